Context: an optimization exercise on an open-source flow, tuned for small area, a short achievable clock period and few clock cycles per item. The choices shown serve that exercise and are no tape-out recipe. Where RTL was checked, it was by simulation tests only, not by an equivalence proof against the original. Runs are listed by start time; runs that overlapped did not see each other's results, and the first one shown may already differ from the original design. Not every run is shown, and edits may drop behaviour that the tests do not exercise. Function not checked in runs 3, 4, 6, 7, 13, 16, 22, 27, 28, 33 and 34: the RTL went through the layout flow alone. No activity file was given, so power comes from the tool's default toggle rates.

[run.sh]
#!/bin/bash
# synth_recipe.tcl (not shown) runs the flow's synth.tcl, then flattens the netlist and writes it again
# the make line also repeats each setting of config.mk as NAME=value (left out here)
make -C /OpenROAD-flow-scripts/flow DESIGN_CONFIG=/design/flow/config.mk WORK_HOME=/design/flow/orfs CLKGATE_MAP_FILE= SYNTH_SCRIPT=/design/flow/synth_recipe.tcl finish
[config.mk]
export PLATFORM = sky130hd
export DESIGN_NAME = AuctionSearch
export DESIGN_NICKNAME = AuctionSearch
export VERILOG_FILES = /design/flow/design.v
export SDC_FILE = /design/flow/constraint.sdc
export NUM_CORES = 4
export LEC_CHECK = 0
export CAP_MARGIN = 20
export CORE_MARGIN = 2
export CORE_UTILIZATION = 40
export PLACE_DENSITY = 0.6
export SLEW_MARGIN = 20
[constraint.sdc]
create_clock -name core_clock -period 4.0 [get_ports {clock}]
set_input_delay 0.8000 -clock core_clock [delete_from_list [all_inputs] [get_ports {clock}]]
set_output_delay 0.8000 -clock core_clock [all_outputs]
set_load 0.01 [all_outputs]
[design.v]
module ProcessingElement(
  input         clock,
  input         reset,
  input  [7:0]  io_price,
  output [10:0] io_agentIdx,
  output        io_rewardIn_ready,
  input         io_rewardIn_valid,
  input  [7:0]  io_rewardIn_bits_reward,
  input  [10:0] io_rewardIn_bits_idx,
  input         io_rewardIn_bits_last,
  input         io_PEResultOut_ready,
  output        io_PEResultOut_valid,
  output [7:0]  io_PEResultOut_bits_benefit,
  output [7:0]  io_PEResultOut_bits_oldPrice,
  output [10:0] io_PEResultOut_bits_id,
  output        io_PEResultOut_bits_last
);
  reg [7:0] s1_last;  
  reg [7:0] s1_reward;  
  reg [7:0] s1_idx;  
  reg  s1_valid;  
  reg [7:0] s2_price;  
  reg [7:0] s2_idx;  
  reg  s2_last;  
  reg  s2_valid;  
  reg [7:0] s2_reward;  
  reg [7:0] s3_benefit;  
  reg [7:0] s3_oldPrice;  
  reg  s3_valid;  
  reg [7:0] s3_last;  
  reg [7:0] s3_idx;  
  wire  stall = ~io_PEResultOut_ready;  
  wire  fire = io_rewardIn_ready & io_rewardIn_valid;  
  wire [10:0] _GEN_2 = fire ? io_rewardIn_bits_idx : {{3'd0}, s1_idx};  
  wire [8:0] _diff_T = {1'b0,$signed(s2_reward)};  
  wire [8:0] _diff_T_1 = {1'b0,$signed(s2_price)};  
  wire [8:0] diff = $signed(_diff_T) - $signed(_diff_T_1);  
  wire [10:0] _GEN_9 = ~stall ? _GEN_2 : {{3'd0}, s1_idx};  
  wire [7:0] _GEN_14 = ~stall ? s1_last : {{7'd0}, s2_last};  
  assign io_agentIdx = stall ? {3'd0, s1_idx} : io_rewardIn_bits_idx;
  assign io_rewardIn_ready = ~stall;  
  assign io_PEResultOut_valid = s3_valid;  
  assign io_PEResultOut_bits_benefit = s3_benefit;  
  assign io_PEResultOut_bits_oldPrice = s3_oldPrice;  
  assign io_PEResultOut_bits_id = {{3'd0}, s3_idx};  
  assign io_PEResultOut_bits_last = s3_last[0];  
  always @(posedge clock) begin
    if (reset) begin  
      s1_last <= 8'h0;  
    end else if (~stall) begin  
      if (fire) begin  
        s1_last <= {{7'd0}, io_rewardIn_bits_last};  
      end
    end
    if (reset) begin  
      s1_reward <= 8'h0;  
    end else if (~stall) begin  
      if (fire) begin  
        s1_reward <= io_rewardIn_bits_reward;  
      end
    end
    if (reset) begin  
      s1_idx <= 8'h0;  
    end else begin
      s1_idx <= _GEN_9[7:0];
    end
    if (reset) begin  
      s1_valid <= 1'h0;  
    end else if (~stall) begin  
      s1_valid <= fire;  
    end
    if (reset) begin  
      s2_price <= 8'h0;  
    end else if (~stall) begin  
      s2_price <= io_price;  
    end
    if (reset) begin  
      s2_idx <= 8'h0;  
    end else if (~stall) begin  
      s2_idx <= s1_idx;  
    end
    if (reset) begin  
      s2_last <= 1'h0;  
    end else begin
      s2_last <= _GEN_14[0];
    end
    if (reset) begin  
      s2_valid <= 1'h0;  
    end else if (~stall) begin  
      s2_valid <= s1_valid;  
    end
    if (reset) begin  
      s2_reward <= 8'h0;  
    end else if (~stall) begin  
      s2_reward <= s1_reward;  
    end
    if (reset) begin  
      s3_benefit <= 8'h0;  
    end else if (~stall) begin  
      if (diff[8]) begin  
        s3_benefit <= 8'h0;
      end else begin
        s3_benefit <= diff[7:0];
      end
    end
    if (reset) begin  
      s3_oldPrice <= 8'h0;  
    end else if (~stall) begin  
      s3_oldPrice <= s2_price;  
    end
    if (reset) begin  
      s3_valid <= 1'h0;  
    end else if (~stall) begin  
      s3_valid <= s2_valid;  
    end
    if (reset) begin  
      s3_last <= 8'h0;  
    end else if (~stall) begin  
      s3_last <= {{7'd0}, s2_last};  
    end
    if (reset) begin  
      s3_idx <= 8'h0;  
    end else if (~stall) begin  
      s3_idx <= s2_idx;  
    end
  end
endmodule
module SearchTask(
  input         clock,
  input         reset,
  output        io_benefitIn_0_ready,
  input         io_benefitIn_0_valid,
  input  [7:0]  io_benefitIn_0_bits_benefit,
  input  [7:0]  io_benefitIn_0_bits_oldPrice,
  input  [10:0] io_benefitIn_0_bits_id,
  input         io_benefitIn_0_bits_last,
  output        io_benefitIn_1_ready,
  input         io_benefitIn_1_valid,
  input  [7:0]  io_benefitIn_1_bits_benefit,
  input  [7:0]  io_benefitIn_1_bits_oldPrice,
  input  [10:0] io_benefitIn_1_bits_id,
  output        io_benefitIn_2_ready,
  input         io_benefitIn_2_valid,
  input  [7:0]  io_benefitIn_2_bits_benefit,
  input  [7:0]  io_benefitIn_2_bits_oldPrice,
  input  [10:0] io_benefitIn_2_bits_id,
  output        io_benefitIn_3_ready,
  input         io_benefitIn_3_valid,
  input  [7:0]  io_benefitIn_3_bits_benefit,
  input  [7:0]  io_benefitIn_3_bits_oldPrice,
  input  [10:0] io_benefitIn_3_bits_id,
  output        io_benefitIn_4_ready,
  input         io_benefitIn_4_valid,
  input  [7:0]  io_benefitIn_4_bits_benefit,
  input  [7:0]  io_benefitIn_4_bits_oldPrice,
  input  [10:0] io_benefitIn_4_bits_id,
  output        io_benefitIn_5_ready,
  input         io_benefitIn_5_valid,
  input  [7:0]  io_benefitIn_5_bits_benefit,
  input  [7:0]  io_benefitIn_5_bits_oldPrice,
  input  [10:0] io_benefitIn_5_bits_id,
  output        io_benefitIn_6_ready,
  input         io_benefitIn_6_valid,
  input  [7:0]  io_benefitIn_6_bits_benefit,
  input  [7:0]  io_benefitIn_6_bits_oldPrice,
  input  [10:0] io_benefitIn_6_bits_id,
  output        io_benefitIn_7_ready,
  input         io_benefitIn_7_valid,
  input  [7:0]  io_benefitIn_7_bits_benefit,
  input  [7:0]  io_benefitIn_7_bits_oldPrice,
  input  [10:0] io_benefitIn_7_bits_id,
  input         io_resultOut_ready,
  output        io_resultOut_valid,
  output [10:0] io_resultOut_bits_winner,
  output [7:0]  io_resultOut_bits_bid
);
  reg  s_valid_0;  
  reg  s_valid_1;  
  reg  s_valid_2;  
  reg  s_valid_3;  
  reg  s_last_0;  
  reg  s_last_1;  
  reg  s_last_2;  
  reg  s_last_3;  
  reg [7:0] compRegs_0_0_benefit;  
  reg [10:0] compRegs_0_0_id;  
  reg [7:0] compRegs_0_0_runningBid;  
  reg [7:0] compRegs_0_0_oldPrice;  
  reg [7:0] compRegs_0_1_benefit;  
  reg [10:0] compRegs_0_1_id;  
  reg [7:0] compRegs_0_1_runningBid;  
  reg [7:0] compRegs_0_1_oldPrice;  
  reg [7:0] compRegs_0_2_benefit;  
  reg [10:0] compRegs_0_2_id;  
  reg [7:0] compRegs_0_2_runningBid;  
  reg [7:0] compRegs_0_2_oldPrice;  
  reg [7:0] compRegs_0_3_benefit;  
  reg [10:0] compRegs_0_3_id;  
  reg [7:0] compRegs_0_3_runningBid;  
  reg [7:0] compRegs_0_3_oldPrice;  
  reg [7:0] compRegs_0_4_benefit;  
  reg [10:0] compRegs_0_4_id;  
  reg [7:0] compRegs_0_4_runningBid;  
  reg [7:0] compRegs_0_4_oldPrice;  
  reg [7:0] compRegs_0_5_benefit;  
  reg [10:0] compRegs_0_5_id;  
  reg [7:0] compRegs_0_5_runningBid;  
  reg [7:0] compRegs_0_5_oldPrice;  
  reg [7:0] compRegs_0_6_benefit;  
  reg [10:0] compRegs_0_6_id;  
  reg [7:0] compRegs_0_6_runningBid;  
  reg [7:0] compRegs_0_6_oldPrice;  
  reg [7:0] compRegs_0_7_benefit;  
  reg [10:0] compRegs_0_7_id;  
  reg [7:0] compRegs_0_7_runningBid;  
  reg [7:0] compRegs_0_7_oldPrice;  
  reg [7:0] compRegs_1_0_benefit;  
  reg [10:0] compRegs_1_0_id;  
  reg [7:0] compRegs_1_0_runningBid;  
  reg [7:0] compRegs_1_0_oldPrice;  
  reg [7:0] compRegs_1_1_benefit;  
  reg [10:0] compRegs_1_1_id;  
  reg [7:0] compRegs_1_1_runningBid;  
  reg [7:0] compRegs_1_1_oldPrice;  
  reg [7:0] compRegs_1_2_benefit;  
  reg [10:0] compRegs_1_2_id;  
  reg [7:0] compRegs_1_2_runningBid;  
  reg [7:0] compRegs_1_2_oldPrice;  
  reg [7:0] compRegs_1_3_benefit;  
  reg [10:0] compRegs_1_3_id;  
  reg [7:0] compRegs_1_3_runningBid;  
  reg [7:0] compRegs_1_3_oldPrice;  
  reg [7:0] compRegs_2_0_benefit;  
  reg [10:0] compRegs_2_0_id;  
  reg [7:0] compRegs_2_0_runningBid;  
  reg [7:0] compRegs_2_0_oldPrice;  
  reg [7:0] compRegs_2_1_benefit;  
  reg [10:0] compRegs_2_1_id;  
  reg [7:0] compRegs_2_1_runningBid;  
  reg [7:0] compRegs_2_1_oldPrice;  
  reg [7:0] compRegs_3_0_benefit;  
  reg [10:0] compRegs_3_0_id;  
  reg [7:0] compRegs_3_0_runningBid;  
  reg [7:0] compRegs_3_0_oldPrice;  
  reg [7:0] slast_runningWinner_benefit;  
  reg [10:0] slast_runningWinner_id;  
  reg [7:0] slast_runningWinner_runningBid;  
  reg [7:0] slast_runningWinner_oldPrice;  
  reg  slast_valid;  
  reg  slast_last;  
  wire  stall = ~io_resultOut_ready & slast_valid;  
  wire  _fire_T = io_benefitIn_0_ready & io_benefitIn_0_valid;  
  wire  _fire_T_1 = io_benefitIn_1_ready & io_benefitIn_1_valid;  
  wire  _fire_T_2 = io_benefitIn_2_ready & io_benefitIn_2_valid;  
  wire  _fire_T_3 = io_benefitIn_3_ready & io_benefitIn_3_valid;  
  wire  _fire_T_4 = io_benefitIn_4_ready & io_benefitIn_4_valid;  
  wire  _fire_T_5 = io_benefitIn_5_ready & io_benefitIn_5_valid;  
  wire  _fire_T_6 = io_benefitIn_6_ready & io_benefitIn_6_valid;  
  wire  _fire_T_7 = io_benefitIn_7_ready & io_benefitIn_7_valid;  
  wire  fire = _fire_T | _fire_T_1 | _fire_T_2 | _fire_T_3 | _fire_T_4 | _fire_T_5 | _fire_T_6 | _fire_T_7;  
  wire [7:0] hypoBid = compRegs_0_0_benefit - compRegs_0_1_benefit;  
  wire [7:0] hypoBid_1 = compRegs_0_1_benefit - compRegs_0_0_benefit;  
  wire [7:0] hypoBid_2 = compRegs_0_2_benefit - compRegs_0_3_benefit;  
  wire [7:0] hypoBid_3 = compRegs_0_3_benefit - compRegs_0_2_benefit;  
  wire [7:0] hypoBid_4 = compRegs_0_4_benefit - compRegs_0_5_benefit;  
  wire [7:0] hypoBid_5 = compRegs_0_5_benefit - compRegs_0_4_benefit;  
  wire [7:0] hypoBid_6 = compRegs_0_6_benefit - compRegs_0_7_benefit;  
  wire [7:0] hypoBid_7 = compRegs_0_7_benefit - compRegs_0_6_benefit;  
  wire [7:0] hypoBid_8 = compRegs_1_0_benefit - compRegs_1_1_benefit;  
  wire [7:0] hypoBid_9 = compRegs_1_1_benefit - compRegs_1_0_benefit;  
  wire [7:0] hypoBid_10 = compRegs_1_2_benefit - compRegs_1_3_benefit;  
  wire [7:0] hypoBid_11 = compRegs_1_3_benefit - compRegs_1_2_benefit;  
  wire [7:0] hypoBid_12 = compRegs_2_0_benefit - compRegs_2_1_benefit;  
  wire [7:0] hypoBid_13 = compRegs_2_1_benefit - compRegs_2_0_benefit;  
  wire [7:0] hypoBid_14 = compRegs_3_0_benefit - slast_runningWinner_benefit;  
  wire [7:0] _slast_runningWinner_runningBid_T_1 = hypoBid_14 < compRegs_3_0_runningBid ? hypoBid_14 :
    compRegs_3_0_runningBid;  
  wire [7:0] hypoBid_15 = slast_runningWinner_benefit - compRegs_3_0_benefit;  
  wire [7:0] _slast_runningWinner_runningBid_T_3 = hypoBid_15 < slast_runningWinner_runningBid ? hypoBid_15 :
    slast_runningWinner_runningBid;  
  wire [7:0] _io_resultOut_bits_bid_T_1 = slast_runningWinner_oldPrice + 8'h1;  
  wire [7:0] _io_resultOut_bits_bid_T_3 = slast_runningWinner_runningBid + slast_runningWinner_oldPrice;  
  wire [7:0] _GEN_152 = slast_runningWinner_benefit == 8'h0 ? 8'h0 : _io_resultOut_bits_bid_T_3;  
  assign io_benefitIn_0_ready = ~stall;  
  assign io_benefitIn_1_ready = ~stall;  
  assign io_benefitIn_2_ready = ~stall;  
  assign io_benefitIn_3_ready = ~stall;  
  assign io_benefitIn_4_ready = ~stall;  
  assign io_benefitIn_5_ready = ~stall;  
  assign io_benefitIn_6_ready = ~stall;  
  assign io_benefitIn_7_ready = ~stall;  
  assign io_resultOut_valid = slast_valid & slast_last;  
  assign io_resultOut_bits_winner = slast_runningWinner_id;  
  assign io_resultOut_bits_bid = slast_runningWinner_runningBid == 8'h0 & slast_runningWinner_benefit > 8'h0 ?
    _io_resultOut_bits_bid_T_1 : _GEN_152;  
  always @(posedge clock) begin
    if (reset) begin  
      s_valid_0 <= 1'h0;  
    end else if (~stall) begin  
      s_valid_0 <= fire;  
    end
    if (reset) begin  
      s_valid_1 <= 1'h0;  
    end else if (~stall) begin  
      s_valid_1 <= s_valid_0;  
    end
    if (reset) begin  
      s_valid_2 <= 1'h0;  
    end else if (~stall) begin  
      s_valid_2 <= s_valid_1;  
    end
    if (reset) begin  
      s_valid_3 <= 1'h0;  
    end else if (~stall) begin  
      s_valid_3 <= s_valid_2;  
    end
    if (reset) begin  
      s_last_0 <= 1'h0;  
    end else if (~stall) begin  
      if (fire) begin  
        s_last_0 <= io_benefitIn_0_bits_last;  
      end
    end
    if (reset) begin  
      s_last_1 <= 1'h0;  
    end else if (~stall) begin  
      s_last_1 <= s_last_0;  
    end
    if (reset) begin  
      s_last_2 <= 1'h0;  
    end else if (~stall) begin  
      s_last_2 <= s_last_1;  
    end
    if (reset) begin  
      s_last_3 <= 1'h0;  
    end else if (~stall) begin  
      s_last_3 <= s_last_2;  
    end
    if (reset) begin  
      compRegs_0_0_benefit <= 8'h0;  
    end else if (~stall) begin  
      if (fire) begin  
        if (_fire_T) begin  
          compRegs_0_0_benefit <= io_benefitIn_0_bits_benefit;  
        end else begin
          compRegs_0_0_benefit <= 8'h0;  
        end
      end
    end
    if (reset) begin  
      compRegs_0_0_id <= 11'h0;  
    end else if (~stall) begin  
      if (fire) begin  
        compRegs_0_0_id <= io_benefitIn_0_bits_id;  
      end
    end
    if (reset) begin  
      compRegs_0_0_runningBid <= 8'h0;  
    end else if (~stall) begin  
      if (fire) begin  
        compRegs_0_0_runningBid <= 8'hff;  
      end
    end
    if (reset) begin  
      compRegs_0_0_oldPrice <= 8'h0;  
    end else if (~stall) begin  
      if (fire) begin  
        compRegs_0_0_oldPrice <= io_benefitIn_0_bits_oldPrice;  
      end
    end
    if (reset) begin  
      compRegs_0_1_benefit <= 8'h0;  
    end else if (~stall) begin  
      if (fire) begin  
        if (_fire_T_1) begin  
          compRegs_0_1_benefit <= io_benefitIn_1_bits_benefit;  
        end else begin
          compRegs_0_1_benefit <= 8'h0;  
        end
      end
    end
    if (reset) begin  
      compRegs_0_1_id <= 11'h0;  
    end else if (~stall) begin  
      if (fire) begin  
        compRegs_0_1_id <= io_benefitIn_1_bits_id;  
      end
    end
    if (reset) begin  
      compRegs_0_1_runningBid <= 8'h0;  
    end else if (~stall) begin  
      if (fire) begin  
        compRegs_0_1_runningBid <= 8'hff;  
      end
    end
    if (reset) begin  
      compRegs_0_1_oldPrice <= 8'h0;  
    end else if (~stall) begin  
      if (fire) begin  
        compRegs_0_1_oldPrice <= io_benefitIn_1_bits_oldPrice;  
      end
    end
    if (reset) begin  
      compRegs_0_2_benefit <= 8'h0;  
    end else if (~stall) begin  
      if (fire) begin  
        if (_fire_T_2) begin  
          compRegs_0_2_benefit <= io_benefitIn_2_bits_benefit;  
        end else begin
          compRegs_0_2_benefit <= 8'h0;  
        end
      end
    end
    if (reset) begin  
      compRegs_0_2_id <= 11'h0;  
    end else if (~stall) begin  
      if (fire) begin  
        compRegs_0_2_id <= io_benefitIn_2_bits_id;  
      end
    end
    if (reset) begin  
      compRegs_0_2_runningBid <= 8'h0;  
    end else if (~stall) begin  
      if (fire) begin  
        compRegs_0_2_runningBid <= 8'hff;  
      end
    end
    if (reset) begin  
      compRegs_0_2_oldPrice <= 8'h0;  
    end else if (~stall) begin  
      if (fire) begin  
        compRegs_0_2_oldPrice <= io_benefitIn_2_bits_oldPrice;  
      end
    end
    if (reset) begin  
      compRegs_0_3_benefit <= 8'h0;  
    end else if (~stall) begin  
      if (fire) begin  
        if (_fire_T_3) begin  
          compRegs_0_3_benefit <= io_benefitIn_3_bits_benefit;  
        end else begin
          compRegs_0_3_benefit <= 8'h0;  
        end
      end
    end
    if (reset) begin  
      compRegs_0_3_id <= 11'h0;  
    end else if (~stall) begin  
      if (fire) begin  
        compRegs_0_3_id <= io_benefitIn_3_bits_id;  
      end
    end
    if (reset) begin  
      compRegs_0_3_runningBid <= 8'h0;  
    end else if (~stall) begin  
      if (fire) begin  
        compRegs_0_3_runningBid <= 8'hff;  
      end
    end
    if (reset) begin  
      compRegs_0_3_oldPrice <= 8'h0;  
    end else if (~stall) begin  
      if (fire) begin  
        compRegs_0_3_oldPrice <= io_benefitIn_3_bits_oldPrice;  
      end
    end
    if (reset) begin  
      compRegs_0_4_benefit <= 8'h0;  
    end else if (~stall) begin  
      if (fire) begin  
        if (_fire_T_4) begin  
          compRegs_0_4_benefit <= io_benefitIn_4_bits_benefit;  
        end else begin
          compRegs_0_4_benefit <= 8'h0;  
        end
      end
    end
    if (reset) begin  
      compRegs_0_4_id <= 11'h0;  
    end else if (~stall) begin  
      if (fire) begin  
        compRegs_0_4_id <= io_benefitIn_4_bits_id;  
      end
    end
    if (reset) begin  
      compRegs_0_4_runningBid <= 8'h0;  
    end else if (~stall) begin  
      if (fire) begin  
        compRegs_0_4_runningBid <= 8'hff;  
      end
    end
    if (reset) begin  
      compRegs_0_4_oldPrice <= 8'h0;  
    end else if (~stall) begin  
      if (fire) begin  
        compRegs_0_4_oldPrice <= io_benefitIn_4_bits_oldPrice;  
      end
    end
    if (reset) begin  
      compRegs_0_5_benefit <= 8'h0;  
    end else if (~stall) begin  
      if (fire) begin  
        if (_fire_T_5) begin  
          compRegs_0_5_benefit <= io_benefitIn_5_bits_benefit;  
        end else begin
          compRegs_0_5_benefit <= 8'h0;  
        end
      end
    end
    if (reset) begin  
      compRegs_0_5_id <= 11'h0;  
    end else if (~stall) begin  
      if (fire) begin  
        compRegs_0_5_id <= io_benefitIn_5_bits_id;  
      end
    end
    if (reset) begin  
      compRegs_0_5_runningBid <= 8'h0;  
    end else if (~stall) begin  
      if (fire) begin  
        compRegs_0_5_runningBid <= 8'hff;  
      end
    end
    if (reset) begin  
      compRegs_0_5_oldPrice <= 8'h0;  
    end else if (~stall) begin  
      if (fire) begin  
        compRegs_0_5_oldPrice <= io_benefitIn_5_bits_oldPrice;  
      end
    end
    if (reset) begin  
      compRegs_0_6_benefit <= 8'h0;  
    end else if (~stall) begin  
      if (fire) begin  
        if (_fire_T_6) begin  
          compRegs_0_6_benefit <= io_benefitIn_6_bits_benefit;  
        end else begin
          compRegs_0_6_benefit <= 8'h0;  
        end
      end
    end
    if (reset) begin  
      compRegs_0_6_id <= 11'h0;  
    end else if (~stall) begin  
      if (fire) begin  
        compRegs_0_6_id <= io_benefitIn_6_bits_id;  
      end
    end
    if (reset) begin  
      compRegs_0_6_runningBid <= 8'h0;  
    end else if (~stall) begin  
      if (fire) begin  
        compRegs_0_6_runningBid <= 8'hff;  
      end
    end
    if (reset) begin  
      compRegs_0_6_oldPrice <= 8'h0;  
    end else if (~stall) begin  
      if (fire) begin  
        compRegs_0_6_oldPrice <= io_benefitIn_6_bits_oldPrice;  
      end
    end
    if (reset) begin  
      compRegs_0_7_benefit <= 8'h0;  
    end else if (~stall) begin  
      if (fire) begin  
        if (_fire_T_7) begin  
          compRegs_0_7_benefit <= io_benefitIn_7_bits_benefit;  
        end else begin
          compRegs_0_7_benefit <= 8'h0;  
        end
      end
    end
    if (reset) begin  
      compRegs_0_7_id <= 11'h0;  
    end else if (~stall) begin  
      if (fire) begin  
        compRegs_0_7_id <= io_benefitIn_7_bits_id;  
      end
    end
    if (reset) begin  
      compRegs_0_7_runningBid <= 8'h0;  
    end else if (~stall) begin  
      if (fire) begin  
        compRegs_0_7_runningBid <= 8'hff;  
      end
    end
    if (reset) begin  
      compRegs_0_7_oldPrice <= 8'h0;  
    end else if (~stall) begin  
      if (fire) begin  
        compRegs_0_7_oldPrice <= io_benefitIn_7_bits_oldPrice;  
      end
    end
    if (reset) begin  
      compRegs_1_0_benefit <= 8'h0;  
    end else if (~stall) begin  
      if (compRegs_0_0_benefit >= compRegs_0_1_benefit) begin  
        compRegs_1_0_benefit <= compRegs_0_0_benefit;  
      end else begin
        compRegs_1_0_benefit <= compRegs_0_1_benefit;  
      end
    end
    if (reset) begin  
      compRegs_1_0_id <= 11'h0;  
    end else if (~stall) begin  
      if (compRegs_0_0_benefit >= compRegs_0_1_benefit) begin  
        compRegs_1_0_id <= compRegs_0_0_id;  
      end else begin
        compRegs_1_0_id <= compRegs_0_1_id;  
      end
    end
    if (reset) begin  
      compRegs_1_0_runningBid <= 8'h0;  
    end else if (~stall) begin  
      if (compRegs_0_0_benefit >= compRegs_0_1_benefit) begin  
        if (hypoBid < compRegs_0_0_runningBid) begin  
          compRegs_1_0_runningBid <= hypoBid;
        end else begin
          compRegs_1_0_runningBid <= compRegs_0_0_runningBid;
        end
      end else if (hypoBid_1 < compRegs_0_1_runningBid) begin  
        compRegs_1_0_runningBid <= hypoBid_1;
      end else begin
        compRegs_1_0_runningBid <= compRegs_0_1_runningBid;
      end
    end
    if (reset) begin  
      compRegs_1_0_oldPrice <= 8'h0;  
    end else if (~stall) begin  
      if (compRegs_0_0_benefit >= compRegs_0_1_benefit) begin  
        compRegs_1_0_oldPrice <= compRegs_0_0_oldPrice;  
      end else begin
        compRegs_1_0_oldPrice <= compRegs_0_1_oldPrice;  
      end
    end
    if (reset) begin  
      compRegs_1_1_benefit <= 8'h0;  
    end else if (~stall) begin  
      if (compRegs_0_2_benefit >= compRegs_0_3_benefit) begin  
        compRegs_1_1_benefit <= compRegs_0_2_benefit;  
      end else begin
        compRegs_1_1_benefit <= compRegs_0_3_benefit;  
      end
    end
    if (reset) begin  
      compRegs_1_1_id <= 11'h0;  
    end else if (~stall) begin  
      if (compRegs_0_2_benefit >= compRegs_0_3_benefit) begin  
        compRegs_1_1_id <= compRegs_0_2_id;  
      end else begin
        compRegs_1_1_id <= compRegs_0_3_id;  
      end
    end
    if (reset) begin  
      compRegs_1_1_runningBid <= 8'h0;  
    end else if (~stall) begin  
      if (compRegs_0_2_benefit >= compRegs_0_3_benefit) begin  
        if (hypoBid_2 < compRegs_0_2_runningBid) begin  
          compRegs_1_1_runningBid <= hypoBid_2;
        end else begin
          compRegs_1_1_runningBid <= compRegs_0_2_runningBid;
        end
      end else if (hypoBid_3 < compRegs_0_3_runningBid) begin  
        compRegs_1_1_runningBid <= hypoBid_3;
      end else begin
        compRegs_1_1_runningBid <= compRegs_0_3_runningBid;
      end
    end
    if (reset) begin  
      compRegs_1_1_oldPrice <= 8'h0;  
    end else if (~stall) begin  
      if (compRegs_0_2_benefit >= compRegs_0_3_benefit) begin  
        compRegs_1_1_oldPrice <= compRegs_0_2_oldPrice;  
      end else begin
        compRegs_1_1_oldPrice <= compRegs_0_3_oldPrice;  
      end
    end
    if (reset) begin  
      compRegs_1_2_benefit <= 8'h0;  
    end else if (~stall) begin  
      if (compRegs_0_4_benefit >= compRegs_0_5_benefit) begin  
        compRegs_1_2_benefit <= compRegs_0_4_benefit;  
      end else begin
        compRegs_1_2_benefit <= compRegs_0_5_benefit;  
      end
    end
    if (reset) begin  
      compRegs_1_2_id <= 11'h0;  
    end else if (~stall) begin  
      if (compRegs_0_4_benefit >= compRegs_0_5_benefit) begin  
        compRegs_1_2_id <= compRegs_0_4_id;  
      end else begin
        compRegs_1_2_id <= compRegs_0_5_id;  
      end
    end
    if (reset) begin  
      compRegs_1_2_runningBid <= 8'h0;  
    end else if (~stall) begin  
      if (compRegs_0_4_benefit >= compRegs_0_5_benefit) begin  
        if (hypoBid_4 < compRegs_0_4_runningBid) begin  
          compRegs_1_2_runningBid <= hypoBid_4;
        end else begin
          compRegs_1_2_runningBid <= compRegs_0_4_runningBid;
        end
      end else if (hypoBid_5 < compRegs_0_5_runningBid) begin  
        compRegs_1_2_runningBid <= hypoBid_5;
      end else begin
        compRegs_1_2_runningBid <= compRegs_0_5_runningBid;
      end
    end
    if (reset) begin  
      compRegs_1_2_oldPrice <= 8'h0;  
    end else if (~stall) begin  
      if (compRegs_0_4_benefit >= compRegs_0_5_benefit) begin  
        compRegs_1_2_oldPrice <= compRegs_0_4_oldPrice;  
      end else begin
        compRegs_1_2_oldPrice <= compRegs_0_5_oldPrice;  
      end
    end
    if (reset) begin  
      compRegs_1_3_benefit <= 8'h0;  
    end else if (~stall) begin  
      if (compRegs_0_6_benefit >= compRegs_0_7_benefit) begin  
        compRegs_1_3_benefit <= compRegs_0_6_benefit;  
      end else begin
        compRegs_1_3_benefit <= compRegs_0_7_benefit;  
      end
    end
    if (reset) begin  
      compRegs_1_3_id <= 11'h0;  
    end else if (~stall) begin  
      if (compRegs_0_6_benefit >= compRegs_0_7_benefit) begin  
        compRegs_1_3_id <= compRegs_0_6_id;  
      end else begin
        compRegs_1_3_id <= compRegs_0_7_id;  
      end
    end
    if (reset) begin  
      compRegs_1_3_runningBid <= 8'h0;  
    end else if (~stall) begin  
      if (compRegs_0_6_benefit >= compRegs_0_7_benefit) begin  
        if (hypoBid_6 < compRegs_0_6_runningBid) begin  
          compRegs_1_3_runningBid <= hypoBid_6;
        end else begin
          compRegs_1_3_runningBid <= compRegs_0_6_runningBid;
        end
      end else if (hypoBid_7 < compRegs_0_7_runningBid) begin  
        compRegs_1_3_runningBid <= hypoBid_7;
      end else begin
        compRegs_1_3_runningBid <= compRegs_0_7_runningBid;
      end
    end
    if (reset) begin  
      compRegs_1_3_oldPrice <= 8'h0;  
    end else if (~stall) begin  
      if (compRegs_0_6_benefit >= compRegs_0_7_benefit) begin  
        compRegs_1_3_oldPrice <= compRegs_0_6_oldPrice;  
      end else begin
        compRegs_1_3_oldPrice <= compRegs_0_7_oldPrice;  
      end
    end
    if (reset) begin  
      compRegs_2_0_benefit <= 8'h0;  
    end else if (~stall) begin  
      if (compRegs_1_0_benefit >= compRegs_1_1_benefit) begin  
        compRegs_2_0_benefit <= compRegs_1_0_benefit;  
      end else begin
        compRegs_2_0_benefit <= compRegs_1_1_benefit;  
      end
    end
    if (reset) begin  
      compRegs_2_0_id <= 11'h0;  
    end else if (~stall) begin  
      if (compRegs_1_0_benefit >= compRegs_1_1_benefit) begin  
        compRegs_2_0_id <= compRegs_1_0_id;  
      end else begin
        compRegs_2_0_id <= compRegs_1_1_id;  
      end
    end
    if (reset) begin  
      compRegs_2_0_runningBid <= 8'h0;  
    end else if (~stall) begin  
      if (compRegs_1_0_benefit >= compRegs_1_1_benefit) begin  
        if (hypoBid_8 < compRegs_1_0_runningBid) begin  
          compRegs_2_0_runningBid <= hypoBid_8;
        end else begin
          compRegs_2_0_runningBid <= compRegs_1_0_runningBid;
        end
      end else if (hypoBid_9 < compRegs_1_1_runningBid) begin  
        compRegs_2_0_runningBid <= hypoBid_9;
      end else begin
        compRegs_2_0_runningBid <= compRegs_1_1_runningBid;
      end
    end
    if (reset) begin  
      compRegs_2_0_oldPrice <= 8'h0;  
    end else if (~stall) begin  
      if (compRegs_1_0_benefit >= compRegs_1_1_benefit) begin  
        compRegs_2_0_oldPrice <= compRegs_1_0_oldPrice;  
      end else begin
        compRegs_2_0_oldPrice <= compRegs_1_1_oldPrice;  
      end
    end
    if (reset) begin  
      compRegs_2_1_benefit <= 8'h0;  
    end else if (~stall) begin  
      if (compRegs_1_2_benefit >= compRegs_1_3_benefit) begin  
        compRegs_2_1_benefit <= compRegs_1_2_benefit;  
      end else begin
        compRegs_2_1_benefit <= compRegs_1_3_benefit;  
      end
    end
    if (reset) begin  
      compRegs_2_1_id <= 11'h0;  
    end else if (~stall) begin  
      if (compRegs_1_2_benefit >= compRegs_1_3_benefit) begin  
        compRegs_2_1_id <= compRegs_1_2_id;  
      end else begin
        compRegs_2_1_id <= compRegs_1_3_id;  
      end
    end
    if (reset) begin  
      compRegs_2_1_runningBid <= 8'h0;  
    end else if (~stall) begin  
      if (compRegs_1_2_benefit >= compRegs_1_3_benefit) begin  
        if (hypoBid_10 < compRegs_1_2_runningBid) begin  
          compRegs_2_1_runningBid <= hypoBid_10;
        end else begin
          compRegs_2_1_runningBid <= compRegs_1_2_runningBid;
        end
      end else if (hypoBid_11 < compRegs_1_3_runningBid) begin  
        compRegs_2_1_runningBid <= hypoBid_11;
      end else begin
        compRegs_2_1_runningBid <= compRegs_1_3_runningBid;
      end
    end
    if (reset) begin  
      compRegs_2_1_oldPrice <= 8'h0;  
    end else if (~stall) begin  
      if (compRegs_1_2_benefit >= compRegs_1_3_benefit) begin  
        compRegs_2_1_oldPrice <= compRegs_1_2_oldPrice;  
      end else begin
        compRegs_2_1_oldPrice <= compRegs_1_3_oldPrice;  
      end
    end
    if (reset) begin  
      compRegs_3_0_benefit <= 8'h0;  
    end else if (~stall) begin  
      if (compRegs_2_0_benefit >= compRegs_2_1_benefit) begin  
        compRegs_3_0_benefit <= compRegs_2_0_benefit;  
      end else begin
        compRegs_3_0_benefit <= compRegs_2_1_benefit;  
      end
    end
    if (reset) begin  
      compRegs_3_0_id <= 11'h0;  
    end else if (~stall) begin  
      if (compRegs_2_0_benefit >= compRegs_2_1_benefit) begin  
        compRegs_3_0_id <= compRegs_2_0_id;  
      end else begin
        compRegs_3_0_id <= compRegs_2_1_id;  
      end
    end
    if (reset) begin  
      compRegs_3_0_runningBid <= 8'h0;  
    end else if (~stall) begin  
      if (compRegs_2_0_benefit >= compRegs_2_1_benefit) begin  
        if (hypoBid_12 < compRegs_2_0_runningBid) begin  
          compRegs_3_0_runningBid <= hypoBid_12;
        end else begin
          compRegs_3_0_runningBid <= compRegs_2_0_runningBid;
        end
      end else if (hypoBid_13 < compRegs_2_1_runningBid) begin  
        compRegs_3_0_runningBid <= hypoBid_13;
      end else begin
        compRegs_3_0_runningBid <= compRegs_2_1_runningBid;
      end
    end
    if (reset) begin  
      compRegs_3_0_oldPrice <= 8'h0;  
    end else if (~stall) begin  
      if (compRegs_2_0_benefit >= compRegs_2_1_benefit) begin  
        compRegs_3_0_oldPrice <= compRegs_2_0_oldPrice;  
      end else begin
        compRegs_3_0_oldPrice <= compRegs_2_1_oldPrice;  
      end
    end
    if (reset) begin  
      slast_runningWinner_benefit <= 8'h0;  
    end else if (~stall) begin  
      if (slast_last | ~slast_valid) begin  
        slast_runningWinner_benefit <= compRegs_3_0_benefit;  
      end else if (compRegs_3_0_benefit > slast_runningWinner_benefit) begin  
        slast_runningWinner_benefit <= compRegs_3_0_benefit;  
      end
    end
    if (reset) begin  
      slast_runningWinner_id <= 11'h0;  
    end else if (~stall) begin  
      if (slast_last | ~slast_valid) begin  
        slast_runningWinner_id <= compRegs_3_0_id;  
      end else if (compRegs_3_0_benefit > slast_runningWinner_benefit) begin  
        slast_runningWinner_id <= compRegs_3_0_id;  
      end
    end
    if (reset) begin  
      slast_runningWinner_runningBid <= 8'h0;  
    end else if (~stall) begin  
      if (slast_last | ~slast_valid) begin  
        slast_runningWinner_runningBid <= compRegs_3_0_runningBid;  
      end else if (compRegs_3_0_benefit > slast_runningWinner_benefit) begin  
        slast_runningWinner_runningBid <= _slast_runningWinner_runningBid_T_1;  
      end else begin
        slast_runningWinner_runningBid <= _slast_runningWinner_runningBid_T_3;  
      end
    end
    if (reset) begin  
      slast_runningWinner_oldPrice <= 8'h0;  
    end else if (~stall) begin  
      if (slast_last | ~slast_valid) begin  
        slast_runningWinner_oldPrice <= compRegs_3_0_oldPrice;  
      end else if (compRegs_3_0_benefit > slast_runningWinner_benefit) begin  
        slast_runningWinner_oldPrice <= compRegs_3_0_oldPrice;  
      end
    end
    if (reset) begin  
      slast_valid <= 1'h0;  
    end else if (~stall) begin  
      slast_valid <= s_valid_3;  
    end
    if (reset) begin  
      slast_last <= 1'h0;  
    end else if (~stall) begin  
      slast_last <= s_last_3;  
    end
  end
endmodule
module AuctionSearch(
  input         clock,
  input         reset,
  output        io_rewardIn_0_ready,
  input         io_rewardIn_0_valid,
  input  [7:0]  io_rewardIn_0_reward,
  input  [10:0] io_rewardIn_0_idx,
  input         io_rewardIn_0_last,
  output [10:0] io_agentIdx_0,
  input  [7:0]  io_price_0,
  output        io_rewardIn_1_ready,
  input         io_rewardIn_1_valid,
  input  [7:0]  io_rewardIn_1_reward,
  input  [10:0] io_rewardIn_1_idx,
  output [10:0] io_agentIdx_1,
  input  [7:0]  io_price_1,
  output        io_rewardIn_2_ready,
  input         io_rewardIn_2_valid,
  input  [7:0]  io_rewardIn_2_reward,
  input  [10:0] io_rewardIn_2_idx,
  output [10:0] io_agentIdx_2,
  input  [7:0]  io_price_2,
  output        io_rewardIn_3_ready,
  input         io_rewardIn_3_valid,
  input  [7:0]  io_rewardIn_3_reward,
  input  [10:0] io_rewardIn_3_idx,
  output [10:0] io_agentIdx_3,
  input  [7:0]  io_price_3,
  output        io_rewardIn_4_ready,
  input         io_rewardIn_4_valid,
  input  [7:0]  io_rewardIn_4_reward,
  input  [10:0] io_rewardIn_4_idx,
  output [10:0] io_agentIdx_4,
  input  [7:0]  io_price_4,
  output        io_rewardIn_5_ready,
  input         io_rewardIn_5_valid,
  input  [7:0]  io_rewardIn_5_reward,
  input  [10:0] io_rewardIn_5_idx,
  output [10:0] io_agentIdx_5,
  input  [7:0]  io_price_5,
  output        io_rewardIn_6_ready,
  input         io_rewardIn_6_valid,
  input  [7:0]  io_rewardIn_6_reward,
  input  [10:0] io_rewardIn_6_idx,
  output [10:0] io_agentIdx_6,
  input  [7:0]  io_price_6,
  output        io_rewardIn_7_ready,
  input         io_rewardIn_7_valid,
  input  [7:0]  io_rewardIn_7_reward,
  input  [10:0] io_rewardIn_7_idx,
  output [10:0] io_agentIdx_7,
  input  [7:0]  io_price_7,
  input         io_resultOut_ready,
  output        io_resultOut_valid,
  output [10:0] io_resultOut_winner,
  output [7:0]  io_resultOut_bid
);
  wire        pe0_valid;
  wire [7:0]  pe0_benefit;
  wire [7:0]  pe0_oldPrice;
  wire [10:0] pe0_id;
  wire        pe0_last;
  wire        pe0_ready;
  wire        pe1_valid;
  wire [7:0]  pe1_benefit;
  wire [7:0]  pe1_oldPrice;
  wire [10:0] pe1_id;
  wire        pe1_last;
  wire        pe1_ready;
  wire        pe2_valid;
  wire [7:0]  pe2_benefit;
  wire [7:0]  pe2_oldPrice;
  wire [10:0] pe2_id;
  wire        pe2_last;
  wire        pe2_ready;
  wire        pe3_valid;
  wire [7:0]  pe3_benefit;
  wire [7:0]  pe3_oldPrice;
  wire [10:0] pe3_id;
  wire        pe3_last;
  wire        pe3_ready;
  wire        pe4_valid;
  wire [7:0]  pe4_benefit;
  wire [7:0]  pe4_oldPrice;
  wire [10:0] pe4_id;
  wire        pe4_last;
  wire        pe4_ready;
  wire        pe5_valid;
  wire [7:0]  pe5_benefit;
  wire [7:0]  pe5_oldPrice;
  wire [10:0] pe5_id;
  wire        pe5_last;
  wire        pe5_ready;
  wire        pe6_valid;
  wire [7:0]  pe6_benefit;
  wire [7:0]  pe6_oldPrice;
  wire [10:0] pe6_id;
  wire        pe6_last;
  wire        pe6_ready;
  wire        pe7_valid;
  wire [7:0]  pe7_benefit;
  wire [7:0]  pe7_oldPrice;
  wire [10:0] pe7_id;
  wire        pe7_last;
  wire        pe7_ready;
  ProcessingElement pes_0 (
    .clock(clock),
    .reset(reset),
    .io_price(io_price_0),
    .io_agentIdx(io_agentIdx_0),
    .io_rewardIn_ready(io_rewardIn_0_ready),
    .io_rewardIn_valid(io_rewardIn_0_valid),
    .io_rewardIn_bits_reward(io_rewardIn_0_reward),
    .io_rewardIn_bits_idx(io_rewardIn_0_idx),
    .io_rewardIn_bits_last(io_rewardIn_0_last),
    .io_PEResultOut_ready(pe0_ready),
    .io_PEResultOut_valid(pe0_valid),
    .io_PEResultOut_bits_benefit(pe0_benefit),
    .io_PEResultOut_bits_oldPrice(pe0_oldPrice),
    .io_PEResultOut_bits_id(pe0_id),
    .io_PEResultOut_bits_last(pe0_last)
  );
  ProcessingElement pes_1 (
    .clock(clock),
    .reset(reset),
    .io_price(io_price_1),
    .io_agentIdx(io_agentIdx_1),
    .io_rewardIn_ready(io_rewardIn_1_ready),
    .io_rewardIn_valid(io_rewardIn_1_valid),
    .io_rewardIn_bits_reward(io_rewardIn_1_reward),
    .io_rewardIn_bits_idx(io_rewardIn_1_idx),
    .io_rewardIn_bits_last(1'b0),
    .io_PEResultOut_ready(pe1_ready),
    .io_PEResultOut_valid(pe1_valid),
    .io_PEResultOut_bits_benefit(pe1_benefit),
    .io_PEResultOut_bits_oldPrice(pe1_oldPrice),
    .io_PEResultOut_bits_id(pe1_id),
    .io_PEResultOut_bits_last(pe1_last)
  );
  ProcessingElement pes_2 (
    .clock(clock),
    .reset(reset),
    .io_price(io_price_2),
    .io_agentIdx(io_agentIdx_2),
    .io_rewardIn_ready(io_rewardIn_2_ready),
    .io_rewardIn_valid(io_rewardIn_2_valid),
    .io_rewardIn_bits_reward(io_rewardIn_2_reward),
    .io_rewardIn_bits_idx(io_rewardIn_2_idx),
    .io_rewardIn_bits_last(1'b0),
    .io_PEResultOut_ready(pe2_ready),
    .io_PEResultOut_valid(pe2_valid),
    .io_PEResultOut_bits_benefit(pe2_benefit),
    .io_PEResultOut_bits_oldPrice(pe2_oldPrice),
    .io_PEResultOut_bits_id(pe2_id),
    .io_PEResultOut_bits_last(pe2_last)
  );
  ProcessingElement pes_3 (
    .clock(clock),
    .reset(reset),
    .io_price(io_price_3),
    .io_agentIdx(io_agentIdx_3),
    .io_rewardIn_ready(io_rewardIn_3_ready),
    .io_rewardIn_valid(io_rewardIn_3_valid),
    .io_rewardIn_bits_reward(io_rewardIn_3_reward),
    .io_rewardIn_bits_idx(io_rewardIn_3_idx),
    .io_rewardIn_bits_last(1'b0),
    .io_PEResultOut_ready(pe3_ready),
    .io_PEResultOut_valid(pe3_valid),
    .io_PEResultOut_bits_benefit(pe3_benefit),
    .io_PEResultOut_bits_oldPrice(pe3_oldPrice),
    .io_PEResultOut_bits_id(pe3_id),
    .io_PEResultOut_bits_last(pe3_last)
  );
  ProcessingElement pes_4 (
    .clock(clock),
    .reset(reset),
    .io_price(io_price_4),
    .io_agentIdx(io_agentIdx_4),
    .io_rewardIn_ready(io_rewardIn_4_ready),
    .io_rewardIn_valid(io_rewardIn_4_valid),
    .io_rewardIn_bits_reward(io_rewardIn_4_reward),
    .io_rewardIn_bits_idx(io_rewardIn_4_idx),
    .io_rewardIn_bits_last(1'b0),
    .io_PEResultOut_ready(pe4_ready),
    .io_PEResultOut_valid(pe4_valid),
    .io_PEResultOut_bits_benefit(pe4_benefit),
    .io_PEResultOut_bits_oldPrice(pe4_oldPrice),
    .io_PEResultOut_bits_id(pe4_id),
    .io_PEResultOut_bits_last(pe4_last)
  );
  ProcessingElement pes_5 (
    .clock(clock),
    .reset(reset),
    .io_price(io_price_5),
    .io_agentIdx(io_agentIdx_5),
    .io_rewardIn_ready(io_rewardIn_5_ready),
    .io_rewardIn_valid(io_rewardIn_5_valid),
    .io_rewardIn_bits_reward(io_rewardIn_5_reward),
    .io_rewardIn_bits_idx(io_rewardIn_5_idx),
    .io_rewardIn_bits_last(1'b0),
    .io_PEResultOut_ready(pe5_ready),
    .io_PEResultOut_valid(pe5_valid),
    .io_PEResultOut_bits_benefit(pe5_benefit),
    .io_PEResultOut_bits_oldPrice(pe5_oldPrice),
    .io_PEResultOut_bits_id(pe5_id),
    .io_PEResultOut_bits_last(pe5_last)
  );
  ProcessingElement pes_6 (
    .clock(clock),
    .reset(reset),
    .io_price(io_price_6),
    .io_agentIdx(io_agentIdx_6),
    .io_rewardIn_ready(io_rewardIn_6_ready),
    .io_rewardIn_valid(io_rewardIn_6_valid),
    .io_rewardIn_bits_reward(io_rewardIn_6_reward),
    .io_rewardIn_bits_idx(io_rewardIn_6_idx),
    .io_rewardIn_bits_last(1'b0),
    .io_PEResultOut_ready(pe6_ready),
    .io_PEResultOut_valid(pe6_valid),
    .io_PEResultOut_bits_benefit(pe6_benefit),
    .io_PEResultOut_bits_oldPrice(pe6_oldPrice),
    .io_PEResultOut_bits_id(pe6_id),
    .io_PEResultOut_bits_last(pe6_last)
  );
  ProcessingElement pes_7 (
    .clock(clock),
    .reset(reset),
    .io_price(io_price_7),
    .io_agentIdx(io_agentIdx_7),
    .io_rewardIn_ready(io_rewardIn_7_ready),
    .io_rewardIn_valid(io_rewardIn_7_valid),
    .io_rewardIn_bits_reward(io_rewardIn_7_reward),
    .io_rewardIn_bits_idx(io_rewardIn_7_idx),
    .io_rewardIn_bits_last(1'b0),
    .io_PEResultOut_ready(pe7_ready),
    .io_PEResultOut_valid(pe7_valid),
    .io_PEResultOut_bits_benefit(pe7_benefit),
    .io_PEResultOut_bits_oldPrice(pe7_oldPrice),
    .io_PEResultOut_bits_id(pe7_id),
    .io_PEResultOut_bits_last(pe7_last)
  );
  SearchTask search (
    .clock(clock),
    .reset(reset),
    .io_benefitIn_0_ready(pe0_ready),
    .io_benefitIn_0_valid(pe0_valid),
    .io_benefitIn_0_bits_benefit(pe0_benefit),
    .io_benefitIn_0_bits_oldPrice(pe0_oldPrice),
    .io_benefitIn_0_bits_id(pe0_id),
    .io_benefitIn_0_bits_last(pe0_last),
    .io_benefitIn_1_ready(pe1_ready),
    .io_benefitIn_1_valid(pe1_valid),
    .io_benefitIn_1_bits_benefit(pe1_benefit),
    .io_benefitIn_1_bits_oldPrice(pe1_oldPrice),
    .io_benefitIn_1_bits_id(pe1_id),
    .io_benefitIn_2_ready(pe2_ready),
    .io_benefitIn_2_valid(pe2_valid),
    .io_benefitIn_2_bits_benefit(pe2_benefit),
    .io_benefitIn_2_bits_oldPrice(pe2_oldPrice),
    .io_benefitIn_2_bits_id(pe2_id),
    .io_benefitIn_3_ready(pe3_ready),
    .io_benefitIn_3_valid(pe3_valid),
    .io_benefitIn_3_bits_benefit(pe3_benefit),
    .io_benefitIn_3_bits_oldPrice(pe3_oldPrice),
    .io_benefitIn_3_bits_id(pe3_id),
    .io_benefitIn_4_ready(pe4_ready),
    .io_benefitIn_4_valid(pe4_valid),
    .io_benefitIn_4_bits_benefit(pe4_benefit),
    .io_benefitIn_4_bits_oldPrice(pe4_oldPrice),
    .io_benefitIn_4_bits_id(pe4_id),
    .io_benefitIn_5_ready(pe5_ready),
    .io_benefitIn_5_valid(pe5_valid),
    .io_benefitIn_5_bits_benefit(pe5_benefit),
    .io_benefitIn_5_bits_oldPrice(pe5_oldPrice),
    .io_benefitIn_5_bits_id(pe5_id),
    .io_benefitIn_6_ready(pe6_ready),
    .io_benefitIn_6_valid(pe6_valid),
    .io_benefitIn_6_bits_benefit(pe6_benefit),
    .io_benefitIn_6_bits_oldPrice(pe6_oldPrice),
    .io_benefitIn_6_bits_id(pe6_id),
    .io_benefitIn_7_ready(pe7_ready),
    .io_benefitIn_7_valid(pe7_valid),
    .io_benefitIn_7_bits_benefit(pe7_benefit),
    .io_benefitIn_7_bits_oldPrice(pe7_oldPrice),
    .io_benefitIn_7_bits_id(pe7_id),
    .io_resultOut_ready(io_resultOut_ready),
    .io_resultOut_valid(io_resultOut_valid),
    .io_resultOut_bits_winner(io_resultOut_winner),
    .io_resultOut_bits_bid(io_resultOut_bid)
  );
endmodule
==> results_tabular.tex, run 1 <==
\begin{tabular}{lr}
\hline
Metric & Value \\
\hline
\multicolumn{2}{l}{\textbf{Yosys}} \\
\quad Share of the synthesized area in the top cell type & 0.4136 \\
\quad Post-synthesis cell area & 48,310 sq um \\
\quad Xor and xnor fraction of the mapped netlist area & 0.02375 \\
\quad Post-synthesis cell type count & 79 \\
\quad Number of cells produced by synthesis & 6,125 \\
\quad Share of cell area taken by muxes after synthesis & 0.03424 \\
\quad Synthesized-area fraction occupied by and/or/nand/nor cells & 0.1908 \\
\quad Top cell type by total area after synthesis & dfxtp\_1 \\
\quad Post-synthesis async set-or-reset flop share & 0 \\
\quad Number of synthesized flops with an enable pin & 0 \\
\quad Most common library cells after synthesis & nand2\_1 (1,579), dfxtp\_1 (998), a21oi\_1 (865), nor2\_1 (415), clkbuf\_1 (340) \\
\quad Yosys reg bits & 998 \\
\quad Most frequent cell after synthesis & nand2\_1 \\
\quad Synthesized-area fraction occupied by adder cells & 0.08910 \\
\quad YS warnings & 2 \\
\quad Dominant register cell in the synthesized netlist & dfxtp\_1 \\
\quad Mean Syn Cell Area & 7.887 sq um \\
\quad Area fraction in compound gates after synthesis & 0.1915 \\
\quad Largest family of logic cells by synthesized area & compound AO/OA/AOI/OAI gates \\
\quad Main area contributors after synthesis & dfxtp\_1 (41\%), nand2\_1 (12\%), a21oi\_1 (9.0\%) \\
\quad Share of synthesized area occupied by flip-flops and latches & 0.4136 \\
\multicolumn{2}{l}{\textbf{Floorplan}} \\
\quad Die footprint & 123,600 sq um \\
\quad I/O pin total & 344 \\
\quad Standard-cell row count & 127 \\
\quad Die Width & 351.5 um \\
\quad Core Region & 119,800 sq um \\
\quad Die H & 351.5 um \\
\quad Initial core utilization & 0.4032 \\
\multicolumn{2}{l}{\textbf{Global routing}} \\
\quad Vias in the first global route & 39,160 \\
\quad Initial antenna violation count & 7 \\
\quad Wire length of the first global-routing pass & 218.2 mm \\
\quad Pin count of the biggest net entering global routing & 215 \\
\quad GRT Resource Usage Total & 0.2196 \\
\quad Remaining Overflow, GRT & 0 \\
\multicolumn{2}{l}{\textbf{Placement}} \\
\quad Count of input and output buffers & 340 \\
\quad Post-DP HPWL & 100.1 mm \\
\quad Placer Congestion & 0.9174 \\
\multicolumn{2}{l}{\textbf{Worst setup path}} \\
\quad Worst Path Arrival & 2.95 ns \\
\quad CP Class & reg -> out \\
\quad Setup crit end kind & output pin \\
\quad Worst endpoint required time & 3.20 ns \\
\quad CP max FO & 7 \\
\quad CP startpoint kind & flop \\
\multicolumn{2}{l}{\textbf{Timing}} \\
\quad Pin slew with the least headroom to its limit & 1.286 ns \\
\quad Peak Freq & 0.2664 GHz \\
\quad Worst Hold Margin & 0.4246 ns \\
\quad Unrepaired setup endpoints after global routing & false \\
\quad Slew headroom & 0.1425 \\
\quad Total Neg Setup Slack & 0 ns \\
\quad Worst clock skew & 0.04684 ns \\
\quad Setup-failing EPs final & 0 \\
\quad Final hold violation count & 0 \\
\quad Final period demand of the worst path & 3.754 ns \\
\quad Portion of the clock cycle consumed by the worst path in the final layout & 0.9386 \\
\quad Final max-slew violation count & 0 \\
\multicolumn{2}{l}{\textbf{Clock network}} \\
\quad Source-to-sink clock delay at the later pin of the worst-skew pair & 0.70 ns \\
\quad Clock root buffer & clkbuf\_16 \\
\quad Clock-pin slew on the worst setup and hold paths & 0.06 ns \\
\quad Max clock buf depth & 3 \\
\quad CTS HTree Levels & 3 \\
\quad CTS hold repair buffers & 0 \\
\quad Clock tree from TritonCTS & done \\
\quad Clock net sink count & 998 \\
\quad Number of clock buffers inserted by TritonCTS & 107 \\
\multicolumn{2}{l}{\textbf{Final layout}} \\
\quad Area overhead of the layout relative to synthesis & 18.32\% \\
\quad Area of all sequential standard cells & 19,990 sq um \\
\quad Share of cells above drive strength 1 & 0.05698 \\
\quad Filler Cell Count & 12,050 \\
\quad Nets & 6,852 \\
\quad Area used by multi-input combinational logic & 25,670 sq um \\
\multicolumn{2}{l}{\textbf{Routing}} \\
\quad Number of vias after detailed routing & 41,280 \\
\quad Remaining antenna violation count after routing & 0 \\
\quad Via density & 5.159 \\
\quad Average wire length per cell after detail routing & 17.29 um \\
\quad Drt initial violations & 2,566 \\
\quad Total wire length after detailed routing & 138.4 mm \\
\quad Remaining routing DRC violations & 0 \\
\quad 1st-pass router iterations & 8 \\
\multicolumn{2}{l}{\textbf{Run status}} \\
\quad Outcome & timing/DRC/antenna clean \\
\multicolumn{2}{l}{\textbf{Pwr}} \\
\quad Fraction of power spent switching nets & 0.2563 \\
\quad Internal power & 17.81 mW \\
\quad Total power density per cell area & 419.1 nW/um\^{}2 \\
\quad Sequential fraction of design power & 0.440 \\
\quad Part of the power in the clock network & 0.438 \\
\quad Switching power & 6.139 mW \\
\quad Combinational share of power & 0.121 \\
\quad Peak VDD IR & 0.3169 mV \\
\quad Static power due to leakage & 22.57 nW \\
\multicolumn{2}{l}{\textbf{Run}} \\
\quad Max-cap viol count & 0 \\
\multicolumn{2}{l}{\textbf{Worst hold path}} \\
\quad Tightest Hold Check Type & reg -> reg \\
\hline
\end{tabular}
path summary, 6_finish.rpt:
check	cells after the start	end	slack, ns	start
worst max-delay path	10	io_resultOut_bid[6]	0.25	search.slast_runningWinner_oldPrice[0]
worst min register to register	2	search.compRegs_0_7_oldPrice[6]	0.42	pes_7.s3_oldPrice[6]
worst min-delay path	2	search.compRegs_0_7_oldPrice[6]	0.42	pes_7.s3_oldPrice[6]
worst max register to register	15	search.compRegs_1_0_runningBid[5]	0.28	search.compRegs_0_1_benefit[0]
timing repair:
| item | CTS | global route |
|---|---|---|
| hold endpoints to repair | 0 | 0 |
| pin swaps | 0 | 1 |
| gates resized for setup | 4 | 9 |
| setup endpoints to repair | 2 | 20 |
| buffers inserted | 0 | 2 |
cell type report:
class	count	share of cell area
flip-flops and latches	998	0.3496
well taps	1612	0.03529
clock inverters	48	0.01116
diodes	2	0.00008756
clock buffers	154	0.05503
multi-input cells	4426	0.4490
repair buffers	466	0.08018
inverters	296	0.01957
layer usage:
layer  GRT usage  vias up  part of all wire
li1            -    21070                 -
met1      0.3018    19320              0.47
met2      0.3568      706              0.46
met3     0.03043      169             0.042
met4     0.06585       14             0.026
met5           0        -           0.00066
power groups by stage:
stage                     clock, mW  sequential (mW)  combinational, mW
after detailed placement          0             10.8               2.90
after global placement            0             10.8               2.88
final                          10.5             10.5               2.91
after global routing           11.1             10.6               3.23
after CTS                      10.7             10.5               2.92
after floorplan                   0             10.7               1.92
logic make-up (layout without fill, tap and decap cells):
kind of cell             after synthesis  count (layout)
AO/OA/AOI/OAI                       1517            1517
adder cells (fa/ha/maj)              329             329
AND/OR/NAND/NOR                     2281            2281
XOR/XNOR                             131             131
flip-flops                           998             998
buffers and inverters                703             964
other                                  1               5
multiplexers                         165             165
per-stage QoR:
stage | util | setup WS, ns | std cells | total power, mW | instance area [sq um]
6_report | 0.4771 | 0.2457 | 8002 | 23.95 | 57160
5_1_grt | 0.4770 | 0.02103 | 8000 | 24.95 | 57150
4_1_cts | 0.4767 | 0.01606 | 7998 | 24.19 | 57120
3_5_place_dp | 0.4451 | 0.2748 | 7796 | 13.66 | 53320
3_3_place_gp | 0.4451 | 0.3366 | 7796 | 13.63 | 53320
2_1_floorplan | - | 0.2018 | 6127 | 12.57 | 48320
layout by cell type, fill, tap and decap left out, types with 27 or more instances in the layout:
cell             count
o21ai_0             85
mux2i_1            163
and2_1              46
ha_1               304
nor3_1              27
a22oi_1             90
clkbuf_16          108
clkbuf_8            27
xor2_1              42
a221oi_1            33
nor2_1             413
a211oi_1           204
xnor2_1             89
nand2_1           1578
nor2b_1             53
buf_4              108
inv_1              294
clkdlybuf4s50_1    336
nand3_1             69
a21oi_1            863
dfxtp_1            995
a21o_1              55
critical path, cell delays in order (launching register included):
cell and delay [ns]:
dfxtp_2 0.36, ha_1 0.23, fa_1 0.40, a21o_1 0.18, a21oi_2 0.16, o21bai_1 0.08
a21oi_1 0.17, xnor2_1 0.13, nor2_1 0.05, a211oi_1 0.20, dlygate4sd2_1 0.30
Testbench counts, summed over its fixed seeds: cycles 66,811, rounds 5,813.
==> run 2: changes to the inputs <==
==> design.v (replaced) <==
module ProcessingElement(
  input         clock,
  input         io_rewardIn_valid,
  input  [7:0]  io_rewardIn_bits_reward,
  input  [10:0] io_rewardIn_bits_idx,
  output [10:0] io_agentIdx,
  input  [7:0]  io_price,
  output [7:0]  io_benefit,
  output [7:0]  io_oldPrice,
  output [7:0]  io_id
);
  reg [7:0] s1_reward;
  reg [7:0] s1_idx;
  reg       s1_valid;
  always @(posedge clock) begin
    s1_reward <= io_rewardIn_bits_reward;
    s1_idx    <= io_rewardIn_bits_idx[7:0];
    s1_valid  <= io_rewardIn_valid;
  end
  assign io_agentIdx = {3'd0, io_rewardIn_bits_idx[7:0]};
  wire [8:0] diff = {1'b0, s1_reward} - {1'b0, io_price};
  assign io_benefit  = (s1_valid & ~diff[8]) ? diff[7:0] : 8'd0;
  assign io_oldPrice = io_price;
  assign io_id       = s1_idx;
endmodule
module SearchTask(
  input         clock,
  input         reset,
  input         io_inValid,
  input         io_inLast,
  output        io_inReady,
  input  [63:0] io_benefit,
  input  [63:0] io_oldPrice,
  input  [63:0] io_id,
  input         io_resultOut_ready,
  output        io_resultOut_valid,
  output [10:0] io_resultOut_bits_winner,
  output [7:0]  io_resultOut_bits_bid
);
  reg       s_valid;    
  reg       s_last;     
  reg       act;        
  reg       done;       
  reg [7:0] accBest;
  reg [7:0] accSecond;
  reg [7:0] accId;
  reg [7:0] accPrice;
  wire busy = (done & ~io_resultOut_ready) | (s_valid & s_last);
  assign io_inReady = ~busy;
  wire [7:0] b [0:7];
  wire [7:0] p [0:7];
  wire [7:0] x [0:7];
  genvar k;
  generate
    for (k = 0; k < 8; k = k + 1) begin : lane
      assign b[k] = io_benefit[8*k +: 8];
      assign p[k] = io_oldPrice[8*k +: 8];
      assign x[k] = io_id[8*k +: 8];
    end
  endgenerate
  reg        g [0:7][0:7];
  reg  [7:0] ga;   
  reg  [7:0] gs;   
  integer i, j;
  always @* begin
    for (i = 0; i < 8; i = i + 1) begin
      for (j = 0; j < 8; j = j + 1)
        g[i][j] = (i < j) ? (b[i] >= b[j]) : 1'b0;
      ga[i] = accBest >= b[i];
      gs[i] = accSecond >= b[i];
    end
  end
  reg [8:0] beat_by [0:7];
  always @* begin
    for (i = 0; i < 8; i = i + 1) begin
      beat_by[i][8] = act & ga[i];
      beat_by[i][7] = act & gs[i];
      for (j = 0; j < 7; j = j + 1)
        beat_by[i][j] = (j < i) ? g[j][i] : ~g[i][j+1];
    end
  end
  function none9(input [8:0] v);
    none9 = ~|v;
  endfunction
  function one9(input [8:0] v);
    reg n01, o01, n23, o23, n45, o45, n67, o67, n03, o03, n47, o47, n07, o07;
    begin
      n01 = ~v[0] & ~v[1]; o01 = v[0] ^ v[1];
      n23 = ~v[2] & ~v[3]; o23 = v[2] ^ v[3];
      n45 = ~v[4] & ~v[5]; o45 = v[4] ^ v[5];
      n67 = ~v[6] & ~v[7]; o67 = v[6] ^ v[7];
      n03 = n01 & n23; o03 = (o01 & n23) | (n01 & o23);
      n47 = n45 & n67; o47 = (o45 & n67) | (n45 & o67);
      n07 = n03 & n47; o07 = (o03 & n47) | (n03 & o47);
      one9 = (o07 & ~v[8]) | (n07 & v[8]);
    end
  endfunction
  function one8(input [7:0] v);
    one8 = one9({1'b0, v});
  endfunction
  reg [7:0] wL, r1L;
  reg       wA, r1A, r1S;
  always @* begin
    for (i = 0; i < 8; i = i + 1) begin
      wL[i]  = none9(beat_by[i]);
      r1L[i] = one9(beat_by[i]);
    end
    wA  = act & (&ga);
    r1A = act & one8(~ga);
    r1S = act & (&gs);
  end
  reg [7:0] nBest, nSecond, nId, nPrice;
  always @* begin
    nBest   = {8{wA}}  & accBest;
    nSecond = ({8{r1A}} & accBest) | ({8{r1S}} & accSecond);
    nId     = {8{wA}}  & accId;
    nPrice  = {8{wA}}  & accPrice;
    for (i = 0; i < 8; i = i + 1) begin
      nBest   = nBest   | ({8{wL[i]}}  & b[i]);
      nSecond = nSecond | ({8{r1L[i]}} & b[i]);
      nId     = nId     | ({8{wL[i]}}  & x[i]);
      nPrice  = nPrice  | ({8{wL[i]}}  & p[i]);
    end
  end
  always @(posedge clock) begin
    if (reset) begin
      s_valid <= 1'b0;
      act     <= 1'b0;
      done    <= 1'b0;
    end else begin
      s_valid <= io_inValid & ~busy;
      if (s_valid) begin
        act  <= ~s_last;
        done <= s_last;
      end else if (io_resultOut_ready) begin
        done <= 1'b0;
      end
    end
    s_last <= io_inLast;
    if (s_valid) begin
      accBest   <= nBest;
      accSecond <= nSecond;
      accId     <= nId;
      accPrice  <= nPrice;
    end
  end
  wire [7:0] gap = accBest - accSecond;
  wire [7:0] inc = (accBest == accSecond) ? 8'd1 : gap;
  assign io_resultOut_valid       = done;
  assign io_resultOut_bits_winner = {3'd0, accId};
  assign io_resultOut_bits_bid    = (accBest == 8'd0) ? 8'd0 : accPrice + inc;
endmodule
module AuctionSearch(
  input         clock,
  input         reset,
  output        io_rewardIn_0_ready,
  input         io_rewardIn_0_valid,
  input  [7:0]  io_rewardIn_0_reward,
  input  [10:0] io_rewardIn_0_idx,
  input         io_rewardIn_0_last,
  output [10:0] io_agentIdx_0,
  input  [7:0]  io_price_0,
  output        io_rewardIn_1_ready,
  input         io_rewardIn_1_valid,
  input  [7:0]  io_rewardIn_1_reward,
  input  [10:0] io_rewardIn_1_idx,
  output [10:0] io_agentIdx_1,
  input  [7:0]  io_price_1,
  output        io_rewardIn_2_ready,
  input         io_rewardIn_2_valid,
  input  [7:0]  io_rewardIn_2_reward,
  input  [10:0] io_rewardIn_2_idx,
  output [10:0] io_agentIdx_2,
  input  [7:0]  io_price_2,
  output        io_rewardIn_3_ready,
  input         io_rewardIn_3_valid,
  input  [7:0]  io_rewardIn_3_reward,
  input  [10:0] io_rewardIn_3_idx,
  output [10:0] io_agentIdx_3,
  input  [7:0]  io_price_3,
  output        io_rewardIn_4_ready,
  input         io_rewardIn_4_valid,
  input  [7:0]  io_rewardIn_4_reward,
  input  [10:0] io_rewardIn_4_idx,
  output [10:0] io_agentIdx_4,
  input  [7:0]  io_price_4,
  output        io_rewardIn_5_ready,
  input         io_rewardIn_5_valid,
  input  [7:0]  io_rewardIn_5_reward,
  input  [10:0] io_rewardIn_5_idx,
  output [10:0] io_agentIdx_5,
  input  [7:0]  io_price_5,
  output        io_rewardIn_6_ready,
  input         io_rewardIn_6_valid,
  input  [7:0]  io_rewardIn_6_reward,
  input  [10:0] io_rewardIn_6_idx,
  output [10:0] io_agentIdx_6,
  input  [7:0]  io_price_6,
  output        io_rewardIn_7_ready,
  input         io_rewardIn_7_valid,
  input  [7:0]  io_rewardIn_7_reward,
  input  [10:0] io_rewardIn_7_idx,
  output [10:0] io_agentIdx_7,
  input  [7:0]  io_price_7,
  input         io_resultOut_ready,
  output        io_resultOut_valid,
  output [10:0] io_resultOut_winner,
  output [7:0]  io_resultOut_bid
);
  wire        ready;
  wire [63:0] benefit, oldPrice, id;
  assign io_rewardIn_0_ready = ready;
  assign io_rewardIn_1_ready = ready;
  assign io_rewardIn_2_ready = ready;
  assign io_rewardIn_3_ready = ready;
  assign io_rewardIn_4_ready = ready;
  assign io_rewardIn_5_ready = ready;
  assign io_rewardIn_6_ready = ready;
  assign io_rewardIn_7_ready = ready;
  ProcessingElement pes_0 (
    .clock(clock),
    .io_rewardIn_valid(io_rewardIn_0_valid),
    .io_rewardIn_bits_reward(io_rewardIn_0_reward),
    .io_rewardIn_bits_idx(io_rewardIn_0_idx),
    .io_agentIdx(io_agentIdx_0),
    .io_price(io_price_0),
    .io_benefit(benefit[7:0]),
    .io_oldPrice(oldPrice[7:0]),
    .io_id(id[7:0])
  );
  ProcessingElement pes_1 (
    .clock(clock),
    .io_rewardIn_valid(io_rewardIn_1_valid),
    .io_rewardIn_bits_reward(io_rewardIn_1_reward),
    .io_rewardIn_bits_idx(io_rewardIn_1_idx),
    .io_agentIdx(io_agentIdx_1),
    .io_price(io_price_1),
    .io_benefit(benefit[15:8]),
    .io_oldPrice(oldPrice[15:8]),
    .io_id(id[15:8])
  );
  ProcessingElement pes_2 (
    .clock(clock),
    .io_rewardIn_valid(io_rewardIn_2_valid),
    .io_rewardIn_bits_reward(io_rewardIn_2_reward),
    .io_rewardIn_bits_idx(io_rewardIn_2_idx),
    .io_agentIdx(io_agentIdx_2),
    .io_price(io_price_2),
    .io_benefit(benefit[23:16]),
    .io_oldPrice(oldPrice[23:16]),
    .io_id(id[23:16])
  );
  ProcessingElement pes_3 (
    .clock(clock),
    .io_rewardIn_valid(io_rewardIn_3_valid),
    .io_rewardIn_bits_reward(io_rewardIn_3_reward),
    .io_rewardIn_bits_idx(io_rewardIn_3_idx),
    .io_agentIdx(io_agentIdx_3),
    .io_price(io_price_3),
    .io_benefit(benefit[31:24]),
    .io_oldPrice(oldPrice[31:24]),
    .io_id(id[31:24])
  );
  ProcessingElement pes_4 (
    .clock(clock),
    .io_rewardIn_valid(io_rewardIn_4_valid),
    .io_rewardIn_bits_reward(io_rewardIn_4_reward),
    .io_rewardIn_bits_idx(io_rewardIn_4_idx),
    .io_agentIdx(io_agentIdx_4),
    .io_price(io_price_4),
    .io_benefit(benefit[39:32]),
    .io_oldPrice(oldPrice[39:32]),
    .io_id(id[39:32])
  );
  ProcessingElement pes_5 (
    .clock(clock),
    .io_rewardIn_valid(io_rewardIn_5_valid),
    .io_rewardIn_bits_reward(io_rewardIn_5_reward),
    .io_rewardIn_bits_idx(io_rewardIn_5_idx),
    .io_agentIdx(io_agentIdx_5),
    .io_price(io_price_5),
    .io_benefit(benefit[47:40]),
    .io_oldPrice(oldPrice[47:40]),
    .io_id(id[47:40])
  );
  ProcessingElement pes_6 (
    .clock(clock),
    .io_rewardIn_valid(io_rewardIn_6_valid),
    .io_rewardIn_bits_reward(io_rewardIn_6_reward),
    .io_rewardIn_bits_idx(io_rewardIn_6_idx),
    .io_agentIdx(io_agentIdx_6),
    .io_price(io_price_6),
    .io_benefit(benefit[55:48]),
    .io_oldPrice(oldPrice[55:48]),
    .io_id(id[55:48])
  );
  ProcessingElement pes_7 (
    .clock(clock),
    .io_rewardIn_valid(io_rewardIn_7_valid),
    .io_rewardIn_bits_reward(io_rewardIn_7_reward),
    .io_rewardIn_bits_idx(io_rewardIn_7_idx),
    .io_agentIdx(io_agentIdx_7),
    .io_price(io_price_7),
    .io_benefit(benefit[63:56]),
    .io_oldPrice(oldPrice[63:56]),
    .io_id(id[63:56])
  );
  SearchTask search (
    .clock(clock),
    .reset(reset),
    .io_inValid(io_rewardIn_0_valid),
    .io_inLast(io_rewardIn_0_last),
    .io_inReady(ready),
    .io_benefit(benefit),
    .io_oldPrice(oldPrice),
    .io_id(id),
    .io_resultOut_ready(io_resultOut_ready),
    .io_resultOut_valid(io_resultOut_valid),
    .io_resultOut_bits_winner(io_resultOut_winner),
    .io_resultOut_bits_bid(io_resultOut_bid)
  );
endmodule
==> run 2 against run 1 <==
Net effect:
- the layout now fails its checks (setup timing)
- combinational power is 120% higher
- clock skew down 0.028 ns
- clock-buffer cell count fell by 137
- utilization grew 20 points
- maximum frequency fell by 31%
- synthesized cell count shrank 65%
- critical path type is now in -> reg
- critical endpoint is now search.accSecond[5]
==> results_tabular.tex, run 2 <==
\begin{tabular}{lr}
\hline
Metric & Value \\
\hline
\multicolumn{2}{l}{\textbf{Run status}} \\
\quad Outcome & finished with violations \\
\quad Causes of the layout check failure & setup timing \\
\multicolumn{2}{l}{\textbf{Timing}} \\
\quad Worst setup slack after layout & -1.459 ns \\
\quad Worst Hold Margin & 0.5224 ns \\
\quad Peak Freq & 0.1832 GHz \\
\quad Worst clock skew & 0.01863 ns \\
\quad Portion of the clock cycle consumed by the worst path in the final layout & 1.365 \\
\quad Total Neg Setup Slack & -40.99 ns \\
\quad Pin slew with the least headroom to its limit & 0.6569 ns \\
\quad Final hold violation count & 0 \\
\quad Final max-slew violation count & 0 \\
\quad Final period demand of the worst path & 5.459 ns \\
\quad Unrepaired setup endpoints after global routing & true \\
\quad Slew headroom & 0.5604 \\
\quad Setup-failing EPs final & 36 \\
\multicolumn{2}{l}{\textbf{Run}} \\
\quad Max-cap viol count & 0 \\
\multicolumn{2}{l}{\textbf{Yosys}} \\
\quad Most common library cells after synthesis & ha\_1 (466), inv\_1 (206), dfxtp\_1 (140), nand2\_1 (131), nor2\_1 (126) \\
\quad Share of synthesized area occupied by flip-flops and latches & 0.2013 \\
\quad Dominant register cell in the synthesized netlist & dfxtp\_1 \\
\quad Mean Syn Cell Area & 8.729 sq um \\
\quad YS warnings & 4 \\
\quad Most frequent cell after synthesis & ha\_1 \\
\quad Top cell type by total area after synthesis & ha\_1 \\
\quad Number of synthesized flops with an enable pin & 32 \\
\quad Share of the synthesized area in the top cell type & 0.3118 \\
\quad Post-synthesis cell type count & 91 \\
\quad Yosys reg bits & 172 \\
\quad Main area contributors after synthesis & ha\_1 (31\%), dfxtp\_1 (15\%), edfxtp\_1 (5.1\%) \\
\quad Number of cells produced by synthesis & 2,142 \\
\quad Post-synthesis async set-or-reset flop share & 0 \\
\quad Post-synthesis cell area & 18,700 sq um \\
\multicolumn{2}{l}{\textbf{Floorplan}} \\
\quad Standard-cell row count & 79 \\
\quad Die footprint & 48,490 sq um \\
\quad Initial core utilization & 0.4033 \\
\quad Core Region & 46,360 sq um \\
\quad Die H & 220.2 um \\
\quad I/O pin total & 344 \\
\quad Die Width & 220.2 um \\
\multicolumn{2}{l}{\textbf{Global routing}} \\
\quad Initial antenna violation count & 0 \\
\quad Vias in the first global route & 21,330 \\
\quad Wire length of the first global-routing pass & 135.2 mm \\
\quad GRT Resource Usage Total & 0.3846 \\
\quad Pin count of the biggest net entering global routing & 36 \\
\quad Remaining Overflow, GRT & 0 \\
\multicolumn{2}{l}{\textbf{Routing}} \\
\quad Number of vias after detailed routing & 21,130 \\
\quad Remaining routing DRC violations & 0 \\
\quad Drt initial violations & 1,532 \\
\quad 1st-pass router iterations & 7 \\
\quad Remaining antenna violation count after routing & 0 \\
\quad Average wire length per cell after detail routing & 25.56 um \\
\quad Via density & 5.654 \\
\quad Total wire length after detailed routing & 95.55 mm \\
\multicolumn{2}{l}{\textbf{Final layout}} \\
\quad Area overhead of the layout relative to synthesis & 67.20\% \\
\quad Share of cells above drive strength 1 & 0.4053 \\
\quad Leading cell type in the layout, fill and taps excluded & buf\_4 \\
\quad Commonest non-fill, non-tap cells in the layout & buf\_4 (673), ha\_1 (379), clkdlybuf4s50\_1 (226), inv\_1 (145), dfxtp\_1 (139) \\
\quad Util after Layout & 0.6744 \\
\quad Diode count & 0 \\
\quad Nets & 3,822 \\
\multicolumn{2}{l}{\textbf{Clock network}} \\
\quad Source-to-sink clock delay at the later pin of the worst-skew pair & 0.47 ns \\
\quad CTS hold repair buffers & 0 \\
\quad CTS HTree Levels & 4 \\
\quad Number of clock buffers inserted by TritonCTS & 17 \\
\quad Clock-pin slew on the worst setup and hold paths & 0.09 ns \\
\quad Clock net sink count & 172 \\
\quad Clock root buffer & clkbuf\_16 \\
\quad Max clock buf depth & 2 \\
\quad Clock tree from TritonCTS & done \\
\multicolumn{2}{l}{\textbf{Placement}} \\
\quad Placer Congestion & 1.031 \\
\quad Post-DP HPWL & 75.88 mm \\
\quad Place WS & -2.664 ns \\
\quad Count of input and output buffers & 292 \\
\multicolumn{2}{l}{\textbf{Pwr}} \\
\quad Overall power consumption & 10.21 mW \\
\quad Static power due to leakage & 14.60 nW \\
\quad Peak VDD IR & 0.3475 mV \\
\quad Total power density per cell area & 326.4 nW/um\^{}2 \\
\multicolumn{2}{l}{\textbf{Worst setup path}} \\
\quad Setup crit end kind & flop \\
\quad CP Class & in -> reg \\
\quad Worst endpoint required time & 4.21 ns \\
\quad Worst Path Arrival & 5.66 ns \\
\quad Slack of the worst reg-to-reg path & -1.41 ns \\
\quad CP startpoint kind & input port \\
\quad CP max FO & 6 \\
\multicolumn{2}{l}{\textbf{Worst hold path}} \\
\quad Tightest Hold Check Type & reg -> reg \\
\hline
\end{tabular}
run 2: cell types whose count changed in the layout (fill, tap and decap cells not counted), moves of 69 or more:
cell	delta
nand2_1	-1469
dfxtp_1	-856
a21oi_1	-790
buf_4	+565
nor2_1	-312
a211oi_1	-192
mux2i_1	-161
inv_1	-149
clkdlybuf4s50_1	-110
clkbuf_16	-88
a22oi_1	-80
ha_1	+75
ha_4	+70
xnor2_1	-69
run 2: repair_timing:
item / in CTS / in global routing
setup buffers: 92 / 55
pin swaps: 159 / 142
gates resized for setup: 516 / 185
setup endpoints to repair: 39 / 37
cloned: 3 / 2
run 2: worst max-delay path, cell delays in order:
cell	delay, ns
buf_8	0.11
ha_4	0.16
fa_2	0.40
nand2b_4	0.16
a21oi_2	0.17
o211ai_1	0.16
a21oi_2	0.16
buf_4	0.15
buf_6	0.13
and3b_2	0.26
inv_8	0.07
ha_4	0.17
a2111oi_4	0.21
nor2b_2	0.19
o21ai_1	0.06
o211ai_1	0.16
inv_1	0.08
ha_1	0.29
a22o_1	0.20
a32o_1	0.22
nand2_1	0.08
a21oi_2	0.07
a31oi_4	0.27
buf_4	0.17
o221ai_2	0.09
a221oi_2	0.19
or4b_1	0.46
run 2: final timing paths:
| check | from | to | depth (start not counted) |
|---|---|---|---|
| worst max-delay path | io_price_5[0] | search.accSecond[5] | 27 |
| worst min-delay path | search.s_last | search.act | 1 |
| worst max register to register | pes_5.s1_reward[0] | search.accSecond[5] | 27 |
| worst min register to register | search.s_last | search.act | 1 |
run 2: report_power, final:
| part | switching (mW) | total, mW | internal, mW |
|---|---|---|---|
| sequential | 0.0631 | 1.94 | 1.88 |
| clock | 0.983 | 1.87 | 0.887 |
| combinational | 3.21 | 6.39 | 3.18 |
run 2: through the flow:
step           std cells  instance area, sq um
2_1_floorplan       2168                 19300
3_3_place_gp        3567                 26990
4_1_cts             3690                 30000
3_5_place_dp        3567                 27000
5_1_grt             3738                 31260
6_report            3738                 31260
run 2: area by class of cell:
type	count	area [sq um]
Sequential cell	172	3765
Multi-Input combinational cell	1658	16020
Fill cell	3788	15090
Tap cell	607	759.5
Inverter	218	889.6
Timing Repair Buffer	1051	9184
Clock buffer	17	425.4
Clock inverter	15	220.2
run 2: logic make-up after synthesis:
family                   count (synthesis)  synth area share
AO/OA/AOI/OAI                          575            0.2238
XOR/XNOR                                36           0.01686
adder cells (fa/ha/maj)                476            0.3225
buffers and inverters                  340           0.08833
flip-flops                             172            0.2013
multiplexers                             6          0.003480
other                                    1         0.0002006
AND/OR/NAND/NOR                        536            0.1435
run 2: layer usage:
layer	vias up	routed length [um]	global-route usage
met1	10090	37720	0.4617
met4	0	6580	0.2360
met3	294	7057	0.06103
li1	9786	-	-
met2	965	44190	0.6443
met5	-	0	0
Testbench counts for the RTL of run 2, summed over its fixed seeds: cycles 31,933, rounds 5,813.
==> run 3: changes to the inputs <==
==> design.v (replaced) <==
module ProcessingElement(
  input         clock,
  input         io_rewardIn_valid,
  input  [7:0]  io_rewardIn_bits_reward,
  input  [10:0] io_rewardIn_bits_idx,
  output [10:0] io_agentIdx,
  input  [7:0]  io_price,
  output [7:0]  io_diff,      
  output        io_neg,       
  output        io_zero,      
  output [7:0]  io_reward,
  output [7:0]  io_id
);
  reg [7:0] s1_reward;
  reg [7:0] s1_idx;
  reg       s1_valid;
  always @(posedge clock) begin
    s1_reward <= io_rewardIn_bits_reward;
    s1_idx    <= io_rewardIn_bits_idx[7:0];
    s1_valid  <= io_rewardIn_valid;
  end
  assign io_agentIdx = {3'd0, io_rewardIn_bits_idx[7:0]};
  wire [7:0] a = s1_reward;
  wire [7:0] nb = ~io_price;
  wire [7:0] g0 = {a[7:1] & nb[7:1], a[0] | nb[0]};
  wire [7:0] t0 = a | nb;
  wire [7:0] h  = a ^ nb;
  wire [7:0] g1, t1, g2, t2, g3, t3;
  genvar i;
  generate
    for (i = 0; i < 8; i = i + 1) begin : ks
      if (i >= 1) begin : l1
        assign g1[i] = g0[i] | (t0[i] & g0[i-1]);
        assign t1[i] = t0[i] & t0[i-1];
      end else begin : l1b
        assign g1[i] = g0[i];
        assign t1[i] = t0[i];
      end
      if (i >= 2) begin : l2
        assign g2[i] = g1[i] | (t1[i] & g1[i-2]);
        assign t2[i] = t1[i] & t1[i-2];
      end else begin : l2b
        assign g2[i] = g1[i];
        assign t2[i] = t1[i];
      end
      if (i >= 4) begin : l3
        assign g3[i] = g2[i] | (t2[i] & g2[i-4]);
      end else begin : l3b
        assign g3[i] = g2[i];
      end
    end
  endgenerate
  wire [7:0] c = {g3[6:0], 1'b1};
  assign io_diff = h ^ c;
  assign io_neg  = ~g3[7] | ~s1_valid;
  assign io_zero = io_neg | (s1_reward == io_price);
  assign io_reward = s1_reward;
  assign io_id     = s1_idx;
endmodule
module SearchTask(
  input         clock,
  input         reset,
  input         io_inValid,
  input         io_inLast,
  output        io_inReady,
  input  [63:0] io_diff,
  input  [7:0]  io_neg,
  input  [7:0]  io_zero,
  input  [63:0] io_reward,
  input  [63:0] io_id,
  input         io_resultOut_ready,
  output        io_resultOut_valid,
  output [10:0] io_resultOut_bits_winner,
  output [7:0]  io_resultOut_bits_bid
);
  function ge8(input [7:0] a, input [7:0] b);
    reg [7:0] g, t;
    reg [3:0] g1, t1;
    reg [1:0] g2, t2;
    integer k;
    begin
      g = a & ~b;
      t = a | ~b;
      for (k = 0; k < 4; k = k + 1) begin
        g1[k] = g[2*k+1] | (t[2*k+1] & g[2*k]);
        t1[k] = t[2*k+1] & t[2*k];
      end
      for (k = 0; k < 2; k = k + 1) begin
        g2[k] = g1[2*k+1] | (t1[2*k+1] & g1[2*k]);
        t2[k] = t1[2*k+1] & t1[2*k];
      end
      ge8 = g2[1] | (t2[1] & (g2[0] | t2[0]));
    end
  endfunction
  reg       s_valid;    
  reg       s_last;
  reg       t_valid;    
  reg       t_last;
  reg       act;        
  reg [7:0] tBest, tSecond, tId, tReward;
  reg [7:0] aBest, aSecond, aId, aReward;
  wire pending = t_valid & t_last;
  wire busy = (s_valid & s_last) | (pending & ~io_resultOut_ready);
  assign io_inReady = ~busy;
  wire [7:0] d [0:7];
  wire [7:0] r [0:7];
  wire [7:0] x [0:7];
  wire [7:0] b [0:7];
  genvar k;
  generate
    for (k = 0; k < 8; k = k + 1) begin : lane
      assign d[k] = io_diff[8*k +: 8];
      assign r[k] = io_reward[8*k +: 8];
      assign x[k] = io_id[8*k +: 8];
      assign b[k] = io_neg[k] ? 8'd0 : d[k];
    end
  endgenerate
  reg g [0:7][0:7];
  reg [6:0] beat_by [0:7];
  integer i, j;
  always @* begin
    for (i = 0; i < 8; i = i + 1)
      for (j = 0; j < 8; j = j + 1)
        g[i][j] = (i < j) ? (io_zero[j] | (~io_neg[i] & ge8(d[i], d[j]))) : 1'b0;
    for (i = 0; i < 8; i = i + 1)
      for (j = 0; j < 7; j = j + 1)
        beat_by[i][j] = (j < i) ? g[j][i] : ~g[i][j+1];
  end
  function one7(input [6:0] v);
    reg n01, o01, n23, o23, n45, o45, n03, o03;
    begin
      n01 = ~v[0] & ~v[1]; o01 = v[0] ^ v[1];
      n23 = ~v[2] & ~v[3]; o23 = v[2] ^ v[3];
      n45 = ~v[4] & ~v[5]; o45 = v[4] ^ v[5];
      n03 = n01 & n23; o03 = (o01 & n23) | (n01 & o23);
      one7 = (o03 & n45 & ~v[6]) | (n03 & o45 & ~v[6]) | (n03 & n45 & v[6]);
    end
  endfunction
  reg [7:0] w, s;
  reg [7:0] nBest, nSecond, nId, nReward;
  always @* begin
    for (i = 0; i < 8; i = i + 1) begin
      w[i] = ~|beat_by[i];
      s[i] = one7(beat_by[i]);
    end
    nBest = 8'd0; nSecond = 8'd0; nId = 8'd0; nReward = 8'd0;
    for (i = 0; i < 8; i = i + 1) begin
      nBest   = nBest   | ({8{w[i]}} & b[i]);
      nSecond = nSecond | ({8{s[i]}} & b[i]);
      nId     = nId     | ({8{w[i]}} & x[i]);
      nReward = nReward | ({8{w[i]}} & r[i]);
    end
  end
  wire accWins = act & ge8(aBest, tBest);
  wire [7:0] mBest   = accWins ? aBest   : tBest;
  wire [7:0] mId     = accWins ? aId     : tId;
  wire [7:0] mReward = accWins ? aReward : tReward;
  wire [7:0] mSecond = accWins ? (ge8(aSecond, tBest) ? aSecond : tBest) :
                       (act & ge8(aBest, tSecond)) ? aBest : tSecond;
  always @(posedge clock) begin
    if (reset) begin
      s_valid <= 1'b0;
      t_valid <= 1'b0;
      act     <= 1'b0;
    end else begin
      s_valid <= io_inValid & ~busy;
      t_valid <= s_valid | (pending & ~io_resultOut_ready);
      if (t_valid & ~t_last)
        act <= 1'b1;
      else if (pending & io_resultOut_ready)
        act <= 1'b0;
    end
    s_last <= io_inLast;
    if (s_valid) begin
      t_last  <= s_last;
      tBest   <= nBest;
      tSecond <= nSecond;
      tId     <= nId;
      tReward <= nReward;
    end
    if (t_valid & ~t_last) begin
      aBest   <= mBest;
      aSecond <= mSecond;
      aId     <= mId;
      aReward <= mReward;
    end
  end
  assign io_resultOut_valid       = pending;
  assign io_resultOut_bits_winner = {3'd0, mId};
  assign io_resultOut_bits_bid    = (mBest == 8'd0) ? 8'd0 :
                                    mReward - mSecond + {7'd0, mBest == mSecond};
endmodule
module AuctionSearch(
  input         clock,
  input         reset,
  output        io_rewardIn_0_ready,
  input         io_rewardIn_0_valid,
  input  [7:0]  io_rewardIn_0_reward,
  input  [10:0] io_rewardIn_0_idx,
  input         io_rewardIn_0_last,
  output [10:0] io_agentIdx_0,
  input  [7:0]  io_price_0,
  output        io_rewardIn_1_ready,
  input         io_rewardIn_1_valid,
  input  [7:0]  io_rewardIn_1_reward,
  input  [10:0] io_rewardIn_1_idx,
  output [10:0] io_agentIdx_1,
  input  [7:0]  io_price_1,
  output        io_rewardIn_2_ready,
  input         io_rewardIn_2_valid,
  input  [7:0]  io_rewardIn_2_reward,
  input  [10:0] io_rewardIn_2_idx,
  output [10:0] io_agentIdx_2,
  input  [7:0]  io_price_2,
  output        io_rewardIn_3_ready,
  input         io_rewardIn_3_valid,
  input  [7:0]  io_rewardIn_3_reward,
  input  [10:0] io_rewardIn_3_idx,
  output [10:0] io_agentIdx_3,
  input  [7:0]  io_price_3,
  output        io_rewardIn_4_ready,
  input         io_rewardIn_4_valid,
  input  [7:0]  io_rewardIn_4_reward,
  input  [10:0] io_rewardIn_4_idx,
  output [10:0] io_agentIdx_4,
  input  [7:0]  io_price_4,
  output        io_rewardIn_5_ready,
  input         io_rewardIn_5_valid,
  input  [7:0]  io_rewardIn_5_reward,
  input  [10:0] io_rewardIn_5_idx,
  output [10:0] io_agentIdx_5,
  input  [7:0]  io_price_5,
  output        io_rewardIn_6_ready,
  input         io_rewardIn_6_valid,
  input  [7:0]  io_rewardIn_6_reward,
  input  [10:0] io_rewardIn_6_idx,
  output [10:0] io_agentIdx_6,
  input  [7:0]  io_price_6,
  output        io_rewardIn_7_ready,
  input         io_rewardIn_7_valid,
  input  [7:0]  io_rewardIn_7_reward,
  input  [10:0] io_rewardIn_7_idx,
  output [10:0] io_agentIdx_7,
  input  [7:0]  io_price_7,
  input         io_resultOut_ready,
  output        io_resultOut_valid,
  output [10:0] io_resultOut_winner,
  output [7:0]  io_resultOut_bid
);
  wire        ready;
  wire [63:0] diff, reward, id;
  wire [7:0]  neg, zero;
  assign io_rewardIn_0_ready = ready;
  assign io_rewardIn_1_ready = ready;
  assign io_rewardIn_2_ready = ready;
  assign io_rewardIn_3_ready = ready;
  assign io_rewardIn_4_ready = ready;
  assign io_rewardIn_5_ready = ready;
  assign io_rewardIn_6_ready = ready;
  assign io_rewardIn_7_ready = ready;
  ProcessingElement pes_0 (
    .clock(clock),
    .io_rewardIn_valid(io_rewardIn_0_valid),
    .io_rewardIn_bits_reward(io_rewardIn_0_reward),
    .io_rewardIn_bits_idx(io_rewardIn_0_idx),
    .io_agentIdx(io_agentIdx_0),
    .io_price(io_price_0),
    .io_diff(diff[7:0]),
    .io_neg(neg[0]),
    .io_zero(zero[0]),
    .io_reward(reward[7:0]),
    .io_id(id[7:0])
  );
  ProcessingElement pes_1 (
    .clock(clock),
    .io_rewardIn_valid(io_rewardIn_1_valid),
    .io_rewardIn_bits_reward(io_rewardIn_1_reward),
    .io_rewardIn_bits_idx(io_rewardIn_1_idx),
    .io_agentIdx(io_agentIdx_1),
    .io_price(io_price_1),
    .io_diff(diff[15:8]),
    .io_neg(neg[1]),
    .io_zero(zero[1]),
    .io_reward(reward[15:8]),
    .io_id(id[15:8])
  );
  ProcessingElement pes_2 (
    .clock(clock),
    .io_rewardIn_valid(io_rewardIn_2_valid),
    .io_rewardIn_bits_reward(io_rewardIn_2_reward),
    .io_rewardIn_bits_idx(io_rewardIn_2_idx),
    .io_agentIdx(io_agentIdx_2),
    .io_price(io_price_2),
    .io_diff(diff[23:16]),
    .io_neg(neg[2]),
    .io_zero(zero[2]),
    .io_reward(reward[23:16]),
    .io_id(id[23:16])
  );
  ProcessingElement pes_3 (
    .clock(clock),
    .io_rewardIn_valid(io_rewardIn_3_valid),
    .io_rewardIn_bits_reward(io_rewardIn_3_reward),
    .io_rewardIn_bits_idx(io_rewardIn_3_idx),
    .io_agentIdx(io_agentIdx_3),
    .io_price(io_price_3),
    .io_diff(diff[31:24]),
    .io_neg(neg[3]),
    .io_zero(zero[3]),
    .io_reward(reward[31:24]),
    .io_id(id[31:24])
  );
  ProcessingElement pes_4 (
    .clock(clock),
    .io_rewardIn_valid(io_rewardIn_4_valid),
    .io_rewardIn_bits_reward(io_rewardIn_4_reward),
    .io_rewardIn_bits_idx(io_rewardIn_4_idx),
    .io_agentIdx(io_agentIdx_4),
    .io_price(io_price_4),
    .io_diff(diff[39:32]),
    .io_neg(neg[4]),
    .io_zero(zero[4]),
    .io_reward(reward[39:32]),
    .io_id(id[39:32])
  );
  ProcessingElement pes_5 (
    .clock(clock),
    .io_rewardIn_valid(io_rewardIn_5_valid),
    .io_rewardIn_bits_reward(io_rewardIn_5_reward),
    .io_rewardIn_bits_idx(io_rewardIn_5_idx),
    .io_agentIdx(io_agentIdx_5),
    .io_price(io_price_5),
    .io_diff(diff[47:40]),
    .io_neg(neg[5]),
    .io_zero(zero[5]),
    .io_reward(reward[47:40]),
    .io_id(id[47:40])
  );
  ProcessingElement pes_6 (
    .clock(clock),
    .io_rewardIn_valid(io_rewardIn_6_valid),
    .io_rewardIn_bits_reward(io_rewardIn_6_reward),
    .io_rewardIn_bits_idx(io_rewardIn_6_idx),
    .io_agentIdx(io_agentIdx_6),
    .io_price(io_price_6),
    .io_diff(diff[55:48]),
    .io_neg(neg[6]),
    .io_zero(zero[6]),
    .io_reward(reward[55:48]),
    .io_id(id[55:48])
  );
  ProcessingElement pes_7 (
    .clock(clock),
    .io_rewardIn_valid(io_rewardIn_7_valid),
    .io_rewardIn_bits_reward(io_rewardIn_7_reward),
    .io_rewardIn_bits_idx(io_rewardIn_7_idx),
    .io_agentIdx(io_agentIdx_7),
    .io_price(io_price_7),
    .io_diff(diff[63:56]),
    .io_neg(neg[7]),
    .io_zero(zero[7]),
    .io_reward(reward[63:56]),
    .io_id(id[63:56])
  );
  SearchTask search (
    .clock(clock),
    .reset(reset),
    .io_inValid(io_rewardIn_0_valid),
    .io_inLast(io_rewardIn_0_last),
    .io_inReady(ready),
    .io_diff(diff),
    .io_neg(neg),
    .io_zero(zero),
    .io_reward(reward),
    .io_id(id),
    .io_resultOut_ready(io_resultOut_ready),
    .io_resultOut_valid(io_resultOut_valid),
    .io_resultOut_bits_winner(io_resultOut_winner),
    .io_resultOut_bits_bid(io_resultOut_bid)
  );
endmodule
==> run 3 against run 2 <==
Net effect:
- the layout still fails its checks (setup timing)
- register-to-register slack barely moved
- clock power rose by 21%
- cell area fell by 6.6%
- sequential cell count rose by 33
- worst setup slack got worse by 0.89 ns
- clock-buffer cell count rose by 14
- cell count fell by 2.9%
- combinational power fell by 8.3%
- power rose by 3.0%
- worst hold slack got worse by 0.085 ns
- critical path type is now reg -> out
- critical endpoint is now io_resultOut_bid[7]
- largest power group unchanged
- highest routed layer is now met5
==> results_tabular.tex, run 3 <==
\begin{tabular}{lr}
\hline
Metric & Value \\
\hline
\multicolumn{2}{l}{\textbf{Worst setup path}} \\
\quad CP max FO & 7 \\
\quad Slowest stage cell, crit path & or4\_4 \\
\quad CP Class & reg -> out \\
\quad Setup crit end kind & output pin \\
\quad CP startpoint kind & flop \\
\quad Worst endpoint required time & 3.20 ns \\
\quad Worst setup path startpoint & search.aBest[0] \\
\quad Worst Path Arrival & 5.55 ns \\
\quad Startpoint of the worst-slack reg-to-reg timing path & pes\_0.s1\_reward[0] \\
\quad Cell breakdown of the critical path & nand2b\_4, maj3\_2, o221ai\_2, o311ai\_2, maj3\_2, maj3\_2, o21bai\_4, and3\_4, mux2i\_4, xnor2\_1, or4\_4, a2111oi\_4, ha\_2, a21o\_1, a21o\_1, a21o\_1, a21oi\_2, o21bai\_1, a21oi\_1, xor2\_1, xnor2\_1, xnor2\_1, nor2b\_4, buf\_2 \\
\quad Largest stage delay on the critical path & 0.52 ns \\
\multicolumn{2}{l}{\textbf{Timing}} \\
\quad Final hold violation count & 0 \\
\quad Pin slew with the least headroom to its limit & 0.9139 ns \\
\quad Slew headroom & 0.3907 \\
\quad Final period demand of the worst path & 6.346 ns \\
\quad Setup-failing EPs final & 48 \\
\quad Worst Hold Margin & 0.4375 ns \\
\quad Worst setup slack after layout & -2.346 ns \\
\quad Portion of the clock cycle consumed by the worst path in the final layout & 1.586 \\
\quad Total Neg Setup Slack & -48.20 ns \\
\quad Unrepaired setup endpoints after global routing & true \\
\quad Peak Freq & 0.1576 GHz \\
\quad Final max-slew violation count & 0 \\
\quad Worst clock skew & 0.01665 ns \\
\multicolumn{2}{l}{\textbf{Final layout}} \\
\quad Post-route cell area & 29,190 sq um \\
\quad Nets & 3,431 \\
\quad Util after Layout & 0.6747 \\
\quad Area overhead of the layout relative to synthesis & 65.91\% \\
\quad Share of cells above drive strength 1 & 0.3985 \\
\quad Diode count & 0 \\
\quad Leading cell type in the layout, fill and taps excluded & buf\_4 \\
\quad Commonest non-fill, non-tap cells in the layout & buf\_4 (748), clkdlybuf4s50\_1 (252), inv\_1 (201), ha\_1 (141), dfxtp\_1 (137) \\
\multicolumn{2}{l}{\textbf{Floorplan}} \\
\quad Initial core utilization & 0.4067 \\
\quad Standard-cell row count & 76 \\
\quad Die Width & 213.7 um \\
\quad Die footprint & 45,680 sq um \\
\quad I/O pin total & 344 \\
\quad Core Region & 43,270 sq um \\
\quad Die H & 213.7 um \\
\multicolumn{2}{l}{\textbf{Routing}} \\
\quad Total wire length after detailed routing & 87.04 mm \\
\quad Average wire length per cell after detail routing & 23.98 um \\
\quad Drt initial violations & 2,317 \\
\quad 1st-pass router iterations & 7 \\
\quad Remaining routing DRC violations & 0 \\
\quad Via density & 5.690 \\
\quad Remaining antenna violation count after routing & 0 \\
\quad Number of vias after detailed routing & 20,650 \\
\multicolumn{2}{l}{\textbf{Run status}} \\
\quad Outcome & finished with violations \\
\quad Causes of the layout check failure & setup timing \\
\multicolumn{2}{l}{\textbf{Global routing}} \\
\quad Remaining Overflow, GRT & 0 \\
\quad Vias in the first global route & 20,400 \\
\quad Initial antenna violation count & 2 \\
\quad Pin count of the biggest net entering global routing & 35 \\
\quad GRT Resource Usage Total & 0.3662 \\
\quad Wire length of the first global-routing pass & 124.3 mm \\
\multicolumn{2}{l}{\textbf{Yosys}} \\
\quad Dominant register cell in the synthesized netlist & dfxtp\_1 \\
\quad Post-synthesis cell type count & 93 \\
\quad Number of synthesized flops with an enable pin & 65 \\
\quad Mean Syn Cell Area & 8.553 sq um \\
\quad Share of synthesized area occupied by flip-flops and latches & 0.2702 \\
\quad Number of cells produced by synthesis & 2,057 \\
\quad Top cell type by total area after synthesis & dfxtp\_1 \\
\quad Main area contributors after synthesis & dfxtp\_1 (16\%), ha\_1 (12\%), edfxtp\_1 (11\%) \\
\quad Most common library cells after synthesis & inv\_1 (223), ha\_1 (168), dfxtp\_1 (140), nor2\_1 (134), nand2\_1 (107) \\
\quad Yosys reg bits & 205 \\
\quad Post-synthesis async set-or-reset flop share & 0 \\
\quad Share of the synthesized area in the top cell type & 0.1593 \\
\quad Post-synthesis cell area & 17,590 sq um \\
\quad Most frequent cell after synthesis & inv\_1 \\
\quad YS warnings & 4 \\
\multicolumn{2}{l}{\textbf{Pwr}} \\
\quad Static power due to leakage & 13.23 nW \\
\quad Overall power consumption & 10.51 mW \\
\quad Peak VDD IR & 0.4423 mV \\
\quad Total power density per cell area & 360.1 nW/um\^{}2 \\
\multicolumn{2}{l}{\textbf{Run}} \\
\quad Max-cap viol count & 0 \\
\multicolumn{2}{l}{\textbf{Placement}} \\
\quad Post-DP Area & 26,090 sq um \\
\quad Count of input and output buffers & 292 \\
\quad Post-DP HPWL & 70.83 mm \\
\quad Placer Congestion & 1.067 \\
\multicolumn{2}{l}{\textbf{Clock network}} \\
\quad CTS HTree Levels & 1 \\
\quad Source-to-sink clock delay at the later pin of the worst-skew pair & 0.56 ns \\
\quad Clock-pin slew on the worst setup and hold paths & 0.06 ns \\
\quad Max clock buf depth & 3 \\
\quad Clock net sink count & 205 \\
\quad Number of clock buffers inserted by TritonCTS & 24 \\
\quad CTS hold repair buffers & 0 \\
\quad Clock tree from TritonCTS & done \\
\quad Clock root buffer & clkbuf\_16 \\
\multicolumn{2}{l}{\textbf{Worst hold path}} \\
\quad Hold Startpoint & search.s\_last \\
\quad Tightest Hold Check Type & reg -> reg \\
\hline
\end{tabular}
==> run 3: worst max-delay path, delay by kind of cell (launching register included) <==
kind	cells	cell delay, ns
AND/OR/NAND/NOR	4	1.04
AO/OA/AOI/OAI	10	1.41
XOR/XNOR	4	0.66
buffers and inverters	1	0.13
flip-flops	1	0.38
adder cells (fa/ha/maj)	4	1.18
multiplexers	1	0.20
==> run 3: final timing paths <==
check | to | slack [ns] | depth (start not counted)
setup / recovery | io_resultOut_bid[7] | -2.35 | 24
setup reg to reg | search.tSecond[6] | -1.40 | 24
hold reg to reg | search.t_last | 0.44 | 0
hold / removal | search.t_last | 0.44 | 0
==> run 3: cell type report <==
cell class,instances,area (sq um)
clock buffers,31,668.1
fillers,3549,14070
multi-input cells,1479,12730
inverters,223,837.1
clock inverters,13,138.9
flip-flops and latches,205,4758
repair buffers,1093,9324
well taps,585,732.0
==> run 3: stage by stage <==
step	setup WS, ns	instances
floorplan	-1.610	2083
global route	-2.582	3629
CTS	-2.385	3597
detailed placement	-2.422	3515
global placement	-2.382	3515
finish	-2.346	3629
==> run 3: cells by family after synthesis <==
logic type | after synthesis | share of synthesized area
XOR/XNOR | 69 | 0.03563
flip-flops | 205 | 0.2702
multiplexers | 41 | 0.02510
AND/OR/NAND/NOR | 535 | 0.1585
AO/OA/AOI/OAI | 576 | 0.2411
other | 1 | 0.0002131
buffers and inverters | 399 | 0.1082
adder cells (fa/ha/maj) | 231 | 0.1610
==> run 3: what timing repair did <==
| action | in CTS | in global routing |
|---|---|---|
| endpoints found under the setup margin | 48 | 48 |
| resized for setup | 287 | 196 |
| buffers inserted | 39 | 37 |
| pin swaps | 116 | 131 |
| gates cloned | 2 | 0 |
==> run 3: metal layers <==
metal	global-route usage	wire, um
met5	0	13
met1	0.4807	35350
met3	0.06693	7681
met4	0.1576	4667
met2	0.5901	39320
==> run 3: power breakdown <==
part / internal (mW) / switching, mW
registers: 2.30 / 0.0799
clock network: 1.32 / 0.956
logic: 2.84 / 3.03
==> run 4: changes to the inputs <==
--- a/design.v
+++ b/design.v
@@ -57,21 +57,16 @@
   assign io_reward = s1_reward;
   assign io_id     = s1_idx;
 endmodule
-module SearchTask(
-  input         clock,
-  input         reset,
-  input         io_inValid,
-  input         io_inLast,
-  output        io_inReady,
+module BeatReduce(
   input  [63:0] io_diff,
   input  [7:0]  io_neg,
   input  [7:0]  io_zero,
   input  [63:0] io_reward,
   input  [63:0] io_id,
-  input         io_resultOut_ready,
-  output        io_resultOut_valid,
-  output [10:0] io_resultOut_bits_winner,
-  output [7:0]  io_resultOut_bits_bid
+  output reg [7:0] io_best,
+  output reg [7:0] io_second,
+  output reg [7:0] io_bestId,
+  output reg [7:0] io_bestReward
 );
   function ge8(input [7:0] a, input [7:0] b);
     reg [7:0] g, t;
@@ -92,16 +87,6 @@
       ge8 = g2[1] | (t2[1] & (g2[0] | t2[0]));
     end
   endfunction
-  reg       s_valid;    
-  reg       s_last;
-  reg       t_valid;    
-  reg       t_last;
-  reg       act;        
-  reg [7:0] tBest, tSecond, tId, tReward;
-  reg [7:0] aBest, aSecond, aId, aReward;
-  wire pending = t_valid & t_last;
-  wire busy = (s_valid & s_last) | (pending & ~io_resultOut_ready);
-  assign io_inReady = ~busy;
   wire [7:0] d [0:7];
   wire [7:0] r [0:7];
   wire [7:0] x [0:7];
@@ -137,20 +122,72 @@
     end
   endfunction
   reg [7:0] w, s;
-  reg [7:0] nBest, nSecond, nId, nReward;
   always @* begin
     for (i = 0; i < 8; i = i + 1) begin
       w[i] = ~|beat_by[i];
       s[i] = one7(beat_by[i]);
     end
-    nBest = 8'd0; nSecond = 8'd0; nId = 8'd0; nReward = 8'd0;
+    io_best = 8'd0; io_second = 8'd0; io_bestId = 8'd0; io_bestReward = 8'd0;
     for (i = 0; i < 8; i = i + 1) begin
-      nBest   = nBest   | ({8{w[i]}} & b[i]);
-      nSecond = nSecond | ({8{s[i]}} & b[i]);
-      nId     = nId     | ({8{w[i]}} & x[i]);
-      nReward = nReward | ({8{w[i]}} & r[i]);
+      io_best   = io_best   | ({8{w[i]}} & b[i]);
+      io_second = io_second | ({8{s[i]}} & b[i]);
+      io_bestId     = io_bestId     | ({8{w[i]}} & x[i]);
+      io_bestReward = io_bestReward | ({8{w[i]}} & r[i]);
     end
   end
+endmodule
+module SearchTask(
+  input         clock,
+  input         reset,
+  input         io_inValid,
+  input         io_inLast,
+  output        io_inReady,
+  input  [63:0] io_diff,
+  input  [7:0]  io_neg,
+  input  [7:0]  io_zero,
+  input  [63:0] io_reward,
+  input  [63:0] io_id,
+  input         io_resultOut_ready,
+  output        io_resultOut_valid,
+  output [10:0] io_resultOut_bits_winner,
+  output [7:0]  io_resultOut_bits_bid
+);
+  function ge8(input [7:0] a, input [7:0] b);
+    reg [7:0] g, t;
+    reg [3:0] g1, t1;
+    reg [1:0] g2, t2;
+    integer k;
+    begin
+      g = a & ~b;
+      t = a | ~b;
+      for (k = 0; k < 4; k = k + 1) begin
+        g1[k] = g[2*k+1] | (t[2*k+1] & g[2*k]);
+        t1[k] = t[2*k+1] & t[2*k];
+      end
+      for (k = 0; k < 2; k = k + 1) begin
+        g2[k] = g1[2*k+1] | (t1[2*k+1] & g1[2*k]);
+        t2[k] = t1[2*k+1] & t1[2*k];
+      end
+      ge8 = g2[1] | (t2[1] & (g2[0] | t2[0]));
+    end
+  endfunction
+  reg       s_valid;    
+  reg       s_last;
+  reg       t_valid;    
+  reg       t_last;
+  reg       act;        
+  reg [7:0] tBest, tSecond, tId, tReward;
+  reg [7:0] aBest, aSecond, aId, aReward;
+  wire pending = t_valid & t_last;
+  wire busy = (s_valid & s_last) | (pending & ~io_resultOut_ready);
+  assign io_inReady = ~busy;
+  wire [7:0] nBest, nSecond, nId, nReward;
+  BeatReduce reduce (
+    .io_diff(io_diff), .io_neg(io_neg), .io_zero(io_zero),
+    .io_reward(io_reward), .io_id(io_id),
+    .io_best(nBest), .io_second(nSecond), .io_bestId(nId), .io_bestReward(nReward)
+  );
+  integer i;
   wire accWins = act & ge8(aBest, tBest);
   wire [7:0] mBest   = accWins ? aBest   : tBest;
   wire [7:0] mId     = accWins ? aId     : tId;
--- a/config.mk
+++ b/config.mk
@@ -10,3 +10,4 @@
 export CORE_UTILIZATION = 40
 export PLACE_DENSITY = 0.6
 export SLEW_MARGIN = 20
+export SYNTH_HIERARCHICAL = 1
==> run 4 against run 3 <==
Net effect:
- still fails the layout checks on setup timing
- highest routed layer is now met4
- cell count down 0.14%
- utilization up 0.063 points
- synthesized cell count up 3.8%
- via count down 2.8%
- synthesized area up 1.8%
- sequential share of layout area down 0.34 points
- largest power group unchanged
==> results_tabular.tex, run 4 <==
\begin{tabular}{lr}
\hline
Metric & Value \\
\hline
\multicolumn{2}{l}{\textbf{Floorplan}} \\
\quad Die footprint & 46,470 sq um \\
\quad Die Width & 215.6 um \\
\quad Die H & 215.6 um \\
\quad Standard-cell row count & 77 \\
\quad I/O pin total & 344 \\
\quad Core Region & 44,220 sq um \\
\quad Initial core utilization & 0.4049 \\
\multicolumn{2}{l}{\textbf{Global routing}} \\
\quad GRT Resource Usage Total & 0.3464 \\
\quad Met2 Usage GRT & 0.5718 \\
\quad Initial antenna violation count & 1 \\
\quad Wire length of the first global-routing pass & 122.0 mm \\
\quad Vias in the first global route & 20,310 \\
\quad Remaining Overflow, GRT & 0 \\
\quad Layer carrying the most global-route usage & met2 \\
\quad Pin count of the biggest net entering global routing & 35 \\
\quad Met1 usage & 0.4230 \\
\quad Met3 Use GR & 0.05314 \\
\multicolumn{2}{l}{\textbf{Clock network}} \\
\quad Clock root buffer & clkbuf\_16 \\
\quad CTS HTree Levels & 1 \\
\quad CTS hold repair buffers & 0 \\
\quad Source-to-sink clock delay at the later pin of the worst-skew pair & 0.57 ns \\
\quad Clock tree from TritonCTS & done \\
\quad Number of clock buffers inserted by TritonCTS & 25 \\
\quad Clock-pin slew on the worst setup and hold paths & 0.06 ns \\
\quad Clock net sink count & 205 \\
\quad Max clock buf depth & 3 \\
\multicolumn{2}{l}{\textbf{Worst setup path}} \\
\quad WP buf/inv & 5 \\
\quad CP max FO & 5 \\
\quad Startpoint of the worst-slack reg-to-reg timing path & pes\_1.s1\_reward[0] \\
\quad Worst endpoint required time & 3.20 ns \\
\quad Worst Path Arrival & 4.87 ns \\
\quad Slowest stage cell, crit path & edfxtp\_1 \\
\quad Cell breakdown of the critical path & buf\_6, nand2b\_4, nand4\_1, buf\_4, nand4\_1, o21ai\_0, a211oi\_1, buf\_4, xnor2\_1, o21ai\_0, nand4\_1, ha\_4, inv\_2, ha\_4, a21o\_1, a21oi\_2, nor2b\_2, o21a\_1, o41ai\_2, xnor2\_1, xor3\_1, nor2\_2, buf\_2 \\
\quad Most frequent CP cell & nand4\_1 \\
\quad Worst setup path startpoint & search.tBest[5] \\
\quad CP startpoint kind & flop \\
\quad Setup crit end kind & output pin \\
\quad CP Class & reg -> out \\
\quad Critical path's top delay family & compound AO/OA/AOI/OAI gates \\
\quad Largest stage delay on the critical path & 0.49 ns \\
\multicolumn{2}{l}{\textbf{Routing}} \\
\quad Remaining routing DRC violations & 0 \\
\quad Number of vias after detailed routing & 20,070 \\
\quad Average wire length per cell after detail routing & 23.05 um \\
\quad Via density & 5.539 \\
\quad Drt initial violations & 1,622 \\
\quad 1st-pass router iterations & 7 \\
\quad Total wire length after detailed routing & 83.53 mm \\
\quad Remaining antenna violation count after routing & 0 \\
\multicolumn{2}{l}{\textbf{Final layout}} \\
\quad Post-route cell area & 29,860 sq um \\
\quad Filler Cell Count & 3,634 \\
\quad Share of cells above drive strength 1 & 0.4306 \\
\quad Commonest non-fill, non-tap cells in the layout & buf\_4 (639), clkdlybuf4s50\_1 (254), inv\_1 (204), nor2\_1 (154), dfxtp\_1 (133) \\
\quad Util after Layout & 0.6753 \\
\quad Area used by multi-input combinational logic & 13,520 sq um \\
\quad Nets & 3,407 \\
\quad Area overhead of the layout relative to synthesis & 66.79\% \\
\quad Leading cell type in the layout, fill and taps excluded & buf\_4 \\
\quad Area of all sequential standard cells & 4766 sq um \\
\multicolumn{2}{l}{\textbf{Pwr}} \\
\quad Peak VDD IR & 0.3768 mV \\
\quad Static power due to leakage & 13.22 nW \\
\quad Total power density per cell area & 354.3 nW/um\^{}2 \\
\multicolumn{2}{l}{\textbf{Timing}} \\
\quad Worst clock skew & 0.01156 ns \\
\quad Worst setup slack after layout & -1.667 ns \\
\quad Unrepaired setup endpoints after global routing & true \\
\quad Final hold violation count & 0 \\
\quad Final max-slew violation count & 0 \\
\quad Pin slew with the least headroom to its limit & 0.8932 ns \\
\quad Portion of the clock cycle consumed by the worst path in the final layout & 1.417 \\
\quad Setup-failing EPs final & 48 \\
\quad Peak Freq & 0.1765 GHz \\
\quad Slew headroom & 0.4033 \\
\quad Final period demand of the worst path & 5.667 ns \\
\multicolumn{2}{l}{\textbf{Worst hold path}} \\
\quad Hold Startpoint & search.s\_last \\
\quad Tightest Hold Check Type & reg -> reg \\
\multicolumn{2}{l}{\textbf{Run status}} \\
\quad Causes of the layout check failure & setup timing \\
\quad Outcome & finished with violations \\
\multicolumn{2}{l}{\textbf{Yosys}} \\
\quad Mean Syn Cell Area & 8.386 sq um \\
\quad Post-synthesis cell area & 17,900 sq um \\
\quad Number of cells produced by synthesis & 2,135 \\
\quad YS warnings & 11 \\
\multicolumn{2}{l}{\textbf{Placement}} \\
\quad Placer Congestion & 1.051 \\
\quad Count of input and output buffers & 292 \\
\quad Post-DP Area & 25,910 sq um \\
\quad Place WS & -2.944 ns \\
\quad Post-DP HPWL & 66.27 mm \\
\multicolumn{2}{l}{\textbf{Run}} \\
\quad Max-cap viol count & 0 \\
\hline
\end{tabular}
[run 4: cell types whose count changed in the layout (fill, tap and decap cells not counted), moves of 21 or more]
cell / delta
maj3_2: +33
a22o_1: -21
a21oi_1: -35
buf_4: -109
buf_6: +22
nor2_1: +30
[run 4: worst reg2reg max path, cell delays in order, from the launching register on]
cell	delay, ns
dfxtp_2	0.32
inv_2	0.06
ha_4	0.13
inv_2	0.04
fa_2	0.53
inv_2	0.04
maj3_2	0.29
maj3_2	0.29
maj3_2	0.30
maj3_2	0.29
maj3_2	0.30
maj3_2	0.33
a211oi_2	0.26
ha_1	0.27
a22o_1	0.21
a32o_2	0.24
o21a_4	0.23
a32o_2	0.26
a2111oi_4	0.36
and4_1	0.29
o221ai_2	0.11
[run 4: timing repair]
item | 4_1_cts | 5_1_grt
resized for setup | 459 | 167
endpoints found under the setup margin | 48 | 48
cloned | 2 | 1
setup buffers | 82 | 37
pin swaps | 214 | 153
[run 4: report_power, final]
| group | internal [mW] | switching [mW] | total (mW) | leakage [nW] |
|---|---|---|---|---|
| clock | 1.30 | 0.967 | 2.26 | 0.406 |
| sequential | 2.27 | 0.0666 | 2.33 | 1.82 |
| combinational | 2.92 | 3.06 | 5.98 | 11.0 |
[run 4: worst paths after layout]
check	to	slack, ns	depth (start not counted)
max	io_resultOut_bid[7]	-1.67	23
max reg2reg	search.tSecond[6]	-1.42	20
min	search.t_last	0.46	0
min reg2reg	search.t_last	0.46	0
[run 4: per-stage QoR]
step	instances	hold slack (ns)	power, mW	setup TNS (ns)
floorplan	2153	0.4086	4.753	-39.88
global placement	3471	0.4312	7.178	-86.76
detailed placement	3471	0.4469	7.215	-87.85
CTS	3593	0.4613	10.15	-46.56
global route	3623	0.4689	10.97	-55.18
finish	3624	0.4649	10.58	-48.25
[run 4: per-layer routing]
layer,vias up,part of all wire
li1,9294,-
met3,288,0.067
met4,0,0.081
met5,-,0
met2,881,0.45
met1,9611,0.40
[run 4: final cells by class]
type | instances | area share
clock buffers | 33 | 0.02438
flip-flops and latches | 205 | 0.1596
inverters | 261 | 0.03398
multi-input cells | 1500 | 0.4528
well taps | 592 | 0.02480
clock inverters | 11 | 0.003017
repair buffers | 1021 | 0.3014
diodes | 1 | 0.00008379
==> run 5: changes to the inputs <==
--- a/design.v
+++ b/design.v
@@ -20,120 +20,125 @@
     s1_valid  <= io_rewardIn_valid;
   end
   assign io_agentIdx = {3'd0, io_rewardIn_bits_idx[7:0]};
-  wire [7:0] a = s1_reward;
-  wire [7:0] nb = ~io_price;
-  wire [7:0] g0 = {a[7:1] & nb[7:1], a[0] | nb[0]};
-  wire [7:0] t0 = a | nb;
-  wire [7:0] h  = a ^ nb;
-  wire [7:0] g1, t1, g2, t2, g3, t3;
-  genvar i;
-  generate
-    for (i = 0; i < 8; i = i + 1) begin : ks
-      if (i >= 1) begin : l1
-        assign g1[i] = g0[i] | (t0[i] & g0[i-1]);
-        assign t1[i] = t0[i] & t0[i-1];
-      end else begin : l1b
-        assign g1[i] = g0[i];
-        assign t1[i] = t0[i];
-      end
-      if (i >= 2) begin : l2
-        assign g2[i] = g1[i] | (t1[i] & g1[i-2]);
-        assign t2[i] = t1[i] & t1[i-2];
-      end else begin : l2b
-        assign g2[i] = g1[i];
-        assign t2[i] = t1[i];
-      end
-      if (i >= 4) begin : l3
-        assign g3[i] = g2[i] | (t2[i] & g2[i-4]);
-      end else begin : l3b
-        assign g3[i] = g2[i];
-      end
-    end
-  endgenerate
-  wire [7:0] c = {g3[6:0], 1'b1};
-  assign io_diff = h ^ c;
-  assign io_neg  = ~g3[7] | ~s1_valid;
-  assign io_zero = io_neg | (s1_reward == io_price);
-  assign io_reward = s1_reward;
-  assign io_id     = s1_idx;
+  wire [7:0] diff;
+  wire borrow;
+  Sub8 sub (.a(s1_reward), .b(io_price), .d(diff), .borrow(borrow));
+  reg [7:0] s2_diff;
+  reg       s2_neg;
+  reg       s2_zero;
+  reg [7:0] s2_reward;
+  reg [7:0] s2_idx;
+  always @(posedge clock) begin
+    s2_diff   <= diff;
+    s2_neg    <= borrow | ~s1_valid;
+    s2_zero   <= borrow | ~s1_valid | (s1_reward == io_price);
+    s2_reward <= s1_reward;
+    s2_idx    <= s1_idx;
+  end
+  assign io_diff   = s2_diff;
+  assign io_neg    = s2_neg;
+  assign io_zero   = s2_zero;
+  assign io_reward = s2_reward;
+  assign io_id     = s2_idx;
 endmodule
-module BeatReduce(
-  input  [63:0] io_diff,
-  input  [7:0]  io_neg,
-  input  [7:0]  io_zero,
-  input  [63:0] io_reward,
-  input  [63:0] io_id,
-  output reg [7:0] io_best,
-  output reg [7:0] io_second,
-  output reg [7:0] io_bestId,
-  output reg [7:0] io_bestReward
-);
-  function ge8(input [7:0] a, input [7:0] b);
-    reg [7:0] g, t;
-    reg [3:0] g1, t1;
-    reg [1:0] g2, t2;
-    integer k;
+module Sub8(
+  input  [7:0] a,
+  input  [7:0] b,
+  output [7:0] d,
+  output       borrow
+);
+  wire [8:0] x = {1'b0, a} - {1'b0, b};
+  assign d = x[7:0];
+  assign borrow = x[8];
+endmodule
+module Ge8(
+  input  [7:0] a,
+  input  [7:0] b,
+  output       y
+);
+  assign y = a >= b;
+endmodule
+module LaneCmp(
+  input  [7:0] di,
+  input        negi,
+  input  [7:0] dj,
+  input        zeroj,
+  output       y
+);
+  wire ge;
+  Ge8 c (.a(di), .b(dj), .y(ge));
+  assign y = zeroj | (~negi & ge);
+endmodule
+module AccCmp(
+  input  [7:0] a,
+  input  [7:0] dj,
+  input        zeroj,
+  output       y
+);
+  wire ge;
+  Ge8 c (.a(a), .b(dj), .y(ge));
+  assign y = zeroj | ge;
+endmodule
+module Rank(
+  input        act,       
+  input  [27:0] g,        
+  input  [7:0] ga,        
+  input  [7:0] gs,        
+  output reg [7:0] wL,
+  output reg [7:0] sL,
+  output reg   wA,
+  output reg   sA,
+  output reg   sS
+);
+  function one9(input [8:0] v);
+    reg n01, o01, n23, o23, n45, o45, n67, o67, n03, o03, n47, o47, n07, o07;
     begin
-      g = a & ~b;
-      t = a | ~b;
-      for (k = 0; k < 4; k = k + 1) begin
-        g1[k] = g[2*k+1] | (t[2*k+1] & g[2*k]);
-        t1[k] = t[2*k+1] & t[2*k];
-      end
-      for (k = 0; k < 2; k = k + 1) begin
-        g2[k] = g1[2*k+1] | (t1[2*k+1] & g1[2*k]);
-        t2[k] = t1[2*k+1] & t1[2*k];
-      end
-      ge8 = g2[1] | (t2[1] & (g2[0] | t2[0]));
+      n01 = ~(v[0] | v[1]); o01 = v[0] ^ v[1];
+      n23 = ~(v[2] | v[3]); o23 = v[2] ^ v[3];
+      n45 = ~(v[4] | v[5]); o45 = v[4] ^ v[5];
+      n67 = ~(v[6] | v[7]); o67 = v[6] ^ v[7];
+      n03 = n01 & n23; o03 = (o01 & n23) | (n01 & o23);
+      n47 = n45 & n67; o47 = (o45 & n67) | (n45 & o67);
+      n07 = n03 & n47; o07 = (o03 & n47) | (n03 & o47);
+      one9 = (o07 & ~v[8]) | (n07 & v[8]);
     end
   endfunction
-  wire [7:0] d [0:7];
-  wire [7:0] r [0:7];
-  wire [7:0] x [0:7];
-  wire [7:0] b [0:7];
-  genvar k;
-  generate
-    for (k = 0; k < 8; k = k + 1) begin : lane
-      assign d[k] = io_diff[8*k +: 8];
-      assign r[k] = io_reward[8*k +: 8];
-      assign x[k] = io_id[8*k +: 8];
-      assign b[k] = io_neg[k] ? 8'd0 : d[k];
-    end
-  endgenerate
-  reg g [0:7][0:7];
-  reg [6:0] beat_by [0:7];
-  integer i, j;
+  reg gm [0:7][0:7];
+  reg [8:0] by [0:7];
+  integer i, j, n;
   always @* begin
+    n = 0;
     for (i = 0; i < 8; i = i + 1)
       for (j = 0; j < 8; j = j + 1)
-        g[i][j] = (i < j) ? (io_zero[j] | (~io_neg[i] & ge8(d[i], d[j]))) : 1'b0;
+        gm[i][j] = 1'b0;
     for (i = 0; i < 8; i = i + 1)
+      for (j = i + 1; j < 8; j = j + 1) begin
+        gm[i][j] = g[n];
+        n = n + 1;
+      end
+    for (i = 0; i < 8; i = i + 1) begin
+      by[i][8] = act & ga[i];
+      by[i][7] = act & gs[i];
       for (j = 0; j < 7; j = j + 1)
-        beat_by[i][j] = (j < i) ? g[j][i] : ~g[i][j+1];
+        by[i][j] = (j < i) ? gm[j][i] : ~gm[i][j+1];
+      wL[i] = ~|by[i];
+      sL[i] = one9(by[i]);
+    end
+    wA = act & (&ga);
+    sA = act & one9({1'b0, ~ga});
+    sS = act & (&gs);
   end
-  function one7(input [6:0] v);
-    reg n01, o01, n23, o23, n45, o45, n03, o03;
-    begin
-      n01 = ~v[0] & ~v[1]; o01 = v[0] ^ v[1];
-      n23 = ~v[2] & ~v[3]; o23 = v[2] ^ v[3];
-      n45 = ~v[4] & ~v[5]; o45 = v[4] ^ v[5];
-      n03 = n01 & n23; o03 = (o01 & n23) | (n01 & o23);
-      one7 = (o03 & n45 & ~v[6]) | (n03 & o45 & ~v[6]) | (n03 & n45 & v[6]);
-    end
-  endfunction
-  reg [7:0] w, s;
+endmodule
+module Sel10(
+  input  [79:0] v,
+  input  [9:0]  s,
+  output reg [7:0] y
+);
+  integer i;
   always @* begin
-    for (i = 0; i < 8; i = i + 1) begin
-      w[i] = ~|beat_by[i];
-      s[i] = one7(beat_by[i]);
-    end
-    io_best = 8'd0; io_second = 8'd0; io_bestId = 8'd0; io_bestReward = 8'd0;
-    for (i = 0; i < 8; i = i + 1) begin
-      io_best   = io_best   | ({8{w[i]}} & b[i]);
-      io_second = io_second | ({8{s[i]}} & b[i]);
-      io_bestId     = io_bestId     | ({8{w[i]}} & x[i]);
-      io_bestReward = io_bestReward | ({8{w[i]}} & r[i]);
-    end
+    y = 8'd0;
+    for (i = 0; i < 10; i = i + 1)
+      y = y | ({8{s[i]}} & v[8*i +: 8]);
   end
 endmodule
 module SearchTask(
@@ -152,80 +157,74 @@
   output [10:0] io_resultOut_bits_winner,
   output [7:0]  io_resultOut_bits_bid
 );
-  function ge8(input [7:0] a, input [7:0] b);
-    reg [7:0] g, t;
-    reg [3:0] g1, t1;
-    reg [1:0] g2, t2;
-    integer k;
-    begin
-      g = a & ~b;
-      t = a | ~b;
-      for (k = 0; k < 4; k = k + 1) begin
-        g1[k] = g[2*k+1] | (t[2*k+1] & g[2*k]);
-        t1[k] = t[2*k+1] & t[2*k];
-      end
-      for (k = 0; k < 2; k = k + 1) begin
-        g2[k] = g1[2*k+1] | (t1[2*k+1] & g1[2*k]);
-        t2[k] = t1[2*k+1] & t1[2*k];
-      end
-      ge8 = g2[1] | (t2[1] & (g2[0] | t2[0]));
-    end
-  endfunction
   reg       s_valid;    
-  reg       s_last;
-  reg       t_valid;    
-  reg       t_last;
+  reg       s_last;     
+  reg       s2_valid;   
+  reg       s2_last;
   reg       act;        
-  reg [7:0] tBest, tSecond, tId, tReward;
-  reg [7:0] aBest, aSecond, aId, aReward;
-  wire pending = t_valid & t_last;
-  wire busy = (s_valid & s_last) | (pending & ~io_resultOut_ready);
+  reg       done;       
+  reg [7:0] accBest;
+  reg [7:0] accSecond;
+  reg [7:0] accId;
+  reg [7:0] accReward;
+  wire busy = (done & ~io_resultOut_ready) | (s_valid & s_last) | (s2_valid & s2_last);
   assign io_inReady = ~busy;
+  wire [27:0] g;
+  wire [7:0]  ga, gs;
+  genvar i, j;
+  generate
+    for (i = 0; i < 8; i = i + 1) begin : row
+      for (j = i + 1; j < 8; j = j + 1) begin : col
+        LaneCmp c (.di(io_diff[8*i +: 8]), .negi(io_neg[i]), .dj(io_diff[8*j +: 8]),
+                   .zeroj(io_zero[j]), .y(g[i*7 - (i*(i-1))/2 + (j-i-1)]));
+      end
+      AccCmp ca (.a(accBest),   .dj(io_diff[8*i +: 8]), .zeroj(io_zero[i]), .y(ga[i]));
+      AccCmp cs (.a(accSecond), .dj(io_diff[8*i +: 8]), .zeroj(io_zero[i]), .y(gs[i]));
+    end
+  endgenerate
+  wire [7:0] wL, sL;
+  wire       wA, sA, sS;
+  Rank rank (.act(act), .g(g), .ga(ga), .gs(gs), .wL(wL), .sL(sL), .wA(wA), .sA(sA), .sS(sS));
+  wire [63:0] ben;
+  generate
+    for (i = 0; i < 8; i = i + 1) begin : bn
+      assign ben[8*i +: 8] = io_neg[i] ? 8'd0 : io_diff[8*i +: 8];
+    end
+  endgenerate
   wire [7:0] nBest, nSecond, nId, nReward;
-  BeatReduce reduce (
-    .io_diff(io_diff), .io_neg(io_neg), .io_zero(io_zero),
-    .io_reward(io_reward), .io_id(io_id),
-    .io_best(nBest), .io_second(nSecond), .io_bestId(nId), .io_bestReward(nReward)
-  );
-  integer i;
-  wire accWins = act & ge8(aBest, tBest);
-  wire [7:0] mBest   = accWins ? aBest   : tBest;
-  wire [7:0] mId     = accWins ? aId     : tId;
-  wire [7:0] mReward = accWins ? aReward : tReward;
-  wire [7:0] mSecond = accWins ? (ge8(aSecond, tBest) ? aSecond : tBest) :
-                       (act & ge8(aBest, tSecond)) ? aBest : tSecond;
+  Sel10 mb (.v({ben, 8'd0, accBest}),       .s({wL, 1'b0, wA}),  .y(nBest));
+  Sel10 ms (.v({ben, accSecond, accBest}),  .s({sL, sS, sA}),    .y(nSecond));
+  Sel10 mi (.v({io_id, 8'd0, accId}),       .s({wL, 1'b0, wA}),  .y(nId));
+  Sel10 mr (.v({io_reward, 8'd0, accReward}), .s({wL, 1'b0, wA}), .y(nReward));
   always @(posedge clock) begin
     if (reset) begin
-      s_valid <= 1'b0;
-      t_valid <= 1'b0;
-      act     <= 1'b0;
+      s_valid  <= 1'b0;
+      s2_valid <= 1'b0;
+      act      <= 1'b0;
+      done    <= 1'b0;
     end else begin
-      s_valid <= io_inValid & ~busy;
-      t_valid <= s_valid | (pending & ~io_resultOut_ready);
-      if (t_valid & ~t_last)
-        act <= 1'b1;
-      else if (pending & io_resultOut_ready)
-        act <= 1'b0;
-    end
-    s_last <= io_inLast;
-    if (s_valid) begin
-      t_last  <= s_last;
-      tBest   <= nBest;
-      tSecond <= nSecond;
-      tId     <= nId;
-      tReward <= nReward;
-    end
-    if (t_valid & ~t_last) begin
-      aBest   <= mBest;
-      aSecond <= mSecond;
-      aId     <= mId;
-      aReward <= mReward;
+      s_valid  <= io_inValid & ~busy;
+      s2_valid <= s_valid;
+      if (s2_valid) begin
+        act  <= ~s2_last;
+        done <= s2_last;
+      end else if (io_resultOut_ready) begin
+        done <= 1'b0;
+      end
+    end
+    s_last  <= io_inLast;
+    s2_last <= s_last;
+    if (s2_valid) begin
+      accBest   <= nBest;
+      accSecond <= nSecond;
+      accId     <= nId;
+      accReward <= nReward;
     end
   end
-  assign io_resultOut_valid       = pending;
-  assign io_resultOut_bits_winner = {3'd0, mId};
-  assign io_resultOut_bits_bid    = (mBest == 8'd0) ? 8'd0 :
-                                    mReward - mSecond + {7'd0, mBest == mSecond};
+  assign io_resultOut_valid       = done;
+  assign io_resultOut_bits_winner = {3'd0, accId};
+  assign io_resultOut_bits_bid    = (accBest == 8'd0) ? 8'd0 :
+                                    accReward - accSecond + {7'd0, accBest == accSecond};
 endmodule
 module AuctionSearch(
   input         clock,
==> run 5 against run 4 <==
Net effect:
- still fails the layout checks on setup timing
- sequential power increased by 100%
- maximum frequency increased by 41%
- via count increased by 3.0%
- first-iteration DRC count decreased by 11%
- global-route usage decreased by 8.8 points
- worst hold slack got worse by 0.14 ns
- worst setup slack improved by 1.6 ns
- cell area increased by 4.5%
- clock power increased by 68%
- synthesized cell count increased by 24%
- die area increased by 41%
- largest cell class unchanged
==> results_tabular.tex, run 5 <==
\begin{tabular}{lr}
\hline
Metric & Value \\
\hline
\multicolumn{2}{l}{\textbf{Yosys}} \\
\quad Top cell type by total area after synthesis & dfxtp\_1 \\
\quad Share of the synthesized area in the top cell type & 0.2764 \\
\quad Dominant register cell in the synthesized netlist & dfxtp\_1 \\
\quad YS warnings & 12 \\
\quad Number of synthesized flops with an enable pin & 32 \\
\quad Post-synthesis async set-or-reset flop share & 0 \\
\quad Number of cells produced by synthesis & 2,656 \\
\quad Share of synthesized area occupied by flip-flops and latches & 0.3144 \\
\quad Post-synthesis cell type count & 53 \\
\quad Most common library cells after synthesis & inv\_1 (505), ha\_1 (466), dfxtp\_1 (350), a21o\_1 (178), a22oi\_1 (106) \\
\quad Mean Syn Cell Area & 9.543 sq um \\
\quad Main area contributors after synthesis & dfxtp\_1 (28\%), ha\_1 (23\%), inv\_1 (7.5\%) \\
\quad Post-synthesis cell area & 25,350 sq um \\
\quad Yosys reg bits & 382 \\
\quad Most frequent cell after synthesis & inv\_1 \\
\multicolumn{2}{l}{\textbf{Floorplan}} \\
\quad Die Width & 255.7 um \\
\quad Core Region & 62,850 sq um \\
\quad Die footprint & 65,390 sq um \\
\quad Initial core utilization & 0.4033 \\
\quad Standard-cell row count & 92 \\
\quad Die H & 255.7 um \\
\quad I/O pin total & 344 \\
\multicolumn{2}{l}{\textbf{Pwr}} \\
\quad Switching power & 4.811 mW \\
\quad Overall power consumption & 13.74 mW \\
\quad Static power due to leakage & 15.97 nW \\
\quad Fraction of power spent switching nets & 0.3503 \\
\quad Part of the power in the clock network & 0.276 \\
\quad Total power density per cell area & 440.1 nW/um\^{}2 \\
\quad Combinational share of power & 0.384 \\
\quad Peak VDD IR & 0.3257 mV \\
\quad Internal power & 8.924 mW \\
\quad Sequential fraction of design power & 0.340 \\
\multicolumn{2}{l}{\textbf{Worst setup path}} \\
\quad CP Class & reg -> out \\
\quad CP max FO & 2 \\
\quad Worst Path Arrival & 3.22 ns \\
\quad CP startpoint kind & flop \\
\quad Worst R2R Path Depth & 14 \\
\quad Setup crit end kind & output pin \\
\quad Worst endpoint required time & 3.20 ns \\
\multicolumn{2}{l}{\textbf{Routing}} \\
\quad 1st-pass router iterations & 6 \\
\quad Via density & 5.305 \\
\quad Remaining antenna violation count after routing & 0 \\
\quad Average wire length per cell after detail routing & 22.16 um \\
\quad Number of vias after detailed routing & 20,680 \\
\quad Total wire length after detailed routing & 86.37 mm \\
\quad Remaining routing DRC violations & 0 \\
\quad Drt initial violations & 1,443 \\
\multicolumn{2}{l}{\textbf{Timing}} \\
\quad Final max-slew violation count & 0 \\
\quad Total Neg Setup Slack & -0.02422 ns \\
\quad Peak Freq & 0.2485 GHz \\
\quad Worst clock skew & 0.01288 ns \\
\quad Worst setup slack after layout & -0.02422 ns \\
\quad Final period demand of the worst path & 4.024 ns \\
\quad Unrepaired setup endpoints after global routing & true \\
\quad Final hold violation count & 0 \\
\quad Slew headroom & 0.3696 \\
\quad Setup-failing EPs final & 1 \\
\quad Pin slew with the least headroom to its limit & 0.9446 ns \\
\quad Portion of the clock cycle consumed by the worst path in the final layout & 1.006 \\
\multicolumn{2}{l}{\textbf{Global routing}} \\
\quad GRT Resource Usage Total & 0.2589 \\
\quad Wire length of the first global-routing pass & 128.7 mm \\
\quad Pin count of the biggest net entering global routing & 36 \\
\quad Vias in the first global route & 21,330 \\
\quad Initial antenna violation count & 8 \\
\quad Remaining Overflow, GRT & 0 \\
\multicolumn{2}{l}{\textbf{Placement}} \\
\quad Count of input and output buffers & 292 \\
\quad Total instance count after detailed placement & 3,823 \\
\quad Place WS & -0.02808 ns \\
\quad Placer Congestion & 0.9486 \\
\quad Post-DP HPWL & 66.96 mm \\
\multicolumn{2}{l}{\textbf{Clock network}} \\
\quad Source-to-sink clock delay at the later pin of the worst-skew pair & 0.55 ns \\
\quad CTS HTree Levels & 2 \\
\quad Clock-pin slew on the worst setup and hold paths & 0.06 ns \\
\quad Clock tree from TritonCTS & done \\
\quad Clock root buffer & clkbuf\_16 \\
\quad CTS hold repair buffers & 0 \\
\quad Number of clock buffers inserted by TritonCTS & 38 \\
\quad Max clock buf depth & 3 \\
\quad Clock net sink count & 382 \\
\multicolumn{2}{l}{\textbf{Run}} \\
\quad Max-cap viol count & 0 \\
\multicolumn{2}{l}{\textbf{Final layout}} \\
\quad Area of all sequential standard cells & 7989 sq um \\
\quad Area used by multi-input combinational logic & 14,680 sq um \\
\quad Finished Layout Cells & 3,898 \\
\quad Leading cell type in the layout, fill and taps excluded & inv\_1 \\
\quad Filler Cell Count & 5,814 \\
\quad Nets & 3,721 \\
\quad Area overhead of the layout relative to synthesis & 23.14\% \\
\quad Commonest non-fill, non-tap cells in the layout & inv\_1 (504), ha\_1 (464), dfxtp\_1 (337), clkdlybuf4s50\_1 (285), a21o\_1 (178) \\
\quad Share of cells above drive strength 1 & 0.1221 \\
\multicolumn{2}{l}{\textbf{Run status}} \\
\quad Causes of the layout check failure & setup timing \\
\quad Outcome & finished with violations \\
\multicolumn{2}{l}{\textbf{Worst hold path}} \\
\quad Worst hold path stage count & 0 \\
\quad Tightest Hold Check Type & reg -> reg \\
\hline
\end{tabular}
-- run 5: cell types whose count changed in the layout (fill, tap and decap cells not counted), moves of 97 or more --
cell	previous run	this run
buf_4	639	100
ha_1	124	464
inv_1	204	504
dfxtp_1	133	337
a21o_1	12	178
nor2_1	154	46
a22oi_1	9	106
-- run 5: routing by layer --
layer	wire [um]	GRT usage
met5	66	0
met4	4825	0.1290
met3	6023	0.04060
met2	39320	0.4321
met1	36130	0.3243
-- run 5: final timing paths --
path	startpoint	end	slack [ns]
setup / recovery	search.accSecond[3]	io_resultOut_bid[4]	-0.02
hold / removal	pes_3.s1_idx[4]	pes_3.s2_idx[4]	0.33
setup reg to reg	pes_5.s2_diff[7]	search.accSecond[7]	0.15
hold reg to reg	pes_3.s1_idx[4]	pes_3.s2_idx[4]	0.33
-- run 5: power groups by stage --
stage	Clock (mW)	Combinational, mW	Sequential, mW
2_1_floorplan	0	3.13	4.61
3_3_place_gp	0	4.87	4.73
3_5_place_dp	0	5.18	4.74
4_1_cts	3.87	5.21	4.66
5_1_grt	4.02	5.83	4.69
6_report	3.80	5.27	4.67
-- run 5: area by class of cell --
cell class                 count  share of cell area
antenna                        5           0.0004009
clock buffer                  49             0.03375
clock inverter                20            0.009902
inverter                     513             0.06170
multi-input combinational   1664              0.4704
sequential                   382              0.2560
tap                          846             0.03391
timing repair buffer         419              0.1340
-- run 5: modules after synthesis (local to each module, per instance) --
module	area [sq um]	times used
AccCmp	6.256	16
AuctionSearch	52.55	1
Ge8	197.7	44
LaneCmp	11.26	28
ProcessingElement	1050	8
Rank	1095	1
SearchTask	2132	1
Sel10	485.5	4
Sub8	326.6	8
-- run 5: logic make-up after synthesis --
logic type / synth area share
adders and majority gates: 0.2372
AOI/OAI and AO/OA: 0.1972
xor gates and xnor gates: 0.04250
DFF: 0.3144
buffers and inverters: 0.1168
and+or+nand+nor: 0.09064
other: 0.001333
-- run 5: timing repair --
item,in CTS,in global routing
setup endpoints to repair,8,21
buffers inserted,1,0
pin swaps,8,8
resized for setup,25,24
-- run 5: through the flow --
stage	hold slack, ns	utilization	area, sq um
final	0.3253	0.4966	31210
after CTS	0.3258	0.4955	31140
after detailed placement	0.3121	0.4735	29760
after global routing	0.3292	0.4964	31200
after floorplan	0.3096	-	25510
after global placement	0.3108	0.4735	29760
-- run 5: critical path: stages, from the launching register on --
cell and delay (ns):
edfxtp_1 0.40, xor2_1 0.19, nor4_2 0.33, nand2_1 0.17
ha_4 0.30, inv_2 0.04, ha_4 0.15, fa_2 0.34
buf_4 0.15, a21o_2 0.21, a211oi_2 0.20, nor3_2 0.06
buf_2 0.15
Testbench counts for the RTL of run 5, summed over its fixed seeds: cycles 37,746, rounds 5,813.
==> run 6: changes to the inputs <==
==> design.v (replaced) <==
module ProcessingElement(
  input         clock,
  input         io_valid,     
  input  [7:0]  io_rewardIn_bits_reward,
  input  [10:0] io_rewardIn_bits_idx,
  output [10:0] io_agentIdx,
  input  [7:0]  io_price,
  output [7:0]  io_ben,       
  output [7:0]  io_diff,      
  output [7:0]  io_ndiff,     
  output        io_pos,       
  output        io_zero,      
  output [7:0]  io_reward,
  output [7:0]  io_id
);
  reg [7:0] s1_reward;
  reg [7:0] s1_idx;
  reg       s1_valid;
  always @(posedge clock) begin
    s1_reward <= io_rewardIn_bits_reward;
    s1_idx    <= io_rewardIn_bits_idx[7:0];
    s1_valid  <= io_valid;
  end
  assign io_agentIdx = {3'd0, io_rewardIn_bits_idx[7:0]};
  wire neg, eq;
  Sub8G sub (.r(s1_reward), .p(io_price), .d(io_diff), .nd(io_ndiff), .neg(neg), .eq(eq));
  assign io_pos  = s1_valid & ~neg;
  assign io_zero = ~io_pos | eq;
  assign io_ben  = io_diff & {8{io_pos}};
  assign io_reward = s1_reward;
  assign io_id     = s1_idx;
endmodule
module Sub8G(
  input  [7:0] r,
  input  [7:0] p,
  output [7:0] d,
  output [7:0] nd,
  output       neg,
  output       eq
);
  wire [7:0] nr, g0, t0, h;
  wire [7:0] ng1, nt1, g2, t2, ng3;
  genvar k;
  generate
    for (k = 0; k < 8; k = k + 1) begin : b
      GInv  inr (.a(r[k]), .y(nr[k]));
      GNor2  ug (.a(nr[k]), .b(p[k]), .y(g0[k]));
      GNand2 ut (.a(nr[k]), .b(p[k]), .y(t0[k]));
      GXnor2 uh (.a(r[k]), .b(p[k]), .y(h[k]));
    end
    GInv l1z (.a(t0[0]), .y(ng1[0]));
    assign nt1[0] = 1'b1;   
    for (k = 1; k < 8; k = k + 1) begin : l1
      if (k == 1) begin : c
        GAoi21 ug (.a1(t0[1]), .a2(t0[0]), .b1(g0[1]), .y(ng1[1]));
      end else begin : n
        GAoi21 ug (.a1(t0[k]), .a2(g0[k-1]), .b1(g0[k]), .y(ng1[k]));
      end
      GNand2 ut (.a(t0[k]), .b(t0[k-1]), .y(nt1[k]));
    end
    for (k = 0; k < 8; k = k + 1) begin : l2
      if (k < 2) begin : c
        GInv ug (.a(ng1[k]), .y(g2[k]));
        assign t2[k] = 1'b0;   
      end else begin : n
        GOai21 ug (.a1(nt1[k]), .a2(ng1[k-2]), .b1(ng1[k]), .y(g2[k]));
        if (k >= 4) begin : t
          GNor2 ut (.a(nt1[k]), .b(nt1[k-2]), .y(t2[k]));
        end else begin : nt
          assign t2[k] = 1'b0;   
        end
      end
    end
    for (k = 0; k < 8; k = k + 1) begin : l3
      if (k < 4) begin : c
        GInv ug (.a(g2[k]), .y(ng3[k]));
      end else begin : n
        GAoi21 ug (.a1(t2[k]), .a2(g2[k-4]), .b1(g2[k]), .y(ng3[k]));
      end
    end
  endgenerate
  GInv  d0 (.a(h[0]), .y(d[0]));
  generate
    for (k = 1; k < 8; k = k + 1) begin : s
      GXnor2 ux (.a(h[k]), .b(ng3[k-1]), .y(d[k]));
    end
    for (k = 0; k < 8; k = k + 1) begin : n
      GInv un (.a(d[k]), .y(nd[k]));
    end
  endgenerate
  assign neg = ng3[7];
  wire e0, e1, ne;
  GNand3 q0 (.a(h[0]), .b(h[1]), .c(h[2]), .y(e0));
  GNand3 q1 (.a(h[3]), .b(h[4]), .c(h[5]), .y(e1));
  wire e2;
  GNand2 q2 (.a(h[6]), .b(h[7]), .y(e2));
  GNor3  q3 (.a(e0), .b(e1), .c(e2), .y(eq));
endmodule
module Ge8G(
  input  [7:0] a,
  input  [7:0] nb,
  output       y
);
  wire [7:0] ng, nt;
  wire [3:0] g1, t1;
  wire nglo, nghi, nthi;
  genvar k;
  generate
    for (k = 0; k < 8; k = k + 1) begin : b
      if (k > 0) begin : g
        GNand2 ug (.a(a[k]), .b(nb[k]), .y(ng[k]));    
      end else begin : g0
        assign ng[k] = 1'b1;  
      end
      GNor2  ut (.a(a[k]), .b(nb[k]), .y(nt[k]));       
    end
    for (k = 0; k < 4; k = k + 1) begin : l1
      if (k == 0) begin : c
        GOai21 ug (.a1(nt[1]), .a2(nt[0]), .b1(ng[1]), .y(g1[0]));
        assign t1[0] = 1'b0;  
      end else begin : n
        GOai21 ug (.a1(nt[2*k+1]), .a2(ng[2*k]), .b1(ng[2*k+1]), .y(g1[k]));
        GNor2  ut (.a(nt[2*k+1]), .b(nt[2*k]), .y(t1[k]));
      end
    end
  endgenerate
  GAoi21 l2a (.a1(t1[1]), .a2(g1[0]), .b1(g1[1]), .y(nglo));
  GAoi21 l2b (.a1(t1[3]), .a2(g1[2]), .b1(g1[3]), .y(nghi));
  GNand2 l2c (.a(t1[3]), .b(t1[2]), .y(nthi));
  GOai21 l3  (.a1(nthi), .a2(nglo), .b1(nghi), .y(y));
endmodule
module GInv(input a, output y); assign y = ~a; endmodule
module GNand2(input a, input b, output y); assign y = ~(a & b); endmodule
module GNor2(input a, input b, output y); assign y = ~(a | b); endmodule
module GNand3(input a, input b, input c, output y); assign y = ~(a & b & c); endmodule
module GNor3(input a, input b, input c, output y); assign y = ~(a | b | c); endmodule
module GXor2(input a, input b, output y); assign y = a ^ b; endmodule
module GXnor2(input a, input b, output y); assign y = ~(a ^ b); endmodule
module GAoi21(input a1, input a2, input b1, output y); assign y = ~((a1 & a2) | b1); endmodule
module GOai21(input a1, input a2, input b1, output y); assign y = ~((a1 | a2) & b1); endmodule
module LaneCmp(
  input  [7:0] di,
  input        posi,
  input  [7:0] ndj,
  input        zeroj,
  output       ny
);
  wire ge;
  Ge8G c (.a(di), .nb(ndj), .y(ge));
  GAoi21 o (.a1(posi), .a2(ge), .b1(zeroj), .y(ny));
endmodule
module AccCmp(
  input  [7:0] a,
  input  [7:0] ndj,
  input        zeroj,
  input        part,
  output       ny
);
  wire ge;
  Ge8G c (.a(a), .nb(ndj), .y(ge));
  GOai21 o (.a1(zeroj), .a2(ge), .b1(part), .y(ny));
endmodule
module All9(input [8:0] nb, output y);
  assign y = &nb;
endmodule
module One9(input [8:0] nb, output y);
  wire [8:0] v = ~nb;
  wire n01 = ~(v[0] | v[1]), o01 = v[0] ^ v[1];
  wire n23 = ~(v[2] | v[3]), o23 = v[2] ^ v[3];
  wire n45 = ~(v[4] | v[5]), o45 = v[4] ^ v[5];
  wire n67 = ~(v[6] | v[7]), o67 = v[6] ^ v[7];
  wire n03 = n01 & n23, o03 = (o01 & n23) | (n01 & o23);
  wire n47 = n45 & n67, o47 = (o45 & n67) | (n45 & o67);
  wire n07 = n03 & n47, o07 = (o03 & n47) | (n03 & o47);
  assign y = (o07 & ~v[8]) | (n07 & v[8]);
endmodule
module Sel10(
  input  [79:0] v,
  input  [9:0]  s,
  output reg [7:0] y
);
  integer i;
  always @* begin
    y = 8'd0;
    for (i = 0; i < 10; i = i + 1)
      y = y | ({8{s[i]}} & v[8*i +: 8]);
  end
endmodule
module BidCalc(
  input  [7:0] best,
  input  [7:0] second,
  input  [7:0] reward,
  output [7:0] bid
);
  wire [7:0] y0 = reward - second;
  wire [7:0] y1 = (reward + 8'd1) - second;
  wire [7:0] y = (best == second) ? y1 : y0;
  assign bid = (best == 8'd0) ? 8'd0 : y;
endmodule
module SearchTask(
  input         clock,
  input         reset,
  input         io_inValid,
  input         io_inLast,
  output        io_inReady,
  output        io_fire,
  input  [63:0] io_ben,
  input  [63:0] io_diff,
  input  [63:0] io_ndiff,
  input  [7:0]  io_pos,
  input  [7:0]  io_zero,
  input  [63:0] io_reward,
  input  [63:0] io_id,
  input         io_resultOut_ready,
  output        io_resultOut_valid,
  output [10:0] io_resultOut_bits_winner,
  output [7:0]  io_resultOut_bits_bid
);
  reg       s_valid;    
  reg       s_last;     
  reg       act;        
  reg       done;       
  reg [7:0] accBest;
  reg [7:0] accSecond;
  reg [7:0] accId;
  reg [7:0] accReward;
  wire busy = (done & ~io_resultOut_ready) | (s_valid & s_last);
  assign io_inReady = ~busy;
  assign io_fire = io_inValid & ~busy;
  wire part = act | ~s_valid;
  wire [8:0] nb [0:7];
  wire [7:0] nga, ngs;
  genvar i, j;
  generate
    for (i = 0; i < 8; i = i + 1) begin : row
      for (j = i + 1; j < 8; j = j + 1) begin : col
        wire ny, y;
        LaneCmp c (.di(io_diff[8*i +: 8]), .posi(io_pos[i]), .ndj(io_ndiff[8*j +: 8]),
                   .zeroj(io_zero[j]), .ny(ny));
        GInv inv (.a(ny), .y(y));
        assign nb[j][i] = ny;       
        assign nb[i][j-1] = y;      
      end
      AccCmp ca (.a(accBest),   .ndj(io_ndiff[8*i +: 8]), .zeroj(io_zero[i]), .part(part), .ny(nga[i]));
      AccCmp cs (.a(accSecond), .ndj(io_ndiff[8*i +: 8]), .zeroj(io_zero[i]), .part(part), .ny(ngs[i]));
      assign nb[i][7] = ngs[i];
      assign nb[i][8] = nga[i];
    end
  endgenerate
  wire [7:0] wL, sL;
  wire       wA, sA, sS;
  generate
    for (i = 0; i < 8; i = i + 1) begin : rk
      All9 w (.nb(nb[i]), .y(wL[i]));
      One9 s (.nb(nb[i]), .y(sL[i]));
    end
  endgenerate
  All9 wa (.nb({1'b1, ~nga}), .y(wA));
  One9 sa (.nb({1'b1, ~nga}), .y(sA));
  All9 ss (.nb({1'b1, ~ngs}), .y(sS));
  wire [7:0] nBest, nSecond, nId, nReward;
  Sel10 mb (.v({io_ben, 8'd0, accBest}),        .s({wL, 1'b0, wA}), .y(nBest));
  Sel10 ms (.v({io_ben, accSecond, accBest}),   .s({sL, sS, sA}),   .y(nSecond));
  Sel10 mi (.v({io_id, 8'd0, accId}),           .s({wL, 1'b0, wA}), .y(nId));
  Sel10 mr (.v({io_reward, 8'd0, accReward}),   .s({wL, 1'b0, wA}), .y(nReward));
  always @(posedge clock) begin
    if (reset) begin
      s_valid <= 1'b0;
      act     <= 1'b0;
      done    <= 1'b0;
    end else begin
      s_valid <= io_fire;
      if (s_valid) begin
        act  <= ~s_last;
        done <= s_last;
      end else if (io_resultOut_ready) begin
        done <= 1'b0;
      end
    end
    s_last    <= io_inLast;
    accBest   <= nBest;
    accSecond <= nSecond;
    accId     <= nId;
    accReward <= nReward;
  end
  assign io_resultOut_valid       = done;
  assign io_resultOut_bits_winner = {3'd0, accId};
  BidCalc bc (.best(accBest), .second(accSecond), .reward(accReward), .bid(io_resultOut_bits_bid));
endmodule
module AuctionSearch(
  input         clock,
  input         reset,
  output        io_rewardIn_0_ready,
  input         io_rewardIn_0_valid,
  input  [7:0]  io_rewardIn_0_reward,
  input  [10:0] io_rewardIn_0_idx,
  input         io_rewardIn_0_last,
  output [10:0] io_agentIdx_0,
  input  [7:0]  io_price_0,
  output        io_rewardIn_1_ready,
  input         io_rewardIn_1_valid,
  input  [7:0]  io_rewardIn_1_reward,
  input  [10:0] io_rewardIn_1_idx,
  output [10:0] io_agentIdx_1,
  input  [7:0]  io_price_1,
  output        io_rewardIn_2_ready,
  input         io_rewardIn_2_valid,
  input  [7:0]  io_rewardIn_2_reward,
  input  [10:0] io_rewardIn_2_idx,
  output [10:0] io_agentIdx_2,
  input  [7:0]  io_price_2,
  output        io_rewardIn_3_ready,
  input         io_rewardIn_3_valid,
  input  [7:0]  io_rewardIn_3_reward,
  input  [10:0] io_rewardIn_3_idx,
  output [10:0] io_agentIdx_3,
  input  [7:0]  io_price_3,
  output        io_rewardIn_4_ready,
  input         io_rewardIn_4_valid,
  input  [7:0]  io_rewardIn_4_reward,
  input  [10:0] io_rewardIn_4_idx,
  output [10:0] io_agentIdx_4,
  input  [7:0]  io_price_4,
  output        io_rewardIn_5_ready,
  input         io_rewardIn_5_valid,
  input  [7:0]  io_rewardIn_5_reward,
  input  [10:0] io_rewardIn_5_idx,
  output [10:0] io_agentIdx_5,
  input  [7:0]  io_price_5,
  output        io_rewardIn_6_ready,
  input         io_rewardIn_6_valid,
  input  [7:0]  io_rewardIn_6_reward,
  input  [10:0] io_rewardIn_6_idx,
  output [10:0] io_agentIdx_6,
  input  [7:0]  io_price_6,
  output        io_rewardIn_7_ready,
  input         io_rewardIn_7_valid,
  input  [7:0]  io_rewardIn_7_reward,
  input  [10:0] io_rewardIn_7_idx,
  output [10:0] io_agentIdx_7,
  input  [7:0]  io_price_7,
  input         io_resultOut_ready,
  output        io_resultOut_valid,
  output [10:0] io_resultOut_winner,
  output [7:0]  io_resultOut_bid
);
  wire        ready;
  wire        fire;
  wire [63:0] ben, diff, ndiff, reward, id;
  wire [7:0]  pos, zero;
  assign io_rewardIn_0_ready = ready;
  assign io_rewardIn_1_ready = ready;
  assign io_rewardIn_2_ready = ready;
  assign io_rewardIn_3_ready = ready;
  assign io_rewardIn_4_ready = ready;
  assign io_rewardIn_5_ready = ready;
  assign io_rewardIn_6_ready = ready;
  assign io_rewardIn_7_ready = ready;
  ProcessingElement pes_0 (
    .clock(clock),
    .io_valid(io_rewardIn_0_valid & fire),
    .io_rewardIn_bits_reward(io_rewardIn_0_reward),
    .io_rewardIn_bits_idx(io_rewardIn_0_idx),
    .io_agentIdx(io_agentIdx_0),
    .io_price(io_price_0),
    .io_ben(ben[7:0]),
    .io_diff(diff[7:0]),
    .io_ndiff(ndiff[7:0]),
    .io_pos(pos[0]),
    .io_zero(zero[0]),
    .io_reward(reward[7:0]),
    .io_id(id[7:0])
  );
  ProcessingElement pes_1 (
    .clock(clock),
    .io_valid(io_rewardIn_1_valid & fire),
    .io_rewardIn_bits_reward(io_rewardIn_1_reward),
    .io_rewardIn_bits_idx(io_rewardIn_1_idx),
    .io_agentIdx(io_agentIdx_1),
    .io_price(io_price_1),
    .io_ben(ben[15:8]),
    .io_diff(diff[15:8]),
    .io_ndiff(ndiff[15:8]),
    .io_pos(pos[1]),
    .io_zero(zero[1]),
    .io_reward(reward[15:8]),
    .io_id(id[15:8])
  );
  ProcessingElement pes_2 (
    .clock(clock),
    .io_valid(io_rewardIn_2_valid & fire),
    .io_rewardIn_bits_reward(io_rewardIn_2_reward),
    .io_rewardIn_bits_idx(io_rewardIn_2_idx),
    .io_agentIdx(io_agentIdx_2),
    .io_price(io_price_2),
    .io_ben(ben[23:16]),
    .io_diff(diff[23:16]),
    .io_ndiff(ndiff[23:16]),
    .io_pos(pos[2]),
    .io_zero(zero[2]),
    .io_reward(reward[23:16]),
    .io_id(id[23:16])
  );
  ProcessingElement pes_3 (
    .clock(clock),
    .io_valid(io_rewardIn_3_valid & fire),
    .io_rewardIn_bits_reward(io_rewardIn_3_reward),
    .io_rewardIn_bits_idx(io_rewardIn_3_idx),
    .io_agentIdx(io_agentIdx_3),
    .io_price(io_price_3),
    .io_ben(ben[31:24]),
    .io_diff(diff[31:24]),
    .io_ndiff(ndiff[31:24]),
    .io_pos(pos[3]),
    .io_zero(zero[3]),
    .io_reward(reward[31:24]),
    .io_id(id[31:24])
  );
  ProcessingElement pes_4 (
    .clock(clock),
    .io_valid(io_rewardIn_4_valid & fire),
    .io_rewardIn_bits_reward(io_rewardIn_4_reward),
    .io_rewardIn_bits_idx(io_rewardIn_4_idx),
    .io_agentIdx(io_agentIdx_4),
    .io_price(io_price_4),
    .io_ben(ben[39:32]),
    .io_diff(diff[39:32]),
    .io_ndiff(ndiff[39:32]),
    .io_pos(pos[4]),
    .io_zero(zero[4]),
    .io_reward(reward[39:32]),
    .io_id(id[39:32])
  );
  ProcessingElement pes_5 (
    .clock(clock),
    .io_valid(io_rewardIn_5_valid & fire),
    .io_rewardIn_bits_reward(io_rewardIn_5_reward),
    .io_rewardIn_bits_idx(io_rewardIn_5_idx),
    .io_agentIdx(io_agentIdx_5),
    .io_price(io_price_5),
    .io_ben(ben[47:40]),
    .io_diff(diff[47:40]),
    .io_ndiff(ndiff[47:40]),
    .io_pos(pos[5]),
    .io_zero(zero[5]),
    .io_reward(reward[47:40]),
    .io_id(id[47:40])
  );
  ProcessingElement pes_6 (
    .clock(clock),
    .io_valid(io_rewardIn_6_valid & fire),
    .io_rewardIn_bits_reward(io_rewardIn_6_reward),
    .io_rewardIn_bits_idx(io_rewardIn_6_idx),
    .io_agentIdx(io_agentIdx_6),
    .io_price(io_price_6),
    .io_ben(ben[55:48]),
    .io_diff(diff[55:48]),
    .io_ndiff(ndiff[55:48]),
    .io_pos(pos[6]),
    .io_zero(zero[6]),
    .io_reward(reward[55:48]),
    .io_id(id[55:48])
  );
  ProcessingElement pes_7 (
    .clock(clock),
    .io_valid(io_rewardIn_7_valid & fire),
    .io_rewardIn_bits_reward(io_rewardIn_7_reward),
    .io_rewardIn_bits_idx(io_rewardIn_7_idx),
    .io_agentIdx(io_agentIdx_7),
    .io_price(io_price_7),
    .io_ben(ben[63:56]),
    .io_diff(diff[63:56]),
    .io_ndiff(ndiff[63:56]),
    .io_pos(pos[7]),
    .io_zero(zero[7]),
    .io_reward(reward[63:56]),
    .io_id(id[63:56])
  );
  SearchTask search (
    .clock(clock),
    .reset(reset),
    .io_inValid(io_rewardIn_0_valid),
    .io_inLast(io_rewardIn_0_last),
    .io_inReady(ready),
    .io_fire(fire),
    .io_ben(ben),
    .io_diff(diff),
    .io_ndiff(ndiff),
    .io_pos(pos),
    .io_zero(zero),
    .io_reward(reward),
    .io_id(id),
    .io_resultOut_ready(io_resultOut_ready),
    .io_resultOut_valid(io_resultOut_valid),
    .io_resultOut_bits_winner(io_resultOut_winner),
    .io_resultOut_bits_bid(io_resultOut_bid)
  );
endmodule
==> run 6 against run 5 <==
Net effect:
- still fails the layout checks on setup timing
- register-to-register slack worse by 0.22 ns
- via count grew 9.4%
- cell count increased by 6.3%
- largest power group unchanged
- largest cell class unchanged
- first-iteration DRC count increased by 61%
- highest routed layer unchanged
==> results_tabular.tex, run 6 <==
\begin{tabular}{lr}
\hline
Metric & Value \\
\hline
\multicolumn{2}{l}{\textbf{Clock network}} \\
\quad Max clock buf depth & 2 \\
\quad Clock tree from TritonCTS & done \\
\quad Number of clock buffers inserted by TritonCTS & 17 \\
\quad Source-to-sink clock delay at the later pin of the worst-skew pair & 0.48 ns \\
\quad CTS HTree Levels & 4 \\
\quad CTS hold repair buffers & 0 \\
\quad Clock net sink count & 172 \\
\quad Clock-pin slew on the worst setup and hold paths & 0.08 ns \\
\quad Clock root buffer & clkbuf\_16 \\
\multicolumn{2}{l}{\textbf{Final layout}} \\
\quad Filler Cell Count & 4,092 \\
\quad Finished Layout Cells & 4,144 \\
\quad Share of cells above drive strength 1 & 0.3606 \\
\quad Area overhead of the layout relative to synthesis & 53.78\% \\
\quad Leading cell type in the layout, fill and taps excluded & nor2\_1 \\
\quad Diode count & 0 \\
\quad Commonest non-fill, non-tap cells in the layout & nor2\_1 (476), buf\_4 (452), nand2\_1 (444), clkdlybuf4s50\_1 (232), inv\_1 (227) \\
\quad Nets & 3,815 \\
\multicolumn{2}{l}{\textbf{Timing}} \\
\quad Pin slew with the least headroom to its limit & 0.8814 ns \\
\quad Setup-failing EPs final & 13 \\
\quad Worst setup slack after layout & -0.09654 ns \\
\quad Slew headroom & 0.4105 \\
\quad Peak Freq & 0.2441 GHz \\
\quad Final max-slew violation count & 0 \\
\quad Final period demand of the worst path & 4.097 ns \\
\quad Unrepaired setup endpoints after global routing & true \\
\quad Portion of the clock cycle consumed by the worst path in the final layout & 1.024 \\
\quad Worst clock skew & 0.01328 ns \\
\quad Final hold violation count & 0 \\
\multicolumn{2}{l}{\textbf{Routing}} \\
\quad Via density & 5.458 \\
\quad Total wire length after detailed routing & 85.94 mm \\
\quad Average wire length per cell after detail routing & 20.74 um \\
\quad Remaining routing DRC violations & 0 \\
\quad 1st-pass router iterations & 6 \\
\quad Number of vias after detailed routing & 22,620 \\
\quad Drt initial violations & 2,321 \\
\quad Remaining antenna violation count after routing & 0 \\
\multicolumn{2}{l}{\textbf{Worst setup path}} \\
\quad CP Class & in -> reg \\
\quad Worst Path Arrival & 4.42 ns \\
\quad Startpoint of the worst-slack reg-to-reg timing path & pes\_5.s1\_reward[1] \\
\quad Worst setup path startpoint & io\_price\_5[0] \\
\quad Setup crit end kind & flop \\
\quad Worst endpoint required time & 4.32 ns \\
\quad CP startpoint kind & input port \\
\quad CP max FO & 9 \\
\multicolumn{2}{l}{\textbf{Pwr}} \\
\quad Overall power consumption & 10.05 mW \\
\quad Static power due to leakage & 12.56 nW \\
\quad Peak VDD IR & 0.3361 mV \\
\quad Total power density per cell area & 356.7 nW/um\^{}2 \\
\multicolumn{2}{l}{\textbf{Floorplan}} \\
\quad Die footprint & 47,520 sq um \\
\quad I/O pin total & 344 \\
\quad Standard-cell row count & 78 \\
\quad Initial core utilization & 0.4045 \\
\quad Die H & 218 um \\
\quad Die Width & 218 um \\
\quad Core Region & 45,280 sq um \\
\multicolumn{2}{l}{\textbf{Placement}} \\
\quad Count of input and output buffers & 292 \\
\quad Placer Congestion & 1.011 \\
\quad Total instance count after detailed placement & 4,052 \\
\quad Post-DP HPWL & 68.03 mm \\
\multicolumn{2}{l}{\textbf{Run}} \\
\quad Max-cap viol count & 0 \\
\multicolumn{2}{l}{\textbf{Global routing}} \\
\quad Wire length of the first global-routing pass & 125.2 mm \\
\quad Initial antenna violation count & 1 \\
\quad Pin count of the biggest net entering global routing & 23 \\
\quad Layer carrying the most global-route usage & met2 \\
\quad Met1 usage & 0.4578 \\
\quad GRT Resource Usage Total & 0.3474 \\
\quad Met3 Use GR & 0.04561 \\
\quad Met2 Usage GRT & 0.5554 \\
\quad Vias in the first global route & 21,370 \\
\quad Remaining Overflow, GRT & 0 \\
\multicolumn{2}{l}{\textbf{Yosys}} \\
\quad YS warnings & 9 \\
\quad Post-synthesis cell area & 18,320 sq um \\
\quad Mean Syn Cell Area & 6.592 sq um \\
\quad Number of cells produced by synthesis & 2,779 \\
\multicolumn{2}{l}{\textbf{Worst hold path}} \\
\quad Hold Startpoint & pes\_0.s1\_idx[5] \\
\quad Tightest Hold Check Type & reg -> reg \\
\multicolumn{2}{l}{\textbf{Run status}} \\
\quad Outcome & finished with violations \\
\quad Causes of the layout check failure & setup timing \\
\hline
\end{tabular}
==> run 6: layout make-up <==
class                      instances  area [sq um]  area share
clock buffer                      17         425.4     0.01510
clock inverter                    15         222.7    0.007906
inverter                         265          1008     0.03580
multi-input combinational       2251         14860      0.5276
sequential                       172          3455      0.1226
tap                              600         750.7     0.02665
timing repair buffer             824          7445      0.2643
==> run 6: routing by layer <==
| metal | wire length, um | part of all wire |
|---|---|---|
| met4 | 4998 | 0.058 |
| met1 | 35960 | 0.42 |
| met5 | 7 | 0.000081 |
| met3 | 6664 | 0.078 |
| met2 | 38310 | 0.45 |
==> run 6: worst paths after layout <==
kind | end | slack, ns | cells past startpoint
setup / recovery | search.accReward[1] | -0.1 | 26
hold reg to reg | search.accId[5] | 0.45 | 2
hold / removal | search.accId[5] | 0.45 | 2
setup reg to reg | search.accReward[1] | -0.07 | 26
==> run 6: critical path, stage by stage <==
cell and delay [ns]:
clkdlybuf4s15_2 0.21, nand2_2 0.06, inv_2 0.08, o21ai_4 0.07
buf_6 0.12, a21oi_4 0.14, xnor2_1 0.13, buf_4 0.18
clkinvlp_4 0.17, buf_12 0.19, nor2_4 0.14, o21ai_2 0.09
a21oi_2 0.11, o21ai_2 0.08, a21oi_2 0.19, inv_1 0.09
buf_4 0.13, buf_4 0.12, buf_4 0.12, buf_4 0.12
nand4_1 0.11, nor3_4 0.07, buf_12 0.15, a22o_1 0.28
a221oi_4 0.26, nand4_1 0.17
==> run 6: timing repair <==
action                     4_1_cts  5_1_grt
pin swaps                       86      140
resized for setup              235      355
setup buffers                   31       31
setup endpoints to repair       35       37
gates cloned                     1        2
==> run 6: report_power, final <==
part | leakage [nW] | internal (mW) | switching (mW)
clock network | 0.311 | 0.877 | 0.915
logic | 10.8 | 2.64 | 3.69
registers | 1.45 | 1.82 | 0.102
total | 12.6 | 5.34 | 4.71
==> run 6: per-stage QoR <==
| step | utilization | setup TNS [ns] | instance area (sq um) | hold WS (ns) | setup slack (ns) |
|---|---|---|---|---|---|
| 6_report | 0.6221 | -0.4628 | 28170 | 0.4533 | -0.09654 |
| 5_1_grt | 0.6221 | -2.281 | 28170 | 0.4769 | -0.1594 |
| 4_1_cts | 0.5944 | -0.1107 | 26910 | 0.4605 | -0.1107 |
| 3_5_place_dp | 0.5601 | -28.47 | 25360 | 0.4432 | -1.005 |
| 3_3_place_gp | 0.5601 | -27.28 | 25360 | 0.4333 | -0.9528 |
| 2_1_floorplan | - | 0 | 18650 | 0.4241 | 0.007264 |
==> run 7: too many edits to list; what changed since run 6 <==
design.v: 498 -> 483 lines; modules unchanged: 11
  ProcessingElement: edited, 32 -> 25 lines
  Benefit8: new, 66 lines
  Ge8G: edited, 33 -> 33 lines
  GAnd2: new, 1 line
  GNor4: new, 1 line
  GAoi22: new, 1 line
  GOai22: new, 1 line
  Win9: new, 9 lines
  One9: edited, 11 -> 20 lines
  One8p: new, 16 lines
  None8p: new, 8 lines
  SearchTask: edited, 90 -> 89 lines, not shown
  AuctionSearch: edited, 209 -> 181 lines, shown in part
  removed: Sub8G, LaneCmp, AccCmp, All9
==> module ProcessingElement as of run 7 <==
module ProcessingElement(
  input         clock,
  input         io_valid,     
  input  [7:0]  io_rewardIn_bits_reward,
  input  [10:0] io_rewardIn_bits_idx,
  output [10:0] io_agentIdx,
  input  [7:0]  io_price,
  output [7:0]  io_ben,
  output [7:0]  io_nben,
  output [7:0]  io_reward,
  output [7:0]  io_id
);
  reg [7:0] s1_reward;
  reg [7:0] s1_idx;
  reg       s1_valid;
  always @(posedge clock) begin
    s1_reward <= io_rewardIn_bits_reward;
    s1_idx    <= io_rewardIn_bits_idx[7:0];
    s1_valid  <= io_valid;
  end
  assign io_agentIdx = {3'd0, io_rewardIn_bits_idx[7:0]};
  Benefit8 sub (.r(s1_reward), .v(s1_valid), .p(io_price), .b(io_ben), .nb(io_nben));
  assign io_reward = s1_reward;
  assign io_id     = s1_idx;
endmodule
==> module Benefit8 as of run 7 <==
module Benefit8(
  input  [7:0] r,
  input        v,
  input  [7:0] p,
  output [7:0] b,
  output [7:0] nb
);
  wire [7:0] nr, g0, t0, h;
  wire [7:0] ng1, nt1, g2, t2, ng3;
  genvar k;
  generate
    for (k = 0; k < 8; k = k + 1) begin : bt
      GInv  inr (.a(r[k]), .y(nr[k]));
      GNor2  ug (.a(nr[k]), .b(p[k]), .y(g0[k]));
      GNand2 ut (.a(nr[k]), .b(p[k]), .y(t0[k]));
      GXnor2 uh (.a(r[k]), .b(p[k]), .y(h[k]));
    end
    GInv l1z (.a(t0[0]), .y(ng1[0]));
    assign nt1[0] = 1'b1;   
    for (k = 1; k < 8; k = k + 1) begin : l1
      if (k == 1) begin : c
        GAoi21 ug (.a1(t0[1]), .a2(t0[0]), .b1(g0[1]), .y(ng1[1]));
      end else begin : n
        GAoi21 ug (.a1(t0[k]), .a2(g0[k-1]), .b1(g0[k]), .y(ng1[k]));
      end
      GNand2 ut (.a(t0[k]), .b(t0[k-1]), .y(nt1[k]));
    end
    for (k = 0; k < 8; k = k + 1) begin : l2
      if (k < 2) begin : c
        GInv ug (.a(ng1[k]), .y(g2[k]));
        assign t2[k] = 1'b0;   
      end else begin : n
        GOai21 ug (.a1(nt1[k]), .a2(ng1[k-2]), .b1(ng1[k]), .y(g2[k]));
        if (k >= 4) begin : t
          GNor2 ut (.a(nt1[k]), .b(nt1[k-2]), .y(t2[k]));
        end else begin : nt
          assign t2[k] = 1'b0;   
        end
      end
    end
    for (k = 0; k < 8; k = k + 1) begin : l3
      if (k < 4) begin : c
        GInv ug (.a(g2[k]), .y(ng3[k]));
      end else begin : n
        GAoi21 ug (.a1(t2[k]), .a2(g2[k-4]), .b1(g2[k]), .y(ng3[k]));
      end
    end
  endgenerate
  wire nv, pos, npos;
  GInv  iv (.a(v), .y(nv));
  GNor2 up (.a(ng3[7]), .b(nv), .y(pos));
  GInv  un (.a(pos), .y(npos));
  wire [7:0] d, nd;
  GInv  d0 (.a(h[0]), .y(d[0]));
  assign nd[0] = h[0];
  generate
    for (k = 1; k < 8; k = k + 1) begin : s
      GXnor2 ux (.a(h[k]), .b(ng3[k-1]), .y(d[k]));
      GXor2  uy (.a(h[k]), .b(ng3[k-1]), .y(nd[k]));
    end
    for (k = 0; k < 8; k = k + 1) begin : m
      GNor2  ub (.a(nd[k]), .b(npos), .y(b[k]));
      GNand2 un (.a(d[k]), .b(pos), .y(nb[k]));
    end
  endgenerate
endmodule
==> module Ge8G as of run 7 <==
module Ge8G(
  input  [7:0] a,
  input  [7:0] nb,
  output       y
);
  wire [7:0] ng, nt;
  wire [3:0] g1, t1;
  wire nglo, nghi, nthi;
  genvar k;
  generate
    for (k = 0; k < 8; k = k + 1) begin : bt
      if (k > 0) begin : g
        GNand2 ug (.a(a[k]), .b(nb[k]), .y(ng[k]));    
      end else begin : g0
        assign ng[k] = 1'b1;   
      end
      GNor2  ut (.a(a[k]), .b(nb[k]), .y(nt[k]));       
    end
    for (k = 0; k < 4; k = k + 1) begin : l1
      if (k == 0) begin : c
        GOai21 ug (.a1(nt[1]), .a2(nt[0]), .b1(ng[1]), .y(g1[0]));
        assign t1[0] = 1'b0;   
      end else begin : n
        GOai21 ug (.a1(nt[2*k+1]), .a2(ng[2*k]), .b1(ng[2*k+1]), .y(g1[k]));
        GNor2  ut (.a(nt[2*k+1]), .b(nt[2*k]), .y(t1[k]));
      end
    end
  endgenerate
  GAoi21 l2a (.a1(t1[1]), .a2(g1[0]), .b1(g1[1]), .y(nglo));
  GAoi21 l2b (.a1(t1[3]), .a2(g1[2]), .b1(g1[3]), .y(nghi));
  GNand2 l2c (.a(t1[3]), .b(t1[2]), .y(nthi));
  GOai21 l3  (.a1(nthi), .a2(nglo), .b1(nghi), .y(y));
endmodule
==> module GAnd2 as of run 7 <==
module GAnd2(input a, input b, output y); assign y = a & b; endmodule
==> module GNor4 as of run 7 <==
module GNor4(input a, input b, input c, input d, output y); assign y = ~(a | b | c | d); endmodule
==> module GAoi22 as of run 7 <==
module GAoi22(input a1, input a2, input b1, input b2, output y); assign y = ~((a1 & a2) | (b1 & b2)); endmodule
==> module GOai22 as of run 7 <==
module GOai22(input a1, input a2, input b1, input b2, output y); assign y = ~((a1 | a2) & (b1 | b2)); endmodule
==> module Win9 as of run 7 <==
module Win9(input [8:0] nb, output y0, output y1, output y2);
  wire a, b, c;
  GNand3 ua (.a(nb[0]), .b(nb[1]), .c(nb[2]), .y(a));
  GNand3 ub (.a(nb[3]), .b(nb[4]), .c(nb[5]), .y(b));
  GNand3 uc (.a(nb[6]), .b(nb[7]), .c(nb[8]), .y(c));
  GNor3  o0 (.a(a), .b(b), .c(c), .y(y0));
  GNor3  o1 (.a(a), .b(b), .c(c), .y(y1));
  GNor3  o2 (.a(a), .b(b), .c(c), .y(y2));
endmodule
==> module One9 as of run 7 <==
module One9(input [8:0] nb, output y);
  wire [3:0] nn2, o2, no2;
  wire [1:0] one4, none4;
  wire none8n, one8n, nb8n;
  genvar k;
  generate
    for (k = 0; k < 4; k = k + 1) begin : l1
      GNand2 un (.a(nb[2*k]), .b(nb[2*k+1]), .y(nn2[k]));    
      GXnor2 uo (.a(nb[2*k]), .b(nb[2*k+1]), .y(no2[k]));    
    end
    for (k = 0; k < 2; k = k + 1) begin : l2
      GOai22 uo (.a1(no2[2*k]), .a2(nn2[2*k+1]), .b1(nn2[2*k]), .b2(no2[2*k+1]), .y(one4[k]));
      GNor2  un (.a(nn2[2*k]), .b(nn2[2*k+1]), .y(none4[k]));
    end
  endgenerate
  GAoi22 l3o (.a1(one4[0]), .a2(none4[1]), .b1(none4[0]), .b2(one4[1]), .y(one8n));
  GNand2 l3n (.a(none4[0]), .b(none4[1]), .y(none8n));
  GInv   i8  (.a(nb[8]), .y(nb8n));
  GOai22 l4  (.a1(one8n), .a2(nb8n), .b1(none8n), .b2(nb[8]), .y(y));
endmodule
==> module One8p as of run 7 <==
module One8p(input [7:0] v, output y);
  wire [3:0] n2, o2;
  wire [1:0] one4n, none4n;
  genvar k;
  generate
    for (k = 0; k < 4; k = k + 1) begin : l1
      GNor2 un (.a(v[2*k]), .b(v[2*k+1]), .y(n2[k]));
      GXor2 uo (.a(v[2*k]), .b(v[2*k+1]), .y(o2[k]));
    end
    for (k = 0; k < 2; k = k + 1) begin : l2
      GAoi22 uo (.a1(o2[2*k]), .a2(n2[2*k+1]), .b1(n2[2*k]), .b2(o2[2*k+1]), .y(one4n[k]));
      GNand2 un (.a(n2[2*k]), .b(n2[2*k+1]), .y(none4n[k]));
    end
  endgenerate
  GOai22 l3 (.a1(one4n[0]), .a2(none4n[1]), .b1(none4n[0]), .b2(one4n[1]), .y(y));
endmodule
==> module None8p as of run 7 <==
module None8p(input [7:0] v, output y0, output y1, output y2);
  wire a, b;
  GNor4 ua (.a(v[0]), .b(v[1]), .c(v[2]), .d(v[3]), .y(a));
  GNor4 ub (.a(v[4]), .b(v[5]), .c(v[6]), .d(v[7]), .y(b));
  GAnd2 o0 (.a(a), .b(b), .y(y0));
  GAnd2 o1 (.a(a), .b(b), .y(y1));
  GAnd2 o2 (.a(a), .b(b), .y(y2));
endmodule
==> module AuctionSearch, changes in run 7, first 71 of 118 lines <==
@@ -57,8 +57,7 @@
 );
   wire        ready;
   wire        fire;
-  wire [63:0] ben, diff, ndiff, reward, id;
-  wire [7:0]  pos, zero;
+  wire [63:0] ben, nben, reward, id;
   assign io_rewardIn_0_ready = ready;
   assign io_rewardIn_1_ready = ready;
   assign io_rewardIn_2_ready = ready;
@@ -75,10 +74,7 @@
     .io_agentIdx(io_agentIdx_0),
     .io_price(io_price_0),
     .io_ben(ben[7:0]),
-    .io_diff(diff[7:0]),
-    .io_ndiff(ndiff[7:0]),
-    .io_pos(pos[0]),
-    .io_zero(zero[0]),
+    .io_nben(nben[7:0]),
     .io_reward(reward[7:0]),
     .io_id(id[7:0])
   );
@@ -90,10 +86,7 @@
     .io_agentIdx(io_agentIdx_1),
     .io_price(io_price_1),
     .io_ben(ben[15:8]),
-    .io_diff(diff[15:8]),
-    .io_ndiff(ndiff[15:8]),
-    .io_pos(pos[1]),
-    .io_zero(zero[1]),
+    .io_nben(nben[15:8]),
     .io_reward(reward[15:8]),
     .io_id(id[15:8])
   );
@@ -105,10 +98,7 @@
     .io_agentIdx(io_agentIdx_2),
     .io_price(io_price_2),
     .io_ben(ben[23:16]),
-    .io_diff(diff[23:16]),
-    .io_ndiff(ndiff[23:16]),
-    .io_pos(pos[2]),
-    .io_zero(zero[2]),
+    .io_nben(nben[23:16]),
     .io_reward(reward[23:16]),
     .io_id(id[23:16])
   );
@@ -120,10 +110,7 @@
     .io_agentIdx(io_agentIdx_3),
     .io_price(io_price_3),
     .io_ben(ben[31:24]),
-    .io_diff(diff[31:24]),
-    .io_ndiff(ndiff[31:24]),
-    .io_pos(pos[3]),
-    .io_zero(zero[3]),
+    .io_nben(nben[31:24]),
     .io_reward(reward[31:24]),
     .io_id(id[31:24])
   );
@@ -135,10 +122,7 @@
     .io_agentIdx(io_agentIdx_4),
     .io_price(io_price_4),
     .io_ben(ben[39:32]),
-    .io_diff(diff[39:32]),
-    .io_ndiff(ndiff[39:32]),
-    .io_pos(pos[4]),
-    .io_zero(zero[4]),
+    .io_nben(nben[39:32]),
     .io_reward(reward[39:32]),
     .io_id(id[39:32])
   );
@@ -150,10 +134,7 @@
==> run 7 against run 6 <==
Net effect:
- via count grew 3.2%
- global-route usage shrank 0.51 points
- critical endpoint is now io_resultOut_bid[7]
- worst hold slack gained 0.0059 ns
- clock power shrank 8%
- still fails the layout checks on setup timing
- highest routed layer unchanged
- sequential power grew 2%
==> results_tabular.tex, run 7 <==
\begin{tabular}{lr}
\hline
Metric & Value \\
\hline
\multicolumn{2}{l}{\textbf{Run status}} \\
\quad Outcome & finished with violations \\
\quad Causes of the layout check failure & setup timing \\
\multicolumn{2}{l}{\textbf{Timing}} \\
\quad Setup-failing EPs final & 1 \\
\quad Pin slew with the least headroom to its limit & 1.222 ns \\
\quad Final period demand of the worst path & 4.033 ns \\
\quad Worst clock skew & 0.01285 ns \\
\quad Worst setup slack after layout & -0.03312 ns \\
\quad Peak Freq & 0.2479 GHz \\
\quad Final hold violation count & 0 \\
\quad Portion of the clock cycle consumed by the worst path in the final layout & 1.008 \\
\quad Total Neg Setup Slack & -0.03312 ns \\
\quad Slew headroom & 0.1851 \\
\quad Worst Hold Margin & 0.4592 ns \\
\quad Final max-slew violation count & 0 \\
\quad Unrepaired setup endpoints after global routing & true \\
\multicolumn{2}{l}{\textbf{Worst setup path}} \\
\quad Worst endpoint required time & 3.20 ns \\
\quad Critical path's top delay family & adder cells \\
\quad CP Class & reg -> out \\
\quad WP buf/inv & 3 \\
\quad Cell breakdown of the critical path & ha\_4, inv\_4, ha\_4, inv\_2, fa\_2, nor4bb\_4, a311oi\_4, o31ai\_4, xor2\_1, a211oi\_2, nor3\_2, buf\_4 \\
\quad Worst Path Arrival & 3.23 ns \\
\quad CP startpoint kind & flop \\
\quad CP max FO & 3 \\
\quad Setup crit end kind & output pin \\
\quad Largest stage delay on the critical path & 0.42 ns \\
\quad Slowest stage cell, crit path & fa\_2 \\
\quad Most frequent CP cell & ha\_4 \\
\multicolumn{2}{l}{\textbf{Placement}} \\
\quad Post-DP Area & 26,510 sq um \\
\quad Placer Congestion & 1.027 \\
\quad Count of input and output buffers & 292 \\
\quad Post-DP HPWL & 67.56 mm \\
\multicolumn{2}{l}{\textbf{Final layout}} \\
\quad Post-route cell area & 29,550 sq um \\
\quad Commonest non-fill, non-tap cells in the layout & buf\_4 (647), nor2\_1 (540), nand2\_1 (504), clkdlybuf4s50\_1 (227), o21ai\_1 (219) \\
\quad Area overhead of the layout relative to synthesis & 64.10\% \\
\quad Nets & 4,023 \\
\quad Leading cell type in the layout, fill and taps excluded & buf\_4 \\
\quad Filler Cell Count & 3,880 \\
\quad Share of cells above drive strength 1 & 0.3664 \\
\multicolumn{2}{l}{\textbf{Yosys}} \\
\quad YS warnings & 9 \\
\quad Post-synthesis cell area & 18,010 sq um \\
\quad Mean Syn Cell Area & 6.396 sq um \\
\quad Number of cells produced by synthesis & 2,816 \\
\multicolumn{2}{l}{\textbf{Floorplan}} \\
\quad Die H & 216.2 um \\
\quad Core Region & 44,320 sq um \\
\quad Standard-cell row count & 77 \\
\quad Die footprint & 46,740 sq um \\
\quad Initial core utilization & 0.4064 \\
\quad I/O pin total & 344 \\
\quad Die Width & 216.2 um \\
\multicolumn{2}{l}{\textbf{Clock network}} \\
\quad Clock-pin slew on the worst setup and hold paths & 0.08 ns \\
\quad Source-to-sink clock delay at the later pin of the worst-skew pair & 0.46 ns \\
\quad Max clock buf depth & 2 \\
\quad Clock net sink count & 172 \\
\quad Number of clock buffers inserted by TritonCTS & 17 \\
\quad Clock root buffer & clkbuf\_16 \\
\quad Clock tree from TritonCTS & done \\
\quad CTS HTree Levels & 4 \\
\multicolumn{2}{l}{\textbf{Routing}} \\
\quad 1st-pass router iterations & 6 \\
\quad Total wire length after detailed routing & 85.21 mm \\
\quad Remaining routing DRC violations & 0 \\
\quad Average wire length per cell after detail routing & 19.45 um \\
\quad Number of vias after detailed routing & 23,330 \\
\quad Via density & 5.325 \\
\quad Remaining antenna violation count after routing & 0 \\
\quad Drt initial violations & 2,196 \\
\multicolumn{2}{l}{\textbf{Global routing}} \\
\quad Initial antenna violation count & 1 \\
\quad Remaining Overflow, GRT & 0 \\
\quad GRT Resource Usage Total & 0.3422 \\
\quad Pin count of the biggest net entering global routing & 20 \\
\quad Vias in the first global route & 22,230 \\
\quad Wire length of the first global-routing pass & 123.2 mm \\
\multicolumn{2}{l}{\textbf{Worst hold path}} \\
\quad Tightest Hold Check Type & reg -> reg \\
\multicolumn{2}{l}{\textbf{Pwr}} \\
\quad Peak VDD IR & 0.2665 mV \\
\quad Overall power consumption & 9.736 mW \\
\quad Static power due to leakage & 13.62 nW \\
\quad Total power density per cell area & 329.4 nW/um\^{}2 \\
\multicolumn{2}{l}{\textbf{Run}} \\
\quad Max-cap viol count & 0 \\
\hline
\end{tabular}
## run 7: cell types whose count changed in the layout (fill, tap and decap cells not counted), moves of 47 or more
cell	delta
and3b_2	-64
buf_4	+195
xnor2_1	+73
nor2_1	+64
dlymetal6s2s_1	+47
xor2_1	+52
nand2_1	+60
## run 7: report_power, final
| group | switching, mW | internal (mW) |
|---|---|---|
| clock network | 0.813 | 0.829 |
| registers | 0.125 | 1.84 |
| logic | 3.30 | 2.83 |
## run 7: final timing paths
path | slack (ns) | from | end | cells after the start
setup / recovery | -0.03 | search.accSecond[1] | io_resultOut_bid[7] | 12
hold reg to reg | 0.46 | pes_0.s1_idx[0] | search.accId[0] | 2
setup reg to reg | 0.14 | pes_2.s1_reward[1] | search.accSecond[0] | 24
hold / removal | 0.46 | pes_0.s1_idx[0] | search.accId[0] | 2
## run 7: worst register-to-register path, cell delays in order, from the launching register on
cell	delay [ns]
dfxtp_1	0.39
inv_1	0.09
nor2_2	0.14
a21oi_2	0.07
o21ai_2	0.19
a21oi_2	0.09
nor2_2	0.20
clkinv_4	0.12
buf_12	0.15
buf_12	0.12
nor2_4	0.22
buf_4	0.18
nand2_1	0.05
o21ai_1	0.17
a21oi_2	0.06
o21ai_2	0.10
buf_4	0.17
xnor2_2	0.10
o22ai_1	0.11
a22oi_2	0.14
o22ai_1	0.10
buf_4	0.18
a22o_1	0.25
a221oi_4	0.19
nand4_1	0.14
## run 7: layer usage
metal / GRT usage / vias up / part of all wire
met5: 0 / - / 0.00020
met4: 0.1651 / 2 / 0.051
met3: 0.04688 / 214 / 0.071
met2: 0.5767 / 1043 / 0.47
met1: 0.4297 / 10960 / 0.41
li1: - / 11110 / -
## run 7: cell type report
| class | instances | area (sq um) | area share |
|---|---|---|---|
| multi-input combinational | 2351 | 14470 | 0.4895 |
| antenna | 1 | 2.502 | 0.00008467 |
| sequential | 172 | 3458 | 0.1170 |
| timing repair buffer | 1033 | 9530 | 0.3225 |
| inverter | 200 | 779.5 | 0.02638 |
| clock buffer | 17 | 425.4 | 0.01439 |
| clock inverter | 15 | 148.9 | 0.005038 |
| tap | 592 | 740.7 | 0.02506 |
## run 7: what timing repair did
action                                  CTS  global route
endpoints found under the setup margin   37            36
gates cloned                              0             5
pin swaps                                26           153
setup buffers                            27            54
gates resized for setup                 123           358
hold endpoints to repair                  0             0
hold buffers                              0             0
## run 7: stage by stage
| step | util | setup slack (ns) | std cells |
|---|---|---|---|
| 5_1_grt | 0.6668 | -0.09857 | 4380 |
| 4_1_cts | 0.6261 | -0.08667 | 4321 |
| 3_5_place_dp | 0.5981 | -0.8988 | 4262 |
| 3_3_place_gp | 0.5981 | -0.8852 | 4262 |
| 2_1_floorplan | - | 0.06452 | 2861 |
| 6_report | 0.6669 | -0.03312 | 4381 |
==> run 8: changes to the inputs <==
--- a/design.v
+++ b/design.v
@@ -129,6 +129,8 @@
 module GNand3(input a, input b, input c, output y); assign y = ~(a & b & c); endmodule
 module GNor3(input a, input b, input c, output y); assign y = ~(a | b | c); endmodule
 module GNor4(input a, input b, input c, input d, output y); assign y = ~(a | b | c | d); endmodule
+module GNand4(input a, input b, input c, input d, output y); assign y = ~(a & b & c & d); endmodule
+module GMux2(input a, input b, input s, output y); assign y = s ? b : a; endmodule
 module GXor2(input a, input b, output y); assign y = a ^ b; endmodule
 module GXnor2(input a, input b, output y); assign y = ~(a ^ b); endmodule
 module GAoi21(input a1, input a2, input b1, output y); assign y = ~((a1 & a2) | b1); endmodule
@@ -206,10 +208,30 @@
   input  [7:0] reward,
   output [7:0] bid
 );
-  wire [7:0] y0 = reward - second;
-  wire [7:0] y1 = (reward + 8'd1) - second;
-  wire [7:0] y = (best == second) ? y1 : y0;
-  assign bid = (best == 8'd0) ? 8'd0 : y;
+  wire [7:0] x;
+  wire e0, e1, e;
+  genvar k;
+  generate
+    for (k = 0; k < 8; k = k + 1) begin : q
+      GXnor2 u (.a(best[k]), .b(second[k]), .y(x[k]));
+    end
+  endgenerate
+  GNand4 q0 (.a(x[0]), .b(x[1]), .c(x[2]), .d(x[3]), .y(e0));
+  GNand4 q1 (.a(x[4]), .b(x[5]), .c(x[6]), .d(x[7]), .y(e1));
+  GNor2  q2 (.a(e0), .b(e1), .y(e));
+  wire z0, z1, nz;
+  GNor4  n0 (.a(best[0]), .b(best[1]), .c(best[2]), .d(best[3]), .y(z0));
+  GNor4  n1 (.a(best[4]), .b(best[5]), .c(best[6]), .d(best[7]), .y(z1));
+  GNand2 n2 (.a(z0), .b(z1), .y(nz));
+  wire [7:0] dec = second - 8'd1;
+  wire [7:0] sub;
+  generate
+    for (k = 0; k < 8; k = k + 1) begin : m
+      GMux2 u (.a(second[k]), .b(dec[k]), .s(e), .y(sub[k]));
+    end
+  endgenerate
+  wire [7:0] nbid;
+  Benefit8 d (.r(reward), .v(nz), .p(sub), .b(bid), .nb(nbid));
 endmodule
 module SearchTask(
   input         clock,
--- a/config.mk
+++ b/config.mk
@@ -8,6 +8,7 @@
 export CAP_MARGIN = 20
 export CORE_MARGIN = 2
 export CORE_UTILIZATION = 40
+export GPL_TIMING_DRIVEN = 0
 export PLACE_DENSITY = 0.6
 export SLEW_MARGIN = 20
 export SYNTH_HIERARCHICAL = 1
==> run 8 against run 7 <==
Net effect:
- still fails the layout checks on setup timing
- via count shrank 2.1%
- clock power grew 8%
- routed wire length grew 2.1%
- die area shrank 0.33%
- register-to-register slack lost 0.09 ns
- clock skew grew 0.0095 ns
- clock-buffer cell count is the same
- critical path type is now in -> reg
- largest cell class unchanged
==> results_tabular.tex, run 8 <==
\begin{tabular}{lr}
\hline
Metric & Value \\
\hline
\multicolumn{2}{l}{\textbf{Global routing}} \\
\quad Wire length of the first global-routing pass & 121.0 mm \\
\quad Initial antenna violation count & 3 \\
\quad Pin count of the biggest net entering global routing & 19 \\
\quad GRT Resource Usage Total & 0.3426 \\
\quad Remaining Overflow, GRT & 0 \\
\quad Vias in the first global route & 20,660 \\
\multicolumn{2}{l}{\textbf{Routing}} \\
\quad Number of vias after detailed routing & 22,850 \\
\quad Drt initial violations & 2,710 \\
\quad Remaining routing DRC violations & 0 \\
\quad 1st-pass router iterations & 9 \\
\quad Total wire length after detailed routing & 87.02 mm \\
\quad Remaining antenna violation count after routing & 0 \\
\quad Average wire length per cell after detail routing & 21.61 um \\
\quad Via density & 5.674 \\
\multicolumn{2}{l}{\textbf{Run status}} \\
\quad Causes of the layout check failure & setup timing \\
\quad Outcome & finished with violations \\
\multicolumn{2}{l}{\textbf{Timing}} \\
\quad Final max-slew violation count & 0 \\
\quad Worst Hold Margin & 0.4501 ns \\
\quad Pin slew with the least headroom to its limit & 1.228 ns \\
\quad Slew headroom & 0.1814 \\
\quad Unrepaired setup endpoints after global routing & true \\
\quad Portion of the clock cycle consumed by the worst path in the final layout & 1.010 \\
\quad Setup-failing EPs final & 1 \\
\quad Final period demand of the worst path & 4.039 ns \\
\quad Final hold violation count & 0 \\
\quad Peak Freq & 0.2476 GHz \\
\quad Worst setup slack after layout & -0.03857 ns \\
\quad Worst clock skew & 0.02232 ns \\
\multicolumn{2}{l}{\textbf{Final layout}} \\
\quad Nets & 3,650 \\
\quad Util after Layout & 0.6085 \\
\quad Commonest non-fill, non-tap cells in the layout & nor2\_1 (546), nand2\_1 (502), buf\_4 (269), o21ai\_1 (221), clkdlybuf4s50\_1 (220) \\
\quad Filler Cell Count & 4,002 \\
\quad Leading cell type in the layout, fill and taps excluded & nor2\_1 \\
\quad Finished Layout Cells & 4,027 \\
\quad Post-route cell area & 26,910 sq um \\
\quad Area overhead of the layout relative to synthesis & 49.92\% \\
\quad Share of cells above drive strength 1 & 0.3093 \\
\multicolumn{2}{l}{\textbf{Clock network}} \\
\quad Source-to-sink clock delay at the later pin of the worst-skew pair & 0.47 ns \\
\quad Clock net sink count & 172 \\
\quad Clock-pin slew on the worst setup and hold paths & 0.07 ns \\
\quad Clock root buffer & clkbuf\_16 \\
\quad Clock tree from TritonCTS & done \\
\quad CTS HTree Levels & 4 \\
\quad Number of clock buffers inserted by TritonCTS & 17 \\
\quad Max clock buf depth & 2 \\
\quad CTS hold repair buffers & 0 \\
\multicolumn{2}{l}{\textbf{Worst hold path}} \\
\quad Worst Hold Path EP & search.accId[4] \\
\quad Tightest Hold Check Type & reg -> reg \\
\quad Hold Startpoint & pes\_0.s1\_idx[4] \\
\quad Worst hold path stage count & 2 \\
\multicolumn{2}{l}{\textbf{Placement}} \\
\quad Place WS & -1.675 ns \\
\quad Placer Congestion & 0.9423 \\
\quad Post-DP HPWL & 59.59 mm \\
\quad Total instance count after detailed placement & 3,759 \\
\quad Post-DP Area & 21,970 sq um \\
\quad Count of input and output buffers & 292 \\
\multicolumn{2}{l}{\textbf{Floorplan}} \\
\quad Die footprint & 46,580 sq um \\
\quad Core Region & 44,220 sq um \\
\quad Initial core utilization & 0.4059 \\
\quad Standard-cell row count & 77 \\
\quad I/O pin total & 344 \\
\quad Die Width & 215.8 um \\
\quad Die H & 215.8 um \\
\multicolumn{2}{l}{\textbf{Pwr}} \\
\quad Peak VDD IR & 0.3278 mV \\
\quad Static power due to leakage & 11.63 nW \\
\quad Total power density per cell area & 354.6 nW/um\^{}2 \\
\multicolumn{2}{l}{\textbf{Worst setup path}} \\
\quad CP max FO & 10 \\
\quad Cell breakdown of the critical path & dlygate4sd2\_1, nand2\_2, a21oi\_2, o21ai\_1, a21oi\_2, nor2\_4, buf\_4, buf\_4, nand2\_2, nor2\_1, o21ai\_1, a21oi\_2, o21ai\_1, nand2\_1, nand3\_1, nor3\_2, buf\_6, a22oi\_1, nand4\_1 \\
\quad Slack of the worst reg-to-reg path & 0.05 ns \\
\quad Startpoint of the worst-slack reg-to-reg timing path & pes\_3.s1\_reward[5] \\
\quad CP Class & in -> reg \\
\quad Slowest stage cell, crit path & a22oi\_1 \\
\quad Largest stage delay on the critical path & 0.43 ns \\
\quad Worst endpoint required time & 4.31 ns \\
\quad CP startpoint kind & input port \\
\quad Worst setup path startpoint & io\_price\_3[5] \\
\quad Worst R2R Path Depth & 23 \\
\quad Setup crit end kind & flop \\
\quad Crit Reg-Reg Endpoint & search.accSecond[7] \\
\quad Worst Path Arrival & 4.35 ns \\
\multicolumn{2}{l}{\textbf{Run}} \\
\quad Max-cap viol count & 0 \\
\multicolumn{2}{l}{\textbf{Yosys}} \\
\quad Number of cells produced by synthesis & 2,830 \\
\quad Post-synthesis cell area & 17,950 sq um \\
\quad YS warnings & 9 \\
\quad Mean Syn Cell Area & 6.343 sq um \\
\hline
\end{tabular}
-- run 8: layout make-up --
type / instances / area (sq um) / area share
diodes: 1 / 2.502 / 0.00009299
plain buffers: 135 / 1008 / 0.03748
clock buffers: 17 / 425.4 / 0.01581
clock inverters: 15 / 200.2 / 0.007439
inverters: 201 / 787.0 / 0.02925
multi-input cells: 2372 / 15030 / 0.5587
flip-flops and latches: 172 / 3507 / 0.1303
well taps: 592 / 740.7 / 0.02753
repair buffers: 521 / 5197 / 0.1931
repair inverters: 1 / 6.256 / 0.0002325
-- run 8: how the worst max path moves through the flow --
stage,end,slack (ns),depth (start not counted)
after global routing,search.accSecond[7],-0.05,21
final,search.accReward[6],-0.04,19
after detailed placement,search.accSecond[5],-1.67,20
after global placement,search.accReward[4],-1.67,18
after floorplan,search.accSecond[6],0.06,20
after CTS,search.accSecond[7],0.002,22
-- run 8: metal layers --
metal	vias to the layer above	share of wire	GRT usage	wire, um
met4	6	0.069	0.2078	5981
met2	1479	0.43	0.5330	37240
li1	10420	-	-	-
met1	10580	0.40	0.4407	34680
met5	-	0.00043	0	37
met3	372	0.10	0.06103	9074
-- run 8: worst max-delay path: cells and delay by family --
| family | cells | cell delay, ns |
|---|---|---|
| compound gates | 7 | 1.42 |
| buf+inv | 4 | 0.75 |
| simple gates | 8 | 1.37 |
-- run 8: per-stage QoR --
step                setup TNS [ns]  power (mW)
finish                    -0.03857       9.543
global placement            -54.41       6.363
CTS                              0       8.932
floorplan                        0       5.018
global route               -0.1756       9.915
detailed placement          -54.75       6.463
-- run 8: where the power goes --
| part | internal, mW | switching [mW] | leakage [nW] |
|---|---|---|---|
| combinational | 2.32 | 3.47 | 9.87 |
| sequential | 1.85 | 0.137 | 1.46 |
| clock | 0.956 | 0.817 | 0.302 |
-- run 8: timing repair --
action                     in CTS  in global routing
resized for setup             384                242
setup buffers                 173                 55
gates cloned                    3                  7
setup endpoints to repair      40                 37
pin swaps                     118                110
Testbench counts for the RTL of run 8, summed over its fixed seeds: cycles 31,933, rounds 5,813.
==> run 9: changes to the inputs <==
--- a/config.mk
+++ b/config.mk
@@ -8,7 +8,6 @@
 export CAP_MARGIN = 20
 export CORE_MARGIN = 2
 export CORE_UTILIZATION = 40
-export GPL_TIMING_DRIVEN = 0
 export PLACE_DENSITY = 0.6
 export SLEW_MARGIN = 20
 export SYNTH_HIERARCHICAL = 1
==> run 9 against run 8 <==
Net effect:
- global-route usage rose by 1.1 points
- combinational power rose by 7.8%
- synthesized cell count did not move
- largest cell class unchanged
- sequential share of layout area fell by 1.3 points
- maximum frequency rose by 3.6%
- now clean on timing, DRC and antenna
- register-to-register slack improved by 0.05 ns
- sequential cell count did not move
- clock skew fell by 0.0041 ns
- sequential power fell by 2%
- die area did not move
- via count rose by 1.4%
- cell area rose by 8.9%
==> results_tabular.tex, run 9 <==
\begin{tabular}{lr}
\hline
Metric & Value \\
\hline
\multicolumn{2}{l}{\textbf{Worst setup path}} \\
\quad Setup crit end kind & flop \\
\quad Worst endpoint required time & 4.41 ns \\
\quad CP startpoint kind & input port \\
\quad CP Class & in -> reg \\
\quad CP max FO & 8 \\
\quad Worst Path Arrival & 4.31 ns \\
\multicolumn{2}{l}{\textbf{Final layout}} \\
\quad Leading cell type in the layout, fill and taps excluded & buf\_4 \\
\quad Commonest non-fill, non-tap cells in the layout & buf\_4 (558), nor2\_1 (534), nand2\_1 (510), clkdlybuf4s50\_1 (221), o21ai\_1 (216) \\
\quad Finished Layout Cells & 4,325 \\
\quad Filler Cell Count & 3,865 \\
\quad Area overhead of the layout relative to synthesis & 63.24\% \\
\quad Nets & 3,949 \\
\quad Post-route cell area & 29,300 sq um \\
\quad Util after Layout & 0.6626 \\
\quad Share of cells above drive strength 1 & 0.3705 \\
\quad Diode count & 0 \\
\multicolumn{2}{l}{\textbf{Routing}} \\
\quad Total wire length after detailed routing & 86.79 mm \\
\quad Via density & 5.356 \\
\quad Average wire length per cell after detail routing & 20.07 um \\
\quad Remaining antenna violation count after routing & 0 \\
\quad 1st-pass router iterations & 7 \\
\quad Number of vias after detailed routing & 23,160 \\
\quad Drt initial violations & 1,965 \\
\quad Remaining routing DRC violations & 0 \\
\multicolumn{2}{l}{\textbf{Pwr}} \\
\quad Combinational share of power & 0.635 \\
\quad Switching power & 4.328 mW \\
\quad Overall power consumption & 9.831 mW \\
\quad Part of the power in the clock network & 0.167 \\
\quad Fraction of power spent switching nets & 0.4402 \\
\quad Static power due to leakage & 13.30 nW \\
\quad Peak VDD IR & 0.3280 mV \\
\quad Internal power & 5.503 mW \\
\quad Sequential fraction of design power & 0.197 \\
\quad Total power density per cell area & 335.5 nW/um\^{}2 \\
\multicolumn{2}{l}{\textbf{Yosys}} \\
\quad YS warnings & 9 \\
\quad Mean Syn Cell Area & 6.343 sq um \\
\quad Number of cells produced by synthesis & 2,830 \\
\quad Post-synthesis cell area & 17,950 sq um \\
\multicolumn{2}{l}{\textbf{Timing}} \\
\quad Total Neg Setup Slack & 0 ns \\
\quad Unrepaired setup endpoints after global routing & true \\
\quad Worst Hold Margin & 0.4594 ns \\
\quad Final hold violation count & 0 \\
\quad Portion of the clock cycle consumed by the worst path in the final layout & 0.9750 \\
\quad Pin slew with the least headroom to its limit & 0.9926 ns \\
\quad Peak Freq & 0.2564 GHz \\
\quad Slew headroom & 0.3383 \\
\quad Worst setup slack after layout & 0.09989 ns \\
\quad Final period demand of the worst path & 3.900 ns \\
\quad Setup-failing EPs final & 0 \\
\quad Final max-slew violation count & 0 \\
\quad Worst clock skew & 0.01823 ns \\
\multicolumn{2}{l}{\textbf{Global routing}} \\
\quad Met3 Use GR & 0.04820 \\
\quad Vias in the first global route & 22,010 \\
\quad Layer carrying the most global-route usage & met2 \\
\quad Wire length of the first global-routing pass & 126.1 mm \\
\quad Initial antenna violation count & 3 \\
\quad Met2 Usage GRT & 0.5860 \\
\quad GRT Resource Usage Total & 0.3539 \\
\quad Met1 usage & 0.4554 \\
\quad Pin count of the biggest net entering global routing & 23 \\
\quad Remaining Overflow, GRT & 0 \\
\multicolumn{2}{l}{\textbf{Clock network}} \\
\quad Clock-pin slew on the worst setup and hold paths & 0.07 ns \\
\quad Clock tree from TritonCTS & done \\
\quad Clock net sink count & 172 \\
\quad Clock root buffer & clkbuf\_16 \\
\quad Number of clock buffers inserted by TritonCTS & 17 \\
\quad CTS HTree Levels & 4 \\
\quad Max clock buf depth & 2 \\
\quad Source-to-sink clock delay at the later pin of the worst-skew pair & 0.47 ns \\
\quad CTS hold repair buffers & 0 \\
\multicolumn{2}{l}{\textbf{Placement}} \\
\quad Post-DP HPWL & 68.50 mm \\
\quad Place WS & -0.8968 ns \\
\quad Total instance count after detailed placement & 4,210 \\
\quad Post-DP Area & 26,090 sq um \\
\quad Placer Congestion & 1.039 \\
\quad Count of input and output buffers & 292 \\
\multicolumn{2}{l}{\textbf{Run status}} \\
\quad Outcome & timing/DRC/antenna clean \\
\multicolumn{2}{l}{\textbf{Floorplan}} \\
\quad Standard-cell row count & 77 \\
\quad Die H & 215.8 um \\
\quad Die Width & 215.8 um \\
\quad Initial core utilization & 0.4059 \\
\quad Die footprint & 46,580 sq um \\
\quad I/O pin total & 344 \\
\quad Core Region & 44,220 sq um \\
\multicolumn{2}{l}{\textbf{Run}} \\
\quad Max-cap viol count & 0 \\
\multicolumn{2}{l}{\textbf{Worst hold path}} \\
\quad Tightest Hold Check Type & reg -> reg \\
\hline
\end{tabular}
run 9: changes by cell type in the layout (fill, tap and decap cells not counted), sizes merged:
cell and delta:
clkdlybuf4s50 +1, buf +323, nor2 -2, bufinv -1, clkdlybuf4s15 +4, clkbuf -10
diode -1, dlymetal6s2s +12, clkinv +2, nand2 -5, inv -2, dlygate4sd2 -23
run 9: metal layers:
metal | routed length (um) | vias to the layer above | share of wire
met1 | 35870 | 10880 | 0.41
met2 | 39770 | 1087 | 0.46
li1 | - | 10990 | -
met5 | 44 | - | 0.00051
met4 | 4104 | 6 | 0.047
met3 | 7006 | 200 | 0.081
run 9: timing repair:
item                       in CTS  in global routing
cloned                          1                  5
setup endpoints to repair      40                 40
gates resized for setup       198                388
pin swaps                      71                174
buffers inserted               29                 50
run 9: path summary, 6_finish.rpt:
check                              to  cells past startpoint  slack (ns)               start
hold reg to reg       search.accId[5]                      2        0.46     pes_0.s1_idx[5]
hold / removal        search.accId[5]                      2        0.46     pes_0.s1_idx[5]
setup reg to reg  search.accSecond[2]                     24         0.1  pes_6.s1_reward[5]
setup / recovery  search.accReward[0]                     24         0.1       io_price_4[1]
run 9: power by group through the flow:
stage	Combinational, mW	Sequential (mW)	Clock, mW
floorplan	2.98	2.04	0
global placement	5.42	1.97	0
detailed placement	5.53	1.97	0
CTS	5.70	1.94	1.67
global route	6.63	1.95	1.74
finish	6.24	1.94	1.65
run 9: worst max-delay path: stages:
cell and delay [ns]:
dlymetal6s2s_1 0.16, nor2_2 0.16, a21oi_2 0.06, o21ai_2 0.15, a21oi_2 0.06, nor2_1 0.08, buf_4 0.15, clkinvlp_4 0.18
nor2_1 0.13, buf_4 0.16, buf_4 0.12, nor2_1 0.05, nor2_1 0.17, nand2_1 0.08, o21ai_1 0.13, buf_4 0.19
buf_4 0.13, nand3_1 0.16, buf_4 0.22, nor3_4 0.36, buf_4 0.20, buf_4 0.12, a22oi_1 0.14, nand4_1 0.12
run 9: layout make-up:
type                    count  area [sq um]  area share
clock inverters            14         152.6    0.005209
flip-flops and latches    172          3448      0.1177
well taps                 592         740.7     0.02528
repair buffers            962          9045      0.3087
inverters                 201         785.8     0.02682
repair inverters            1         8.758   0.0002989
clock buffers              18         429.2     0.01465
multi-input cells        2365         14690      0.5014
==> run 10: changes to the inputs <==
--- a/config.mk
+++ b/config.mk
@@ -7,7 +7,7 @@
 export LEC_CHECK = 0
 export CAP_MARGIN = 20
 export CORE_MARGIN = 2
-export CORE_UTILIZATION = 40
-export PLACE_DENSITY = 0.6
+export CORE_UTILIZATION = 60
+export PLACE_DENSITY = 0.75
 export SLEW_MARGIN = 20
 export SYNTH_HIERARCHICAL = 1
==> run 10 against run 9 <==
Net effect:
- the flow now stops in global routing
- synthesized cell count stayed put
- synthesized area did not move
==> results_tabular.tex, run 10 <==
\begin{tabular}{lr}
\hline
Metric & Value \\
\hline
\multicolumn{2}{l}{\textbf{Run status}} \\
\quad Outcome & stopped before the end \\
\quad Halt point of the flow & global routing \\
\quad First error in the log & [ERROR GRT-0116] Global routing finished with congestion. Check the congestion regions in the DRC Viewer. \\
\multicolumn{2}{l}{\textbf{Placement}} \\
\quad Post-DP HPWL & 66.49 mm \\
\quad Count of input and output buffers & 292 \\
\quad Placer Congestion & 1.084 \\
\quad Total instance count after detailed placement & 3,955 \\
\multicolumn{2}{l}{\textbf{Clock network}} \\
\quad Clock root buffer & clkbuf\_16 \\
\quad Max clock buf depth & 2 \\
\quad Number of clock buffers inserted by TritonCTS & 17 \\
\quad CTS HTree Levels & 4 \\
\quad Clock net sink count & 172 \\
\quad CTS hold repair buffers & 0 \\
\multicolumn{2}{l}{\textbf{Global routing}} \\
\quad Remaining Overflow, GRT & 74 \\
\quad Pin count of the biggest net entering global routing & 23 \\
\quad GRT Resource Usage Total & 0.7765 \\
\quad Wire length of the first global-routing pass & 184.0 mm \\
\quad Vias in the first global route & 29,990 \\
\multicolumn{2}{l}{\textbf{Floorplan}} \\
\quad I/O pin total & 344 \\
\quad Standard-cell row count & 63 \\
\quad Initial core utilization & 0.6072 \\
\quad Die Width & 177.0 um \\
\quad Die H & 177.0 um \\
\multicolumn{2}{l}{\textbf{Yosys}} \\
\quad Mean Syn Cell Area & 6.343 sq um \\
\quad Number of cells produced by synthesis & 2,830 \\
\quad Post-synthesis cell area & 17,950 sq um \\
\quad YS warnings & 9 \\
\hline
\end{tabular}
run 10: worst max-delay path by stage:
stage,end,cells past startpoint
floorplan,search.accSecond[6],20
global placement,search.accSecond[5],22
detailed placement,search.accId[6],19
CTS,search.accId[6],20
run 10: per-layer routing:
| metal | track usage | GRT overflow |
|---|---|---|
| met1 | 0.7511 | 0 |
| met2 | 0.9441 | 29 |
| met3 | 0.6568 | 1 |
| met4 | 0.7696 | 44 |
| met5 | 0.3542 | 0 |
run 10: repair_timing:
action | 4_1_cts
endpoints found under the setup margin | 40
setup buffers | 25
cloned | 1
resized for setup | 193
pin swaps | 47
run 10: stage by stage:
stage	instance area [sq um]	setup TNS, ns	hold WS [ns]	total power, mW	setup WS [ns]
3_3_place_gp	25180	-20.41	0.4298	7.050	-0.6999
4_1_cts	26660	0	0.4793	9.380	0.0006697
3_5_place_dp	25180	-25.51	0.4607	7.339	-0.8734
2_1_floorplan	18300	0	0.4241	5.018	0.06450
run 10: power groups by stage:
stage,clock (mW),combinational (mW),sequential [mW]
2_1_floorplan,0,2.98,2.04
3_3_place_gp,0,5.07,1.98
3_5_place_dp,0,5.35,1.99
4_1_cts,1.78,5.65,1.95
==> run 11: changes to the inputs <==
==> flow/run.sh (new file) <==
#!/bin/bash
# The standard layout (standard.sh), with plain buf_2 buffers on the ports
# instead of the flow's default choice (a delay cell). Every port still gets
# its own buffer. The full output of the flow goes to standard.log; ORFS's own
# per-step logs are under orfs/logs/.
set -euo pipefail
export BUFFER_PORTS_ARGS="-buffer_cell sky130_fd_sc_hd__buf_2"
bash standard.sh > standard.log 2>&1
==> standard.sh (new file) <==
#!/bin/bash
# synth_recipe.tcl (not shown) runs the flow's synth.tcl, then flattens the netlist and writes it again
# the make line also repeats each setting of config.mk as NAME=value (left out here)
make -C /OpenROAD-flow-scripts/flow DESIGN_CONFIG=/design/flow/config.mk WORK_HOME=/design/flow/orfs CLKGATE_MAP_FILE= SYNTH_SCRIPT=/design/flow/synth_recipe.tcl "${@:-finish}"
--- a/config.mk
+++ b/config.mk
@@ -7,7 +7,7 @@
 export LEC_CHECK = 0
 export CAP_MARGIN = 20
 export CORE_MARGIN = 2
-export CORE_UTILIZATION = 60
-export PLACE_DENSITY = 0.75
+export CORE_UTILIZATION = 40
+export PLACE_DENSITY = 0.6
 export SLEW_MARGIN = 20
 export SYNTH_HIERARCHICAL = 1
removed: run.sh
==> run 11 against run 10 <==
Net effect:
- synthesized cell count is the same
- the run now finishes clean
- synthesized area did not move
==> results_tabular.tex, run 11 <==
\begin{tabular}{lr}
\hline
Metric & Value \\
\hline
\multicolumn{2}{l}{\textbf{Worst setup path}} \\
\quad CP max FO & 9 \\
\quad Worst endpoint required time & 4.38 ns \\
\quad Cell breakdown of the critical path & buf\_2, nor2\_2, a21oi\_2, o21ai\_2, a21oi\_2, nor2\_2, clkinvlp\_4, buf\_12, nor2\_2, buf\_12, nor2\_1, o21ai\_1, a21oi\_2, o21ai\_2, buf\_4, nand3\_1, nor3\_4, a22oi\_1, buf\_4, nand4\_1 \\
\quad Largest stage delay on the critical path & 0.63 ns \\
\quad CP startpoint kind & input port \\
\quad CP Class & in -> reg \\
\quad Setup crit end kind & flop \\
\quad Worst Path Arrival & 4.27 ns \\
\quad Slowest stage cell, crit path & nor3\_4 \\
\multicolumn{2}{l}{\textbf{Clock network}} \\
\quad Max clock buf depth & 2 \\
\quad Clock-pin slew on the worst setup and hold paths & 0.07 ns \\
\quad Clock net sink count & 172 \\
\quad Clock root buffer & clkbuf\_16 \\
\quad Clock tree from TritonCTS & done \\
\quad Source-to-sink clock delay at the later pin of the worst-skew pair & 0.45 ns \\
\quad Number of clock buffers inserted by TritonCTS & 17 \\
\quad CTS HTree Levels & 4 \\
\multicolumn{2}{l}{\textbf{Yosys}} \\
\quad Mean Syn Cell Area & 6.343 sq um \\
\quad Number of cells produced by synthesis & 2,830 \\
\quad Post-synthesis cell area & 17,950 sq um \\
\quad YS warnings & 9 \\
\multicolumn{2}{l}{\textbf{Final layout}} \\
\quad Finished Layout Cells & 4,197 \\
\quad Filler Cell Count & 4,353 \\
\quad Diode count & 0 \\
\quad Area used by multi-input combinational logic & 13,400 sq um \\
\quad Share of cells above drive strength 1 & 0.3417 \\
\quad Leading cell type in the layout, fill and taps excluded & nor2\_1 \\
\quad Area of all sequential standard cells & 3455 sq um \\
\quad Commonest non-fill, non-tap cells in the layout & nor2\_1 (641), nand2\_1 (599), buf\_4 (483), buf\_2 (292), o21ai\_1 (256) \\
\quad Post-route cell area & 25,260 sq um \\
\quad Area overhead of the layout relative to synthesis & 40.72\% \\
\quad Nets & 3,821 \\
\quad Util after Layout & 0.5712 \\
\multicolumn{2}{l}{\textbf{Run}} \\
\quad Max-cap viol count & 0 \\
\multicolumn{2}{l}{\textbf{Placement}} \\
\quad Place WS & -0.5951 ns \\
\quad Total instance count after detailed placement & 4,154 \\
\quad Post-DP HPWL & 64.91 mm \\
\quad Count of input and output buffers & 292 \\
\quad Post-DP Area & 24,210 sq um \\
\quad Placer Congestion & 0.9385 \\
\multicolumn{2}{l}{\textbf{Timing}} \\
\quad Slew headroom & 0.3467 \\
\quad Peak Freq & 0.2575 GHz \\
\quad Final period demand of the worst path & 3.884 ns \\
\quad Final max-slew violation count & 0 \\
\quad Pin slew with the least headroom to its limit & 0.9757 ns \\
\quad Worst clock skew & 0.009174 ns \\
\quad Worst setup slack after layout & 0.1164 ns \\
\quad Final hold violation count & 0 \\
\quad Portion of the clock cycle consumed by the worst path in the final layout & 0.9709 \\
\quad Worst Hold Margin & 0.4456 ns \\
\quad Setup-failing EPs final & 0 \\
\multicolumn{2}{l}{\textbf{Global routing}} \\
\quad Remaining Overflow, GRT & 0 \\
\quad Vias in the first global route & 20,880 \\
\quad GRT Resource Usage Total & 0.3304 \\
\quad Pin count of the biggest net entering global routing & 23 \\
\quad Initial antenna violation count & 0 \\
\quad Wire length of the first global-routing pass & 118.4 mm \\
\multicolumn{2}{l}{\textbf{Routing}} \\
\quad 1st-pass router iterations & 6 \\
\quad Total wire length after detailed routing & 79.60 mm \\
\quad Number of vias after detailed routing & 22,180 \\
\quad Drt initial violations & 2,035 \\
\quad Average wire length per cell after detail routing & 18.97 um \\
\quad Via density & 5.284 \\
\quad Remaining routing DRC violations & 0 \\
\quad Remaining antenna violation count after routing & 0 \\
\multicolumn{2}{l}{\textbf{Run status}} \\
\quad Outcome & timing/DRC/antenna clean \\
\multicolumn{2}{l}{\textbf{Pwr}} \\
\quad Peak VDD IR & 0.2528 mV \\
\quad Total power density per cell area & 358.2 nW/um\^{}2 \\
\quad Static power due to leakage & 11.97 nW \\
\multicolumn{2}{l}{\textbf{Floorplan}} \\
\quad Die H & 215.8 um \\
\quad Die Width & 215.8 um \\
\quad Initial core utilization & 0.4059 \\
\quad Standard-cell row count & 77 \\
\quad Core Region & 44,220 sq um \\
\quad Die footprint & 46,580 sq um \\
\quad I/O pin total & 344 \\
\multicolumn{2}{l}{\textbf{Worst hold path}} \\
\quad Tightest Hold Check Type & in -> reg \\
\hline
\end{tabular}
==> run 11: layout make-up <==
cell class | count | share of cell area
Clock inverter | 14 | 0.006935
Tap cell | 592 | 0.02933
Clock buffer | 18 | 0.01699
Sequential cell | 172 | 0.1368
Inverter | 201 | 0.03022
Timing Repair Buffer | 836 | 0.2494
Multi-Input combinational cell | 2364 | 0.5303
==> run 11: layer usage <==
| metal | vias to the layer above | routed length, um | track usage |
|---|---|---|---|
| met5 | - | 0 | 0 |
| met4 | 0 | 2973 | 0.1340 |
| met3 | 131 | 6141 | 0.03566 |
| met2 | 985 | 35970 | 0.5422 |
| met1 | 10330 | 34520 | 0.4416 |
| li1 | 10730 | - | - |
==> run 11: through the flow <==
| step | setup TNS [ns] | total power, mW |
|---|---|---|
| 4_1_cts | 0 | 8.863 |
| 3_5_place_dp | -14.34 | 7.100 |
| 3_3_place_gp | -14.16 | 6.993 |
| 2_1_floorplan | 0 | 5.018 |
| 5_1_grt | -0.1342 | 9.545 |
| 6_report | 0 | 9.048 |
==> run 11: final timing paths <==
| check | from | endpoint | slack, ns | cells past startpoint |
|---|---|---|---|---|
| setup / recovery | io_price_3[1] | search.accReward[6] | 0.12 | 20 |
| hold / removal | io_rewardIn_3_reward[4] | pes_3.s1_reward[4] | 0.45 | 1 |
| setup reg to reg | pes_3.s1_reward[5] | search.accReward[6] | 0.17 | 20 |
| hold reg to reg | pes_0.s1_idx[1] | search.accId[1] | 0.45 | 2 |
==> run 11: worst max-delay path, delay by kind of cell <==
kind / cells / cell delay (ns)
AO/OA/AOI/OAI: 7 / 0.95
buffers and inverters: 6 / 0.97
AND/OR/NAND/NOR: 7 / 1.54
==> run 11: what timing repair did <==
| item | 4_1_cts | 5_1_grt |
|---|---|---|
| pin swaps | 0 | 9 |
| hold buffers | 0 | 0 |
| buffers inserted | 0 | 11 |
| gates resized for setup | 4 | 75 |
| endpoints found under the setup margin | 24 | 40 |
==> run 11: report_power, final <==
part	total (mW)	switching (mW)	internal [mW]	leakage, nW
Clock	1.75	0.797	0.949	0.295
Combinational	5.37	3.10	2.26	10.2
Sequential	1.94	0.0994	1.84	1.45
==> run 12: changes to the inputs <==
==> flow/run.sh (replaced) <==
#!/bin/bash
# The standard layout (standard.sh), with two changes:
# - plain buf_2 buffers on the ports instead of the flow's default choice (a
#   delay cell); every port still gets its own buffer;
# - after synthesis, every combinational cell is set to the smallest drive of
#   its kind (flow/downsize.tcl); the flow's resizing sizes up what timing needs.
# Each tool's full output goes to a log of its own here; ORFS's per-step logs
# are under orfs/logs/.
set -euo pipefail
export BUFFER_PORTS_ARGS="-buffer_cell sky130_fd_sc_hd__buf_2"
bash standard.sh synth > standard_synth.log 2>&1
export SYNTH_ODB=orfs/results/${FLOW_PLATFORM}/AuctionSearch/base/1_synth.odb
openroad -no_init -exit flow/downsize.tcl > downsize.log 2>&1
touch orfs/results/${FLOW_PLATFORM}/AuctionSearch/base/1_synth.sdc
bash standard.sh > standard.log 2>&1
==> flow/downsize.tcl (new file) <==
# Set every combinational cell of the synthesized netlist to the smallest
# drive of its kind (same function and footprint); placement's and timing
# repair's resizing then sizes up what the timing needs. Registers, tie cells
# and delay cells are left as synthesis made them.
read_db $::env(SYNTH_ODB)
set db [ord::get_db]
set block [ord::get_db_block]
set swapped 0
set saved 0.0
foreach inst [$block getInsts] {
  set m [$inst getMaster]
  set name [$m getName]
  if {![regexp {^(sky130_fd_sc_hd__([a-z0-9]+))_([0-9]+)$} $name -> base kind n]} { continue }
  if {[regexp {^(df|edf|sdf|dl|conb|tap|fill|decap|clkdly|dlygate|dlymetal|probe|lpflow|ebuf|einv)} $kind]} { continue }
  set best $m
  foreach s {0 1 2} {
    set c [$db findMaster ${base}_$s]
    if {$c ne "NULL" && [$c getWidth] < [$best getWidth]} { set best $c }
  }
  if {$best ne $m} {
    set saved [expr {$saved + ([$m getWidth] - [$best getWidth]) * [$m getHeight] / 1e6}]
    $inst swapMaster $best
    incr swapped
  }
}
puts "downsize: swapped $swapped cells, [format %.1f $saved] um2 less"
write_db $::env(SYNTH_ODB)
==> run 12 against run 11 <==
Net effect:
- via count grew 0.94%
- combinational power shrank 5.2%
- clock power shrank 4%
- sequential power is essentially flat
- clock skew grew 0.0077 ns
- die area shrank 9.2%
- critical path depth shrank 7
- routed wire length shrank 4.0%
- worst hold slack lost 0.015 ns
- global-route usage grew 1.8 points
==> results_tabular.tex, run 12 <==
\begin{tabular}{lr}
\hline
Metric & Value \\
\hline
\multicolumn{2}{l}{\textbf{Run status}} \\
\quad Outcome & timing/DRC/antenna clean \\
\multicolumn{2}{l}{\textbf{Global routing}} \\
\quad GRT Resource Usage Total & 0.3483 \\
\quad Layer carrying the most global-route usage & met2 \\
\quad Met3 Use GR & 0.05195 \\
\quad Met1 usage & 0.4516 \\
\quad Remaining Overflow, GRT & 0 \\
\quad Pin count of the biggest net entering global routing & 23 \\
\quad Initial antenna violation count & 2 \\
\quad Wire length of the first global-routing pass & 111.9 mm \\
\quad Met2 Usage GRT & 0.5565 \\
\quad Vias in the first global route & 20,460 \\
\multicolumn{2}{l}{\textbf{Timing}} \\
\quad Setup-failing EPs final & 0 \\
\quad Unrepaired setup endpoints after global routing & true \\
\quad Portion of the clock cycle consumed by the worst path in the final layout & 0.9733 \\
\quad Total Neg Setup Slack & 0 ns \\
\quad Slew headroom & 0.2635 \\
\quad Peak Freq & 0.2569 GHz \\
\quad Worst setup slack after layout & 0.1069 ns \\
\quad Final hold violation count & 0 \\
\quad Worst clock skew & 0.01684 ns \\
\quad Final max-slew violation count & 0 \\
\quad Pin slew with the least headroom to its limit & 1.105 ns \\
\quad Final period demand of the worst path & 3.893 ns \\
\multicolumn{2}{l}{\textbf{Clock network}} \\
\quad Number of clock buffers inserted by TritonCTS & 17 \\
\quad Clock-pin slew on the worst setup and hold paths & 0.08 ns \\
\quad Max clock buf depth & 2 \\
\quad CTS HTree Levels & 4 \\
\quad Clock tree from TritonCTS & done \\
\quad Clock net sink count & 172 \\
\quad Clock root buffer & clkbuf\_16 \\
\quad Source-to-sink clock delay at the later pin of the worst-skew pair & 0.46 ns \\
\quad CTS hold repair buffers & 0 \\
\multicolumn{2}{l}{\textbf{Pwr}} \\
\quad Fraction of power spent switching nets & 0.4428 \\
\quad Peak VDD IR & 0.2781 mV \\
\quad Total power density per cell area & 352.2 nW/um\^{}2 \\
\quad Internal power & 4.847 mW \\
\quad Combinational share of power & 0.585 \\
\quad Static power due to leakage & 12.01 nW \\
\quad Sequential fraction of design power & 0.222 \\
\quad Part of the power in the clock network & 0.193 \\
\quad Switching power & 3.852 mW \\
\multicolumn{2}{l}{\textbf{Routing}} \\
\quad Number of vias after detailed routing & 22,380 \\
\quad Total wire length after detailed routing & 76.45 mm \\
\quad Remaining routing DRC violations & 0 \\
\quad Remaining antenna violation count after routing & 0 \\
\quad Average wire length per cell after detail routing & 18.25 um \\
\quad 1st-pass router iterations & 12 \\
\quad Drt initial violations & 2,570 \\
\quad Via density & 5.345 \\
\multicolumn{2}{l}{\textbf{Worst setup path}} \\
\quad Setup crit end kind & output pin \\
\quad WP buf/inv & 3 \\
\quad Slack of the worst reg-to-reg path & 0.15 ns \\
\quad Startpoint of the worst-slack reg-to-reg timing path & pes\_3.s1\_reward[2] \\
\quad CP startpoint kind & flop \\
\quad Critical path's top delay family & simple AND/OR/NAND/NOR gates \\
\quad Cell breakdown of the critical path & xnor2\_1, nand4\_1, nor2\_2, buf\_4, mux2\_1, nand2\_1, nand2\_1, o21ai\_1, a21oi\_1, nor2\_1, inv\_1, nor2\_1, buf\_2 \\
\quad CP max FO & 8 \\
\quad Worst endpoint required time & 3.20 ns \\
\quad Worst Path Arrival & 3.09 ns \\
\quad Largest stage delay on the critical path & 0.43 ns \\
\quad Crit Reg-Reg Endpoint & search.accSecond[3] \\
\quad CP Class & reg -> out \\
\quad Slowest stage cell, crit path & mux2\_1 \\
\quad Worst R2R Path Depth & 25 \\
\multicolumn{2}{l}{\textbf{Final layout}} \\
\quad Finished Layout Cells & 4,188 \\
\quad Area overhead of the layout relative to synthesis & 51.76\% \\
\quad Commonest non-fill, non-tap cells in the layout & nor2\_1 (638), nand2\_1 (586), buf\_4 (527), buf\_2 (294), o21ai\_1 (257) \\
\quad Leading cell type in the layout, fill and taps excluded & nor2\_1 \\
\quad Share of cells above drive strength 1 & 0.2962 \\
\quad Diode count & 0 \\
\quad Nets & 3,879 \\
\multicolumn{2}{l}{\textbf{Placement}} \\
\quad Place WS & -0.8218 ns \\
\quad Total instance count after detailed placement & 4,112 \\
\quad Placer Congestion & 1.049 \\
\quad Post-DP HPWL & 61.24 mm \\
\quad Count of input and output buffers & 292 \\
\multicolumn{2}{l}{\textbf{Worst hold path}} \\
\quad Worst hold path stage count & 1 \\
\quad Worst Hold Path EP & pes\_0.s1\_reward[0] \\
\quad Hold Startpoint & io\_rewardIn\_0\_reward[0] \\
\quad Tightest Hold Check Type & in -> reg \\
\multicolumn{2}{l}{\textbf{Floorplan}} \\
\quad Standard-cell row count & 73 \\
\quad Die Width & 205.7 um \\
\quad Core Region & 39,910 sq um \\
\quad Initial core utilization & 0.4077 \\
\quad Die H & 205.7 um \\
\quad Die footprint & 42,310 sq um \\
\quad I/O pin total & 344 \\
\multicolumn{2}{l}{\textbf{Yosys}} \\
\quad Mean Syn Cell Area & 5.751 sq um \\
\quad YS warnings & 9 \\
\quad Post-synthesis cell area & 16,270 sq um \\
\quad Number of cells produced by synthesis & 2,830 \\
\multicolumn{2}{l}{\textbf{Run}} \\
\quad Max-cap viol count & 0 \\
\hline
\end{tabular}
run 12: layout make-up:
class	instances	area [sq um]
flip-flops and latches	172	3452
well taps	525	656.9
inverters	201	765.7
fillers	3809	15220
clock buffers	17	425.4
repair buffers	894	6784
multi-input cells	2364	12440
clock inverters	15	175.2
run 12: power groups by stage:
stage,logic (mW),registers [mW],clock network [mW]
6_report,5.09,1.93,1.68
5_1_grt,5.45,1.94,1.75
4_1_cts,4.73,1.93,1.68
3_5_place_dp,4.70,1.97,0
3_3_place_gp,4.60,1.96,0
2_1_floorplan,2.57,2.03,0
run 12: worst max path at each step:
stage | slack (ns) | to | cells past startpoint | start
final | 0.11 | io_resultOut_bid[3] | 13 | search.accSecond[7]
after detailed placement | -0.82 | search.accBest[5] | 23 | io_price_0[1]
after global placement | -0.74 | search.accBest[3] | 23 | io_price_0[3]
after CTS | 0.002 | search.accSecond[6] | 24 | io_price_1[1]
after global routing | -0.11 | search.accBest[2] | 19 | pes_4.s1_reward[5]
after floorplan | -0.0005 | search.accSecond[6] | 20 | io_price_0[1]
run 12: repair_timing:
item / CTS / global route
pin swaps: 3 / 63
buffers inserted: 0 / 44
endpoints found under the setup margin: 29 / 40
gates resized for setup: 10 / 148
gates cloned: 0 / 1
run 12: metrics by stage:
step	hold slack, ns	area [sq um]	power (mW)	utilization
2_1_floorplan	0.4241	16610	4.594	-
3_3_place_gp	0.4338	23070	6.566	0.5780
3_5_place_dp	0.4370	23080	6.668	0.5783
4_1_cts	0.4207	23730	8.334	0.5944
5_1_grt	0.4192	24700	9.139	0.6188
6_report	0.4301	24700	8.698	0.6188
run 12: metal layers:
layer	share of wire	vias to the layer above	routed length, um
met2	0.44	1152	33700
met1	0.42	10160	31800
met5	0.00013	-	10
li1	-	10850	-
met3	0.087	219	6627
met4	0.056	2	4314
==> run 13: changes to the inputs <==
--- a/design.v
+++ b/design.v
@@ -166,29 +166,33 @@
   GInv   i8  (.a(nb[8]), .y(nb8n));
   GOai22 l4  (.a1(one8n), .a2(nb8n), .b1(none8n), .b2(nb[8]), .y(y));
 endmodule
-module One8p(input [7:0] v, output y);
-  wire [3:0] n2, o2;
-  wire [1:0] one4n, none4n;
+module One8e(input [7:0] nb, input en, output y);
+  wire [3:0] nn2, no2;
+  wire [1:0] one4, none4;
+  wire one8n, nen;
   genvar k;
   generate
     for (k = 0; k < 4; k = k + 1) begin : l1
-      GNor2 un (.a(v[2*k]), .b(v[2*k+1]), .y(n2[k]));
-      GXor2 uo (.a(v[2*k]), .b(v[2*k+1]), .y(o2[k]));
+      GNand2 un (.a(nb[2*k]), .b(nb[2*k+1]), .y(nn2[k]));    
+      GXnor2 uo (.a(nb[2*k]), .b(nb[2*k+1]), .y(no2[k]));    
     end
     for (k = 0; k < 2; k = k + 1) begin : l2
-      GAoi22 uo (.a1(o2[2*k]), .a2(n2[2*k+1]), .b1(n2[2*k]), .b2(o2[2*k+1]), .y(one4n[k]));
-      GNand2 un (.a(n2[2*k]), .b(n2[2*k+1]), .y(none4n[k]));
+      GOai22 uo (.a1(no2[2*k]), .a2(nn2[2*k+1]), .b1(nn2[2*k]), .b2(no2[2*k+1]), .y(one4[k]));
+      GNor2  un (.a(nn2[2*k]), .b(nn2[2*k+1]), .y(none4[k]));
     end
   endgenerate
-  GOai22 l3 (.a1(one4n[0]), .a2(none4n[1]), .b1(none4n[0]), .b2(one4n[1]), .y(y));
+  GAoi22 l3 (.a1(one4[0]), .a2(none4[1]), .b1(none4[0]), .b2(one4[1]), .y(one8n));
+  GInv   ie (.a(en), .y(nen));
+  GNor2  l4 (.a(one8n), .b(nen), .y(y));
 endmodule
-module None8p(input [7:0] v, output y0, output y1, output y2);
-  wire a, b;
-  GNor4 ua (.a(v[0]), .b(v[1]), .c(v[2]), .d(v[3]), .y(a));
-  GNor4 ub (.a(v[4]), .b(v[5]), .c(v[6]), .d(v[7]), .y(b));
-  GAnd2 o0 (.a(a), .b(b), .y(y0));
-  GAnd2 o1 (.a(a), .b(b), .y(y1));
-  GAnd2 o2 (.a(a), .b(b), .y(y2));
+module All8e(input [7:0] v, input en, output y0, output y1, output y2);
+  wire a, b, c;
+  GNand3 ua (.a(v[0]), .b(v[1]), .c(v[2]), .y(a));
+  GNand3 ub (.a(v[3]), .b(v[4]), .c(v[5]), .y(b));
+  GNand3 uc (.a(v[6]), .b(v[7]), .c(en), .y(c));
+  GNor3  o0 (.a(a), .b(b), .c(c), .y(y0));
+  GNor3  o1 (.a(a), .b(b), .c(c), .y(y1));
+  GNor3  o2 (.a(a), .b(b), .c(c), .y(y2));
 endmodule
 module Sel10(
   input  [79:0] v,
@@ -262,7 +266,7 @@
   assign io_fire = io_inValid & ~busy;
   wire part = act | ~s_valid;
   wire [8:0] nb [0:7];
-  wire [7:0] bA, bS;    
+  wire [7:0] yA, yS;    
   genvar i, j;
   generate
     for (i = 0; i < 8; i = i + 1) begin : row
@@ -273,13 +277,10 @@
         assign nb[j][i]   = ny;
         assign nb[i][j-1] = y;
       end
-      wire ya, ys;
-      Ge8G ca (.a(accBest),   .nb(io_nben[8*i +: 8]), .y(ya));
-      Ge8G cs (.a(accSecond), .nb(io_nben[8*i +: 8]), .y(ys));
-      GNand2 na (.a(ya), .b(part), .y(nb[i][8]));
-      GNand2 ns (.a(ys), .b(part), .y(nb[i][7]));
-      assign bA[i] = nb[i][8];
-      assign bS[i] = nb[i][7];
+      Ge8G ca (.a(accBest),   .nb(io_nben[8*i +: 8]), .y(yA[i]));
+      Ge8G cs (.a(accSecond), .nb(io_nben[8*i +: 8]), .y(yS[i]));
+      GNand2 na (.a(yA[i]), .b(part), .y(nb[i][8]));
+      GNand2 ns (.a(yS[i]), .b(part), .y(nb[i][7]));
     end
   endgenerate
   wire [7:0] wB, wI, wR, sL;
@@ -290,9 +291,9 @@
       One9 s (.nb(nb[i]), .y(sL[i]));
     end
   endgenerate
-  None8p wa (.v(bA), .y0(wAB), .y1(wAI), .y2(wAR));
-  One8p  sa (.v(bA), .y(sA));
-  None8p ss (.v(bS), .y0(sS), .y1(sS1), .y2(sS2));
+  All8e wa (.v(yA), .en(part), .y0(wAB), .y1(wAI), .y2(wAR));
+  One8e sa (.nb(yA), .en(part), .y(sA));
+  All8e ss (.v(yS), .en(part), .y0(sS), .y1(sS1), .y2(sS2));
   wire [7:0] nBest, nSecond, nId, nReward;
   Sel10 mb (.v({io_ben, 8'd0, accBest}),        .s({wB, 1'b0, wAB}), .y(nBest));
   Sel10 ms (.v({io_ben, accSecond, accBest}),   .s({sL, sS, sA}),    .y(nSecond));
--- a/config.mk
+++ b/config.mk
@@ -8,6 +8,7 @@
 export CAP_MARGIN = 20
 export CORE_MARGIN = 2
 export CORE_UTILIZATION = 40
+export GPL_TIMING_DRIVEN = 0
 export PLACE_DENSITY = 0.6
 export SLEW_MARGIN = 20
 export SYNTH_HIERARCHICAL = 1
==> run 13 against run 12 <==
Net effect:
- now fails the layout checks on setup timing
- critical endpoint is now search.accReward[7]
- sequential power grew about 20%
- sequential cell count is the same
- cell area shrank 11%
- register-to-register slack lost 0.15 ns
- first-iteration DRC count grew 9.8%
- synthesized cell count grew 0.14%
- largest cell class unchanged
- highest routed layer unchanged
==> results_tabular.tex, run 13 <==
\begin{tabular}{lr}
\hline
Metric & Value \\
\hline
\multicolumn{2}{l}{\textbf{Worst hold path}} \\
\quad Tightest Hold Check Type & in -> reg \\
\quad Worst hold path stage count & 1 \\
\quad Worst Hold Path EP & pes\_3.s1\_reward[7] \\
\quad Hold Startpoint & io\_rewardIn\_3\_reward[7] \\
\multicolumn{2}{l}{\textbf{Timing}} \\
\quad Worst setup slack after layout & -0.03941 ns \\
\quad Portion of the clock cycle consumed by the worst path in the final layout & 1.010 \\
\quad Unrepaired setup endpoints after global routing & true \\
\quad Peak Freq & 0.2476 GHz \\
\quad Final max-slew violation count & 0 \\
\quad Final period demand of the worst path & 4.039 ns \\
\quad Pin slew with the least headroom to its limit & 1.008 ns \\
\quad Worst clock skew & 0.01107 ns \\
\quad Worst Hold Margin & 0.4334 ns \\
\quad Final hold violation count & 0 \\
\quad Setup-failing EPs final & 1 \\
\quad Slew headroom & 0.3278 \\
\multicolumn{2}{l}{\textbf{Final layout}} \\
\quad Area overhead of the layout relative to synthesis & 34.94\% \\
\quad Leading cell type in the layout, fill and taps excluded & nor2\_1 \\
\quad Commonest non-fill, non-tap cells in the layout & nor2\_1 (623), nand2\_1 (567), buf\_2 (299), o21ai\_1 (229), inv\_1 (192) \\
\quad Share of cells above drive strength 1 & 0.2154 \\
\quad Nets & 3,563 \\
\multicolumn{2}{l}{\textbf{Global routing}} \\
\quad Remaining Overflow, GRT & 0 \\
\quad Wire length of the first global-routing pass & 108.1 mm \\
\quad Initial antenna violation count & 1 \\
\quad Pin count of the biggest net entering global routing & 24 \\
\quad Vias in the first global route & 18,790 \\
\quad GRT Resource Usage Total & 0.3391 \\
\multicolumn{2}{l}{\textbf{Floorplan}} \\
\quad Initial core utilization & 0.4079 \\
\quad Die footprint & 42,330 sq um \\
\quad Die Width & 205.7 um \\
\quad I/O pin total & 344 \\
\quad Standard-cell row count & 73 \\
\quad Core Region & 39,910 sq um \\
\quad Die H & 205.7 um \\
\multicolumn{2}{l}{\textbf{Routing}} \\
\quad Remaining routing DRC violations & 0 \\
\quad Total wire length after detailed routing & 78.42 mm \\
\quad 1st-pass router iterations & 7 \\
\quad Number of vias after detailed routing & 21,660 \\
\quad Via density & 5.593 \\
\quad Remaining antenna violation count after routing & 0 \\
\quad Drt initial violations & 2,822 \\
\quad Average wire length per cell after detail routing & 20.25 um \\
\multicolumn{2}{l}{\textbf{Clock network}} \\
\quad Source-to-sink clock delay at the later pin of the worst-skew pair & 0.46 ns \\
\quad Clock tree from TritonCTS & done \\
\quad Clock net sink count & 172 \\
\quad Number of clock buffers inserted by TritonCTS & 17 \\
\quad Clock-pin slew on the worst setup and hold paths & 0.08 ns \\
\quad Clock root buffer & clkbuf\_16 \\
\quad Max clock buf depth & 2 \\
\quad CTS hold repair buffers & 0 \\
\quad CTS HTree Levels & 4 \\
\multicolumn{2}{l}{\textbf{Worst setup path}} \\
\quad Setup crit end kind & flop \\
\quad CP startpoint kind & input port \\
\quad Startpoint of the worst-slack reg-to-reg timing path & pes\_2.s1\_reward[1] \\
\quad Worst Path Arrival & 4.43 ns \\
\quad Worst endpoint required time & 4.39 ns \\
\quad Worst setup path startpoint & io\_price\_2[2] \\
\quad Slack of the worst reg-to-reg path & 0 ns \\
\quad CP max FO & 8 \\
\quad Worst R2R Path Depth & 19 \\
\quad Crit Reg-Reg Endpoint & search.accReward[7] \\
\quad CP Class & in -> reg \\
\multicolumn{2}{l}{\textbf{Pwr}} \\
\quad Peak VDD IR & 0.2615 mV \\
\quad Static power due to leakage & 10.12 nW \\
\quad Combinational share of power & 0.528 \\
\quad Total power density per cell area & 389.4 nW/um\^{}2 \\
\quad Sequential fraction of design power & 0.270 \\
\quad Switching power & 4.066 mW \\
\quad Internal power & 4.489 mW \\
\quad Overall power consumption & 8.555 mW \\
\quad Fraction of power spent switching nets & 0.4753 \\
\quad Part of the power in the clock network & 0.202 \\
\multicolumn{2}{l}{\textbf{Yosys}} \\
\quad Number of cells produced by synthesis & 2,834 \\
\quad Post-synthesis cell area & 16,280 sq um \\
\quad Mean Syn Cell Area & 5.744 sq um \\
\quad YS warnings & 9 \\
\multicolumn{2}{l}{\textbf{Run status}} \\
\quad Causes of the layout check failure & setup timing \\
\quad Outcome & finished with violations \\
\multicolumn{2}{l}{\textbf{Placement}} \\
\quad Count of input and output buffers & 292 \\
\quad Placer Congestion & 0.9585 \\
\quad Post-DP HPWL & 55.67 mm \\
\multicolumn{2}{l}{\textbf{Run}} \\
\quad Max-cap viol count & 0 \\
\hline
\end{tabular}
-- run 13: power groups by stage --
stage | registers [mW] | logic (mW) | clock network, mW
floorplan | 2.18 | 2.54 | 0
global route | 2.31 | 4.81 | 1.81
finish | 2.31 | 4.52 | 1.72
CTS | 2.36 | 3.85 | 1.75
detailed placement | 2.39 | 3.51 | 0
global placement | 2.38 | 3.42 | 0
-- run 13: how the worst max path moves through the flow --
stage | endpoint | slack [ns] | depth (start not counted)
after floorplan | search.accSecond[6] | 0.004 | 20
after global placement | search.accReward[5] | -1.51 | 17
after detailed placement | search.accReward[3] | -1.52 | 17
after CTS | io_resultOut_bid[3] | 0.0004 | 12
after global routing | search.accSecond[4] | -0.08 | 21
final | search.accReward[7] | -0.04 | 18
-- run 13: what timing repair did --
action                     CTS  global route
cloned                       2             2
setup endpoints to repair   40            40
gates resized for setup    174           155
pin swaps                   35            44
setup buffers               90            52
-- run 13: worst max-delay path: stages --
cell and delay, ns:
buf_2 0.12, nand2_1 0.09, a21oi_1 0.20, o21ai_1 0.12, a21oi_1 0.29, xor2_1 0.27, nor2_4 0.07, buf_12 0.14
nor2_1 0.17, nor2_1 0.10, a21oi_1 0.28, o21ai_4 0.17, inv_1 0.15, nand3_1 0.16, nor3_1 0.51, buf_2 0.36
a22oi_1 0.24, nand4_1 0.17
-- run 13: metal layers --
layer,global-route usage,up-vias,wire length [um]
met5,0,-,13
met4,0.1737,2,4708
met3,0.06826,282,8456
met2,0.5333,1401,33580
met1,0.4380,9759,31660
li1,-,10220,-
-- run 13: cell type report --
type | count | area (sq um)
buffer | 135 | 526.8
clock inverter | 15 | 193.9
inverter | 202 | 780.7
clock buffer | 17 | 425.4
sequential | 172 | 3523
antenna | 1 | 2.502
tap | 525 | 656.9
fill | 4013 | 17950
multi-input combinational | 2371 | 12940
timing repair buffer | 435 | 2917
-- run 13: per-stage QoR --
| step | instance area [sq um] | utilization | instances | setup TNS (ns) | setup WS (ns) |
|---|---|---|---|---|---|
| floorplan | 16620 | - | 2879 | 0 | 0.004209 |
| global placement | 18740 | 0.4694 | 3696 | -42.90 | -1.514 |
| global route | 21960 | 0.5503 | 3872 | -0.4085 | -0.07763 |
| detailed placement | 18750 | 0.4697 | 3697 | -43.51 | -1.517 |
| finish | 21970 | 0.5504 | 3873 | -0.03941 | -0.03941 |
| CTS | 20930 | 0.5244 | 3819 | 0 | 0.0003892 |
==> run 14: changes to the inputs <==
--- a/design.v
+++ b/design.v
@@ -71,20 +71,17 @@
       end
     end
   endgenerate
-  wire nv, pos, npos;
+  wire nv, pos;
   GInv  iv (.a(v), .y(nv));
   GNor2 up (.a(ng3[7]), .b(nv), .y(pos));
-  GInv  un (.a(pos), .y(npos));
-  wire [7:0] d, nd;
+  wire [7:0] d;
   GInv  d0 (.a(h[0]), .y(d[0]));
-  assign nd[0] = h[0];
   generate
     for (k = 1; k < 8; k = k + 1) begin : s
       GXnor2 ux (.a(h[k]), .b(ng3[k-1]), .y(d[k]));
-      GXor2  uy (.a(h[k]), .b(ng3[k-1]), .y(nd[k]));
     end
     for (k = 0; k < 8; k = k + 1) begin : m
-      GNor2  ub (.a(nd[k]), .b(npos), .y(b[k]));
+      GAnd2  ub (.a(d[k]), .b(pos), .y(b[k]));
       GNand2 un (.a(d[k]), .b(pos), .y(nb[k]));
     end
   endgenerate
--- a/config.mk
+++ b/config.mk
@@ -10,5 +10,6 @@
 export CORE_UTILIZATION = 40
 export GPL_TIMING_DRIVEN = 0
 export PLACE_DENSITY = 0.6
+export SETUP_SLACK_MARGIN = 0.1
 export SLEW_MARGIN = 20
 export SYNTH_HIERARCHICAL = 1
==> run 14 against run 13 <==
Net effect:
- worst setup slack gained 0.15 ns
- critical path type is now reg -> out
- highest routed layer is now met4
- sequential power decreased by 8%
- clock skew rose by 0.0012 ns
- sequential cell count unchanged
- largest power group unchanged
- now clean on timing, DRC and antenna
- power increased by 1.7%
- non-clock buffer count shrank 11
- synthesized cell count shrank 2.3%
- cell count shrank 1.9%
- clock power increased by 6%
- sequential share of layout area rose by 0.31 points
==> results_tabular.tex, run 14 <==
\begin{tabular}{lr}
\hline
Metric & Value \\
\hline
\multicolumn{2}{l}{\textbf{Routing}} \\
\quad Total wire length after detailed routing & 76.04 mm \\
\quad Via density & 5.571 \\
\quad Remaining routing DRC violations & 0 \\
\quad Remaining antenna violation count after routing & 0 \\
\quad Drt initial violations & 2,613 \\
\quad Average wire length per cell after detail routing & 20.01 um \\
\quad 1st-pass router iterations & 17 \\
\quad Number of vias after detailed routing & 21,170 \\
\multicolumn{2}{l}{\textbf{Timing}} \\
\quad Slew headroom & 0.3555 \\
\quad Worst clock skew & 0.01224 ns \\
\quad Unrepaired setup endpoints after global routing & true \\
\quad Setup-failing EPs final & 0 \\
\quad Total Neg Setup Slack & 0 ns \\
\quad Final period demand of the worst path & 3.890 ns \\
\quad Portion of the clock cycle consumed by the worst path in the final layout & 0.9726 \\
\quad Final max-slew violation count & 0 \\
\quad Worst setup slack after layout & 0.1096 ns \\
\quad Final hold violation count & 0 \\
\quad Peak Freq & 0.2570 GHz \\
\quad Pin slew with the least headroom to its limit & 0.9667 ns \\
\multicolumn{2}{l}{\textbf{Global routing}} \\
\quad Wire length of the first global-routing pass & 107.1 mm \\
\quad GRT Resource Usage Total & 0.3416 \\
\quad Pin count of the biggest net entering global routing & 20 \\
\quad Vias in the first global route & 18,620 \\
\quad Initial antenna violation count & 0 \\
\quad Remaining Overflow, GRT & 0 \\
\multicolumn{2}{l}{\textbf{Clock network}} \\
\quad Number of clock buffers inserted by TritonCTS & 17 \\
\quad Source-to-sink clock delay at the later pin of the worst-skew pair & 0.46 ns \\
\quad CTS hold repair buffers & 0 \\
\quad Clock net sink count & 172 \\
\quad Clock root buffer & clkbuf\_16 \\
\quad Clock tree from TritonCTS & done \\
\quad Max clock buf depth & 2 \\
\quad Clock-pin slew on the worst setup and hold paths & 0.08 ns \\
\quad CTS HTree Levels & 4 \\
\multicolumn{2}{l}{\textbf{Yosys}} \\
\quad Post-synthesis cell area & 15,940 sq um \\
\quad YS warnings & 9 \\
\quad Mean Syn Cell Area & 5.754 sq um \\
\quad Number of cells produced by synthesis & 2,770 \\
\multicolumn{2}{l}{\textbf{Worst setup path}} \\
\quad Slowest stage cell, crit path & or4\_4 \\
\quad Worst Path Arrival & 3.09 ns \\
\quad Startpoint of the worst-slack reg-to-reg timing path & pes\_0.s1\_reward[4] \\
\quad CP Class & reg -> out \\
\quad Slack of the worst reg-to-reg path & 0.17 ns \\
\quad CP max FO & 12 \\
\quad Setup crit end kind & output pin \\
\quad Largest stage delay on the critical path & 0.57 ns \\
\quad Worst endpoint required time & 3.20 ns \\
\quad Crit Reg-Reg Endpoint & search.accReward[7] \\
\quad Worst R2R Path Depth & 18 \\
\quad CP startpoint kind & flop \\
\quad Cell breakdown of the critical path & or4\_4, nor2\_1, xor2\_1, mux2\_4, nand2\_1, a21oi\_2, o21ai\_1, a21oi\_1, nor2\_2, buf\_4, and2\_1, buf\_2 \\
\multicolumn{2}{l}{\textbf{Placement}} \\
\quad Place WS & -1.361 ns \\
\quad Placer Congestion & 0.9606 \\
\quad Count of input and output buffers & 292 \\
\quad Post-DP HPWL & 54.18 mm \\
\multicolumn{2}{l}{\textbf{Pwr}} \\
\quad Static power due to leakage & 10.04 nW \\
\quad Peak VDD IR & 0.2845 mV \\
\quad Total power density per cell area & 400.9 nW/um\^{}2 \\
\multicolumn{2}{l}{\textbf{Floorplan}} \\
\quad Standard-cell row count & 73 \\
\quad Die H & 203.6 um \\
\quad Die footprint & 41,460 sq um \\
\quad Initial core utilization & 0.4030 \\
\quad Die Width & 203.6 um \\
\quad I/O pin total & 344 \\
\quad Core Region & 39,550 sq um \\
\multicolumn{2}{l}{\textbf{Worst hold path}} \\
\quad Tightest Hold Check Type & in -> reg \\
\quad Worst Hold Path EP & pes\_3.s1\_reward[0] \\
\quad Worst hold path stage count & 1 \\
\quad Hold Startpoint & io\_rewardIn\_3\_reward[0] \\
\multicolumn{2}{l}{\textbf{Final layout}} \\
\quad Commonest non-fill, non-tap cells in the layout & nor2\_1 (593), nand2\_1 (557), buf\_2 (298), o21ai\_1 (227), inv\_1 (189) \\
\quad Diode count & 0 \\
\quad Area overhead of the layout relative to synthesis & 36.10\% \\
\quad Area used by multi-input combinational logic & 12,890 sq um \\
\quad Area of all sequential standard cells & 3546 sq um \\
\quad Nets & 3,490 \\
\quad Share of cells above drive strength 1 & 0.2450 \\
\quad Filler Cell Count & 3,988 \\
\quad Leading cell type in the layout, fill and taps excluded & nor2\_1 \\
\multicolumn{2}{l}{\textbf{Run}} \\
\quad Max-cap viol count & 0 \\
\multicolumn{2}{l}{\textbf{Run status}} \\
\quad Outcome & timing/DRC/antenna clean \\
\hline
\end{tabular}
-- run 14: metal layers --
metal  vias up  GRT usage  part of all wire
met2      1268     0.5375              0.43
met4         0     0.1840             0.059
met1      9622     0.4486              0.41
li1      10040          -                 -
met5         -          0                 0
met3       235    0.05209             0.099
-- run 14: worst max-delay path, delay by kind of cell, from the launching register on --
family | cells | cell delay [ns]
AOI/OAI and AO/OA | 3 | 0.47
xor gates and xnor gates | 1 | 0.20
DFF | 1 | 0.42
muxes | 1 | 0.22
buffers and inverters | 2 | 0.29
and+or+nand+nor | 5 | 1.04
-- run 14: worst max path at each step --
| stage | start | endpoint | slack [ns] | cells past startpoint |
|---|---|---|---|---|
| after floorplan | io_price_6[1] | search.accSecond[4] | 0.10 | 19 |
| after global placement | io_price_1[1] | search.accSecond[6] | -1.26 | 20 |
| after detailed placement | io_price_0[1] | search.accSecond[6] | -1.36 | 20 |
| after CTS | search.accSecond[1] | io_resultOut_bid[0] | 0.11 | 11 |
| after global routing | search.accSecond[1] | io_resultOut_bid[0] | 0.007 | 12 |
| final | search.accSecond[1] | io_resultOut_bid[0] | 0.11 | 12 |
-- run 14: area by class of cell --
class,instances,share of cell area
clock buffers,17,0.01961
inverters,194,0.03357
multi-input cells,2317,0.5942
plain buffers,138,0.02567
repair buffers,421,0.1234
flip-flops and latches,172,0.1635
well taps,525,0.03028
clock inverters,15,0.009863
-- run 14: where the power goes --
part	total (mW)	switching [mW]	leakage [nW]	internal, mW
logic	4.74	2.91	8.27	1.83
registers	2.13	0.215	1.46	1.92
clock network	1.82	0.848	0.314	0.972
-- run 14: metrics by stage --
stage	instance area [sq um]	total power [mW]	instances	hold slack [ns]	util
floorplan	16120	4.618	2815	0.4241	-
global placement	18240	5.672	3632	0.4310	0.4611
detailed placement	18250	5.766	3633	0.4409	0.4615
CTS	20060	8.030	3723	0.4142	0.5073
global route	21690	9.083	3799	0.4240	0.5485
finish	21690	8.697	3799	0.4339	0.5485
-- run 14: timing repair --
| action | CTS | global route |
|---|---|---|
| setup buffers | 54 | 74 |
| pin swaps | 23 | 60 |
| cloned | 4 | 2 |
| setup endpoints to repair | 40 | 40 |
| resized for setup | 222 | 264 |
Testbench counts for the RTL of run 14, summed over its fixed seeds: cycles 31,933, rounds 5,813.
==> run 15: changes to the inputs <==
--- a/config.mk
+++ b/config.mk
@@ -10,6 +10,6 @@
 export CORE_UTILIZATION = 40
 export GPL_TIMING_DRIVEN = 0
 export PLACE_DENSITY = 0.6
-export SETUP_SLACK_MARGIN = 0.1
+export SETUP_SLACK_MARGIN = 0.2
 export SLEW_MARGIN = 20
 export SYNTH_HIERARCHICAL = 1
==> run 15 against run 14 <==
Net effect:
- power rose by 4.2%
- highest routed layer unchanged
- clock skew grew 0.0025 ns
- maximum frequency up 2.2%
- critical endpoint is now search.accSecond[4]
- worst hold slack better by 0.0016 ns
- largest power group unchanged
- via count up 2.9%
- synthesized cell count is the same
==> results_tabular.tex, run 15 <==
\begin{tabular}{lr}
\hline
Metric & Value \\
\hline
\multicolumn{2}{l}{\textbf{Routing}} \\
\quad Drt initial violations & 2,631 \\
\quad 1st-pass router iterations & 12 \\
\quad Remaining routing DRC violations & 0 \\
\quad Remaining antenna violation count after routing & 0 \\
\quad Number of vias after detailed routing & 21,780 \\
\quad Via density & 5.665 \\
\quad Average wire length per cell after detail routing & 20.62 um \\
\quad Total wire length after detailed routing & 79.29 mm \\
\multicolumn{2}{l}{\textbf{Worst setup path}} \\
\quad CP Class & reg -> reg \\
\quad Slowest stage cell, crit path & dfxtp\_1 \\
\quad Slack of the worst reg-to-reg path & 0.19 ns \\
\quad Worst R2R Path Depth & 20 \\
\quad Worst Path Arrival & 4.13 ns \\
\quad Worst endpoint required time & 4.32 ns \\
\quad Largest stage delay on the critical path & 0.44 ns \\
\quad CP max FO & 8 \\
\quad Crit Reg-Reg Endpoint & search.accSecond[4] \\
\quad Most frequent CP cell & inv\_1 \\
\quad Startpoint of the worst-slack reg-to-reg timing path & pes\_0.s1\_reward[0] \\
\quad Cell breakdown of the critical path & inv\_1, nand2\_1, inv\_1, o21ai\_1, a21oi\_2, xnor2\_2, and2\_4, buf\_4, nor2\_1, nor2\_1, nand2\_1, o21ai\_4, inv\_1, xnor2\_1, o22ai\_1, a22oi\_1, o22ai\_1, buf\_2, a22oi\_1, nand4\_1 \\
\quad CP startpoint kind & flop \\
\quad Critical path's top delay family & compound AO/OA/AOI/OAI gates \\
\quad Setup crit end kind & flop \\
\quad WP buf/inv & 5 \\
\multicolumn{2}{l}{\textbf{Final layout}} \\
\quad Leading cell type in the layout, fill and taps excluded & nor2\_1 \\
\quad Nets & 3,535 \\
\quad Share of cells above drive strength 1 & 0.3091 \\
\quad Area overhead of the layout relative to synthesis & 44.16\% \\
\quad Finished Layout Cells & 3,845 \\
\quad Commonest non-fill, non-tap cells in the layout & nor2\_1 (545), nand2\_1 (533), buf\_2 (294), o21ai\_1 (212), inv\_1 (181) \\
\multicolumn{2}{l}{\textbf{Clock network}} \\
\quad Number of clock buffers inserted by TritonCTS & 17 \\
\quad Source-to-sink clock delay at the later pin of the worst-skew pair & 0.46 ns \\
\quad Clock tree from TritonCTS & done \\
\quad Clock root buffer & clkbuf\_16 \\
\quad Max clock buf depth & 2 \\
\quad CTS HTree Levels & 4 \\
\quad Clock net sink count & 172 \\
\quad CTS hold repair buffers & 0 \\
\quad Clock-pin slew on the worst setup and hold paths & 0.08 ns \\
\multicolumn{2}{l}{\textbf{Pwr}} \\
\quad Overall power consumption & 9.066 mW \\
\quad Peak VDD IR & 0.3072 mV \\
\quad Total power density per cell area & 394.6 nW/um\^{}2 \\
\quad Static power due to leakage & 10.50 nW \\
\multicolumn{2}{l}{\textbf{Yosys}} \\
\quad Post-synthesis cell area & 15,940 sq um \\
\quad Mean Syn Cell Area & 5.754 sq um \\
\quad Number of cells produced by synthesis & 2,770 \\
\quad YS warnings & 9 \\
\multicolumn{2}{l}{\textbf{Run status}} \\
\quad Outcome & timing/DRC/antenna clean \\
\multicolumn{2}{l}{\textbf{Global routing}} \\
\quad Initial antenna violation count & 1 \\
\quad Pin count of the biggest net entering global routing & 20 \\
\quad Remaining Overflow, GRT & 0 \\
\quad Vias in the first global route & 18,750 \\
\quad Wire length of the first global-routing pass & 107.5 mm \\
\quad GRT Resource Usage Total & 0.3414 \\
\multicolumn{2}{l}{\textbf{Floorplan}} \\
\quad Die H & 203.6 um \\
\quad Core Region & 39,550 sq um \\
\quad Initial core utilization & 0.4030 \\
\quad Standard-cell row count & 73 \\
\quad Die footprint & 41,460 sq um \\
\quad I/O pin total & 344 \\
\quad Die Width & 203.6 um \\
\multicolumn{2}{l}{\textbf{Timing}} \\
\quad Setup-failing EPs final & 0 \\
\quad Portion of the clock cycle consumed by the worst path in the final layout & 0.9515 \\
\quad Final period demand of the worst path & 3.806 ns \\
\quad Total Neg Setup Slack & 0 ns \\
\quad Slew headroom & 0.2910 \\
\quad Peak Freq & 0.2628 GHz \\
\quad Pin slew with the least headroom to its limit & 1.063 ns \\
\quad Worst clock skew & 0.01474 ns \\
\quad Unrepaired setup endpoints after global routing & true \\
\quad Worst Hold Margin & 0.4355 ns \\
\quad Final max-slew violation count & 0 \\
\quad Final hold violation count & 0 \\
\multicolumn{2}{l}{\textbf{Run}} \\
\quad Max-cap viol count & 0 \\
\multicolumn{2}{l}{\textbf{Worst hold path}} \\
\quad Worst Hold Path EP & pes\_0.s1\_reward[6] \\
\quad Worst hold path stage count & 1 \\
\quad Hold Startpoint & io\_rewardIn\_0\_reward[6] \\
\quad Tightest Hold Check Type & in -> reg \\
\multicolumn{2}{l}{\textbf{Placement}} \\
\quad Count of input and output buffers & 292 \\
\quad Total instance count after detailed placement & 3,633 \\
\quad Placer Congestion & 0.9507 \\
\quad Post-DP HPWL & 53.79 mm \\
\hline
\end{tabular}
[run 15: final cells by class]
cell class,count,area (sq um)
clock inverters,15,196.4
fillers,3793,16570
inverters,194,728.2
flip-flops and latches,172,3575
multi-input cells,2324,13890
plain buffers,138,564.3
clock buffers,17,425.4
diodes,1,2.502
well taps,525,656.9
repair buffers,459,2942
[run 15: where the power goes]
part           leakage (nW)  total (mW)  switching, mW  internal (mW)
clock network         0.299        1.74          0.835          0.904
logic                  8.74        5.20           3.16           2.04
registers              1.46        2.13          0.209           1.92
[run 15: timing repair]
item	CTS	global route
pin swaps	32	144
gates resized for setup	268	486
buffers inserted	52	114
endpoints found under the setup margin	40	40
cloned	6	7
[run 15: metrics by stage]
step	cell area, sq um	worst slack (ns)	util
floorplan	16140	0.2111	-
global placement	18260	-1.253	0.4616
detailed placement	18270	-1.390	0.4620
CTS	20210	0.1970	0.5110
global route	22970	0.09692	0.5809
finish	22980	0.1941	0.5810
[run 15: worst max-delay path by stage]
| stage | from | endpoint | slack (ns) | cells past startpoint |
|---|---|---|---|---|
| after floorplan | io_price_0[1] | search.accSecond[6] | 0.21 | 19 |
| after global placement | io_price_5[1] | search.accReward[2] | -1.25 | 17 |
| after detailed placement | io_price_5[1] | search.accReward[5] | -1.39 | 17 |
| after CTS | io_price_4[1] | search.accSecond[6] | 0.20 | 20 |
| after global routing | pes_4.s1_reward[4] | search.accSecond[0] | 0.1 | 20 |
| final | pes_0.s1_reward[0] | search.accSecond[4] | 0.19 | 20 |
[run 15: layer usage]
| layer | GRT usage | wire length [um] |
|---|---|---|
| met1 | 0.4353 | 31360 |
| met2 | 0.5305 | 33940 |
| met3 | 0.07127 | 8382 |
| met4 | 0.2018 | 5604 |
| met5 | 0 | 0 |
==> run 16: changes to the inputs <==
--- a/design.v
+++ b/design.v
@@ -128,6 +128,7 @@
 module GNor4(input a, input b, input c, input d, output y); assign y = ~(a | b | c | d); endmodule
 module GNand4(input a, input b, input c, input d, output y); assign y = ~(a & b & c & d); endmodule
 module GMux2(input a, input b, input s, output y); assign y = s ? b : a; endmodule
+module GOr3(input a, input b, input c, output y); assign y = a | b | c; endmodule
 module GXor2(input a, input b, output y); assign y = a ^ b; endmodule
 module GXnor2(input a, input b, output y); assign y = ~(a ^ b); endmodule
 module GAoi21(input a1, input a2, input b1, output y); assign y = ~((a1 & a2) | b1); endmodule
@@ -194,14 +195,22 @@
 module Sel10(
   input  [79:0] v,
   input  [9:0]  s,
-  output reg [7:0] y
+  output [7:0]  y
 );
-  integer i;
-  always @* begin
-    y = 8'd0;
-    for (i = 0; i < 10; i = i + 1)
-      y = y | ({8{s[i]}} & v[8*i +: 8]);
-  end
+  genvar b, i;
+  generate
+    for (b = 0; b < 8; b = b + 1) begin : bsl
+      wire [9:0] t;
+      wire p0, p1, p2;
+      for (i = 0; i < 10; i = i + 1) begin : term
+        GNand2 u (.a(s[i]), .b(v[8*i+b]), .y(t[i]));
+      end
+      GNand4 o0 (.a(t[0]), .b(t[1]), .c(t[2]), .d(t[3]), .y(p0));
+      GNand3 o1 (.a(t[4]), .b(t[5]), .c(t[6]), .y(p1));
+      GNand3 o2 (.a(t[7]), .b(t[8]), .c(t[9]), .y(p2));
+      GOr3   o3 (.a(p0), .b(p1), .c(p2), .y(y[b]));
+    end
+  endgenerate
 endmodule
 module BidCalc(
   input  [7:0] best,
--- a/config.mk
+++ b/config.mk
@@ -10,6 +10,6 @@
 export CORE_UTILIZATION = 40
 export GPL_TIMING_DRIVEN = 0
 export PLACE_DENSITY = 0.6
-export SETUP_SLACK_MARGIN = 0.2
+export SETUP_SLACK_MARGIN = 0.1
 export SLEW_MARGIN = 20
 export SYNTH_HIERARCHICAL = 1
==> run 16 against run 15 <==
Net effect:
- still clean on timing, DRC and antenna
- via count rose by 3.0%
- maximum frequency is 2.3% lower
- cell area shrank 1.9%
- synthesized cell count grew 7.8%
- register-to-register slack got worse by 0.09 ns
- sequential cell count stayed put
- non-clock buffer count decreased by 59
- first-iteration DRC count shrank 0.53%
- clock-buffer cell count increased by 3
- clock power increased by 4%
- cell count increased by 5.7%
- critical path depth is 1 lower
- critical path type unchanged
==> results_tabular.tex, run 16 <==
\begin{tabular}{lr}
\hline
Metric & Value \\
\hline
\multicolumn{2}{l}{\textbf{Worst setup path}} \\
\quad CP max FO & 12 \\
\quad Slowest stage cell, crit path & xnor2\_2 \\
\quad Worst endpoint required time & 4.34 ns \\
\quad CP startpoint kind & flop \\
\quad Crit Reg-Reg Endpoint & search.accSecond[5] \\
\quad Worst R2R Path Depth & 19 \\
\quad Largest stage delay on the critical path & 0.45 ns \\
\quad Setup crit end kind & flop \\
\quad Startpoint of the worst-slack reg-to-reg timing path & pes\_2.s1\_reward[1] \\
\quad Cell breakdown of the critical path & inv\_1, nor2\_2, a21oi\_2, inv\_1, inv\_1, xnor2\_2, and2\_4, nand2\_1, o21ai\_1, a21oi\_1, o21ai\_4, inv\_1, xnor2\_1, o22ai\_1, a22oi\_2, o22ai\_4, nand2\_1, nand3\_1, or3\_1 \\
\quad Most frequent CP cell & inv\_1 \\
\quad Slack of the worst reg-to-reg path & 0.11 ns \\
\quad CP Class & reg -> reg \\
\quad Worst Path Arrival & 4.24 ns \\
\multicolumn{2}{l}{\textbf{Floorplan}} \\
\quad Initial core utilization & 0.4066 \\
\quad Die H & 205.4 um \\
\quad I/O pin total & 344 \\
\quad Die Width & 205.4 um \\
\quad Core Region & 39,910 sq um \\
\quad Standard-cell row count & 73 \\
\quad Die footprint & 42,200 sq um \\
\multicolumn{2}{l}{\textbf{Placement}} \\
\quad Total instance count after detailed placement & 3,876 \\
\quad Placer Congestion & 0.9739 \\
\quad Post-DP HPWL & 58.22 mm \\
\quad Count of input and output buffers & 292 \\
\multicolumn{2}{l}{\textbf{Final layout}} \\
\quad Share of cells above drive strength 1 & 0.2314 \\
\quad Leading cell type in the layout, fill and taps excluded & nand2\_1 \\
\quad Finished Layout Cells & 4,063 \\
\quad Commonest non-fill, non-tap cells in the layout & nand2\_1 (876), nor2\_1 (590), buf\_2 (292), o21ai\_1 (227), inv\_1 (188) \\
\quad Area overhead of the layout relative to synthesis & 38.94\% \\
\quad Nets & 3,751 \\
\multicolumn{2}{l}{\textbf{Global routing}} \\
\quad GRT Resource Usage Total & 0.3522 \\
\quad Vias in the first global route & 19,440 \\
\quad Remaining Overflow, GRT & 0 \\
\quad Wire length of the first global-routing pass & 110.6 mm \\
\quad Initial antenna violation count & 13 \\
\quad Pin count of the biggest net entering global routing & 23 \\
\multicolumn{2}{l}{\textbf{Worst hold path}} \\
\quad Worst hold path stage count & 1 \\
\quad Tightest Hold Check Type & in -> reg \\
\quad Worst Hold Path EP & pes\_0.s1\_reward[7] \\
\quad Hold Startpoint & io\_rewardIn\_0\_reward[7] \\
\multicolumn{2}{l}{\textbf{Clock network}} \\
\quad CTS hold repair buffers & 0 \\
\quad Max clock buf depth & 2 \\
\quad Source-to-sink clock delay at the later pin of the worst-skew pair & 0.46 ns \\
\quad Clock root buffer & clkbuf\_16 \\
\quad Clock tree from TritonCTS & done \\
\quad Number of clock buffers inserted by TritonCTS & 17 \\
\quad CTS HTree Levels & 4 \\
\quad Clock net sink count & 172 \\
\quad Clock-pin slew on the worst setup and hold paths & 0.08 ns \\
\multicolumn{2}{l}{\textbf{Timing}} \\
\quad Unrepaired setup endpoints after global routing & true \\
\quad Final hold violation count & 0 \\
\quad Final period demand of the worst path & 3.895 ns \\
\quad Total Neg Setup Slack & 0 ns \\
\quad Setup-failing EPs final & 0 \\
\quad Portion of the clock cycle consumed by the worst path in the final layout & 0.9737 \\
\quad Worst clock skew & 0.01071 ns \\
\quad Final max-slew violation count & 0 \\
\quad Peak Freq & 0.2568 GHz \\
\quad Pin slew with the least headroom to its limit & 0.9755 ns \\
\quad Slew headroom & 0.3496 \\
\multicolumn{2}{l}{\textbf{Yosys}} \\
\quad Post-synthesis cell area & 16,230 sq um \\
\quad Mean Syn Cell Area & 5.436 sq um \\
\quad YS warnings & 8 \\
\quad Number of cells produced by synthesis & 2,986 \\
\multicolumn{2}{l}{\textbf{Routing}} \\
\quad Via density & 5.519 \\
\quad Total wire length after detailed routing & 83.13 mm \\
\quad Remaining routing DRC violations & 0 \\
\quad Remaining antenna violation count after routing & 0 \\
\quad 1st-pass router iterations & 9 \\
\quad Average wire length per cell after detail routing & 20.46 um \\
\quad Number of vias after detailed routing & 22,430 \\
\quad Drt initial violations & 2,617 \\
\multicolumn{2}{l}{\textbf{Pwr}} \\
\quad Sequential fraction of design power & 0.244 \\
\quad Static power due to leakage & 10.68 nW \\
\quad Total power density per cell area & 400.5 nW/um\^{}2 \\
\quad Fraction of power spent switching nets & 0.4618 \\
\quad Peak VDD IR & 0.2483 mV \\
\quad Part of the power in the clock network & 0.200 \\
\quad Internal power & 4.861 mW \\
\quad Switching power & 4.171 mW \\
\quad Combinational share of power & 0.555 \\
\multicolumn{2}{l}{\textbf{Run}} \\
\quad Max-cap viol count & 0 \\
\multicolumn{2}{l}{\textbf{Run status}} \\
\quad Outcome & timing/DRC/antenna clean \\
\hline
\end{tabular}
run 16: cell count changes in the layout (fill, tap and decap cells not counted), sizes merged, moves of 25 or more:
cell and delta:
or3 +32, nand3 +64, nand2 +317, a22oi -96
clkbuf -25, buf -31, a22o -32, a221oi -32
run 16: what timing repair did:
item,4_1_cts,5_1_grt
pin swaps,16,72
setup endpoints to repair,40,40
setup buffers,20,121
resized for setup,231,248
cloned,2,9
run 16: critical path, delay by kind of cell, from the launching register on:
kind	cells	cell delay (ns)
DFF	1	0.41
and+or+nand+nor	6	1.21
xor gates and xnor gates	2	0.64
AOI/OAI and AO/OA	7	1.14
buffers and inverters	4	0.37
run 16: cell type report:
type / instances / area, sq um
antenna: 3 / 7.507
buffer: 98 / 367.9
clock buffer: 20 / 456.7
clock inverter: 12 / 177.7
fill: 4060 / 17360
inverter: 194 / 728.2
multi-input combinational: 2599 / 13850
sequential: 172 / 3525
tap: 525 / 656.9
timing repair buffer: 440 / 2778
run 16: power by group through the flow:
stage | clock, mW | sequential (mW) | combinational [mW]
global route | 1.90 | 2.21 | 5.29
CTS | 1.83 | 2.37 | 3.75
finish | 1.81 | 2.21 | 5.01
floorplan | 0 | 2.18 | 2.43
detailed placement | 0 | 2.40 | 3.47
global placement | 0 | 2.38 | 3.38
run 16: stage by stage:
| step | hold WS, ns | utilization | worst slack, ns | cell area, sq um | power [mW] |
|---|---|---|---|---|---|
| 2_1_floorplan | 0.4652 | - | 0.1056 | 16480 | 4.610 |
| 3_3_place_gp | 0.4819 | 0.4660 | -1.606 | 18600 | 5.765 |
| 3_5_place_dp | 0.4890 | 0.4691 | -1.457 | 18720 | 5.869 |
| 4_1_cts | 0.4192 | 0.5096 | 0.09863 | 20340 | 7.950 |
| 5_1_grt | 0.4253 | 0.5648 | 0.02939 | 22550 | 9.408 |
| 6_report | 0.4392 | 0.5650 | 0.1052 | 22550 | 9.032 |
run 16: worst max-delay path by stage:
| stage | start | endpoint | slack (ns) | depth (start not counted) |
|---|---|---|---|---|
| final | pes_2.s1_reward[1] | search.accSecond[5] | 0.11 | 19 |
| after global placement | io_price_2[1] | search.accId[1] | -1.61 | 16 |
| after detailed placement | io_price_2[1] | search.accReward[0] | -1.46 | 16 |
| after global routing | pes_1.s1_reward[3] | search.accSecond[7] | 0.03 | 19 |
| after floorplan | io_price_1[1] | search.accSecond[7] | 0.11 | 18 |
| after CTS | pes_4.s1_reward[1] | search.accSecond[5] | 0.1 | 19 |
run 16: layer usage:
metal,vias to the layer above,part of all wire,GRT usage
met2,1457,0.44,0.5770
met3,317,0.11,0.05512
met1,10090,0.38,0.4356
met4,8,0.070,0.2109
li1,10550,-,-
met5,-,0.00055,0
==> run 17: changes to the inputs <==
--- a/design.v
+++ b/design.v
@@ -128,7 +128,6 @@
 module GNor4(input a, input b, input c, input d, output y); assign y = ~(a | b | c | d); endmodule
 module GNand4(input a, input b, input c, input d, output y); assign y = ~(a & b & c & d); endmodule
 module GMux2(input a, input b, input s, output y); assign y = s ? b : a; endmodule
-module GOr3(input a, input b, input c, output y); assign y = a | b | c; endmodule
 module GXor2(input a, input b, output y); assign y = a ^ b; endmodule
 module GXnor2(input a, input b, output y); assign y = ~(a ^ b); endmodule
 module GAoi21(input a1, input a2, input b1, output y); assign y = ~((a1 & a2) | b1); endmodule
@@ -195,22 +194,14 @@
 module Sel10(
   input  [79:0] v,
   input  [9:0]  s,
-  output [7:0]  y
+  output reg [7:0] y
 );
-  genvar b, i;
-  generate
-    for (b = 0; b < 8; b = b + 1) begin : bsl
-      wire [9:0] t;
-      wire p0, p1, p2;
-      for (i = 0; i < 10; i = i + 1) begin : term
-        GNand2 u (.a(s[i]), .b(v[8*i+b]), .y(t[i]));
-      end
-      GNand4 o0 (.a(t[0]), .b(t[1]), .c(t[2]), .d(t[3]), .y(p0));
-      GNand3 o1 (.a(t[4]), .b(t[5]), .c(t[6]), .y(p1));
-      GNand3 o2 (.a(t[7]), .b(t[8]), .c(t[9]), .y(p2));
-      GOr3   o3 (.a(p0), .b(p1), .c(p2), .y(y[b]));
-    end
-  endgenerate
+  integer i;
+  always @* begin
+    y = 8'd0;
+    for (i = 0; i < 10; i = i + 1)
+      y = y | ({8{s[i]}} & v[8*i +: 8]);
+  end
 endmodule
 module BidCalc(
   input  [7:0] best,
--- a/config.mk
+++ b/config.mk
@@ -8,7 +8,6 @@
 export CAP_MARGIN = 20
 export CORE_MARGIN = 2
 export CORE_UTILIZATION = 40
-export GPL_TIMING_DRIVEN = 0
 export PLACE_DENSITY = 0.6
 export SETUP_SLACK_MARGIN = 0.1
 export SLEW_MARGIN = 20
==> run 17 against run 16 <==
Net effect:
- sequential power fell by 8%
- critical endpoint is now search.accSecond[2]
- largest power group unchanged
- die area down 1.8%
- cell count is 0.64% lower
- sequential cell count is the same
==> results_tabular.tex, run 17 <==
\begin{tabular}{lr}
\hline
Metric & Value \\
\hline
\multicolumn{2}{l}{\textbf{Timing}} \\
\quad Final hold violation count & 0 \\
\quad Peak Freq & 0.2586 GHz \\
\quad Portion of the clock cycle consumed by the worst path in the final layout & 0.9667 \\
\quad Final max-slew violation count & 0 \\
\quad Slew headroom & 0.2628 \\
\quad Final period demand of the worst path & 3.867 ns \\
\quad Pin slew with the least headroom to its limit & 1.106 ns \\
\quad Total Neg Setup Slack & 0 ns \\
\quad Worst setup slack after layout & 0.1333 ns \\
\quad Unrepaired setup endpoints after global routing & true \\
\quad Worst Hold Margin & 0.4379 ns \\
\quad Worst clock skew & 0.02077 ns \\
\quad Setup-failing EPs final & 0 \\
\multicolumn{2}{l}{\textbf{Final layout}} \\
\quad Area used by multi-input combinational logic & 12,500 sq um \\
\quad Diode count & 0 \\
\quad Area of all sequential standard cells & 3472 sq um \\
\quad Filler Cell Count & 3,852 \\
\quad Commonest non-fill, non-tap cells in the layout & nand2\_1 (582), nor2\_1 (570), buf\_4 (449), buf\_2 (294), o21ai\_1 (231) \\
\quad Leading cell type in the layout, fill and taps excluded & nand2\_1 \\
\quad Area overhead of the layout relative to synthesis & 49.59\% \\
\quad Finished Layout Cells & 4,037 \\
\quad Nets & 3,728 \\
\quad Share of cells above drive strength 1 & 0.3149 \\
\multicolumn{2}{l}{\textbf{Floorplan}} \\
\quad Die H & 203.6 um \\
\quad Die footprint & 41,460 sq um \\
\quad I/O pin total & 344 \\
\quad Die Width & 203.6 um \\
\quad Core Region & 39,550 sq um \\
\quad Initial core utilization & 0.4030 \\
\quad Standard-cell row count & 73 \\
\multicolumn{2}{l}{\textbf{Clock network}} \\
\quad Clock-pin slew on the worst setup and hold paths & 0.08 ns \\
\quad Clock tree from TritonCTS & done \\
\quad CTS HTree Levels & 4 \\
\quad Clock net sink count & 172 \\
\quad Max clock buf depth & 2 \\
\quad CTS hold repair buffers & 0 \\
\quad Number of clock buffers inserted by TritonCTS & 17 \\
\quad Clock root buffer & clkbuf\_16 \\
\quad Source-to-sink clock delay at the later pin of the worst-skew pair & 0.46 ns \\
\multicolumn{2}{l}{\textbf{Run}} \\
\quad Max-cap viol count & 0 \\
\multicolumn{2}{l}{\textbf{Worst setup path}} \\
\quad CP max FO & 8 \\
\quad CP Class & in -> reg \\
\quad CP startpoint kind & input port \\
\quad Worst Path Arrival & 4.16 ns \\
\quad Setup crit end kind & flop \\
\quad Worst endpoint required time & 4.30 ns \\
\multicolumn{2}{l}{\textbf{Placement}} \\
\quad Place WS & -0.6129 ns \\
\quad Post-DP HPWL & 60.05 mm \\
\quad Total instance count after detailed placement & 3,988 \\
\quad Placer Congestion & 1.007 \\
\quad Count of input and output buffers & 292 \\
\multicolumn{2}{l}{\textbf{Yosys}} \\
\quad Post-synthesis cell area & 15,940 sq um \\
\quad Mean Syn Cell Area & 5.754 sq um \\
\quad Number of cells produced by synthesis & 2,770 \\
\quad YS warnings & 9 \\
\multicolumn{2}{l}{\textbf{Global routing}} \\
\quad Initial antenna violation count & 0 \\
\quad Remaining Overflow, GRT & 0 \\
\quad Pin count of the biggest net entering global routing & 23 \\
\quad Wire length of the first global-routing pass & 108.8 mm \\
\quad GRT Resource Usage Total & 0.3410 \\
\quad Vias in the first global route & 19,530 \\
\multicolumn{2}{l}{\textbf{Pwr}} \\
\quad Peak VDD IR & 0.3155 mV \\
\quad Total power density per cell area & 365.7 nW/um\^{}2 \\
\quad Static power due to leakage & 11.43 nW \\
\multicolumn{2}{l}{\textbf{Worst hold path}} \\
\quad Tightest Hold Check Type & in -> reg \\
\multicolumn{2}{l}{\textbf{Routing}} \\
\quad 1st-pass router iterations & 6 \\
\quad Remaining antenna violation count after routing & 0 \\
\quad Average wire length per cell after detail routing & 18.50 um \\
\quad Via density & 5.349 \\
\quad Drt initial violations & 2,303 \\
\quad Number of vias after detailed routing & 21,590 \\
\quad Remaining routing DRC violations & 0 \\
\quad Total wire length after detailed routing & 74.68 mm \\
\multicolumn{2}{l}{\textbf{Run status}} \\
\quad Outcome & timing/DRC/antenna clean \\
\hline
\end{tabular}
## run 17: what timing repair did
item                                    4_1_cts  5_1_grt
hold endpoints to repair                      0        0
setup buffers                                 0       15
endpoints found under the setup margin       27       40
gates cloned                                  0        2
pin swaps                                     1       64
resized for setup                            29      297
## run 17: worst paths after layout
| path | cells after the start | startpoint | end | slack [ns] |
|---|---|---|---|---|
| setup / recovery | 24 | io_price_3[2] | search.accSecond[2] | 0.13 |
| hold / removal | 1 | io_rewardIn_3_reward[0] | pes_3.s1_reward[0] | 0.44 |
| setup reg to reg | 24 | pes_3.s1_reward[2] | search.accSecond[2] | 0.17 |
| hold reg to reg | 2 | pes_0.s1_idx[3] | search.accId[3] | 0.46 |
## run 17: critical path, stage by stage
cell      delay, ns
buf_2          0.14
nor2_2         0.17
a21oi_2        0.09
buf_4          0.13
o21ai_1        0.12
a21oi_1        0.06
xnor2_1        0.26
nand2_1        0.12
buf_6          0.16
buf_4          0.15
nor2_1         0.13
nor2_1         0.08
a21oi_1        0.16
o21ai_2        0.09
buf_4          0.17
inv_4          0.06
xnor2_1        0.11
o22ai_1        0.10
a22oi_1        0.17
o22ai_1        0.10
buf_4          0.17
a22o_1         0.27
a221oi_4       0.18
nand4_1        0.15
## run 17: power by group
part	internal [mW]	total, mW	switching [mW]
Combinational	2.16	5.03	2.87
Sequential	1.90	2.04	0.145
Clock	0.847	1.65	0.803
## run 17: per-layer routing
metal	wire length [um]	GRT usage	part of all wire
met5	0	0	0
met4	3694	0.1770	0.049
met3	6782	0.05513	0.091
met2	32570	0.5296	0.44
met1	31640	0.4538	0.42
## run 17: final cells by class
class / instances / area share
Clock buffer: 18 / 0.01842
Clock inverter: 14 / 0.006245
Inverter: 194 / 0.03075
Multi-Input combinational cell: 2311 / 0.5244
Sequential cell: 172 / 0.1456
Tap cell: 525 / 0.02755
Timing Repair Buffer: 803 / 0.2470
## run 17: through the flow
step                      area, sq um  utilization  power [mW]
final                           23840       0.6029       8.720
after global routing            23840       0.6029       9.192
after CTS                       22650       0.5727       8.224
after detailed placement        21960       0.5554       6.539
after global placement          21940       0.5549       6.426
after floorplan                 16120            -       4.618
Testbench counts for the RTL of run 17, summed over its fixed seeds: cycles 31,933, rounds 5,813.
==> run 18: changes to the inputs <==
--- a/config.mk
+++ b/config.mk
@@ -5,10 +5,11 @@
 export SDC_FILE = /design/flow/constraint.sdc
 export NUM_CORES = 4
 export LEC_CHECK = 0
-export CAP_MARGIN = 20
+export CAP_MARGIN = 5
 export CORE_MARGIN = 2
 export CORE_UTILIZATION = 40
+export GPL_TIMING_DRIVEN = 0
 export PLACE_DENSITY = 0.6
 export SETUP_SLACK_MARGIN = 0.1
-export SLEW_MARGIN = 20
+export SLEW_MARGIN = 5
 export SYNTH_HIERARCHICAL = 1
==> run 18 against run 17 <==
Net effect:
- still clean on timing, DRC and antenna
- first-iteration DRC count grew 13%
- critical endpoint is now io_resultOut_bid[0]
- cell count shrank 5.9%
- worst setup slack worse by 0.024 ns
- sequential power grew 4%
- routed wire length is 1.8% higher
- sequential share of layout area is 1.8 points higher
- clock-buffer cell count down 1
- largest power group unchanged
- register-to-register slack about the same
- clock power is about 10% higher
- synthesized cell count stayed put
==> results_tabular.tex, run 18 <==
\begin{tabular}{lr}
\hline
Metric & Value \\
\hline
\multicolumn{2}{l}{\textbf{Run status}} \\
\quad Outcome & timing/DRC/antenna clean \\
\multicolumn{2}{l}{\textbf{Floorplan}} \\
\quad Initial core utilization & 0.4030 \\
\quad Die Width & 203.6 um \\
\quad Die footprint & 41,460 sq um \\
\quad I/O pin total & 344 \\
\quad Die H & 203.6 um \\
\quad Core Region & 39,550 sq um \\
\quad Standard-cell row count & 73 \\
\multicolumn{2}{l}{\textbf{Yosys}} \\
\quad YS warnings & 9 \\
\quad Post-synthesis cell area & 15,940 sq um \\
\quad Number of cells produced by synthesis & 2,770 \\
\quad Mean Syn Cell Area & 5.754 sq um \\
\multicolumn{2}{l}{\textbf{Final layout}} \\
\quad Share of cells above drive strength 1 & 0.2450 \\
\quad Area used by multi-input combinational logic & 12,890 sq um \\
\quad Area overhead of the layout relative to synthesis & 36.10\% \\
\quad Finished Layout Cells & 3,799 \\
\quad Util after Layout & 0.5485 \\
\quad Leading cell type in the layout, fill and taps excluded & nor2\_1 \\
\quad Post-route cell area & 21,690 sq um \\
\quad Commonest non-fill, non-tap cells in the layout & nor2\_1 (593), nand2\_1 (557), buf\_2 (298), o21ai\_1 (227), inv\_1 (189) \\
\quad Nets & 3,490 \\
\quad Area of all sequential standard cells & 3546 sq um \\
\quad Filler Cell Count & 3,988 \\
\quad Diode count & 0 \\
\multicolumn{2}{l}{\textbf{Timing}} \\
\quad Final period demand of the worst path & 3.890 ns \\
\quad Worst clock skew & 0.01224 ns \\
\quad Setup-failing EPs final & 0 \\
\quad Unrepaired setup endpoints after global routing & true \\
\quad Portion of the clock cycle consumed by the worst path in the final layout & 0.9726 \\
\quad Final hold violation count & 0 \\
\quad Peak Freq & 0.2570 GHz \\
\quad Final max-slew violation count & 0 \\
\quad Worst Hold Margin & 0.4339 ns \\
\quad Pin slew with the least headroom to its limit & 0.9667 ns \\
\quad Slew headroom & 0.3555 \\
\multicolumn{2}{l}{\textbf{Routing}} \\
\quad Average wire length per cell after detail routing & 20.01 um \\
\quad 1st-pass router iterations & 17 \\
\quad Number of vias after detailed routing & 21,170 \\
\quad Via density & 5.571 \\
\quad Remaining routing DRC violations & 0 \\
\quad Remaining antenna violation count after routing & 0 \\
\quad Drt initial violations & 2,613 \\
\quad Total wire length after detailed routing & 76.04 mm \\
\multicolumn{2}{l}{\textbf{Clock network}} \\
\quad Clock net sink count & 172 \\
\quad Clock-pin slew on the worst setup and hold paths & 0.08 ns \\
\quad Max clock buf depth & 2 \\
\quad Clock tree from TritonCTS & done \\
\quad CTS HTree Levels & 4 \\
\quad Source-to-sink clock delay at the later pin of the worst-skew pair & 0.46 ns \\
\quad Number of clock buffers inserted by TritonCTS & 17 \\
\quad Clock root buffer & clkbuf\_16 \\
\multicolumn{2}{l}{\textbf{Global routing}} \\
\quad Vias in the first global route & 18,620 \\
\quad GRT Resource Usage Total & 0.3416 \\
\quad Remaining Overflow, GRT & 0 \\
\quad Initial antenna violation count & 0 \\
\quad Pin count of the biggest net entering global routing & 20 \\
\quad Wire length of the first global-routing pass & 107.1 mm \\
\multicolumn{2}{l}{\textbf{Pwr}} \\
\quad Total power density per cell area & 400.9 nW/um\^{}2 \\
\quad Static power due to leakage & 10.04 nW \\
\quad Peak VDD IR & 0.2845 mV \\
\quad Overall power consumption & 8.697 mW \\
\multicolumn{2}{l}{\textbf{Worst setup path}} \\
\quad CP max FO & 12 \\
\quad Setup crit end kind & output pin \\
\quad CP startpoint kind & flop \\
\quad Critical path's top delay family & simple AND/OR/NAND/NOR gates \\
\quad Largest stage delay on the critical path & 0.57 ns \\
\quad Startpoint of the worst-slack reg-to-reg timing path & pes\_0.s1\_reward[4] \\
\quad Cell breakdown of the critical path & or4\_4, nor2\_1, xor2\_1, mux2\_4, nand2\_1, a21oi\_2, o21ai\_1, a21oi\_1, nor2\_2, buf\_4, and2\_1, buf\_2 \\
\quad Path length in cells of the critical path & 12 \\
\quad Worst Path Arrival & 3.09 ns \\
\quad WP buf/inv & 2 \\
\quad Worst endpoint required time & 3.20 ns \\
\quad Worst setup path startpoint & search.accSecond[1] \\
\quad Slowest stage cell, crit path & or4\_4 \\
\quad Worst R2R Path Depth & 18 \\
\quad CP Class & reg -> out \\
\multicolumn{2}{l}{\textbf{Worst hold path}} \\
\quad Hold Startpoint & io\_rewardIn\_3\_reward[0] \\
\quad Tightest Hold Check Type & in -> reg \\
\quad Worst hold path stage count & 1 \\
\multicolumn{2}{l}{\textbf{Placement}} \\
\quad Total instance count after detailed placement & 3,633 \\
\quad Post-DP HPWL & 54.18 mm \\
\quad Placer Congestion & 0.9606 \\
\quad Count of input and output buffers & 292 \\
\quad Post-DP Area & 18,250 sq um \\
\multicolumn{2}{l}{\textbf{Run}} \\
\quad Max-cap viol count & 0 \\
\hline
\end{tabular}
run 18: layout make-up:
cell class,count,area share
Multi-Input combinational cell,2317,0.5942
Sequential cell,172,0.1635
Timing Repair Buffer,421,0.1234
Inverter,194,0.03357
Tap cell,525,0.03028
Buffer,138,0.02567
Clock buffer,17,0.01961
Clock inverter,15,0.009863
run 18: power breakdown:
group | internal (mW) | switching (mW) | leakage, nW
logic | 1.83 | 2.91 | 8.27
clock network | 0.972 | 0.848 | 0.314
registers | 1.92 | 0.215 | 1.46
total | 4.72 | 3.98 | 10.0
run 18: worst paths after layout:
kind	endpoint	slack [ns]
max	io_resultOut_bid[0]	0.11
min	pes_3.s1_reward[0]	0.43
max reg2reg	search.accReward[7]	0.17
min reg2reg	search.accId[0]	0.45
run 18: what timing repair did:
| item | 4_1_cts | 5_1_grt |
|---|---|---|
| resized for setup | 222 | 264 |
| endpoints found under the setup margin | 40 | 40 |
| gates cloned | 4 | 2 |
| pin swaps | 23 | 60 |
| buffers inserted | 54 | 74 |
| endpoints found under the hold margin | 0 | 0 |
| hold buffers | 0 | 0 |
run 18: metrics by stage:
step           TNS (ns)  setup slack, ns
4_1_cts               0           0.1097
5_1_grt               0         0.007456
3_5_place_dp     -38.37           -1.361
6_report              0           0.1096
3_3_place_gp     -34.48           -1.258
2_1_floorplan         0           0.1030
run 18: layer usage:
layer | up-vias | wire [um] | part of all wire | global-route usage
met4 | 0 | 4489 | 0.059 | 0.1840
met2 | 1268 | 33020 | 0.43 | 0.5375
li1 | 10040 | - | - | -
met1 | 9622 | 31020 | 0.41 | 0.4486
met5 | - | 0 | 0 | 0
met3 | 235 | 7499 | 0.099 | 0.05209
==> run 19: changes to the inputs <==
--- a/config.mk
+++ b/config.mk
@@ -5,11 +5,11 @@
 export SDC_FILE = /design/flow/constraint.sdc
 export NUM_CORES = 4
 export LEC_CHECK = 0
-export CAP_MARGIN = 5
+export CAP_MARGIN = 20
 export CORE_MARGIN = 2
 export CORE_UTILIZATION = 40
 export GPL_TIMING_DRIVEN = 0
-export PLACE_DENSITY = 0.6
+export PLACE_DENSITY = 0.5
 export SETUP_SLACK_MARGIN = 0.1
-export SLEW_MARGIN = 5
+export SLEW_MARGIN = 20
 export SYNTH_HIERARCHICAL = 1
==> run 19 against run 18 <==
Net effect:
- still clean
- routed wire length up 4.9%
- sequential cell count stayed put
- cell area increased by 1.7%
- synthesized cell count did not move
- combinational power up 2%
- worst hold slack worse by 0.0084 ns
- maximum frequency rose by 1.5%
==> results_tabular.tex, run 19 <==
\begin{tabular}{lr}
\hline
Metric & Value \\
\hline
\multicolumn{2}{l}{\textbf{Run status}} \\
\quad Outcome & timing/DRC/antenna clean \\
\multicolumn{2}{l}{\textbf{Timing}} \\
\quad Unrepaired setup endpoints after global routing & false \\
\quad Worst setup slack after layout & 0.1673 ns \\
\quad Portion of the clock cycle consumed by the worst path in the final layout & 0.9582 \\
\quad Peak Freq & 0.2609 GHz \\
\quad Final period demand of the worst path & 3.833 ns \\
\quad Pin slew with the least headroom to its limit & 0.9658 ns \\
\quad Worst clock skew & 0.02573 ns \\
\quad Setup-failing EPs final & 0 \\
\quad Slew headroom & 0.3562 \\
\quad Worst Hold Margin & 0.4255 ns \\
\quad Final max-slew violation count & 0 \\
\quad Final hold violation count & 0 \\
\multicolumn{2}{l}{\textbf{Worst setup path}} \\
\quad Slowest stage cell, crit path & o21ai\_2 \\
\quad Worst Path Arrival & 4.16 ns \\
\quad CP Class & in -> reg \\
\quad CP max FO & 8 \\
\quad CP startpoint kind & input port \\
\quad Setup crit end kind & flop \\
\quad Most frequent CP cell & nand2\_1 \\
\quad Largest stage delay on the critical path & 0.28 ns \\
\quad Worst endpoint required time & 4.33 ns \\
\quad Cell breakdown of the critical path & buf\_2, nand2\_1, a21oi\_2, o21ai\_2, a21oi\_4, nor2\_4, buf\_4, nand2\_1, nor2\_1, nor2\_1, nand2\_1, o21ai\_2, nand2\_1, xnor2\_1, o22ai\_1, a22oi\_1, o22ai\_1, buf\_2, a22o\_1, a221oi\_1, nand4\_1 \\
\multicolumn{2}{l}{\textbf{Yosys}} \\
\quad Post-synthesis cell area & 15,940 sq um \\
\quad YS warnings & 9 \\
\quad Mean Syn Cell Area & 5.754 sq um \\
\quad Number of cells produced by synthesis & 2,770 \\
\multicolumn{2}{l}{\textbf{Clock network}} \\
\quad Clock-pin slew on the worst setup and hold paths & 0.08 ns \\
\quad CTS HTree Levels & 4 \\
\quad Max clock buf depth & 2 \\
\quad Clock root buffer & clkbuf\_16 \\
\quad Clock tree from TritonCTS & done \\
\quad CTS hold repair buffers & 0 \\
\quad Number of clock buffers inserted by TritonCTS & 17 \\
\quad Clock net sink count & 172 \\
\quad Source-to-sink clock delay at the later pin of the worst-skew pair & 0.47 ns \\
\multicolumn{2}{l}{\textbf{Final layout}} \\
\quad Share of cells above drive strength 1 & 0.2680 \\
\quad Nets & 3,529 \\
\quad Leading cell type in the layout, fill and taps excluded & nor2\_1 \\
\quad Commonest non-fill, non-tap cells in the layout & nor2\_1 (573), nand2\_1 (561), buf\_2 (300), o21ai\_1 (222), inv\_1 (191) \\
\quad Area overhead of the layout relative to synthesis & 38.35\% \\
\quad Post-route cell area & 22,050 sq um \\
\multicolumn{2}{l}{\textbf{Placement}} \\
\quad Place WS & -1.605 ns \\
\quad Placer Congestion & 0.9662 \\
\quad Post-DP Area & 18,240 sq um \\
\quad Post-DP HPWL & 56.45 mm \\
\quad Count of input and output buffers & 292 \\
\multicolumn{2}{l}{\textbf{Routing}} \\
\quad Via density & 5.545 \\
\quad Number of vias after detailed routing & 21,290 \\
\quad Total wire length after detailed routing & 79.77 mm \\
\quad 1st-pass router iterations & 8 \\
\quad Average wire length per cell after detail routing & 20.78 um \\
\quad Drt initial violations & 2,733 \\
\quad Remaining antenna violation count after routing & 0 \\
\quad Remaining routing DRC violations & 0 \\
\multicolumn{2}{l}{\textbf{Pwr}} \\
\quad Switching power & 4.006 mW \\
\quad Total power density per cell area & 396.7 nW/um\^{}2 \\
\quad Sequential fraction of design power & 0.250 \\
\quad Part of the power in the clock network & 0.196 \\
\quad Internal power & 4.742 mW \\
\quad Overall power consumption & 8.748 mW \\
\quad Peak VDD IR & 0.3028 mV \\
\quad Static power due to leakage & 10.18 nW \\
\quad Fraction of power spent switching nets & 0.4579 \\
\quad Combinational share of power & 0.554 \\
\multicolumn{2}{l}{\textbf{Global routing}} \\
\quad GRT Resource Usage Total & 0.3570 \\
\quad Vias in the first global route & 18,390 \\
\quad Met2 Usage GRT & 0.5647 \\
\quad Wire length of the first global-routing pass & 110.8 mm \\
\quad Pin count of the biggest net entering global routing & 20 \\
\quad Remaining Overflow, GRT & 0 \\
\quad Met3 Use GR & 0.04858 \\
\quad Met1 usage & 0.4689 \\
\quad Layer carrying the most global-route usage & met2 \\
\quad Initial antenna violation count & 2 \\
\multicolumn{2}{l}{\textbf{Floorplan}} \\
\quad Standard-cell row count & 73 \\
\quad Die Width & 203.6 um \\
\quad Initial core utilization & 0.4030 \\
\quad I/O pin total & 344 \\
\quad Die footprint & 41,460 sq um \\
\quad Core Region & 39,550 sq um \\
\quad Die H & 203.6 um \\
\multicolumn{2}{l}{\textbf{Worst hold path}} \\
\quad Tightest Hold Check Type & in -> reg \\
\multicolumn{2}{l}{\textbf{Run}} \\
\quad Max-cap viol count & 0 \\
\hline
\end{tabular}
-- run 19: path summary, 6_finish.rpt --
path | startpoint | to | slack [ns] | cells past startpoint
setup / recovery | io_price_2[0] | search.accSecond[7] | 0.17 | 21
hold reg to reg | pes_0.s1_idx[5] | search.accId[5] | 0.46 | 2
setup reg to reg | pes_2.s1_reward[1] | search.accSecond[7] | 0.20 | 21
hold / removal | io_rewardIn_1_reward[4] | pes_1.s1_reward[4] | 0.43 | 1
-- run 19: what timing repair did --
item                                   CTS  global route
pin swaps                               28            75
setup endpoints to repair               40            40
cloned                                   4             9
gates resized for setup                240           284
endpoints found under the hold margin    0             0
buffers inserted                        66            96
-- run 19: critical path: cells and delay by family --
| family | cells | cell delay, ns |
|---|---|---|
| simple gates | 8 | 1.01 |
| compound gates | 9 | 1.63 |
| xor+xnor | 1 | 0.22 |
| buf+inv | 3 | 0.49 |
-- run 19: layer usage --
metal	share of wire	up-vias
met2	0.44	1205
met1	0.41	9722
met5	0	-
met4	0.057	0
met3	0.095	232
li1	-	10130
-- run 19: stage by stage --
| stage | cells | utilization | setup TNS (ns) |
|---|---|---|---|
| finish | 3839 | 0.5576 | 0 |
| global route | 3839 | 0.5576 | 0 |
| CTS | 3734 | 0.5130 | 0 |
| detailed placement | 3632 | 0.4612 | -46.28 |
| global placement | 3632 | 0.4611 | -42.76 |
| floorplan | 2815 | - | 0 |
-- run 19: area by class of cell --
type | instances | area (sq um)
timing repair buffer | 454 | 2893
multi-input combinational | 2324 | 13090
clock buffer | 17 | 425.4
buffer | 137 | 546.8
sequential | 172 | 3540
fill | 4022 | 17500
inverter | 194 | 728.2
tap | 525 | 656.9
clock inverter | 15 | 175.2
antenna | 1 | 2.502
-- run 19: power by group through the flow --
stage / Sequential (mW) / Clock [mW] / Combinational, mW
finish: 2.19 / 1.71 / 4.85
global route: 2.20 / 1.80 / 5.16
CTS: 2.27 / 1.73 / 3.99
detailed placement: 2.38 / 0 / 3.43
global placement: 2.37 / 0 / 3.37
floorplan: 2.18 / 0 / 2.44
==> run 20: changes to the inputs <==
--- a/design.v
+++ b/design.v
@@ -119,6 +119,39 @@
   GNand2 l2c (.a(t1[3]), .b(t1[2]), .y(nthi));
   GOai21 l3  (.a1(nthi), .a2(nglo), .b1(nghi), .y(y));
 endmodule
+module Gt8G(
+  input  [7:0] a,
+  input  [7:0] nb,
+  output       y
+);
+  wire [7:0] ng, nt;
+  wire [3:0] g1, t1;
+  wire nglo, nghi, nthi;
+  genvar k;
+  generate
+    for (k = 0; k < 8; k = k + 1) begin : bt
+      GNand2 ug (.a(a[k]), .b(nb[k]), .y(ng[k]));       
+      if (k > 0) begin : t
+        GNor2  ut (.a(a[k]), .b(nb[k]), .y(nt[k]));     
+      end else begin : t0
+        assign nt[k] = 1'b1;   
+      end
+    end
+    for (k = 0; k < 4; k = k + 1) begin : l1
+      if (k == 0) begin : c
+        GOai21 ug (.a1(nt[1]), .a2(ng[0]), .b1(ng[1]), .y(g1[0]));
+        assign t1[0] = 1'b0;   
+      end else begin : n
+        GOai21 ug (.a1(nt[2*k+1]), .a2(ng[2*k]), .b1(ng[2*k+1]), .y(g1[k]));
+        GNor2  ut (.a(nt[2*k+1]), .b(nt[2*k]), .y(t1[k]));
+      end
+    end
+  endgenerate
+  GAoi21 l2a (.a1(t1[1]), .a2(g1[0]), .b1(g1[1]), .y(nglo));
+  GAoi21 l2b (.a1(t1[3]), .a2(g1[2]), .b1(g1[3]), .y(nghi));
+  GNand2 l2c (.a(t1[3]), .b(t1[2]), .y(nthi));
+  GOai21 l3  (.a1(nthi), .a2(nglo), .b1(nghi), .y(y));
+endmodule
 module GInv(input a, output y); assign y = ~a; endmodule
 module GAnd2(input a, input b, output y); assign y = a & b; endmodule
 module GNand2(input a, input b, output y); assign y = ~(a & b); endmodule
@@ -268,11 +301,18 @@
   generate
     for (i = 0; i < 8; i = i + 1) begin : row
       for (j = i + 1; j < 8; j = j + 1) begin : col
-        wire y, ny;    
-        Ge8G c (.a(io_ben[8*i +: 8]), .nb(io_nben[8*j +: 8]), .y(y));
-        GInv inv (.a(y), .y(ny));
-        assign nb[j][i]   = ny;
-        assign nb[i][j-1] = y;
+        wire y, ny;
+        if ((i + j) % 2 == 0) begin : fwd
+          Ge8G c (.a(io_ben[8*i +: 8]), .nb(io_nben[8*j +: 8]), .y(y));
+          GInv inv (.a(y), .y(ny));
+          assign nb[j][i]   = ny;
+          assign nb[i][j-1] = y;
+        end else begin : rev
+          Gt8G c (.a(io_ben[8*j +: 8]), .nb(io_nben[8*i +: 8]), .y(y));
+          GInv inv (.a(y), .y(ny));
+          assign nb[i][j-1] = ny;
+          assign nb[j][i]   = y;
+        end
       end
       Ge8G ca (.a(accBest),   .nb(io_nben[8*i +: 8]), .y(yA[i]));
       Ge8G cs (.a(accSecond), .nb(io_nben[8*i +: 8]), .y(yS[i]));
--- a/config.mk
+++ b/config.mk
@@ -9,7 +9,7 @@
 export CORE_MARGIN = 2
 export CORE_UTILIZATION = 40
 export GPL_TIMING_DRIVEN = 0
-export PLACE_DENSITY = 0.5
+export PLACE_DENSITY = 0.6
 export SETUP_SLACK_MARGIN = 0.1
 export SLEW_MARGIN = 20
 export SYNTH_HIERARCHICAL = 1
==> run 20 against run 19 <==
Net effect:
- still clean
- worst setup slack improved by 0.012 ns
- clock-buffer cell count rose by 4
- highest routed layer is now met5
- die area did not move
- sequential power fell by 4%
- clock power barely moved
- largest cell class unchanged
- sequential cell count did not move
- cell area fell by 2.2%
==> results_tabular.tex, run 20 <==
\begin{tabular}{lr}
\hline
Metric & Value \\
\hline
\multicolumn{2}{l}{\textbf{Run status}} \\
\quad Outcome & timing/DRC/antenna clean \\
\multicolumn{2}{l}{\textbf{Clock network}} \\
\quad Source-to-sink clock delay at the later pin of the worst-skew pair & 0.49 ns \\
\quad CTS HTree Levels & 4 \\
\quad Clock-pin slew on the worst setup and hold paths & 0.08 ns \\
\quad Clock net sink count & 172 \\
\quad Clock tree from TritonCTS & done \\
\quad CTS hold repair buffers & 0 \\
\quad Number of clock buffers inserted by TritonCTS & 17 \\
\quad Clock root buffer & clkbuf\_16 \\
\quad Max clock buf depth & 2 \\
\multicolumn{2}{l}{\textbf{Worst setup path}} \\
\quad Most frequent CP cell & nand2\_1 \\
\quad Cell breakdown of the critical path & xnor2\_1, nand4\_1, nor2\_4, mux2\_2, nand2\_1, nand2\_1, o21ai\_2, a21oi\_1, nor2\_2, buf\_4, and2\_1, buf\_2 \\
\quad WP buf/inv & 2 \\
\quad Critical path's top delay family & simple AND/OR/NAND/NOR gates \\
\quad CP startpoint kind & flop \\
\quad Worst Path Arrival & 3.02 ns \\
\quad Slowest stage cell, crit path & mux2\_2 \\
\quad CP max FO & 8 \\
\quad Setup crit end kind & output pin \\
\quad CP Class & reg -> out \\
\quad Worst endpoint required time & 3.20 ns \\
\quad Largest stage delay on the critical path & 0.41 ns \\
\multicolumn{2}{l}{\textbf{Final layout}} \\
\quad Finished Layout Cells & 3,778 \\
\quad Post-route cell area & 21,570 sq um \\
\quad Leading cell type in the layout, fill and taps excluded & nor2\_1 \\
\quad Share of cells above drive strength 1 & 0.2499 \\
\quad Nets & 3,469 \\
\quad Util after Layout & 0.5453 \\
\quad Area overhead of the layout relative to synthesis & 35.30\% \\
\quad Diode count & 0 \\
\quad Commonest non-fill, non-tap cells in the layout & nor2\_1 (575), nand2\_1 (560), buf\_2 (300), o21ai\_1 (223), inv\_1 (192) \\
\multicolumn{2}{l}{\textbf{Global routing}} \\
\quad Wire length of the first global-routing pass & 107.6 mm \\
\quad Initial antenna violation count & 3 \\
\quad GRT Resource Usage Total & 0.3475 \\
\quad Vias in the first global route & 18,550 \\
\quad Pin count of the biggest net entering global routing & 20 \\
\quad Remaining Overflow, GRT & 0 \\
\multicolumn{2}{l}{\textbf{Floorplan}} \\
\quad I/O pin total & 344 \\
\quad Die footprint & 41,460 sq um \\
\quad Standard-cell row count & 73 \\
\quad Die Width & 203.6 um \\
\quad Core Region & 39,550 sq um \\
\quad Die H & 203.6 um \\
\quad Initial core utilization & 0.4030 \\
\multicolumn{2}{l}{\textbf{Timing}} \\
\quad Setup-failing EPs final & 0 \\
\quad Slew headroom & 0.3949 \\
\quad Final period demand of the worst path & 3.820 ns \\
\quad Final max-slew violation count & 0 \\
\quad Pin slew with the least headroom to its limit & 0.9077 ns \\
\quad Peak Freq & 0.2618 GHz \\
\quad Total Neg Setup Slack & 0 ns \\
\quad Final hold violation count & 0 \\
\quad Portion of the clock cycle consumed by the worst path in the final layout & 0.9551 \\
\quad Unrepaired setup endpoints after global routing & true \\
\quad Worst clock skew & 0.02735 ns \\
\multicolumn{2}{l}{\textbf{Pwr}} \\
\quad Static power due to leakage & 9.898 nW \\
\quad Peak VDD IR & 0.4206 mV \\
\quad Total power density per cell area & 402.1 nW/um\^{}2 \\
\multicolumn{2}{l}{\textbf{Yosys}} \\
\quad Mean Syn Cell Area & 5.754 sq um \\
\quad YS warnings & 9 \\
\quad Number of cells produced by synthesis & 2,770 \\
\quad Post-synthesis cell area & 15,940 sq um \\
\multicolumn{2}{l}{\textbf{Routing}} \\
\quad Total wire length after detailed routing & 76.70 mm \\
\quad Number of vias after detailed routing & 21,080 \\
\quad 1st-pass router iterations & 6 \\
\quad Remaining routing DRC violations & 0 \\
\quad Drt initial violations & 2,340 \\
\quad Remaining antenna violation count after routing & 0 \\
\quad Via density & 5.580 \\
\quad Average wire length per cell after detail routing & 20.30 um \\
\multicolumn{2}{l}{\textbf{Worst hold path}} \\
\quad Tightest Hold Check Type & in -> reg \\
\multicolumn{2}{l}{\textbf{Run}} \\
\quad Max-cap viol count & 0 \\
\multicolumn{2}{l}{\textbf{Placement}} \\
\quad Placer Congestion & 0.9885 \\
\quad Count of input and output buffers & 292 \\
\quad Post-DP Area & 18,240 sq um \\
\quad Post-DP HPWL & 55.86 mm \\
\quad Total instance count after detailed placement & 3,633 \\
\hline
\end{tabular}
## run 20: cell count changes in the layout (fill, tap and decap cells not counted), moves of 6 or more
cell and delta:
nor2_2 -21, and2_1 -18, inv_8 -6, buf_4 -41
nand2_2 +14, and2_4 +21, dfxtp_1 +23, clkbuf_1 +6
dfxtp_2 -23, buf_12 -6
## run 20: cell type report
cell class | count | area, sq um
plain buffers | 138 | 543.0
clock buffers | 21 | 460.4
fillers | 4003 | 17980
flip-flops and latches | 172 | 3511
inverters | 194 | 728.2
clock inverters | 11 | 133.9
repair buffers | 401 | 2406
well taps | 525 | 656.9
multi-input cells | 2316 | 13130
## run 20: per-layer routing
layer  vias up  part of all wire  global-route usage
met5         -           0.00016                   0
met3       254              0.10             0.07303
met4         2             0.066              0.2143
met2      1188              0.43              0.5383
li1       9991                 -                   -
met1      9647              0.40              0.4410
## run 20: worst paths after layout
kind / startpoint / endpoint / slack (ns) / depth (start not counted)
max reg2reg: pes_7.s1_reward[3] / search.accSecond[6] / 0.19 / 22
min reg2reg: pes_0.s1_idx[5] / search.accId[5] / 0.44 / 2
min: io_rewardIn_7_reward[2] / pes_7.s1_reward[2] / 0.43 / 1
max: search.accSecond[5] / io_resultOut_bid[6] / 0.18 / 12
## run 20: repair_timing
| action | 4_1_cts | 5_1_grt |
|---|---|---|
| pin swaps | 19 | 61 |
| setup buffers | 42 | 66 |
| cloned | 2 | 3 |
| resized for setup | 274 | 255 |
| endpoints found under the setup margin | 40 | 40 |
## run 20: per-stage QoR
stage               hold slack (ns)  worst slack [ns]  power [mW]
floorplan                    0.4241            0.1073       4.598
global placement             0.4332            -1.653       5.699
detailed placement           0.4356            -1.685       5.801
CTS                          0.3945           0.08457       8.014
global route                 0.4047           0.01990       9.062
finish                       0.4264            0.1796       8.671
## run 20: worst reg2reg max path, delay by kind of cell (launching register included)
family                 cells  cell delay, ns
XOR/XNOR                   1            0.17
AO/OA/AOI/OAI              9            1.78
flip-flops                 1            0.36
buffers and inverters      5            0.74
AND/OR/NAND/NOR            7            0.66
## run 20: where the power goes
part	switching [mW]	leakage, nW	total (mW)	internal [mW]
sequential	0.189	1.45	2.11	1.92
combinational	3.01	8.17	4.87	1.86
clock	0.741	0.277	1.70	0.958
Testbench counts for the RTL of run 20, summed over its fixed seeds: cycles 31,933, rounds 5,813.
==> run 21: changes to the inputs <==
--- a/config.mk
+++ b/config.mk
@@ -8,6 +8,7 @@
 export CAP_MARGIN = 20
 export CORE_MARGIN = 2
 export CORE_UTILIZATION = 40
+export CTS_BUF_LIST = sky130_fd_sc_hd__clkbuf_4 sky130_fd_sc_hd__clkbuf_8
 export GPL_TIMING_DRIVEN = 0
 export PLACE_DENSITY = 0.6
 export SETUP_SLACK_MARGIN = 0.1
==> run 21 against run 20 <==
Net effect:
- first-iteration DRC count grew 7.7%
- largest cell class unchanged
- utilization is 0.73 points lower
- synthesized area stayed put
- still clean
- register-to-register slack hardly changed
- non-clock buffer count decreased by 7
- synthesized cell count unchanged
- clock-buffer cell count is the same
==> results_tabular.tex, run 21 <==
\begin{tabular}{lr}
\hline
Metric & Value \\
\hline
\multicolumn{2}{l}{\textbf{Run status}} \\
\quad Outcome & timing/DRC/antenna clean \\
\multicolumn{2}{l}{\textbf{Timing}} \\
\quad Worst clock skew & 0.04219 ns \\
\quad Setup-failing EPs final & 0 \\
\quad Portion of the clock cycle consumed by the worst path in the final layout & 0.9555 \\
\quad Total Neg Setup Slack & 0 ns \\
\quad Pin slew with the least headroom to its limit & 0.9067 ns \\
\quad Peak Freq & 0.2616 GHz \\
\quad Final period demand of the worst path & 3.822 ns \\
\quad Final hold violation count & 0 \\
\quad Unrepaired setup endpoints after global routing & true \\
\quad Slew headroom & 0.3955 \\
\quad Final max-slew violation count & 0 \\
\multicolumn{2}{l}{\textbf{Clock network}} \\
\quad Clock tree from TritonCTS & done \\
\quad Number of clock buffers inserted by TritonCTS & 17 \\
\quad Clock root buffer & clkbuf\_8 \\
\quad Clock-pin slew on the worst setup and hold paths & 0.12 ns \\
\quad CTS HTree Levels & 4 \\
\quad Source-to-sink clock delay at the later pin of the worst-skew pair & 0.57 ns \\
\quad Clock net sink count & 172 \\
\quad Max clock buf depth & 2 \\
\multicolumn{2}{l}{\textbf{Global routing}} \\
\quad Wire length of the first global-routing pass & 107.6 mm \\
\quad Pin count of the biggest net entering global routing & 20 \\
\quad Remaining Overflow, GRT & 0 \\
\quad GRT Resource Usage Total & 0.3478 \\
\quad Vias in the first global route & 18,570 \\
\quad Initial antenna violation count & 2 \\
\multicolumn{2}{l}{\textbf{Pwr}} \\
\quad Static power due to leakage & 9.810 nW \\
\quad Sequential fraction of design power & 0.253 \\
\quad Internal power & 4.413 mW \\
\quad Switching power & 3.894 mW \\
\quad Total power density per cell area & 390.5 nW/um\^{}2 \\
\quad Peak VDD IR & 0.3390 mV \\
\quad Combinational share of power & 0.590 \\
\quad Fraction of power spent switching nets & 0.4688 \\
\quad Part of the power in the clock network & 0.157 \\
\multicolumn{2}{l}{\textbf{Placement}} \\
\quad Total instance count after detailed placement & 3,633 \\
\quad Placer Congestion & 0.9885 \\
\quad Count of input and output buffers & 292 \\
\quad Post-DP HPWL & 55.86 mm \\
\multicolumn{2}{l}{\textbf{Worst setup path}} \\
\quad CP max FO & 16 \\
\quad Worst Path Arrival & 4.27 ns \\
\quad CP startpoint kind & flop \\
\quad Cell breakdown of the critical path & inv\_1, nor2\_1, a21oi\_1, o21ai\_1, a21oi\_2, nor2\_4, buf\_12, and2\_2, nor2\_1, nor2\_1, a21oi\_1, o21ai\_4, inv\_1, xnor2\_1, o22ai\_1, a22oi\_1, o22ai\_1, buf\_2, a22o\_1, a221oi\_2, nand4\_1 \\
\quad Setup crit end kind & flop \\
\quad Largest stage delay on the critical path & 0.37 ns \\
\quad Slowest stage cell, crit path & dfxtp\_1 \\
\quad Worst endpoint required time & 4.45 ns \\
\quad Most frequent CP cell & nor2\_1 \\
\quad CP Class & reg -> reg \\
\multicolumn{2}{l}{\textbf{Floorplan}} \\
\quad Standard-cell row count & 73 \\
\quad Die Width & 203.6 um \\
\quad Core Region & 39,550 sq um \\
\quad Initial core utilization & 0.4030 \\
\quad I/O pin total & 344 \\
\quad Die footprint & 41,460 sq um \\
\quad Die H & 203.6 um \\
\multicolumn{2}{l}{\textbf{Routing}} \\
\quad Drt initial violations & 2,521 \\
\quad 1st-pass router iterations & 7 \\
\quad Via density & 5.570 \\
\quad Remaining routing DRC violations & 0 \\
\quad Total wire length after detailed routing & 76.65 mm \\
\quad Average wire length per cell after detail routing & 20.34 um \\
\quad Number of vias after detailed routing & 20,990 \\
\quad Remaining antenna violation count after routing & 0 \\
\multicolumn{2}{l}{\textbf{Final layout}} \\
\quad Commonest non-fill, non-tap cells in the layout & nor2\_1 (571), nand2\_1 (561), buf\_2 (299), o21ai\_1 (222), inv\_1 (193) \\
\quad Nets & 3,460 \\
\quad Leading cell type in the layout, fill and taps excluded & nor2\_1 \\
\quad Diode count & 0 \\
\quad Area overhead of the layout relative to synthesis & 33.48\% \\
\quad Share of cells above drive strength 1 & 0.2500 \\
\quad Finished Layout Cells & 3,769 \\
\multicolumn{2}{l}{\textbf{Run}} \\
\quad Max-cap viol count & 0 \\
\multicolumn{2}{l}{\textbf{Yosys}} \\
\quad Number of cells produced by synthesis & 2,770 \\
\quad Mean Syn Cell Area & 5.754 sq um \\
\quad Post-synthesis cell area & 15,940 sq um \\
\quad YS warnings & 9 \\
\multicolumn{2}{l}{\textbf{Worst hold path}} \\
\quad Tightest Hold Check Type & in -> reg \\
\hline
\end{tabular}
[run 21: final cells by class]
| type | instances | area, sq um |
|---|---|---|
| Fill cell | 4016 | 18270 |
| Multi-Input combinational cell | 2314 | 13030 |
| Sequential cell | 172 | 3520 |
| Timing Repair Buffer | 394 | 2381 |
| Inverter | 194 | 728.2 |
| Tap cell | 525 | 656.9 |
| Buffer | 138 | 546.8 |
| Clock buffer | 21 | 276.5 |
| Clock inverter | 11 | 133.9 |
[run 21: repair_timing]
action                     CTS  global route
setup endpoints to repair   40            40
resized for setup          264           273
pin swaps                   19            56
gates cloned                 1             2
setup buffers               59            42
hold buffers                 0             0
[run 21: power groups by stage]
stage	sequential, mW	combinational [mW]	clock (mW)
final	2.10	4.90	1.31
after global placement	2.34	3.36	0
after CTS	2.08	4.24	1.34
after floorplan	2.18	2.42	0
after detailed placement	2.35	3.45	0
after global routing	2.11	5.18	1.40
[run 21: stage by stage]
| step | area, sq um | total power, mW | worst slack (ns) | hold slack, ns | util |
|---|---|---|---|---|---|
| finish | 21280 | 8.307 | 0.1781 | 0.3444 | 0.5379 |
| global route | 21280 | 8.696 | 0.05110 | 0.3159 | 0.5379 |
| CTS | 19930 | 7.661 | 0.07657 | 0.3061 | 0.5039 |
| detailed placement | 18240 | 5.801 | -1.685 | 0.4356 | 0.4612 |
| global placement | 18230 | 5.699 | -1.653 | 0.4332 | 0.4609 |
| floorplan | 16110 | 4.598 | 0.1073 | 0.4241 | - |
[run 21: critical path: cells and delay by family, from the launching register on]
family / cells / cell delay, ns
compound gates: 10 / 1.63
simple gates: 6 / 0.96
buf+inv: 4 / 0.58
flops: 1 / 0.37
xor+xnor: 1 / 0.17
[run 21: metal layers]
layer  vias to the layer above  GRT usage  part of all wire
li1                       9966          -                 -
met1                      9634     0.4454              0.40
met2                      1167     0.5362              0.43
met3                       225    0.06839              0.10
met4                         2     0.2164             0.063
met5                         -          0           0.00017
[run 21: worst paths after layout]
check / startpoint / to / slack (ns) / depth (start not counted)
max: pes_6.s1_reward[4] / search.accSecond[5] / 0.18 / 21
min: io_rewardIn_7_reward[2] / pes_7.s1_reward[2] / 0.34 / 1
max reg2reg: pes_6.s1_reward[4] / search.accSecond[5] / 0.18 / 21
min reg2reg: pes_0.s1_idx[5] / search.accId[5] / 0.43 / 2
==> run 22: changes to the inputs <==
--- a/design.v
+++ b/design.v
@@ -224,17 +224,33 @@
   GNor3  o1 (.a(a), .b(b), .c(c), .y(y1));
   GNor3  o2 (.a(a), .b(b), .c(c), .y(y2));
 endmodule
-module Sel10(
+module Sel10n(
   input  [79:0] v,
   input  [9:0]  s,
-  output reg [7:0] y
+  output [7:0]  ny
 );
-  integer i;
-  always @* begin
-    y = 8'd0;
-    for (i = 0; i < 10; i = i + 1)
-      y = y | ({8{s[i]}} & v[8*i +: 8]);
-  end
+  genvar b, i;
+  generate
+    for (b = 0; b < 8; b = b + 1) begin : bsl
+      wire [9:0] t;
+      wire p0, p1, p2;
+      for (i = 0; i < 10; i = i + 1) begin : term
+        GNand2 u (.a(s[i]), .b(v[8*i+b]), .y(t[i]));
+      end
+      GNand4 o0 (.a(t[0]), .b(t[1]), .c(t[2]), .d(t[3]), .y(p0));
+      GNand3 o1 (.a(t[4]), .b(t[5]), .c(t[6]), .y(p1));
+      GNand3 o2 (.a(t[7]), .b(t[8]), .c(t[9]), .y(p2));
+      GNor3  o3 (.a(p0), .b(p1), .c(p2), .y(ny[b]));
+    end
+  endgenerate
+endmodule
+module Inv8(input [7:0] a, output [7:0] y);
+  genvar k;
+  generate
+    for (k = 0; k < 8; k = k + 1) begin : b
+      GInv u (.a(a[k]), .y(y[k]));
+    end
+  endgenerate
 endmodule
 module BidCalc(
   input  [7:0] best,
@@ -287,10 +303,15 @@
   reg       s_last;     
   reg       act;        
   reg       done;       
-  reg [7:0] accBest;
-  reg [7:0] accSecond;
-  reg [7:0] accId;
-  reg [7:0] accReward;
+  reg [7:0] accBestN;
+  reg [7:0] accSecondN;
+  reg [7:0] accIdN;
+  reg [7:0] accRewardN;
+  wire [7:0] accBest, accSecond, accId, accReward;
+  Inv8 ib (.a(accBestN),   .y(accBest));
+  Inv8 is (.a(accSecondN), .y(accSecond));
+  Inv8 ii (.a(accIdN),     .y(accId));
+  Inv8 ir (.a(accRewardN), .y(accReward));
   wire busy = (done & ~io_resultOut_ready) | (s_valid & s_last);
   assign io_inReady = ~busy;
   assign io_fire = io_inValid & ~busy;
@@ -331,11 +352,11 @@
   All8e wa (.v(yA), .en(part), .y0(wAB), .y1(wAI), .y2(wAR));
   One8e sa (.nb(yA), .en(part), .y(sA));
   All8e ss (.v(yS), .en(part), .y0(sS), .y1(sS1), .y2(sS2));
-  wire [7:0] nBest, nSecond, nId, nReward;
-  Sel10 mb (.v({io_ben, 8'd0, accBest}),        .s({wB, 1'b0, wAB}), .y(nBest));
-  Sel10 ms (.v({io_ben, accSecond, accBest}),   .s({sL, sS, sA}),    .y(nSecond));
-  Sel10 mi (.v({io_id, 8'd0, accId}),           .s({wI, 1'b0, wAI}), .y(nId));
-  Sel10 mr (.v({io_reward, 8'd0, accReward}),   .s({wR, 1'b0, wAR}), .y(nReward));
+  wire [7:0] nBestN, nSecondN, nIdN, nRewardN;
+  Sel10n mb (.v({io_ben, 8'd0, accBest}),        .s({wB, 1'b0, wAB}), .ny(nBestN));
+  Sel10n ms (.v({io_ben, accSecond, accBest}),   .s({sL, sS, sA}),    .ny(nSecondN));
+  Sel10n mi (.v({io_id, 8'd0, accId}),           .s({wI, 1'b0, wAI}), .ny(nIdN));
+  Sel10n mr (.v({io_reward, 8'd0, accReward}),   .s({wR, 1'b0, wAR}), .ny(nRewardN));
   always @(posedge clock) begin
     if (reset) begin
       s_valid <= 1'b0;
@@ -351,10 +372,10 @@
       end
     end
     s_last    <= io_inLast;
-    accBest   <= nBest;
-    accSecond <= nSecond;
-    accId     <= nId;
-    accReward <= nReward;
+    accBestN   <= nBestN;
+    accSecondN <= nSecondN;
+    accIdN     <= nIdN;
+    accRewardN <= nRewardN;
   end
   assign io_resultOut_valid       = done;
   assign io_resultOut_bits_winner = {3'd0, accId};
--- a/config.mk
+++ b/config.mk
@@ -8,7 +8,6 @@
 export CAP_MARGIN = 20
 export CORE_MARGIN = 2
 export CORE_UTILIZATION = 40
-export CTS_BUF_LIST = sky130_fd_sc_hd__clkbuf_4 sky130_fd_sc_hd__clkbuf_8
 export GPL_TIMING_DRIVEN = 0
 export PLACE_DENSITY = 0.6
 export SETUP_SLACK_MARGIN = 0.1
==> run 22 against run 21 <==
Net effect:
- sequential cell count is the same
- routed wire length grew 1.9%
- highest routed layer is now met4
- power grew 4.1%
- synthesized cell count rose by 9.0%
- critical path depth down 7
- utilization is 0.41 points higher
- largest cell class unchanged
- largest power group unchanged
- clock power rose by 29%
- sequential share of layout area shrank 0.56 points
- maximum frequency down 0.79%
==> results_tabular.tex, run 22 <==
\begin{tabular}{lr}
\hline
Metric & Value \\
\hline
\multicolumn{2}{l}{\textbf{Worst setup path}} \\
\quad CP Class & reg -> out \\
\quad Startpoint of the worst-slack reg-to-reg timing path & pes\_5.s1\_reward[3] \\
\quad Setup crit end kind & output pin \\
\quad CP startpoint kind & flop \\
\quad Worst setup path startpoint & search.accSecondN[6] \\
\quad Worst R2R Path Depth & 19 \\
\quad Worst Path Arrival & 3.05 ns \\
\quad Slack of the worst reg-to-reg path & 0.23 ns \\
\quad CP max FO & 8 \\
\quad Crit Reg-Reg Endpoint & search.accRewardN[5] \\
\quad Worst endpoint required time & 3.20 ns \\
\multicolumn{2}{l}{\textbf{Pwr}} \\
\quad Peak VDD IR & 0.2949 mV \\
\quad Internal power & 4.467 mW \\
\quad Switching power & 4.179 mW \\
\quad Total power density per cell area & 398.7 nW/um\^{}2 \\
\quad Part of the power in the clock network & 0.196 \\
\quad Sequential fraction of design power & 0.234 \\
\quad Combinational share of power & 0.571 \\
\quad Overall power consumption & 8.646 mW \\
\quad Fraction of power spent switching nets & 0.4834 \\
\quad Static power due to leakage & 10.16 nW \\
\multicolumn{2}{l}{\textbf{Global routing}} \\
\quad Met2 Usage GRT & 0.5292 \\
\quad Met1 usage & 0.4633 \\
\quad Met3 Use GR & 0.07490 \\
\quad Pin count of the biggest net entering global routing & 20 \\
\quad Remaining Overflow, GRT & 0 \\
\quad Vias in the first global route & 19,330 \\
\quad Initial antenna violation count & 0 \\
\quad Wire length of the first global-routing pass & 110.9 mm \\
\quad GRT Resource Usage Total & 0.3511 \\
\quad Layer carrying the most global-route usage & met2 \\
\multicolumn{2}{l}{\textbf{Final layout}} \\
\quad Util after Layout & 0.5420 \\
\quad Finished Layout Cells & 4,016 \\
\quad Area overhead of the layout relative to synthesis & 32.94\% \\
\quad Filler Cell Count & 4,143 \\
\quad Commonest non-fill, non-tap cells in the layout & nand2\_1 (873), nor2\_1 (583), buf\_2 (292), o21ai\_1 (231), inv\_1 (209) \\
\quad Nets & 3,707 \\
\quad Diode count & 0 \\
\quad Post-route cell area & 21,680 sq um \\
\quad Leading cell type in the layout, fill and taps excluded & nand2\_1 \\
\quad Share of cells above drive strength 1 & 0.2088 \\
\multicolumn{2}{l}{\textbf{Clock network}} \\
\quad CTS HTree Levels & 4 \\
\quad Clock net sink count & 172 \\
\quad Clock-pin slew on the worst setup and hold paths & 0.09 ns \\
\quad Clock root buffer & clkbuf\_16 \\
\quad Number of clock buffers inserted by TritonCTS & 17 \\
\quad Source-to-sink clock delay at the later pin of the worst-skew pair & 0.46 ns \\
\quad Max clock buf depth & 2 \\
\quad Clock tree from TritonCTS & done \\
\multicolumn{2}{l}{\textbf{Timing}} \\
\quad Final max-slew violation count & 0 \\
\quad Portion of the clock cycle consumed by the worst path in the final layout & 0.9630 \\
\quad Slew headroom & 0.4480 \\
\quad Setup-failing EPs final & 0 \\
\quad Worst setup slack after layout & 0.1478 ns \\
\quad Pin slew with the least headroom to its limit & 0.8235 ns \\
\quad Peak Freq & 0.2596 GHz \\
\quad Total Neg Setup Slack & 0 ns \\
\quad Final period demand of the worst path & 3.852 ns \\
\quad Final hold violation count & 0 \\
\quad Worst Hold Margin & 0.4442 ns \\
\quad Unrepaired setup endpoints after global routing & true \\
\quad Worst clock skew & 0.01828 ns \\
\multicolumn{2}{l}{\textbf{Routing}} \\
\quad Average wire length per cell after detail routing & 19.44 um \\
\quad Number of vias after detailed routing & 21,780 \\
\quad Remaining antenna violation count after routing & 0 \\
\quad Remaining routing DRC violations & 0 \\
\quad Via density & 5.424 \\
\quad 1st-pass router iterations & 9 \\
\quad Drt initial violations & 2,986 \\
\quad Total wire length after detailed routing & 78.09 mm \\
\multicolumn{2}{l}{\textbf{Floorplan}} \\
\quad Standard-cell row count & 73 \\
\quad Initial core utilization & 0.4077 \\
\quad I/O pin total & 344 \\
\quad Die H & 205.9 um \\
\quad Die footprint & 42,410 sq um \\
\quad Die Width & 205.9 um \\
\quad Core Region & 40,010 sq um \\
\multicolumn{2}{l}{\textbf{Worst hold path}} \\
\quad Worst Hold Path EP & pes\_1.s1\_reward[7] \\
\quad Tightest Hold Check Type & in -> reg \\
\quad Worst hold path stage count & 1 \\
\quad Hold Startpoint & io\_rewardIn\_1\_reward[7] \\
\multicolumn{2}{l}{\textbf{Placement}} \\
\quad Post-DP HPWL & 56.33 mm \\
\quad Place WS & -1.668 ns \\
\quad Count of input and output buffers & 292 \\
\quad Total instance count after detailed placement & 3,906 \\
\quad Placer Congestion & 0.9734 \\
\quad Post-DP Area & 18,860 sq um \\
\multicolumn{2}{l}{\textbf{Run status}} \\
\quad Outcome & timing/DRC/antenna clean \\
\multicolumn{2}{l}{\textbf{Run}} \\
\quad Max-cap viol count & 0 \\
\multicolumn{2}{l}{\textbf{Yosys}} \\
\quad Number of cells produced by synthesis & 3,018 \\
\quad YS warnings & 8 \\
\quad Mean Syn Cell Area & 5.404 sq um \\
\quad Post-synthesis cell area & 16,310 sq um \\
\hline
\end{tabular}
## run 22: critical path, cell delays in order (launching register included)
cell        delay (ns)
dfxtp_2           0.38
clkinvlp_4        0.22
xnor2_2           0.20
nand4_1           0.20
nor2_4            0.18
buf_12            0.14
buf_6             0.11
mux2_4            0.33
nor2_2            0.15
a21oi_1           0.08
o21ai_1           0.10
a21oi_2           0.06
nor2_4            0.15
and2_4            0.16
buf_2             0.12
## run 22: power groups by stage
| stage | Sequential [mW] | Combinational, mW | Clock, mW |
|---|---|---|---|
| final | 2.02 | 4.94 | 1.69 |
| after global routing | 2.04 | 5.23 | 1.80 |
| after CTS | 2.02 | 4.28 | 1.72 |
| after detailed placement | 2.00 | 3.87 | 0 |
| after global placement | 2.00 | 3.72 | 0 |
| after floorplan | 1.98 | 2.63 | 0 |
## run 22: repair_timing
action,4_1_cts,5_1_grt
gates cloned,14,4
pin swaps,15,45
setup endpoints to repair,40,40
buffers inserted,34,26
hold buffers,0,0
gates resized for setup,155,247
## run 22: cell type report
type	instances	area [sq um]	area share
clock inverters	14	168.9	0.007790
multi-input cells	2592	13410	0.6185
repair inverters	14	70.07	0.003231
inverters	226	908.4	0.04189
plain buffers	98	367.9	0.01696
clock buffers	18	439.2	0.02025
repair buffers	357	2195	0.1012
well taps	525	656.9	0.03029
flip-flops and latches	172	3466	0.1598
## run 22: metal layers
layer  wire length [um]  up-vias
li1                   -    10430
met1              31000     9808
met2              32440     1300
met3               9554      246
met4               5093        0
met5                  0        -
## run 22: how the worst max path moves through the flow
stage	to	slack [ns]	cells after the start
2_1_floorplan	search.accSecondN[0]	0.32	18
3_3_place_gp	search.accRewardN[5]	-2.03	17
3_5_place_dp	search.accSecondN[0]	-1.67	19
4_1_cts	search.accRewardN[5]	0.09	19
5_1_grt	search.accSecondN[5]	0.03	20
6_report	io_resultOut_bid[0]	0.15	14
==> run 23: changes to the inputs <==
==> design.v: back to that of run 20 <==
--- a/config.mk
+++ b/config.mk
@@ -13,3 +13,4 @@
 export SETUP_SLACK_MARGIN = 0.1
 export SLEW_MARGIN = 20
 export SYNTH_HIERARCHICAL = 1
+export TNS_END_PERCENT = 50
==> run 23 against run 22 <==
Net effect:
- worst hold slack worse by 0.017 ns
- maximum frequency decreased by 0.98%
- first-iteration DRC count decreased by 19%
- cell area is 1.1% lower
- largest cell class unchanged
- power is 0.56% lower
- largest power group unchanged
- via count shrank 3.2%
- global-route usage shrank 0.36 points
- register-to-register slack got worse by 0.05 ns
- sequential cell count unchanged
- worst setup slack lost 0.038 ns
- die area down 2.2%
==> results_tabular.tex, run 23 <==
\begin{tabular}{lr}
\hline
Metric & Value \\
\hline
\multicolumn{2}{l}{\textbf{Routing}} \\
\quad Via density & 5.596 \\
\quad Remaining antenna violation count after routing & 0 \\
\quad Remaining routing DRC violations & 0 \\
\quad Average wire length per cell after detail routing & 20.32 um \\
\quad 1st-pass router iterations & 6 \\
\quad Drt initial violations & 2,419 \\
\quad Number of vias after detailed routing & 21,090 \\
\quad Total wire length after detailed routing & 76.56 mm \\
\multicolumn{2}{l}{\textbf{Run status}} \\
\quad Outcome & timing/DRC/antenna clean \\
\multicolumn{2}{l}{\textbf{Timing}} \\
\quad Portion of the clock cycle consumed by the worst path in the final layout & 0.9726 \\
\quad Peak Freq & 0.2570 GHz \\
\quad Setup-failing EPs final & 0 \\
\quad Final period demand of the worst path & 3.890 ns \\
\quad Pin slew with the least headroom to its limit & 0.8779 ns \\
\quad Worst setup slack after layout & 0.1096 ns \\
\quad Final hold violation count & 0 \\
\quad Worst Hold Margin & 0.4269 ns \\
\quad Worst clock skew & 0.02986 ns \\
\quad Final max-slew violation count & 0 \\
\quad Unrepaired setup endpoints after global routing & true \\
\quad Slew headroom & 0.4147 \\
\multicolumn{2}{l}{\textbf{Pwr}} \\
\quad Peak VDD IR & 0.4204 mV \\
\quad Overall power consumption & 8.597 mW \\
\quad Static power due to leakage & 9.841 nW \\
\quad Total power density per cell area & 400.7 nW/um\^{}2 \\
\multicolumn{2}{l}{\textbf{Placement}} \\
\quad Post-DP Area & 18,240 sq um \\
\quad Count of input and output buffers & 292 \\
\quad Place WS & -1.685 ns \\
\quad Post-DP HPWL & 55.86 mm \\
\quad Placer Congestion & 0.9885 \\
\multicolumn{2}{l}{\textbf{Global routing}} \\
\quad Wire length of the first global-routing pass & 107.6 mm \\
\quad Vias in the first global route & 18,550 \\
\quad Initial antenna violation count & 3 \\
\quad Remaining Overflow, GRT & 0 \\
\quad Pin count of the biggest net entering global routing & 20 \\
\quad GRT Resource Usage Total & 0.3475 \\
\multicolumn{2}{l}{\textbf{Yosys}} \\
\quad YS warnings & 9 \\
\quad Mean Syn Cell Area & 5.754 sq um \\
\quad Number of cells produced by synthesis & 2,770 \\
\quad Post-synthesis cell area & 15,940 sq um \\
\multicolumn{2}{l}{\textbf{Clock network}} \\
\quad Source-to-sink clock delay at the later pin of the worst-skew pair & 0.49 ns \\
\quad Max clock buf depth & 2 \\
\quad Clock root buffer & clkbuf\_16 \\
\quad CTS hold repair buffers & 0 \\
\quad Clock-pin slew on the worst setup and hold paths & 0.07 ns \\
\quad Clock net sink count & 172 \\
\quad Clock tree from TritonCTS & done \\
\quad Number of clock buffers inserted by TritonCTS & 17 \\
\quad CTS HTree Levels & 4 \\
\multicolumn{2}{l}{\textbf{Final layout}} \\
\quad Share of cells above drive strength 1 & 0.2448 \\
\quad Util after Layout & 0.5425 \\
\quad Post-route cell area & 21,450 sq um \\
\quad Diode count & 0 \\
\quad Leading cell type in the layout, fill and taps excluded & nor2\_1 \\
\quad Nets & 3,459 \\
\quad Area overhead of the layout relative to synthesis & 34.60\% \\
\quad Filler Cell Count & 4,014 \\
\quad Commonest non-fill, non-tap cells in the layout & nor2\_1 (577), nand2\_1 (561), buf\_2 (300), o21ai\_1 (224), inv\_1 (192) \\
\multicolumn{2}{l}{\textbf{Worst setup path}} \\
\quad Worst endpoint required time & 3.20 ns \\
\quad CP startpoint kind & flop \\
\quad Cell breakdown of the critical path & xnor2\_1, nand4\_1, nor2\_4, mux2\_1, nor2\_1, a21oi\_1, o21ai\_1, a21oi\_1, nor2\_2, buf\_4, and2\_1, buf\_2 \\
\quad Slowest stage cell, crit path & dfxtp\_4 \\
\quad CP Class & reg -> out \\
\quad Setup crit end kind & output pin \\
\quad Largest stage delay on the critical path & 0.48 ns \\
\quad Worst Path Arrival & 3.09 ns \\
\quad Most frequent CP cell & a21oi\_1 \\
\quad CP max FO & 12 \\
\multicolumn{2}{l}{\textbf{Floorplan}} \\
\quad Die H & 203.6 um \\
\quad Standard-cell row count & 73 \\
\quad Die footprint & 41,460 sq um \\
\quad Core Region & 39,550 sq um \\
\quad Initial core utilization & 0.4030 \\
\quad Die Width & 203.6 um \\
\quad I/O pin total & 344 \\
\multicolumn{2}{l}{\textbf{Run}} \\
\quad Max-cap viol count & 0 \\
\multicolumn{2}{l}{\textbf{Worst hold path}} \\
\quad Tightest Hold Check Type & in -> reg \\
\hline
\end{tabular}
-- run 23: path summary, 6_finish.rpt --
check	from	end	slack, ns	cells past startpoint
hold / removal	io_rewardIn_7_reward[2]	pes_7.s1_reward[2]	0.43	1
setup reg to reg	pes_7.s1_reward[3]	search.accSecond[6]	0.18	22
setup / recovery	search.accBest[0]	io_resultOut_bid[2]	0.11	12
hold reg to reg	pes_0.s1_idx[5]	search.accId[5]	0.44	2
-- run 23: layout make-up --
class / instances / area [sq um] / share of cell area
multi-input combinational: 2316 / 13090 / 0.6101
inverter: 194 / 728.2 / 0.03394
sequential: 172 / 3511 / 0.1636
clock inverter: 11 / 133.9 / 0.006240
buffer: 138 / 543.0 / 0.02531
tap: 525 / 656.9 / 0.03062
clock buffer: 21 / 460.4 / 0.02146
timing repair buffer: 391 / 2331 / 0.1086
-- run 23: power by group --
part | switching (mW) | leakage (nW) | internal (mW) | total (mW)
Sequential | 0.224 | 1.45 | 1.92 | 2.14
Combinational | 2.94 | 8.11 | 1.82 | 4.76
Clock | 0.740 | 0.277 | 0.958 | 1.70
-- run 23: worst max-delay path: cells and delay by family (launching register included) --
family,cells,cell delay (ns)
simple gates,5,0.85
flops,1,0.48
compound gates,3,0.43
mux,1,0.40
buf+inv,2,0.30
xor+xnor,1,0.15
-- run 23: stage by stage --
step / instances / TNS (ns)
after floorplan: 2815 / 0
after global placement: 3632 / -43.86
after detailed placement: 3633 / -45.89
after CTS: 3709 / 0
after global routing: 3768 / -0.001542
final: 3768 / 0
-- run 23: layer usage --
| layer | vias to the layer above | GRT usage | wire length, um |
|---|---|---|---|
| li1 | 9970 | - | - |
| met1 | 9635 | 0.4410 | 30930 |
| met2 | 1206 | 0.5383 | 32790 |
| met3 | 273 | 0.07303 | 7614 |
| met4 | 2 | 0.2143 | 5205 |
| met5 | - | 0 | 12 |
-- run 23: timing repair --
| item | CTS | global route |
|---|---|---|
| pin swaps | 19 | 59 |
| endpoints found under the setup margin | 40 | 40 |
| cloned | 2 | 3 |
| gates resized for setup | 274 | 241 |
| buffers inserted | 42 | 56 |
Testbench counts for the RTL of run 23, summed over its fixed seeds: cycles 31,933, rounds 5,813.
==> run 24: changes to the inputs <==
--- a/config.mk
+++ b/config.mk
@@ -13,4 +13,4 @@
 export SETUP_SLACK_MARGIN = 0.1
 export SLEW_MARGIN = 20
 export SYNTH_HIERARCHICAL = 1
-export TNS_END_PERCENT = 50
+export TNS_END_PERCENT = 10
==> run 24 against run 23 <==
Net effect:
- routed wire length fell by 0.45%
- synthesized cell count did not move
- die area did not move
- clock-buffer cell count did not move
- sequential cell count did not move
- clock power barely moved
- worst hold slack got worse by 0.0062 ns
- non-clock buffer count fell by 1
==> results_tabular.tex, run 24 <==
\begin{tabular}{lr}
\hline
Metric & Value \\
\hline
\multicolumn{2}{l}{\textbf{Run status}} \\
\quad Outcome & timing/DRC/antenna clean \\
\multicolumn{2}{l}{\textbf{Routing}} \\
\quad Total wire length after detailed routing & 76.21 mm \\
\quad 1st-pass router iterations & 6 \\
\quad Remaining routing DRC violations & 0 \\
\quad Remaining antenna violation count after routing & 0 \\
\quad Via density & 5.587 \\
\quad Average wire length per cell after detail routing & 20.23 um \\
\quad Drt initial violations & 2,486 \\
\quad Number of vias after detailed routing & 21,050 \\
\multicolumn{2}{l}{\textbf{Yosys}} \\
\quad YS warnings & 9 \\
\quad Number of cells produced by synthesis & 2,770 \\
\quad Post-synthesis cell area & 15,940 sq um \\
\quad Mean Syn Cell Area & 5.754 sq um \\
\multicolumn{2}{l}{\textbf{Floorplan}} \\
\quad Core Region & 39,550 sq um \\
\quad I/O pin total & 344 \\
\quad Standard-cell row count & 73 \\
\quad Initial core utilization & 0.4030 \\
\quad Die H & 203.6 um \\
\quad Die Width & 203.6 um \\
\quad Die footprint & 41,460 sq um \\
\multicolumn{2}{l}{\textbf{Timing}} \\
\quad Portion of the clock cycle consumed by the worst path in the final layout & 0.9694 \\
\quad Total Neg Setup Slack & 0 ns \\
\quad Slew headroom & 0.3912 \\
\quad Final period demand of the worst path & 3.878 ns \\
\quad Final max-slew violation count & 0 \\
\quad Peak Freq & 0.2579 GHz \\
\quad Unrepaired setup endpoints after global routing & true \\
\quad Worst clock skew & 0.02634 ns \\
\quad Pin slew with the least headroom to its limit & 0.9132 ns \\
\quad Final hold violation count & 0 \\
\quad Worst Hold Margin & 0.4207 ns \\
\quad Setup-failing EPs final & 0 \\
\multicolumn{2}{l}{\textbf{Global routing}} \\
\quad Pin count of the biggest net entering global routing & 23 \\
\quad Vias in the first global route & 18,450 \\
\quad Wire length of the first global-routing pass & 106.4 mm \\
\quad Remaining Overflow, GRT & 0 \\
\quad GRT Resource Usage Total & 0.3428 \\
\quad Initial antenna violation count & 2 \\
\multicolumn{2}{l}{\textbf{Pwr}} \\
\quad Static power due to leakage & 9.820 nW \\
\quad Total power density per cell area & 401.0 nW/um\^{}2 \\
\quad Overall power consumption & 8.577 mW \\
\quad Peak VDD IR & 0.4200 mV \\
\multicolumn{2}{l}{\textbf{Final layout}} \\
\quad Finished Layout Cells & 3,767 \\
\quad Post-route cell area & 21,390 sq um \\
\quad Diode count & 0 \\
\quad Share of cells above drive strength 1 & 0.2428 \\
\quad Nets & 3,458 \\
\quad Leading cell type in the layout, fill and taps excluded & nor2\_1 \\
\quad Area overhead of the layout relative to synthesis & 34.19\% \\
\quad Commonest non-fill, non-tap cells in the layout & nor2\_1 (576), nand2\_1 (560), buf\_2 (301), o21ai\_1 (222), inv\_1 (193) \\
\multicolumn{2}{l}{\textbf{Worst setup path}} \\
\quad CP startpoint kind & flop \\
\quad Worst endpoint required time & 3.20 ns \\
\quad CP Class & reg -> out \\
\quad CP max FO & 8 \\
\quad Worst Path Arrival & 3.08 ns \\
\quad Setup crit end kind & output pin \\
\multicolumn{2}{l}{\textbf{Clock network}} \\
\quad CTS HTree Levels & 4 \\
\quad Source-to-sink clock delay at the later pin of the worst-skew pair & 0.49 ns \\
\quad Clock net sink count & 172 \\
\quad CTS hold repair buffers & 0 \\
\quad Clock root buffer & clkbuf\_16 \\
\quad Clock tree from TritonCTS & done \\
\quad Clock-pin slew on the worst setup and hold paths & 0.08 ns \\
\quad Number of clock buffers inserted by TritonCTS & 17 \\
\quad Max clock buf depth & 2 \\
\multicolumn{2}{l}{\textbf{Run}} \\
\quad Max-cap viol count & 0 \\
\multicolumn{2}{l}{\textbf{Worst hold path}} \\
\quad Tightest Hold Check Type & in -> reg \\
\multicolumn{2}{l}{\textbf{Placement}} \\
\quad Post-DP HPWL & 55.86 mm \\
\quad Placer Congestion & 0.9885 \\
\quad Post-DP Area & 18,240 sq um \\
\quad Count of input and output buffers & 292 \\
\quad Total instance count after detailed placement & 3,633 \\
\hline
\end{tabular}
run 24: changes by cell type in the layout (fill, tap and decap cells not counted), sizes merged:
cell | previous run | this run
clkbuf | 44 | 45
buf | 506 | 504
run 24: metrics by stage:
step | worst slack [ns] | util
6_report | 0.1223 | 0.5408
5_1_grt | 0.007781 | 0.5408
4_1_cts | 0.05083 | 0.5026
3_5_place_dp | -1.685 | 0.4612
3_3_place_gp | -1.653 | 0.4609
2_1_floorplan | 0.1073 | -
run 24: routing by layer:
layer	vias to the layer above	track usage	wire length, um
li1	9960	-	-
met1	9573	0.4382	30480
met2	1251	0.5397	33070
met3	263	0.06360	7872
met4	0	0.1976	4793
met5	-	0	0
run 24: what timing repair did:
| item | in CTS | in global routing |
|---|---|---|
| pin swaps | 15 | 57 |
| setup buffers | 32 | 65 |
| setup endpoints to repair | 40 | 40 |
| cloned | 2 | 3 |
| resized for setup | 250 | 259 |
run 24: layout make-up:
| class | count | area (sq um) |
|---|---|---|
| flip-flops and latches | 172 | 3511 |
| inverters | 194 | 728.2 |
| well taps | 525 | 656.9 |
| clock buffers | 21 | 460.4 |
| repair buffers | 390 | 2322 |
| multi-input cells | 2316 | 13030 |
| fillers | 4013 | 18160 |
| clock inverters | 11 | 133.9 |
| plain buffers | 138 | 544.3 |
run 24: path summary, 6_finish.rpt:
kind,endpoint,from,slack (ns),depth (start not counted)
max,io_resultOut_bid[6],search.accBest[4],0.12,12
min,pes_7.s1_reward[2],io_rewardIn_7_reward[2],0.42,1
max reg2reg,search.accReward[0],pes_2.s1_reward[0],0.18,17
min reg2reg,search.accId[5],pes_0.s1_idx[5],0.44,2
run 24: power breakdown:
part	switching (mW)	internal (mW)
Clock	0.741	0.958
Combinational	2.90	1.81
Sequential	0.251	1.92
run 24: critical path, stage by stage (launching register included):
cell     delay, ns
dfxtp_4       0.46
xnor2_1       0.14
nand4_1       0.18
nor2_4        0.29
mux2_2        0.41
nand2_1       0.13
nand2_1       0.10
o21ai_2       0.19
a21oi_1       0.10
nor2_2        0.10
buf_4         0.15
and2_1        0.17
buf_2         0.15
==> run 25: changes to the inputs <==
--- a/design.v
+++ b/design.v
@@ -18,7 +18,7 @@
     s1_idx    <= io_rewardIn_bits_idx[7:0];
     s1_valid  <= io_valid;
   end
-  assign io_agentIdx = {3'd0, io_rewardIn_bits_idx[7:0]};
+  assign io_agentIdx = io_rewardIn_bits_idx;
   Benefit8 sub (.r(s1_reward), .v(s1_valid), .p(io_price), .b(io_ben), .nb(io_nben));
   assign io_reward = s1_reward;
   assign io_id     = s1_idx;
@@ -71,9 +71,10 @@
       end
     end
   endgenerate
-  wire nv, pos;
+  wire nv, pos, pos2;
   GInv  iv (.a(v), .y(nv));
   GNor2 up (.a(ng3[7]), .b(nv), .y(pos));
+  GNor2 uq (.a(ng3[7]), .b(nv), .y(pos2));
   wire [7:0] d;
   GInv  d0 (.a(h[0]), .y(d[0]));
   generate
@@ -82,7 +83,7 @@
     end
     for (k = 0; k < 8; k = k + 1) begin : m
       GAnd2  ub (.a(d[k]), .b(pos), .y(b[k]));
-      GNand2 un (.a(d[k]), .b(pos), .y(nb[k]));
+      GNand2 un (.a(d[k]), .b(pos2), .y(nb[k]));
     end
   endgenerate
 endmodule
--- a/config.mk
+++ b/config.mk
@@ -13,4 +13,4 @@
 export SETUP_SLACK_MARGIN = 0.1
 export SLEW_MARGIN = 20
 export SYNTH_HIERARCHICAL = 1
-export TNS_END_PERCENT = 10
+export TNS_END_PERCENT = 50
==> run 25 against run 24 <==
Net effect:
- combinational power about the same
- clock power about the same
- cell area up 0.13%
- critical endpoint is now io_resultOut_bid[4]
- largest power group unchanged
==> results_tabular.tex, run 25 <==
\begin{tabular}{lr}
\hline
Metric & Value \\
\hline
\multicolumn{2}{l}{\textbf{Floorplan}} \\
\quad Core Region & 39,550 sq um \\
\quad Die Width & 203.6 um \\
\quad Die footprint & 41,460 sq um \\
\quad Standard-cell row count & 73 \\
\quad Die H & 203.6 um \\
\quad Initial core utilization & 0.4030 \\
\quad I/O pin total & 344 \\
\multicolumn{2}{l}{\textbf{Timing}} \\
\quad Setup-failing EPs final & 0 \\
\quad Unrepaired setup endpoints after global routing & true \\
\quad Worst clock skew & 0.01203 ns \\
\quad Final period demand of the worst path & 3.875 ns \\
\quad Final hold violation count & 0 \\
\quad Portion of the clock cycle consumed by the worst path in the final layout & 0.9687 \\
\quad Pin slew with the least headroom to its limit & 0.7452 ns \\
\quad Slew headroom & 0.5032 \\
\quad Final max-slew violation count & 0 \\
\quad Peak Freq & 0.2581 GHz \\
\multicolumn{2}{l}{\textbf{Worst hold path}} \\
\quad Tightest Hold Check Type & in -> reg \\
\multicolumn{2}{l}{\textbf{Clock network}} \\
\quad Clock-pin slew on the worst setup and hold paths & 0.08 ns \\
\quad Clock root buffer & clkbuf\_16 \\
\quad Max clock buf depth & 2 \\
\quad CTS HTree Levels & 4 \\
\quad Source-to-sink clock delay at the later pin of the worst-skew pair & 0.47 ns \\
\quad CTS hold repair buffers & 0 \\
\quad Number of clock buffers inserted by TritonCTS & 17 \\
\quad Clock tree from TritonCTS & done \\
\quad Clock net sink count & 172 \\
\multicolumn{2}{l}{\textbf{Routing}} \\
\quad 1st-pass router iterations & 7 \\
\quad Number of vias after detailed routing & 21,260 \\
\quad Remaining antenna violation count after routing & 0 \\
\quad Drt initial violations & 2,732 \\
\quad Via density & 5.630 \\
\quad Remaining routing DRC violations & 0 \\
\quad Average wire length per cell after detail routing & 20.17 um \\
\quad Total wire length after detailed routing & 76.18 mm \\
\multicolumn{2}{l}{\textbf{Pwr}} \\
\quad Total power density per cell area & 401.7 nW/um\^{}2 \\
\quad Overall power consumption & 8.604 mW \\
\quad Static power due to leakage & 9.984 nW \\
\quad Peak VDD IR & 0.3262 mV \\
\multicolumn{2}{l}{\textbf{Yosys}} \\
\quad Mean Syn Cell Area & 5.754 sq um \\
\quad Number of cells produced by synthesis & 2,770 \\
\quad Post-synthesis cell area & 15,940 sq um \\
\quad YS warnings & 9 \\
\multicolumn{2}{l}{\textbf{Worst setup path}} \\
\quad Cell breakdown of the critical path & xnor2\_1, nand4\_1, nor2\_4, mux2\_2, nor2\_1, a21oi\_1, o21ai\_1, a21oi\_1, nor2\_2, and2\_1, buf\_2 \\
\quad WP buf/inv & 1 \\
\quad Most frequent CP cell & a21oi\_1 \\
\quad Worst endpoint required time & 3.20 ns \\
\quad Largest stage delay on the critical path & 0.41 ns \\
\quad Critical path's top delay family & simple AND/OR/NAND/NOR gates \\
\quad Slowest stage cell, crit path & mux2\_2 \\
\quad CP startpoint kind & flop \\
\quad Worst Path Arrival & 3.07 ns \\
\quad Setup crit end kind & output pin \\
\quad CP max FO & 8 \\
\quad CP Class & reg -> out \\
\quad Slack of the worst reg-to-reg path & 0.24 ns \\
\multicolumn{2}{l}{\textbf{Final layout}} \\
\quad Util after Layout & 0.5416 \\
\quad Leading cell type in the layout, fill and taps excluded & nor2\_1 \\
\quad Post-route cell area & 21,420 sq um \\
\quad Share of cells above drive strength 1 & 0.2445 \\
\quad Diode count & 0 \\
\quad Filler Cell Count & 3,957 \\
\quad Nets & 3,467 \\
\quad Area overhead of the layout relative to synthesis & 34.37\% \\
\quad Commonest non-fill, non-tap cells in the layout & nor2\_1 (588), nand2\_1 (559), buf\_2 (325), o21ai\_1 (227), inv\_1 (194) \\
\multicolumn{2}{l}{\textbf{Global routing}} \\
\quad Remaining Overflow, GRT & 0 \\
\quad Pin count of the biggest net entering global routing & 23 \\
\quad GRT Resource Usage Total & 0.3399 \\
\quad Initial antenna violation count & 0 \\
\quad Vias in the first global route & 18,840 \\
\quad Wire length of the first global-routing pass & 106.6 mm \\
\multicolumn{2}{l}{\textbf{Run status}} \\
\quad Outcome & timing/DRC/antenna clean \\
\multicolumn{2}{l}{\textbf{Placement}} \\
\quad Post-DP Area & 18,300 sq um \\
\quad Count of input and output buffers & 316 \\
\quad Post-DP HPWL & 55.75 mm \\
\quad Placer Congestion & 0.9973 \\
\multicolumn{2}{l}{\textbf{Run}} \\
\quad Max-cap viol count & 0 \\
\hline
\end{tabular}
-- run 25: final cells by class --
cell class              count  area [sq um]  area share
clock inverters            15         178.9    0.008354
plain buffers             138         544.3     0.02541
inverters                 194         728.2     0.03400
repair buffers            414          2414      0.1127
clock buffers              17         425.4     0.01986
well taps                 525         656.9     0.03067
multi-input cells        2301         12960      0.6052
flip-flops and latches    172          3508      0.1638
-- run 25: per-stage QoR --
stage / hold slack (ns) / std cells / TNS [ns] / worst slack, ns
final: 0.4270 / 3776 / 0 / 0.1253
after global routing: 0.4113 / 3776 / 0 / 0.04652
after CTS: 0.4044 / 3699 / 0 / 0.07259
after detailed placement: 0.4465 / 3641 / -30.73 / -1.208
after global placement: 0.4333 / 3640 / -27.98 / -1.153
after floorplan: 0.4241 / 2799 / 0 / 0.3306
-- run 25: worst paths after layout --
check	cells past startpoint	start	endpoint
setup / recovery	11	search.accSecond[5]	io_resultOut_bid[4]
hold / removal	1	io_rewardIn_7_reward[0]	pes_7.s1_reward[0]
setup reg to reg	20	pes_0.s1_reward[2]	search.accSecond[0]
hold reg to reg	2	pes_0.s1_idx[1]	search.accId[1]
-- run 25: worst register-to-register path, stage by stage (launching register included) --
cell and delay, ns:
dfxtp_1 0.38, inv_1 0.07, nor2_1 0.18, a21oi_2 0.09, o21ai_1 0.18, a21oi_2 0.06, xnor2_2 0.31, and2_4 0.28
nor2_1 0.05, nor2_1 0.21, nand2_1 0.12, o21ai_4 0.25, inv_1 0.13, xnor2_1 0.15, o22ai_1 0.09, a22oi_1 0.20
o22ai_1 0.11, buf_2 0.21, a22o_1 0.23, a221oi_1 0.22, nand4_1 0.12
-- run 25: timing repair --
action,4_1_cts,5_1_grt
buffers inserted,26,71
setup endpoints to repair,40,40
resized for setup,254,243
pin swaps,11,59
cloned,0,6
-- run 25: report_power, final --
group          internal, mW  switching [mW]
clock network         0.895           0.826
logic                  1.82            2.91
registers              1.92           0.240
total                  4.63            3.97
-- run 25: metal layers --
| metal | wire [um] | vias up | global-route usage |
|---|---|---|---|
| li1 | - | 10020 | - |
| met1 | 30300 | 9677 | 0.4388 |
| met2 | 32700 | 1321 | 0.5300 |
| met3 | 8833 | 244 | 0.07015 |
| met4 | 4346 | 0 | 0.1838 |
| met5 | 0 | - | 0 |
Testbench counts for the RTL of run 25, summed over its fixed seeds: cycles 31,933, rounds 5,813.
==> run 26: changes to the inputs <==
--- a/design.v
+++ b/design.v
@@ -18,7 +18,7 @@
     s1_idx    <= io_rewardIn_bits_idx[7:0];
     s1_valid  <= io_valid;
   end
-  assign io_agentIdx = io_rewardIn_bits_idx;
+  assign io_agentIdx = {3'd0, io_rewardIn_bits_idx[7:0]};
   Benefit8 sub (.r(s1_reward), .v(s1_valid), .p(io_price), .b(io_ben), .nb(io_nben));
   assign io_reward = s1_reward;
   assign io_id     = s1_idx;
@@ -71,10 +71,9 @@
       end
     end
   endgenerate
-  wire nv, pos, pos2;
+  wire nv, pos;
   GInv  iv (.a(v), .y(nv));
   GNor2 up (.a(ng3[7]), .b(nv), .y(pos));
-  GNor2 uq (.a(ng3[7]), .b(nv), .y(pos2));
   wire [7:0] d;
   GInv  d0 (.a(h[0]), .y(d[0]));
   generate
@@ -83,7 +82,7 @@
     end
     for (k = 0; k < 8; k = k + 1) begin : m
       GAnd2  ub (.a(d[k]), .b(pos), .y(b[k]));
-      GNand2 un (.a(d[k]), .b(pos2), .y(nb[k]));
+      GNand2 un (.a(d[k]), .b(pos), .y(nb[k]));
     end
   endgenerate
 endmodule
--- a/config.mk
+++ b/config.mk
@@ -10,7 +10,7 @@
 export CORE_UTILIZATION = 40
 export GPL_TIMING_DRIVEN = 0
 export PLACE_DENSITY = 0.6
-export SETUP_SLACK_MARGIN = 0.1
+export SETUP_SLACK_MARGIN = 0.15
 export SLEW_MARGIN = 20
 export SYNTH_HIERARCHICAL = 1
-export TNS_END_PERCENT = 50
+export TNS_END_PERCENT = 10
==> run 26 against run 25 <==
Net effect:
- still clean on timing, DRC and antenna
- critical path depth is 9 higher
- register-to-register slack worse by 0.06 ns
- synthesized cell count unchanged
- die area did not move
- sequential power about the same
- power increased by 2.3%
- cell area increased by 1.4%
- largest cell class unchanged
- largest power group unchanged
==> results_tabular.tex, run 26 <==
\begin{tabular}{lr}
\hline
Metric & Value \\
\hline
\multicolumn{2}{l}{\textbf{Floorplan}} \\
\quad Die footprint & 41,460 sq um \\
\quad Die H & 203.6 um \\
\quad I/O pin total & 344 \\
\quad Die Width & 203.6 um \\
\quad Core Region & 39,550 sq um \\
\quad Initial core utilization & 0.4030 \\
\quad Standard-cell row count & 73 \\
\multicolumn{2}{l}{\textbf{Final layout}} \\
\quad Commonest non-fill, non-tap cells in the layout & nor2\_1 (572), nand2\_1 (553), buf\_2 (300), o21ai\_1 (219), inv\_1 (193) \\
\quad Util after Layout & 0.5491 \\
\quad Share of cells above drive strength 1 & 0.2557 \\
\quad Nets & 3,466 \\
\quad Area overhead of the layout relative to synthesis & 36.25\% \\
\quad Diode count & 0 \\
\quad Leading cell type in the layout, fill and taps excluded & nor2\_1 \\
\multicolumn{2}{l}{\textbf{Yosys}} \\
\quad Mean Syn Cell Area & 5.754 sq um \\
\quad Post-synthesis cell area & 15,940 sq um \\
\quad YS warnings & 9 \\
\quad Number of cells produced by synthesis & 2,770 \\
\multicolumn{2}{l}{\textbf{Pwr}} \\
\quad Static power due to leakage & 9.950 nW \\
\quad Part of the power in the clock network & 0.208 \\
\quad Overall power consumption & 8.800 mW \\
\quad Switching power & 3.975 mW \\
\quad Fraction of power spent switching nets & 0.4517 \\
\quad Combinational share of power & 0.547 \\
\quad Peak VDD IR & 0.2872 mV \\
\quad Internal power & 4.825 mW \\
\quad Total power density per cell area & 405.2 nW/um\^{}2 \\
\quad Sequential fraction of design power & 0.245 \\
\multicolumn{2}{l}{\textbf{Routing}} \\
\quad 1st-pass router iterations & 6 \\
\quad Number of vias after detailed routing & 21,360 \\
\quad Via density & 5.659 \\
\quad Total wire length after detailed routing & 76.45 mm \\
\quad Drt initial violations & 2,793 \\
\quad Remaining antenna violation count after routing & 0 \\
\quad Average wire length per cell after detail routing & 20.25 um \\
\quad Remaining routing DRC violations & 0 \\
\multicolumn{2}{l}{\textbf{Clock network}} \\
\quad Clock net sink count & 172 \\
\quad Max clock buf depth & 2 \\
\quad Clock tree from TritonCTS & done \\
\quad CTS hold repair buffers & 0 \\
\quad Clock root buffer & clkbuf\_16 \\
\quad CTS HTree Levels & 4 \\
\quad Clock-pin slew on the worst setup and hold paths & 0.08 ns \\
\quad Source-to-sink clock delay at the later pin of the worst-skew pair & 0.47 ns \\
\quad Number of clock buffers inserted by TritonCTS & 17 \\
\multicolumn{2}{l}{\textbf{Worst setup path}} \\
\quad CP Class & in -> reg \\
\quad CP startpoint kind & input port \\
\quad Largest stage delay on the critical path & 0.32 ns \\
\quad Worst Path Arrival & 4.18 ns \\
\quad Worst endpoint required time & 4.35 ns \\
\quad Setup crit end kind & flop \\
\quad WP buf/inv & 3 \\
\quad Slowest stage cell, crit path & xnor2\_2 \\
\quad Critical path's top delay family & compound AO/OA/AOI/OAI gates \\
\quad Cell breakdown of the critical path & buf\_2, nand2\_1, nand2\_1, o21ai\_1, a21oi\_2, xnor2\_2, and2\_4, nor2\_1, nor2\_1, nand2\_1, o21ai\_4, inv\_1, xnor2\_1, o22ai\_1, a22oi\_1, o22ai\_1, buf\_2, a22o\_1, a221oi\_1, nand4\_1 \\
\quad Startpoint of the worst-slack reg-to-reg timing path & pes\_5.s1\_reward[0] \\
\quad Most frequent CP cell & nand2\_1 \\
\quad CP max FO & 8 \\
\quad Worst setup path startpoint & io\_price\_4[2] \\
\multicolumn{2}{l}{\textbf{Global routing}} \\
\quad Layer carrying the most global-route usage & met2 \\
\quad Met2 Usage GRT & 0.5138 \\
\quad Met3 Use GR & 0.06935 \\
\quad Pin count of the biggest net entering global routing & 21 \\
\quad Remaining Overflow, GRT & 0 \\
\quad GRT Resource Usage Total & 0.3367 \\
\quad Vias in the first global route & 18,560 \\
\quad Met1 usage & 0.4380 \\
\quad Wire length of the first global-routing pass & 105.8 mm \\
\quad Initial antenna violation count & 2 \\
\multicolumn{2}{l}{\textbf{Run status}} \\
\quad Outcome & timing/DRC/antenna clean \\
\multicolumn{2}{l}{\textbf{Worst hold path}} \\
\quad Tightest Hold Check Type & in -> reg \\
\quad Hold Startpoint & io\_rewardIn\_5\_reward[6] \\
\multicolumn{2}{l}{\textbf{Placement}} \\
\quad Placer Congestion & 1.002 \\
\quad Post-DP HPWL & 54.23 mm \\
\quad Count of input and output buffers & 292 \\
\multicolumn{2}{l}{\textbf{Run}} \\
\quad Max-cap viol count & 0 \\
\multicolumn{2}{l}{\textbf{Timing}} \\
\quad Final period demand of the worst path & 3.829 ns \\
\quad Portion of the clock cycle consumed by the worst path in the final layout & 0.9572 \\
\quad Final hold violation count & 0 \\
\quad Unrepaired setup endpoints after global routing & true \\
\quad Setup-failing EPs final & 0 \\
\quad Worst clock skew & 0.02011 ns \\
\quad Peak Freq & 0.2612 GHz \\
\quad Slew headroom & 0.4253 \\
\quad Pin slew with the least headroom to its limit & 0.8621 ns \\
\quad Final max-slew violation count & 0 \\
\hline
\end{tabular}
==> run 26: routing by layer <==
metal,up-vias,wire (um),share of wire
li1,9990,-,-
met4,0,4744,0.062
met1,9789,30020,0.39
met3,240,9392,0.12
met5,-,0,0
met2,1345,32290,0.42
==> run 26: worst reg2reg max path, stage by stage, from the launching register on <==
cell	delay (ns)
dfxtp_1	0.39
inv_1	0.06
nand2_1	0.08
inv_1	0.06
inv_1	0.08
inv_1	0.05
xnor2_1	0.56
nand2_2	0.30
nor2_1	0.16
o21ai_1	0.08
a21oi_1	0.30
o21ai_1	0.26
nand2_1	0.18
nand3_1	0.16
nor3_2	0.32
clkbuf_1	0.43
a221oi_1	0.18
nand4_1	0.12
==> run 26: final timing paths <==
kind / to / slack, ns / cells after the start
worst max-delay path: search.accSecond[7] / 0.17 / 20
worst min-delay path: pes_5.s1_reward[6] / 0.43 / 1
worst max register to register: search.accReward[6] / 0.18 / 17
worst min register to register: search.accId[2] / 0.45 / 2
==> run 26: through the flow <==
step,worst slack (ns),std cells,hold slack [ns],area [sq um],setup TNS (ns)
2_1_floorplan,0.1417,2815,0.4241,16120,0
3_5_place_dp,-1.448,3633,0.4396,18250,-41.36
6_report,0.1713,3775,0.4334,21720,0
3_3_place_gp,-1.376,3632,0.4301,18240,-39.61
5_1_grt,0.05373,3775,0.4213,21720,0
4_1_cts,0.1400,3703,0.4128,19990,0
==> run 26: power groups by stage <==
| stage | logic (mW) | clock network, mW | registers, mW |
|---|---|---|---|
| 2_1_floorplan | 2.42 | 0 | 2.18 |
| 3_3_place_gp | 3.34 | 0 | 2.33 |
| 3_5_place_dp | 3.43 | 0 | 2.34 |
| 4_1_cts | 4.04 | 1.86 | 2.16 |
| 5_1_grt | 5.09 | 1.92 | 2.17 |
| 6_report | 4.81 | 1.83 | 2.16 |
==> run 26: repair_timing <==
| item | 4_1_cts | 5_1_grt |
|---|---|---|
| pin swaps | 17 | 70 |
| endpoints found under the setup margin | 40 | 40 |
| gates resized for setup | 242 | 309 |
| gates cloned | 1 | 11 |
| buffers inserted | 37 | 61 |
==> run 26: layout make-up <==
cell class,count,area (sq um)
fillers,3981,17830
multi-input cells,2321,13230
flip-flops and latches,172,3522
repair buffers,393,2406
inverters,194,728.2
well taps,525,656.9
plain buffers,138,541.8
clock buffers,18,429.2
clock inverters,14,207.7
Testbench counts for the RTL of run 26, summed over its fixed seeds: cycles 31,933, rounds 5,813.
==> run 27: changes to the inputs <==
--- a/design.v
+++ b/design.v
@@ -18,7 +18,7 @@
     s1_idx    <= io_rewardIn_bits_idx[7:0];
     s1_valid  <= io_valid;
   end
-  assign io_agentIdx = {3'd0, io_rewardIn_bits_idx[7:0]};
+  assign io_agentIdx = io_rewardIn_bits_idx;
   Benefit8 sub (.r(s1_reward), .v(s1_valid), .p(io_price), .b(io_ben), .nb(io_nben));
   assign io_reward = s1_reward;
   assign io_id     = s1_idx;
@@ -71,9 +71,10 @@
       end
     end
   endgenerate
-  wire nv, pos;
+  wire nv, pos, pos2;
   GInv  iv (.a(v), .y(nv));
   GNor2 up (.a(ng3[7]), .b(nv), .y(pos));
+  GNor2 uq (.a(ng3[7]), .b(nv), .y(pos2));
   wire [7:0] d;
   GInv  d0 (.a(h[0]), .y(d[0]));
   generate
@@ -82,7 +83,7 @@
     end
     for (k = 0; k < 8; k = k + 1) begin : m
       GAnd2  ub (.a(d[k]), .b(pos), .y(b[k]));
-      GNand2 un (.a(d[k]), .b(pos), .y(nb[k]));
+      GNand2 un (.a(d[k]), .b(pos2), .y(nb[k]));
     end
   endgenerate
 endmodule
@@ -176,6 +177,62 @@
   GNor3  o1 (.a(a), .b(b), .c(c), .y(y1));
   GNor3  o2 (.a(a), .b(b), .c(c), .y(y2));
 endmodule
+module Win8(input [7:0] nb, output y0, output y1, output y2);
+  wire a, b, c;
+  GNand3 ua (.a(nb[0]), .b(nb[1]), .c(nb[2]), .y(a));
+  GNand3 ub (.a(nb[3]), .b(nb[4]), .c(nb[5]), .y(b));
+  GNand2 uc (.a(nb[6]), .b(nb[7]), .y(c));
+  GNor3  o0 (.a(a), .b(b), .c(c), .y(y0));
+  GNor3  o1 (.a(a), .b(b), .c(c), .y(y1));
+  GNor3  o2 (.a(a), .b(b), .c(c), .y(y2));
+endmodule
+module One8(input [7:0] nb, output y);
+  wire [3:0] n2, o2;
+  wire [1:0] one4n, none4n;
+  genvar k;
+  generate
+    for (k = 0; k < 4; k = k + 1) begin : l1
+      GAnd2 un (.a(nb[2*k]), .b(nb[2*k+1]), .y(n2[k]));    
+      GXor2 uo (.a(nb[2*k]), .b(nb[2*k+1]), .y(o2[k]));    
+    end
+    for (k = 0; k < 2; k = k + 1) begin : l2
+      GAoi22 uo (.a1(o2[2*k]), .a2(n2[2*k+1]), .b1(n2[2*k]), .b2(o2[2*k+1]), .y(one4n[k]));
+      GNand2 un (.a(n2[2*k]), .b(n2[2*k+1]), .y(none4n[k]));
+    end
+  endgenerate
+  GOai22 l3 (.a1(one4n[0]), .a2(none4n[1]), .b1(none4n[0]), .b2(one4n[1]), .y(y));
+endmodule
+module Sel9(
+  input  [71:0] v,
+  input  [8:0]  s,
+  output reg [7:0] y
+);
+  integer i;
+  always @* begin
+    y = 8'd0;
+    for (i = 0; i < 9; i = i + 1)
+      y = y | ({8{s[i]}} & v[8*i +: 8]);
+  end
+endmodule
+module Max8(input [7:0] a, input [7:0] b, output [7:0] y, output ge);
+  wire [7:0] nb;
+  Inv8 ib (.a(b), .y(nb));
+  Ge8G c (.a(a), .nb(nb), .y(ge));
+  genvar k;
+  generate
+    for (k = 0; k < 8; k = k + 1) begin : m
+      GMux2 u (.a(b[k]), .b(a[k]), .s(ge), .y(y[k]));
+    end
+  endgenerate
+endmodule
+module Inv8(input [7:0] a, output [7:0] y);
+  genvar k;
+  generate
+    for (k = 0; k < 8; k = k + 1) begin : b
+      GInv u (.a(a[k]), .y(y[k]));
+    end
+  endgenerate
+endmodule
 module One9(input [8:0] nb, output y);
   wire [3:0] nn2, o2, no2;
   wire [1:0] one4, none4;
@@ -288,15 +345,19 @@
   reg       act;        
   reg       done;       
   reg [7:0] accBest;
-  reg [7:0] accSecond;
+  reg [7:0] accSecond1;   
+  reg [7:0] accSecond2;
   reg [7:0] accId;
   reg [7:0] accReward;
   wire busy = (done & ~io_resultOut_ready) | (s_valid & s_last);
   assign io_inReady = ~busy;
   assign io_fire = io_inValid & ~busy;
   wire part = act | ~s_valid;
-  wire [8:0] nb [0:7];
-  wire [7:0] yA, yS;    
+  wire [7:0] accSecond;
+  wire       second1;
+  Max8 ms2 (.a(accSecond1), .b(accSecond2), .y(accSecond), .ge(second1));
+  wire [7:0] nb [0:7];
+  wire [7:0] yA;    
   genvar i, j;
   generate
     for (i = 0; i < 8; i = i + 1) begin : row
@@ -314,28 +375,25 @@
           assign nb[j][i]   = y;
         end
       end
-      Ge8G ca (.a(accBest),   .nb(io_nben[8*i +: 8]), .y(yA[i]));
-      Ge8G cs (.a(accSecond), .nb(io_nben[8*i +: 8]), .y(yS[i]));
-      GNand2 na (.a(yA[i]), .b(part), .y(nb[i][8]));
-      GNand2 ns (.a(yS[i]), .b(part), .y(nb[i][7]));
+      Ge8G ca (.a(accBest), .nb(io_nben[8*i +: 8]), .y(yA[i]));
+      GNand2 na (.a(yA[i]), .b(part), .y(nb[i][7]));
     end
   endgenerate
   wire [7:0] wB, wI, wR, sL;
-  wire       wAB, wAI, wAR, sA, sS, sS1, sS2;
+  wire       wAB, wAI, wAR, sA;
   generate
     for (i = 0; i < 8; i = i + 1) begin : rk
-      Win9 w (.nb(nb[i]), .y0(wB[i]), .y1(wI[i]), .y2(wR[i]));
-      One9 s (.nb(nb[i]), .y(sL[i]));
+      Win8 w (.nb(nb[i]), .y0(wB[i]), .y1(wI[i]), .y2(wR[i]));
+      One8 s (.nb(nb[i]), .y(sL[i]));
     end
   endgenerate
   All8e wa (.v(yA), .en(part), .y0(wAB), .y1(wAI), .y2(wAR));
   One8e sa (.nb(yA), .en(part), .y(sA));
-  All8e ss (.v(yS), .en(part), .y0(sS), .y1(sS1), .y2(sS2));
-  wire [7:0] nBest, nSecond, nId, nReward;
-  Sel10 mb (.v({io_ben, 8'd0, accBest}),        .s({wB, 1'b0, wAB}), .y(nBest));
-  Sel10 ms (.v({io_ben, accSecond, accBest}),   .s({sL, sS, sA}),    .y(nSecond));
-  Sel10 mi (.v({io_id, 8'd0, accId}),           .s({wI, 1'b0, wAI}), .y(nId));
-  Sel10 mr (.v({io_reward, 8'd0, accReward}),   .s({wR, 1'b0, wAR}), .y(nReward));
+  wire [7:0] nBest, nNext, nId, nReward;
+  Sel9 mb (.v({io_ben, accBest}),      .s({wB, wAB}), .y(nBest));
+  Sel9 ms (.v({io_ben, accBest}),      .s({sL, sA}),  .y(nNext));
+  Sel9 mi (.v({io_id, accId}),         .s({wI, wAI}), .y(nId));
+  Sel9 mr (.v({io_reward, accReward}), .s({wR, wAR}), .y(nReward));
   always @(posedge clock) begin
     if (reset) begin
       s_valid <= 1'b0;
@@ -350,15 +408,23 @@
         done <= 1'b0;
       end
     end
-    s_last    <= io_inLast;
-    accBest   <= nBest;
-    accSecond <= nSecond;
-    accId     <= nId;
-    accReward <= nReward;
+    s_last     <= io_inLast;
+    accBest    <= nBest;
+    accSecond1 <= accSecond & {8{wAB}};
+    accSecond2 <= nNext;
+    accId      <= nId;
+    accReward  <= nReward;
   end
   assign io_resultOut_valid       = done;
   assign io_resultOut_bits_winner = {3'd0, accId};
-  BidCalc bc (.best(accBest), .second(accSecond), .reward(accReward), .bid(io_resultOut_bits_bid));
+  wire [7:0] bid1, bid2;
+  BidCalc bc1 (.best(accBest), .second(accSecond1), .reward(accReward), .bid(bid1));
+  BidCalc bc2 (.best(accBest), .second(accSecond2), .reward(accReward), .bid(bid2));
+  generate
+    for (i = 0; i < 8; i = i + 1) begin : bm
+      GMux2 u (.a(bid2[i]), .b(bid1[i]), .s(second1), .y(io_resultOut_bits_bid[i]));
+    end
+  endgenerate
 endmodule
 module AuctionSearch(
   input         clock,
--- a/config.mk
+++ b/config.mk
@@ -10,7 +10,7 @@
 export CORE_UTILIZATION = 40
 export GPL_TIMING_DRIVEN = 0
 export PLACE_DENSITY = 0.6
-export SETUP_SLACK_MARGIN = 0.15
+export SETUP_SLACK_MARGIN = 0.1
 export SLEW_MARGIN = 20
 export SYNTH_HIERARCHICAL = 1
 export TNS_END_PERCENT = 10
==> run 27 against run 26 <==
Net effect:
- the layout now fails its checks (setup timing)
- combinational power is 4.4% lower
- worst hold slack worse by 0.020 ns
- power is 5.1% lower
- first-iteration DRC count is 2.8% lower
- worst setup slack worse by 0.23 ns
- utilization is 0.50 points lower
- routed wire length is 3.8% lower
==> results_tabular.tex, run 27 <==
\begin{tabular}{lr}
\hline
Metric & Value \\
\hline
\multicolumn{2}{l}{\textbf{Floorplan}} \\
\quad Standard-cell row count & 73 \\
\quad Die Width & 204.3 um \\
\quad Die H & 204.3 um \\
\quad Core Region & 39,640 sq um \\
\quad Die footprint & 41,760 sq um \\
\quad I/O pin total & 344 \\
\quad Initial core utilization & 0.4050 \\
\multicolumn{2}{l}{\textbf{Pwr}} \\
\quad Fraction of power spent switching nets & 0.4498 \\
\quad Combinational share of power & 0.551 \\
\quad Sequential fraction of design power & 0.243 \\
\quad Static power due to leakage & 9.856 nW \\
\quad Total power density per cell area & 387.3 nW/um\^{}2 \\
\quad Part of the power in the clock network & 0.206 \\
\quad Overall power consumption & 8.354 mW \\
\quad Peak VDD IR & 0.3206 mV \\
\quad Internal power & 4.597 mW \\
\quad Switching power & 3.758 mW \\
\multicolumn{2}{l}{\textbf{Routing}} \\
\quad Drt initial violations & 2,714 \\
\quad 1st-pass router iterations & 8 \\
\quad Number of vias after detailed routing & 20,510 \\
\quad Total wire length after detailed routing & 73.56 mm \\
\quad Remaining routing DRC violations & 0 \\
\quad Remaining antenna violation count after routing & 0 \\
\quad Via density & 5.616 \\
\quad Average wire length per cell after detail routing & 20.14 um \\
\multicolumn{2}{l}{\textbf{Worst setup path}} \\
\quad Worst setup path startpoint & io\_price\_7[3] \\
\quad CP startpoint kind & input port \\
\quad Worst Path Arrival & 4.35 ns \\
\quad CP Class & in -> reg \\
\quad Worst endpoint required time & 4.30 ns \\
\quad Slack of the worst reg-to-reg path & -0.04 ns \\
\quad Worst R2R Path Depth & 18 \\
\quad Capturing element of the worst setup path & search.accSecond2[4] \\
\quad CP max FO & 10 \\
\quad Startpoint of the worst-slack reg-to-reg timing path & pes\_1.s1\_reward[5] \\
\quad Crit Reg-Reg Endpoint & search.accSecond2[4] \\
\quad Setup crit end kind & flop \\
\multicolumn{2}{l}{\textbf{Final layout}} \\
\quad Commonest non-fill, non-tap cells in the layout & nand2\_1 (505), nor2\_1 (489), buf\_2 (319), inv\_1 (214), o21ai\_1 (190) \\
\quad Area used by multi-input combinational logic & 12,890 sq um \\
\quad Nets & 3,345 \\
\quad Diode count & 0 \\
\quad Share of cells above drive strength 1 & 0.2727 \\
\quad Post-route cell area & 21,570 sq um \\
\quad Area overhead of the layout relative to synthesis & 34.35\% \\
\quad Leading cell type in the layout, fill and taps excluded & nand2\_1 \\
\quad Filler Cell Count & 3,957 \\
\quad Area of all sequential standard cells & 3725 sq um \\
\multicolumn{2}{l}{\textbf{Global routing}} \\
\quad Initial antenna violation count & 3 \\
\quad Vias in the first global route & 18,100 \\
\quad Pin count of the biggest net entering global routing & 20 \\
\quad Remaining Overflow, GRT & 0 \\
\quad Wire length of the first global-routing pass & 101.6 mm \\
\quad GRT Resource Usage Total & 0.3223 \\
\multicolumn{2}{l}{\textbf{Yosys}} \\
\quad Post-synthesis cell area & 16,060 sq um \\
\quad Mean Syn Cell Area & 5.993 sq um \\
\quad Number of cells produced by synthesis & 2,679 \\
\quad YS warnings & 9 \\
\multicolumn{2}{l}{\textbf{Timing}} \\
\quad Worst setup slack after layout & -0.05451 ns \\
\quad Unrepaired setup endpoints after global routing & true \\
\quad Final max-slew violation count & 0 \\
\quad Final hold violation count & 0 \\
\quad Pin slew with the least headroom to its limit & 1.048 ns \\
\quad Peak Freq & 0.2466 GHz \\
\quad Portion of the clock cycle consumed by the worst path in the final layout & 1.014 \\
\quad Final period demand of the worst path & 4.055 ns \\
\quad Setup-failing EPs final & 1 \\
\quad Worst Hold Margin & 0.4133 ns \\
\quad Slew headroom & 0.3013 \\
\quad Worst clock skew & 0.02864 ns \\
\multicolumn{2}{l}{\textbf{Clock network}} \\
\quad CTS HTree Levels & 4 \\
\quad Clock tree from TritonCTS & done \\
\quad Clock-pin slew on the worst setup and hold paths & 0.08 ns \\
\quad Max clock buf depth & 2 \\
\quad Source-to-sink clock delay at the later pin of the worst-skew pair & 0.49 ns \\
\quad Clock net sink count & 180 \\
\quad Number of clock buffers inserted by TritonCTS & 17 \\
\quad CTS hold repair buffers & 0 \\
\quad Clock root buffer & clkbuf\_16 \\
\multicolumn{2}{l}{\textbf{Placement}} \\
\quad Post-DP HPWL & 52.76 mm \\
\quad Post-DP Area & 18,340 sq um \\
\quad Placer Congestion & 0.9780 \\
\quad Place WS & -0.9877 ns \\
\quad Count of input and output buffers & 316 \\
\multicolumn{2}{l}{\textbf{Worst hold path}} \\
\quad Tightest Hold Check Type & in -> reg \\
\multicolumn{2}{l}{\textbf{Run status}} \\
\quad Outcome & finished with violations \\
\quad Causes of the layout check failure & setup timing \\
\multicolumn{2}{l}{\textbf{Run}} \\
\quad Max-cap viol count & 0 \\
\hline
\end{tabular}
[run 27: worst max-delay path, cell delays in order]
cell,delay (ns)
buf_2,0.11
nand2_1,0.08
a21oi_1,0.26
o21ai_2,0.11
a21oi_2,0.27
nor2_2,0.09
buf_4,0.15
and2_4,0.19
nor2_1,0.16
nor2_1,0.06
a21oi_1,0.36
o21ai_4,0.11
inv_1,0.12
xor2_1,0.08
a22oi_1,0.15
o22ai_1,0.15
buf_4,0.20
a222oi_1,0.67
nand3_1,0.24
[run 27: metrics by stage]
step	TNS (ns)	cells	utilization
global route	-0.08706	3653	0.5442
CTS	0	3586	0.5000
global placement	-31.87	3522	0.4617
finish	-0.05451	3653	0.5442
detailed placement	-28.35	3524	0.4626
floorplan	0	2681	-
[run 27: final cells by class]
| cell class | count | share of cell area |
|---|---|---|
| timing repair buffer | 406 | 0.1096 |
| buffer | 134 | 0.02488 |
| clock inverter | 14 | 0.007251 |
| tap | 525 | 0.03045 |
| sequential | 180 | 0.1727 |
| clock buffer | 18 | 0.02036 |
| multi-input combinational | 2162 | 0.5975 |
| inverter | 214 | 0.03724 |
[run 27: metal layers]
metal	routed length, um	up-vias	GRT usage
met3	8033	250	0.07270
met5	23	-	0
met1	28420	9396	0.4003
met4	4400	4	0.1812
li1	-	9644	-
met2	32680	1220	0.5142
[run 27: power groups by stage]
stage | registers [mW] | logic (mW) | clock network, mW
after floorplan | 2.03 | 2.47 | 0
after global placement | 2.08 | 3.34 | 0
after detailed placement | 2.08 | 3.46 | 0
final | 2.03 | 4.60 | 1.72
after CTS | 2.02 | 3.74 | 1.74
after global routing | 2.04 | 4.91 | 1.81
[run 27: how the worst min path moves through the flow]
stage               cells after the start  slack (ns)                 end                    start
floorplan                               2        0.42     search.accId[0]          pes_3.s1_idx[0]
global placement                        2        0.43     search.accId[4]          pes_3.s1_idx[4]
detailed placement                      2        0.43     search.accId[2]          pes_3.s1_idx[2]
CTS                                     1        0.40  pes_0.s1_reward[3]  io_rewardIn_0_reward[3]
global route                            1        0.40  pes_0.s1_reward[5]  io_rewardIn_0_reward[5]
finish                                  1        0.41  pes_5.s1_reward[4]  io_rewardIn_5_reward[4]
[run 27: timing repair]
| item | CTS | global route |
|---|---|---|
| buffers inserted | 30 | 57 |
| gates cloned | 0 | 10 |
| pin swaps | 16 | 92 |
| resized for setup | 265 | 330 |
| setup endpoints to repair | 40 | 40 |
==> run 28: changes to the inputs <==
--- a/design.v
+++ b/design.v
@@ -162,6 +162,7 @@
 module GNor4(input a, input b, input c, input d, output y); assign y = ~(a | b | c | d); endmodule
 module GNand4(input a, input b, input c, input d, output y); assign y = ~(a & b & c & d); endmodule
 module GMux2(input a, input b, input s, output y); assign y = s ? b : a; endmodule
+module GOr3(input a, input b, input c, output y); assign y = a | b | c; endmodule
 module GXor2(input a, input b, output y); assign y = a ^ b; endmodule
 module GXnor2(input a, input b, output y); assign y = ~(a ^ b); endmodule
 module GAoi21(input a1, input a2, input b1, output y); assign y = ~((a1 & a2) | b1); endmodule
@@ -205,14 +206,22 @@
 module Sel9(
   input  [71:0] v,
   input  [8:0]  s,
-  output reg [7:0] y
+  output [7:0]  y
 );
-  integer i;
-  always @* begin
-    y = 8'd0;
-    for (i = 0; i < 9; i = i + 1)
-      y = y | ({8{s[i]}} & v[8*i +: 8]);
-  end
+  genvar b, i;
+  generate
+    for (b = 0; b < 8; b = b + 1) begin : bsl
+      wire [8:0] t;
+      wire p0, p1, p2;
+      for (i = 0; i < 9; i = i + 1) begin : term
+        GNand2 u (.a(s[i]), .b(v[8*i+b]), .y(t[i]));
+      end
+      GNand3 o0 (.a(t[0]), .b(t[1]), .c(t[2]), .y(p0));
+      GNand3 o1 (.a(t[3]), .b(t[4]), .c(t[5]), .y(p1));
+      GNand3 o2 (.a(t[6]), .b(t[7]), .c(t[8]), .y(p2));
+      GOr3   o3 (.a(p0), .b(p1), .c(p2), .y(y[b]));
+    end
+  endgenerate
 endmodule
 module Max8(input [7:0] a, input [7:0] b, output [7:0] y, output ge);
   wire [7:0] nb;
==> run 28 against run 27 <==
Net effect:
- now clean on timing, DRC and antenna
- utilization decreased by 2.0 points
- combinational power decreased by 5.4%
- first-iteration DRC count decreased by 5.8%
- via count increased by 1.6%
- non-clock buffer count decreased by 61
- critical path depth decreased by 6
==> results_tabular.tex, run 28 <==
\begin{tabular}{lr}
\hline
Metric & Value \\
\hline
\multicolumn{2}{l}{\textbf{Clock network}} \\
\quad Clock root buffer & clkbuf\_16 \\
\quad Clock net sink count & 180 \\
\quad CTS HTree Levels & 4 \\
\quad Max clock buf depth & 2 \\
\quad Clock tree from TritonCTS & done \\
\quad Source-to-sink clock delay at the later pin of the worst-skew pair & 0.49 ns \\
\quad Clock-pin slew on the worst setup and hold paths & 0.09 ns \\
\quad Number of clock buffers inserted by TritonCTS & 17 \\
\quad CTS hold repair buffers & 0 \\
\multicolumn{2}{l}{\textbf{Routing}} \\
\quad 1st-pass router iterations & 9 \\
\quad Drt initial violations & 2,556 \\
\quad Via density & 5.410 \\
\quad Remaining routing DRC violations & 0 \\
\quad Total wire length after detailed routing & 72.33 mm \\
\quad Average wire length per cell after detail routing & 18.78 um \\
\quad Remaining antenna violation count after routing & 0 \\
\quad Number of vias after detailed routing & 20,840 \\
\multicolumn{2}{l}{\textbf{Timing}} \\
\quad Final period demand of the worst path & 3.906 ns \\
\quad Unrepaired setup endpoints after global routing & true \\
\quad Final hold violation count & 0 \\
\quad Pin slew with the least headroom to its limit & 0.8486 ns \\
\quad Peak Freq & 0.2560 GHz \\
\quad Final max-slew violation count & 0 \\
\quad Worst Hold Margin & 0.3985 ns \\
\quad Worst clock skew & 0.02152 ns \\
\quad Setup-failing EPs final & 0 \\
\quad Portion of the clock cycle consumed by the worst path in the final layout & 0.9765 \\
\quad Slew headroom & 0.4299 \\
\multicolumn{2}{l}{\textbf{Floorplan}} \\
\quad Die H & 206.5 um \\
\quad I/O pin total & 344 \\
\quad Core Region & 40,650 sq um \\
\quad Standard-cell row count & 74 \\
\quad Die footprint & 42,640 sq um \\
\quad Initial core utilization & 0.4035 \\
\quad Die Width & 206.5 um \\
\multicolumn{2}{l}{\textbf{Final layout}} \\
\quad Filler Cell Count & 4,144 \\
\quad Leading cell type in the layout, fill and taps excluded & nand2\_1 \\
\quad Finished Layout Cells & 3,851 \\
\quad Commonest non-fill, non-tap cells in the layout & nand2\_1 (791), nor2\_1 (504), buf\_2 (316), inv\_1 (214), o21ai\_1 (205) \\
\quad Nets & 3,535 \\
\quad Share of cells above drive strength 1 & 0.2170 \\
\quad Area overhead of the layout relative to synthesis & 29.79\% \\
\multicolumn{2}{l}{\textbf{Placement}} \\
\quad Post-DP HPWL & 52.43 mm \\
\quad Total instance count after detailed placement & 3,755 \\
\quad Placer Congestion & 1.000 \\
\quad Count of input and output buffers & 316 \\
\multicolumn{2}{l}{\textbf{Global routing}} \\
\quad Wire length of the first global-routing pass & 101.1 mm \\
\quad GRT Resource Usage Total & 0.3183 \\
\quad Initial antenna violation count & 6 \\
\quad Remaining Overflow, GRT & 0 \\
\quad Vias in the first global route & 18,230 \\
\quad Pin count of the biggest net entering global routing & 21 \\
\multicolumn{2}{l}{\textbf{Worst setup path}} \\
\quad CP startpoint kind & flop \\
\quad CP max FO & 7 \\
\quad CP Class & reg -> out \\
\quad Worst endpoint required time & 3.20 ns \\
\quad Setup crit end kind & output pin \\
\quad Worst Path Arrival & 3.11 ns \\
\multicolumn{2}{l}{\textbf{Pwr}} \\
\quad Total power density per cell area & 382.2 nW/um\^{}2 \\
\quad Overall power consumption & 8.136 mW \\
\quad Peak VDD IR & 0.3235 mV \\
\quad Static power due to leakage & 9.958 nW \\
\multicolumn{2}{l}{\textbf{Yosys}} \\
\quad Mean Syn Cell Area & 5.657 sq um \\
\quad Post-synthesis cell area & 16,400 sq um \\
\quad Number of cells produced by synthesis & 2,899 \\
\quad YS warnings & 8 \\
\multicolumn{2}{l}{\textbf{Run}} \\
\quad Max-cap viol count & 0 \\
\multicolumn{2}{l}{\textbf{Worst hold path}} \\
\quad Tightest Hold Check Type & in -> reg \\
\multicolumn{2}{l}{\textbf{Run status}} \\
\quad Outcome & timing/DRC/antenna clean \\
\hline
\end{tabular}
run 28: repair_timing:
item	CTS	global route
pin swaps	4	52
gates cloned	0	4
setup endpoints to repair	40	48
setup buffers	21	38
gates resized for setup	125	309
run 28: cell type report:
type,instances,area (sq um),share of cell area
repair buffers,381,2198,0.1033
clock buffers,18,439.2,0.02063
plain buffers,98,367.9,0.01728
flip-flops and latches,180,3684,0.1730
multi-input cells,2413,12950,0.6084
well taps,532,665.6,0.03127
inverters,214,803.3,0.03774
clock inverters,14,176.4,0.008288
diodes,1,2.502,0.0001176
run 28: stage by stage:
step           utilization  cell area (sq um)  setup TNS (ns)  worst slack [ns]
5_1_grt             0.5236              21280         -0.2356           -0.1007
6_report            0.5237              21290               0           0.09383
4_1_cts             0.4878              19830               0          0.005678
2_1_floorplan            -              16410               0            0.4554
3_5_place_dp        0.4613              18750          -31.29            -1.023
3_3_place_gp        0.4590              18660          -42.93            -1.108
run 28: power by group:
part           switching [mW]  total (mW)  internal [mW]
Combinational            2.64        4.35           1.71
Clock                   0.914        1.78          0.864
Sequential              0.108        2.01           1.90
Total                    3.66        8.14           4.47
run 28: worst max-delay path, stage by stage (launching register included):
cell and delay [ns]:
dfxtp_2 0.43, xnor2_1 0.14, nand4_1 0.15, nor2_4 0.20
buf_4 0.15, mux2_4 0.33, nor2_2 0.16, a21oi_1 0.11
o21ai_1 0.15, a21oi_1 0.07, xnor2_1 0.12, and2_1 0.15
mux2_1 0.30, buf_2 0.15
run 28: path summary, 6_finish.rpt:
kind	startpoint	to	slack, ns	depth (start not counted)
worst min-delay path	io_rewardIn_1_reward[7]	pes_1.s1_reward[7]	0.40	1
worst min register to register	search.act	search.act	0.50	2
worst max register to register	pes_2.s1_reward[1]	search.accSecond2[3]	0.18	19
worst max-delay path	search.accSecond1[6]	io_resultOut_bid[5]	0.09	13
run 28: layer usage:
metal  GRT usage  part of all wire  vias to the layer above
met5           0           0.00018                        -
met4      0.2028             0.066                        2
met3     0.07458              0.10                      264
met2      0.4914              0.44                     1132
met1      0.3969              0.39                     9416
li1            -                 -                    10020
==> run 29: changes to the inputs <==
==> design.v: back to that of run 25 <==
==> run 29 against run 28 <==
Net effect:
- worst setup slack improved by 0.052 ns
- non-clock buffer count increased by 58
- utilization increased by 1.4 points
- clock power decreased by 3%
- die area decreased by 2.8%
- highest routed layer is now met4
- clock-buffer cell count decreased by 1
- critical endpoint is now search.accReward[0]
- synthesized area decreased by 2.8%
- worst hold slack improved by 0.030 ns
- maximum frequency increased by 1.3%
- routed wire length increased by 5.0%
- cell count decreased by 2.3%
==> results_tabular.tex, run 29 <==
\begin{tabular}{lr}
\hline
Metric & Value \\
\hline
\multicolumn{2}{l}{\textbf{Final layout}} \\
\quad Nets & 3,452 \\
\quad Util after Layout & 0.5376 \\
\quad Finished Layout Cells & 3,761 \\
\quad Leading cell type in the layout, fill and taps excluded & nor2\_1 \\
\quad Area overhead of the layout relative to synthesis & 33.40\% \\
\quad Diode count & 0 \\
\quad Filler Cell Count & 3,991 \\
\quad Area used by multi-input combinational logic & 12,880 sq um \\
\quad Area of all sequential standard cells & 3518 sq um \\
\quad Commonest non-fill, non-tap cells in the layout & nor2\_1 (585), nand2\_1 (561), buf\_2 (325), o21ai\_1 (227), inv\_1 (194) \\
\quad Share of cells above drive strength 1 & 0.2417 \\
\multicolumn{2}{l}{\textbf{Worst setup path}} \\
\quad Largest stage delay on the critical path & 0.40 ns \\
\quad Most frequent CP cell & nor2\_1 \\
\quad Cell breakdown of the critical path & buf\_2, nor2\_1, a21oi\_1, o21ai\_1, inv\_1, xnor2\_2, nand2\_4, nor2\_1, nor2\_1, a21oi\_1, o21ai\_2, nand2\_1, nand3\_1, nor3\_2, clkbuf\_2, a22o\_1, a221oi\_1, nand4\_1 \\
\quad WP buf/inv & 3 \\
\quad CP max FO & 12 \\
\quad Worst endpoint required time & 4.41 ns \\
\quad Slowest stage cell, crit path & nor3\_2 \\
\quad CP Class & in -> reg \\
\quad Setup crit end kind & flop \\
\quad CP startpoint kind & input port \\
\quad Worst Path Arrival & 4.26 ns \\
\quad Critical path's top delay family & simple AND/OR/NAND/NOR gates \\
\multicolumn{2}{l}{\textbf{Run}} \\
\quad Max-cap viol count & 0 \\
\multicolumn{2}{l}{\textbf{Routing}} \\
\quad Total wire length after detailed routing & 75.96 mm \\
\quad Met2 wire length & 32.42 mm \\
\quad Via density & 5.615 \\
\quad 1st-pass router iterations & 8 \\
\quad WL met3 & 8.918 mm \\
\quad Top routing layer in use & met4 \\
\quad Routed metal-1 wirelength & 30.17 mm \\
\quad Remaining routing DRC violations & 0 \\
\quad Drt initial violations & 2,540 \\
\quad Average wire length per cell after detail routing & 20.20 um \\
\quad Number of vias after detailed routing & 21,120 \\
\quad Remaining antenna violation count after routing & 0 \\
\multicolumn{2}{l}{\textbf{Pwr}} \\
\quad Total power density per cell area & 401.3 nW/um\^{}2 \\
\quad Peak VDD IR & 0.3268 mV \\
\quad Static power due to leakage & 9.859 nW \\
\multicolumn{2}{l}{\textbf{Global routing}} \\
\quad Pin count of the biggest net entering global routing & 23 \\
\quad Initial antenna violation count & 1 \\
\quad Wire length of the first global-routing pass & 106.4 mm \\
\quad GRT Resource Usage Total & 0.3394 \\
\quad Vias in the first global route & 18,800 \\
\quad Remaining Overflow, GRT & 0 \\
\multicolumn{2}{l}{\textbf{Yosys}} \\
\quad YS warnings & 9 \\
\quad Post-synthesis cell area & 15,940 sq um \\
\quad Mean Syn Cell Area & 5.754 sq um \\
\quad Number of cells produced by synthesis & 2,770 \\
\multicolumn{2}{l}{\textbf{Clock network}} \\
\quad Number of clock buffers inserted by TritonCTS & 17 \\
\quad Clock tree from TritonCTS & done \\
\quad CTS HTree Levels & 4 \\
\quad Max clock buf depth & 2 \\
\quad Clock-pin slew on the worst setup and hold paths & 0.08 ns \\
\quad CTS hold repair buffers & 0 \\
\quad Clock root buffer & clkbuf\_16 \\
\quad Source-to-sink clock delay at the later pin of the worst-skew pair & 0.47 ns \\
\quad Clock net sink count & 172 \\
\multicolumn{2}{l}{\textbf{Timing}} \\
\quad Setup-failing EPs final & 0 \\
\quad Worst clock skew & 0.01226 ns \\
\quad Pin slew with the least headroom to its limit & 0.7629 ns \\
\quad Final period demand of the worst path & 3.854 ns \\
\quad Final hold violation count & 0 \\
\quad Portion of the clock cycle consumed by the worst path in the final layout & 0.9636 \\
\quad Unrepaired setup endpoints after global routing & true \\
\quad Slew headroom & 0.4914 \\
\quad Final max-slew violation count & 0 \\
\quad Peak Freq & 0.2594 GHz \\
\multicolumn{2}{l}{\textbf{Placement}} \\
\quad Placer Congestion & 0.9973 \\
\quad Total instance count after detailed placement & 3,641 \\
\quad Count of input and output buffers & 316 \\
\quad Post-DP HPWL & 55.75 mm \\
\multicolumn{2}{l}{\textbf{Floorplan}} \\
\quad Standard-cell row count & 73 \\
\quad I/O pin total & 344 \\
\quad Core Region & 39,550 sq um \\
\quad Die H & 203.6 um \\
\quad Initial core utilization & 0.4030 \\
\quad Die Width & 203.6 um \\
\quad Die footprint & 41,460 sq um \\
\multicolumn{2}{l}{\textbf{Worst hold path}} \\
\quad Tightest Hold Check Type & in -> reg \\
\multicolumn{2}{l}{\textbf{Run status}} \\
\quad Outcome & timing/DRC/antenna clean \\
\hline
\end{tabular}
run 29: power breakdown:
group          leakage, nW  total (mW)  switching, mW  internal (mW)
Clock                0.291        1.72          0.823          0.894
Combinational         8.11        4.66           2.87           1.79
Sequential            1.45        2.16          0.241           1.92
Total                 9.86        8.53           3.93           4.60
run 29: timing repair:
action,4_1_cts,5_1_grt
pin swaps,10,62
endpoints found under the setup margin,40,40
hold endpoints to repair,0,0
gates cloned,0,6
setup buffers,25,57
resized for setup,233,258
run 29: through the flow:
stage	area, sq um	setup WS, ns	TNS (ns)	power [mW]	hold WS [ns]
after floorplan	16050	0.3306	0	4.600	0.4241
after global placement	18290	-1.153	-27.98	5.666	0.4333
after detailed placement	18300	-1.208	-30.73	5.779	0.4465
after CTS	19760	0.05443	0	7.844	0.4044
after global routing	21260	0.02561	0	8.928	0.4113
final	21260	0.1455	0	8.534	0.4284
run 29: final timing paths:
check | start | endpoint | slack [ns] | cells after the start
worst max register to register | pes_2.s1_reward[1] | search.accReward[0] | 0.19 | 18
worst max-delay path | io_price_2[1] | search.accReward[0] | 0.15 | 18
worst min register to register | pes_0.s1_idx[1] | search.accId[1] | 0.46 | 2
worst min-delay path | io_rewardIn_1_reward[7] | pes_1.s1_reward[7] | 0.43 | 1
run 29: metal layers:
metal | vias up | global-route usage
li1 | 9994 | -
met1 | 9631 | 0.4369
met2 | 1239 | 0.5294
met3 | 253 | 0.07207
met4 | 0 | 0.1835
met5 | - | 0
run 29: final cells by class:
cell class / count / area share
Clock inverter: 15 / 0.008415
Sequential cell: 172 / 0.1655
Inverter: 194 / 0.03425
Tap cell: 525 / 0.03089
Multi-Input combinational cell: 2301 / 0.6056
Buffer: 138 / 0.02554
Timing Repair Buffer: 399 / 0.1099
Clock buffer: 17 / 0.02001
Testbench counts for the RTL of run 29, summed over its fixed seeds: cycles 31,933, rounds 5,813.
==> run 30: changes to the inputs <==
--- a/design.v
+++ b/design.v
@@ -87,6 +87,59 @@
     end
   endgenerate
 endmodule
+module Diff8(
+  input  [7:0] r,
+  input  [7:0] p,
+  output [7:0] d
+);
+  wire [7:0] nr, g0, t0, h;
+  wire [7:0] ng1, nt1, g2, t2, ng3;
+  genvar k;
+  generate
+    for (k = 0; k < 8; k = k + 1) begin : bt
+      GInv  inr (.a(r[k]), .y(nr[k]));
+      GNor2  ug (.a(nr[k]), .b(p[k]), .y(g0[k]));
+      GNand2 ut (.a(nr[k]), .b(p[k]), .y(t0[k]));
+      GXnor2 uh (.a(r[k]), .b(p[k]), .y(h[k]));
+    end
+    GInv l1z (.a(t0[0]), .y(ng1[0]));
+    assign nt1[0] = 1'b1;   
+    for (k = 1; k < 8; k = k + 1) begin : l1
+      if (k == 1) begin : c
+        GAoi21 ug (.a1(t0[1]), .a2(t0[0]), .b1(g0[1]), .y(ng1[1]));
+      end else begin : n
+        GAoi21 ug (.a1(t0[k]), .a2(g0[k-1]), .b1(g0[k]), .y(ng1[k]));
+      end
+      GNand2 ut (.a(t0[k]), .b(t0[k-1]), .y(nt1[k]));
+    end
+    for (k = 0; k < 8; k = k + 1) begin : l2
+      if (k < 2) begin : c
+        GInv ug (.a(ng1[k]), .y(g2[k]));
+        assign t2[k] = 1'b0;   
+      end else begin : n
+        GOai21 ug (.a1(nt1[k]), .a2(ng1[k-2]), .b1(ng1[k]), .y(g2[k]));
+        if (k >= 4) begin : t
+          GNor2 ut (.a(nt1[k]), .b(nt1[k-2]), .y(t2[k]));
+        end else begin : nt
+          assign t2[k] = 1'b0;   
+        end
+      end
+    end
+    for (k = 0; k < 8; k = k + 1) begin : l3
+      if (k < 4) begin : c
+        GInv ug (.a(g2[k]), .y(ng3[k]));
+      end else begin : n
+        GAoi21 ug (.a1(t2[k]), .a2(g2[k-4]), .b1(g2[k]), .y(ng3[k]));
+      end
+    end
+  endgenerate
+  GInv  d0 (.a(h[0]), .y(d[0]));
+  generate
+    for (k = 1; k < 8; k = k + 1) begin : s
+      GXnor2 ux (.a(h[k]), .b(ng3[k-1]), .y(d[k]));
+    end
+  endgenerate
+endmodule
 module Ge8G(
   input  [7:0] a,
   input  [7:0] nb,
@@ -162,6 +215,8 @@
 module GNor4(input a, input b, input c, input d, output y); assign y = ~(a | b | c | d); endmodule
 module GNand4(input a, input b, input c, input d, output y); assign y = ~(a & b & c & d); endmodule
 module GMux2(input a, input b, input s, output y); assign y = s ? b : a; endmodule
+module GOr3(input a, input b, input c, output y); assign y = a | b | c; endmodule
+module GAo22(input a1, input a2, input b1, input b2, output y); assign y = (a1 & a2) | (b1 & b2); endmodule
 module GXor2(input a, input b, output y); assign y = a ^ b; endmodule
 module GXnor2(input a, input b, output y); assign y = ~(a ^ b); endmodule
 module GAoi21(input a1, input a2, input b1, output y); assign y = ~((a1 & a2) | b1); endmodule
@@ -177,6 +232,70 @@
   GNor3  o1 (.a(a), .b(b), .c(c), .y(y1));
   GNor3  o2 (.a(a), .b(b), .c(c), .y(y2));
 endmodule
+module Win8(input [7:0] nb, output y0, output y1, output y2);
+  wire a, b, c;
+  GNand3 ua (.a(nb[0]), .b(nb[1]), .c(nb[2]), .y(a));
+  GNand3 ub (.a(nb[3]), .b(nb[4]), .c(nb[5]), .y(b));
+  GNand2 uc (.a(nb[6]), .b(nb[7]), .y(c));
+  GNor3  o0 (.a(a), .b(b), .c(c), .y(y0));
+  GNor3  o1 (.a(a), .b(b), .c(c), .y(y1));
+  GNor3  o2 (.a(a), .b(b), .c(c), .y(y2));
+endmodule
+module One8(input [7:0] nb, output y);
+  wire [3:0] n2, o2;
+  wire [1:0] one4n, none4n;
+  genvar k;
+  generate
+    for (k = 0; k < 4; k = k + 1) begin : l1
+      GAnd2 un (.a(nb[2*k]), .b(nb[2*k+1]), .y(n2[k]));    
+      GXor2 uo (.a(nb[2*k]), .b(nb[2*k+1]), .y(o2[k]));    
+    end
+    for (k = 0; k < 2; k = k + 1) begin : l2
+      GAoi22 uo (.a1(o2[2*k]), .a2(n2[2*k+1]), .b1(n2[2*k]), .b2(o2[2*k+1]), .y(one4n[k]));
+      GNand2 un (.a(n2[2*k]), .b(n2[2*k+1]), .y(none4n[k]));
+    end
+  endgenerate
+  GOai22 l3 (.a1(one4n[0]), .a2(none4n[1]), .b1(none4n[0]), .b2(one4n[1]), .y(y));
+endmodule
+module Sel9(
+  input  [71:0] v,
+  input  [8:0]  s,
+  output [7:0]  y
+);
+  genvar b, i;
+  generate
+    for (b = 0; b < 8; b = b + 1) begin : bsl
+      wire [8:0] t;
+      wire p0, p1, p2;
+      for (i = 0; i < 9; i = i + 1) begin : term
+        GNand2 u (.a(s[i]), .b(v[8*i+b]), .y(t[i]));
+      end
+      GNand3 o0 (.a(t[0]), .b(t[1]), .c(t[2]), .y(p0));
+      GNand3 o1 (.a(t[3]), .b(t[4]), .c(t[5]), .y(p1));
+      GNand3 o2 (.a(t[6]), .b(t[7]), .c(t[8]), .y(p2));
+      GOr3   o3 (.a(p0), .b(p1), .c(p2), .y(y[b]));
+    end
+  endgenerate
+endmodule
+module Max8(input [7:0] a, input [7:0] b, output [7:0] y, output ge);
+  wire [7:0] nb;
+  Inv8 ib (.a(b), .y(nb));
+  Ge8G c (.a(a), .nb(nb), .y(ge));
+  genvar k;
+  generate
+    for (k = 0; k < 8; k = k + 1) begin : m
+      GMux2 u (.a(b[k]), .b(a[k]), .s(ge), .y(y[k]));
+    end
+  endgenerate
+endmodule
+module Inv8(input [7:0] a, output [7:0] y);
+  genvar k;
+  generate
+    for (k = 0; k < 8; k = k + 1) begin : b
+      GInv u (.a(a[k]), .y(y[k]));
+    end
+  endgenerate
+endmodule
 module One9(input [8:0] nb, output y);
   wire [3:0] nn2, o2, no2;
   wire [1:0] one4, none4;
@@ -237,14 +356,14 @@
       y = y | ({8{s[i]}} & v[8*i +: 8]);
   end
 endmodule
-module BidCalc(
+module BidPart(
   input  [7:0] best,
   input  [7:0] second,
   input  [7:0] reward,
-  output [7:0] bid
+  output [7:0] d
 );
   wire [7:0] x;
-  wire e0, e1, e;
+  wire e0, e1, e, ne;
   genvar k;
   generate
     for (k = 0; k < 8; k = k + 1) begin : q
@@ -254,19 +373,40 @@
   GNand4 q0 (.a(x[0]), .b(x[1]), .c(x[2]), .d(x[3]), .y(e0));
   GNand4 q1 (.a(x[4]), .b(x[5]), .c(x[6]), .d(x[7]), .y(e1));
   GNor2  q2 (.a(e0), .b(e1), .y(e));
-  wire z0, z1, nz;
+  GInv   q3 (.a(e), .y(ne));
+  wire [7:0] dec = second - 8'd1;
+  wire [7:0] sub;
+  generate
+    for (k = 0; k < 8; k = k + 1) begin : m
+      GAo22 u (.a1(e), .a2(dec[k]), .b1(ne), .b2(second[k]), .y(sub[k]));
+    end
+  endgenerate
+  Diff8 df (.r(reward), .p(sub), .d(d));
+endmodule
+module BidCalc2(
+  input  [7:0] best,
+  input  [7:0] second1,
+  input  [7:0] second2,
+  input        first,     
+  input  [7:0] reward,
+  output [7:0] bid
+);
+  wire z0, z1, nz, nfirst, sel1, sel2;
   GNor4  n0 (.a(best[0]), .b(best[1]), .c(best[2]), .d(best[3]), .y(z0));
   GNor4  n1 (.a(best[4]), .b(best[5]), .c(best[6]), .d(best[7]), .y(z1));
   GNand2 n2 (.a(z0), .b(z1), .y(nz));
-  wire [7:0] dec = second - 8'd1;
-  wire [7:0] sub;
+  GInv   n3 (.a(first), .y(nfirst));
+  GAnd2  n4 (.a(nz), .b(first), .y(sel1));
+  GAnd2  n5 (.a(nz), .b(nfirst), .y(sel2));
+  wire [7:0] d1, d2;
+  BidPart p1 (.best(best), .second(second1), .reward(reward), .d(d1));
+  BidPart p2 (.best(best), .second(second2), .reward(reward), .d(d2));
+  genvar k;
   generate
     for (k = 0; k < 8; k = k + 1) begin : m
-      GMux2 u (.a(second[k]), .b(dec[k]), .s(e), .y(sub[k]));
+      GAo22 u (.a1(sel1), .a2(d1[k]), .b1(sel2), .b2(d2[k]), .y(bid[k]));
     end
   endgenerate
-  wire [7:0] nbid;
-  Benefit8 d (.r(reward), .v(nz), .p(sub), .b(bid), .nb(nbid));
 endmodule
 module SearchTask(
   input         clock,
@@ -289,15 +429,19 @@
   reg       act;        
   reg       done;       
   reg [7:0] accBest;
-  reg [7:0] accSecond;
+  reg [7:0] accSecond1;   
+  reg [7:0] accSecond2;
   reg [7:0] accId;
   reg [7:0] accReward;
   wire busy = (done & ~io_resultOut_ready) | (s_valid & s_last);
   assign io_inReady = ~busy;
   assign io_fire = io_inValid & ~busy;
   wire part = act | ~s_valid;
-  wire [8:0] nb [0:7];
-  wire [7:0] yA, yS;    
+  wire [7:0] accSecond;
+  wire       second1;
+  Max8 ms2 (.a(accSecond1), .b(accSecond2), .y(accSecond), .ge(second1));
+  wire [7:0] nb [0:7];
+  wire [7:0] yA;    
   genvar i, j;
   generate
     for (i = 0; i < 8; i = i + 1) begin : row
@@ -315,28 +459,25 @@
           assign nb[j][i]   = y;
         end
       end
-      Ge8G ca (.a(accBest),   .nb(io_nben[8*i +: 8]), .y(yA[i]));
-      Ge8G cs (.a(accSecond), .nb(io_nben[8*i +: 8]), .y(yS[i]));
-      GNand2 na (.a(yA[i]), .b(part), .y(nb[i][8]));
-      GNand2 ns (.a(yS[i]), .b(part), .y(nb[i][7]));
+      Ge8G ca (.a(accBest), .nb(io_nben[8*i +: 8]), .y(yA[i]));
+      GNand2 na (.a(yA[i]), .b(part), .y(nb[i][7]));
     end
   endgenerate
   wire [7:0] wB, wI, wR, sL;
-  wire       wAB, wAI, wAR, sA, sS, sS1, sS2;
+  wire       wAB, wAI, wAR, sA;
   generate
     for (i = 0; i < 8; i = i + 1) begin : rk
-      Win9 w (.nb(nb[i]), .y0(wB[i]), .y1(wI[i]), .y2(wR[i]));
-      One9 s (.nb(nb[i]), .y(sL[i]));
+      Win8 w (.nb(nb[i]), .y0(wB[i]), .y1(wI[i]), .y2(wR[i]));
+      One8 s (.nb(nb[i]), .y(sL[i]));
     end
   endgenerate
   All8e wa (.v(yA), .en(part), .y0(wAB), .y1(wAI), .y2(wAR));
   One8e sa (.nb(yA), .en(part), .y(sA));
-  All8e ss (.v(yS), .en(part), .y0(sS), .y1(sS1), .y2(sS2));
-  wire [7:0] nBest, nSecond, nId, nReward;
-  Sel10 mb (.v({io_ben, 8'd0, accBest}),        .s({wB, 1'b0, wAB}), .y(nBest));
-  Sel10 ms (.v({io_ben, accSecond, accBest}),   .s({sL, sS, sA}),    .y(nSecond));
-  Sel10 mi (.v({io_id, 8'd0, accId}),           .s({wI, 1'b0, wAI}), .y(nId));
-  Sel10 mr (.v({io_reward, 8'd0, accReward}),   .s({wR, 1'b0, wAR}), .y(nReward));
+  wire [7:0] nBest, nNext, nId, nReward;
+  Sel9 mb (.v({io_ben, accBest}),      .s({wB, wAB}), .y(nBest));
+  Sel9 ms (.v({io_ben, accBest}),      .s({sL, sA}),  .y(nNext));
+  Sel9 mi (.v({io_id, accId}),         .s({wI, wAI}), .y(nId));
+  Sel9 mr (.v({io_reward, accReward}), .s({wR, wAR}), .y(nReward));
   always @(posedge clock) begin
     if (reset) begin
       s_valid <= 1'b0;
@@ -351,15 +492,17 @@
         done <= 1'b0;
       end
     end
-    s_last    <= io_inLast;
-    accBest   <= nBest;
-    accSecond <= nSecond;
-    accId     <= nId;
-    accReward <= nReward;
+    s_last     <= io_inLast;
+    accBest    <= nBest;
+    accSecond1 <= accSecond & {8{wAB}};
+    accSecond2 <= nNext;
+    accId      <= nId;
+    accReward  <= nReward;
   end
   assign io_resultOut_valid       = done;
   assign io_resultOut_bits_winner = {3'd0, accId};
-  BidCalc bc (.best(accBest), .second(accSecond), .reward(accReward), .bid(io_resultOut_bits_bid));
+  BidCalc2 bc (.best(accBest), .second1(accSecond1), .second2(accSecond2), .first(second1),
+               .reward(accReward), .bid(io_resultOut_bits_bid));
 endmodule
 module AuctionSearch(
   input         clock,
==> flow/run.sh (replaced) <==
#!/bin/bash
# The standard layout (standard.sh), with two changes:
# - plain buf_1 buffers on the ports instead of the flow's default choice (a
#   delay cell); every port still gets its own buffer;
# - after synthesis, every combinational cell is set to the smallest drive of
#   its kind (flow/downsize.tcl); the flow's resizing sizes up what timing needs.
# Each tool's full output goes to a log of its own here; ORFS's per-step logs
# are under orfs/logs/.
set -euo pipefail
export BUFFER_PORTS_ARGS="-buffer_cell sky130_fd_sc_hd__buf_1"
bash standard.sh synth > standard_synth.log 2>&1
export SYNTH_ODB=orfs/results/${FLOW_PLATFORM}/AuctionSearch/base/1_synth.odb
openroad -no_init -exit flow/downsize.tcl > downsize.log 2>&1
touch orfs/results/${FLOW_PLATFORM}/AuctionSearch/base/1_synth.sdc
bash standard.sh > standard.log 2>&1
==> run 30 against run 29 <==
Net effect:
- still clean on timing, DRC and antenna
- routed wire length decreased by 9.6%
- cell count increased by 0.77%
- cell area decreased by 2.5%
- global-route usage decreased by 3.2 points
- worst hold slack got worse by 0.052 ns
- synthesized cell count increased by 3.4%
- die area increased by 1.4%
- critical path type unchanged
- highest routed layer unchanged
==> results_tabular.tex, run 30 <==
\begin{tabular}{lr}
\hline
Metric & Value \\
\hline
\multicolumn{2}{l}{\textbf{Timing}} \\
\quad Final period demand of the worst path & 3.851 ns \\
\quad Final hold violation count & 0 \\
\quad Slew headroom & 0.3981 \\
\quad Portion of the clock cycle consumed by the worst path in the final layout & 0.9628 \\
\quad Worst setup slack after layout & 0.1487 ns \\
\quad Worst clock skew & 0.01209 ns \\
\quad Peak Freq & 0.2596 GHz \\
\quad Final max-slew violation count & 0 \\
\quad Worst Hold Margin & 0.3764 ns \\
\quad Setup-failing EPs final & 0 \\
\quad Unrepaired setup endpoints after global routing & true \\
\quad Pin slew with the least headroom to its limit & 0.8969 ns \\
\multicolumn{2}{l}{\textbf{Worst hold path}} \\
\quad Tightest Hold Check Type & in -> reg \\
\quad Hold Startpoint & io\_rewardIn\_4\_reward[4] \\
\multicolumn{2}{l}{\textbf{Clock network}} \\
\quad Source-to-sink clock delay at the later pin of the worst-skew pair & 0.51 ns \\
\quad Clock net sink count & 180 \\
\quad CTS HTree Levels & 4 \\
\quad Clock tree from TritonCTS & done \\
\quad Max clock buf depth & 2 \\
\quad CTS hold repair buffers & 0 \\
\quad Number of clock buffers inserted by TritonCTS & 17 \\
\quad Clock root buffer & clkbuf\_16 \\
\quad Clock-pin slew on the worst setup and hold paths & 0.08 ns \\
\multicolumn{2}{l}{\textbf{Floorplan}} \\
\quad Standard-cell row count & 73 \\
\quad Die Width & 205.0 um \\
\quad Core Region & 39,820 sq um \\
\quad Die footprint & 42,040 sq um \\
\quad I/O pin total & 344 \\
\quad Die H & 205.0 um \\
\quad Initial core utilization & 0.4059 \\
\multicolumn{2}{l}{\textbf{Worst setup path}} \\
\quad CP max FO & 8 \\
\quad CP Class & in -> reg \\
\quad Setup crit end kind & flop \\
\quad Startpoint of the worst-slack reg-to-reg timing path & pes\_3.s1\_reward[3] \\
\quad Worst Path Arrival & 4.22 ns \\
\quad Worst setup path startpoint & io\_price\_3[3] \\
\quad CP startpoint kind & input port \\
\quad Worst endpoint required time & 4.37 ns \\
\multicolumn{2}{l}{\textbf{Yosys}} \\
\quad Number of cells produced by synthesis & 2,865 \\
\quad YS warnings & 8 \\
\quad Post-synthesis cell area & 16,170 sq um \\
\quad Mean Syn Cell Area & 5.642 sq um \\
\multicolumn{2}{l}{\textbf{Routing}} \\
\quad Drt initial violations & 2,235 \\
\quad Average wire length per cell after detail routing & 18.12 um \\
\quad Total wire length after detailed routing & 68.68 mm \\
\quad Number of vias after detailed routing & 20,300 \\
\quad Via density & 5.355 \\
\quad Remaining routing DRC violations & 0 \\
\quad 1st-pass router iterations & 6 \\
\quad Remaining antenna violation count after routing & 0 \\
\multicolumn{2}{l}{\textbf{Final layout}} \\
\quad Nets & 3,482 \\
\quad Leading cell type in the layout, fill and taps excluded & nand2\_1 \\
\quad Share of cells above drive strength 1 & 0.1207 \\
\quad Area overhead of the layout relative to synthesis & 28.27\% \\
\quad Commonest non-fill, non-tap cells in the layout & nand2\_1 (782), nor2\_1 (507), buf\_1 (414), inv\_1 (213), o21ai\_1 (206) \\
\quad Diode count & 0 \\
\multicolumn{2}{l}{\textbf{Placement}} \\
\quad Count of input and output buffers & 316 \\
\quad Placer Congestion & 0.9574 \\
\quad Place WS & -0.9943 ns \\
\quad Post-DP HPWL & 51.64 mm \\
\multicolumn{2}{l}{\textbf{Pwr}} \\
\quad Total power density per cell area & 387.4 nW/um\^{}2 \\
\quad Static power due to leakage & 9.036 nW \\
\quad Peak VDD IR & 0.3774 mV \\
\multicolumn{2}{l}{\textbf{Global routing}} \\
\quad GRT Resource Usage Total & 0.3072 \\
\quad Initial antenna violation count & 1 \\
\quad Wire length of the first global-routing pass & 96.80 mm \\
\quad Vias in the first global route & 17,490 \\
\quad Remaining Overflow, GRT & 0 \\
\quad Pin count of the biggest net entering global routing & 21 \\
\multicolumn{2}{l}{\textbf{Run status}} \\
\quad Outcome & timing/DRC/antenna clean \\
\multicolumn{2}{l}{\textbf{Run}} \\
\quad Max-cap viol count & 0 \\
\hline
\end{tabular}
==> run 30: worst paths after layout <==
check	end	slack (ns)	depth (start not counted)
hold / removal	pes_4.s1_reward[4]	0.38	1
setup / recovery	search.accSecond2[3]	0.15	19
setup reg to reg	search.accSecond2[3]	0.21	19
hold reg to reg	search.act	0.50	2
==> run 30: power breakdown <==
part | internal [mW] | total (mW) | leakage (nW) | switching (mW)
clock network | 0.905 | 1.80 | 0.301 | 0.894
registers | 1.90 | 2.03 | 1.51 | 0.125
logic | 1.56 | 4.21 | 7.22 | 2.65
total | 4.36 | 8.03 | 9.04 | 3.67
==> run 30: per-layer routing <==
| layer | vias to the layer above | global-route usage | share of wire |
|---|---|---|---|
| met3 | 229 | 0.06697 | 0.092 |
| met2 | 1019 | 0.4918 | 0.45 |
| li1 | 9888 | - | - |
| met5 | - | 0 | 0 |
| met4 | 0 | 0.1904 | 0.064 |
| met1 | 9161 | 0.3746 | 0.39 |
==> run 30: critical path: stages <==
cell and delay [ns]:
buf_1 0.17, nand2_1 0.13, a21oi_2 0.19, o21ai_2 0.10
a21oi_4 0.28, nor2_4 0.10, buf_12 0.15, nand2_1 0.15
nand2_1 0.09, o21ai_1 0.22, a21oi_2 0.12, o21ai_4 0.25
inv_1 0.13, xor2_1 0.18, a22oi_2 0.25, o22ai_4 0.16
nand2_1 0.10, nand3_1 0.15, or3_1 0.47
==> run 30: layout make-up <==
cell class	count	area (sq um)
multi-input cells	2379	12990
repair buffers	363	1643
flip-flops and latches	180	3649
fillers	4201	19090
plain buffers	98	367.9
clock buffers	17	425.4
well taps	525	656.9
clock inverters	15	203.9
inverters	213	799.5
==> run 30: per-stage QoR <==
step                  util  instance area, sq um  total power, mW  instances  setup TNS, ns
CTS                 0.4800                 19120            7.374       3750              0
floorplan                -                 16170            4.488       2867              0
global placement    0.4524                 18020            5.339       3708         -40.44
global route        0.5207                 20740            8.478       3790              0
detailed placement  0.4541                 18080            5.434       3711         -30.46
finish              0.5207                 20740            8.033       3790              0
==> run 30: what timing repair did <==
| action | 4_1_cts | 5_1_grt |
|---|---|---|
| gates cloned | 0 | 3 |
| setup endpoints to repair | 40 | 42 |
| buffers inserted | 7 | 37 |
| pin swaps | 0 | 51 |
| gates resized for setup | 117 | 320 |
Testbench counts for the RTL of run 30, summed over its fixed seeds: cycles 31,933, rounds 5,813.
==> run 31: changes to the inputs <==
--- a/design.v
+++ b/design.v
@@ -257,10 +257,10 @@
   endgenerate
   GOai22 l3 (.a1(one4n[0]), .a2(none4n[1]), .b1(none4n[0]), .b2(one4n[1]), .y(y));
 endmodule
-module Sel9(
+module Sel9n(
   input  [71:0] v,
   input  [8:0]  s,
-  output [7:0]  y
+  output [7:0]  ny
 );
   genvar b, i;
   generate
@@ -273,7 +273,7 @@
       GNand3 o0 (.a(t[0]), .b(t[1]), .c(t[2]), .y(p0));
       GNand3 o1 (.a(t[3]), .b(t[4]), .c(t[5]), .y(p1));
       GNand3 o2 (.a(t[6]), .b(t[7]), .c(t[8]), .y(p2));
-      GOr3   o3 (.a(p0), .b(p1), .c(p2), .y(y[b]));
+      GNor3  o3 (.a(p0), .b(p1), .c(p2), .y(ny[b]));
     end
   endgenerate
 endmodule
@@ -428,11 +428,16 @@
   reg       s_last;     
   reg       act;        
   reg       done;       
-  reg [7:0] accBest;
+  reg [7:0] accBestN;
   reg [7:0] accSecond1;   
-  reg [7:0] accSecond2;
-  reg [7:0] accId;
-  reg [7:0] accReward;
+  reg [7:0] accSecond2N;
+  reg [7:0] accIdN;
+  reg [7:0] accRewardN;
+  wire [7:0] accBest, accSecond2, accId, accReward;
+  Inv8 ib (.a(accBestN),    .y(accBest));
+  Inv8 is (.a(accSecond2N), .y(accSecond2));
+  Inv8 ii (.a(accIdN),      .y(accId));
+  Inv8 ir (.a(accRewardN),  .y(accReward));
   wire busy = (done & ~io_resultOut_ready) | (s_valid & s_last);
   assign io_inReady = ~busy;
   assign io_fire = io_inValid & ~busy;
@@ -473,11 +478,11 @@
   endgenerate
   All8e wa (.v(yA), .en(part), .y0(wAB), .y1(wAI), .y2(wAR));
   One8e sa (.nb(yA), .en(part), .y(sA));
-  wire [7:0] nBest, nNext, nId, nReward;
-  Sel9 mb (.v({io_ben, accBest}),      .s({wB, wAB}), .y(nBest));
-  Sel9 ms (.v({io_ben, accBest}),      .s({sL, sA}),  .y(nNext));
-  Sel9 mi (.v({io_id, accId}),         .s({wI, wAI}), .y(nId));
-  Sel9 mr (.v({io_reward, accReward}), .s({wR, wAR}), .y(nReward));
+  wire [7:0] nBestN, nNextN, nIdN, nRewardN;
+  Sel9n mb (.v({io_ben, accBest}),      .s({wB, wAB}), .ny(nBestN));
+  Sel9n ms (.v({io_ben, accBest}),      .s({sL, sA}),  .ny(nNextN));
+  Sel9n mi (.v({io_id, accId}),         .s({wI, wAI}), .ny(nIdN));
+  Sel9n mr (.v({io_reward, accReward}), .s({wR, wAR}), .ny(nRewardN));
   always @(posedge clock) begin
     if (reset) begin
       s_valid <= 1'b0;
@@ -493,11 +498,11 @@
       end
     end
     s_last     <= io_inLast;
-    accBest    <= nBest;
-    accSecond1 <= accSecond & {8{wAB}};
-    accSecond2 <= nNext;
-    accId      <= nId;
-    accReward  <= nReward;
+    accBestN    <= nBestN;
+    accSecond1  <= accSecond & {8{wAB}};
+    accSecond2N <= nNextN;
+    accIdN      <= nIdN;
+    accRewardN  <= nRewardN;
   end
   assign io_resultOut_valid       = done;
   assign io_resultOut_bits_winner = {3'd0, accId};
==> run 31 against run 30 <==
Net effect:
- highest routed layer unchanged
- power decreased by 2.9%
- critical endpoint is now io_resultOut_bid[7]
- sequential cell count unchanged
- non-clock buffer count shrank 18
- synthesized cell count grew 1.1%
- sequential power is 3% lower
- largest cell class unchanged
- cell count grew 0.47%
- critical path type is now reg -> out
- utilization is 2.1 points lower
- synthesized area is 0.50% higher
- via count increased by 1.4%
- clock skew is 0.0065 ns higher
- clock-buffer cell count stayed put
- maximum frequency shrank 0.13%
==> results_tabular.tex, run 31 <==
\begin{tabular}{lr}
\hline
Metric & Value \\
\hline
\multicolumn{2}{l}{\textbf{Run status}} \\
\quad Outcome & timing/DRC/antenna clean \\
\multicolumn{2}{l}{\textbf{Pwr}} \\
\quad Total power density per cell area & 390.6 nW/um\^{}2 \\
\quad Peak VDD IR & 0.2973 mV \\
\quad Static power due to leakage & 8.701 nW \\
\multicolumn{2}{l}{\textbf{Final layout}} \\
\quad Nets & 3,500 \\
\quad Leading cell type in the layout, fill and taps excluded & nand2\_1 \\
\quad Area overhead of the layout relative to synthesis & 22.89\% \\
\quad Filler Cell Count & 4,216 \\
\quad Finished Layout Cells & 3,808 \\
\quad Diode count & 0 \\
\quad Share of cells above drive strength 1 & 0.08925 \\
\quad Util after Layout & 0.5002 \\
\quad Commonest non-fill, non-tap cells in the layout & nand2\_1 (808), nor2\_1 (506), buf\_1 (412), inv\_1 (236), o21ai\_1 (209) \\
\quad Post-route cell area & 19,960 sq um \\
\multicolumn{2}{l}{\textbf{Worst setup path}} \\
\quad Worst endpoint required time & 3.20 ns \\
\quad Slowest stage cell, crit path & dfxtp\_4 \\
\quad Worst Path Arrival & 3.06 ns \\
\quad Setup crit end kind & output pin \\
\quad CP Class & reg -> out \\
\quad Largest stage delay on the critical path & 0.38 ns \\
\quad Slack of the worst reg-to-reg path & 0.17 ns \\
\quad Cell breakdown of the critical path & clkinvlp\_4, buf\_4, xnor2\_1, nand4\_1, nor2\_4, inv\_2, a22o\_1, nor2\_1, a21oi\_1, o21ai\_1, a21oi\_2, xnor2\_1, a22o\_1, buf\_1 \\
\quad CP startpoint kind & flop \\
\quad CP max FO & 8 \\
\multicolumn{2}{l}{\textbf{Timing}} \\
\quad Unrepaired setup endpoints after global routing & true \\
\quad Pin slew with the least headroom to its limit & 0.8304 ns \\
\quad Peak Freq & 0.2593 GHz \\
\quad Final max-slew violation count & 0 \\
\quad Worst clock skew & 0.01859 ns \\
\quad Setup-failing EPs final & 0 \\
\quad Final hold violation count & 0 \\
\quad Worst Hold Margin & 0.3799 ns \\
\quad Final period demand of the worst path & 3.856 ns \\
\quad Slew headroom & 0.4434 \\
\quad Portion of the clock cycle consumed by the worst path in the final layout & 0.9641 \\
\multicolumn{2}{l}{\textbf{Run}} \\
\quad Max-cap viol count & 0 \\
\multicolumn{2}{l}{\textbf{Worst hold path}} \\
\quad Tightest Hold Check Type & in -> reg \\
\multicolumn{2}{l}{\textbf{Floorplan}} \\
\quad Die footprint & 42,240 sq um \\
\quad I/O pin total & 344 \\
\quad Initial core utilization & 0.4070 \\
\quad Standard-cell row count & 73 \\
\quad Die H & 205.5 um \\
\quad Core Region & 39,910 sq um \\
\quad Die Width & 205.5 um \\
\multicolumn{2}{l}{\textbf{Global routing}} \\
\quad Pin count of the biggest net entering global routing & 22 \\
\quad Vias in the first global route & 18,460 \\
\quad Initial antenna violation count & 0 \\
\quad Remaining Overflow, GRT & 0 \\
\quad GRT Resource Usage Total & 0.3206 \\
\quad Wire length of the first global-routing pass & 101.9 mm \\
\multicolumn{2}{l}{\textbf{Routing}} \\
\quad Remaining antenna violation count after routing & 0 \\
\quad Remaining routing DRC violations & 0 \\
\quad Total wire length after detailed routing & 69.87 mm \\
\quad Drt initial violations & 2,439 \\
\quad 1st-pass router iterations & 8 \\
\quad Number of vias after detailed routing & 20,570 \\
\quad Average wire length per cell after detail routing & 18.35 um \\
\quad Via density & 5.403 \\
\multicolumn{2}{l}{\textbf{Clock network}} \\
\quad Clock tree from TritonCTS & done \\
\quad Max clock buf depth & 2 \\
\quad Clock root buffer & clkbuf\_16 \\
\quad Source-to-sink clock delay at the later pin of the worst-skew pair & 0.51 ns \\
\quad Clock net sink count & 180 \\
\quad CTS HTree Levels & 4 \\
\quad Clock-pin slew on the worst setup and hold paths & 0.09 ns \\
\quad Number of clock buffers inserted by TritonCTS & 17 \\
\multicolumn{2}{l}{\textbf{Yosys}} \\
\quad Number of cells produced by synthesis & 2,897 \\
\quad YS warnings & 8 \\
\quad Post-synthesis cell area & 16,250 sq um \\
\quad Mean Syn Cell Area & 5.608 sq um \\
\multicolumn{2}{l}{\textbf{Placement}} \\
\quad Post-DP Area & 18,220 sq um \\
\quad Placer Congestion & 0.9797 \\
\quad Post-DP HPWL & 53.28 mm \\
\quad Count of input and output buffers & 316 \\
\quad Total instance count after detailed placement & 3,745 \\
\hline
\end{tabular}
==> run 31: critical path: cells and delay by family (launching register included) <==
| kind | cells | cell delay (ns) |
|---|---|---|
| AO/OA/AOI/OAI | 5 | 0.75 |
| XOR/XNOR | 2 | 0.29 |
| buffers and inverters | 4 | 0.66 |
| flip-flops | 1 | 0.38 |
| AND/OR/NAND/NOR | 3 | 0.50 |
==> run 31: layout make-up <==
class / count / area, sq um / area share
multi-input combinational: 2376 / 12260 / 0.6139
sequential: 180 / 3615 / 0.1811
timing repair buffer: 345 / 1458 / 0.07301
inverter: 245 / 949.7 / 0.04757
tap: 525 / 656.9 / 0.03290
clock buffer: 17 / 425.4 / 0.02131
buffer: 98 / 367.9 / 0.01843
clock inverter: 15 / 200.2 / 0.01003
timing repair inverter: 7 / 35.03 / 0.001755
==> run 31: final timing paths <==
| kind | end | startpoint | cells past startpoint |
|---|---|---|---|
| worst min register to register | search.accIdN[3] | pes_6.s1_idx[3] | 3 |
| worst max register to register | search.accSecond2N[2] | pes_0.s1_reward[2] | 18 |
| worst max-delay path | io_resultOut_bid[7] | search.accBestN[3] | 14 |
| worst min-delay path | pes_2.s1_reward[1] | io_rewardIn_2_reward[1] | 1 |
==> run 31: report_power, final <==
part / internal, mW / total, mW / switching (mW)
clock: 0.858 / 1.79 / 0.935
sequential: 1.90 / 1.96 / 0.0593
combinational: 1.44 / 4.04 / 2.60
==> run 31: what timing repair did <==
item	CTS	global route
endpoints found under the setup margin	48	48
buffers inserted	17	7
pin swaps	3	17
cloned	7	0
gates resized for setup	94	168
hold buffers	0	0
==> run 31: stage by stage <==
stage	worst slack (ns)	TNS, ns	power [mW]
3_3_place_gp	-1.482	-44.75	5.369
4_1_cts	0.04649	0	7.480
2_1_floorplan	0.6079	0	4.497
5_1_grt	-0.02119	-0.04266	8.244
3_5_place_dp	-0.8523	-29.34	5.489
6_report	0.1437	0	7.798
==> run 31: layer usage <==
metal | up-vias | routed length (um) | global-route usage
met2 | 1122 | 31320 | 0.5230
li1 | 9910 | - | -
met3 | 231 | 6307 | 0.06082
met4 | 0 | 4286 | 0.1775
met1 | 9311 | 27960 | 0.3969
met5 | - | 0 | 0
Testbench counts for the RTL of run 31, summed over its fixed seeds: cycles 31,933, rounds 5,813.
==> run 32: changes to the inputs <==
--- a/config.mk
+++ b/config.mk
@@ -13,4 +13,3 @@
 export SETUP_SLACK_MARGIN = 0.1
 export SLEW_MARGIN = 20
 export SYNTH_HIERARCHICAL = 1
-export TNS_END_PERCENT = 10
==> run 32 against run 31 <==
Net effect:
- critical endpoint unchanged
- synthesized area unchanged
- largest cell class unchanged
- combinational power grew 3%
- via count up 0.61%
- sequential power barely moved
- routed wire length is 0.21% higher
- utilization up 0.80 points
- still clean
- critical path depth did not move
- non-clock buffer count up 13
- synthesized cell count unchanged
- global-route usage about the same
- die area stayed put
- worst setup slack worse by 0.075 ns
==> results_tabular.tex, run 32 <==
\begin{tabular}{lr}
\hline
Metric & Value \\
\hline
\multicolumn{2}{l}{\textbf{Run status}} \\
\quad Outcome & timing/DRC/antenna clean \\
\multicolumn{2}{l}{\textbf{Worst setup path}} \\
\quad Slowest stage cell, crit path & dfxtp\_2 \\
\quad Largest stage delay on the critical path & 0.37 ns \\
\quad Setup crit end kind & output pin \\
\quad WP buf/inv & 4 \\
\quad Critical path's top delay family & compound AO/OA/AOI/OAI gates \\
\quad Worst endpoint required time & 3.20 ns \\
\quad Cell breakdown of the critical path & clkinvlp\_4, buf\_4, xnor2\_1, nand4\_1, nor2\_4, buf\_4, a22o\_1, nand2\_1, a21oi\_1, o21ai\_1, a21oi\_2, xnor2\_1, a22o\_1, buf\_1 \\
\quad CP startpoint kind & flop \\
\quad Worst Path Arrival & 3.13 ns \\
\quad CP max FO & 6 \\
\quad CP Class & reg -> out \\
\multicolumn{2}{l}{\textbf{Global routing}} \\
\quad Initial antenna violation count & 0 \\
\quad GRT Resource Usage Total & 0.3205 \\
\quad Remaining Overflow, GRT & 0 \\
\quad Pin count of the biggest net entering global routing & 22 \\
\quad Wire length of the first global-routing pass & 101.9 mm \\
\quad Vias in the first global route & 18,520 \\
\multicolumn{2}{l}{\textbf{Placement}} \\
\quad Post-DP HPWL & 53.28 mm \\
\quad Post-DP Area & 18,220 sq um \\
\quad Place WS & -0.8523 ns \\
\quad Placer Congestion & 0.9797 \\
\quad Count of input and output buffers & 316 \\
\quad Total instance count after detailed placement & 3,745 \\
\multicolumn{2}{l}{\textbf{Timing}} \\
\quad Worst clock skew & 0.02097 ns \\
\quad Pin slew with the least headroom to its limit & 0.8290 ns \\
\quad Final max-slew violation count & 0 \\
\quad Slew headroom & 0.4443 \\
\quad Final hold violation count & 0 \\
\quad Setup-failing EPs final & 0 \\
\quad Unrepaired setup endpoints after global routing & true \\
\quad Portion of the clock cycle consumed by the worst path in the final layout & 0.9827 \\
\quad Peak Freq & 0.2544 GHz \\
\quad Final period demand of the worst path & 3.931 ns \\
\quad Worst Hold Margin & 0.3827 ns \\
\quad Worst setup slack after layout & 0.06904 ns \\
\multicolumn{2}{l}{\textbf{Floorplan}} \\
\quad Die Width & 205.5 um \\
\quad Standard-cell row count & 73 \\
\quad Die footprint & 42,240 sq um \\
\quad I/O pin total & 344 \\
\quad Core Region & 39,910 sq um \\
\quad Initial core utilization & 0.4070 \\
\quad Die H & 205.5 um \\
\multicolumn{2}{l}{\textbf{Pwr}} \\
\quad Peak VDD IR & 0.2920 mV \\
\quad Switching power & 3.648 mW \\
\quad Static power due to leakage & 8.790 nW \\
\quad Internal power & 4.266 mW \\
\quad Part of the power in the clock network & 0.226 \\
\quad Overall power consumption & 7.914 mW \\
\quad Sequential fraction of design power & 0.248 \\
\quad Fraction of power spent switching nets & 0.4609 \\
\quad Total power density per cell area & 390.2 nW/um\^{}2 \\
\quad Combinational share of power & 0.526 \\
\multicolumn{2}{l}{\textbf{Routing}} \\
\quad Drt initial violations & 2,351 \\
\quad 1st-pass router iterations & 8 \\
\quad Via density & 5.417 \\
\quad Number of vias after detailed routing & 20,700 \\
\quad Remaining routing DRC violations & 0 \\
\quad Remaining antenna violation count after routing & 0 \\
\quad Average wire length per cell after detail routing & 18.33 um \\
\quad Total wire length after detailed routing & 70.02 mm \\
\multicolumn{2}{l}{\textbf{Clock network}} \\
\quad Clock net sink count & 180 \\
\quad CTS hold repair buffers & 0 \\
\quad Number of clock buffers inserted by TritonCTS & 17 \\
\quad Clock tree from TritonCTS & done \\
\quad Clock root buffer & clkbuf\_16 \\
\quad CTS HTree Levels & 4 \\
\quad Source-to-sink clock delay at the later pin of the worst-skew pair & 0.50 ns \\
\quad Clock-pin slew on the worst setup and hold paths & 0.09 ns \\
\quad Max clock buf depth & 2 \\
\multicolumn{2}{l}{\textbf{Worst hold path}} \\
\quad Tightest Hold Check Type & in -> reg \\
\multicolumn{2}{l}{\textbf{Final layout}} \\
\quad Nets & 3,513 \\
\quad Share of cells above drive strength 1 & 0.1047 \\
\quad Filler Cell Count & 4,200 \\
\quad Diode count & 0 \\
\quad Area used by multi-input combinational logic & 12,430 sq um \\
\quad Post-route cell area & 20,280 sq um \\
\quad Area of all sequential standard cells & 3625 sq um \\
\quad Finished Layout Cells & 3,821 \\
\quad Commonest non-fill, non-tap cells in the layout & nand2\_1 (794), nor2\_1 (501), buf\_1 (411), inv\_1 (235), o21ai\_1 (206) \\
\quad Area overhead of the layout relative to synthesis & 24.85\% \\
\quad Leading cell type in the layout, fill and taps excluded & nand2\_1 \\
\multicolumn{2}{l}{\textbf{Yosys}} \\
\quad Number of cells produced by synthesis & 2,897 \\
\quad Mean Syn Cell Area & 5.608 sq um \\
\quad Post-synthesis cell area & 16,250 sq um \\
\quad YS warnings & 8 \\
\multicolumn{2}{l}{\textbf{Run}} \\
\quad Max-cap viol count & 0 \\
\hline
\end{tabular}
## run 32: changes by cell type in the layout (fill, tap and decap cells not counted), moves of 7 or more
| cell | before | now |
|---|---|---|
| nand2_2 | 26 | 45 |
| buf_4 | 23 | 32 |
| nor2_4 | 7 | 14 |
| nand2_1 | 808 | 794 |
## run 32: stage by stage
step / utilization / TNS [ns]
floorplan: - / 0
global placement: 0.4534 / -44.75
detailed placement: 0.4565 / -29.34
CTS: 0.4863 / 0
global route: 0.5082 / -0.03645
finish: 0.5082 / 0
## run 32: area by class of cell
cell class | instances | share of cell area
plain buffers | 98 | 0.01814
clock buffers | 17 | 0.02097
clock inverters | 15 | 0.009870
inverters | 245 | 0.04713
multi-input cells | 2376 | 0.6127
flip-flops and latches | 180 | 0.1787
well taps | 525 | 0.03239
repair buffers | 358 | 0.07834
repair inverters | 7 | 0.001727
## run 32: metal layers
| layer | routed length [um] | global-route usage | up-vias |
|---|---|---|---|
| met5 | 0 | 0 | - |
| met4 | 4347 | 0.1881 | 0 |
| met3 | 6457 | 0.05622 | 232 |
| met2 | 31580 | 0.5222 | 1125 |
| met1 | 27640 | 0.3960 | 9401 |
| li1 | - | - | 9941 |
## run 32: final timing paths
| check | from | endpoint | slack (ns) | cells after the start |
|---|---|---|---|---|
| worst max register to register | pes_2.s1_reward[1] | search.accIdN[2] | 0.25 | 17 |
| worst min register to register | pes_6.s1_idx[2] | search.accIdN[2] | 0.49 | 3 |
| worst min-delay path | io_rewardIn_2_reward[1] | pes_2.s1_reward[1] | 0.38 | 1 |
| worst max-delay path | search.accBestN[7] | io_resultOut_bid[7] | 0.07 | 14 |
## run 32: worst reg2reg max path: cells and delay by family (launching register included)
| kind | cells | cell delay, ns |
|---|---|---|
| AOI/OAI and AO/OA | 5 | 0.79 |
| xor gates and xnor gates | 1 | 0.43 |
| buffers and inverters | 3 | 0.28 |
| DFF | 1 | 0.43 |
| and+or+nand+nor | 8 | 1.72 |
## run 32: power groups by stage
stage	Sequential [mW]	Combinational, mW	Clock [mW]
floorplan	1.98	2.51	0
detailed placement	2.00	3.49	0
global route	1.97	4.49	1.90
finish	1.96	4.16	1.79
CTS	1.96	3.69	1.84
global placement	2.00	3.37	0
## run 32: repair_timing
action / 4_1_cts / 5_1_grt
resized for setup: 107 / 208
pin swaps: 5 / 24
buffers inserted: 19 / 18
gates cloned: 7 / 0
endpoints found under the setup margin: 48 / 48
==> run 33: changes to the inputs <==
--- a/design.v
+++ b/design.v
@@ -38,7 +38,7 @@
       GInv  inr (.a(r[k]), .y(nr[k]));
       GNor2  ug (.a(nr[k]), .b(p[k]), .y(g0[k]));
       GNand2 ut (.a(nr[k]), .b(p[k]), .y(t0[k]));
-      GXnor2 uh (.a(r[k]), .b(p[k]), .y(h[k]));
+      GNor2b uh (.a(g0[k]), .bn(t0[k]), .y(h[k]));       
     end
     GInv l1z (.a(t0[0]), .y(ng1[0]));
     assign nt1[0] = 1'b1;   
@@ -100,7 +100,7 @@
       GInv  inr (.a(r[k]), .y(nr[k]));
       GNor2  ug (.a(nr[k]), .b(p[k]), .y(g0[k]));
       GNand2 ut (.a(nr[k]), .b(p[k]), .y(t0[k]));
-      GXnor2 uh (.a(r[k]), .b(p[k]), .y(h[k]));
+      GNor2b uh (.a(g0[k]), .bn(t0[k]), .y(h[k]));       
     end
     GInv l1z (.a(t0[0]), .y(ng1[0]));
     assign nt1[0] = 1'b1;   
@@ -217,6 +217,7 @@
 module GMux2(input a, input b, input s, output y); assign y = s ? b : a; endmodule
 module GOr3(input a, input b, input c, output y); assign y = a | b | c; endmodule
 module GAo22(input a1, input a2, input b1, input b2, output y); assign y = (a1 & a2) | (b1 & b2); endmodule
+module GNor2b(input a, input bn, output y); assign y = ~(a | ~bn); endmodule
 module GXor2(input a, input b, output y); assign y = a ^ b; endmodule
 module GXnor2(input a, input b, output y); assign y = ~(a ^ b); endmodule
 module GAoi21(input a1, input a2, input b1, output y); assign y = ~((a1 & a2) | b1); endmodule
--- a/config.mk
+++ b/config.mk
@@ -13,3 +13,4 @@
 export SETUP_SLACK_MARGIN = 0.1
 export SLEW_MARGIN = 20
 export SYNTH_HIERARCHICAL = 1
+export TNS_END_PERCENT = 10
==> run 33 against run 32 <==
Net effect:
- largest cell class unchanged
- register-to-register slack lost 0.10 ns
- sequential power is essentially flat
- first-iteration DRC count shrank 2.8%
- critical path depth shrank 1
- sequential cell count is the same
- worst setup slack gained 0.020 ns
- still clean
- largest power group unchanged
==> results_tabular.tex, run 33 <==
\begin{tabular}{lr}
\hline
Metric & Value \\
\hline
\multicolumn{2}{l}{\textbf{Pwr}} \\
\quad Peak VDD IR & 0.3172 mV \\
\quad Fraction of power spent switching nets & 0.4455 \\
\quad Overall power consumption & 7.526 mW \\
\quad Sequential fraction of design power & 0.259 \\
\quad Combinational share of power & 0.513 \\
\quad Total power density per cell area & 375.7 nW/um\^{}2 \\
\quad Static power due to leakage & 8.781 nW \\
\quad Switching power & 3.353 mW \\
\quad Part of the power in the clock network & 0.229 \\
\quad Internal power & 4.173 mW \\
\multicolumn{2}{l}{\textbf{Clock network}} \\
\quad CTS hold repair buffers & 0 \\
\quad Clock root buffer & clkbuf\_16 \\
\quad Clock-pin slew on the worst setup and hold paths & 0.09 ns \\
\quad Number of clock buffers inserted by TritonCTS & 17 \\
\quad Clock tree from TritonCTS & done \\
\quad CTS HTree Levels & 4 \\
\quad Source-to-sink clock delay at the later pin of the worst-skew pair & 0.49 ns \\
\quad Max clock buf depth & 2 \\
\quad Clock net sink count & 180 \\
\multicolumn{2}{l}{\textbf{Final layout}} \\
\quad Share of cells above drive strength 1 & 0.09791 \\
\quad Nets & 3,527 \\
\quad Filler Cell Count & 4,162 \\
\quad Area of all sequential standard cells & 3613 sq um \\
\quad Post-route cell area & 20,030 sq um \\
\quad Area used by multi-input combinational logic & 12,260 sq um \\
\quad Finished Layout Cells & 3,834 \\
\quad Area overhead of the layout relative to synthesis & 24.37\% \\
\quad Diode count & 0 \\
\quad Commonest non-fill, non-tap cells in the layout & nand2\_1 (809), nor2\_1 (513), buf\_1 (412), inv\_1 (238), o21ai\_1 (205) \\
\quad Leading cell type in the layout, fill and taps excluded & nand2\_1 \\
\multicolumn{2}{l}{\textbf{Routing}} \\
\quad Number of vias after detailed routing & 20,600 \\
\quad Remaining antenna violation count after routing & 0 \\
\quad Via density & 5.372 \\
\quad Average wire length per cell after detail routing & 18.40 um \\
\quad Total wire length after detailed routing & 70.55 mm \\
\quad Remaining routing DRC violations & 0 \\
\quad 1st-pass router iterations & 7 \\
\quad Drt initial violations & 2,284 \\
\multicolumn{2}{l}{\textbf{Worst setup path}} \\
\quad CP max FO & 4 \\
\quad Cell breakdown of the critical path & clkinvlp\_4, xnor2\_2, nand4\_1, nor2\_4, buf\_4, a22o\_1, nand2\_2, a21oi\_2, o21ai\_1, a21oi\_1, xnor2\_1, a22o\_1, buf\_1 \\
\quad CP Class & reg -> out \\
\quad Worst Path Arrival & 3.11 ns \\
\quad Crit Reg-Reg Endpoint & search.accSecond2N[1] \\
\quad Critical path's top delay family & compound AO/OA/AOI/OAI gates \\
\quad Startpoint of the worst-slack reg-to-reg timing path & pes\_0.s1\_reward[1] \\
\quad Worst R2R Path Depth & 18 \\
\quad Largest stage delay on the critical path & 0.39 ns \\
\quad Slowest stage cell, crit path & dfxtp\_2 \\
\quad Most frequent CP cell & a22o\_1 \\
\quad Setup crit end kind & output pin \\
\quad CP startpoint kind & flop \\
\quad WP buf/inv & 3 \\
\quad Worst endpoint required time & 3.20 ns \\
\quad Slack of the worst reg-to-reg path & 0.15 ns \\
\multicolumn{2}{l}{\textbf{Run}} \\
\quad Max-cap viol count & 0 \\
\multicolumn{2}{l}{\textbf{Floorplan}} \\
\quad Die footprint & 41,880 sq um \\
\quad Die H & 204.7 um \\
\quad Initial core utilization & 0.4054 \\
\quad Standard-cell row count & 73 \\
\quad Core Region & 39,730 sq um \\
\quad I/O pin total & 344 \\
\quad Die Width & 204.7 um \\
\multicolumn{2}{l}{\textbf{Worst hold path}} \\
\quad Hold Startpoint & io\_rewardIn\_5\_reward[5] \\
\quad Tightest Hold Check Type & in -> reg \\
\quad Worst Hold Path EP & pes\_5.s1\_reward[5] \\
\quad Worst hold path stage count & 1 \\
\multicolumn{2}{l}{\textbf{Timing}} \\
\quad Unrepaired setup endpoints after global routing & true \\
\quad Total Neg Setup Slack & 0 ns \\
\quad Pin slew with the least headroom to its limit & 0.9549 ns \\
\quad Worst clock skew & 0.03613 ns \\
\quad Worst setup slack after layout & 0.08864 ns \\
\quad Final max-slew violation count & 0 \\
\quad Setup-failing EPs final & 0 \\
\quad Final hold violation count & 0 \\
\quad Slew headroom & 0.3591 \\
\quad Portion of the clock cycle consumed by the worst path in the final layout & 0.9778 \\
\quad Final period demand of the worst path & 3.911 ns \\
\quad Peak Freq & 0.2557 GHz \\
\multicolumn{2}{l}{\textbf{Placement}} \\
\quad Count of input and output buffers & 316 \\
\quad Place WS & -0.8894 ns \\
\quad Post-DP Area & 18,090 sq um \\
\quad Placer Congestion & 0.9910 \\
\quad Post-DP HPWL & 52.74 mm \\
\quad Total instance count after detailed placement & 3,762 \\
\multicolumn{2}{l}{\textbf{Global routing}} \\
\quad Vias in the first global route & 18,450 \\
\quad Wire length of the first global-routing pass & 102.3 mm \\
\quad Remaining Overflow, GRT & 0 \\
\quad GRT Resource Usage Total & 0.3220 \\
\quad Pin count of the biggest net entering global routing & 19 \\
\quad Initial antenna violation count & 1 \\
\multicolumn{2}{l}{\textbf{Yosys}} \\
\quad Number of cells produced by synthesis & 2,913 \\
\quad Mean Syn Cell Area & 5.529 sq um \\
\quad YS warnings & 8 \\
\quad Post-synthesis cell area & 16,110 sq um \\
\multicolumn{2}{l}{\textbf{Run status}} \\
\quad Outcome & timing/DRC/antenna clean \\
\hline
\end{tabular}
## run 33: cell count changes in the layout (fill, tap and decap cells not counted), sizes merged
cell	delta
clkinvlp	-1
bufinv	+1
buf	-3
nor2b	+80
nand2	+2
nor2	+12
clkinv	-3
inv	+4
and2	+1
xnor2	-80
## run 33: worst max-delay path by stage
| stage | start | end | slack, ns | cells past startpoint |
|---|---|---|---|---|
| floorplan | io_price_4[3] | search.accBestN[0] | 0.60 | 15 |
| global placement | io_price_6[1] | search.accRewardN[4] | -1.24 | 17 |
| detailed placement | io_price_1[2] | search.accSecond2N[4] | -0.89 | 18 |
| CTS | search.accBestN[4] | io_resultOut_bid[7] | 0.1 | 13 |
| global route | search.accBestN[4] | io_resultOut_bid[4] | -0.03 | 13 |
| finish | search.accBestN[4] | io_resultOut_bid[5] | 0.09 | 13 |
## run 33: stage by stage
step / hold WS [ns] / util
after detailed placement: 0.4786 / 0.4552
final: 0.4100 / 0.5041
after global placement: 0.4711 / 0.4519
after global routing: 0.3926 / 0.5041
after CTS: 0.3907 / 0.4825
after floorplan: 0.4607 / -
## run 33: layer usage
layer	vias to the layer above	global-route usage	part of all wire
met1	9319	0.4068	0.40
met3	214	0.06300	0.10
met2	1078	0.5116	0.44
met4	0	0.1817	0.061
met5	-	0	0
li1	9986	-	-
## run 33: final cells by class
class / instances / area share
sequential: 180 / 0.1804
timing repair inverter: 7 / 0.001749
buffer: 98 / 0.01836
timing repair buffer: 355 / 0.07733
clock buffer: 17 / 0.02124
clock inverter: 14 / 0.008058
multi-input combinational: 2391 / 0.6122
tap: 525 / 0.03279
inverter: 247 / 0.04791
## run 33: power groups by stage
stage          Clock, mW  Sequential, mW  Combinational, mW
3_3_place_gp           0            1.98               3.06
4_1_cts             1.75            1.95               3.34
6_report            1.72            1.95               3.86
3_5_place_dp           0            1.98               3.18
5_1_grt             1.82            1.95               4.16
2_1_floorplan          0            1.97               2.27
## run 33: what timing repair did
action | CTS | global route
pin swaps | 3 | 24
endpoints found under the setup margin | 40 | 48
resized for setup | 100 | 202
setup buffers | 20 | 13
cloned | 7 | 1
==> run 34: changes to the inputs <==
--- a/config.mk
+++ b/config.mk
@@ -10,7 +10,7 @@
 export CORE_UTILIZATION = 40
 export GPL_TIMING_DRIVEN = 0
 export PLACE_DENSITY = 0.6
-export SETUP_SLACK_MARGIN = 0.1
+export SETUP_SLACK_MARGIN = 0.11
 export SLEW_MARGIN = 20
 export SYNTH_HIERARCHICAL = 1
 export TNS_END_PERCENT = 10
==> run 34 against run 33 <==
Net effect:
- utilization rose by 0.20 points
- cell count did not move
- worst hold slack got worse by 0.0029 ns
- synthesized cell count did not move
- via count fell by 0.42%
- worst setup slack got worse by 0.00077 ns
- die area did not move
- highest routed layer unchanged
==> results_tabular.tex, run 34 <==
\begin{tabular}{lr}
\hline
Metric & Value \\
\hline
\multicolumn{2}{l}{\textbf{Run status}} \\
\quad Outcome & timing/DRC/antenna clean \\
\multicolumn{2}{l}{\textbf{Routing}} \\
\quad Average wire length per cell after detail routing & 18.40 um \\
\quad Via density & 5.350 \\
\quad Drt initial violations & 2,349 \\
\quad Remaining antenna violation count after routing & 0 \\
\quad Total wire length after detailed routing & 70.54 mm \\
\quad 1st-pass router iterations & 7 \\
\quad Remaining routing DRC violations & 0 \\
\quad Number of vias after detailed routing & 20,510 \\
\multicolumn{2}{l}{\textbf{Floorplan}} \\
\quad Die footprint & 41,880 sq um \\
\quad Die H & 204.7 um \\
\quad Initial core utilization & 0.4054 \\
\quad Die Width & 204.7 um \\
\quad Standard-cell row count & 73 \\
\quad I/O pin total & 344 \\
\quad Core Region & 39,730 sq um \\
\multicolumn{2}{l}{\textbf{Final layout}} \\
\quad Share of cells above drive strength 1 & 0.09943 \\
\quad Post-route cell area & 20,110 sq um \\
\quad Diode count & 0 \\
\quad Nets & 3,527 \\
\quad Finished Layout Cells & 3,834 \\
\quad Area overhead of the layout relative to synthesis & 24.88\% \\
\quad Commonest non-fill, non-tap cells in the layout & nand2\_1 (808), nor2\_1 (512), buf\_1 (412), inv\_1 (238), o21ai\_1 (205) \\
\quad Leading cell type in the layout, fill and taps excluded & nand2\_1 \\
\multicolumn{2}{l}{\textbf{Worst hold path}} \\
\quad Tightest Hold Check Type & in -> reg \\
\multicolumn{2}{l}{\textbf{Clock network}} \\
\quad Clock net sink count & 180 \\
\quad Max clock buf depth & 2 \\
\quad Clock tree from TritonCTS & done \\
\quad Clock-pin slew on the worst setup and hold paths & 0.09 ns \\
\quad Clock root buffer & clkbuf\_16 \\
\quad CTS HTree Levels & 4 \\
\quad CTS hold repair buffers & 0 \\
\quad Source-to-sink clock delay at the later pin of the worst-skew pair & 0.49 ns \\
\quad Number of clock buffers inserted by TritonCTS & 17 \\
\multicolumn{2}{l}{\textbf{Yosys}} \\
\quad Mean Syn Cell Area & 5.529 sq um \\
\quad Number of cells produced by synthesis & 2,913 \\
\quad Post-synthesis cell area & 16,110 sq um \\
\quad YS warnings & 8 \\
\multicolumn{2}{l}{\textbf{Timing}} \\
\quad Worst setup slack after layout & 0.08787 ns \\
\quad Final hold violation count & 0 \\
\quad Final period demand of the worst path & 3.912 ns \\
\quad Portion of the clock cycle consumed by the worst path in the final layout & 0.9780 \\
\quad Worst clock skew & 0.03427 ns \\
\quad Unrepaired setup endpoints after global routing & true \\
\quad Peak Freq & 0.2556 GHz \\
\quad Setup-failing EPs final & 0 \\
\quad Final max-slew violation count & 0 \\
\quad Total Neg Setup Slack & 0 ns \\
\quad Slew headroom & 0.3404 \\
\quad Pin slew with the least headroom to its limit & 0.9828 ns \\
\multicolumn{2}{l}{\textbf{Worst setup path}} \\
\quad Startpoint of the worst-slack reg-to-reg timing path & pes\_0.s1\_reward[1] \\
\quad Worst setup path startpoint & search.accBestN[5] \\
\quad Worst R2R Path Depth & 18 \\
\quad Setup crit end kind & output pin \\
\quad CP max FO & 4 \\
\quad Crit Reg-Reg Endpoint & search.accSecond2N[7] \\
\quad CP Class & reg -> out \\
\quad Worst Path Arrival & 3.11 ns \\
\quad Worst endpoint required time & 3.20 ns \\
\quad Capturing element of the worst setup path & io\_resultOut\_bid[5] \\
\quad Slack of the worst reg-to-reg path & 0.14 ns \\
\quad CP startpoint kind & flop \\
\multicolumn{2}{l}{\textbf{Placement}} \\
\quad Post-DP Area & 18,090 sq um \\
\quad Post-DP HPWL & 52.74 mm \\
\quad Placer Congestion & 0.9910 \\
\quad Total instance count after detailed placement & 3,762 \\
\quad Count of input and output buffers & 316 \\
\quad Place WS & -0.8894 ns \\
\multicolumn{2}{l}{\textbf{Pwr}} \\
\quad Static power due to leakage & 8.855 nW \\
\quad Peak VDD IR & 0.3178 mV \\
\quad Overall power consumption & 7.546 mW \\
\quad Total power density per cell area & 375.2 nW/um\^{}2 \\
\multicolumn{2}{l}{\textbf{Global routing}} \\
\quad Remaining Overflow, GRT & 0 \\
\quad Pin count of the biggest net entering global routing & 19 \\
\quad GRT Resource Usage Total & 0.3219 \\
\quad Initial antenna violation count & 1 \\
\quad Vias in the first global route & 18,450 \\
\quad Wire length of the first global-routing pass & 102.2 mm \\
\multicolumn{2}{l}{\textbf{Run}} \\
\quad Max-cap viol count & 0 \\
\hline
\end{tabular}
[run 34: changes by cell type in the layout (fill, tap and decap cells not counted), moves of 2 or more]
cell,delta
and2_2,-2
and2_4,+2
nand2_2,-5
nand2_4,+6
xnor2_1,-3
xnor2_2,+3
[run 34: worst min path at each step]
stage / end / cells past startpoint / slack [ns] / from
floorplan: search.accIdN[0] / 3 / 0.46 / pes_6.s1_idx[0]
global placement: search.accIdN[5] / 3 / 0.47 / pes_6.s1_idx[5]
detailed placement: search.accIdN[7] / 3 / 0.48 / pes_6.s1_idx[7]
CTS: pes_5.s1_reward[5] / 1 / 0.39 / io_rewardIn_5_reward[5]
global route: pes_5.s1_reward[6] / 1 / 0.39 / io_rewardIn_5_reward[6]
finish: pes_5.s1_reward[5] / 1 / 0.41 / io_rewardIn_5_reward[5]
[run 34: critical path: stages (launching register included)]
cell	delay, ns
dfxtp_2	0.40
clkinvlp_4	0.24
xnor2_1	0.21
nand4_1	0.17
nor2_4	0.17
buf_4	0.14
a22o_1	0.25
nand2_2	0.12
a21oi_2	0.20
o21ai_1	0.09
a21oi_1	0.15
xnor2_1	0.17
a22o_1	0.17
buf_1	0.14
[run 34: power breakdown]
part	leakage, nW	internal [mW]	switching (mW)
Clock	0.286	0.885	0.836
Combinational	7.07	1.39	2.49
Sequential	1.50	1.90	0.0448
[run 34: layer usage]
layer | share of wire | up-vias | global-route usage
met5 | 0 | - | 0
met4 | 0.059 | 0 | 0.1814
met3 | 0.096 | 219 | 0.06284
met2 | 0.44 | 1029 | 0.5117
met1 | 0.40 | 9280 | 0.4067
li1 | - | 9982 | -
[run 34: through the flow]
stage | util | hold WS (ns)
after floorplan | - | 0.4607
after global placement | 0.4519 | 0.4711
after detailed placement | 0.4552 | 0.4786
after CTS | 0.4828 | 0.3907
after global routing | 0.5062 | 0.3926
final | 0.5062 | 0.4071
[run 34: area by class of cell]
| cell class | instances | area [sq um] |
|---|---|---|
| clock buffer | 17 | 425.4 |
| buffer | 98 | 367.9 |
| tap | 525 | 656.9 |
| timing repair buffer | 355 | 1558 |
| timing repair inverter | 7 | 35.03 |
| sequential | 180 | 3613 |
| fill | 4155 | 19620 |
| inverter | 247 | 959.7 |
| clock inverter | 14 | 161.4 |
| multi-input combinational | 2391 | 12330 |
[run 34: repair_timing]
action                     in CTS  in global routing
setup endpoints to repair      40                 48
pin swaps                       3                 26
cloned                          7                  1
setup buffers                  20                 13
gates resized for setup       103                213
==> run 35: changes to the inputs <==
--- a/design.v
+++ b/design.v
@@ -38,7 +38,7 @@
       GInv  inr (.a(r[k]), .y(nr[k]));
       GNor2  ug (.a(nr[k]), .b(p[k]), .y(g0[k]));
       GNand2 ut (.a(nr[k]), .b(p[k]), .y(t0[k]));
-      GNor2b uh (.a(g0[k]), .bn(t0[k]), .y(h[k]));       
+      GXnor2 uh (.a(r[k]), .b(p[k]), .y(h[k]));
     end
     GInv l1z (.a(t0[0]), .y(ng1[0]));
     assign nt1[0] = 1'b1;   
@@ -100,7 +100,7 @@
       GInv  inr (.a(r[k]), .y(nr[k]));
       GNor2  ug (.a(nr[k]), .b(p[k]), .y(g0[k]));
       GNand2 ut (.a(nr[k]), .b(p[k]), .y(t0[k]));
-      GNor2b uh (.a(g0[k]), .bn(t0[k]), .y(h[k]));       
+      GXnor2 uh (.a(r[k]), .b(p[k]), .y(h[k]));
     end
     GInv l1z (.a(t0[0]), .y(ng1[0]));
     assign nt1[0] = 1'b1;   
@@ -215,24 +215,13 @@
 module GNor4(input a, input b, input c, input d, output y); assign y = ~(a | b | c | d); endmodule
 module GNand4(input a, input b, input c, input d, output y); assign y = ~(a & b & c & d); endmodule
 module GMux2(input a, input b, input s, output y); assign y = s ? b : a; endmodule
-module GOr3(input a, input b, input c, output y); assign y = a | b | c; endmodule
 module GAo22(input a1, input a2, input b1, input b2, output y); assign y = (a1 & a2) | (b1 & b2); endmodule
-module GNor2b(input a, input bn, output y); assign y = ~(a | ~bn); endmodule
 module GXor2(input a, input b, output y); assign y = a ^ b; endmodule
 module GXnor2(input a, input b, output y); assign y = ~(a ^ b); endmodule
 module GAoi21(input a1, input a2, input b1, output y); assign y = ~((a1 & a2) | b1); endmodule
 module GOai21(input a1, input a2, input b1, output y); assign y = ~((a1 | a2) & b1); endmodule
 module GAoi22(input a1, input a2, input b1, input b2, output y); assign y = ~((a1 & a2) | (b1 & b2)); endmodule
 module GOai22(input a1, input a2, input b1, input b2, output y); assign y = ~((a1 | a2) & (b1 | b2)); endmodule
-module Win9(input [8:0] nb, output y0, output y1, output y2);
-  wire a, b, c;
-  GNand3 ua (.a(nb[0]), .b(nb[1]), .c(nb[2]), .y(a));
-  GNand3 ub (.a(nb[3]), .b(nb[4]), .c(nb[5]), .y(b));
-  GNand3 uc (.a(nb[6]), .b(nb[7]), .c(nb[8]), .y(c));
-  GNor3  o0 (.a(a), .b(b), .c(c), .y(y0));
-  GNor3  o1 (.a(a), .b(b), .c(c), .y(y1));
-  GNor3  o2 (.a(a), .b(b), .c(c), .y(y2));
-endmodule
 module Win8(input [7:0] nb, output y0, output y1, output y2);
   wire a, b, c;
   GNand3 ua (.a(nb[0]), .b(nb[1]), .c(nb[2]), .y(a));
@@ -297,26 +286,6 @@
     end
   endgenerate
 endmodule
-module One9(input [8:0] nb, output y);
-  wire [3:0] nn2, o2, no2;
-  wire [1:0] one4, none4;
-  wire none8n, one8n, nb8n;
-  genvar k;
-  generate
-    for (k = 0; k < 4; k = k + 1) begin : l1
-      GNand2 un (.a(nb[2*k]), .b(nb[2*k+1]), .y(nn2[k]));    
-      GXnor2 uo (.a(nb[2*k]), .b(nb[2*k+1]), .y(no2[k]));    
-    end
-    for (k = 0; k < 2; k = k + 1) begin : l2
-      GOai22 uo (.a1(no2[2*k]), .a2(nn2[2*k+1]), .b1(nn2[2*k]), .b2(no2[2*k+1]), .y(one4[k]));
-      GNor2  un (.a(nn2[2*k]), .b(nn2[2*k+1]), .y(none4[k]));
-    end
-  endgenerate
-  GAoi22 l3o (.a1(one4[0]), .a2(none4[1]), .b1(none4[0]), .b2(one4[1]), .y(one8n));
-  GNand2 l3n (.a(none4[0]), .b(none4[1]), .y(none8n));
-  GInv   i8  (.a(nb[8]), .y(nb8n));
-  GOai22 l4  (.a1(one8n), .a2(nb8n), .b1(none8n), .b2(nb[8]), .y(y));
-endmodule
 module One8e(input [7:0] nb, input en, output y);
   wire [3:0] nn2, no2;
   wire [1:0] one4, none4;
@@ -345,18 +314,6 @@
   GNor3  o1 (.a(a), .b(b), .c(c), .y(y1));
   GNor3  o2 (.a(a), .b(b), .c(c), .y(y2));
 endmodule
-module Sel10(
-  input  [79:0] v,
-  input  [9:0]  s,
-  output reg [7:0] y
-);
-  integer i;
-  always @* begin
-    y = 8'd0;
-    for (i = 0; i < 10; i = i + 1)
-      y = y | ({8{s[i]}} & v[8*i +: 8]);
-  end
-endmodule
 module BidPart(
   input  [7:0] best,
   input  [7:0] second,
--- a/config.mk
+++ b/config.mk
@@ -10,7 +10,7 @@
 export CORE_UTILIZATION = 40
 export GPL_TIMING_DRIVEN = 0
 export PLACE_DENSITY = 0.6
-export SETUP_SLACK_MARGIN = 0.11
+export SETUP_SLACK_MARGIN = 0.1
 export SLEW_MARGIN = 20
 export SYNTH_HIERARCHICAL = 1
 export TNS_END_PERCENT = 10
==> run 35 against run 34 <==
Net effect:
- still clean on timing, DRC and antenna
- cell count down 0.68%
- clock power up 4%
- sequential share of layout area up 0.14 points
- power up 3.3%
- routed wire length down 0.94%
- first-iteration DRC count up 3.8%
==> results_tabular.tex, run 35 <==
\begin{tabular}{lr}
\hline
Metric & Value \\
\hline
\multicolumn{2}{l}{\textbf{Routing}} \\
\quad Remaining routing DRC violations & 0 \\
\quad Total wire length after detailed routing & 69.87 mm \\
\quad Via density & 5.403 \\
\quad Drt initial violations & 2,439 \\
\quad Average wire length per cell after detail routing & 18.35 um \\
\quad Remaining antenna violation count after routing & 0 \\
\quad Number of vias after detailed routing & 20,570 \\
\quad 1st-pass router iterations & 8 \\
\multicolumn{2}{l}{\textbf{Floorplan}} \\
\quad Die Width & 205.5 um \\
\quad Die H & 205.5 um \\
\quad Initial core utilization & 0.4070 \\
\quad Standard-cell row count & 73 \\
\quad I/O pin total & 344 \\
\quad Die footprint & 42,240 sq um \\
\quad Core Region & 39,910 sq um \\
\multicolumn{2}{l}{\textbf{Run}} \\
\quad Max-cap viol count & 0 \\
\multicolumn{2}{l}{\textbf{Clock network}} \\
\quad CTS HTree Levels & 4 \\
\quad Source-to-sink clock delay at the later pin of the worst-skew pair & 0.51 ns \\
\quad CTS hold repair buffers & 0 \\
\quad Number of clock buffers inserted by TritonCTS & 17 \\
\quad Clock tree from TritonCTS & done \\
\quad Clock root buffer & clkbuf\_16 \\
\quad Clock net sink count & 180 \\
\quad Clock-pin slew on the worst setup and hold paths & 0.09 ns \\
\quad Max clock buf depth & 2 \\
\multicolumn{2}{l}{\textbf{Timing}} \\
\quad Final max-slew violation count & 0 \\
\quad Worst Hold Margin & 0.3799 ns \\
\quad Unrepaired setup endpoints after global routing & true \\
\quad Slew headroom & 0.4434 \\
\quad Worst clock skew & 0.01859 ns \\
\quad Portion of the clock cycle consumed by the worst path in the final layout & 0.9641 \\
\quad Peak Freq & 0.2593 GHz \\
\quad Setup-failing EPs final & 0 \\
\quad Pin slew with the least headroom to its limit & 0.8304 ns \\
\quad Worst setup slack after layout & 0.1437 ns \\
\quad Final hold violation count & 0 \\
\quad Final period demand of the worst path & 3.856 ns \\
\multicolumn{2}{l}{\textbf{Final layout}} \\
\quad Nets & 3,500 \\
\quad Util after Layout & 0.5002 \\
\quad Share of cells above drive strength 1 & 0.08925 \\
\quad Filler Cell Count & 4,216 \\
\quad Area overhead of the layout relative to synthesis & 22.89\% \\
\quad Leading cell type in the layout, fill and taps excluded & nand2\_1 \\
\quad Diode count & 0 \\
\quad Commonest non-fill, non-tap cells in the layout & nand2\_1 (808), nor2\_1 (506), buf\_1 (412), inv\_1 (236), o21ai\_1 (209) \\
\multicolumn{2}{l}{\textbf{Placement}} \\
\quad Place WS & -0.8523 ns \\
\quad Post-DP HPWL & 53.28 mm \\
\quad Count of input and output buffers & 316 \\
\quad Placer Congestion & 0.9797 \\
\multicolumn{2}{l}{\textbf{Global routing}} \\
\quad Vias in the first global route & 18,460 \\
\quad Wire length of the first global-routing pass & 101.9 mm \\
\quad Initial antenna violation count & 0 \\
\quad Remaining Overflow, GRT & 0 \\
\quad GRT Resource Usage Total & 0.3206 \\
\quad Pin count of the biggest net entering global routing & 22 \\
\multicolumn{2}{l}{\textbf{Pwr}} \\
\quad Overall power consumption & 7.798 mW \\
\quad Total power density per cell area & 390.6 nW/um\^{}2 \\
\quad Peak VDD IR & 0.2973 mV \\
\quad Static power due to leakage & 8.701 nW \\
\multicolumn{2}{l}{\textbf{Worst setup path}} \\
\quad CP max FO & 8 \\
\quad Setup crit end kind & output pin \\
\quad Worst Path Arrival & 3.06 ns \\
\quad CP startpoint kind & flop \\
\quad CP Class & reg -> out \\
\quad Worst endpoint required time & 3.20 ns \\
\multicolumn{2}{l}{\textbf{Worst hold path}} \\
\quad Tightest Hold Check Type & in -> reg \\
\multicolumn{2}{l}{\textbf{Yosys}} \\
\quad Number of cells produced by synthesis & 2,897 \\
\quad Post-synthesis cell area & 16,250 sq um \\
\quad Mean Syn Cell Area & 5.608 sq um \\
\quad YS warnings & 8 \\
\multicolumn{2}{l}{\textbf{Run status}} \\
\quad Outcome & timing/DRC/antenna clean \\
\hline
\end{tabular}
-- run 35: layer usage --
layer  up-vias  GRT usage  wire (um)
li1       9910          -          -
met1      9311     0.3969      27960
met2      1122     0.5230      31320
met3       231    0.06082       6307
met4         0     0.1775       4286
met5         -          0          0
-- run 35: worst paths after layout --
path | start | end | slack (ns) | cells past startpoint
min reg2reg | pes_6.s1_idx[3] | search.accIdN[3] | 0.49 | 3
min | io_rewardIn_2_reward[1] | pes_2.s1_reward[1] | 0.38 | 1
max reg2reg | pes_0.s1_reward[2] | search.accSecond2N[2] | 0.17 | 18
max | search.accBestN[3] | io_resultOut_bid[7] | 0.14 | 14
-- run 35: cell type report --
| type | instances | area (sq um) | area share |
|---|---|---|---|
| multi-input combinational | 2376 | 12260 | 0.6139 |
| sequential | 180 | 3615 | 0.1811 |
| timing repair buffer | 345 | 1458 | 0.07301 |
| inverter | 245 | 949.7 | 0.04757 |
| tap | 525 | 656.9 | 0.03290 |
| clock buffer | 17 | 425.4 | 0.02131 |
| buffer | 98 | 367.9 | 0.01843 |
| clock inverter | 15 | 200.2 | 0.01003 |
| timing repair inverter | 7 | 35.03 | 0.001755 |
-- run 35: what timing repair did --
action	CTS	global route
gates resized for setup	94	168
cloned	7	0
endpoints found under the setup margin	48	48
buffers inserted	17	7
pin swaps	3	17
-- run 35: worst max-delay path: stages, from the launching register on --
cell	delay (ns)
dfxtp_4	0.38
clkinvlp_4	0.17
buf_4	0.21
xnor2_1	0.14
nand4_1	0.16
nor2_4	0.18
inv_2	0.12
a22o_1	0.29
nor2_1	0.16
a21oi_1	0.07
o21ai_1	0.18
a21oi_2	0.06
xnor2_1	0.15
a22o_1	0.15
buf_1	0.16
-- run 35: power by group --
| group | internal [mW] | leakage [nW] | switching, mW |
|---|---|---|---|
| Clock | 0.858 | 0.298 | 0.935 |
| Combinational | 1.44 | 6.90 | 2.60 |
| Sequential | 1.90 | 1.50 | 0.0593 |
| Total | 4.20 | 8.70 | 3.59 |
-- run 35: per-stage QoR --
stage                     setup TNS [ns]  instances  area [sq um]
after floorplan                        0       2899         16250
after global placement            -44.75       3740         18100
after detailed placement          -29.34       3745         18220
after CTS                              0       3801         19340
after global routing            -0.04266       3808         19960
final                                  0       3808         19960
Testbench counts for the RTL of run 35, summed over its fixed seeds: cycles 31,933, rounds 5,813.
==> run 36: changes to the inputs <==
--- a/config.mk
+++ b/config.mk
@@ -8,7 +8,7 @@
 export CAP_MARGIN = 20
 export CORE_MARGIN = 2
 export CORE_UTILIZATION = 40
-export GPL_TIMING_DRIVEN = 0
+export GPL_TIMING_DRIVEN = 1
 export PLACE_DENSITY = 0.6
 export SETUP_SLACK_MARGIN = 0.1
 export SLEW_MARGIN = 20
==> run 36 against run 35 <==
Net effect:
- via count up 4.5%
- power rose by 7.8%
- highest routed layer unchanged
- register-to-register slack improved by 0.05 ns
- non-clock buffer count grew 325
- combinational power increased by 15%
- still clean on timing, DRC and antenna
- first-iteration DRC count is 13% lower
- sequential cell count did not move
- largest power group unchanged
- worst setup slack better by 0.031 ns
- sequential share of layout area down 2.1 points
==> results_tabular.tex, run 36 <==
\begin{tabular}{lr}
\hline
Metric & Value \\
\hline
\multicolumn{2}{l}{\textbf{Floorplan}} \\
\quad Initial core utilization & 0.4070 \\
\quad I/O pin total & 344 \\
\quad Die H & 205.5 um \\
\quad Die Width & 205.5 um \\
\quad Standard-cell row count & 73 \\
\quad Core Region & 39,910 sq um \\
\quad Die footprint & 42,240 sq um \\
\multicolumn{2}{l}{\textbf{Timing}} \\
\quad Slew headroom & 0.2843 \\
\quad Pin slew with the least headroom to its limit & 1.069 ns \\
\quad Portion of the clock cycle consumed by the worst path in the final layout & 0.9563 \\
\quad Total Neg Setup Slack & 0 ns \\
\quad Worst Hold Margin & 0.3873 ns \\
\quad Peak Freq & 0.2614 GHz \\
\quad Final max-slew violation count & 0 \\
\quad Unrepaired setup endpoints after global routing & true \\
\quad Setup-failing EPs final & 0 \\
\quad Worst clock skew & 0.01910 ns \\
\quad Final period demand of the worst path & 3.825 ns \\
\quad Final hold violation count & 0 \\
\quad Worst setup slack after layout & 0.1748 ns \\
\multicolumn{2}{l}{\textbf{Clock network}} \\
\quad Clock-pin slew on the worst setup and hold paths & 0.08 ns \\
\quad Max clock buf depth & 2 \\
\quad Number of clock buffers inserted by TritonCTS & 17 \\
\quad Clock root buffer & clkbuf\_16 \\
\quad Clock net sink count & 180 \\
\quad Source-to-sink clock delay at the later pin of the worst-skew pair & 0.50 ns \\
\quad CTS HTree Levels & 4 \\
\quad Clock tree from TritonCTS & done \\
\multicolumn{2}{l}{\textbf{Routing}} \\
\quad Number of vias after detailed routing & 21,510 \\
\quad Remaining routing DRC violations & 0 \\
\quad Drt initial violations & 2,122 \\
\quad Average wire length per cell after detail routing & 17.88 um \\
\quad Remaining antenna violation count after routing & 0 \\
\quad Via density & 5.212 \\
\quad 1st-pass router iterations & 9 \\
\quad Total wire length after detailed routing & 73.77 mm \\
\multicolumn{2}{l}{\textbf{Yosys}} \\
\quad Number of cells produced by synthesis & 2,897 \\
\quad YS warnings & 8 \\
\quad Mean Syn Cell Area & 5.608 sq um \\
\quad Post-synthesis cell area & 16,250 sq um \\
\multicolumn{2}{l}{\textbf{Placement}} \\
\quad Total instance count after detailed placement & 4,087 \\
\quad Placer Congestion & 1.035 \\
\quad Post-DP Area & 21,410 sq um \\
\quad Post-DP HPWL & 60.02 mm \\
\quad Count of input and output buffers & 292 \\
\quad Place WS & -0.6015 ns \\
\multicolumn{2}{l}{\textbf{Worst setup path}} \\
\quad CP Class & in -> reg \\
\quad Setup crit end kind & flop \\
\quad Worst Path Arrival & 4.21 ns \\
\quad Crit Reg-Reg Endpoint & search.accRewardN[1] \\
\quad Worst R2R Path Depth & 21 \\
\quad Worst endpoint required time & 4.39 ns \\
\quad Slack of the worst reg-to-reg path & 0.22 ns \\
\quad CP startpoint kind & input port \\
\quad Startpoint of the worst-slack reg-to-reg timing path & pes\_3.s1\_reward[3] \\
\quad CP max FO & 8 \\
\multicolumn{2}{l}{\textbf{Global routing}} \\
\quad Remaining Overflow, GRT & 0 \\
\quad Pin count of the biggest net entering global routing & 23 \\
\quad Vias in the first global route & 19,630 \\
\quad Wire length of the first global-routing pass & 107.4 mm \\
\quad Initial antenna violation count & 1 \\
\quad GRT Resource Usage Total & 0.3391 \\
\multicolumn{2}{l}{\textbf{Final layout}} \\
\quad Nets & 3,818 \\
\quad Share of cells above drive strength 1 & 0.1711 \\
\quad Leading cell type in the layout, fill and taps excluded & nand2\_1 \\
\quad Post-route cell area & 22,510 sq um \\
\quad Area overhead of the layout relative to synthesis & 38.57\% \\
\quad Commonest non-fill, non-tap cells in the layout & nand2\_1 (838), nor2\_1 (513), buf\_4 (455), buf\_1 (289), inv\_1 (235) \\
\quad Finished Layout Cells & 4,126 \\
\quad Diode count & 0 \\
\quad Filler Cell Count & 4,021 \\
\quad Util after Layout & 0.5640 \\
\multicolumn{2}{l}{\textbf{Pwr}} \\
\quad Peak VDD IR & 0.4387 mV \\
\quad Static power due to leakage & 10.52 nW \\
\quad Overall power consumption & 8.404 mW \\
\quad Total power density per cell area & 373.3 nW/um\^{}2 \\
\multicolumn{2}{l}{\textbf{Worst hold path}} \\
\quad Tightest Hold Check Type & in -> reg \\
\quad Worst hold path stage count & 1 \\
\quad Hold Startpoint & io\_rewardIn\_0\_reward[5] \\
\quad Worst Hold Path EP & pes\_0.s1\_reward[5] \\
\multicolumn{2}{l}{\textbf{Run status}} \\
\quad Outcome & timing/DRC/antenna clean \\
\multicolumn{2}{l}{\textbf{Run}} \\
\quad Max-cap viol count & 0 \\
\hline
\end{tabular}
-- run 36: per-layer routing --
layer / global-route usage / share of wire / routed length, um
met2: 0.5611 / 0.45 / 33210
met4: 0.2127 / 0.066 / 4893
met5: 0 / 0 / 0
met1: 0.4060 / 0.40 / 29410
met3: 0.06050 / 0.085 / 6259
-- run 36: repair_timing --
item | in CTS | in global routing
gates cloned | 0 | 0
gates resized for setup | 6 | 114
pin swaps | 0 | 3
buffers inserted | 0 | 7
endpoints found under the setup margin | 22 | 46
hold buffers | 0 | 0
-- run 36: critical path: stages --
cell and delay, ns:
buf_1 0.17, nor2_1 0.09, a21oi_1 0.24, o21ai_1 0.15, a21oi_2 0.22, nor2_2 0.11
and2_2 0.25, nor2_1 0.17, o21ai_1 0.09, a21oi_1 0.17, o21ai_1 0.16, buf_4 0.18
inv_1 0.08, buf_4 0.11, nand3_1 0.11, buf_4 0.16, nor3_1 0.34, buf_4 0.25
nand2_1 0.07, nand3_1 0.20, nor3_1 0.07
-- run 36: worst max-delay path by stage --
stage | cells after the start | slack (ns) | endpoint | start
after floorplan | 15 | 0.61 | search.accBestN[0] | io_price_4[3]
after global placement | 21 | -0.72 | search.accBestN[4] | io_price_4[3]
after CTS | 18 | 0.07 | search.accSecond2N[5] | io_price_2[1]
after global routing | 14 | 0.005 | io_resultOut_bid[6] | search.accBestN[2]
after detailed placement | 19 | -0.60 | search.accSecond2N[2] | io_price_3[2]
final | 21 | 0.17 | search.accRewardN[1] | io_price_3[2]
-- run 36: power breakdown --
group	internal (mW)	switching, mW
Clock	0.866	0.928
Sequential	1.90	0.0598
Combinational	1.99	2.66
-- run 36: area by class of cell --
cell class	instances	area, sq um	share of cell area
Clock inverter	15	216.5	0.009615
Clock buffer	17	425.4	0.01890
Timing Repair Buffer	768	4918	0.2185
Tap cell	525	656.9	0.02918
Multi-Input combinational cell	2376	11750	0.5221
Inverter	245	927.1	0.04118
Sequential cell	180	3613	0.1605
==> run 37: changes to the inputs <==
--- a/config.mk
+++ b/config.mk
@@ -8,7 +8,8 @@
 export CAP_MARGIN = 20
 export CORE_MARGIN = 2
 export CORE_UTILIZATION = 40
-export GPL_TIMING_DRIVEN = 1
+export CTS_CLUSTER_SIZE = 30
+export GPL_TIMING_DRIVEN = 0
 export PLACE_DENSITY = 0.6
 export SETUP_SLACK_MARGIN = 0.1
 export SLEW_MARGIN = 20
==> run 37 against run 36 <==
Net effect:
- utilization fell by 6.4 points
- cell area fell by 11%
- sequential share of layout area rose by 2.1 points
- clock-buffer cell count did not move
- critical path depth fell by 7
- sequential cell count did not move
- largest power group unchanged
==> results_tabular.tex, run 37 <==
\begin{tabular}{lr}
\hline
Metric & Value \\
\hline
\multicolumn{2}{l}{\textbf{Global routing}} \\
\quad Remaining Overflow, GRT & 0 \\
\quad Met2 Usage GRT & 0.5230 \\
\quad Initial antenna violation count & 0 \\
\quad Pin count of the biggest net entering global routing & 22 \\
\quad Wire length of the first global-routing pass & 101.9 mm \\
\quad Met1 usage & 0.3969 \\
\quad GRT Resource Usage Total & 0.3206 \\
\quad Met3 Use GR & 0.06082 \\
\quad Vias in the first global route & 18,460 \\
\quad Layer carrying the most global-route usage & met2 \\
\multicolumn{2}{l}{\textbf{Yosys}} \\
\quad Mean Syn Cell Area & 5.608 sq um \\
\quad Number of cells produced by synthesis & 2,897 \\
\quad Post-synthesis cell area & 16,250 sq um \\
\quad YS warnings & 8 \\
\multicolumn{2}{l}{\textbf{Final layout}} \\
\quad Leading cell type in the layout, fill and taps excluded & nand2\_1 \\
\quad Nets & 3,500 \\
\quad Share of cells above drive strength 1 & 0.08925 \\
\quad Diode count & 0 \\
\quad Post-route cell area & 19,960 sq um \\
\quad Commonest non-fill, non-tap cells in the layout & nand2\_1 (808), nor2\_1 (506), buf\_1 (412), inv\_1 (236), o21ai\_1 (209) \\
\quad Area overhead of the layout relative to synthesis & 22.89\% \\
\multicolumn{2}{l}{\textbf{Floorplan}} \\
\quad Die footprint & 42,240 sq um \\
\quad Standard-cell row count & 73 \\
\quad Die Width & 205.5 um \\
\quad Initial core utilization & 0.4070 \\
\quad Core Region & 39,910 sq um \\
\quad I/O pin total & 344 \\
\quad Die H & 205.5 um \\
\multicolumn{2}{l}{\textbf{Routing}} \\
\quad Total wire length after detailed routing & 69.87 mm \\
\quad 1st-pass router iterations & 8 \\
\quad Remaining antenna violation count after routing & 0 \\
\quad Average wire length per cell after detail routing & 18.35 um \\
\quad Number of vias after detailed routing & 20,570 \\
\quad Remaining routing DRC violations & 0 \\
\quad Via density & 5.403 \\
\quad Drt initial violations & 2,439 \\
\multicolumn{2}{l}{\textbf{Clock network}} \\
\quad CTS HTree Levels & 4 \\
\quad Number of clock buffers inserted by TritonCTS & 17 \\
\quad Clock tree from TritonCTS & done \\
\quad Max clock buf depth & 2 \\
\quad Clock root buffer & clkbuf\_16 \\
\quad Clock-pin slew on the worst setup and hold paths & 0.09 ns \\
\quad Clock net sink count & 180 \\
\quad Source-to-sink clock delay at the later pin of the worst-skew pair & 0.51 ns \\
\quad CTS hold repair buffers & 0 \\
\multicolumn{2}{l}{\textbf{Timing}} \\
\quad Worst clock skew & 0.01859 ns \\
\quad Setup-failing EPs final & 0 \\
\quad Slew headroom & 0.4434 \\
\quad Final hold violation count & 0 \\
\quad Final period demand of the worst path & 3.856 ns \\
\quad Final max-slew violation count & 0 \\
\quad Pin slew with the least headroom to its limit & 0.8304 ns \\
\quad Portion of the clock cycle consumed by the worst path in the final layout & 0.9641 \\
\quad Peak Freq & 0.2593 GHz \\
\quad Unrepaired setup endpoints after global routing & true \\
\multicolumn{2}{l}{\textbf{Worst setup path}} \\
\quad Worst endpoint required time & 3.20 ns \\
\quad Slowest stage cell, crit path & dfxtp\_4 \\
\quad CP max FO & 8 \\
\quad Slack of the worst reg-to-reg path & 0.17 ns \\
\quad Critical path's top delay family & compound AO/OA/AOI/OAI gates \\
\quad CP startpoint kind & flop \\
\quad Setup crit end kind & output pin \\
\quad WP buf/inv & 4 \\
\quad Worst Path Arrival & 3.06 ns \\
\quad Largest stage delay on the critical path & 0.38 ns \\
\quad CP Class & reg -> out \\
\quad Cell breakdown of the critical path & clkinvlp\_4, buf\_4, xnor2\_1, nand4\_1, nor2\_4, inv\_2, a22o\_1, nor2\_1, a21oi\_1, o21ai\_1, a21oi\_2, xnor2\_1, a22o\_1, buf\_1 \\
\multicolumn{2}{l}{\textbf{Pwr}} \\
\quad Part of the power in the clock network & 0.230 \\
\quad Combinational share of power & 0.518 \\
\quad Switching power & 3.593 mW \\
\quad Overall power consumption & 7.798 mW \\
\quad Sequential fraction of design power & 0.251 \\
\quad Peak VDD IR & 0.2973 mV \\
\quad Fraction of power spent switching nets & 0.4608 \\
\quad Internal power & 4.204 mW \\
\quad Static power due to leakage & 8.701 nW \\
\quad Total power density per cell area & 390.6 nW/um\^{}2 \\
\multicolumn{2}{l}{\textbf{Placement}} \\
\quad Placer Congestion & 0.9797 \\
\quad Post-DP Area & 18,220 sq um \\
\quad Post-DP HPWL & 53.28 mm \\
\quad Count of input and output buffers & 316 \\
\multicolumn{2}{l}{\textbf{Run}} \\
\quad Max-cap viol count & 0 \\
\multicolumn{2}{l}{\textbf{Run status}} \\
\quad Outcome & timing/DRC/antenna clean \\
\multicolumn{2}{l}{\textbf{Worst hold path}} \\
\quad Tightest Hold Check Type & in -> reg \\
\hline
\end{tabular}
run 37: cell types whose count changed in the layout (fill, tap and decap cells not counted), moves of 9 or more:
| cell | delta |
|---|---|
| buf_4 | -432 |
| buf_1 | +123 |
| and2_1 | -36 |
| nand2_1 | -30 |
| nand2_2 | +25 |
| nor3_1 | -25 |
| and2_2 | +20 |
| o21ai_1 | -20 |
| o21ai_2 | +18 |
| and2_4 | +16 |
| nor3_4 | +16 |
| buf_12 | -15 |
| nor3_2 | +9 |
run 37: power groups by stage:
stage	Clock [mW]	Sequential, mW	Combinational (mW)
2_1_floorplan	0	1.98	2.51
3_3_place_gp	0	2.00	3.37
3_5_place_dp	0	2.00	3.49
4_1_cts	1.84	1.96	3.68
5_1_grt	1.91	1.97	4.36
6_report	1.79	1.96	4.04
run 37: path summary, 6_finish.rpt:
check	startpoint	endpoint	depth (start not counted)
worst max-delay path	search.accBestN[3]	io_resultOut_bid[7]	14
worst min-delay path	io_rewardIn_2_reward[1]	pes_2.s1_reward[1]	1
worst max register to register	pes_0.s1_reward[2]	search.accSecond2N[2]	18
worst min register to register	pes_6.s1_idx[3]	search.accIdN[3]	3
run 37: stage by stage:
stage,hold slack [ns],util,setup WS [ns],instances,setup TNS [ns]
after floorplan,0.4607,-,0.6079,2899,0
after global placement,0.4726,0.4534,-1.482,3740,-44.75
after detailed placement,0.4754,0.4565,-0.8523,3745,-29.34
after CTS,0.3456,0.4844,0.04649,3801,0
after global routing,0.3626,0.5002,-0.02119,3808,-0.04266
final,0.3799,0.5002,0.1437,3808,0
run 37: cell type report:
| class | count | area [sq um] |
|---|---|---|
| fill | 4216 | 19950 |
| multi-input combinational | 2376 | 12260 |
| sequential | 180 | 3615 |
| timing repair buffer | 345 | 1458 |
| inverter | 245 | 949.7 |
| tap | 525 | 656.9 |
| clock buffer | 17 | 425.4 |
| buffer | 98 | 367.9 |
| clock inverter | 15 | 200.2 |
| timing repair inverter | 7 | 35.03 |
run 37: layer usage:
layer	wire length, um	vias to the layer above	part of all wire
li1	-	9910	-
met1	27960	9311	0.40
met2	31320	1122	0.45
met3	6307	231	0.090
met4	4286	0	0.061
met5	0	-	0
run 37: repair_timing:
item                       CTS  global route
pin swaps                    3            17
gates resized for setup     94           168
setup endpoints to repair   48            48
buffers inserted            17             7
cloned                       7             0
==> run 38: changes to the inputs <==
--- a/config.mk
+++ b/config.mk
@@ -8,7 +8,8 @@
 export CAP_MARGIN = 20
 export CORE_MARGIN = 2
 export CORE_UTILIZATION = 40
-export CTS_CLUSTER_SIZE = 30
+export CTS_CLUSTER_DIAMETER = 150
+export CTS_CLUSTER_SIZE = 40
 export GPL_TIMING_DRIVEN = 0
 export PLACE_DENSITY = 0.6
 export SETUP_SLACK_MARGIN = 0.1
==> run 38 against run 37 <==
Net effect:
- worst hold slack stayed put
- maximum frequency stayed put
- highest routed layer unchanged
- critical endpoint unchanged
- cell count stayed put
- critical path depth stayed put
- first-iteration DRC count stayed put
- critical path type unchanged
- combinational power hardly changed
==> results_tabular.tex, run 38 <==
\begin{tabular}{lr}
\hline
Metric & Value \\
\hline
\multicolumn{2}{l}{\textbf{Clock network}} \\
\quad Max clock buf depth & 2 \\
\quad Clock tree from TritonCTS & done \\
\quad Clock-pin slew on the worst setup and hold paths & 0.09 ns \\
\quad CTS HTree Levels & 4 \\
\quad Source-to-sink clock delay at the later pin of the worst-skew pair & 0.51 ns \\
\quad Clock net sink count & 180 \\
\quad Clock root buffer & clkbuf\_16 \\
\quad Number of clock buffers inserted by TritonCTS & 17 \\
\multicolumn{2}{l}{\textbf{Placement}} \\
\quad Post-DP Area & 18,220 sq um \\
\quad Placer Congestion & 0.9797 \\
\quad Total instance count after detailed placement & 3,745 \\
\quad Count of input and output buffers & 316 \\
\quad Post-DP HPWL & 53.28 mm \\
\quad Place WS & -0.8523 ns \\
\multicolumn{2}{l}{\textbf{Final layout}} \\
\quad Nets & 3,500 \\
\quad Leading cell type in the layout, fill and taps excluded & nand2\_1 \\
\quad Finished Layout Cells & 3,808 \\
\quad Area overhead of the layout relative to synthesis & 22.89\% \\
\quad Commonest non-fill, non-tap cells in the layout & nand2\_1 (808), nor2\_1 (506), buf\_1 (412), inv\_1 (236), o21ai\_1 (209) \\
\quad Diode count & 0 \\
\quad Filler Cell Count & 4,216 \\
\quad Post-route cell area & 19,960 sq um \\
\quad Share of cells above drive strength 1 & 0.08925 \\
\multicolumn{2}{l}{\textbf{Worst setup path}} \\
\quad CP max FO & 8 \\
\quad Worst endpoint required time & 3.20 ns \\
\quad Largest stage delay on the critical path & 0.38 ns \\
\quad Cell breakdown of the critical path & clkinvlp\_4, buf\_4, xnor2\_1, nand4\_1, nor2\_4, inv\_2, a22o\_1, nor2\_1, a21oi\_1, o21ai\_1, a21oi\_2, xnor2\_1, a22o\_1, buf\_1 \\
\quad Slowest stage cell, crit path & dfxtp\_4 \\
\quad Setup crit end kind & output pin \\
\quad Worst Path Arrival & 3.06 ns \\
\quad CP Class & reg -> out \\
\quad CP startpoint kind & flop \\
\multicolumn{2}{l}{\textbf{Global routing}} \\
\quad Vias in the first global route & 18,460 \\
\quad GRT Resource Usage Total & 0.3206 \\
\quad Wire length of the first global-routing pass & 101.9 mm \\
\quad Initial antenna violation count & 0 \\
\quad Pin count of the biggest net entering global routing & 22 \\
\quad Remaining Overflow, GRT & 0 \\
\multicolumn{2}{l}{\textbf{Worst hold path}} \\
\quad Tightest Hold Check Type & in -> reg \\
\multicolumn{2}{l}{\textbf{Timing}} \\
\quad Peak Freq & 0.2593 GHz \\
\quad Final hold violation count & 0 \\
\quad Unrepaired setup endpoints after global routing & true \\
\quad Final period demand of the worst path & 3.856 ns \\
\quad Slew headroom & 0.4434 \\
\quad Final max-slew violation count & 0 \\
\quad Pin slew with the least headroom to its limit & 0.8304 ns \\
\quad Worst clock skew & 0.01859 ns \\
\quad Portion of the clock cycle consumed by the worst path in the final layout & 0.9641 \\
\quad Worst setup slack after layout & 0.1437 ns \\
\quad Setup-failing EPs final & 0 \\
\quad Total Neg Setup Slack & 0 ns \\
\multicolumn{2}{l}{\textbf{Yosys}} \\
\quad YS warnings & 8 \\
\quad Number of cells produced by synthesis & 2,897 \\
\quad Mean Syn Cell Area & 5.608 sq um \\
\quad Post-synthesis cell area & 16,250 sq um \\
\multicolumn{2}{l}{\textbf{Floorplan}} \\
\quad Die Width & 205.5 um \\
\quad I/O pin total & 344 \\
\quad Core Region & 39,910 sq um \\
\quad Die H & 205.5 um \\
\quad Initial core utilization & 0.4070 \\
\quad Die footprint & 42,240 sq um \\
\quad Standard-cell row count & 73 \\
\multicolumn{2}{l}{\textbf{Pwr}} \\
\quad Peak VDD IR & 0.2973 mV \\
\quad Total power density per cell area & 390.6 nW/um\^{}2 \\
\quad Static power due to leakage & 8.701 nW \\
\multicolumn{2}{l}{\textbf{Routing}} \\
\quad Total wire length after detailed routing & 69.87 mm \\
\quad Remaining antenna violation count after routing & 0 \\
\quad Via density & 5.403 \\
\quad 1st-pass router iterations & 8 \\
\quad Drt initial violations & 2,439 \\
\quad Remaining routing DRC violations & 0 \\
\quad Number of vias after detailed routing & 20,570 \\
\quad Average wire length per cell after detail routing & 18.35 um \\
\multicolumn{2}{l}{\textbf{Run}} \\
\quad Max-cap viol count & 0 \\
\multicolumn{2}{l}{\textbf{Run status}} \\
\quad Outcome & timing/DRC/antenna clean \\
\hline
\end{tabular}
## run 38: what timing repair did
action | 4_1_cts | 5_1_grt
hold buffers | 0 | 0
buffers inserted | 17 | 7
pin swaps | 3 | 17
cloned | 7 | 0
gates resized for setup | 94 | 168
setup endpoints to repair | 48 | 48
## run 38: power by group
group	switching (mW)	total [mW]	internal (mW)
clock network	0.935	1.79	0.858
logic	2.60	4.04	1.44
registers	0.0593	1.96	1.90
## run 38: final cells by class
type,count,area (sq um),share of cell area
plain buffers,98,367.9,0.01843
flip-flops and latches,180,3615,0.1811
clock inverters,15,200.2,0.01003
clock buffers,17,425.4,0.02131
repair buffers,345,1458,0.07301
multi-input cells,2376,12260,0.6139
inverters,245,949.7,0.04757
well taps,525,656.9,0.03290
repair inverters,7,35.03,0.001755
## run 38: layer usage
layer / track usage / up-vias / share of wire
met4: 0.1775 / 0 / 0.061
met5: 0 / - / 0
met1: 0.3969 / 9311 / 0.40
met3: 0.06082 / 231 / 0.090
met2: 0.5230 / 1122 / 0.45
li1: - / 9910 / -
## run 38: worst max-delay path: cells and delay by family, from the launching register on
family | cells | cell delay (ns)
simple gates | 3 | 0.50
xor+xnor | 2 | 0.29
buf+inv | 4 | 0.66
flops | 1 | 0.38
compound gates | 5 | 0.75
## run 38: path summary, 6_finish.rpt
| check | from | endpoint | slack [ns] | cells past startpoint |
|---|---|---|---|---|
| max reg2reg | pes_0.s1_reward[2] | search.accSecond2N[2] | 0.17 | 18 |
| max | search.accBestN[3] | io_resultOut_bid[7] | 0.14 | 14 |
| min | io_rewardIn_2_reward[1] | pes_2.s1_reward[1] | 0.38 | 1 |
| min reg2reg | pes_6.s1_idx[3] | search.accIdN[3] | 0.49 | 3 |
## run 38: through the flow
step | hold slack, ns | util | power, mW
after floorplan | 0.4607 | - | 4.497
after global placement | 0.4726 | 0.4534 | 5.369
after detailed placement | 0.4754 | 0.4565 | 5.489
after CTS | 0.3456 | 0.4844 | 7.480
after global routing | 0.3626 | 0.5002 | 8.244
final | 0.3799 | 0.5002 | 7.798

==> separate check: timing with driven ports <==
The results above use ideal ports. As a check the final layouts listed here were re-extracted and re-timed, cells and wires unchanged. Step 1 (the two cells are an assumption about what drives the block):
set clk [get_ports {clock}]
set_driving_cell -lib_cell sky130_fd_sc_hd__clkbuf_16 $clk
set_driving_cell -lib_cell sky130_fd_sc_hd__buf_2 [delete_from_list [all_inputs] $clk]
Step 2 moves the port delays by t, midway between the first and last clock arrival at a register: inputs arrive t later, outputs are due t later. That takes back most of the time a late clock gives input paths. a / b / c = ideal / step 1 / step 2; a / b = the first two.
run | shift t [ns] | setup WS [ns] | latest minus earliest clock arrival (ns) | slew at the worst register clock pin (ns) | cell pins on the clock port's net
run 1 | 0.754 | 0.246 / 0.170 / 0.276 | 0.050 / 0.050 | 0.06 / 0.06 | 1
run 2 | 0.515 | -1.459 / -1.449 / -1.964 | 0.018 / 0.018 | 0.10 / 0.10 | 1
run 3 | 0.603 | -2.346 / -2.402 / -2.023 | 0.018 / 0.018 | 0.07 / 0.07 | 1
run 4 | 0.621 | -1.667 / -1.727 / -2.016 | 0.011 / 0.011 | 0.06 / 0.06 | 1
run 5 | 0.605 | -0.024 / -0.086 / 0.150 | 0.013 / 0.013 | 0.07 / 0.07 | 1
run 6 | 0.508 | -0.097 / -0.089 / -0.596 | 0.013 / 0.013 | 0.09 / 0.09 | 1
run 7 | 0.506 | -0.033 / -0.085 / -0.433 | 0.014 / 0.014 | 0.08 / 0.08 | 1
run 8 | 0.516 | -0.039 / -0.002 / -0.518 | 0.022 / 0.022 | 0.09 / 0.09 | 1
run 9 | 0.516 | 0.100 / 0.055 / -0.395 | 0.018 / 0.019 | 0.07 / 0.07 | 1
run 11 | 0.503 | 0.116 / 0.101 / -0.354 | 0.010 / 0.010 | 0.08 / 0.08 | 1
run 12 | 0.495 | 0.107 / 0.065 / -0.368 | 0.017 / 0.017 | 0.08 / 0.08 | 1
run 13 | 0.496 | -0.039 / -0.021 / -0.518 | 0.011 / 0.011 | 0.08 / 0.08 | 1
run 14 | 0.510 | 0.110 / 0.054 / -0.320 | 0.013 / 0.013 | 0.08 / 0.08 | 1
run 15 | 0.499 | 0.194 / 0.194 / -0.275 | 0.015 / 0.015 | 0.08 / 0.08 | 1
run 16 | 0.501 | 0.105 / 0.105 / -0.376 | 0.012 / 0.012 | 0.08 / 0.08 | 1
run 17 | 0.506 | 0.133 / 0.162 / -0.345 | 0.021 / 0.021 | 0.08 / 0.08 | 1
run 18 | 0.510 | 0.110 / 0.054 / -0.320 | 0.013 / 0.013 | 0.08 / 0.08 | 1
run 19 | 0.506 | 0.167 / 0.193 / -0.313 | 0.026 / 0.026 | 0.08 / 0.08 | 1
run 20 | 0.536 | 0.180 / 0.119 / -0.309 | 0.027 / 0.027 | 0.08 / 0.08 | 1
run 21 | 0.603 | 0.178 / 0.164 / -0.356 | 0.042 / 0.042 | 0.12 / 0.12 | 1
run 22 | 0.506 | 0.148 / 0.092 / -0.296 | 0.019 / 0.018 | 0.09 / 0.09 | 1
run 23 | 0.533 | 0.110 / 0.050 / -0.305 | 0.030 / 0.030 | 0.08 / 0.08 | 1
run 24 | 0.534 | 0.122 / 0.063 / -0.315 | 0.027 / 0.026 | 0.08 / 0.08 | 1
run 25 | 0.521 | 0.125 / 0.064 / -0.274 | 0.012 / 0.012 | 0.08 / 0.08 | 1
run 26 | 0.522 | 0.171 / 0.179 / -0.316 | 0.020 / 0.020 | 0.08 / 0.08 | 1
run 27 | 0.528 | -0.055 / -0.037 / -0.565 | 0.029 / 0.029 | 0.09 / 0.09 | 1
run 28 | 0.542 | 0.094 / 0.035 / -0.341 | 0.021 / 0.021 | 0.09 / 0.09 | 1
run 29 | 0.520 | 0.146 / 0.112 / -0.333 | 0.012 / 0.012 | 0.08 / 0.08 | 1
run 30 | 0.558 | 0.149 / 0.156 / -0.372 | 0.013 / 0.013 | 0.08 / 0.08 | 1
run 31 | 0.544 | 0.144 / 0.096 / -0.346 | 0.019 / 0.019 | 0.09 / 0.09 | 1
run 32 | 0.540 | 0.069 / 0.020 / -0.304 | 0.021 / 0.021 | 0.09 / 0.09 | 1
run 33 | 0.519 | 0.089 / 0.042 / -0.382 | 0.036 / 0.036 | 0.09 / 0.09 | 1
run 34 | 0.519 | 0.088 / 0.042 / -0.383 | 0.034 / 0.034 | 0.09 / 0.09 | 1
run 35 | 0.544 | 0.144 / 0.096 / -0.346 | 0.019 / 0.019 | 0.09 / 0.09 | 1
run 36 | 0.544 | 0.175 / 0.156 / -0.342 | 0.019 / 0.019 | 0.09 / 0.09 | 1
run 37 | 0.544 | 0.144 / 0.096 / -0.346 | 0.019 / 0.019 | 0.09 / 0.09 | 1
run 38 | 0.544 | 0.144 / 0.096 / -0.346 | 0.019 / 0.019 | 0.09 / 0.09 | 1
Met with ideal ports but missed after step 2: setup timing in 27 of these runs. For run 21, which loses most, drivers alone change the setup slack by -0.014 ns; drivers and shift together by -0.534 ns.
